Context: an optimization exercise on an open-source flow, tuned for small area and a short achievable clock period. The choices shown serve that exercise and are no tape-out recipe.
Where RTL was checked, it was by simulation tests only, not by an equivalence proof against the original.
Order is by start time. A run may have started before the one above it ended, and the first run may already hold edits.
The series may have gaps, and a smaller design here may also do less where the tests do not look.
The RTL of runs 2 to 5, 7, 9 and 20 was laid out without a check of its function.
In runs 21 to 24 the design's own scripts or RTL, not TritonCTS, make the clock network.
The clock port is modelled as an ideal driver, which makes a skipped or thinned clock tree look cheaper than it is; a real chip needs a root buffer or a tree.

File: run.sh
#!/bin/bash
# synth_recipe.tcl (not shown) runs the flow's synth.tcl, then flattens the netlist and writes it again
# the make line also repeats each setting of config.mk as NAME=value (left out here)
make -C /OpenROAD-flow-scripts/flow DESIGN_CONFIG=/design/flow/config.mk WORK_HOME=/design/flow/orfs CLKGATE_MAP_FILE= SYNTH_SCRIPT=/design/flow/synth_recipe.tcl finish
File: constraint.sdc
create_clock -name core_clock -period 40.0 [get_ports {clk}]
set_input_delay 8.0000 -clock core_clock [delete_from_list [all_inputs] [get_ports {clk}]]
set_output_delay 8.0000 -clock core_clock [all_outputs]
set_load 0.01 [all_outputs]
File: config.mk
export PLATFORM = sky130hd
export DESIGN_NAME = conv2d_3x3
export DESIGN_NICKNAME = conv2d_3x3
export VERILOG_FILES = /design/flow/design.v
export SDC_FILE = /design/flow/constraint.sdc
export NUM_CORES = 8
export LEC_CHECK = 0
export CAP_MARGIN = 20
export CORE_MARGIN = 2
export CORE_UTILIZATION = 32
export PLACE_DENSITY = 0.42
export SLEW_MARGIN = 20
File: design.v
`timescale 1ns / 1ps
module   register 
#(
    parameter SIZE = 32
)
(
    input clk,
    input reset_n,
    input load,
    input [SIZE-1:0] in,
    output reg[SIZE-1:0] out
);
    always @(negedge reset_n, posedge clk) begin
        if(!reset_n) begin
            out <= {SIZE{1'b0}};
        end else if (load) begin
            out <= in;
        end
    end
endmodule
`timescale 1ns / 1ps
module shift_register 
#(
    parameter LENGHT = 32,
    localparam SIZE = 32 
)
(
    input clk,
    input reset_n,
    input load,
    input [SIZE -1 : 0 ] in,
    output[SIZE -1 : 0 ] out  
);
    wire [SIZE -1 : 0 ] flow[LENGHT - 1 : 0];
    genvar i;
    generate
        for(i = 0;i<LENGHT;i=i+1) begin : shift
            if( !i ) begin
                register regg_b
                (
                    .clk(clk),
                    .reset_n(reset_n),
                    .load(load),
                    .in(in),
                    .out(flow[i])
                );
            end
            else if (i  == LENGHT -1 ) begin
                register regg_l
                (
                    .clk(clk),
                    .reset_n(reset_n),
                    .load(load),
                    .in(flow[i-1]),
                    .out(out)
                );
            end else begin
                register regg
                (
                    .clk(clk),
                    .reset_n(reset_n),
                    .load(load),
                    .in(flow[i-1]),
                    .out(flow[i])
                );
            end
        end
    endgenerate
endmodule
`timescale 1ns / 1ps
module shift_left
#(parameter SIZE = 32)
(
    input[SIZE-1:0] In,
    input [$clog2(SIZE)-1:0]  Bit_shift,
    input Check,
    output [SIZE-1:0]Out
);
    assign Out[SIZE-2:0]=   Check ? (In[SIZE-2:0] << ( Bit_shift-(SIZE/2) ) ) : 0;
    assign Out[SIZE-1]  =   Check ? In[SIZE-1] : 0;
endmodule
`timescale 1ns / 1ps
module shift_right
#(parameter SIZE = 32)
(
    input[SIZE-1:0]             In,
    input [$clog2(SIZE/2)-1:0]  Bit_shift,
    input                       Check,
    output [SIZE-1:0]           Out
);
    assign Out[SIZE-2:0]=   Check ? (In[SIZE-2:0] >> (SIZE/2-Bit_shift)) : 0;
    assign Out[SIZE-1]  =   Check ? In[SIZE-1] : 0;
endmodule
`timescale 1ns / 1ps
module Adder 
#(
parameter SIZE = 32
)
(   input  [SIZE-1:0] A,
    input  [SIZE-1:0] B,
    output [SIZE-1:0] Out
);
    wire [SIZE-2 : 0 ] Sub_AB;
    wire [SIZE-2 : 0 ] Sub_BA;
    wire [SIZE-2 : 0 ] Sum;
    assign Sub_AB = A[SIZE-2:0] - B[SIZE-2:0];
    assign Sub_BA = B[SIZE-2:0] - A[SIZE-2:0];
    assign Sum = A[SIZE-2:0] + B[SIZE-2:0];
    assign Out[SIZE-2 : 0] =  (A[SIZE-1]== B[SIZE-1]) ? Sum : ( (A[SIZE-2:0] >= B[SIZE-2 : 0]) ? Sub_AB : Sub_BA ) ;
    assign Out[SIZE-1] =  (A[SIZE-1] == B[SIZE-1]) ? A[SIZE-1] : ( (A[SIZE-2:0] >= B[SIZE-2:0]) ? A[SIZE-1] : B[SIZE-1] );
endmodule
`timescale 1ns / 1ps
module Mul_int
#(parameter SIZE = 32)
(
    input [SIZE-1:0] A,  
    input [SIZE-1:0] B,  
    output [SIZE-1:0] Out  
);
    wire [SIZE-1:0] Mul_w  [SIZE/2-1:0];
    wire [SIZE-1:0] Mul_w2 [SIZE/4-1:0];
    wire [SIZE-1:0] Mul_w3 [SIZE/8-1:0];
    wire [SIZE-1:0] Mul_w4;
    genvar i;
    generate 
        for(i=0;i<8;i=i+1) begin
                shift_left sl(.In(A),.Bit_shift(i+16),.Check(B[i+16]),.Out(Mul_w[i]));
                if( (i+1)%2 == 0 ) 
                    Adder add1(.A(Mul_w[i-1]),.B(Mul_w[i]),.Out(Mul_w2[i/2]));
                if( (i+1)%4 == 0 )
                    Adder add2(.A(Mul_w2[(i+1)/2-2]),.B(Mul_w2[(i+1)/2-1]),.Out(Mul_w3[i/4]));
                if( (i+1)%8 == 0 )
                    Adder add3(.A(Mul_w3[(i+1)/4-2]),.B(Mul_w3[(i+1)/4-1]),.Out(Mul_w4));
        end
    endgenerate
    assign Out = Mul_w4;
endmodule
`timescale 1ns / 1ps
module Mul_frac
#(parameter SIZE = 32)
(
    input [SIZE-1:0] A,
    input [SIZE-1:0] B,
    output [SIZE-1:0] Out
);
    wire [SIZE-1:0] Mul_w  [SIZE/2-1:0];
    wire [SIZE-1:0] Mul_w2 [SIZE/4-1:0];
    wire [SIZE-1:0] Mul_w3 [SIZE/8-1:0];
    wire [SIZE-1:0] Mul_w4 [SIZE/16-1:0];
    wire [SIZE-1:0] Mul_w5; 
    genvar i;
    generate 
        for(i=0;i<(SIZE/2);i=i+1) begin
                shift_right sft(.In(A),.Bit_shift(i),.Check(B[i]),.Out(Mul_w[i]));
                if( (i+1)%2 == 0 ) 
                    Adder add1(.A(Mul_w[i-1]),.B(Mul_w[i]),.Out(Mul_w2[i/2]));
                if( (i+1)%4 == 0 )
                    Adder add2(.A(Mul_w2[(i+1)/2-2]),.B(Mul_w2[(i+1)/2-1]),.Out(Mul_w3[i/4]));
                if( (i+1)%8 == 0 )
                    Adder add3(.A(Mul_w3[(i+1)/4-2]),.B(Mul_w3[(i+1)/4-1]),.Out(Mul_w4[i/8]));
                if( (i+1)%16 == 0 )
                    Adder add4(.A(Mul_w4[(i+1)/8-2]),.B(Mul_w4[(i+1)/8-1]),.Out(Mul_w5));
        end
    endgenerate
    assign Out = Mul_w5;
endmodule
`timescale 1ns / 1ps
module Mul
#(parameter SIZE = 32)
(
    input [SIZE-1:0] A,
    input [SIZE-1:0] B,
    output[SIZE-1:0] Out
); 
    wire [SIZE-1:0] wire_frac;
    wire [SIZE-1:0] wire_int;
    wire [SIZE-1:0] wire_out;
    Mul_int ngn(.A(A),.B(B),.Out(wire_frac));
    Mul_frac tp(.A(A),.B(B),.Out(wire_int));
    Adder add(.A(wire_frac),.B(wire_int),.Out(wire_out));
    assign Out[SIZE-2:0] = wire_out[SIZE-2:0];
    assign Out[SIZE-1] = (A[31] && B[31]) ? 0 : ((~A[31] && ~B[31]) ? 0 : 1); 
endmodule
`timescale 1ns/1ps
module line_buffer_3x3 
#(
    parameter SIZE = 32,
    parameter WEIGHT = 10
)
(
    input clk,
    input reset_n,
    input en,
    input load,
    input [SIZE - 1: 0] in,
    output[SIZE -1 : 0] w1,
    output[SIZE -1 : 0] w2,
    output[SIZE -1 : 0] w3,
    output[SIZE -1 : 0] w4,
    output[SIZE -1 : 0] w5,
    output[SIZE -1 : 0] w6,
    output[SIZE -1 : 0] w7,
    output[SIZE -1 : 0] w8,
    output[SIZE -1 : 0] w9
);
    wire [SIZE -1 : 0 ] wire_w1;
    wire [SIZE -1 : 0 ] wire_w2;
    wire [SIZE -1 : 0 ] wire_w3;
    wire [SIZE -1 : 0 ] wire_w4;
    wire [SIZE -1 : 0 ] wire_w5;
    wire [SIZE -1 : 0 ] wire_w6;
    wire [SIZE -1 : 0 ] wire_w7;
    wire [SIZE -1 : 0 ] wire_w8;
    wire [SIZE -1 : 0 ] wire_w9;
    register ww9
    (
        .clk(clk),
        .reset_n(reset_n),
        .load(load),
        .in(in),
        .out(wire_w9)
    );
    register ww8
    (
        .clk(clk),
        .reset_n(reset_n),
        .load(load),
        .in(wire_w9),
        .out(wire_w8)
    );
    register ww7
    (
        .clk(clk),
        .reset_n(reset_n),
        .load(load),
        .in(wire_w8),
        .out(wire_w7)
    );
    shift_register #(.LENGHT(WEIGHT - 2)) ww6
    (
        .clk(clk),
        .reset_n(reset_n),
        .load(load),
        .in(wire_w7),
        .out(wire_w6)
    );
    register ww5
    (
        .clk(clk),
        .reset_n(reset_n),
        .load(load),
        .in(wire_w6),
        .out(wire_w5)
    );
    register ww4
    (
        .clk(clk),
        .reset_n(reset_n),
        .load(load),
        .in(wire_w5),
        .out(wire_w4)
    );
    shift_register #(.LENGHT(WEIGHT - 2)) ww3
    (
        .clk(clk),
        .reset_n(reset_n),
        .load(load),
        .in(wire_w4),
        .out(wire_w3)
    );
    register ww2
    (
        .clk(clk),
        .reset_n(reset_n),
        .load(load),
        .in(wire_w3),
        .out(wire_w2)
    );
    register ww1
    (
        .clk(clk),
        .reset_n(reset_n),
        .load(load),
        .in(wire_w2),
        .out(wire_w1)
    );
    assign w1 = en ? wire_w1 : 32'b0;
    assign w2 = en ? wire_w2 : 32'b0;
    assign w3 = en ? wire_w3 : 32'b0;
    assign w4 = en ? wire_w4 : 32'b0;
    assign w5 = en ? wire_w5 : 32'b0;
    assign w6 = en ? wire_w6 : 32'b0;
    assign w7 = en ? wire_w7 : 32'b0;
    assign w8 = en ? wire_w8 : 32'b0;
    assign w9 = en ? wire_w9 : 32'b0;
endmodule
`timescale 1ns / 1ps
module conv2d_calculator 
#(
    parameter SIZE = 32
) 
(   
    input clk,
    input reset_n,
    input load,
    input  en,
    input  [SIZE-1:0] w1,
    input  [SIZE-1:0] w2,
    input  [SIZE-1:0] w3,    
    input  [SIZE-1:0] w4,
    input  [SIZE-1:0] w5,
    input  [SIZE-1:0] w6,
    input  [SIZE-1:0] w7,
    input  [SIZE-1:0] w8,
    input  [SIZE-1:0] w9,
    input  [SIZE-1:0] k1,
    input  [SIZE-1:0] k2,
    input  [SIZE-1:0] k3,
    input  [SIZE-1:0] k4,
    input  [SIZE-1:0] k5,
    input  [SIZE-1:0] k6,
    input  [SIZE-1:0] k7,
    input  [SIZE-1:0] k8,
    input  [SIZE-1:0] k9,
    output            valid_out,
    output [SIZE-1:0] out
);
    wire [SIZE-1:0] w [8:0];
    wire [SIZE-1:0] k [8:0];
    assign w[0] = w1;
    assign w[1] = w2;
    assign w[2] = w3;
    assign w[3] = w4;
    assign w[4] = w5;
    assign w[5] = w6;
    assign w[6] = w7;
    assign w[7] = w8;
    assign w[8] = w9;
    assign k[0] = k1;
    assign k[1] = k2;
    assign k[2] = k3;
    assign k[3] = k4;
    assign k[4] = k5;
    assign k[5] = k6;
    assign k[6] = k7;
    assign k[7] = k8;
    assign k[8] = k9;
    wire [SIZE-1:0] Mul_w  [SIZE/2-1:0];
    wire [SIZE-1:0] add_w2 [SIZE/4-1:0];
    wire [SIZE-1:0] add_w3 [SIZE/8-1:0];
    wire [SIZE-1:0] add_w4;
    wire [SIZE-1:0] add_w5;
    wire [SIZE-1:0] Mul_ww  [SIZE/2-1:0];
    wire [SIZE-1:0] add_ww2 [SIZE/4-1:0];
    wire [SIZE-1:0] add_ww3 [SIZE/8-1:0];
    wire [SIZE-1:0] add_ww4;
    wire [SIZE-1:0] add_ww5;
    wire [SIZE-1:0] wire_mul_w9[4:0];
    genvar i;
    generate 
        for(i=0;i<8;i=i+1) begin
            Mul mul(.A(w[i]),.B(k[i]),.Out(Mul_ww[i]));
            register r(.clk(clk),.reset_n(reset_n),.load(load),.in(Mul_ww[i]),.out(Mul_w[i]));
            if( (i+1)%2 == 0 ) begin
                Adder add1(.A(Mul_w[i-1]),.B(Mul_w[i]),.Out(add_ww2[i/2]));
                register r1(.clk(clk),.reset_n(reset_n),.load(load),.in(add_ww2[i/2]),.out(add_w2[i/2]));
            end
            if( (i+1)%4 == 0 ) begin
                Adder add2(.A(add_w2[(i+1)/2-2]),.B(add_w2[(i+1)/2-1]),.Out(add_ww3[i/4]));
                register r2(.clk(clk),.reset_n(reset_n),.load(load),.in(add_ww3[i/4]),.out(add_w3[i/4]));
            end
            if( (i+1)%8 == 0 ) begin
                Adder add3(.A(add_w3[(i+1)/4-2]),.B(add_w3[(i+1)/4-1]),.Out(add_ww4));
                register r3(.clk(clk),.reset_n(reset_n),.load(load),.in(add_ww4),.out(add_w4));
            end
        end
    endgenerate 
    Mul mulw9(.A(w[8]),.B(k[8]),.Out(wire_mul_w9[0]));
    register r(.clk(clk),.reset_n(reset_n),.load(load),.in(wire_mul_w9[0]),.out(wire_mul_w9[1]));
    register r1(.clk(clk),.reset_n(reset_n),.load(load),.in(wire_mul_w9[1]),.out(wire_mul_w9[2]));
    register r2(.clk(clk),.reset_n(reset_n),.load(load),.in(wire_mul_w9[2]),.out(wire_mul_w9[3]));
    register r3(.clk(clk),.reset_n(reset_n),.load(load),.in(wire_mul_w9[3]),.out(wire_mul_w9[4]));
    wire  en1,en2,en3,en4,en5;
    register #(.SIZE(1)) r_en(.clk(clk),.reset_n(reset_n),.load(load),.in(en),.out(en1));
    register #(.SIZE(1)) r_en1(.clk(clk),.reset_n(reset_n),.load(load),.in(en1),.out(en2));
    register #(.SIZE(1)) r_en2(.clk(clk),.reset_n(reset_n),.load(load),.in(en2),.out(en3));
    register #(.SIZE(1)) r_en3(.clk(clk),.reset_n(reset_n),.load(load),.in(en3),.out(en4));
    register #(.SIZE(1)) r_en4(.clk(clk),.reset_n(reset_n),.load(load),.in(en4),.out(en5));
    Adder add4(.A(add_w4),.B(wire_mul_w9[4]),.Out(add_ww5));
    register r4(.clk(clk),.reset_n(reset_n),.load(load),.in(add_ww5),.out(add_w5));
    assign  out = en5 ? add_w5: 32'b0;
    assign  valid_out = en5 ? 1 : 0;
endmodule
`timescale 1ns / 1ps
module conv2d_3x3 #(
    parameter SIZE  = 32 ,
    WEIGHT = 34,
    LENGHT = 302   
) (
    input clk,
    input reset_n,
    input load,
    input en,
    input [SIZE-1:0] in,
    input [SIZE-1:0] k1,
    input [SIZE-1:0] k2,
    input [SIZE-1:0] k3,
    input [SIZE-1:0] k4,
    input [SIZE-1:0] k5,
    input [SIZE-1:0] k6,
    input [SIZE-1:0] k7,
    input [SIZE-1:0] k8,
    input [SIZE-1:0] k9,
    output valid_out,
    output[SIZE-1:0] out
);  
    wire [SIZE-1:0] w1;
    wire [SIZE-1:0] w2;
    wire [SIZE-1:0] w3;
    wire [SIZE-1:0] w4;
    wire [SIZE-1:0] w5;
    wire [SIZE-1:0] w6;
    wire [SIZE-1:0] w7;
    wire [SIZE-1:0] w8;
    wire [SIZE-1:0] w9;
    line_buffer_3x3 #(.WEIGHT(WEIGHT)) lb
    (
        .clk(clk),
        .reset_n(reset_n),
        .en(en),
        .load(load),
        .in(in),
        .w1(w1),
        .w2(w2),
        .w3(w3),
        .w4(w4),
        .w5(w5),
        .w6(w6),
        .w7(w7),
        .w8(w8),
        .w9(w9)
    );
    conv2d_calculator conv2dd
    (   .clk(clk),
        .reset_n(reset_n),
        .en(en),
        .load(load),
        .w1(w1),
        .w2(w2),
        .w3(w3),
        .w4(w4),
        .w5(w5),
        .w6(w6),
        .w7(w7),
        .w8(w8),
        .w9(w9),
        .k1(k1),
        .k2(k2),
        .k3(k3),
        .k4(k4),
        .k5(k5),
        .k6(k6),
        .k7(k7),
        .k8(k8),
        .k9(k9),
        .valid_out(valid_out),
        .out(out)
    );
endmodule
==> results of run 1 <==
[cell families (layout without fill, tap and decap cells)]
logic type                 count (synthesis)  after routing  synth area share (%)
buffers and inverters                  24200          19300                  9.41
xor gates and xnor gates                6880           6880                  6.22
and+or+nand+nor                        37700          37700                  18.0
AOI/OAI and AO/OA                      45100          45100                  29.3
adders and majority gates              17700          17700                  23.3
muxes                                   5569           5569                  6.14
DFF                                     2917           2917                  7.53
other                                      0            892                     0
[worst register-to-register path, delay by kind of cell (launching register included)]
family          cells  cell delay, ps
fa+ha+maj           5            2500
mux                 4             860
flops               1             430
simple gates       18            6370
xor+xnor            4            2420
compound gates     39           11020
buf+inv             9            3110
[synth_stat cells (1310+ instances only)]
| cell type | count |
|---|---|
| ha_1 | 17100 |
| a21oi_1 | 16600 |
| inv_1 | 16200 |
| nor2_1 | 12900 |
| nand2_1 | 9889 |
| o21ai_0 | 7912 |
| clkbuf_1 | 7035 |
| xnor2_1 | 5666 |
| o21bai_1 | 4503 |
| a21o_1 | 3487 |
| nor3_1 | 3060 |
| mux2_2 | 3018 |
| dfrtp_1 | 2917 |
| mux2i_1 | 2547 |
| and3_1 | 2431 |
| a211oi_1 | 1596 |
| nand3_1 | 1496 |
| a31oi_1 | 1416 |
| nor2b_1 | 1398 |
| nand2b_1 | 1310 |
[sequential cells by signal, indices dropped and copies added, names as in the netlist, 64 cells and up]
| register | flops |
|---|---|
| lb.ww3.shift.genblk1.genblk1.regg.out | 960 |
| conv2dd.genblk1.r.out | 256 |
| lb.ww6.shift.genblk1.genblk1.regg.out | 960 |
| conv2dd.genblk1.genblk2.r2.out | 64 |
| conv2dd.genblk1.genblk1.r1.out | 128 |
[worst paths after layout]
kind	from	to	slack, ps	cells past startpoint
setup reg to reg	lb.ww2.out[26]$_DFFE_PN0P_	conv2dd.genblk1[1].r.out[18]$_DFFE_PN0P_	13050	79
max in group asynchronous	reset_n	lb.ww7.out[18]$_DFFE_PN0P_	27560	8
hold reg to reg	lb.ww3.shift[23].genblk1.genblk1.regg.out[22]$_DFFE_PN0P_	lb.ww3.shift[24].genblk1.genblk1.regg.out[22]$_DFFE_PN0P_	400	1
hold / removal	lb.ww3.shift[23].genblk1.genblk1.regg.out[22]$_DFFE_PN0P_	lb.ww3.shift[24].genblk1.genblk1.regg.out[22]$_DFFE_PN0P_	400	1
min in group asynchronous	reset_n	lb.ww1.out[16]$_DFFE_PN0P_	6630	1
setup / recovery	en	conv2dd.r.out[30]$_DFFE_PN0P_	5350	81
[per-stage QoR]
| step | setup WS, ps | utilization [%] | hold WS (ps) | area (µm²) |
|---|---|---|---|---|
| after floorplan | 10280 | - | 442 | 969000 |
| after global placement | 4890 | 33.4 | 477 | 1010000 |
| after detailed placement | 5020 | 33.4 | 479 | 1010000 |
| after CTS | 6160 | 33.8 | 391 | 1020000 |
| after global routing | 4330 | 33.9 | 428 | 1020000 |
| final | 5350 | 33.9 | 395 | 1030000 |
[metal layers]
metal	share of wire, %	vias to the layer above	wire [µm]
met1	45	484000	2020000
met4	4.9	76	218000
met2	45	32600	2010000
li1	-	478000	-
met3	5.5	4998	248000
met5	0.016	-	740
[cell type report]
cell class / count / area (µm²) / area share, %
Clock buffer: 495 / 10200 / 0.999
Clock inverter: 138 / 1890 / 0.184
Multi-Input combinational cell: 113000 / 808000 / 78.8
Timing Repair Buffer: 2279 / 18200 / 1.77
Inverter: 16400 / 61500 / 5.99
Sequential cell: 2917 / 73100 / 7.13
Antenna cell: 892 / 2230 / 0.218
Tap cell: 40400 / 50500 / 4.93
==> impl_results.md, run 1 <==
- First-pass GRT wire length: ~6500000 µm
- Clock transition at the registers of the reported paths: around 60 ps
- Setup bufs post-CTS: 0
- Mapped Area: around 0.97 mm²
- Drt pass-1 iters: 7
- Starting density of the core: 32.1%
- Io pins: around 360
- Layout fillers: 331000
- Slowest stage delay, CP: just under 900 ps
- CP max stage cell: xnor2_1
- Initial antenna violation count: 566
- Post-CTS Resized: 0
- Max-Cap Viols: 0
- Via count: 999000
- Fmax: 28.9 MHz
- Vias in the first global route: 950000
- Post-synth EDFFs: 0
- Die W: 1740 µm
- Crit path buf inv count: 11
- Rel. slew slack: 7.46%
- Max Transition Viols Final: 0
- Hold Path Class: register to register
- CP Capture Type: register
- Cts bufs inserted: between 300 and 400
- Global placement routability congestion: approximately 0.95
- Cell variety after synth: ~130
- Layout area overhead: 5.82%
- CTS tree: built
- RSZ-0062 raised after global routing: false
- Post-detail-place hpwl: 3660000 µm
- Clock Path Buffers: 5
- CTS sink count: 2917
- # DRC: 0
- Setup TNS: 0 ps
- Nets: 153000
- Sequential area share after synthesis: 7.53%
- Yosys top cell area share: roughly 22%
- CORE AREA: around 3 mm²
- Tightest Pin Transition: about 1400 ps
- Most crowded layer after global routing: met2
- H-tree depth: 5
- Top cells by area, synth: ha_1, a21oi_1, dfrtp_1, inv_1, xnor2_1
- Ys flop type: dfrtp_1
- Chip height: roughly 1700 µm
- GRT Overall Usage: 27.8%
- Share of layout cells above drive strength 1: under 10%
- Wire per inst: 25.5 µm
- Antenna-violating nets left: 0
- Worst-Skew Late Latency: 1230 ps
- Commonest cells after routing, fill and taps aside: ha_1, a21oi_1, inv_1
- Most common cell after layout, fill and taps aside: ha_1
- Yosys reg bits: 2917
- WL final: around 4500000 µm
- Row cnt: ~640
- Setup Viol. Count Final: 0
- Period utilisation layout: 86.6%
- CP Max Fanout: 57
- Async set-reset flop share out of synthesis: 100%
- GR Layer Usage met1: 37.5%
- Syn_area_per_cell: 6.92 µm²
- Initial DRC Count: 92700
- Cell mode on critical path: a21oi_1
- Final min period: 34650 ps
- CP Data Required Time: 40970 ps
- Cell count after synthesis: 140000
- Worst path top cell family by delay: compound AO/OA/AOI/OAI gates
- Placed Cells incl. Taps: 175000
- GRT Residual Overflow: 0
- Root Buffer: clkbuf_16
- CP Data Arrival Time: ~36000 ps
- Grt met2 use: 44.9%
- Die footprint: 3.04 mm²
- Hold_buf cts: 0
- Port bufs: 293
- Worst setup path class: input pin to register
- Largest net degree at the start of global routing: 180
- Layout Cells excl Fill: 176000
- Vias/cell: 5.66
- Final Hold Fails: 0
- Clock Skews: 171 ps
- Area leader, netlist: ha_1
- M3 GR Usage: 2.83%
- Status: finished clean
- Synth Warn #: 22
- Crit start category: input pin
Power of run 1 is not shown: the default activity estimate is doubtful for this run.
==> inputs of run 2 (changes only) <==
==> design.v (replaced) <==
`timescale 1ns / 1ps
`timescale 1ns / 1ps
`timescale 1ns / 1ps
`timescale 1ns / 1ps
`timescale 1ns / 1ps
`timescale 1ns / 1ps
`timescale 1ns / 1ps
`timescale 1ns / 1ps
`timescale 1ns / 1ps
`timescale 1ns / 1ps
`timescale 1ns / 1ps
module mulmag (
    input  [30:0] a,
    input  [23:0] b,
    output [30:0] p
);
    wire [30:0] t [0:23];
    genvar i;
    generate
        for (i = 0; i < 16; i = i + 1) begin : fr
            assign t[i] = b[i] ? (a >> (16 - i)) : 31'd0;
        end
        for (i = 16; i < 24; i = i + 1) begin : it
            assign t[i] = b[i] ? (a << (i - 16)) : 31'd0;
        end
    endgenerate
    assign p = t[0] + t[1] + t[2] + t[3] + t[4] + t[5] + t[6] + t[7]
             + t[8] + t[9] + t[10] + t[11] + t[12] + t[13] + t[14] + t[15]
             + t[16] + t[17] + t[18] + t[19] + t[20] + t[21] + t[22] + t[23];
endmodule
module mulsm (
    input  [31:0] a,
    input  [24:0] b,       
    input         v,
    output [31:0] p
);
    wire [30:0] m;
    mulmag u (.a(a[30:0]), .b(b[23:0] & {24{v}}), .p(m));
    assign p = {(a[31] & v) ^ b[24], m};
endmodule
module smadd (
    input  [31:0] x,
    input  [31:0] y,
    output [31:0] z
);
    wire        same = x[31] == y[31];
    wire [31:0] d    = {1'b0, x[30:0]} - {1'b0, y[30:0]};
    wire        ge   = ~d[31];
    wire [30:0] s    = x[30:0] + y[30:0];
    wire [30:0] dn   = y[30:0] - x[30:0];
    assign z[30:0] = same ? s : (ge ? d[30:0] : dn);
    assign z[31]   = (same | ge) ? x[31] : y[31];
endmodule
module conv2d_3x3 #(
    parameter SIZE  = 32 ,
    WEIGHT = 34,
    LENGHT = 302
) (
    input clk,
    input reset_n,
    input load,
    input en,
    input [SIZE-1:0] in,
    input [SIZE-1:0] k1,
    input [SIZE-1:0] k2,
    input [SIZE-1:0] k3,
    input [SIZE-1:0] k4,
    input [SIZE-1:0] k5,
    input [SIZE-1:0] k6,
    input [SIZE-1:0] k7,
    input [SIZE-1:0] k8,
    input [SIZE-1:0] k9,
    output valid_out,
    output[SIZE-1:0] out
);
    localparam N = 2 * WEIGHT + 4;    
    reg  [32*N-1:0] chain;
    always @(posedge clk)
        if (load) chain <= {chain[32*(N-1)-1:0], in};
    wire [31:0] c [0:N-1];
    genvar g;
    generate
        for (g = 0; g < N; g = g + 1) begin : cw
            assign c[g] = chain[32*g +: 32];
        end
    endgenerate
    reg [6:0] cnt;
    always @(posedge clk or negedge reset_n)
        if (!reset_n)            cnt <= 7'd0;
        else if (load && cnt != N) cnt <= cnt + 7'd1;
    reg e1, e2, e3, e4, e5;
    always @(posedge clk or negedge reset_n)
        if (!reset_n) {e1, e2, e3, e4, e5} <= 5'b0;
        else if (load) {e1, e2, e3, e4, e5} <= {en, e1, e2, e3, e4};
    reg [24:0] kr1, kr2, kr3, kr4, kr5, kr6, kr7, kr8, kr9;
    always @(posedge clk)
        if (load) begin
            kr1 <= {k1[31], k1[23:0]}; kr2 <= {k2[31], k2[23:0]};
            kr3 <= {k3[31], k3[23:0]}; kr4 <= {k4[31], k4[23:0]};
            kr5 <= {k5[31], k5[23:0]}; kr6 <= {k6[31], k6[23:0]};
            kr7 <= {k7[31], k7[23:0]}; kr8 <= {k8[31], k8[23:0]};
            kr9 <= {k9[31], k9[23:0]};
        end
    localparam W = WEIGHT;
    wire [31:0] p1, p2, p3, p4, p5, p6, p7, p8, p9;
    mulsm m1 (.a(c[2*W+3]), .b(kr1), .v(cnt > 2*W+3), .p(p1));
    mulsm m2 (.a(c[2*W+2]), .b(kr2), .v(cnt > 2*W+2), .p(p2));
    mulsm m3 (.a(c[2*W+1]), .b(kr3), .v(cnt > 2*W+1), .p(p3));
    mulsm m4 (.a(c[W+3]),   .b(kr4), .v(cnt > W+3),   .p(p4));
    mulsm m5 (.a(c[W+2]),   .b(kr5), .v(cnt > W+2),   .p(p5));
    mulsm m6 (.a(c[W+1]),   .b(kr6), .v(cnt > W+1),   .p(p6));
    mulsm m7 (.a(c[3]),     .b(kr7), .v(cnt > 3),     .p(p7));
    mulsm m8 (.a(c[2]),     .b(kr8), .v(cnt > 2),     .p(p8));
    wire [31:0] s12, s34, s56, s78;
    smadd a12 (.x(p1), .y(p2), .z(s12));
    smadd a34 (.x(p3), .y(p4), .z(s34));
    smadd a56 (.x(p5), .y(p6), .z(s56));
    smadd a78 (.x(p7), .y(p8), .z(s78));
    reg [31:0] r12, r34, r56, r78;
    reg [24:0] kd9;
    always @(posedge clk)
        if (load) begin
            r12 <= s12; r34 <= s34; r56 <= s56; r78 <= s78; kd9 <= kr9;
        end
    wire [31:0] s1234, s5678, s18;
    smadd a1234 (.x(r12), .y(r34), .z(s1234));
    smadd a5678 (.x(r56), .y(r78), .z(s5678));
    smadd a18   (.x(s1234), .y(s5678), .z(s18));
    reg [31:0] r18;
    reg [24:0] kdd9;
    always @(posedge clk)
        if (load) begin
            r18 <= s18; kdd9 <= kd9;
        end
    wire [31:0] sall;
    mulsm m9 (.a(c[3]), .b(kdd9), .v(cnt > 3), .p(p9));
    smadd a19 (.x(r18), .y(p9), .z(sall));
    reg [31:0] r19;
    always @(posedge clk)
        if (load) r19 <= sall;
    reg [31:0] r_out;
    always @(posedge clk)
        if (load) r_out <= r19;
    assign out       = r_out;
    assign valid_out = e5;
endmodule
==> impl_results.md, run 2 <==
- Chip height: 939 µm
- Rel. slew slack: 20.3%
- Cell variety after synth: 92
- Starting density of the core: approximately a third
- Top cells by area, synth: fa_1, edfxtp_1, ha_1, inv_1, nand2_1
- Cell mode on critical path: fa_1
- Status: finished clean
- Share of layout cells above drive strength 1: roughly 4.3%
- Cell count after synthesis: 26700
- Final worst slack: 23880 ps
- Die footprint: about 0.88 mm²
- Mapped Area: 0.280 mm²
- Max Transition Viols Final: 0
- Clock Path Buffers: 4
- Via count: 185000
- CP Capture Type: register
- Worst-Skew Late Latency: 1040 ps
- Port bufs: around 290
- Post-synth EDFFs: 2803
- First-pass GRT wire length: 1260000 µm
- CTS sink count: between 2000 and 3000
- Largest net degree at the start of global routing: 179
- # DRC: 0
- Layout area overhead: 9.65%
- Setup TNS: 0 ps
- Post-detail-place hpwl: 649000 µm
- Ys flop type: edfxtp_1
- Vias/cell: between 4 and 5
- Crit path buf inv count: 6
- Initial antenna violation count: 47
- Vias in the first global route: a little under 200k
- Setup Viol. Count Final: 0
- Initial DRC Count: 12200
- CORE AREA: slightly below 0.9 mm²
- Area leader, netlist: fa_1
- Worst path top cell family by delay: adder cells
- Yosys reg bits: 2815
- Crit start category: register
- Commonest cells after routing, fill and taps aside: inv_1, fa_1, nand2_1
- Root Buffer: clkbuf_16
- CTS tree: built
- Post-CTS Resized: 0
- Max-Cap Viols: 0
- CP max stage cell: xnor2_1
- Hold Path Class: register to register
- Count leader, synth: inv_1
- H-tree depth: 5
- Tightest Pin Transition: between 1000 and 1500 ps
- Nets: 32700
- Number of flip-flops in the largest register: 2304
- Syn_area_per_cell: 10.5 µm²
- Hold_buf cts: 0
- Worst setup path class: register to register
- Slowest stage delay, CP: 910 ps
- Drt pass-1 iters: 6
- Fmax: 62.0 MHz
- GRT Residual Overflow: 0
- Layout fillers: between 80000 and 90000
- Synth top cells by count: inv_1, fa_1, nand2_1
- CP Max Fanout: 52
- Die W: 939 µm
- Period utilisation layout: 40.3%
- Most common cell after layout, fill and taps aside: inv_1
- WL final: approximately 800000 µm
- Row cnt: 343
- Final min period: 16120 ps
- GRT Overall Usage: between 10% and 20%
- Synth Warn #: 2
- Hold slack: 349 ps
- Setup bufs post-CTS: 0
- Largest Register: chain
- Yosys top cell area share: about a third
- Async set-reset flop share out of synthesis: less than 1%
- Sequential area share after synthesis: 30.2%
- Pre-CTS setup slack: 23300 ps
- Clock transition at the registers of the reported paths: around 60 ps
- Io pins: 357
- Antenna-violating nets left: 0
- Cts bufs inserted: 333
- Global placement routability congestion: ~0.88
- RSZ-0062 raised after global routing: false
- CP Data Arrival Time: around 17000 ps
- CP Data Required Time: between 40000 and 50000 ps
- Clock Skews: roughly 94 ps
- Final Hold Fails: 0
- Wire per inst: 21.5 µm
==> run 2: final timing paths <==
| check | start | cells after the start | slack, ps | endpoint |
|---|---|---|---|---|
| setup / recovery | cnt[5]$_DFFE_PN0P_ | 46 | 23880 | r19[23]$_DFFE_PP_ |
| hold / removal | chain[1627]$_DFFE_PP_ | 0 | 350 | chain[1659]$_DFFE_PP_ |
| setup reg to reg | cnt[5]$_DFFE_PN0P_ | 46 | 23880 | r19[23]$_DFFE_PP_ |
| hold reg to reg | chain[1627]$_DFFE_PP_ | 0 | 350 | chain[1659]$_DFFE_PP_ |
| max in group asynchronous | reset_n | 2 | 32320 | e3$_DFFE_PN0P_ |
| min in group asynchronous | reset_n | 2 | 7370 | cnt[1]$_DFFE_PN0P_ |
==> run 2: layout make-up <==
cell class,count,area (µm²),share of cell area (%)
flip-flops and latches,2815,84500,27.6
clock buffers,402,8650,2.82
clock inverters,194,2200,0.718
inverters,4925,18500,6.03
repair buffers,762,6620,2.16
well taps,11600,14500,4.72
multi-input cells,17500,172000,56.0
diodes,15,37.5,0.0122
==> run 2: cells by family after synthesis <==
kind of cell             count (synthesis)  share of synthesized area (%)
AO/OA/AOI/OAI                         2921                           6.70
XOR/XNOR                               783                           2.45
adder cells (fa/ha/maj)               6021                           38.9
buffers and inverters                 6349                           8.55
flip-flops                            2815                           30.2
multiplexers                           118                          0.435
AND/OR/NAND/NOR                       7683                           12.7
==> run 2: metrics by stage <==
| stage | utilization, % | instances | area [µm²] |
|---|---|---|---|
| after floorplan | - | 26700 | 280000 |
| after global placement | 33.9 | 37600 | 296000 |
| after detailed placement | 33.9 | 37600 | 296000 |
| after CTS | 35.2 | 38200 | 306000 |
| after global routing | 35.2 | 38200 | 307000 |
| final | 35.2 | 38200 | 307000 |
==> run 2: worst register-to-register path, delay by kind of cell, from the launching register on <==
family / cells / cell delay [ps]
AO/OA/AOI/OAI: 16 / 3850
XOR/XNOR: 2 / 1560
adder cells (fa/ha/maj): 11 / 4620
buffers and inverters: 6 / 1280
flip-flops: 1 / 490
multiplexers: 1 / 430
AND/OR/NAND/NOR: 10 / 3540
==> run 2: layer usage <==
metal | vias to the layer above | GRT usage [%] | wire, µm
li1 | 84100 | - | -
met3 | 783 | 1.63 | 30600
met1 | 96800 | 25.9 | 372000
met2 | 3488 | 31.7 | 400000
met5 | - | 0 | 7
met4 | 2 | 3.83 | 18900
Power of run 2 is left out: the tool's default activity adds up to more than one toggle a clock period on the data nets, which glitch-free logic cannot reach.
==> run 3: too many edits to list; what changed since run 2 <==
design.v: 146 -> 2915 lines; modules unchanged: 0
  smadd: edited, 13 -> 35 lines
  mulmag: edited, 19 -> 2755 lines, shown in part
  fa_cell: new, 4 lines
  ha_cell: new, 4 lines
  mulsm: edited, 10 -> 10 lines
  conv2d_3x3: edited, 93 -> 96 lines
==> module smadd as of run 3 <==
module smadd (input [31:0] x, input [31:0] y, output [31:0] z);
    wire        op = x[31] ^ y[31];
    wire [30:0] a = x[30:0];
    wire [30:0] b = y[30:0] ^ {31{op}};
    wire [30:0] g0 = a & b;
    wire [30:0] p0 = a ^ b;
    wire [30:0] G [0:5];
    wire [30:0] P [0:5];
    assign G[0] = g0;
    assign P[0] = p0;
    genvar l, i;
    generate
        for (l = 0; l < 5; l = l + 1) begin : lv
            for (i = 0; i < 31; i = i + 1) begin : bt
                if ((i >> l) & 1) begin : m
                    localparam integer j = ((i >> l) << l) - 1;
                    assign G[l+1][i] = G[l][i] | (P[l][i] & G[l][j]);
                    assign P[l+1][i] = P[l][i] & P[l][j];
                end else begin : k
                    assign G[l+1][i] = G[l][i];
                    assign P[l+1][i] = P[l][i];
                end
            end
        end
    endgenerate
    wire [30:0] gc = G[5];   
    wire [30:0] pc = P[5];   
    wire [30:0] c0 = {gc[29:0], 1'b0};
    wire [30:0] c1 = {gc[29:0] | pc[29:0], 1'b1};
    wire [30:0] u0 = p0 ^ c0;
    wire [30:0] u1 = p0 ^ c1;
    wire        co = gc[30];           
    assign z[30:0] = ~op ? u0 : (co ? u1 : ~u0);
    assign z[31]   = (op & ~co & ~(&pc)) ? y[31] : x[31];
endmodule
==> module mulmag, changes in run 3, first 88 of 2774 lines <==
@@ -1,19 +1,2755 @@
-module mulmag (
-    input  [30:0] a,
-    input  [23:0] b,
-    output [30:0] p
-);
-    wire [30:0] t [0:23];
-    genvar i;
-    generate
-        for (i = 0; i < 16; i = i + 1) begin : fr
-            assign t[i] = b[i] ? (a >> (16 - i)) : 31'd0;
-        end
-        for (i = 16; i < 24; i = i + 1) begin : it
-            assign t[i] = b[i] ? (a << (i - 16)) : 31'd0;
-        end
-    endgenerate
-    assign p = t[0] + t[1] + t[2] + t[3] + t[4] + t[5] + t[6] + t[7]
-             + t[8] + t[9] + t[10] + t[11] + t[12] + t[13] + t[14] + t[15]
-             + t[16] + t[17] + t[18] + t[19] + t[20] + t[21] + t[22] + t[23];
+module mulmag (input [30:0] a, input [23:0] b, output [30:0] p);
+    wire pp1;
+    wire pp2;
+    wire pp3;
+    wire pp4;
+    wire pp5;
+    wire pp6;
+    wire pp7;
+    wire pp8;
+    wire pp9;
+    wire pp10;
+    wire pp11;
+    wire pp12;
+    wire pp13;
+    wire pp14;
+    wire pp15;
+    wire pp16;
+    wire pp17;
+    wire pp18;
+    wire pp19;
+    wire pp20;
+    wire pp21;
+    wire pp22;
+    wire pp23;
+    wire pp24;
+    wire pp25;
+    wire pp26;
+    wire pp27;
+    wire pp28;
+    wire pp29;
+    wire pp30;
+    wire pp31;
+    wire pp32;
+    wire pp33;
+    wire pp34;
+    wire pp35;
+    wire pp36;
+    wire pp37;
+    wire pp38;
+    wire pp39;
+    wire pp40;
+    wire pp41;
+    wire pp42;
+    wire pp43;
+    wire pp44;
+    wire pp45;
+    wire pp46;
+    wire pp47;
+    wire pp48;
+    wire pp49;
+    wire pp50;
+    wire pp51;
+    wire pp52;
+    wire pp53;
+    wire pp54;
+    wire pp55;
+    wire pp56;
+    wire pp57;
+    wire pp58;
+    wire pp59;
+    wire pp60;
+    wire pp61;
+    wire pp62;
+    wire pp63;
+    wire pp64;
+    wire pp65;
+    wire pp66;
+    wire pp67;
+    wire pp68;
==> module fa_cell as of run 3 <==
module fa_cell (input a, input b, input c, output s, output co);
    assign s = a ^ b ^ c;
    assign co = (a & b) | (a & c) | (b & c);
endmodule
==> module ha_cell as of run 3 <==
module ha_cell (input a, input b, output s, output co);
    assign s = a ^ b;
    assign co = a & b;
endmodule
==> module mulsm as of run 3 <==
module mulsm (
    input  [31:0] a,
    input  [24:0] b,
    input         v,
    output [31:0] p
);
    wire [30:0] m;
    mulmag u (.a(a[30:0]), .b(b[23:0]), .p(m));
    assign p = {(a[31] & v) ^ b[24], m};
endmodule
==> module conv2d_3x3 as of run 3 <==
module conv2d_3x3 #(
    parameter SIZE  = 32 ,
    WEIGHT = 34,
    LENGHT = 302
) (
    input clk,
    input reset_n,
    input load,
    input en,
    input [SIZE-1:0] in,
    input [SIZE-1:0] k1,
    input [SIZE-1:0] k2,
    input [SIZE-1:0] k3,
    input [SIZE-1:0] k4,
    input [SIZE-1:0] k5,
    input [SIZE-1:0] k6,
    input [SIZE-1:0] k7,
    input [SIZE-1:0] k8,
    input [SIZE-1:0] k9,
    output valid_out,
    output[SIZE-1:0] out
);
    localparam W = WEIGHT;
    localparam N = 2 * W + 4;    
    reg  [32*N-1:0] chain;
    always @(posedge clk)
        if (load) chain <= {chain[32*(N-1)-1:0], in};
    wire [31:0] c [0:N-1];
    genvar g;
    generate
        for (g = 0; g < N; g = g + 1) begin : cw
            assign c[g] = chain[32*g +: 32];
        end
    endgenerate
    reg [6:0] cnt;
    always @(posedge clk or negedge reset_n)
        if (!reset_n)              cnt <= 7'd0;
        else if (load && cnt != N) cnt <= cnt + 7'd1;
    reg e1, e2, e3, e4, e5;
    always @(posedge clk or negedge reset_n)
        if (!reset_n) {e1, e2, e3, e4, e5} <= 5'b0;
        else if (load) {e1, e2, e3, e4, e5} <= {en, e1, e2, e3, e4};
    reg [24:0] kr1, kr2, kr3, kr4, kr5, kr6, kr7, kr8, kr9;
    always @(posedge clk)
        if (load) begin
            kr1 <= {k1[31], k1[23:0] & {24{cnt >= 2*W+3}}};
            kr2 <= {k2[31], k2[23:0] & {24{cnt >= 2*W+2}}};
            kr3 <= {k3[31], k3[23:0] & {24{cnt >= 2*W+1}}};
            kr4 <= {k4[31], k4[23:0] & {24{cnt >= W+3}}};
            kr5 <= {k5[31], k5[23:0] & {24{cnt >= W+2}}};
            kr6 <= {k6[31], k6[23:0] & {24{cnt >= W+1}}};
            kr7 <= {k7[31], k7[23:0] & {24{cnt >= 3}}};
            kr8 <= {k8[31], k8[23:0] & {24{cnt >= 2}}};
            kr9 <= {k9[31], k9[23:0] & {24{cnt >= 1}}};
        end
    wire [31:0] p1, p2, p3, p4, p5, p6, p7, p8, p9;
    mulsm m1 (.a(c[2*W+3]), .b(kr1), .v(cnt > 2*W+3), .p(p1));
    mulsm m2 (.a(c[2*W+2]), .b(kr2), .v(cnt > 2*W+2), .p(p2));
    mulsm m3 (.a(c[2*W+1]), .b(kr3), .v(cnt > 2*W+1), .p(p3));
    mulsm m4 (.a(c[W+3]),   .b(kr4), .v(cnt > W+3),   .p(p4));
    mulsm m5 (.a(c[W+2]),   .b(kr5), .v(cnt > W+2),   .p(p5));
    mulsm m6 (.a(c[W+1]),   .b(kr6), .v(cnt > W+1),   .p(p6));
    mulsm m7 (.a(c[3]),     .b(kr7), .v(cnt > 3),     .p(p7));
    mulsm m8 (.a(c[2]),     .b(kr8), .v(cnt > 2),     .p(p8));
    wire [31:0] s12, s34, s56, s78;
    smadd a12 (.x(p1), .y(p2), .z(s12));
    smadd a34 (.x(p3), .y(p4), .z(s34));
    smadd a56 (.x(p5), .y(p6), .z(s56));
    smadd a78 (.x(p7), .y(p8), .z(s78));
    reg [31:0] r12, r34, r56, r78;
    reg [24:0] kd9;
    always @(posedge clk)
        if (load) begin
            r12 <= s12; r34 <= s34; r56 <= s56; r78 <= s78; kd9 <= kr9;
        end
    wire [31:0] s1234, s5678, s18;
    smadd a1234 (.x(r12), .y(r34), .z(s1234));
    smadd a5678 (.x(r56), .y(r78), .z(s5678));
    smadd a18   (.x(s1234), .y(s5678), .z(s18));
    mulsm m9 (.a(c[2]), .b(kd9), .v(cnt > 2), .p(p9));
    reg [31:0] r18, rp9;
    always @(posedge clk)
        if (load) begin
            r18 <= s18; rp9 <= p9;
        end
    wire [31:0] sall;
    smadd a19 (.x(r18), .y(rp9), .z(sall));
    reg [31:0] r19;
    always @(posedge clk)
        if (load) r19 <= sall;
    reg [31:0] r_out;
    always @(posedge clk)
        if (load) r_out <= r19;
    assign out       = r_out;
    assign valid_out = e5;
endmodule
removed: run.sh
==> flow/run.sh (new file) <==
#!/bin/bash
set -euo pipefail
export SETUP_SLACK_MARGIN=${FLOW_SETUP_MARGIN:-30}
bash standard.sh > flow_make.log 2>&1
==> standard.sh (new file) <==
#!/bin/bash
# synth_recipe.tcl (not shown) runs the flow's synth.tcl, then flattens the netlist and writes it again
# the make line also repeats each setting of config.mk as NAME=value (left out here)
make -C /OpenROAD-flow-scripts/flow DESIGN_CONFIG=/design/flow/config.mk WORK_HOME=/design/flow/orfs CLKGATE_MAP_FILE= SYNTH_SCRIPT=/design/flow/synth_recipe.tcl "${@:-finish}"
--- a/config.mk
+++ b/config.mk
@@ -7,6 +7,7 @@
 export LEC_CHECK = 0
 export CAP_MARGIN = 20
 export CORE_MARGIN = 2
-export CORE_UTILIZATION = 32
-export PLACE_DENSITY = 0.42
+export CORE_UTILIZATION = 45
+export PLACE_DENSITY = 0.55
 export SLEW_MARGIN = 20
+export SYNTH_HIERARCHICAL = 1
==> impl_results.md, run 3 <==
- Status: finished clean
- Placed cell area: 0.252 mm²
- Via count: 152000
- First-pass GRT wire length: ~1100000 µm
- Worst-Skew Late Latency: roughly 1000 ps
- Reg-to-reg critical path endpoint: r12[6]$_DFFE_PP_
- Clock Skews: 80.2 ps
- Period utilisation layout: 24.7%
- # DRC: 0
- Hold Path Class: register to register
- Most common cell after layout, fill and taps aside: nand2_1
- Row cnt: 268
- Rel. slew slack: between 20% and 30%
- Final Hold Fails: 0
- Fmax: 101 MHz
- GRT Overall Usage: roughly 26%
- CP Max Fanout: 1
- Ys flop type: edfxtp_1
- WL final: 687000 µm
- RSZ-0062 raised after global routing: true
- Multi-input logic area: around 0.15 mm²
- GRT Residual Overflow: 0
- Setup Viol. Count Final: 0
- Crit start category: register
- Layout fillers: 46500
- FF-to-FF setup slack: 30280 ps
- Initial DRC Count: between 10000 and 15000
- Final Util: 49.6%
- Global placement routability congestion: around 0.9
- Reg-to-reg critical path startpoint: kr2[6]$_DFFE_PP_
- Async set-reset flop share out of synthesis: 0.425%
- CTS tree: built
- Finished Cell Area: around 0.26 mm²
- Drt pass-1 iters: 6
- Area leader, netlist: fa_1
- Setup TNS: 0 ps
- Cell variety after synth: 85
- Share of layout cells above drive strength 1: under 10%
- Vias in the first global route: 167000
- Top cells by area, synth: fa_1, edfxtp_1, nand2_1, ha_1, xnor2_1
- CP Depth: 1
- Io pins: 357
- Max Transition Viols Final: 0
- Sequential area share after synthesis: a little over a third
- H-tree depth: 5
- Setup crit end: out[18]
- Crit path buf inv count: 1
- Vias/cell: 5.72
- Root Buffer: clkbuf_16
- Yosys reg bits: 2822
- CP Launch Point: r_out[18]$_DFFE_PP_
- Worst path top cell family by delay: buffers and inverters
- CP Data Arrival Time: 1870 ps
- CP Data Required Time: between 30000 and 40000 ps
- Nets: 24900
- Cell count after synthesis: around 19000
- Antenna-violating nets left: 0
- CP Capture Type: output port
- Chip height: 736 µm
- Largest Register: chain
- Initial antenna violation count: 24
- Post-detail-place hpwl: 471000 µm
- Final min period: 9870 ps
- Starting density of the core: 45.2%
- Mapped Area: between 0.2 and 0.25 mm²
- Layout area overhead: 9.69%
- CTS sink count: approximately 2800
- Cts bufs inserted: 304
- Max-Cap Viols: 0
- Wire per inst: 25.8 µm
- Clock transition at the registers of the reported paths: 70 ps
- Syn_area_per_cell: 12.5 µm²
- Die footprint: 0.542 mm²
- Die W: 736 µm
- Synth Warn #: 8
- CP max stage cell: clkdlybuf4s50_1
- Worst setup path class: register to output port
- Commonest cells after routing, fill and taps aside: nand2_1, fa_1, edfxtp_1
- Yosys top cell area share: 38.6%
- CORE AREA: 0.533 mm²
- Largest net degree at the start of global routing: 161
- Clock Path Buffers: 4
- Worst Reg-to-Reg Cells: 29
- Count leader, synth: nand2_1
- Tightest Pin Transition: 1100 ps
- Synth top cells by count: nand2_1, fa_1, edfxtp_1
- Crit path cell chain: clkdlybuf4s50_1
- Post-synth EDFFs: 2810
- Number of flip-flops in the largest register: 2304
- Slowest stage delay, CP: 600 ps
- Reg area: 0.0847 mm²
- Port bufs: a little under 300
-- run 3: modules after synthesis, one instance, submodules excluded --
module / cell area [µm²] / times used / flops+latches / cells inside
conv2d_3x3: 86700 / 1 / 2822 / 3137
mulmag: 4630 / 9 / 0 / 973
smadd: 2600 / 8 / 0 / 343
fa_cell: 20.0 / 4599 / 0 / 1
mulsm: 12.5 / 9 / 0 / 2
-- run 3: layer usage --
layer | part of all wire, % | track usage (%) | up-vias
li1 | - | - | 63400
met1 | 39 | 33.7 | 80400
met2 | 48 | 42.4 | 7000
met3 | 8.0 | 4.59 | 1649
met4 | 5.2 | 11.3 | 12
met5 | 0.010 | 0 | -
-- run 3: layout make-up --
class / count / area share, %
multi-input combinational: 14800 / 56.9
sequential: 2822 / 32.0
tap: 7155 / 3.38
timing repair buffer: 888 / 3.34
clock buffer: 355 / 2.97
clock inverter: 188 / 0.842
inverter: 383 / 0.543
antenna: 27 / 0.0255
-- run 3: logic make-up (layout without fill, tap and decap cells) --
group / count (synthesis) / in the layout / share of synthesized area, %
and+or+nand+nor: 6905 / 6905 / 12.1
xor gates and xnor gates: 725 / 725 / 2.63
AOI/OAI and AO/OA: 1834 / 1834 / 5.30
DFF: 2822 / 2822 / 35.1
buffers and inverters: 1587 / 1814 / 2.60
other: 0 / 27 / 0
muxes: 70 / 70 / 0.331
adders and majority gates: 5312 / 5312 / 42.0
-- run 3: worst min-delay path by stage --
| stage | to | startpoint | cells past startpoint | slack [ps] |
|---|---|---|---|---|
| CTS | chain[1035]$_DFFE_PP_ | chain[1003]$_DFFE_PP_ | 0 | 380 |
| detailed placement | chain[1009]$_DFFE_PP_ | chain[977]$_DFFE_PP_ | 0 | 400 |
| global placement | chain[1127]$_DFFE_PP_ | chain[1095]$_DFFE_PP_ | 0 | 400 |
| finish | chain[2161]$_DFFE_PP_ | chain[2129]$_DFFE_PP_ | 0 | 370 |
| floorplan | chain[1000]$_DFFE_PP_ | chain[968]$_DFFE_PP_ | 0 | 400 |
| global route | chain[1035]$_DFFE_PP_ | chain[1003]$_DFFE_PP_ | 0 | 390 |
-- run 3: metrics by stage --
| step | instances | worst slack (ps) | hold WS, ps |
|---|---|---|---|
| 5_1_grt | 26700 | 29970 | 385 |
| 4_1_cts | 26600 | 30010 | 376 |
| 3_5_place_dp | 25900 | 26210 | 405 |
| 6_report | 26700 | 30130 | 374 |
| 3_3_place_gp | 25900 | 26290 | 400 |
| 2_1_floorplan | 19300 | 31240 | 400 |
-- run 3: timing repair --
action | in CTS | in global routing
endpoints found under the setup margin | 1532 | 619
hold buffers | 0 | 0
gates resized for setup | 69 | 75
hold endpoints to repair | 0 | 0
pin swaps | 0 | 7
cloned | 8 | 2
buffers inserted | 122 | 47
Power of run 3 is left out for the same reason.
==> inputs of run 4 (changes only) <==
==> flow/run.sh (replaced) <==
#!/bin/bash
# Standard ORFS layout with timing repair aimed below the design's period
# (repair_timing treats slack under SETUP_SLACK_MARGIN as a violation) and
# plain buffers on the ports.  The SDC is the standard flow's, unchanged.
set -euo pipefail
export SETUP_SLACK_MARGIN=30.6
export BUFFER_PORTS_ARGS="-buffer_cell sky130_fd_sc_hd__buf_4"
bash standard.sh > flow_make.log 2>&1
==> impl_results.md, run 4 <==
- Die W: 736 µm
- Initial antenna violation count: 31
- Io pins: 357
- Ys flop type: edfxtp_1
- Synth Warn #: 8
- Final min period: around 9700 ps
- CP Capture Type: output port
- CP Data Arrival Time: about 1700 ps
- Status: finished clean
- Final Hold Fails: 0
- Chip height: 736 µm
- Clock Path Buffers: 4
- Mapped Area: 0.241 mm²
- Antenna-violating nets left: 0
- Fmax: 103 MHz
- Synth top cells by count: nand2_1, fa_1, edfxtp_1
- CP Max Fanout: 1
- Largest net degree at the start of global routing: 193
- Max Transition Viols Final: 0
- Share of layout cells above drive strength 1: 10.0%
- First-pass GRT wire length: between 1000000 and 1500000 µm
- Max-Cap Viols: 0
- Yosys top cell area share: around two fifths
- CP max stage cell: edfxtp_1
- # DRC: 0
- Worst setup path class: register to output port
- Top cells by area, synth: fa_1, edfxtp_1, nand2_1, ha_1, xnor2_1
- Crit path cell chain: buf_6
- CORE AREA: roughly 0.53 mm²
- Slowest stage delay, CP: 540 ps
- Reg-to-reg critical path startpoint: chain[82]$_DFFE_PP_
- Setup TNS: 0 ps
- CP Data Required Time: 32000 ps
- Layout fillers: between 40000 and 50000
- Async set-reset flop share out of synthesis: 0.425%
- Syn_area_per_cell: around 13 µm²
- Count leader, synth: nand2_1
- Largest Register: chain
- CTS sink count: approximately 2800
- Reg area: 0.0847 mm²
- Initial DRC Count: 13000
- H-tree depth: 5
- Layout area overhead: 11.0%
- Starting density of the core: a little under half
- Cell count after synthesis: 19300
- Post-detail-place hpwl: 469000 µm
- Vias/cell: ~5.7
- Area leader, netlist: fa_1
- Wire per inst: around 26 µm
- Tightest Pin Transition: 1090 ps
- Period utilisation layout: 24.3%
- Commonest cells after routing, fill and taps aside: nand2_1, fa_1, edfxtp_1
- Most common cell after layout, fill and taps aside: nand2_1
- Via count: 153000
- GRT Overall Usage: 25.8%
- Row cnt: 268
- Clock transition at the registers of the reported paths: 60 ps
- Crit start category: register
- Hold Path Class: register to register
- Global placement routability congestion: 0.906
- Multi-input logic area: roughly 0.15 mm²
- Root Buffer: clkbuf_16
- CTS tree: built
- Drt pass-1 iters: 6
- Number of flip-flops in the largest register: roughly 2300
- Worst path top cell family by delay: flip-flops
- Die footprint: 0.542 mm²
- Nets: 25000
- GRT Residual Overflow: 0
- Yosys reg bits: between 2000 and 3000
- Hold Crit Start: chain[1329]$_DFFE_PP_
- Port bufs: 293
- Sequential area share after synthesis: around a third
- Setup Viol. Count Final: 0
- WL final: 692000 µm
- Worst-Skew Late Latency: 990 ps
- Post-synth EDFFs: 2810
- CP Launch Point: r_out[6]$_DFFE_PP_
- RSZ-0062 raised after global routing: true
- Vias in the first global route: 167000
- Cts bufs inserted: 309
- Crit path buf inv count: 1
- Cell variety after synth: 85
- Clock Skews: around 77 ps
- Rel. slew slack: 27.2%
[run 4: cell counts after synthesis]
No cell type changed its count.
[run 4: per-module statistics from Yosys, one instance, submodules excluded]
module      flops+latches  times used
mulsm                   0           9
conv2d_3x3           2822           1
smadd                   0           8
mulmag                  0           9
fa_cell                 0        4599
[run 4: metrics by stage]
stage | instance area [µm²] | worst slack (ps) | util (%) | hold WS (ps) | instances
3_3_place_gp | 251000 | 23480 | 47.0 | 400 | 25900
4_1_cts | 265000 | 30200 | 49.7 | 339 | 26700
5_1_grt | 268000 | 30250 | 50.2 | 369 | 26800
2_1_floorplan | 241000 | 31240 | - | 400 | 19300
3_5_place_dp | 251000 | 23360 | 47.1 | 405 | 25900
6_report | 268000 | 30280 | 50.2 | 347 | 26800
[run 4: layout make-up]
type                            instances  area share, %
Sequential cell                      2822           31.6
Antenna cell                           34         0.0317
Inverter                              383          0.536
Multi-Input combinational cell      14900           56.5
Clock inverter                        192          0.807
Tap cell                             7155           3.34
Timing Repair Buffer                 1035           4.22
Clock buffer                          366           2.99
[run 4: logic make-up after synthesis]
| kind of cell | Yosys count | synth area share (%) |
|---|---|---|
| AO/OA/AOI/OAI | 1834 | 5.30 |
| flip-flops | 2822 | 35.1 |
| multiplexers | 70 | 0.331 |
| AND/OR/NAND/NOR | 6905 | 12.1 |
| buffers and inverters | 1587 | 2.60 |
| adder cells (fa/ha/maj) | 5312 | 42.0 |
| XOR/XNOR | 725 | 2.63 |
[run 4: timing repair]
item / 4_1_cts / 5_1_grt
buffers inserted: 177 / 95
pin swaps: 9 / 47
hold buffers: 0 / 0
resized for setup: 247 / 345
gates cloned: 33 / 21
endpoints found under the setup margin: 2188 / 642
[run 4: path summary, 6_finish.rpt]
path / end / slack [ps] / cells past startpoint
hold reg to reg: chain[1361]$_DFFE_PP_ / 350 / 0
setup / recovery: out[6] / 30280 / 1
min in group asynchronous: cnt[5]$_DFFE_PN0P_ / 6930 / 1
max in group asynchronous: e3$_DFFE_PN0P_ / 32790 / 1
setup reg to reg: r78[22]$_DFFE_PP_ / 30760 / 29
hold / removal: chain[1361]$_DFFE_PP_ / 350 / 0
[run 4: per-layer routing]
layer | wire [µm] | global-route usage, % | vias to the layer above
met3 | 54700 | 4.53 | 1659
met1 | 269000 | 33.8 | 81000
li1 | - | - | 63800
met5 | 88 | 0 | -
met2 | 331000 | 42.2 | 6900
met4 | 37000 | 11.9 | 12
Power of run 4 is left out for the same reason.
==> inputs of run 5 (changes only) <==
--- a/design.v
+++ b/design.v
@@ -3,45 +3,832 @@
 `timescale 1ns / 1ps
 `timescale 1ns / 1ps
 `timescale 1ns / 1ps
-module smadd (input [31:0] x, input [31:0] y, output [31:0] z);
-    wire        op = x[31] ^ y[31];
-    wire [30:0] a = x[30:0];
-    wire [30:0] b = y[30:0] ^ {31{op}};
-    wire [30:0] g0 = a & b;
-    wire [30:0] p0 = a ^ b;
-    wire [30:0] G [0:5];
-    wire [30:0] P [0:5];
-    assign G[0] = g0;
-    assign P[0] = p0;
-    genvar l, i;
-    generate
-        for (l = 0; l < 5; l = l + 1) begin : lv
-            for (i = 0; i < 31; i = i + 1) begin : bt
-                if ((i >> l) & 1) begin : m
-                    localparam integer j = ((i >> l) << l) - 1;
-                    assign G[l+1][i] = G[l][i] | (P[l][i] & G[l][j]);
-                    assign P[l+1][i] = P[l][i] & P[l][j];
-                end else begin : k
-                    assign G[l+1][i] = G[l][i];
-                    assign P[l+1][i] = P[l][i];
-                end
-            end
-        end
-    endgenerate
-    wire [30:0] gc = G[5];   
-    wire [30:0] pc = P[5];   
-    wire [30:0] c0 = {gc[29:0], 1'b0};
-    wire [30:0] c1 = {gc[29:0] | pc[29:0], 1'b1};
-    wire [30:0] u0 = p0 ^ c0;
-    wire [30:0] u1 = p0 ^ c1;
-    wire        co = gc[30];           
-    assign z[30:0] = ~op ? u0 : (co ? u1 : ~u0);
-    assign z[31]   = (op & ~co & ~(&pc)) ? y[31] : x[31];
+module csa4 (input [30:0] r0, input [30:0] r1, input [30:0] r2, input [30:0] r3, input ci, output [31:0] sa, output [31:0] sb);
+    wire s1;
+    wire c2;
+    wire s3;
+    wire c4;
+    wire s5;
+    wire c6;
+    wire s7;
+    wire c8;
+    wire s9;
+    wire c10;
+    wire s11;
+    wire c12;
+    wire s13;
+    wire c14;
+    wire s15;
+    wire c16;
+    wire s17;
+    wire c18;
+    wire s19;
+    wire c20;
+    wire s21;
+    wire c22;
+    wire s23;
+    wire c24;
+    wire s25;
+    wire c26;
+    wire s27;
+    wire c28;
+    wire s29;
+    wire c30;
+    wire s31;
+    wire c32;
+    wire s33;
+    wire c34;
+    wire s35;
+    wire c36;
+    wire s37;
+    wire c38;
+    wire s39;
+    wire c40;
+    wire s41;
+    wire c42;
+    wire s43;
+    wire c44;
+    wire s45;
+    wire c46;
+    wire s47;
+    wire c48;
+    wire s49;
+    wire c50;
+    wire s51;
+    wire c52;
+    wire s53;
+    wire c54;
+    wire s55;
+    wire c56;
+    wire s57;
+    wire c58;
+    wire s59;
+    wire c60;
+    wire s61;
+    wire c62;
+    wire s63;
+    wire c64;
+    wire s65;
+    wire c66;
+    wire s67;
+    wire c68;
+    wire s69;
+    wire c70;
+    wire s71;
+    wire c72;
+    wire s73;
+    wire c74;
+    wire s75;
+    wire c76;
+    wire s77;
+    wire c78;
+    wire s79;
+    wire c80;
+    wire s81;
+    wire c82;
+    wire s83;
+    wire c84;
+    wire s85;
+    wire c86;
+    wire s87;
+    wire c88;
+    wire s89;
+    wire c90;
+    wire s91;
+    wire c92;
+    wire s93;
+    wire c94;
+    wire s95;
+    wire c96;
+    wire s97;
+    wire c98;
+    wire s99;
+    wire c100;
+    wire s101;
+    wire c102;
+    wire s103;
+    wire c104;
+    wire s105;
+    wire c106;
+    wire s107;
+    wire c108;
+    wire s109;
+    wire c110;
+    wire s111;
+    wire c112;
+    wire s113;
+    wire c114;
+    wire s115;
+    wire c116;
+    wire s117;
+    wire c118;
+    wire s119;
+    wire c120;
+    wire s121;
+    wire c122;
+    wire s123;
+    wire c124;
+    wire s125;
+    wire c126;
+    wire s127;
+    wire c128;
+    wire s129;
+    wire c130;
+    wire s131;
+    wire c132;
+    wire s133;
+    wire c134;
+    wire s135;
+    wire c136;
+    wire s137;
+    wire c138;
+    wire s139;
+    wire c140;
+    wire s141;
+    wire c142;
+    wire s143;
+    wire c144;
+    wire s145;
+    wire c146;
+    wire s147;
+    wire c148;
+    wire s149;
+    wire c150;
+    wire s151;
+    wire c152;
+    wire s153;
+    wire c154;
+    wire s155;
+    wire c156;
+    wire s157;
+    wire c158;
+    wire s159;
+    wire c160;
+    wire s161;
+    wire c162;
+    wire s163;
+    wire c164;
+    wire s165;
+    wire c166;
+    wire s167;
+    wire c168;
+    wire s169;
+    wire c170;
+    wire s171;
+    wire c172;
+    wire s173;
+    wire c174;
+    wire s175;
+    wire c176;
+    wire s177;
+    wire c178;
+    wire s179;
+    wire c180;
+    wire s181;
+    wire c182;
+    wire s183;
+    wire c184;
+    wire s185;
+    wire c186;
+    wire s187;
+    wire c188;
+    assign s1 = ~(r0[0] ^ r1[0]);
+    assign c2 = r0[0] | r1[0];
+    assign s3 = ~(r0[1] ^ r1[1]);
+    assign c4 = r0[1] | r1[1];
+    assign s5 = ~(r0[2] ^ r1[2]);
+    assign c6 = r0[2] | r1[2];
+    assign s7 = ~(r0[3] ^ r1[3]);
+    assign c8 = r0[3] | r1[3];
+    assign s9 = ~(r0[4] ^ r1[4]);
+    assign c10 = r0[4] | r1[4];
+    assign s11 = ~(r0[5] ^ r1[5]);
+    assign c12 = r0[5] | r1[5];
+    assign s13 = ~(r0[6] ^ r1[6]);
+    assign c14 = r0[6] | r1[6];
+    assign s15 = ~(r0[7] ^ r1[7]);
+    assign c16 = r0[7] | r1[7];
+    assign s17 = ~(r0[8] ^ r1[8]);
+    assign c18 = r0[8] | r1[8];
+    assign s19 = ~(r0[9] ^ r1[9]);
+    assign c20 = r0[9] | r1[9];
+    assign s21 = ~(r0[10] ^ r1[10]);
+    assign c22 = r0[10] | r1[10];
+    assign s23 = ~(r0[11] ^ r1[11]);
+    assign c24 = r0[11] | r1[11];
+    assign s25 = ~(r0[12] ^ r1[12]);
+    assign c26 = r0[12] | r1[12];
+    assign s27 = ~(r0[13] ^ r1[13]);
+    assign c28 = r0[13] | r1[13];
+    assign s29 = ~(r0[14] ^ r1[14]);
+    assign c30 = r0[14] | r1[14];
+    assign s31 = ~(r0[15] ^ r1[15]);
+    assign c32 = r0[15] | r1[15];
+    assign s33 = ~(r0[16] ^ r1[16]);
+    assign c34 = r0[16] | r1[16];
+    assign s35 = ~(r0[17] ^ r1[17]);
+    assign c36 = r0[17] | r1[17];
+    assign s37 = ~(r0[18] ^ r1[18]);
+    assign c38 = r0[18] | r1[18];
+    assign s39 = ~(r0[19] ^ r1[19]);
+    assign c40 = r0[19] | r1[19];
+    assign s41 = ~(r0[20] ^ r1[20]);
+    assign c42 = r0[20] | r1[20];
+    assign s43 = ~(r0[21] ^ r1[21]);
+    assign c44 = r0[21] | r1[21];
+    assign s45 = ~(r0[22] ^ r1[22]);
+    assign c46 = r0[22] | r1[22];
+    assign s47 = ~(r0[23] ^ r1[23]);
+    assign c48 = r0[23] | r1[23];
+    assign s49 = ~(r0[24] ^ r1[24]);
+    assign c50 = r0[24] | r1[24];
+    assign s51 = ~(r0[25] ^ r1[25]);
+    assign c52 = r0[25] | r1[25];
+    assign s53 = ~(r0[26] ^ r1[26]);
+    assign c54 = r0[26] | r1[26];
+    assign s55 = ~(r0[27] ^ r1[27]);
+    assign c56 = r0[27] | r1[27];
+    assign s57 = ~(r0[28] ^ r1[28]);
+    assign c58 = r0[28] | r1[28];
+    assign s59 = ~(r0[29] ^ r1[29]);
+    assign c60 = r0[29] | r1[29];
+    assign s61 = ~(r0[30] ^ r1[30]);
+    assign c62 = r0[30] | r1[30];
+    assign s63 = ~(s1 ^ r2[0]);
+    assign c64 = s1 | r2[0];
+    fa_cell us65 (.a(c2), .b(s3), .c(r2[1]), .s(s65), .co(c66));
+    fa_cell us67 (.a(c4), .b(s5), .c(r2[2]), .s(s67), .co(c68));
+    fa_cell us69 (.a(c6), .b(s7), .c(r2[3]), .s(s69), .co(c70));
+    fa_cell us71 (.a(c8), .b(s9), .c(r2[4]), .s(s71), .co(c72));
+    fa_cell us73 (.a(c10), .b(s11), .c(r2[5]), .s(s73), .co(c74));
+    fa_cell us75 (.a(c12), .b(s13), .c(r2[6]), .s(s75), .co(c76));
+    fa_cell us77 (.a(c14), .b(s15), .c(r2[7]), .s(s77), .co(c78));
+    fa_cell us79 (.a(c16), .b(s17), .c(r2[8]), .s(s79), .co(c80));
+    fa_cell us81 (.a(c18), .b(s19), .c(r2[9]), .s(s81), .co(c82));
+    fa_cell us83 (.a(c20), .b(s21), .c(r2[10]), .s(s83), .co(c84));
+    fa_cell us85 (.a(c22), .b(s23), .c(r2[11]), .s(s85), .co(c86));
+    fa_cell us87 (.a(c24), .b(s25), .c(r2[12]), .s(s87), .co(c88));
+    fa_cell us89 (.a(c26), .b(s27), .c(r2[13]), .s(s89), .co(c90));
+    fa_cell us91 (.a(c28), .b(s29), .c(r2[14]), .s(s91), .co(c92));
+    fa_cell us93 (.a(c30), .b(s31), .c(r2[15]), .s(s93), .co(c94));
+    fa_cell us95 (.a(c32), .b(s33), .c(r2[16]), .s(s95), .co(c96));
+    fa_cell us97 (.a(c34), .b(s35), .c(r2[17]), .s(s97), .co(c98));
+    fa_cell us99 (.a(c36), .b(s37), .c(r2[18]), .s(s99), .co(c100));
+    fa_cell us101 (.a(c38), .b(s39), .c(r2[19]), .s(s101), .co(c102));
+    fa_cell us103 (.a(c40), .b(s41), .c(r2[20]), .s(s103), .co(c104));
+    fa_cell us105 (.a(c42), .b(s43), .c(r2[21]), .s(s105), .co(c106));
+    fa_cell us107 (.a(c44), .b(s45), .c(r2[22]), .s(s107), .co(c108));
+    fa_cell us109 (.a(c46), .b(s47), .c(r2[23]), .s(s109), .co(c110));
+    fa_cell us111 (.a(c48), .b(s49), .c(r2[24]), .s(s111), .co(c112));
+    fa_cell us113 (.a(c50), .b(s51), .c(r2[25]), .s(s113), .co(c114));
+    fa_cell us115 (.a(c52), .b(s53), .c(r2[26]), .s(s115), .co(c116));
+    fa_cell us117 (.a(c54), .b(s55), .c(r2[27]), .s(s117), .co(c118));
+    fa_cell us119 (.a(c56), .b(s57), .c(r2[28]), .s(s119), .co(c120));
+    fa_cell us121 (.a(c58), .b(s59), .c(r2[29]), .s(s121), .co(c122));
+    fa_cell us123 (.a(c60), .b(s61), .c(r2[30]), .s(s123), .co(c124));
+    assign s125 = ~(s63 ^ r3[0]);
+    assign c126 = s63 | r3[0];
+    fa_cell us127 (.a(c64), .b(s65), .c(r3[1]), .s(s127), .co(c128));
+    fa_cell us129 (.a(c66), .b(s67), .c(r3[2]), .s(s129), .co(c130));
+    fa_cell us131 (.a(c68), .b(s69), .c(r3[3]), .s(s131), .co(c132));
+    fa_cell us133 (.a(c70), .b(s71), .c(r3[4]), .s(s133), .co(c134));
+    fa_cell us135 (.a(c72), .b(s73), .c(r3[5]), .s(s135), .co(c136));
+    fa_cell us137 (.a(c74), .b(s75), .c(r3[6]), .s(s137), .co(c138));
+    fa_cell us139 (.a(c76), .b(s77), .c(r3[7]), .s(s139), .co(c140));
+    fa_cell us141 (.a(c78), .b(s79), .c(r3[8]), .s(s141), .co(c142));
+    fa_cell us143 (.a(c80), .b(s81), .c(r3[9]), .s(s143), .co(c144));
+    fa_cell us145 (.a(c82), .b(s83), .c(r3[10]), .s(s145), .co(c146));
+    fa_cell us147 (.a(c84), .b(s85), .c(r3[11]), .s(s147), .co(c148));
+    fa_cell us149 (.a(c86), .b(s87), .c(r3[12]), .s(s149), .co(c150));
+    fa_cell us151 (.a(c88), .b(s89), .c(r3[13]), .s(s151), .co(c152));
+    fa_cell us153 (.a(c90), .b(s91), .c(r3[14]), .s(s153), .co(c154));
+    fa_cell us155 (.a(c92), .b(s93), .c(r3[15]), .s(s155), .co(c156));
+    fa_cell us157 (.a(c94), .b(s95), .c(r3[16]), .s(s157), .co(c158));
+    fa_cell us159 (.a(c96), .b(s97), .c(r3[17]), .s(s159), .co(c160));
+    fa_cell us161 (.a(c98), .b(s99), .c(r3[18]), .s(s161), .co(c162));
+    fa_cell us163 (.a(c100), .b(s101), .c(r3[19]), .s(s163), .co(c164));
+    fa_cell us165 (.a(c102), .b(s103), .c(r3[20]), .s(s165), .co(c166));
+    fa_cell us167 (.a(c104), .b(s105), .c(r3[21]), .s(s167), .co(c168));
+    fa_cell us169 (.a(c106), .b(s107), .c(r3[22]), .s(s169), .co(c170));
+    fa_cell us171 (.a(c108), .b(s109), .c(r3[23]), .s(s171), .co(c172));
+    fa_cell us173 (.a(c110), .b(s111), .c(r3[24]), .s(s173), .co(c174));
+    fa_cell us175 (.a(c112), .b(s113), .c(r3[25]), .s(s175), .co(c176));
+    fa_cell us177 (.a(c114), .b(s115), .c(r3[26]), .s(s177), .co(c178));
+    fa_cell us179 (.a(c116), .b(s117), .c(r3[27]), .s(s179), .co(c180));
+    fa_cell us181 (.a(c118), .b(s119), .c(r3[28]), .s(s181), .co(c182));
+    fa_cell us183 (.a(c120), .b(s121), .c(r3[29]), .s(s183), .co(c184));
+    fa_cell us185 (.a(c122), .b(s123), .c(r3[30]), .s(s185), .co(c186));
+    assign s187 = ~(c124 ^ c62);
+    assign c188 = c124 | c62;
+    assign sa = {c186, c184, c182, c180, c178, c176, c174, c172, c170, c168, c166, c164, c162, c160, c158, c156, c154, c152, c150, c148, c146, c144, c142, c140, c138, c136, c134, c132, c130, c128, c126, s125};
+    assign sb = {s187, s185, s183, s181, s179, s177, s175, s173, s171, s169, s167, s165, s163, s161, s159, s157, s155, s153, s151, s149, s147, s145, s143, s141, s139, s137, s135, s133, s131, s129, s127, ci};
+endmodule
+module csa3 (input [30:0] r0, input [30:0] r1, input [30:0] r2, input ci, output [31:0] sa, output [31:0] sb);
+    wire s1;
+    wire c2;
+    wire s3;
+    wire c4;
+    wire s5;
+    wire c6;
+    wire s7;
+    wire c8;
+    wire s9;
+    wire c10;
+    wire s11;
+    wire c12;
+    wire s13;
+    wire c14;
+    wire s15;
+    wire c16;
+    wire s17;
+    wire c18;
+    wire s19;
+    wire c20;
+    wire s21;
+    wire c22;
+    wire s23;
+    wire c24;
+    wire s25;
+    wire c26;
+    wire s27;
+    wire c28;
+    wire s29;
+    wire c30;
+    wire s31;
+    wire c32;
+    wire s33;
+    wire c34;
+    wire s35;
+    wire c36;
+    wire s37;
+    wire c38;
+    wire s39;
+    wire c40;
+    wire s41;
+    wire c42;
+    wire s43;
+    wire c44;
+    wire s45;
+    wire c46;
+    wire s47;
+    wire c48;
+    wire s49;
+    wire c50;
+    wire s51;
+    wire c52;
+    wire s53;
+    wire c54;
+    wire s55;
+    wire c56;
+    wire s57;
+    wire c58;
+    wire s59;
+    wire c60;
+    wire s61;
+    wire c62;
+    wire s63;
+    wire c64;
+    wire s65;
+    wire c66;
+    wire s67;
+    wire c68;
+    wire s69;
+    wire c70;
+    wire s71;
+    wire c72;
+    wire s73;
+    wire c74;
+    wire s75;
+    wire c76;
+    wire s77;
+    wire c78;
+    wire s79;
+    wire c80;
+    wire s81;
+    wire c82;
+    wire s83;
+    wire c84;
+    wire s85;
+    wire c86;
+    wire s87;
+    wire c88;
+    wire s89;
+    wire c90;
+    wire s91;
+    wire c92;
+    wire s93;
+    wire c94;
+    wire s95;
+    wire c96;
+    wire s97;
+    wire c98;
+    wire s99;
+    wire c100;
+    wire s101;
+    wire c102;
+    wire s103;
+    wire c104;
+    wire s105;
+    wire c106;
+    wire s107;
+    wire c108;
+    wire s109;
+    wire c110;
+    wire s111;
+    wire c112;
+    wire s113;
+    wire c114;
+    wire s115;
+    wire c116;
+    wire s117;
+    wire c118;
+    wire s119;
+    wire c120;
+    wire s121;
+    wire c122;
+    wire s123;
+    wire c124;
+    assign s1 = ~(r0[0] ^ r1[0]);
+    assign c2 = r0[0] | r1[0];
+    assign s3 = ~(r0[1] ^ r1[1]);
+    assign c4 = r0[1] | r1[1];
+    assign s5 = ~(r0[2] ^ r1[2]);
+    assign c6 = r0[2] | r1[2];
+    assign s7 = ~(r0[3] ^ r1[3]);
+    assign c8 = r0[3] | r1[3];
+    assign s9 = ~(r0[4] ^ r1[4]);
+    assign c10 = r0[4] | r1[4];
+    assign s11 = ~(r0[5] ^ r1[5]);
+    assign c12 = r0[5] | r1[5];
+    assign s13 = ~(r0[6] ^ r1[6]);
+    assign c14 = r0[6] | r1[6];
+    assign s15 = ~(r0[7] ^ r1[7]);
+    assign c16 = r0[7] | r1[7];
+    assign s17 = ~(r0[8] ^ r1[8]);
+    assign c18 = r0[8] | r1[8];
+    assign s19 = ~(r0[9] ^ r1[9]);
+    assign c20 = r0[9] | r1[9];
+    assign s21 = ~(r0[10] ^ r1[10]);
+    assign c22 = r0[10] | r1[10];
+    assign s23 = ~(r0[11] ^ r1[11]);
+    assign c24 = r0[11] | r1[11];
+    assign s25 = ~(r0[12] ^ r1[12]);
+    assign c26 = r0[12] | r1[12];
+    assign s27 = ~(r0[13] ^ r1[13]);
+    assign c28 = r0[13] | r1[13];
+    assign s29 = ~(r0[14] ^ r1[14]);
+    assign c30 = r0[14] | r1[14];
+    assign s31 = ~(r0[15] ^ r1[15]);
+    assign c32 = r0[15] | r1[15];
+    assign s33 = ~(r0[16] ^ r1[16]);
+    assign c34 = r0[16] | r1[16];
+    assign s35 = ~(r0[17] ^ r1[17]);
+    assign c36 = r0[17] | r1[17];
+    assign s37 = ~(r0[18] ^ r1[18]);
+    assign c38 = r0[18] | r1[18];
+    assign s39 = ~(r0[19] ^ r1[19]);
+    assign c40 = r0[19] | r1[19];
+    assign s41 = ~(r0[20] ^ r1[20]);
+    assign c42 = r0[20] | r1[20];
+    assign s43 = ~(r0[21] ^ r1[21]);
+    assign c44 = r0[21] | r1[21];
+    assign s45 = ~(r0[22] ^ r1[22]);
+    assign c46 = r0[22] | r1[22];
+    assign s47 = ~(r0[23] ^ r1[23]);
+    assign c48 = r0[23] | r1[23];
+    assign s49 = ~(r0[24] ^ r1[24]);
+    assign c50 = r0[24] | r1[24];
+    assign s51 = ~(r0[25] ^ r1[25]);
+    assign c52 = r0[25] | r1[25];
+    assign s53 = ~(r0[26] ^ r1[26]);
+    assign c54 = r0[26] | r1[26];
+    assign s55 = ~(r0[27] ^ r1[27]);
+    assign c56 = r0[27] | r1[27];
+    assign s57 = ~(r0[28] ^ r1[28]);
+    assign c58 = r0[28] | r1[28];
+    assign s59 = ~(r0[29] ^ r1[29]);
+    assign c60 = r0[29] | r1[29];
+    assign s61 = ~(r0[30] ^ r1[30]);
+    assign c62 = r0[30] | r1[30];
+    assign s63 = ~(s1 ^ r2[0]);
+    assign c64 = s1 | r2[0];
+    fa_cell us65 (.a(c2), .b(s3), .c(r2[1]), .s(s65), .co(c66));
+    fa_cell us67 (.a(c4), .b(s5), .c(r2[2]), .s(s67), .co(c68));
+    fa_cell us69 (.a(c6), .b(s7), .c(r2[3]), .s(s69), .co(c70));
+    fa_cell us71 (.a(c8), .b(s9), .c(r2[4]), .s(s71), .co(c72));
+    fa_cell us73 (.a(c10), .b(s11), .c(r2[5]), .s(s73), .co(c74));
+    fa_cell us75 (.a(c12), .b(s13), .c(r2[6]), .s(s75), .co(c76));
+    fa_cell us77 (.a(c14), .b(s15), .c(r2[7]), .s(s77), .co(c78));
+    fa_cell us79 (.a(c16), .b(s17), .c(r2[8]), .s(s79), .co(c80));
+    fa_cell us81 (.a(c18), .b(s19), .c(r2[9]), .s(s81), .co(c82));
+    fa_cell us83 (.a(c20), .b(s21), .c(r2[10]), .s(s83), .co(c84));
+    fa_cell us85 (.a(c22), .b(s23), .c(r2[11]), .s(s85), .co(c86));
+    fa_cell us87 (.a(c24), .b(s25), .c(r2[12]), .s(s87), .co(c88));
+    fa_cell us89 (.a(c26), .b(s27), .c(r2[13]), .s(s89), .co(c90));
+    fa_cell us91 (.a(c28), .b(s29), .c(r2[14]), .s(s91), .co(c92));
+    fa_cell us93 (.a(c30), .b(s31), .c(r2[15]), .s(s93), .co(c94));
+    fa_cell us95 (.a(c32), .b(s33), .c(r2[16]), .s(s95), .co(c96));
+    fa_cell us97 (.a(c34), .b(s35), .c(r2[17]), .s(s97), .co(c98));
+    fa_cell us99 (.a(c36), .b(s37), .c(r2[18]), .s(s99), .co(c100));
+    fa_cell us101 (.a(c38), .b(s39), .c(r2[19]), .s(s101), .co(c102));
+    fa_cell us103 (.a(c40), .b(s41), .c(r2[20]), .s(s103), .co(c104));
+    fa_cell us105 (.a(c42), .b(s43), .c(r2[21]), .s(s105), .co(c106));
+    fa_cell us107 (.a(c44), .b(s45), .c(r2[22]), .s(s107), .co(c108));
+    fa_cell us109 (.a(c46), .b(s47), .c(r2[23]), .s(s109), .co(c110));
+    fa_cell us111 (.a(c48), .b(s49), .c(r2[24]), .s(s111), .co(c112));
+    fa_cell us113 (.a(c50), .b(s51), .c(r2[25]), .s(s113), .co(c114));
+    fa_cell us115 (.a(c52), .b(s53), .c(r2[26]), .s(s115), .co(c116));
+    fa_cell us117 (.a(c54), .b(s55), .c(r2[27]), .s(s117), .co(c118));
+    fa_cell us119 (.a(c56), .b(s57), .c(r2[28]), .s(s119), .co(c120));
+    fa_cell us121 (.a(c58), .b(s59), .c(r2[29]), .s(s121), .co(c122));
+    fa_cell us123 (.a(c60), .b(s61), .c(r2[30]), .s(s123), .co(c124));
+    assign sa = {c124, c122, c120, c118, c116, c114, c112, c110, c108, c106, c104, c102, c100, c98, c96, c94, c92, c90, c88, c86, c84, c82, c80, c78, c76, c74, c72, c70, c68, c66, c64, s63};
+    assign sb = {c62, s123, s121, s119, s117, s115, s113, s111, s109, s107, s105, s103, s101, s99, s97, s95, s93, s91, s89, s87, s85, s83, s81, s79, s77, s75, s73, s71, s69, s67, s65, ci};
+endmodule
+module cadd32 (input [31:0] a, input [31:0] b, output [31:0] s0, output [31:0] s1, output co0, output co1);
+    wire [31:0] g = a & b;
+    wire [31:0] p = a ^ b;
+    wire G1_1 = g[1] | (p[1] & g[0]);
+    wire P1_1 = p[1] & p[0];
+    wire G3_2 = g[3] | (p[3] & g[2]);
+    wire P3_2 = p[3] & p[2];
+    wire G5_3 = g[5] | (p[5] & g[4]);
+    wire P5_3 = p[5] & p[4];
+    wire G7_4 = g[7] | (p[7] & g[6]);
+    wire P7_4 = p[7] & p[6];
+    wire G9_5 = g[9] | (p[9] & g[8]);
+    wire P9_5 = p[9] & p[8];
+    wire G11_6 = g[11] | (p[11] & g[10]);
+    wire P11_6 = p[11] & p[10];
+    wire G13_7 = g[13] | (p[13] & g[12]);
+    wire P13_7 = p[13] & p[12];
+    wire G15_8 = g[15] | (p[15] & g[14]);
+    wire P15_8 = p[15] & p[14];
+    wire G17_9 = g[17] | (p[17] & g[16]);
+    wire P17_9 = p[17] & p[16];
+    wire G19_10 = g[19] | (p[19] & g[18]);
+    wire P19_10 = p[19] & p[18];
+    wire G21_11 = g[21] | (p[21] & g[20]);
+    wire P21_11 = p[21] & p[20];
+    wire G23_12 = g[23] | (p[23] & g[22]);
+    wire P23_12 = p[23] & p[22];
+    wire G25_13 = g[25] | (p[25] & g[24]);
+    wire P25_13 = p[25] & p[24];
+    wire G27_14 = g[27] | (p[27] & g[26]);
+    wire P27_14 = p[27] & p[26];
+    wire G29_15 = g[29] | (p[29] & g[28]);
+    wire P29_15 = p[29] & p[28];
+    wire G31_16 = g[31] | (p[31] & g[30]);
+    wire P31_16 = p[31] & p[30];
+    wire G2_17 = g[2] | (p[2] & G1_1);
+    wire P2_17 = p[2] & P1_1;
+    wire G3_18 = G3_2 | (P3_2 & G1_1);
+    wire P3_18 = P3_2 & P1_1;
+    wire G6_19 = g[6] | (p[6] & G5_3);
+    wire P6_19 = p[6] & P5_3;
+    wire G7_20 = G7_4 | (P7_4 & G5_3);
+    wire P7_20 = P7_4 & P5_3;
+    wire G10_21 = g[10] | (p[10] & G9_5);
+    wire P10_21 = p[10] & P9_5;
+    wire G11_22 = G11_6 | (P11_6 & G9_5);
+    wire P11_22 = P11_6 & P9_5;
+    wire G14_23 = g[14] | (p[14] & G13_7);
+    wire P14_23 = p[14] & P13_7;
+    wire G15_24 = G15_8 | (P15_8 & G13_7);
+    wire P15_24 = P15_8 & P13_7;
+    wire G18_25 = g[18] | (p[18] & G17_9);
+    wire P18_25 = p[18] & P17_9;
+    wire G19_26 = G19_10 | (P19_10 & G17_9);
+    wire P19_26 = P19_10 & P17_9;
+    wire G22_27 = g[22] | (p[22] & G21_11);
+    wire P22_27 = p[22] & P21_11;
+    wire G23_28 = G23_12 | (P23_12 & G21_11);
+    wire P23_28 = P23_12 & P21_11;
+    wire G26_29 = g[26] | (p[26] & G25_13);
+    wire P26_29 = p[26] & P25_13;
+    wire G27_30 = G27_14 | (P27_14 & G25_13);
+    wire P27_30 = P27_14 & P25_13;
+    wire G30_31 = g[30] | (p[30] & G29_15);
+    wire P30_31 = p[30] & P29_15;
+    wire G31_32 = G31_16 | (P31_16 & G29_15);
+    wire P31_32 = P31_16 & P29_15;
+    wire G4_33 = g[4] | (p[4] & G3_18);
+    wire P4_33 = p[4] & P3_18;
+    wire G5_34 = G5_3 | (P5_3 & G3_18);
+    wire P5_34 = P5_3 & P3_18;
+    wire G6_35 = G6_19 | (P6_19 & G3_18);
+    wire P6_35 = P6_19 & P3_18;
+    wire G7_36 = G7_20 | (P7_20 & G3_18);
+    wire P7_36 = P7_20 & P3_18;
+    wire G12_37 = g[12] | (p[12] & G11_22);
+    wire P12_37 = p[12] & P11_22;
+    wire G13_38 = G13_7 | (P13_7 & G11_22);
+    wire P13_38 = P13_7 & P11_22;
+    wire G14_39 = G14_23 | (P14_23 & G11_22);
+    wire P14_39 = P14_23 & P11_22;
+    wire G15_40 = G15_24 | (P15_24 & G11_22);
+    wire P15_40 = P15_24 & P11_22;
+    wire G20_41 = g[20] | (p[20] & G19_26);
+    wire P20_41 = p[20] & P19_26;
+    wire G21_42 = G21_11 | (P21_11 & G19_26);
+    wire P21_42 = P21_11 & P19_26;
+    wire G22_43 = G22_27 | (P22_27 & G19_26);
+    wire P22_43 = P22_27 & P19_26;
+    wire G23_44 = G23_28 | (P23_28 & G19_26);
+    wire P23_44 = P23_28 & P19_26;
+    wire G28_45 = g[28] | (p[28] & G27_30);
+    wire P28_45 = p[28] & P27_30;
+    wire G29_46 = G29_15 | (P29_15 & G27_30);
+    wire P29_46 = P29_15 & P27_30;
+    wire G30_47 = G30_31 | (P30_31 & G27_30);
+    wire P30_47 = P30_31 & P27_30;
+    wire G31_48 = G31_32 | (P31_32 & G27_30);
+    wire P31_48 = P31_32 & P27_30;
+    wire G8_49 = g[8] | (p[8] & G7_36);
+    wire P8_49 = p[8] & P7_36;
+    wire G9_50 = G9_5 | (P9_5 & G7_36);
+    wire P9_50 = P9_5 & P7_36;
+    wire G10_51 = G10_21 | (P10_21 & G7_36);
+    wire P10_51 = P10_21 & P7_36;
+    wire G11_52 = G11_22 | (P11_22 & G7_36);
+    wire P11_52 = P11_22 & P7_36;
+    wire G12_53 = G12_37 | (P12_37 & G7_36);
+    wire P12_53 = P12_37 & P7_36;
+    wire G13_54 = G13_38 | (P13_38 & G7_36);
+    wire P13_54 = P13_38 & P7_36;
+    wire G14_55 = G14_39 | (P14_39 & G7_36);
+    wire P14_55 = P14_39 & P7_36;
+    wire G15_56 = G15_40 | (P15_40 & G7_36);
+    wire P15_56 = P15_40 & P7_36;
+    wire G24_57 = g[24] | (p[24] & G23_44);
+    wire P24_57 = p[24] & P23_44;
+    wire G25_58 = G25_13 | (P25_13 & G23_44);
+    wire P25_58 = P25_13 & P23_44;
+    wire G26_59 = G26_29 | (P26_29 & G23_44);
+    wire P26_59 = P26_29 & P23_44;
+    wire G27_60 = G27_30 | (P27_30 & G23_44);
+    wire P27_60 = P27_30 & P23_44;
+    wire G28_61 = G28_45 | (P28_45 & G23_44);
+    wire P28_61 = P28_45 & P23_44;
+    wire G29_62 = G29_46 | (P29_46 & G23_44);
+    wire P29_62 = P29_46 & P23_44;
+    wire G30_63 = G30_47 | (P30_47 & G23_44);
+    wire P30_63 = P30_47 & P23_44;
+    wire G31_64 = G31_48 | (P31_48 & G23_44);
+    wire P31_64 = P31_48 & P23_44;
+    wire G16_65 = g[16] | (p[16] & G15_56);
+    wire P16_65 = p[16] & P15_56;
+    wire G17_66 = G17_9 | (P17_9 & G15_56);
+    wire P17_66 = P17_9 & P15_56;
+    wire G18_67 = G18_25 | (P18_25 & G15_56);
+    wire P18_67 = P18_25 & P15_56;
+    wire G19_68 = G19_26 | (P19_26 & G15_56);
+    wire P19_68 = P19_26 & P15_56;
+    wire G20_69 = G20_41 | (P20_41 & G15_56);
+    wire P20_69 = P20_41 & P15_56;
+    wire G21_70 = G21_42 | (P21_42 & G15_56);
+    wire P21_70 = P21_42 & P15_56;
+    wire G22_71 = G22_43 | (P22_43 & G15_56);
+    wire P22_71 = P22_43 & P15_56;
+    wire G23_72 = G23_44 | (P23_44 & G15_56);
+    wire P23_72 = P23_44 & P15_56;
+    wire G24_73 = G24_57 | (P24_57 & G15_56);
+    wire P24_73 = P24_57 & P15_56;
+    wire G25_74 = G25_58 | (P25_58 & G15_56);
+    wire P25_74 = P25_58 & P15_56;
+    wire G26_75 = G26_59 | (P26_59 & G15_56);
+    wire P26_75 = P26_59 & P15_56;
+    wire G27_76 = G27_60 | (P27_60 & G15_56);
+    wire P27_76 = P27_60 & P15_56;
+    wire G28_77 = G28_61 | (P28_61 & G15_56);
+    wire P28_77 = P28_61 & P15_56;
+    wire G29_78 = G29_62 | (P29_62 & G15_56);
+    wire P29_78 = P29_62 & P15_56;
+    wire G30_79 = G30_63 | (P30_63 & G15_56);
+    wire P30_79 = P30_63 & P15_56;
+    wire G31_80 = G31_64 | (P31_64 & G15_56);
+    wire P31_80 = P31_64 & P15_56;
+    assign s0 = p ^ {G30_79, G29_78, G28_77, G27_76, G26_75, G25_74, G24_73, G23_72, G22_71, G21_70, G20_69, G19_68, G18_67, G17_66, G16_65, G15_56, G14_55, G13_54, G12_53, G11_52, G10_51, G9_50, G8_49, G7_36, G6_35, G5_34, G4_33, G3_18, G2_17, G1_1, g[0], 1'b0};
+    assign s1 = p ^ {(G30_79 | P30_79), (G29_78 | P29_78), (G28_77 | P28_77), (G27_76 | P27_76), (G26_75 | P26_75), (G25_74 | P25_74), (G24_73 | P24_73), (G23_72 | P23_72), (G22_71 | P22_71), (G21_70 | P21_70), (G20_69 | P20_69), (G19_68 | P19_68), (G18_67 | P18_67), (G17_66 | P17_66), (G16_65 | P16_65), (G15_56 | P15_56), (G14_55 | P14_55), (G13_54 | P13_54), (G12_53 | P12_53), (G11_52 | P11_52), (G10_51 | P10_51), (G9_50 | P9_50), (G8_49 | P8_49), (G7_36 | P7_36), (G6_35 | P6_35), (G5_34 | P5_34), (G4_33 | P4_33), (G3_18 | P3_18), (G2_17 | P2_17), (G1_1 | P1_1), (g[0] | p[0]), 1'b1};
+    assign co0 = G31_80;
+    assign co1 = G31_80 | P31_80;
+endmodule
+module cadd31 (input [30:0] a, input [30:0] b, output [30:0] s0, output [30:0] s1, output co0, output co1);
+    wire [30:0] g = a & b;
+    wire [30:0] p = a ^ b;
+    wire G1_1 = g[1] | (p[1] & g[0]);
+    wire P1_1 = p[1] & p[0];
+    wire G3_2 = g[3] | (p[3] & g[2]);
+    wire P3_2 = p[3] & p[2];
+    wire G5_3 = g[5] | (p[5] & g[4]);
+    wire P5_3 = p[5] & p[4];
+    wire G7_4 = g[7] | (p[7] & g[6]);
+    wire P7_4 = p[7] & p[6];
+    wire G9_5 = g[9] | (p[9] & g[8]);
+    wire P9_5 = p[9] & p[8];
+    wire G11_6 = g[11] | (p[11] & g[10]);
+    wire P11_6 = p[11] & p[10];
+    wire G13_7 = g[13] | (p[13] & g[12]);
+    wire P13_7 = p[13] & p[12];
+    wire G15_8 = g[15] | (p[15] & g[14]);
+    wire P15_8 = p[15] & p[14];
+    wire G17_9 = g[17] | (p[17] & g[16]);
+    wire P17_9 = p[17] & p[16];
+    wire G19_10 = g[19] | (p[19] & g[18]);
+    wire P19_10 = p[19] & p[18];
+    wire G21_11 = g[21] | (p[21] & g[20]);
+    wire P21_11 = p[21] & p[20];
+    wire G23_12 = g[23] | (p[23] & g[22]);
+    wire P23_12 = p[23] & p[22];
+    wire G25_13 = g[25] | (p[25] & g[24]);
+    wire P25_13 = p[25] & p[24];
+    wire G27_14 = g[27] | (p[27] & g[26]);
+    wire P27_14 = p[27] & p[26];
+    wire G29_15 = g[29] | (p[29] & g[28]);
+    wire P29_15 = p[29] & p[28];
+    wire G3_16 = G3_2 | (P3_2 & G1_1);
+    wire P3_16 = P3_2 & P1_1;
+    wire G7_17 = G7_4 | (P7_4 & G5_3);
+    wire P7_17 = P7_4 & P5_3;
+    wire G11_18 = G11_6 | (P11_6 & G9_5);
+    wire P11_18 = P11_6 & P9_5;
+    wire G15_19 = G15_8 | (P15_8 & G13_7);
+    wire P15_19 = P15_8 & P13_7;
+    wire G19_20 = G19_10 | (P19_10 & G17_9);
+    wire P19_20 = P19_10 & P17_9;
+    wire G23_21 = G23_12 | (P23_12 & G21_11);
+    wire P23_21 = P23_12 & P21_11;
+    wire G27_22 = G27_14 | (P27_14 & G25_13);
+    wire P27_22 = P27_14 & P25_13;
+    wire G7_23 = G7_17 | (P7_17 & G3_16);
+    wire P7_23 = P7_17 & P3_16;
+    wire G15_24 = G15_19 | (P15_19 & G11_18);
+    wire P15_24 = P15_19 & P11_18;
+    wire G23_25 = G23_21 | (P23_21 & G19_20);
+    wire P23_25 = P23_21 & P19_20;
+    wire G15_26 = G15_24 | (P15_24 & G7_23);
+    wire P15_26 = P15_24 & P7_23;
+    wire G2_27 = g[2] | (p[2] & G1_1);
+    wire P2_27 = p[2] & P1_1;
+    wire G4_28 = g[4] | (p[4] & G3_16);
+    wire P4_28 = p[4] & P3_16;
+    wire G5_29 = G5_3 | (P5_3 & G3_16);
+    wire P5_29 = P5_3 & P3_16;
+    wire G6_30 = g[6] | (p[6] & G5_29);
+    wire P6_30 = p[6] & P5_29;
+    wire G8_31 = g[8] | (p[8] & G7_23);
+    wire P8_31 = p[8] & P7_23;
+    wire G9_32 = G9_5 | (P9_5 & G7_23);
+    wire P9_32 = P9_5 & P7_23;
+    wire G10_33 = g[10] | (p[10] & G9_32);
+    wire P10_33 = p[10] & P9_32;
+    wire G11_34 = G11_18 | (P11_18 & G7_23);
+    wire P11_34 = P11_18 & P7_23;
+    wire G12_35 = g[12] | (p[12] & G11_34);
+    wire P12_35 = p[12] & P11_34;
+    wire G13_36 = G13_7 | (P13_7 & G11_34);
+    wire P13_36 = P13_7 & P11_34;
+    wire G14_37 = g[14] | (p[14] & G13_36);
+    wire P14_37 = p[14] & P13_36;
+    wire G16_38 = g[16] | (p[16] & G15_26);
+    wire P16_38 = p[16] & P15_26;
+    wire G17_39 = G17_9 | (P17_9 & G15_26);
+    wire P17_39 = P17_9 & P15_26;
+    wire G18_40 = g[18] | (p[18] & G17_39);
+    wire P18_40 = p[18] & P17_39;
+    wire G19_41 = G19_20 | (P19_20 & G15_26);
+    wire P19_41 = P19_20 & P15_26;
+    wire G20_42 = g[20] | (p[20] & G19_41);
+    wire P20_42 = p[20] & P19_41;
+    wire G21_43 = G21_11 | (P21_11 & G19_41);
+    wire P21_43 = P21_11 & P19_41;
+    wire G22_44 = g[22] | (p[22] & G21_43);
+    wire P22_44 = p[22] & P21_43;
+    wire G23_45 = G23_25 | (P23_25 & G15_26);
+    wire P23_45 = P23_25 & P15_26;
+    wire G24_46 = g[24] | (p[24] & G23_45);
+    wire P24_46 = p[24] & P23_45;
+    wire G25_47 = G25_13 | (P25_13 & G23_45);
+    wire P25_47 = P25_13 & P23_45;
+    wire G26_48 = g[26] | (p[26] & G25_47);
+    wire P26_48 = p[26] & P25_47;
+    wire G27_49 = G27_22 | (P27_22 & G23_45);
+    wire P27_49 = P27_22 & P23_45;
+    wire G28_50 = g[28] | (p[28] & G27_49);
+    wire P28_50 = p[28] & P27_49;
+    wire G29_51 = G29_15 | (P29_15 & G27_49);
+    wire P29_51 = P29_15 & P27_49;
+    wire G30_52 = g[30] | (p[30] & G29_51);
+    wire P30_52 = p[30] & P29_51;
+    assign s0 = p ^ {G29_51, G28_50, G27_49, G26_48, G25_47, G24_46, G23_45, G22_44, G21_43, G20_42, G19_41, G18_40, G17_39, G16_38, G15_26, G14_37, G13_36, G12_35, G11_34, G10_33, G9_32, G8_31, G7_23, G6_30, G5_29, G4_28, G3_16, G2_27, G1_1, g[0], 1'b0};
+    assign s1 = p ^ {(G29_51 | P29_51), (G28_50 | P28_50), (G27_49 | P27_49), (G26_48 | P26_48), (G25_47 | P25_47), (G24_46 | P24_46), (G23_45 | P23_45), (G22_44 | P22_44), (G21_43 | P21_43), (G20_42 | P20_42), (G19_41 | P19_41), (G18_40 | P18_40), (G17_39 | P17_39), (G16_38 | P16_38), (G15_26 | P15_26), (G14_37 | P14_37), (G13_36 | P13_36), (G12_35 | P12_35), (G11_34 | P11_34), (G10_33 | P10_33), (G9_32 | P9_32), (G8_31 | P8_31), (G7_23 | P7_23), (G6_30 | P6_30), (G5_29 | P5_29), (G4_28 | P4_28), (G3_16 | P3_16), (G2_27 | P2_27), (G1_1 | P1_1), (g[0] | p[0]), 1'b1};
+    assign co0 = G30_52;
+    assign co1 = G30_52 | P30_52;
 endmodule
 `timescale 1ns / 1ps
 `timescale 1ns / 1ps
 `timescale 1ns / 1ps
-module mulmag (input [30:0] a, input [23:0] b, output [30:0] p);
+module mul_rows (input [30:0] a, input [23:0] b, output [30:0] ra, output [30:0] rb);
     wire pp1;
     wire pp2;
     wire pp3;
@@ -2791,32 +3578,64 @@
     fa_cell us1625 (.a(c1562), .b(s1563), .c(s1497), .s(s1625), .co(c1626));
     fa_cell us1627 (.a(c1564), .b(s1565), .c(s1501), .s(s1627), .co(c1628));
     fa_cell us1629 (.a(c1566), .b(s1567), .c(s1505), .s(s1629), .co(c1630));
-    wire [30:0] ra = {c1628, c1626, c1624, c1622, c1620, c1618, c1616, c1614, c1612, c1610, c1608, c1606, c1604, c1602, c1600, c1598, c1596, c1594, c1592, c1590, c1588, c1586, c1584, c1582, c1580, c1578, c1576, c1574, c1572, c1570, s1569};
-    wire [30:0] rb = {s1629, s1627, s1625, s1623, s1621, s1619, s1617, s1615, s1613, s1611, s1609, s1607, s1605, s1603, s1601, s1599, s1597, s1595, s1593, s1591, s1589, s1587, s1585, s1583, s1581, s1579, s1577, s1575, s1573, s1571, pp361};
-    wire [30:0] sn = ra + rb + 31'd1;
-    assign p = ~sn;
+    assign ra = {c1628, c1626, c1624, c1622, c1620, c1618, c1616, c1614, c1612, c1610, c1608, c1606, c1604, c1602, c1600, c1598, c1596, c1594, c1592, c1590, c1588, c1586, c1584, c1582, c1580, c1578, c1576, c1574, c1572, c1570, s1569};
+    assign rb = {s1629, s1627, s1625, s1623, s1621, s1619, s1617, s1615, s1613, s1611, s1609, s1607, s1605, s1603, s1601, s1599, s1597, s1595, s1593, s1591, s1589, s1587, s1585, s1583, s1581, s1579, s1577, s1575, s1573, s1571, pp361};
 endmodule
 module fa_cell (input a, input b, input c, output s, output co);
-    assign s = a ^ b ^ c;
+    assign s  = a ^ b ^ c;
     assign co = (a & b) | (a & c) | (b & c);
 endmodule
-module ha_cell (input a, input b, output s, output co);
-    assign s = a ^ b;
-    assign co = a & b;
-endmodule
 `timescale 1ns / 1ps
 `timescale 1ns / 1ps
-`timescale 1ns / 1ps
-module mulsm (
-    input  [31:0] a,
-    input  [24:0] b,
-    input         v,
-    output [31:0] p
+module wrap31 (input [30:0] ra, input [30:0] rb, output c);
+    wire [31:0] t = {1'b0, ra} + {1'b0, rb} + 32'd1;
+    assign c = ~t[31];
+endmodule
+module pair_add (
+    input  [30:0] ra1, input [30:0] rb1, input s1,
+    input  [30:0] ra2, input [30:0] rb2, input s2,
+    output [31:0] z
+);
+    wire        op = s1 ^ s2;
+    wire [31:0] sa, sb, h0, h1;
+    wire        c1, c2, u0, u1;
+    csa4 cs (.r0(ra1), .r1(rb1), .r2(ra2 ^ {31{op}}), .r3(rb2 ^ {31{op}}), .ci(~op), .sa(sa), .sb(sb));
+    cadd32 ad (.a(sa), .b(sb), .s0(h0), .s1(h1), .co0(u0), .co1(u1));
+    wrap31 w1 (.ra(ra1), .rb(rb1), .c(c1));
+    wrap31 w2 (.ra(ra2), .rb(rb2), .c(c2));
+    wire        neg = op & (~h0[31] ^ c1 ^ c2);
+    assign z[30:0] = ~op ? ~h1[30:0] : (neg ? h1[30:0] : ~h0[30:0]);
+    assign z[31]   = neg ? s2 : s1;
+endmodule
+module p9_add (
+    input  [30:0] xi, input sx,
+    input  [30:0] ra, input [30:0] rb, input s9,
+    output [31:0] z
 );
-    wire [30:0] m;
-    mulmag u (.a(a[30:0]), .b(b[23:0]), .p(m));
-    assign p = {(a[31] & v) ^ b[24], m};
+    wire        op = sx ^ s9;
+    wire [31:0] sa, sb, h0, h1;
+    wire        c9, u0, u1;
+    csa3 cs (.r0(xi), .r1(ra ^ {31{op}}), .r2(rb ^ {31{op}}), .ci(~op), .sa(sa), .sb(sb));
+    cadd32 ad (.a(sa), .b(sb), .s0(h0), .s1(h1), .co0(u0), .co1(u1));
+    wrap31 w9 (.ra(ra), .rb(rb), .c(c9));
+    wire        neg = op & (~h0[31] ^ c9);
+    assign z[30:0] = ~op ? ~h1[30:0] : (neg ? h1[30:0] : ~h0[30:0]);
+    assign z[31]   = neg ? s9 : sx;
 endmodule
+module smadd #(parameter INV = 0) (
+    input  [31:0] x,
+    input  [31:0] y,
+    output [31:0] z
+);
+    wire        op = x[31] ^ y[31];
+    wire [30:0] u0, u1;
+    wire        c0, ge;
+    cadd31 ad (.a(x[30:0]), .b(y[30:0] ^ {31{op}}), .s0(u0), .s1(u1), .co0(c0), .co1(ge));
+    wire [30:0] m = ~op ? u0 : (ge ? u1 : ~u0);
+    assign z[30:0] = INV ? ~m : m;
+    assign z[31]   = (op & ~ge) ? y[31] : x[31];
+endmodule
+`timescale 1ns / 1ps
 module conv2d_3x3 #(
     parameter SIZE  = 32 ,
     WEIGHT = 34,
@@ -2872,20 +3691,29 @@
             kr8 <= {k8[31], k8[23:0] & {24{cnt >= 2}}};
             kr9 <= {k9[31], k9[23:0] & {24{cnt >= 1}}};
         end
-    wire [31:0] p1, p2, p3, p4, p5, p6, p7, p8, p9;
-    mulsm m1 (.a(c[2*W+3]), .b(kr1), .v(cnt > 2*W+3), .p(p1));
-    mulsm m2 (.a(c[2*W+2]), .b(kr2), .v(cnt > 2*W+2), .p(p2));
-    mulsm m3 (.a(c[2*W+1]), .b(kr3), .v(cnt > 2*W+1), .p(p3));
-    mulsm m4 (.a(c[W+3]),   .b(kr4), .v(cnt > W+3),   .p(p4));
-    mulsm m5 (.a(c[W+2]),   .b(kr5), .v(cnt > W+2),   .p(p5));
-    mulsm m6 (.a(c[W+1]),   .b(kr6), .v(cnt > W+1),   .p(p6));
-    mulsm m7 (.a(c[3]),     .b(kr7), .v(cnt > 3),     .p(p7));
-    mulsm m8 (.a(c[2]),     .b(kr8), .v(cnt > 2),     .p(p8));
+    wire [30:0] ra1, rb1, ra2, rb2, ra3, rb3, ra4, rb4;
+    wire [30:0] ra5, rb5, ra6, rb6, ra7, rb7, ra8, rb8, ra9, rb9;
+    mul_rows m1 (.a(c[2*W+3][30:0]), .b(kr1[23:0]), .ra(ra1), .rb(rb1));
+    mul_rows m2 (.a(c[2*W+2][30:0]), .b(kr2[23:0]), .ra(ra2), .rb(rb2));
+    mul_rows m3 (.a(c[2*W+1][30:0]), .b(kr3[23:0]), .ra(ra3), .rb(rb3));
+    mul_rows m4 (.a(c[W+3][30:0]),   .b(kr4[23:0]), .ra(ra4), .rb(rb4));
+    mul_rows m5 (.a(c[W+2][30:0]),   .b(kr5[23:0]), .ra(ra5), .rb(rb5));
+    mul_rows m6 (.a(c[W+1][30:0]),   .b(kr6[23:0]), .ra(ra6), .rb(rb6));
+    mul_rows m7 (.a(c[3][30:0]),     .b(kr7[23:0]), .ra(ra7), .rb(rb7));
+    mul_rows m8 (.a(c[2][30:0]),     .b(kr8[23:0]), .ra(ra8), .rb(rb8));
+    wire sg1 = kr1[24] ^ (c[2*W+3][31] & (cnt > 2*W+3));
+    wire sg2 = kr2[24] ^ (c[2*W+2][31] & (cnt > 2*W+2));
+    wire sg3 = kr3[24] ^ (c[2*W+1][31] & (cnt > 2*W+1));
+    wire sg4 = kr4[24] ^ (c[W+3][31]   & (cnt > W+3));
+    wire sg5 = kr5[24] ^ (c[W+2][31]   & (cnt > W+2));
+    wire sg6 = kr6[24] ^ (c[W+1][31]   & (cnt > W+1));
+    wire sg7 = kr7[24] ^ (c[3][31]     & (cnt > 3));
+    wire sg8 = kr8[24] ^ (c[2][31]     & (cnt > 2));
     wire [31:0] s12, s34, s56, s78;
-    smadd a12 (.x(p1), .y(p2), .z(s12));
-    smadd a34 (.x(p3), .y(p4), .z(s34));
-    smadd a56 (.x(p5), .y(p6), .z(s56));
-    smadd a78 (.x(p7), .y(p8), .z(s78));
+    pair_add a12 (.ra1(ra1), .rb1(rb1), .s1(sg1), .ra2(ra2), .rb2(rb2), .s2(sg2), .z(s12));
+    pair_add a34 (.ra1(ra3), .rb1(rb3), .s1(sg3), .ra2(ra4), .rb2(rb4), .s2(sg4), .z(s34));
+    pair_add a56 (.ra1(ra5), .rb1(rb5), .s1(sg5), .ra2(ra6), .rb2(rb6), .s2(sg6), .z(s56));
+    pair_add a78 (.ra1(ra7), .rb1(rb7), .s1(sg7), .ra2(ra8), .rb2(rb8), .s2(sg8), .z(s78));
     reg [31:0] r12, r34, r56, r78;
     reg [24:0] kd9;
     always @(posedge clk)
@@ -2893,17 +3721,19 @@
             r12 <= s12; r34 <= s34; r56 <= s56; r78 <= s78; kd9 <= kr9;
         end
     wire [31:0] s1234, s5678, s18;
-    smadd a1234 (.x(r12), .y(r34), .z(s1234));
-    smadd a5678 (.x(r56), .y(r78), .z(s5678));
-    smadd a18   (.x(s1234), .y(s5678), .z(s18));
-    mulsm m9 (.a(c[2]), .b(kd9), .v(cnt > 2), .p(p9));
-    reg [31:0] r18, rp9;
+    smadd           a1234 (.x(r12), .y(r34), .z(s1234));
+    smadd           a5678 (.x(r56), .y(r78), .z(s5678));
+    smadd #(.INV(1)) a18  (.x(s1234), .y(s5678), .z(s18));    
+    reg [31:0] r18;
+    reg [24:0] kdd9;
     always @(posedge clk)
         if (load) begin
-            r18 <= s18; rp9 <= p9;
+            r18 <= s18; kdd9 <= kd9;
         end
+    mul_rows m9 (.a(c[3][30:0]), .b(kdd9[23:0]), .ra(ra9), .rb(rb9));
+    wire sg9 = kdd9[24] ^ (c[3][31] & (cnt > 3));
     wire [31:0] sall;
-    smadd a19 (.x(r18), .y(rp9), .z(sall));
+    p9_add a19 (.xi(r18[30:0]), .sx(r18[31]), .ra(ra9), .rb(rb9), .s9(sg9), .z(sall));
     reg [31:0] r19;
     always @(posedge clk)
         if (load) r19 <= sall;
==> impl_results.md, run 5 <==
- Crit path buf inv count: 1
- Worst setup path class: register to output port
- CP Capture Type: output port
- Hold Path Class: register to register
- Die footprint: 0.581 mm²
- Layout Cells excl Fill: 27600
- WL final: 692000 µm
- Setup TNS: 0 ps
- Io pins: 357
- Placed Cells incl. Taps: ~27000
- CP Data Arrival Time: between 1500 and 2000 ps
- Mapped Area: roughly 0.26 mm²
- GRT Residual Overflow: 0
- GRT Overall Usage: 24.0%
- RSZ-0062 raised after global routing: true
- Initial antenna violation count: 16
- Worst-Skew Late Latency: 1000 ps
- Via count: 153000
- Die W: 762 µm
- Final min period: 9640 ps
- Syn_area_per_cell: roughly 13 µm²
- Largest Register: chain
- Tightest Pin Transition: 1220 ps
- CP max stage cell: edfxtp_1
- H-tree depth: 5
- Setup Viol. Count Final: 0
- Port bufs: approximately 290
- Root Buffer: clkbuf_16
- Vias/cell: around 5.6
- Global placement routability congestion: 0.890
- Most common cell after layout, fill and taps aside: nand2_1
- Layout area overhead: 5.47%
- Number of flip-flops in the largest register: 2304
- Antenna-violating nets left: 0
- Post-detail-place hpwl: about 470000 µm
- CTS sink count: 2815
- Initial DRC Count: 13100
- Rel. slew slack: a little under a fifth
- Chip height: 762 µm
- Drt pass-1 iters: 6
- Starting density of the core: 45.2%
- Status: finished clean
- Slowest stage delay, CP: 470 ps
- Vias in the first global route: between 150k and 200k
- # DRC: 0
- Clock transition at the registers of the reported paths: 60 ps
- Crit start category: register
- Final Util: between 40% and 50%
- CP Data Required Time: 32000 ps
- Cell count after synthesis: slightly above 20000
- Row cnt: 278
- CTS tree: built
- Fmax: 104 MHz
- Worst path top cell family by delay: flip-flops
- Synth Warn #: 7
- Nets: 25900
- Wire per inst: 25.1 µm
- Hold slack: around 360 ps
- Largest net degree at the start of global routing: 190
- First-pass GRT wire length: 1050000 µm
- Max Transition Viols Final: 0
- CORE AREA: 0.573 mm²
- Crit path cell chain: buf_6
- Clock Skews: 122 ps
- CP Max Fanout: 1
- Cts bufs inserted: slightly above 300
- Share of layout cells above drive strength 1: 8.66%
- Clock Path Buffers: 4
- Period utilisation layout: approximately 24%
- Final Hold Fails: 0
- Hold_buf cts: 0
- Commonest cells after routing, fill and taps aside: nand2_1, fa_1, edfxtp_1
- Max-Cap Viols: 0
run 5: repair_timing:
item | in CTS | in global routing
pin swaps | 5 | 13
gates resized for setup | 217 | 192
gates cloned | 31 | 17
buffers inserted | 126 | 85
endpoints found under the setup margin | 2314 | 846
run 5: path summary, 6_finish.rpt:
check / startpoint / end / slack (ps) / depth (start not counted)
setup / recovery: r_out[4]$_DFFE_PP_ / out[4] / 30360 / 1
hold / removal: chain[993]$_DFFE_PP_ / chain[1025]$_DFFE_PP_ / 360 / 0
setup reg to reg: chain[2227]$_DFFE_PP_ / r34[27]$_DFFE_PP_ / 30750 / 24
hold reg to reg: chain[993]$_DFFE_PP_ / chain[1025]$_DFFE_PP_ / 360 / 0
max in group asynchronous: reset_n / cnt[2]$_DFFE_PN0P_ / 32820 / 1
min in group asynchronous: reset_n / e1$_DFFE_PN0P_ / 6890 / 1
run 5: metrics by stage:
| stage | setup slack, ps | area (µm²) |
|---|---|---|
| after floorplan | 31170 | 259000 |
| after global placement | 24540 | 258000 |
| after detailed placement | 24430 | 258000 |
| after CTS | 30190 | 271000 |
| after global routing | 30250 | 273000 |
| final | 30360 | 273000 |
run 5: metal layers:
metal | track usage [%] | wire length (µm)
met4 | 9.29 | 30600
met5 | 0 | 32
met3 | 4.94 | 61300
met1 | 32.1 | 274000
met2 | 38.8 | 326000
run 5: area by class of cell:
class,count,area (µm²)
multi-input cells,14700,155000
clock inverters,184,1890
inverters,991,3730
repair buffers,964,10700
diodes,10,25.0
fillers,50500,300000
well taps,7560,9460
clock buffers,366,7950
flip-flops and latches,2815,84500
Power of run 5 is left out for the same reason.
==> inputs of run 6 (changes only) <==
--- a/design.v
+++ b/design.v
@@ -128,200 +128,70 @@
     wire c122;
     wire s123;
     wire c124;
-    wire s125;
-    wire c126;
-    wire s127;
-    wire c128;
-    wire s129;
-    wire c130;
-    wire s131;
-    wire c132;
-    wire s133;
-    wire c134;
-    wire s135;
-    wire c136;
-    wire s137;
-    wire c138;
-    wire s139;
-    wire c140;
-    wire s141;
-    wire c142;
-    wire s143;
-    wire c144;
-    wire s145;
-    wire c146;
-    wire s147;
-    wire c148;
-    wire s149;
-    wire c150;
-    wire s151;
-    wire c152;
-    wire s153;
-    wire c154;
-    wire s155;
-    wire c156;
-    wire s157;
-    wire c158;
-    wire s159;
-    wire c160;
-    wire s161;
-    wire c162;
-    wire s163;
-    wire c164;
-    wire s165;
-    wire c166;
-    wire s167;
-    wire c168;
-    wire s169;
-    wire c170;
-    wire s171;
-    wire c172;
-    wire s173;
-    wire c174;
-    wire s175;
-    wire c176;
-    wire s177;
-    wire c178;
-    wire s179;
-    wire c180;
-    wire s181;
-    wire c182;
-    wire s183;
-    wire c184;
-    wire s185;
-    wire c186;
-    wire s187;
-    wire c188;
-    assign s1 = ~(r0[0] ^ r1[0]);
-    assign c2 = r0[0] | r1[0];
-    assign s3 = ~(r0[1] ^ r1[1]);
-    assign c4 = r0[1] | r1[1];
-    assign s5 = ~(r0[2] ^ r1[2]);
-    assign c6 = r0[2] | r1[2];
-    assign s7 = ~(r0[3] ^ r1[3]);
-    assign c8 = r0[3] | r1[3];
-    assign s9 = ~(r0[4] ^ r1[4]);
-    assign c10 = r0[4] | r1[4];
-    assign s11 = ~(r0[5] ^ r1[5]);
-    assign c12 = r0[5] | r1[5];
-    assign s13 = ~(r0[6] ^ r1[6]);
-    assign c14 = r0[6] | r1[6];
-    assign s15 = ~(r0[7] ^ r1[7]);
-    assign c16 = r0[7] | r1[7];
-    assign s17 = ~(r0[8] ^ r1[8]);
-    assign c18 = r0[8] | r1[8];
-    assign s19 = ~(r0[9] ^ r1[9]);
-    assign c20 = r0[9] | r1[9];
-    assign s21 = ~(r0[10] ^ r1[10]);
-    assign c22 = r0[10] | r1[10];
-    assign s23 = ~(r0[11] ^ r1[11]);
-    assign c24 = r0[11] | r1[11];
-    assign s25 = ~(r0[12] ^ r1[12]);
-    assign c26 = r0[12] | r1[12];
-    assign s27 = ~(r0[13] ^ r1[13]);
-    assign c28 = r0[13] | r1[13];
-    assign s29 = ~(r0[14] ^ r1[14]);
-    assign c30 = r0[14] | r1[14];
-    assign s31 = ~(r0[15] ^ r1[15]);
-    assign c32 = r0[15] | r1[15];
-    assign s33 = ~(r0[16] ^ r1[16]);
-    assign c34 = r0[16] | r1[16];
-    assign s35 = ~(r0[17] ^ r1[17]);
-    assign c36 = r0[17] | r1[17];
-    assign s37 = ~(r0[18] ^ r1[18]);
-    assign c38 = r0[18] | r1[18];
-    assign s39 = ~(r0[19] ^ r1[19]);
-    assign c40 = r0[19] | r1[19];
-    assign s41 = ~(r0[20] ^ r1[20]);
-    assign c42 = r0[20] | r1[20];
-    assign s43 = ~(r0[21] ^ r1[21]);
-    assign c44 = r0[21] | r1[21];
-    assign s45 = ~(r0[22] ^ r1[22]);
-    assign c46 = r0[22] | r1[22];
-    assign s47 = ~(r0[23] ^ r1[23]);
-    assign c48 = r0[23] | r1[23];
-    assign s49 = ~(r0[24] ^ r1[24]);
-    assign c50 = r0[24] | r1[24];
-    assign s51 = ~(r0[25] ^ r1[25]);
-    assign c52 = r0[25] | r1[25];
-    assign s53 = ~(r0[26] ^ r1[26]);
-    assign c54 = r0[26] | r1[26];
-    assign s55 = ~(r0[27] ^ r1[27]);
-    assign c56 = r0[27] | r1[27];
-    assign s57 = ~(r0[28] ^ r1[28]);
-    assign c58 = r0[28] | r1[28];
-    assign s59 = ~(r0[29] ^ r1[29]);
-    assign c60 = r0[29] | r1[29];
-    assign s61 = ~(r0[30] ^ r1[30]);
-    assign c62 = r0[30] | r1[30];
-    assign s63 = ~(s1 ^ r2[0]);
-    assign c64 = s1 | r2[0];
-    fa_cell us65 (.a(c2), .b(s3), .c(r2[1]), .s(s65), .co(c66));
-    fa_cell us67 (.a(c4), .b(s5), .c(r2[2]), .s(s67), .co(c68));
-    fa_cell us69 (.a(c6), .b(s7), .c(r2[3]), .s(s69), .co(c70));
-    fa_cell us71 (.a(c8), .b(s9), .c(r2[4]), .s(s71), .co(c72));
-    fa_cell us73 (.a(c10), .b(s11), .c(r2[5]), .s(s73), .co(c74));
-    fa_cell us75 (.a(c12), .b(s13), .c(r2[6]), .s(s75), .co(c76));
-    fa_cell us77 (.a(c14), .b(s15), .c(r2[7]), .s(s77), .co(c78));
-    fa_cell us79 (.a(c16), .b(s17), .c(r2[8]), .s(s79), .co(c80));
-    fa_cell us81 (.a(c18), .b(s19), .c(r2[9]), .s(s81), .co(c82));
-    fa_cell us83 (.a(c20), .b(s21), .c(r2[10]), .s(s83), .co(c84));
-    fa_cell us85 (.a(c22), .b(s23), .c(r2[11]), .s(s85), .co(c86));
-    fa_cell us87 (.a(c24), .b(s25), .c(r2[12]), .s(s87), .co(c88));
-    fa_cell us89 (.a(c26), .b(s27), .c(r2[13]), .s(s89), .co(c90));
-    fa_cell us91 (.a(c28), .b(s29), .c(r2[14]), .s(s91), .co(c92));
-    fa_cell us93 (.a(c30), .b(s31), .c(r2[15]), .s(s93), .co(c94));
-    fa_cell us95 (.a(c32), .b(s33), .c(r2[16]), .s(s95), .co(c96));
-    fa_cell us97 (.a(c34), .b(s35), .c(r2[17]), .s(s97), .co(c98));
-    fa_cell us99 (.a(c36), .b(s37), .c(r2[18]), .s(s99), .co(c100));
-    fa_cell us101 (.a(c38), .b(s39), .c(r2[19]), .s(s101), .co(c102));
-    fa_cell us103 (.a(c40), .b(s41), .c(r2[20]), .s(s103), .co(c104));
-    fa_cell us105 (.a(c42), .b(s43), .c(r2[21]), .s(s105), .co(c106));
-    fa_cell us107 (.a(c44), .b(s45), .c(r2[22]), .s(s107), .co(c108));
-    fa_cell us109 (.a(c46), .b(s47), .c(r2[23]), .s(s109), .co(c110));
-    fa_cell us111 (.a(c48), .b(s49), .c(r2[24]), .s(s111), .co(c112));
-    fa_cell us113 (.a(c50), .b(s51), .c(r2[25]), .s(s113), .co(c114));
-    fa_cell us115 (.a(c52), .b(s53), .c(r2[26]), .s(s115), .co(c116));
-    fa_cell us117 (.a(c54), .b(s55), .c(r2[27]), .s(s117), .co(c118));
-    fa_cell us119 (.a(c56), .b(s57), .c(r2[28]), .s(s119), .co(c120));
-    fa_cell us121 (.a(c58), .b(s59), .c(r2[29]), .s(s121), .co(c122));
-    fa_cell us123 (.a(c60), .b(s61), .c(r2[30]), .s(s123), .co(c124));
-    assign s125 = ~(s63 ^ r3[0]);
-    assign c126 = s63 | r3[0];
-    fa_cell us127 (.a(c64), .b(s65), .c(r3[1]), .s(s127), .co(c128));
-    fa_cell us129 (.a(c66), .b(s67), .c(r3[2]), .s(s129), .co(c130));
-    fa_cell us131 (.a(c68), .b(s69), .c(r3[3]), .s(s131), .co(c132));
-    fa_cell us133 (.a(c70), .b(s71), .c(r3[4]), .s(s133), .co(c134));
-    fa_cell us135 (.a(c72), .b(s73), .c(r3[5]), .s(s135), .co(c136));
-    fa_cell us137 (.a(c74), .b(s75), .c(r3[6]), .s(s137), .co(c138));
-    fa_cell us139 (.a(c76), .b(s77), .c(r3[7]), .s(s139), .co(c140));
-    fa_cell us141 (.a(c78), .b(s79), .c(r3[8]), .s(s141), .co(c142));
-    fa_cell us143 (.a(c80), .b(s81), .c(r3[9]), .s(s143), .co(c144));
-    fa_cell us145 (.a(c82), .b(s83), .c(r3[10]), .s(s145), .co(c146));
-    fa_cell us147 (.a(c84), .b(s85), .c(r3[11]), .s(s147), .co(c148));
-    fa_cell us149 (.a(c86), .b(s87), .c(r3[12]), .s(s149), .co(c150));
-    fa_cell us151 (.a(c88), .b(s89), .c(r3[13]), .s(s151), .co(c152));
-    fa_cell us153 (.a(c90), .b(s91), .c(r3[14]), .s(s153), .co(c154));
-    fa_cell us155 (.a(c92), .b(s93), .c(r3[15]), .s(s155), .co(c156));
-    fa_cell us157 (.a(c94), .b(s95), .c(r3[16]), .s(s157), .co(c158));
-    fa_cell us159 (.a(c96), .b(s97), .c(r3[17]), .s(s159), .co(c160));
-    fa_cell us161 (.a(c98), .b(s99), .c(r3[18]), .s(s161), .co(c162));
-    fa_cell us163 (.a(c100), .b(s101), .c(r3[19]), .s(s163), .co(c164));
-    fa_cell us165 (.a(c102), .b(s103), .c(r3[20]), .s(s165), .co(c166));
-    fa_cell us167 (.a(c104), .b(s105), .c(r3[21]), .s(s167), .co(c168));
-    fa_cell us169 (.a(c106), .b(s107), .c(r3[22]), .s(s169), .co(c170));
-    fa_cell us171 (.a(c108), .b(s109), .c(r3[23]), .s(s171), .co(c172));
-    fa_cell us173 (.a(c110), .b(s111), .c(r3[24]), .s(s173), .co(c174));
-    fa_cell us175 (.a(c112), .b(s113), .c(r3[25]), .s(s175), .co(c176));
-    fa_cell us177 (.a(c114), .b(s115), .c(r3[26]), .s(s177), .co(c178));
-    fa_cell us179 (.a(c116), .b(s117), .c(r3[27]), .s(s179), .co(c180));
-    fa_cell us181 (.a(c118), .b(s119), .c(r3[28]), .s(s181), .co(c182));
-    fa_cell us183 (.a(c120), .b(s121), .c(r3[29]), .s(s183), .co(c184));
-    fa_cell us185 (.a(c122), .b(s123), .c(r3[30]), .s(s185), .co(c186));
-    assign s187 = ~(c124 ^ c62);
-    assign c188 = c124 | c62;
-    assign sa = {c186, c184, c182, c180, c178, c176, c174, c172, c170, c168, c166, c164, c162, c160, c158, c156, c154, c152, c150, c148, c146, c144, c142, c140, c138, c136, c134, c132, c130, c128, c126, s125};
-    assign sb = {s187, s185, s183, s181, s179, s177, s175, s173, s171, s169, s167, s165, s163, s161, s159, s157, s155, s153, s151, s149, s147, s145, s143, s141, s139, s137, s135, s133, s131, s129, s127, ci};
+    fa_cell us1 (.a(r0[0]), .b(r1[0]), .c(r2[0]), .s(s1), .co(c2));
+    fa_cell us3 (.a(r0[1]), .b(r1[1]), .c(r2[1]), .s(s3), .co(c4));
+    fa_cell us5 (.a(r0[2]), .b(r1[2]), .c(r2[2]), .s(s5), .co(c6));
+    fa_cell us7 (.a(r0[3]), .b(r1[3]), .c(r2[3]), .s(s7), .co(c8));
+    fa_cell us9 (.a(r0[4]), .b(r1[4]), .c(r2[4]), .s(s9), .co(c10));
+    fa_cell us11 (.a(r0[5]), .b(r1[5]), .c(r2[5]), .s(s11), .co(c12));
+    fa_cell us13 (.a(r0[6]), .b(r1[6]), .c(r2[6]), .s(s13), .co(c14));
+    fa_cell us15 (.a(r0[7]), .b(r1[7]), .c(r2[7]), .s(s15), .co(c16));
+    fa_cell us17 (.a(r0[8]), .b(r1[8]), .c(r2[8]), .s(s17), .co(c18));
+    fa_cell us19 (.a(r0[9]), .b(r1[9]), .c(r2[9]), .s(s19), .co(c20));
+    fa_cell us21 (.a(r0[10]), .b(r1[10]), .c(r2[10]), .s(s21), .co(c22));
+    fa_cell us23 (.a(r0[11]), .b(r1[11]), .c(r2[11]), .s(s23), .co(c24));
+    fa_cell us25 (.a(r0[12]), .b(r1[12]), .c(r2[12]), .s(s25), .co(c26));
+    fa_cell us27 (.a(r0[13]), .b(r1[13]), .c(r2[13]), .s(s27), .co(c28));
+    fa_cell us29 (.a(r0[14]), .b(r1[14]), .c(r2[14]), .s(s29), .co(c30));
+    fa_cell us31 (.a(r0[15]), .b(r1[15]), .c(r2[15]), .s(s31), .co(c32));
+    fa_cell us33 (.a(r0[16]), .b(r1[16]), .c(r2[16]), .s(s33), .co(c34));
+    fa_cell us35 (.a(r0[17]), .b(r1[17]), .c(r2[17]), .s(s35), .co(c36));
+    fa_cell us37 (.a(r0[18]), .b(r1[18]), .c(r2[18]), .s(s37), .co(c38));
+    fa_cell us39 (.a(r0[19]), .b(r1[19]), .c(r2[19]), .s(s39), .co(c40));
+    fa_cell us41 (.a(r0[20]), .b(r1[20]), .c(r2[20]), .s(s41), .co(c42));
+    fa_cell us43 (.a(r0[21]), .b(r1[21]), .c(r2[21]), .s(s43), .co(c44));
+    fa_cell us45 (.a(r0[22]), .b(r1[22]), .c(r2[22]), .s(s45), .co(c46));
+    fa_cell us47 (.a(r0[23]), .b(r1[23]), .c(r2[23]), .s(s47), .co(c48));
+    fa_cell us49 (.a(r0[24]), .b(r1[24]), .c(r2[24]), .s(s49), .co(c50));
+    fa_cell us51 (.a(r0[25]), .b(r1[25]), .c(r2[25]), .s(s51), .co(c52));
+    fa_cell us53 (.a(r0[26]), .b(r1[26]), .c(r2[26]), .s(s53), .co(c54));
+    fa_cell us55 (.a(r0[27]), .b(r1[27]), .c(r2[27]), .s(s55), .co(c56));
+    fa_cell us57 (.a(r0[28]), .b(r1[28]), .c(r2[28]), .s(s57), .co(c58));
+    fa_cell us59 (.a(r0[29]), .b(r1[29]), .c(r2[29]), .s(s59), .co(c60));
+    fa_cell us61 (.a(r0[30]), .b(r1[30]), .c(r2[30]), .s(s61), .co(c62));
+    fa_cell us63 (.a(s1), .b(r3[0]), .c(ci), .s(s63), .co(c64));
+    fa_cell us65 (.a(s3), .b(r3[1]), .c(c2), .s(s65), .co(c66));
+    fa_cell us67 (.a(s5), .b(r3[2]), .c(c4), .s(s67), .co(c68));
+    fa_cell us69 (.a(s7), .b(r3[3]), .c(c6), .s(s69), .co(c70));
+    fa_cell us71 (.a(s9), .b(r3[4]), .c(c8), .s(s71), .co(c72));
+    fa_cell us73 (.a(s11), .b(r3[5]), .c(c10), .s(s73), .co(c74));
+    fa_cell us75 (.a(s13), .b(r3[6]), .c(c12), .s(s75), .co(c76));
+    fa_cell us77 (.a(s15), .b(r3[7]), .c(c14), .s(s77), .co(c78));
+    fa_cell us79 (.a(s17), .b(r3[8]), .c(c16), .s(s79), .co(c80));
+    fa_cell us81 (.a(s19), .b(r3[9]), .c(c18), .s(s81), .co(c82));
+    fa_cell us83 (.a(s21), .b(r3[10]), .c(c20), .s(s83), .co(c84));
+    fa_cell us85 (.a(s23), .b(r3[11]), .c(c22), .s(s85), .co(c86));
+    fa_cell us87 (.a(s25), .b(r3[12]), .c(c24), .s(s87), .co(c88));
+    fa_cell us89 (.a(s27), .b(r3[13]), .c(c26), .s(s89), .co(c90));
+    fa_cell us91 (.a(s29), .b(r3[14]), .c(c28), .s(s91), .co(c92));
+    fa_cell us93 (.a(s31), .b(r3[15]), .c(c30), .s(s93), .co(c94));
+    fa_cell us95 (.a(s33), .b(r3[16]), .c(c32), .s(s95), .co(c96));
+    fa_cell us97 (.a(s35), .b(r3[17]), .c(c34), .s(s97), .co(c98));
+    fa_cell us99 (.a(s37), .b(r3[18]), .c(c36), .s(s99), .co(c100));
+    fa_cell us101 (.a(s39), .b(r3[19]), .c(c38), .s(s101), .co(c102));
+    fa_cell us103 (.a(s41), .b(r3[20]), .c(c40), .s(s103), .co(c104));
+    fa_cell us105 (.a(s43), .b(r3[21]), .c(c42), .s(s105), .co(c106));
+    fa_cell us107 (.a(s45), .b(r3[22]), .c(c44), .s(s107), .co(c108));
+    fa_cell us109 (.a(s47), .b(r3[23]), .c(c46), .s(s109), .co(c110));
+    fa_cell us111 (.a(s49), .b(r3[24]), .c(c48), .s(s111), .co(c112));
+    fa_cell us113 (.a(s51), .b(r3[25]), .c(c50), .s(s113), .co(c114));
+    fa_cell us115 (.a(s53), .b(r3[26]), .c(c52), .s(s115), .co(c116));
+    fa_cell us117 (.a(s55), .b(r3[27]), .c(c54), .s(s117), .co(c118));
+    fa_cell us119 (.a(s57), .b(r3[28]), .c(c56), .s(s119), .co(c120));
+    fa_cell us121 (.a(s59), .b(r3[29]), .c(c58), .s(s121), .co(c122));
+    fa_cell us123 (.a(s61), .b(r3[30]), .c(c60), .s(s123), .co(c124));
+    assign sa = {c62, s123, s121, s119, s117, s115, s113, s111, s109, s107, s105, s103, s101, s99, s97, s95, s93, s91, s89, s87, s85, s83, s81, s79, s77, s75, s73, s71, s69, s67, s65, s63};
+    assign sb = {c124, c122, c120, c118, c116, c114, c112, c110, c108, c106, c104, c102, c100, c98, c96, c94, c92, c90, c88, c86, c84, c82, c80, c78, c76, c74, c72, c70, c68, c66, c64, 1'b1};
 endmodule
 module csa3 (input [30:0] r0, input [30:0] r1, input [30:0] r2, input ci, output [31:0] sa, output [31:0] sb);
     wire s1;
@@ -386,164 +256,39 @@
     wire c60;
     wire s61;
     wire c62;
-    wire s63;
-    wire c64;
-    wire s65;
-    wire c66;
-    wire s67;
-    wire c68;
-    wire s69;
-    wire c70;
-    wire s71;
-    wire c72;
-    wire s73;
-    wire c74;
-    wire s75;
-    wire c76;
-    wire s77;
-    wire c78;
-    wire s79;
-    wire c80;
-    wire s81;
-    wire c82;
-    wire s83;
-    wire c84;
-    wire s85;
-    wire c86;
-    wire s87;
-    wire c88;
-    wire s89;
-    wire c90;
-    wire s91;
-    wire c92;
-    wire s93;
-    wire c94;
-    wire s95;
-    wire c96;
-    wire s97;
-    wire c98;
-    wire s99;
-    wire c100;
-    wire s101;
-    wire c102;
-    wire s103;
-    wire c104;
-    wire s105;
-    wire c106;
-    wire s107;
-    wire c108;
-    wire s109;
-    wire c110;
-    wire s111;
-    wire c112;
-    wire s113;
-    wire c114;
-    wire s115;
-    wire c116;
-    wire s117;
-    wire c118;
-    wire s119;
-    wire c120;
-    wire s121;
-    wire c122;
-    wire s123;
-    wire c124;
-    assign s1 = ~(r0[0] ^ r1[0]);
-    assign c2 = r0[0] | r1[0];
-    assign s3 = ~(r0[1] ^ r1[1]);
-    assign c4 = r0[1] | r1[1];
-    assign s5 = ~(r0[2] ^ r1[2]);
-    assign c6 = r0[2] | r1[2];
-    assign s7 = ~(r0[3] ^ r1[3]);
-    assign c8 = r0[3] | r1[3];
-    assign s9 = ~(r0[4] ^ r1[4]);
-    assign c10 = r0[4] | r1[4];
-    assign s11 = ~(r0[5] ^ r1[5]);
-    assign c12 = r0[5] | r1[5];
-    assign s13 = ~(r0[6] ^ r1[6]);
-    assign c14 = r0[6] | r1[6];
-    assign s15 = ~(r0[7] ^ r1[7]);
-    assign c16 = r0[7] | r1[7];
-    assign s17 = ~(r0[8] ^ r1[8]);
-    assign c18 = r0[8] | r1[8];
-    assign s19 = ~(r0[9] ^ r1[9]);
-    assign c20 = r0[9] | r1[9];
-    assign s21 = ~(r0[10] ^ r1[10]);
-    assign c22 = r0[10] | r1[10];
-    assign s23 = ~(r0[11] ^ r1[11]);
-    assign c24 = r0[11] | r1[11];
-    assign s25 = ~(r0[12] ^ r1[12]);
-    assign c26 = r0[12] | r1[12];
-    assign s27 = ~(r0[13] ^ r1[13]);
-    assign c28 = r0[13] | r1[13];
-    assign s29 = ~(r0[14] ^ r1[14]);
-    assign c30 = r0[14] | r1[14];
-    assign s31 = ~(r0[15] ^ r1[15]);
-    assign c32 = r0[15] | r1[15];
-    assign s33 = ~(r0[16] ^ r1[16]);
-    assign c34 = r0[16] | r1[16];
-    assign s35 = ~(r0[17] ^ r1[17]);
-    assign c36 = r0[17] | r1[17];
-    assign s37 = ~(r0[18] ^ r1[18]);
-    assign c38 = r0[18] | r1[18];
-    assign s39 = ~(r0[19] ^ r1[19]);
-    assign c40 = r0[19] | r1[19];
-    assign s41 = ~(r0[20] ^ r1[20]);
-    assign c42 = r0[20] | r1[20];
-    assign s43 = ~(r0[21] ^ r1[21]);
-    assign c44 = r0[21] | r1[21];
-    assign s45 = ~(r0[22] ^ r1[22]);
-    assign c46 = r0[22] | r1[22];
-    assign s47 = ~(r0[23] ^ r1[23]);
-    assign c48 = r0[23] | r1[23];
-    assign s49 = ~(r0[24] ^ r1[24]);
-    assign c50 = r0[24] | r1[24];
-    assign s51 = ~(r0[25] ^ r1[25]);
-    assign c52 = r0[25] | r1[25];
-    assign s53 = ~(r0[26] ^ r1[26]);
-    assign c54 = r0[26] | r1[26];
-    assign s55 = ~(r0[27] ^ r1[27]);
-    assign c56 = r0[27] | r1[27];
-    assign s57 = ~(r0[28] ^ r1[28]);
-    assign c58 = r0[28] | r1[28];
-    assign s59 = ~(r0[29] ^ r1[29]);
-    assign c60 = r0[29] | r1[29];
-    assign s61 = ~(r0[30] ^ r1[30]);
-    assign c62 = r0[30] | r1[30];
-    assign s63 = ~(s1 ^ r2[0]);
-    assign c64 = s1 | r2[0];
-    fa_cell us65 (.a(c2), .b(s3), .c(r2[1]), .s(s65), .co(c66));
-    fa_cell us67 (.a(c4), .b(s5), .c(r2[2]), .s(s67), .co(c68));
-    fa_cell us69 (.a(c6), .b(s7), .c(r2[3]), .s(s69), .co(c70));
-    fa_cell us71 (.a(c8), .b(s9), .c(r2[4]), .s(s71), .co(c72));
-    fa_cell us73 (.a(c10), .b(s11), .c(r2[5]), .s(s73), .co(c74));
-    fa_cell us75 (.a(c12), .b(s13), .c(r2[6]), .s(s75), .co(c76));
-    fa_cell us77 (.a(c14), .b(s15), .c(r2[7]), .s(s77), .co(c78));
-    fa_cell us79 (.a(c16), .b(s17), .c(r2[8]), .s(s79), .co(c80));
-    fa_cell us81 (.a(c18), .b(s19), .c(r2[9]), .s(s81), .co(c82));
-    fa_cell us83 (.a(c20), .b(s21), .c(r2[10]), .s(s83), .co(c84));
-    fa_cell us85 (.a(c22), .b(s23), .c(r2[11]), .s(s85), .co(c86));
-    fa_cell us87 (.a(c24), .b(s25), .c(r2[12]), .s(s87), .co(c88));
-    fa_cell us89 (.a(c26), .b(s27), .c(r2[13]), .s(s89), .co(c90));
-    fa_cell us91 (.a(c28), .b(s29), .c(r2[14]), .s(s91), .co(c92));
-    fa_cell us93 (.a(c30), .b(s31), .c(r2[15]), .s(s93), .co(c94));
-    fa_cell us95 (.a(c32), .b(s33), .c(r2[16]), .s(s95), .co(c96));
-    fa_cell us97 (.a(c34), .b(s35), .c(r2[17]), .s(s97), .co(c98));
-    fa_cell us99 (.a(c36), .b(s37), .c(r2[18]), .s(s99), .co(c100));
-    fa_cell us101 (.a(c38), .b(s39), .c(r2[19]), .s(s101), .co(c102));
-    fa_cell us103 (.a(c40), .b(s41), .c(r2[20]), .s(s103), .co(c104));
-    fa_cell us105 (.a(c42), .b(s43), .c(r2[21]), .s(s105), .co(c106));
-    fa_cell us107 (.a(c44), .b(s45), .c(r2[22]), .s(s107), .co(c108));
-    fa_cell us109 (.a(c46), .b(s47), .c(r2[23]), .s(s109), .co(c110));
-    fa_cell us111 (.a(c48), .b(s49), .c(r2[24]), .s(s111), .co(c112));
-    fa_cell us113 (.a(c50), .b(s51), .c(r2[25]), .s(s113), .co(c114));
-    fa_cell us115 (.a(c52), .b(s53), .c(r2[26]), .s(s115), .co(c116));
-    fa_cell us117 (.a(c54), .b(s55), .c(r2[27]), .s(s117), .co(c118));
-    fa_cell us119 (.a(c56), .b(s57), .c(r2[28]), .s(s119), .co(c120));
-    fa_cell us121 (.a(c58), .b(s59), .c(r2[29]), .s(s121), .co(c122));
-    fa_cell us123 (.a(c60), .b(s61), .c(r2[30]), .s(s123), .co(c124));
-    assign sa = {c124, c122, c120, c118, c116, c114, c112, c110, c108, c106, c104, c102, c100, c98, c96, c94, c92, c90, c88, c86, c84, c82, c80, c78, c76, c74, c72, c70, c68, c66, c64, s63};
-    assign sb = {c62, s123, s121, s119, s117, s115, s113, s111, s109, s107, s105, s103, s101, s99, s97, s95, s93, s91, s89, s87, s85, s83, s81, s79, s77, s75, s73, s71, s69, s67, s65, ci};
+    fa_cell us1 (.a(r0[0]), .b(r1[0]), .c(r2[0]), .s(s1), .co(c2));
+    fa_cell us3 (.a(r0[1]), .b(r1[1]), .c(r2[1]), .s(s3), .co(c4));
+    fa_cell us5 (.a(r0[2]), .b(r1[2]), .c(r2[2]), .s(s5), .co(c6));
+    fa_cell us7 (.a(r0[3]), .b(r1[3]), .c(r2[3]), .s(s7), .co(c8));
+    fa_cell us9 (.a(r0[4]), .b(r1[4]), .c(r2[4]), .s(s9), .co(c10));
+    fa_cell us11 (.a(r0[5]), .b(r1[5]), .c(r2[5]), .s(s11), .co(c12));
+    fa_cell us13 (.a(r0[6]), .b(r1[6]), .c(r2[6]), .s(s13), .co(c14));
+    fa_cell us15 (.a(r0[7]), .b(r1[7]), .c(r2[7]), .s(s15), .co(c16));
+    fa_cell us17 (.a(r0[8]), .b(r1[8]), .c(r2[8]), .s(s17), .co(c18));
+    fa_cell us19 (.a(r0[9]), .b(r1[9]), .c(r2[9]), .s(s19), .co(c20));
+    fa_cell us21 (.a(r0[10]), .b(r1[10]), .c(r2[10]), .s(s21), .co(c22));
+    fa_cell us23 (.a(r0[11]), .b(r1[11]), .c(r2[11]), .s(s23), .co(c24));
+    fa_cell us25 (.a(r0[12]), .b(r1[12]), .c(r2[12]), .s(s25), .co(c26));
+    fa_cell us27 (.a(r0[13]), .b(r1[13]), .c(r2[13]), .s(s27), .co(c28));
+    fa_cell us29 (.a(r0[14]), .b(r1[14]), .c(r2[14]), .s(s29), .co(c30));
+    fa_cell us31 (.a(r0[15]), .b(r1[15]), .c(r2[15]), .s(s31), .co(c32));
+    fa_cell us33 (.a(r0[16]), .b(r1[16]), .c(r2[16]), .s(s33), .co(c34));
+    fa_cell us35 (.a(r0[17]), .b(r1[17]), .c(r2[17]), .s(s35), .co(c36));
+    fa_cell us37 (.a(r0[18]), .b(r1[18]), .c(r2[18]), .s(s37), .co(c38));
+    fa_cell us39 (.a(r0[19]), .b(r1[19]), .c(r2[19]), .s(s39), .co(c40));
+    fa_cell us41 (.a(r0[20]), .b(r1[20]), .c(r2[20]), .s(s41), .co(c42));
+    fa_cell us43 (.a(r0[21]), .b(r1[21]), .c(r2[21]), .s(s43), .co(c44));
+    fa_cell us45 (.a(r0[22]), .b(r1[22]), .c(r2[22]), .s(s45), .co(c46));
+    fa_cell us47 (.a(r0[23]), .b(r1[23]), .c(r2[23]), .s(s47), .co(c48));
+    fa_cell us49 (.a(r0[24]), .b(r1[24]), .c(r2[24]), .s(s49), .co(c50));
+    fa_cell us51 (.a(r0[25]), .b(r1[25]), .c(r2[25]), .s(s51), .co(c52));
+    fa_cell us53 (.a(r0[26]), .b(r1[26]), .c(r2[26]), .s(s53), .co(c54));
+    fa_cell us55 (.a(r0[27]), .b(r1[27]), .c(r2[27]), .s(s55), .co(c56));
+    fa_cell us57 (.a(r0[28]), .b(r1[28]), .c(r2[28]), .s(s57), .co(c58));
+    fa_cell us59 (.a(r0[29]), .b(r1[29]), .c(r2[29]), .s(s59), .co(c60));
+    fa_cell us61 (.a(r0[30]), .b(r1[30]), .c(r2[30]), .s(s61), .co(c62));
+    assign sa = {1'b1, s61, s59, s57, s55, s53, s51, s49, s47, s45, s43, s41, s39, s37, s35, s33, s31, s29, s27, s25, s23, s21, s19, s17, s15, s13, s11, s9, s7, s5, s3, s1};
+    assign sb = {c62, c60, c58, c56, c54, c52, c50, c48, c46, c44, c42, c40, c38, c36, c34, c32, c30, c28, c26, c24, c22, c20, c18, c16, c14, c12, c10, c8, c6, c4, c2, ci};
 endmodule
 module cadd32 (input [31:0] a, input [31:0] b, output [31:0] s0, output [31:0] s1, output co0, output co1);
     wire [31:0] g = a & b;
@@ -3039,26 +2784,21 @@
     assign pp578 = ~(a[21] & b[23]);
     assign pp579 = ~(a[22] & b[23]);
     assign pp580 = ~(a[23] & b[23]);
-    assign s581 = ~(pp4 ^ pp19);
-    assign c582 = pp4 | pp19;
+    fa_cell us581 (.a(pp4), .b(pp19), .c(1'b1), .s(s581), .co(c582));
     fa_cell us583 (.a(pp5), .b(pp20), .c(pp36), .s(s583), .co(c584));
-    assign s585 = ~(pp53 ^ pp71);
-    assign c586 = pp53 | pp71;
+    fa_cell us585 (.a(pp53), .b(pp71), .c(1'b1), .s(s585), .co(c586));
     fa_cell us587 (.a(pp6), .b(pp21), .c(pp37), .s(s587), .co(c588));
     fa_cell us589 (.a(pp54), .b(pp72), .c(pp91), .s(s589), .co(c590));
-    assign s591 = ~(pp111 ^ pp132);
-    assign c592 = pp111 | pp132;
+    fa_cell us591 (.a(pp111), .b(pp132), .c(1'b1), .s(s591), .co(c592));
     fa_cell us593 (.a(pp7), .b(pp22), .c(pp38), .s(s593), .co(c594));
     fa_cell us595 (.a(pp55), .b(pp73), .c(pp92), .s(s595), .co(c596));
     fa_cell us597 (.a(pp112), .b(pp133), .c(pp155), .s(s597), .co(c598));
-    assign s599 = ~(pp178 ^ pp202);
-    assign c600 = pp178 | pp202;
+    fa_cell us599 (.a(pp178), .b(pp202), .c(1'b1), .s(s599), .co(c600));
     fa_cell us601 (.a(pp8), .b(pp23), .c(pp39), .s(s601), .co(c602));
     fa_cell us603 (.a(pp56), .b(pp74), .c(pp93), .s(s603), .co(c604));
     fa_cell us605 (.a(pp113), .b(pp134), .c(pp156), .s(s605), .co(c606));
     fa_cell us607 (.a(pp179), .b(pp203), .c(pp228), .s(s607), .co(c608));
-    assign s609 = ~(pp254 ^ pp281);
-    assign c610 = pp254 | pp281;
+    fa_cell us609 (.a(pp254), .b(pp281), .c(1'b1), .s(s609), .co(c610));
     fa_cell us611 (.a(pp9), .b(pp24), .c(pp40), .s(s611), .co(c612));
     fa_cell us613 (.a(pp57), .b(pp75), .c(pp94), .s(s613), .co(c614));
     fa_cell us615 (.a(pp114), .b(pp135), .c(pp157), .s(s615), .co(c616));
@@ -3098,8 +2838,7 @@
     fa_cell us683 (.a(pp82), .b(pp101), .c(pp121), .s(s683), .co(c684));
     fa_cell us685 (.a(pp142), .b(pp164), .c(pp187), .s(s685), .co(c686));
     fa_cell us687 (.a(pp211), .b(pp236), .c(pp262), .s(s687), .co(c688));
-    assign s689 = ~(pp289 ^ pp317);
-    assign c690 = pp289 | pp317;
+    fa_cell us689 (.a(pp289), .b(pp317), .c(1'b1), .s(s689), .co(c690));
     fa_cell us691 (.a(pp48), .b(pp65), .c(pp83), .s(s691), .co(c692));
     fa_cell us693 (.a(pp102), .b(pp122), .c(pp143), .s(s693), .co(c694));
     fa_cell us695 (.a(pp165), .b(pp188), .c(pp212), .s(s695), .co(c696));
@@ -3115,8 +2854,7 @@
     fa_cell us715 (.a(pp2), .b(pp17), .c(pp33), .s(s715), .co(c716));
     fa_cell us717 (.a(pp50), .b(pp68), .c(pp87), .s(s717), .co(c718));
     fa_cell us719 (.a(pp107), .b(pp128), .c(pp150), .s(s719), .co(c720));
-    assign s721 = ~(pp173 ^ pp197);
-    assign c722 = pp173 | pp197;
+    fa_cell us721 (.a(pp173), .b(pp197), .c(1'b1), .s(s721), .co(c722));
     fa_cell us723 (.a(pp3), .b(pp18), .c(pp34), .s(s723), .co(c724));
     fa_cell us725 (.a(pp51), .b(pp69), .c(pp88), .s(s725), .co(c726));
     fa_cell us727 (.a(pp108), .b(pp129), .c(pp151), .s(s727), .co(c728));
@@ -3127,8 +2865,7 @@
     fa_cell us737 (.a(pp130), .b(pp152), .c(pp175), .s(s737), .co(c738));
     fa_cell us739 (.a(pp199), .b(pp224), .c(pp250), .s(s739), .co(c740));
     fa_cell us741 (.a(pp277), .b(pp305), .c(pp334), .s(s741), .co(c742));
-    assign s743 = ~(pp364 ^ pp394);
-    assign c744 = pp364 | pp394;
+    fa_cell us743 (.a(pp364), .b(pp394), .c(1'b1), .s(s743), .co(c744));
     fa_cell us745 (.a(c582), .b(s583), .c(s585), .s(s745), .co(c746));
     fa_cell us747 (.a(pp90), .b(pp110), .c(pp131), .s(s747), .co(c748));
     fa_cell us749 (.a(pp153), .b(pp176), .c(pp200), .s(s749), .co(c750));
@@ -3254,8 +2991,7 @@
     fa_cell us989 (.a(c716), .b(c718), .c(c720), .s(s989), .co(c990));
     fa_cell us991 (.a(c722), .b(s723), .c(s725), .s(s991), .co(c992));
     fa_cell us993 (.a(s727), .b(s729), .c(s731), .s(s993), .co(c994));
-    assign s995 = ~(pp333 ^ pp363);
-    assign c996 = pp333 | pp363;
+    fa_cell us995 (.a(pp333), .b(pp363), .c(1'b1), .s(s995), .co(c996));
     fa_cell us997 (.a(c724), .b(c726), .c(c728), .s(s997), .co(c998));
     fa_cell us999 (.a(c730), .b(c732), .c(s733), .s(s999), .co(c1000));
     fa_cell us1001 (.a(s735), .b(s737), .c(s739), .s(s1001), .co(c1002));
@@ -3359,12 +3095,10 @@
     fa_cell us1197 (.a(pp419), .b(pp448), .c(pp476), .s(s1197), .co(c1198));
     fa_cell us1199 (.a(pp360), .b(pp390), .c(pp420), .s(s1199), .co(c1200));
     fa_cell us1201 (.a(s979), .b(s981), .c(pp196), .s(s1201), .co(c1202));
-    assign s1203 = ~(pp221 ^ pp247);
-    assign c1204 = pp221 | pp247;
+    fa_cell us1203 (.a(pp221), .b(pp247), .c(1'b1), .s(s1203), .co(c1204));
     fa_cell us1205 (.a(c980), .b(c982), .c(s983), .s(s1205), .co(c1206));
     fa_cell us1207 (.a(s985), .b(s987), .c(pp303), .s(s1207), .co(c1208));
-    assign s1209 = ~(pp332 ^ pp362);
-    assign c1210 = pp332 | pp362;
+    fa_cell us1209 (.a(pp332), .b(pp362), .c(1'b1), .s(s1209), .co(c1210));
     fa_cell us1211 (.a(c984), .b(c986), .c(c988), .s(s1211), .co(c1212));
     fa_cell us1213 (.a(s989), .b(s991), .c(s993), .s(s1213), .co(c1214));
     fa_cell us1215 (.a(s995), .b(pp393), .c(pp422), .s(s1215), .co(c1216));
@@ -3454,8 +3188,7 @@
     fa_cell us1383 (.a(pp531), .b(pp556), .c(pp580), .s(s1383), .co(c1384));
     fa_cell us1385 (.a(s1201), .b(s1203), .c(pp274), .s(s1385), .co(c1386));
     fa_cell us1387 (.a(c1202), .b(c1204), .c(s1205), .s(s1387), .co(c1388));
-    assign s1389 = ~(s1207 ^ s1209);
-    assign c1390 = s1207 | s1209;
+    fa_cell us1389 (.a(s1207), .b(s1209), .c(1'b1), .s(s1389), .co(c1390));
     fa_cell us1391 (.a(c1206), .b(c1208), .c(c1210), .s(s1391), .co(c1392));
     fa_cell us1393 (.a(s1211), .b(s1213), .c(s1215), .s(s1393), .co(c1394));
     fa_cell us1395 (.a(c1212), .b(c1214), .c(c1216), .s(s1395), .co(c1396));
@@ -3514,8 +3247,7 @@
     fa_cell us1501 (.a(s1373), .b(s1375), .c(s1377), .s(s1501), .co(c1502));
     fa_cell us1503 (.a(c1374), .b(c1376), .c(c1378), .s(s1503), .co(c1504));
     fa_cell us1505 (.a(s1379), .b(s1381), .c(s1383), .s(s1505), .co(c1506));
-    assign s1507 = ~(s1385 ^ pp302);
-    assign c1508 = s1385 | pp302;
+    fa_cell us1507 (.a(s1385), .b(pp302), .c(1'b1), .s(s1507), .co(c1508));
     fa_cell us1509 (.a(c1386), .b(s1387), .c(s1389), .s(s1509), .co(c1510));
     fa_cell us1511 (.a(c1388), .b(c1390), .c(s1391), .s(s1511), .co(c1512));
     fa_cell us1513 (.a(c1392), .b(c1394), .c(s1395), .s(s1513), .co(c1514));
@@ -3546,8 +3278,7 @@
     fa_cell us1563 (.a(c1492), .b(c1494), .c(s1495), .s(s1563), .co(c1564));
     fa_cell us1565 (.a(c1496), .b(c1498), .c(s1499), .s(s1565), .co(c1566));
     fa_cell us1567 (.a(c1500), .b(c1502), .c(s1503), .s(s1567), .co(c1568));
-    assign s1569 = ~(s1507 ^ pp331);
-    assign c1570 = s1507 | pp331;
+    fa_cell us1569 (.a(s1507), .b(pp331), .c(1'b1), .s(s1569), .co(c1570));
     fa_cell us1571 (.a(c1508), .b(s1509), .c(pp392), .s(s1571), .co(c1572));
     fa_cell us1573 (.a(c1510), .b(s1511), .c(s1393), .s(s1573), .co(c1574));
     fa_cell us1575 (.a(c1512), .b(s1513), .c(s1397), .s(s1575), .co(c1576));
==> flow/run.sh (replaced) <==
#!/bin/bash
# Standard ORFS layout (standard.sh) with:
#  - timing repair aimed below the design's period: repair_timing treats
#    slack under SETUP_SLACK_MARGIN as a violation (the SDC is the standard flow's);
#  - plain buffers on the ports;
#  - after repair_design, flow/load_tree.tcl rebuilds the buffer tree of the
#    load input as a clustered two-level tree, and puts each output's port
#    buffer and its flip-flop next to the pin;
#  - larger clock-tree sink clusters.
set -euo pipefail
export SETUP_SLACK_MARGIN=30.55
export BUFFER_PORTS_ARGS="-buffer_cell sky130_fd_sc_hd__buf_4"
export POST_RESIZE_TCL=$PWD/flow/load_tree.tcl
export CTS_ARGS="-sink_clustering_enable -repair_clock_nets -sink_clustering_size 25 -sink_clustering_max_diameter 80"
bash standard.sh > flow_make.log 2>&1
==> flow/load_tree.tcl (new file) <==
# Rebuild the buffer tree of the load input as a balanced, clustered tree.
# Sourced after repair_design (POST_RESIZE), before detailed placement.
namespace eval lt {
  variable block
  proc is_buf {inst} {
    return [regexp {__(buf|clkbuf|bufbuf)_[0-9]+$} [[$inst getMaster] getName]]
  }
  proc drv_iterm {net} {
    foreach it [$net getITerms] { if {[$it isOutputSignal]} { return $it } }
    return ""
  }
  # all non-buffer sinks below net, deleting the buffers in between
  proc collect {net sinksVar} {
    upvar $sinksVar sinks
    foreach it [$net getITerms] {
      if {[$it isOutputSignal]} continue
      set inst [$it getInst]
      if {[is_buf $inst]} {
        set onet ""
        foreach o [$inst getITerms] { if {[$o isOutputSignal]} { set onet [$o getNet] } }
        if {$onet ne "" && $onet ne "NULL"} { collect $onet sinks }
        odb::dbInst_destroy $inst
        if {$onet ne "" && $onet ne "NULL"} { odb::dbNet_destroy $onet }
      } else {
        lappend sinks $it
      }
    }
  }
  proc center {inst} {
    set b [$inst getBBox]
    return [list [expr {([$b xMin] + [$b xMax]) / 2}] [expr {([$b yMin] + [$b yMax]) / 2}]]
  }
  # k-means of points {x y}, returns list of cluster index per point
  proc kmeans {pts k} {
    set n [llength $pts]
    set cs {}
    for {set i 0} {$i < $k} {incr i} { lappend cs [lindex $pts [expr {($i * $n) / $k}]] }
    # seed by sorting along x then y bands for a spread start
    set asg [lrepeat $n 0]
    for {set it 0} {$it < 25} {incr it} {
      set asg {}
      foreach p $pts {
        set best 0; set bd 1e30; set j 0
        lassign $p px py
        foreach c $cs {
          lassign $c cx cy
          set d [expr {abs($px - $cx) + abs($py - $cy)}]
          if {$d < $bd} { set bd $d; set best $j }
          incr j
        }
        lappend asg $best
      }
      set sx [lrepeat $k 0.0]; set sy [lrepeat $k 0.0]; set sn [lrepeat $k 0]
      foreach p $pts a $asg {
        lset sx $a [expr {[lindex $sx $a] + [lindex $p 0]}]
        lset sy $a [expr {[lindex $sy $a] + [lindex $p 1]}]
        lset sn $a [expr {[lindex $sn $a] + 1}]
      }
      set ncs {}
      for {set j 0} {$j < $k} {incr j} {
        if {[lindex $sn $j] > 0} {
          lappend ncs [list [expr {int([lindex $sx $j] / [lindex $sn $j])}] [expr {int([lindex $sy $j] / [lindex $sn $j])}]]
        } else { lappend ncs [lindex $cs $j] }
      }
      set cs $ncs
    }
    return [list $asg $cs]
  }
  variable cnt 0
  proc mkbuf {master x y innet outnet} {
    variable block; variable cnt
    incr cnt
    set inst [odb::dbInst_create $block $master "ltbuf_$cnt"]
    $inst setLocation $x $y
    $inst setPlacementStatus PLACED
    [$inst findITerm A] connect $innet
    [$inst findITerm X] connect $outnet
    return $inst
  }
  proc mknet {} {
    variable block; variable cnt
    incr cnt
    set net [odb::dbNet_create $block "ltnet_$cnt"]
    $net setSigType SIGNAL
    return $net
  }
  proc build {port leaf_size fan2 leafcell midcell} {
    variable block
    set block [ord::get_db_block]
    set db [ord::get_db]
    set bt [$block findBTerm $port]
    set pnet [$bt getNet]
    # the input buffer on the port
    set ibuf ""
    foreach it [$pnet getITerms] { set ibuf [$it getInst] }
    set root ""
    foreach o [$ibuf getITerms] { if {[$o isOutputSignal]} { set root [$o getNet] } }
    set sinks {}
    collect $root sinks
    foreach it $sinks { $it disconnect }
    set n [llength $sinks]
    set pts {}
    foreach it $sinks { lappend pts [center [$it getInst]] }
    set k1 [expr {($n + $leaf_size - 1) / $leaf_size}]
    lassign [kmeans $pts $k1] asg cs
    set lm [$db findMaster $leafcell]
    set mm [$db findMaster $midcell]
    # level 2 clustering of leaf buffers
    set k2 [expr {($k1 + $fan2 - 1) / $fan2}]
    lassign [kmeans $cs $k2] asg2 cs2
    set midnets {}
    foreach c $cs2 {
      set net [mknet]
      lassign $c x y
      mkbuf $mm $x $y $root $net
      lappend midnets $net
    }
    set j 0
    foreach c $cs a2 $asg2 {
      set net [mknet]
      lassign $c x y
      mkbuf $lm $x $y [lindex $midnets $a2] $net
      set leafnets($j) $net
      incr j
    }
    foreach it $sinks a $asg { $it connect $leafnets($a) }
    puts "load tree: $n sinks, $k1 leaf buffers ($leafcell), $k2 mid buffers ($midcell)"
  }
}
lt::build load 40 8 sky130_fd_sc_hd__buf_8 sky130_fd_sc_hd__buf_16

# Put each output's port buffer and the flip-flop that drives it next to the
# port's pin, so that the register-to-output paths stay short.
namespace eval lt {
  proc out_regs {} {
    set block [ord::get_db_block]
    set core [$block getCoreArea]
    set cx0 [$core xMin]; set cy0 [$core yMin]; set cx1 [$core xMax]; set cy1 [$core yMax]
    set moved 0
    foreach bt [$block getBTerms] {
      if {[$bt getIoType] ne "OUTPUT"} continue
      set net [$bt getNet]
      set buf ""
      foreach it [$net getITerms] { if {[$it isOutputSignal]} { set buf [$it getInst] } }
      if {$buf eq ""} continue
      set bnet [[$buf findITerm A] getNet]
      set ff ""
      foreach it [$bnet getITerms] { if {[$it isOutputSignal]} { set ff [$it getInst] } }
      if {$ff eq ""} continue
      set bb [$bt getBBox]
      set px [expr {([$bb xMin] + [$bb xMax]) / 2}]
      set py [expr {([$bb yMin] + [$bb yMax]) / 2}]
      # inside the core, a little away from the edge
      set m 4000
      set x [expr {min(max($px, $cx0 + $m), $cx1 - $m - 20000)}]
      set y [expr {min(max($py, $cy0 + $m), $cy1 - $m - 3000)}]
      # direction towards the core: flop one cell further in
      set dx 0; set dy 0
      if {$px <= $cx0} { set dx 6000 } elseif {$px >= $cx1} { set dx -6000 } elseif {$py <= $cy0} { set dy 3000 } else { set dy -3000 }
      $buf setLocation $x $y
      $ff setLocation [expr {$x + $dx}] [expr {$y + $dy}]
      incr moved
    }
    puts "output registers moved next to their pins: $moved"
  }
}
lt::out_regs

# Inputs other than load have time to spare: their port buffers can be the
# smallest buffer (repair_timing sizes them up if a path needs it).
namespace eval lt {
  proc small_inbufs {keep cell} {
    set block [ord::get_db_block]
    set m [[ord::get_db] findMaster $cell]
    set n 0
    foreach bt [$block getBTerms] {
      if {[$bt getIoType] ne "INPUT" || [lsearch $keep [$bt getName]] >= 0} continue
      set net [$bt getNet]
      if {$net eq "NULL"} continue
      foreach it [$net getITerms] {
        set inst [$it getInst]
        if {[regexp {__buf_[0-9]+$} [[$inst getMaster] getName]]} { $inst swapMaster $m; incr n }
      }
    }
    puts "input port buffers set to $cell: $n"
  }
}
lt::small_inbufs {load clk reset_n} sky130_fd_sc_hd__buf_1
==> impl_results.md, run 6 <==
- Setup Viol. Count Final: 0
- Crit path cell chain: buf_6
- Largest net degree at the start of global routing: 94
- Wire per inst: 25.6 µm
- RSZ-0062 raised after global routing: true
- CP Data Required Time: 32000 ps
- Reg area: between 0.08 and 0.09 mm²
- CP Max Fanout: 1
- Mapped Area: about 0.25 mm²
- Post-detail-place hpwl: 469000 µm
- Routed length on met1: 261000 µm
- Share of layout cells above drive strength 1: 6.78%
- Initial DRC Count: 12600
- Tightest Pin Transition: 1120 ps
- Cell count after synthesis: 19700
- Fmax: 105 MHz
- Row cnt: 276
- WL met2: 315000 µm
- Clock Skews: 62.4 ps
- Starting density of the core: around 45%
- Crit path buf inv count: 1
- Layout Cells excl Fill: 26300
- Global placement routability congestion: 0.890
- Root Buffer: clkbuf_16
- Status: finished clean
- Layout fillers: 50300
- Most common cell after layout, fill and taps aside: nand2_1
- Final min period: between 9000 and 10000 ps
- Clock transition at the registers of the reported paths: ~100 ps
- Antenna-violating nets left: 0
- Placed Cells incl. Taps: approximately 26000
- Setup TNS: 0 ps
- Multi-input logic area: 0.154 mm²
- Worst path top cell family by delay: flip-flops
- Max Transition Viols Final: 0
- CTS tree: built
- Number of flip-flops in the largest register: approximately 2300
- Clock Path Buffers: 4
- Chip height: approximately 760 µm
- Worst-Skew Late Latency: 950 ps
- # DRC: 0
- GRT Overall Usage: 24.0%
- Die W: 756 µm
- Rel. slew slack: 25.0%
- Slowest stage delay, CP: 430 ps
- H-tree depth: 4
- Synth Warn #: 7
- Vias/cell: 5.63
- Layout area overhead: 3.02%
- Largest Register: chain
- DR top layer: met5
- Vias in the first global route: 163000
- Hold slack: 374 ps
- Hold Path Class: register to register
- First-pass GRT wire length: 1030000 µm
- Hold_buf cts: 0
- Die footprint: 0.572 mm²
- Io pins: around 360
- WL met3: a little under 60000 µm
- GRT Residual Overflow: 0
- Port bufs: 293
- Final Hold Fails: 0
- CP Capture Type: output port
- Nets: between 20000 and 25000
- Commonest cells after routing, fill and taps aside: nand2_1, fa_1, edfxtp_1
- Cts bufs inserted: 174
- Drt pass-1 iters: 8
- CP Data Arrival Time: around 1500 ps
- Initial antenna violation count: 11
- CP max stage cell: edfxtp_1
- Crit start category: register
- CORE AREA: approximately 0.56 mm²
- Period utilisation layout: about a quarter
- CTS sink count: 2815
- Max-Cap Viols: 0
- Via count: 148000
- WL final: 674000 µm
- Syn_area_per_cell: 12.9 µm²
- Worst setup path class: register to output port
## run 6: through the flow
| stage | worst slack, ps | instance area [µm²] | util (%) |
|---|---|---|---|
| CTS | 30400 | 261000 | 46.3 |
| global placement | 27250 | 253000 | 44.9 |
| floorplan | 31170 | 255000 | - |
| detailed placement | 29130 | 253000 | 44.9 |
| finish | 30490 | 262000 | 46.5 |
| global route | 30410 | 262000 | 46.5 |
## run 6: what timing repair did
action | CTS | global route
pin swaps | 1 | 3
cloned | 1 | 1
buffers inserted | 129 | 54
resized for setup | 72 | 114
endpoints found under the setup margin | 200 | 193
## run 6: final cells by class
cell class | instances | share of cell area [%]
buffer | 80 | 0.501
inverter | 120 | 0.175
sequential | 2815 | 32.2
clock inverter | 90 | 0.632
multi-input combinational | 14700 | 58.6
tap | 7506 | 3.58
clock buffer | 189 | 1.69
antenna | 5 | 0.00477
timing repair buffer | 855 | 2.61
## run 6: final timing paths
path,endpoint,cells after the start,from,slack [ps]
setup / recovery,out[29],1,r_out[29]$_DFFE_PP_,30490
hold / removal,chain[663]$_DFFE_PP_,0,chain[631]$_DFFE_PP_,370
setup reg to reg,r56[28]$_DFFE_PP_,21,kr5[14]$_DFFE_PP_,30800
hold reg to reg,chain[663]$_DFFE_PP_,0,chain[631]$_DFFE_PP_,370
max in group asynchronous,e5$_DFFE_PN0P_,1,reset_n,32780
min in group asynchronous,cnt[6]$_DFFE_PN0P_,1,reset_n,6970
## run 6: worst register-to-register path: stages (launching register included)
cell and delay [ps]:
edfxtp_1 330, buf_4 490, nand2_1 180, fa_1 520
fa_1 520, fa_1 580, fa_1 440, fa_1 400
fa_1 510, fa_1 610, fa_1 470, fa_1 620
ha_1 450, a211oi_2 300, o21ai_1 200, a41oi_4 370
nand2_4 230, o31ai_2 300, xnor2_1 220, xnor3_2 420
buf_12 210, a311o_1 500
## run 6: layer usage
| metal | vias up | track usage (%) |
|---|---|---|
| met5 | - | 0.0673 |
| met4 | 5 | 11.0 |
| met3 | 1751 | 5.00 |
| met2 | 6925 | 38.3 |
| met1 | 78600 | 31.7 |
| li1 | 61100 | - |
Power of run 6 is left out for the same reason.
==> inputs of run 7 (changes only) <==
--- a/design.v
+++ b/design.v
@@ -3469,8 +3469,9 @@
     always @(posedge clk)
         if (load) r19 <= sall;
     reg [31:0] r_out;
-    always @(posedge clk)
-        if (load) r_out <= r19;
+    always @(posedge clk or negedge reset_n)
+        if (!reset_n)  r_out <= 32'd0;
+        else if (load) r_out <= r19;
     assign out       = r_out;
     assign valid_out = e5;
 endmodule
--- a/flow/run.sh
+++ b/flow/run.sh
@@ -8,7 +8,7 @@
 #    buffer and its flip-flop next to the pin;
 #  - larger clock-tree sink clusters.
 set -euo pipefail
-export SETUP_SLACK_MARGIN=30.55
+export SETUP_SLACK_MARGIN=30.65
 export BUFFER_PORTS_ARGS="-buffer_cell sky130_fd_sc_hd__buf_4"
 export POST_RESIZE_TCL=$PWD/flow/load_tree.tcl
 export CTS_ARGS="-sink_clustering_enable -repair_clock_nets -sink_clustering_size 25 -sink_clustering_max_diameter 80"
--- a/config.mk
+++ b/config.mk
@@ -7,7 +7,7 @@
 export LEC_CHECK = 0
 export CAP_MARGIN = 20
 export CORE_MARGIN = 2
-export CORE_UTILIZATION = 45
-export PLACE_DENSITY = 0.55
+export CORE_UTILIZATION = 55
+export PLACE_DENSITY = 0.65
 export SLEW_MARGIN = 20
 export SYNTH_HIERARCHICAL = 1
==> impl_results.md, run 7 <==
- Status: finished clean
- WL final: 650000 µm
- Die footprint: 0.469 mm²
- Via count: between 150k and 200k
- Drt pass-1 iters: 7
- CP max stage cell: dfrtp_1
- Final min period: ~9500 ps
- CP Capture Type: output port
- CTS tree: built
- Number of flip-flops in the largest register: around 2300
- CTS sink count: 2815
- Mapped Area: 0.255 mm²
- RSZ-0062 raised after global routing: true
- Root Buffer: clkbuf_16
- Hold Path Class: register to register
- Max-Cap Viols: 0
- GRT Residual Overflow: 0
- Multi-input logic area: 0.154 mm²
- CORE AREA: 0.463 mm²
- Nets: 24800
- Antenna-violating nets left: 0
- Starting density of the core: a little under three fifths
- Row cnt: 250
- Initial DRC Count: 14200
- Reg area: 0.0843 mm²
- Worst setup path class: register to output port
- Cell count after synthesis: 19800
- Syn_area_per_cell: 12.9 µm²
- Setup TNS: 0 ps
- Vias/cell: 5.99
- Chip height: roughly 680 µm
- Clock transition at the registers of the reported paths: 100 ps
- Global placement routability congestion: 0.927
- Commonest cells after routing, fill and taps aside: nand2_1, fa_1, edfxtp_1
- CP Data Arrival Time: between 1500 and 2000 ps
- Synth Warn #: 7
- H-tree depth: 4
- Layout Cells excl Fill: around 25000
- Io pins: ~360
- Tightest Pin Transition: 1150 ps
- Setup Viol. Count Final: 0
- Fmax: 105 MHz
- Crit path cell chain: buf_6
- Layout area overhead: 2.65%
- Crit path buf inv count: 1
- Rel. slew slack: 23.4%
- Clock Skews: 113 ps
- Slowest stage delay, CP: 440 ps
- Worst-Skew Late Latency: 980 ps
- Initial antenna violation count: 15
- Share of layout cells above drive strength 1: roughly 7.4%
- Post-detail-place hpwl: 445000 µm
- Die W: 685 µm
- Layout fillers: 37000
- Most common cell after layout, fill and taps aside: nand2_1
- Port bufs: slightly below 300
- Vias in the first global route: 164000
- Crit start category: register
- Period utilisation layout: 23.8%
- CP Max Fanout: 2
- Largest net degree at the start of global routing: 74
- CP Data Required Time: 32000 ps
- Cts bufs inserted: 165
- Max Transition Viols Final: 0
- Largest Register: chain
- Final Hold Fails: 0
- First-pass GRT wire length: 998000 µm
- Placed Cells incl. Taps: 24500
- Worst path top cell family by delay: flip-flops
- GRT Overall Usage: 28.3%
- Wire per inst: 25.9 µm
- Hold slack: 375 ps
- Clock Path Buffers: 4
- # DRC: 0
-- run 7: final timing paths --
| kind | startpoint | endpoint | slack, ps | cells past startpoint |
|---|---|---|---|---|
| setup / recovery | r_out[14]$_DFFE_PN0P_ | out[14] | 30490 | 1 |
| hold / removal | chain[1029]$_DFFE_PP_ | chain[1061]$_DFFE_PP_ | 370 | 0 |
| setup reg to reg | chain[112]$_DFFE_PP_ | r78[23]$_DFFE_PP_ | 30810 | 21 |
| hold reg to reg | chain[1029]$_DFFE_PP_ | chain[1061]$_DFFE_PP_ | 370 | 0 |
| max in group asynchronous | reset_n | r_out[2]$_DFFE_PN0P_ | 32480 | 1 |
| min in group asynchronous | reset_n | r_out[25]$_DFFE_PN0P_ | 7060 | 1 |
-- run 7: cell type report --
class	count	area share (%)
Multi-Input combinational cell	14700	59.0
Sequential cell	2815	32.2
Timing Repair Buffer	962	3.10
Tap cell	6174	2.95
Clock buffer	176	1.60
Buffer	80	0.502
Clock inverter	64	0.435
Inverter	120	0.176
Antenna cell	8	0.00765
-- run 7: repair_timing --
| item | CTS | global route |
|---|---|---|
| resized for setup | 92 | 159 |
| hold buffers | 0 | 0 |
| setup endpoints to repair | 201 | 225 |
| buffers inserted | 182 | 144 |
| gates cloned | 5 | 2 |
| pin swaps | 3 | 4 |
-- run 7: per-layer routing --
metal / track usage (%) / vias to the layer above / routed length [µm]
li1: - / 61400 / -
met1: 36.5 / 78100 / 234000
met2: 44.7 / 8776 / 303000
met3: 6.96 / 2282 / 69700
met4: 15.1 / 12 / 43400
met5: 0.0714 / - / 69
-- run 7: stage by stage --
step / instance area (µm²) / worst slack, ps / utilization [%]
after global routing: 262000 / 30430 / 56.6
after detailed placement: 252000 / 28840 / 54.4
final: 262000 / 30490 / 56.6
after CTS: 259000 / 30410 / 56.1
after floorplan: 255000 / 31100 / -
after global placement: 252000 / 25030 / 54.4
Power of run 7 is left out for the same reason.
==> inputs of run 8 (changes only) <==
--- a/design.v
+++ b/design.v
@@ -3469,9 +3469,8 @@
     always @(posedge clk)
         if (load) r19 <= sall;
     reg [31:0] r_out;
-    always @(posedge clk or negedge reset_n)
-        if (!reset_n)  r_out <= 32'd0;
-        else if (load) r_out <= r19;
+    always @(posedge clk)
+        if (load) r_out <= r19;
     assign out       = r_out;
     assign valid_out = e5;
 endmodule
--- a/flow/run.sh
+++ b/flow/run.sh
@@ -8,8 +8,8 @@
 #    buffer and its flip-flop next to the pin;
 #  - larger clock-tree sink clusters.
 set -euo pipefail
-export SETUP_SLACK_MARGIN=30.65
+export SETUP_SLACK_MARGIN=30.55
 export BUFFER_PORTS_ARGS="-buffer_cell sky130_fd_sc_hd__buf_4"
 export POST_RESIZE_TCL=$PWD/flow/load_tree.tcl
-export CTS_ARGS="-sink_clustering_enable -repair_clock_nets -sink_clustering_size 25 -sink_clustering_max_diameter 80"
+export CTS_ARGS="-sink_clustering_enable -repair_clock_nets -sink_clustering_size 25 -sink_clustering_max_diameter 80 -dont_use_dummy_load"
 bash standard.sh > flow_make.log 2>&1
--- a/flow/load_tree.tcl
+++ b/flow/load_tree.tcl
@@ -127,7 +127,7 @@
     puts "load tree: $n sinks, $k1 leaf buffers ($leafcell), $k2 mid buffers ($midcell)"
   }
 }
-lt::build load 40 8 sky130_fd_sc_hd__buf_8 sky130_fd_sc_hd__buf_16
+lt::build load 50 8 sky130_fd_sc_hd__buf_6 sky130_fd_sc_hd__buf_16
 
 # Put each output's port buffer and the flip-flop that drives it next to the
 # port's pin, so that the register-to-output paths stay short.
--- a/config.mk
+++ b/config.mk
@@ -7,7 +7,7 @@
 export LEC_CHECK = 0
 export CAP_MARGIN = 20
 export CORE_MARGIN = 2
-export CORE_UTILIZATION = 55
-export PLACE_DENSITY = 0.65
+export CORE_UTILIZATION = 45
+export PLACE_DENSITY = 0.55
 export SLEW_MARGIN = 20
 export SYNTH_HIERARCHICAL = 1
==> impl_results.md, run 8 <==
- Clock Skews: 112 ps
- Drt pass-1 iters: 9
- Final min period: 9460 ps
- Cts bufs inserted: 169
- Crit start category: register
- Initial DRC Count: roughly 13000
- Setup TNS: 0 ps
- Worst Reg-to-Reg Cells: 21
- Clock transition at the registers of the reported paths: 90 ps
- Cell count after synthesis: slightly below 20000
- Vias/cell: 5.64
- Syn_area_per_cell: 12.9 µm²
- Synth Warn #: 7
- H-tree depth: 4
- Number of flip-flops in the largest register: 2304
- Clock Path Buffers: 4
- Tightest Pin Transition: 1150 ps
- Worst-Skew Late Latency: 920 ps
- Port bufs: 293
- Worst hold path depth: 0
- Largest Register: chain
- GRT Residual Overflow: 0
- Vias in the first global route: between 150k and 200k
- Global placement routability congestion: just under 0.9
- Crit path buf inv count: 1
- Io pins: roughly 360
- Hold Path Class: register to register
- Setup Viol. Count Final: 0
- CP Capture Type: output port
- RSZ-0062 raised after global routing: true
- Via count: between 100k and 150k
- Antenna-violating nets left: 0
- First-pass GRT wire length: 1030000 µm
- Worst path top cell family by delay: flip-flops
- Nets: 24700
- Root Buffer: clkbuf_16
- CP Data Arrival Time: around 1500 ps
- CTS tree: built
- Die W: 756 µm
- GRT Overall Usage: a little under a quarter
- Max Transition Viols Final: 0
- CP max stage cell: edfxtp_1
- Rel. slew slack: 23.6%
- Share of layout cells above drive strength 1: 6.23%
- Status: finished clean
- Starting density of the core: 45.1%
- Most common cell after layout, fill and taps aside: nand2_1
- Worst setup path class: register to output port
- Wire per inst: 25.7 µm
- Initial antenna violation count: 7
- Die footprint: 0.572 mm²
- WL final: between 600000 and 700000 µm
- Crit path cell chain: buf_6
- Mapped Area: 0.255 mm²
- CP Depth: 1
- CP Max Fanout: 1
- Period utilisation layout: 23.7%
- CORE AREA: 0.564 mm²
- CTS sink count: 2815
- Final Hold Fails: 0
- Chip height: 756 µm
- Largest net degree at the start of global routing: 94
- Slowest stage delay, CP: 420 ps
- Commonest cells after routing, fill and taps aside: nand2_1, fa_1, edfxtp_1
- CP Data Required Time: 32000 ps
- Fmax: 106 MHz
- Post-detail-place hpwl: between 400000 and 500000 µm
- Row cnt: 276
- Hold_buf cts: 0
- # DRC: 0
- Max-Cap Viols: 0
- Layout area overhead: 2.11%
==> run 8: worst paths after layout <==
path                                       from                    to  slack (ps)
setup / recovery            r_out[19]$_DFFE_PP_               out[19]       30540
hold / removal             chain[637]$_DFFE_PP_  chain[669]$_DFFE_PP_         360
setup reg to reg           chain[107]$_DFFE_PP_     r78[11]$_DFFE_PP_       30770
hold reg to reg            chain[637]$_DFFE_PP_  chain[669]$_DFFE_PP_         360
max in group asynchronous               reset_n    cnt[0]$_DFFE_PN0P_       32700
min in group asynchronous               reset_n        e4$_DFFE_PN0P_        6990
==> run 8: area by class of cell <==
type / instances / area, µm²
multi-input cells: 14700 / 154000
inverters: 120 / 460
fillers: 50400 / 304000
plain buffers: 65 / 862
diodes: 7 / 17.5
repair buffers: 857 / 6840
clock buffers: 169 / 4230
well taps: 7506 / 9390
flip-flops and latches: 2815 / 84500
==> run 8: metal layers <==
layer | global-route usage, % | vias to the layer above | wire (µm)
met4 | 10.8 | 2 | 38000
li1 | - | 60900 | -
met1 | 31.7 | 78300 | 262000
met5 | 0 | - | 13
met3 | 4.99 | 1741 | 58900
met2 | 38.4 | 6954 | 314000
==> run 8: stage by stage <==
stage / util, % / std cells / instance area [µm²] / hold slack (ps) / setup slack (ps)
floorplan: - / 19800 / 255000 / 400 / 31170
finish: 46.1 / 26200 / 260000 / 357 / 30540
global placement: 44.9 / 25800 / 253000 / 400 / 27250
detailed placement: 44.8 / 25900 / 253000 / 405 / 29160
global route: 46.1 / 26200 / 260000 / 350 / 30450
CTS: 45.9 / 26200 / 259000 / 344 / 30420
==> run 8: repair_timing <==
item,4_1_cts,5_1_grt
hold endpoints to repair,0,0
gates cloned,1,1
setup endpoints to repair,209,192
gates resized for setup,65,136
buffers inserted,135,49
pin swaps,1,3
Power of run 8 is left out for the same reason.
==> inputs of run 9 (changes only) <==
--- a/design.v
+++ b/design.v
@@ -3412,34 +3412,33 @@
     reg [24:0] kr1, kr2, kr3, kr4, kr5, kr6, kr7, kr8, kr9;
     always @(posedge clk)
         if (load) begin
-            kr1 <= {k1[31], k1[23:0] & {24{cnt >= 2*W+3}}};
-            kr2 <= {k2[31], k2[23:0] & {24{cnt >= 2*W+2}}};
-            kr3 <= {k3[31], k3[23:0] & {24{cnt >= 2*W+1}}};
-            kr4 <= {k4[31], k4[23:0] & {24{cnt >= W+3}}};
-            kr5 <= {k5[31], k5[23:0] & {24{cnt >= W+2}}};
-            kr6 <= {k6[31], k6[23:0] & {24{cnt >= W+1}}};
-            kr7 <= {k7[31], k7[23:0] & {24{cnt >= 3}}};
-            kr8 <= {k8[31], k8[23:0] & {24{cnt >= 2}}};
-            kr9 <= {k9[31], k9[23:0] & {24{cnt >= 1}}};
+            kr1 <= {k1[31], k1[23:0]}; kr2 <= {k2[31], k2[23:0]};
+            kr3 <= {k3[31], k3[23:0]}; kr4 <= {k4[31], k4[23:0]};
+            kr5 <= {k5[31], k5[23:0]}; kr6 <= {k6[31], k6[23:0]};
+            kr7 <= {k7[31], k7[23:0]}; kr8 <= {k8[31], k8[23:0]};
+            kr9 <= {k9[31], k9[23:0]};
         end
     wire [30:0] ra1, rb1, ra2, rb2, ra3, rb3, ra4, rb4;
     wire [30:0] ra5, rb5, ra6, rb6, ra7, rb7, ra8, rb8, ra9, rb9;
-    mul_rows m1 (.a(c[2*W+3][30:0]), .b(kr1[23:0]), .ra(ra1), .rb(rb1));
-    mul_rows m2 (.a(c[2*W+2][30:0]), .b(kr2[23:0]), .ra(ra2), .rb(rb2));
-    mul_rows m3 (.a(c[2*W+1][30:0]), .b(kr3[23:0]), .ra(ra3), .rb(rb3));
-    mul_rows m4 (.a(c[W+3][30:0]),   .b(kr4[23:0]), .ra(ra4), .rb(rb4));
-    mul_rows m5 (.a(c[W+2][30:0]),   .b(kr5[23:0]), .ra(ra5), .rb(rb5));
-    mul_rows m6 (.a(c[W+1][30:0]),   .b(kr6[23:0]), .ra(ra6), .rb(rb6));
-    mul_rows m7 (.a(c[3][30:0]),     .b(kr7[23:0]), .ra(ra7), .rb(rb7));
-    mul_rows m8 (.a(c[2][30:0]),     .b(kr8[23:0]), .ra(ra8), .rb(rb8));
-    wire sg1 = kr1[24] ^ (c[2*W+3][31] & (cnt > 2*W+3));
-    wire sg2 = kr2[24] ^ (c[2*W+2][31] & (cnt > 2*W+2));
-    wire sg3 = kr3[24] ^ (c[2*W+1][31] & (cnt > 2*W+1));
-    wire sg4 = kr4[24] ^ (c[W+3][31]   & (cnt > W+3));
-    wire sg5 = kr5[24] ^ (c[W+2][31]   & (cnt > W+2));
-    wire sg6 = kr6[24] ^ (c[W+1][31]   & (cnt > W+1));
-    wire sg7 = kr7[24] ^ (c[3][31]     & (cnt > 3));
-    wire sg8 = kr8[24] ^ (c[2][31]     & (cnt > 2));
+    wire v1 = cnt > 2*W+3, v2 = cnt > 2*W+2, v3 = cnt > 2*W+1;
+    wire v4 = cnt > W+3,   v5 = cnt > W+2,   v6 = cnt > W+1;
+    wire v7 = cnt > 3,     v8 = cnt > 2;
+    mul_rows m1 (.a(c[2*W+3][30:0]), .b(kr1[23:0] & {24{v1}}), .ra(ra1), .rb(rb1));
+    mul_rows m2 (.a(c[2*W+2][30:0]), .b(kr2[23:0] & {24{v2}}), .ra(ra2), .rb(rb2));
+    mul_rows m3 (.a(c[2*W+1][30:0]), .b(kr3[23:0] & {24{v3}}), .ra(ra3), .rb(rb3));
+    mul_rows m4 (.a(c[W+3][30:0]),   .b(kr4[23:0] & {24{v4}}), .ra(ra4), .rb(rb4));
+    mul_rows m5 (.a(c[W+2][30:0]),   .b(kr5[23:0] & {24{v5}}), .ra(ra5), .rb(rb5));
+    mul_rows m6 (.a(c[W+1][30:0]),   .b(kr6[23:0] & {24{v6}}), .ra(ra6), .rb(rb6));
+    mul_rows m7 (.a(c[3][30:0]),     .b(kr7[23:0] & {24{v7}}), .ra(ra7), .rb(rb7));
+    mul_rows m8 (.a(c[2][30:0]),     .b(kr8[23:0] & {24{v8}}), .ra(ra8), .rb(rb8));
+    wire sg1 = kr1[24] ^ (c[2*W+3][31] & v1);
+    wire sg2 = kr2[24] ^ (c[2*W+2][31] & v2);
+    wire sg3 = kr3[24] ^ (c[2*W+1][31] & v3);
+    wire sg4 = kr4[24] ^ (c[W+3][31]   & v4);
+    wire sg5 = kr5[24] ^ (c[W+2][31]   & v5);
+    wire sg6 = kr6[24] ^ (c[W+1][31]   & v6);
+    wire sg7 = kr7[24] ^ (c[3][31]     & v7);
+    wire sg8 = kr8[24] ^ (c[2][31]     & v8);
     wire [31:0] s12, s34, s56, s78;
     pair_add a12 (.ra1(ra1), .rb1(rb1), .s1(sg1), .ra2(ra2), .rb2(rb2), .s2(sg2), .z(s12));
     pair_add a34 (.ra1(ra3), .rb1(rb3), .s1(sg3), .ra2(ra4), .rb2(rb4), .s2(sg4), .z(s34));
@@ -3461,8 +3460,9 @@
         if (load) begin
             r18 <= s18; kdd9 <= kd9;
         end
-    mul_rows m9 (.a(c[3][30:0]), .b(kdd9[23:0]), .ra(ra9), .rb(rb9));
-    wire sg9 = kdd9[24] ^ (c[3][31] & (cnt > 3));
+    wire v9 = cnt > 3;
+    mul_rows m9 (.a(c[3][30:0]), .b(kdd9[23:0] & {24{v9}}), .ra(ra9), .rb(rb9));
+    wire sg9 = kdd9[24] ^ (c[3][31] & v9);
     wire [31:0] sall;
     p9_add a19 (.xi(r18[30:0]), .sx(r18[31]), .ra(ra9), .rb(rb9), .s9(sg9), .z(sall));
     reg [31:0] r19;
==> impl_results.md, run 9 <==
- Status: finished clean
- CP Max Fanout: 8
- Most common cell after layout, fill and taps aside: nand2_1
- Share of layout cells above drive strength 1: roughly 15%
- CORE AREA: between 0.5 and 0.6 mm²
- Hold_buf cts: 0
- Synth Warn #: 7
- Hold Crit Start: chain[166]$_DFFE_PP_
- CP Data Required Time: approximately 41000 ps
- Initial DRC Count: 14300
- Worst-Skew Late Latency: 930 ps
- Fmax: 102 MHz
- FF-to-FF setup slack: 30180 ps
- Rel. slew slack: a little over 20%
- Io pins: 357
- Hold Path Class: register to register
- Number of flip-flops in the largest register: 2304
- Tightest Pin Transition: 1190 ps
- Global placement routability congestion: just under 0.9
- Period utilisation layout: roughly a quarter
- Final Hold Fails: 0
- Via count: 154000
- Final min period: between 9000 and 10000 ps
- Max-Cap Viols: 0
- CTS sink count: ~2800
- Commonest cells after routing, fill and taps aside: nand2_1, fa_1, edfxtp_1
- CTS tree: built
- Clock transition at the registers of the reported paths: 90 ps
- Drt pass-1 iters: 8
- Worst Reg-to-Reg Cells: 33
- GRT Residual Overflow: 0
- # DRC: 0
- Largest net degree at the start of global routing: 78
- WL final: roughly 730000 µm
- Syn_area_per_cell: 12.9 µm²
- Chip height: 756 µm
- Mapped Area: 0.255 mm²
- Worst setup path class: register to register
- Starting density of the core: 45.1%
- Wire per inst: roughly 27 µm
- Crit start category: register
- CP Capture Type: register
- Die footprint: 0.572 mm²
- Cell mode on critical path: fa_2
- Max Transition Viols Final: 0
- Root Buffer: clkbuf_16
- Row cnt: 276
- Worst hold path depth: 0
- Largest Register: chain
- Port bufs: 293
- Reg-to-reg critical path endpoint: r56[30]$_DFFE_PP_
- GRT Overall Usage: 25.6%
- Cts bufs inserted: 176
- H-tree depth: 4
- Layout area overhead: 7.56%
- Reg-to-reg critical path startpoint: cnt[1]$_DFFE_PN0P_
- CP max stage cell: fa_2
- Setup TNS: 0 ps
- Nets: 25200
- Vias/cell: 5.74
- Vias in the first global route: 167000
- Die W: 756 µm
- RSZ-0062 raised after global routing: true
- Post-detail-place hpwl: 464000 µm
- First-pass GRT wire length: 1090000 µm
- Slowest stage delay, CP: 580 ps
- Cell count after synthesis: 19700
- Setup Viol. Count Final: 0
- Clock Skews: 108 ps
- CP Data Arrival Time: around 10000 ps
- Layout fillers: 49100
- Hold EP: chain[198]$_DFFE_PP_
- Clock Path Buffers: 4
- Antenna-violating nets left: 0
- Initial antenna violation count: 19
## run 9: cell count changes in the layout (fill, tap and decap cells not counted), sizes merged, moves of 5 or more
cell    before   now
buf        916  1362
bufbuf       0    34
and3        65    98
nor2b      119   141
clkbuf     175   195
and2b       10     0
diode        7    14
and2       168   174
o21ai      141   147
inv        120   115
## run 9: timing repair
action,in CTS,in global routing
gates cloned,142,21
gates resized for setup,1423,436
setup buffers,506,132
pin swaps,713,351
endpoints found under the setup margin,225,225
## run 9: how the worst max path moves through the flow
stage	cells after the start	start	endpoint	slack (ps)
4_1_cts	32	cnt[1]$_DFFE_PN0P_	r56[30]$_DFFE_PP_	30300
2_1_floorplan	30	cnt[0]$_DFFE_PN0P_	r56[10]$_DFFE_PP_	30570
6_report	33	cnt[1]$_DFFE_PN0P_	r56[30]$_DFFE_PP_	30180
5_1_grt	33	cnt[1]$_DFFE_PN0P_	r34[6]$_DFFE_PP_	30050
3_5_place_dp	28	r12[31]$_DFFE_PP_	r18[19]$_DFFE_PP_	28410
3_3_place_gp	7	load	e3$_DFFE_PN0P_	27310
## run 9: cell type report
class,instances,area [µm²],area share (%)
antenna,14,35.0,0.0128
buffer,65,862,0.315
clock buffer,176,4400,1.61
inverter,119,472,0.172
multi-input combinational,14700,160000,58.3
sequential,2815,84500,30.9
tap,7506,9390,3.43
timing repair buffer,1350,14500,5.28
## run 9: worst max-delay path, delay by kind of cell (launching register included)
family,cells,cell delay (ps)
xor gates and xnor gates,3,790
adders and majority gates,11,4810
and+or+nand+nor,5,670
DFF,1,440
AOI/OAI and AO/OA,6,1550
buffers and inverters,8,1190
## run 9: metrics by stage
stage	hold WS, ps	std cells	cell area [µm²]	worst slack (ps)	util [%]
finish	336	26800	274000	30180	48.5
floorplan	400	19800	255000	30570	-
CTS	329	26600	270000	30300	47.9
detailed placement	405	25800	253000	28410	44.8
global route	323	26800	274000	30050	48.5
global placement	400	25700	253000	27310	44.9
## run 9: per-layer routing
| layer | up-vias | share of wire, % | GRT usage, % |
|---|---|---|---|
| met5 | - | 0.011 | 0 |
| met4 | 14 | 5.9 | 11.6 |
| met3 | 2202 | 10 | 6.06 |
| met2 | 8170 | 47 | 41.0 |
| met1 | 81100 | 38 | 33.3 |
| li1 | 62200 | - | - |
Power of run 9 is left out for the same reason.
==> inputs of run 10 (changes only) <==
==> design.v: back to that of run 6 <==
--- a/flow/run.sh
+++ b/flow/run.sh
@@ -11,5 +11,5 @@
 export SETUP_SLACK_MARGIN=30.55
 export BUFFER_PORTS_ARGS="-buffer_cell sky130_fd_sc_hd__buf_4"
 export POST_RESIZE_TCL=$PWD/flow/load_tree.tcl
-export CTS_ARGS="-sink_clustering_enable -repair_clock_nets -sink_clustering_size 25 -sink_clustering_max_diameter 80 -dont_use_dummy_load"
+export CTS_ARGS="-sink_clustering_enable -repair_clock_nets -sink_clustering_size 25 -sink_clustering_max_diameter 120 -dont_use_dummy_load"
 bash standard.sh > flow_make.log 2>&1
--- a/config.mk
+++ b/config.mk
@@ -5,9 +5,9 @@
 export SDC_FILE = /design/flow/constraint.sdc
 export NUM_CORES = 8
 export LEC_CHECK = 0
-export CAP_MARGIN = 20
+export CAP_MARGIN = 5
 export CORE_MARGIN = 2
 export CORE_UTILIZATION = 45
 export PLACE_DENSITY = 0.55
-export SLEW_MARGIN = 20
+export SLEW_MARGIN = 5
 export SYNTH_HIERARCHICAL = 1
==> impl_results.md, run 10 <==
- Status: finished clean
- Root Buffer: clkbuf_16
- CP Capture Type: output port
- Hold_buf cts: 0
- Cts bufs inserted: ~150
- Cell count after synthesis: 19700
- Largest net degree at the start of global routing: 94
- Hold Path Class: register to register
- Final worst slack: 30530 ps
- Fmax: 106 MHz
- # DRC: 0
- Crit start category: register
- Placed cell area: between 0.2 and 0.3 mm²
- Finished Cell Area: about 0.26 mm²
- Vias/cell: 5.64
- Tightest Pin Transition: 1260 ps
- CTS tree: built
- CTS sink count: 2815
- Post-detail-place hpwl: 468000 µm
- Final min period: 9470 ps
- Number of flip-flops in the largest register: 2304
- GRT Overall Usage: a little under a quarter
- Wire per inst: 25.7 µm
- Mapped Area: 0.255 mm²
- Share of layout cells above drive strength 1: 6.13%
- Crit path cell chain: buf_6
- Setup Viol. Count Final: 0
- Antenna-violating nets left: 0
- Layout area overhead: 1.93%
- Reg-to-reg critical path endpoint: r78[30]$_DFFE_PP_
- RSZ-0062 raised after global routing: true
- GRT Residual Overflow: 0
- Port bufs: 293
- Period utilisation layout: a little under a quarter
- Chip height: 756 µm
- Hold EP: chain[1273]$_DFFE_PP_
- Nets: 24600
- CP max stage cell: edfxtp_1
- H-tree depth: 4
- CP Data Arrival Time: 1470 ps
- Max-Cap Viols: 0
- Final Hold Fails: 0
- Via count: 148000
- Row cnt: approximately 280
- Worst-Skew Late Latency: 920 ps
- Most common cell after layout, fill and taps aside: nand2_1
- Starting density of the core: a little under half
- Global placement routability congestion: 0.890
- Largest Register: chain
- First-pass GRT wire length: slightly above 1000000 µm
- Pre-CTS setup slack: 29100 ps
- Commonest cells after routing, fill and taps aside: nand2_1, fa_1, edfxtp_1
- Synth Warn #: 7
- FF-to-FF setup slack: 30720 ps
- Die W: 756 µm
- CP Data Required Time: 32000 ps
- CORE AREA: 0.564 mm²
- Rel. slew slack: 16.3%
- Die footprint: 0.572 mm²
- Max Transition Viols Final: 0
- Clock Skews: between 100 and 150 ps
- Slowest stage delay, CP: 430 ps
- Reg-to-reg critical path startpoint: chain[120]$_DFFE_PP_
- Worst path top cell family by delay: flip-flops
- Hold slack: 346 ps
- Crit path buf inv count: 1
- WL final: 673000 µm
- Syn_area_per_cell: around 13 µm²
- Hold Crit Start: chain[1241]$_DFFE_PP_
- Clock Path Buffers: 4
- Initial antenna violation count: 11
- Clock transition at the registers of the reported paths: 100 ps
- Vias in the first global route: 163000
- Worst Reg-to-Reg Cells: 21
- Setup TNS: 0 ps
- CP Max Fanout: 1
- Io pins: around 360
- Drt pass-1 iters: 8
- Initial DRC Count: roughly 13000
- Worst setup path class: register to output port
- Worst hold path depth: 0
==> run 10: cell type report <==
class	instances	area (µm²)
Timing Repair Buffer	853	6850
Inverter	120	460
Clock buffer	151	3780
Tap cell	7506	9390
Sequential cell	2815	84500
Antenna cell	6	15.0
Buffer	65	862
Multi-Input combinational cell	14700	154000
Fill cell	50300	305000
==> run 10: what timing repair did <==
item | 4_1_cts | 5_1_grt
setup buffers | 143 | 42
resized for setup | 67 | 134
pin swaps | 1 | 4
gates cloned | 1 | 1
endpoints found under the setup margin | 207 | 193
==> run 10: worst max path at each step <==
stage	start	endpoint	slack [ps]	cells after the start
floorplan	load	cnt[1]$_DFFE_PN0P_	31170	3
global placement	load	chain[1666]$_DFFE_PP_	27250	6
detailed placement	r34[31]$_DFFE_PP_	r18[10]$_DFFE_PP_	29100	28
CTS	r_out[9]$_DFFE_PP_	out[9]	30420	1
global route	r_out[9]$_DFFE_PP_	out[9]	30460	1
finish	r_out[9]$_DFFE_PP_	out[9]	30530	1
==> run 10: metal layers <==
metal  routed length [µm]  part of all wire [%]  global-route usage [%]
met1               263000                    39                    31.8
met2               316000                    47                    38.4
met3                57300                   8.5                    4.89
met4                36300                   5.4                    10.6
met5                   21                0.0031                       0
==> run 10: per-stage QoR <==
stage	std cells	util, %
detailed placement	25900	44.8
global placement	25800	44.9
global route	26200	46.0
floorplan	19800	-
CTS	26200	45.8
finish	26200	46.0
Power of run 10 is left out for the same reason.
==> inputs of run 11 (changes only) <==
--- a/design.v
+++ b/design.v
@@ -570,6 +570,69 @@
     assign co0 = G30_52;
     assign co1 = G30_52 | P30_52;
 endmodule
+module wrap31 (input [30:0] ra, input [30:0] rb, output c);
+    wire g1 = (ra[1] & rb[1]) | ((ra[1] | rb[1]) & (ra[0] & rb[0]));
+    wire t1 = (ra[1] | rb[1]) & (ra[0] | rb[0]);
+    wire g2 = (ra[3] & rb[3]) | ((ra[3] | rb[3]) & (ra[2] & rb[2]));
+    wire t2 = (ra[3] | rb[3]) & (ra[2] | rb[2]);
+    wire g3 = (ra[5] & rb[5]) | ((ra[5] | rb[5]) & (ra[4] & rb[4]));
+    wire t3 = (ra[5] | rb[5]) & (ra[4] | rb[4]);
+    wire g4 = (ra[7] & rb[7]) | ((ra[7] | rb[7]) & (ra[6] & rb[6]));
+    wire t4 = (ra[7] | rb[7]) & (ra[6] | rb[6]);
+    wire g5 = (ra[9] & rb[9]) | ((ra[9] | rb[9]) & (ra[8] & rb[8]));
+    wire t5 = (ra[9] | rb[9]) & (ra[8] | rb[8]);
+    wire g6 = (ra[11] & rb[11]) | ((ra[11] | rb[11]) & (ra[10] & rb[10]));
+    wire t6 = (ra[11] | rb[11]) & (ra[10] | rb[10]);
+    wire g7 = (ra[13] & rb[13]) | ((ra[13] | rb[13]) & (ra[12] & rb[12]));
+    wire t7 = (ra[13] | rb[13]) & (ra[12] | rb[12]);
+    wire g8 = (ra[15] & rb[15]) | ((ra[15] | rb[15]) & (ra[14] & rb[14]));
+    wire t8 = (ra[15] | rb[15]) & (ra[14] | rb[14]);
+    wire g9 = (ra[17] & rb[17]) | ((ra[17] | rb[17]) & (ra[16] & rb[16]));
+    wire t9 = (ra[17] | rb[17]) & (ra[16] | rb[16]);
+    wire g10 = (ra[19] & rb[19]) | ((ra[19] | rb[19]) & (ra[18] & rb[18]));
+    wire t10 = (ra[19] | rb[19]) & (ra[18] | rb[18]);
+    wire g11 = (ra[21] & rb[21]) | ((ra[21] | rb[21]) & (ra[20] & rb[20]));
+    wire t11 = (ra[21] | rb[21]) & (ra[20] | rb[20]);
+    wire g12 = (ra[23] & rb[23]) | ((ra[23] | rb[23]) & (ra[22] & rb[22]));
+    wire t12 = (ra[23] | rb[23]) & (ra[22] | rb[22]);
+    wire g13 = (ra[25] & rb[25]) | ((ra[25] | rb[25]) & (ra[24] & rb[24]));
+    wire t13 = (ra[25] | rb[25]) & (ra[24] | rb[24]);
+    wire g14 = (ra[27] & rb[27]) | ((ra[27] | rb[27]) & (ra[26] & rb[26]));
+    wire t14 = (ra[27] | rb[27]) & (ra[26] | rb[26]);
+    wire g15 = (ra[29] & rb[29]) | ((ra[29] | rb[29]) & (ra[28] & rb[28]));
+    wire t15 = (ra[29] | rb[29]) & (ra[28] | rb[28]);
+    wire g16 = g2 | (t2 & g1);
+    wire t16 = t2 & t1;
+    wire g17 = g4 | (t4 & g3);
+    wire t17 = t4 & t3;
+    wire g18 = g6 | (t6 & g5);
+    wire t18 = t6 & t5;
+    wire g19 = g8 | (t8 & g7);
+    wire t19 = t8 & t7;
+    wire g20 = g10 | (t10 & g9);
+    wire t20 = t10 & t9;
+    wire g21 = g12 | (t12 & g11);
+    wire t21 = t12 & t11;
+    wire g22 = g14 | (t14 & g13);
+    wire t22 = t14 & t13;
+    wire g23 = (ra[30] & rb[30]) | ((ra[30] | rb[30]) & g15);
+    wire t23 = (ra[30] | rb[30]) & t15;
+    wire g24 = g17 | (t17 & g16);
+    wire t24 = t17 & t16;
+    wire g25 = g19 | (t19 & g18);
+    wire t25 = t19 & t18;
+    wire g26 = g21 | (t21 & g20);
+    wire t26 = t21 & t20;
+    wire g27 = g23 | (t23 & g22);
+    wire t27 = t23 & t22;
+    wire g28 = g25 | (t25 & g24);
+    wire t28 = t25 & t24;
+    wire g29 = g27 | (t27 & g26);
+    wire t29 = t27 & t26;
+    wire g30 = g29 | (t29 & g28);
+    wire t30 = t29 & t28;
+    assign c = ~(g30 | t30);
+endmodule
 `timescale 1ns / 1ps
 `timescale 1ns / 1ps
 `timescale 1ns / 1ps
@@ -3318,10 +3381,6 @@
 endmodule
 `timescale 1ns / 1ps
 `timescale 1ns / 1ps
-module wrap31 (input [30:0] ra, input [30:0] rb, output c);
-    wire [31:0] t = {1'b0, ra} + {1'b0, rb} + 32'd1;
-    assign c = ~t[31];
-endmodule
 module pair_add (
     input  [30:0] ra1, input [30:0] rb1, input s1,
     input  [30:0] ra2, input [30:0] rb2, input s2,
--- a/flow/run.sh
+++ b/flow/run.sh
@@ -11,5 +11,5 @@
 export SETUP_SLACK_MARGIN=30.55
 export BUFFER_PORTS_ARGS="-buffer_cell sky130_fd_sc_hd__buf_4"
 export POST_RESIZE_TCL=$PWD/flow/load_tree.tcl
-export CTS_ARGS="-sink_clustering_enable -repair_clock_nets -sink_clustering_size 25 -sink_clustering_max_diameter 120 -dont_use_dummy_load"
+export CTS_ARGS="-sink_clustering_enable -repair_clock_nets -sink_clustering_size 25 -sink_clustering_max_diameter 80 -dont_use_dummy_load"
 bash standard.sh > flow_make.log 2>&1
--- a/config.mk
+++ b/config.mk
@@ -5,9 +5,9 @@
 export SDC_FILE = /design/flow/constraint.sdc
 export NUM_CORES = 8
 export LEC_CHECK = 0
-export CAP_MARGIN = 5
+export CAP_MARGIN = 20
 export CORE_MARGIN = 2
 export CORE_UTILIZATION = 45
 export PLACE_DENSITY = 0.55
-export SLEW_MARGIN = 5
+export SLEW_MARGIN = 20
 export SYNTH_HIERARCHICAL = 1
==> impl_results.md, run 11 <==
- Status: finished clean
- Reg area: 0.0845 mm²
- Layout area overhead: 2.25%
- Multi-input logic area: roughly 0.15 mm²
- Commonest cells after routing, fill and taps aside: nand2_1, fa_1, edfxtp_1
- Layout fillers: 50000
- Setup TNS: 0 ps
- Worst-Skew Late Latency: about 940 ps
- CP max stage cell: edfxtp_1
- Slowest stage delay, CP: 430 ps
- Syn_area_per_cell: 12.9 µm²
- Clock Skews: 99.5 ps
- Vias in the first global route: 162000
- Clock transition at the registers of the reported paths: 80 ps
- Initial DRC Count: approximately 13000
- Tightest Pin Transition: 1140 ps
- Final Hold Fails: 0
- Starting density of the core: 45.1%
- Via count: between 100k and 150k
- Final min period: 9470 ps
- Fmax: 106 MHz
- CORE AREA: 0.561 mm²
- Die W: approximately 750 µm
- Placed cell area: 0.251 mm²
- CTS tree: built
- Worst setup path class: register to output port
- Setup Viol. Count Final: 0
- First-pass GRT wire length: 1030000 µm
- Post-detail-place hpwl: ~460000 µm
- Rel. slew slack: 23.9%
- CP Data Required Time: 32000 ps
- CP Data Arrival Time: around 1500 ps
- Die footprint: ~0.57 mm²
- Period utilisation layout: a little under a quarter
- Wire per inst: around 26 µm
- Synth Warn #: 7
- Cts bufs inserted: 176
- Crit start category: register
- Chip height: 754 µm
- Hold slack: 327 ps
- CP Capture Type: output port
- # DRC: 0
- Nets: 24300
- WL final: 672000 µm
- Worst path top cell family by delay: flip-flops
- Most common cell after layout, fill and taps aside: nand2_1
- Crit path cell chain: buf_6
- Antenna-violating nets left: 0
- Share of layout cells above drive strength 1: under 10%
- RSZ-0062 raised after global routing: true
- Final Util: 46.2%
- FF-to-FF setup slack: 30730 ps
- Row cnt: 275
- Drt pass-1 iters: 9
- CTS sink count: 2815
- Port bufs: 293
- Io pins: 357
- CP Max Fanout: 1
- Crit path buf inv count: 1
- Cell count after synthesis: 19700
- Number of flip-flops in the largest register: 2304
- Clock Path Buffers: 4
- Vias/cell: about 5.7
- H-tree depth: 4
- Global placement routability congestion: a little over 0.9
- Finished Cell Area: 0.259 mm²
- Root Buffer: clkbuf_16
- Hold Path Class: register to register
- Initial antenna violation count: 20
- Largest net degree at the start of global routing: 84
- Max-Cap Viols: 0
- GRT Overall Usage: 24.0%
- GRT Residual Overflow: 0
- Largest Register: chain
- Mapped Area: 0.253 mm²
- Max Transition Viols Final: 0
## run 11: layer usage
layer	routed length [µm]	global-route usage, %	part of all wire (%)
met5	75	0	0.011
met4	32200	9.34	4.8
met3	57300	4.54	8.5
met2	319000	39.0	47
met1	264000	32.1	39
## run 11: cell type report
| class | instances | share of cell area, % |
|---|---|---|
| antenna | 12 | 0.0116 |
| buffer | 65 | 0.333 |
| clock buffer | 176 | 1.70 |
| inverter | 111 | 0.165 |
| multi-input combinational | 14600 | 58.8 |
| sequential | 2815 | 32.6 |
| tap | 7479 | 3.62 |
| timing repair buffer | 852 | 2.71 |
## run 11: timing repair
item / 4_1_cts / 5_1_grt
gates resized for setup: 66 / 154
cloned: 2 / 0
hold buffers: 0 / 0
setup buffers: 113 / 65
pin swaps: 2 / 2
endpoints found under the setup margin: 214 / 225
hold endpoints to repair: 0 / 0
## run 11: path summary, 6_finish.rpt
kind                                       startpoint               endpoint  cells past startpoint
worst min register to register   chain[983]$_DFFE_PP_  chain[1015]$_DFFE_PP_                      0
worst max register to register  chain[1136]$_DFFE_PP_      r56[30]$_DFFE_PP_                     22
max in group asynchronous                     reset_n         e3$_DFFE_PN0P_                      1
min in group asynchronous                     reset_n         e4$_DFFE_PN0P_                      1
worst min-delay path             chain[983]$_DFFE_PP_  chain[1015]$_DFFE_PP_                      0
worst max-delay path               r_out[1]$_DFFE_PP_                 out[1]                      1
## run 11: per-stage QoR
stage,std cells,setup WS [ps]
after floorplan,19800,31170
after global placement,25700,24880
after detailed placement,25800,29500
after CTS,26100,30450
after global routing,26100,30470
final,26100,30530
Power of run 11 is left out for the same reason.
==> inputs of run 12 (changes only) <==
--- a/flow/run.sh
+++ b/flow/run.sh
@@ -11,5 +11,5 @@
 export SETUP_SLACK_MARGIN=30.55
 export BUFFER_PORTS_ARGS="-buffer_cell sky130_fd_sc_hd__buf_4"
 export POST_RESIZE_TCL=$PWD/flow/load_tree.tcl
-export CTS_ARGS="-sink_clustering_enable -repair_clock_nets -sink_clustering_size 25 -sink_clustering_max_diameter 80 -dont_use_dummy_load"
+export CTS_ARGS="-sink_clustering_enable -repair_clock_nets -sink_clustering_size 25 -sink_clustering_max_diameter 120 -dont_use_dummy_load"
 bash standard.sh > flow_make.log 2>&1
--- a/config.mk
+++ b/config.mk
@@ -5,6 +5,7 @@
 export SDC_FILE = /design/flow/constraint.sdc
 export NUM_CORES = 8
 export LEC_CHECK = 0
+export ABC_CLOCK_PERIOD_IN_PS = 9500
 export CAP_MARGIN = 20
 export CORE_MARGIN = 2
 export CORE_UTILIZATION = 45
==> impl_results.md, run 12 <==
- WL final: 674000 µm
- Post-detail-place hpwl: roughly 460000 µm
- Commonest cells after routing, fill and taps aside: nand2_1, fa_1, edfxtp_1
- Reg area: 0.0845 mm²
- Clock transition at the registers of the reported paths: approximately 100 ps
- GRT Residual Overflow: 0
- Worst setup path class: register to output port
- Crit path buf inv count: 1
- Final Hold Fails: 0
- GRT Overall Usage: 24.0%
- CP Max Fanout: 1
- Status: finished clean
- RSZ-0062 raised after global routing: true
- CP Data Required Time: between 30000 and 40000 ps
- Multi-input logic area: approximately 0.15 mm²
- Max-Cap Viols: 0
- Chip height: roughly 750 µm
- CP Capture Type: output port
- Rel. slew slack: 23.2%
- Max Transition Viols Final: 0
- Setup TNS: 0 ps
- Vias in the first global route: 162000
- Clock Path Buffers: 4
- Starting density of the core: 45.1%
- Syn_area_per_cell: 12.9 µm²
- Fmax: between 100 and 150 MHz
- Slowest stage delay, CP: between 400 and 500 ps
- Share of layout cells above drive strength 1: 6.39%
- Most common cell after layout, fill and taps aside: nand2_1
- Die footprint: 0.568 mm²
- Root Buffer: clkbuf_16
- Number of flip-flops in the largest register: ~2300
- CTS sink count: about 2800
- Io pins: 357
- Crit start category: register
- CORE AREA: 0.561 mm²
- Nets: 24300
- CTS tree: built
- Largest Register: chain
- CP max stage cell: edfxtp_1
- Port bufs: ~300
- Setup Viol. Count Final: 0
- Initial antenna violation count: 19
- Hold_buf cts: 0
- First-pass GRT wire length: between 1000000 and 1500000 µm
- Drt pass-1 iters: 8
- Worst path top cell family by delay: flip-flops
- CP Data Arrival Time: 1460 ps
- Mapped Area: roughly 0.25 mm²
- Cell count after synthesis: roughly 20000
- Clock Skews: just under 90 ps
- Via count: 148000
- Hold Path Class: register to register
- Row cnt: 275
- Period utilisation layout: 23.6%
- Synth Warn #: 7
- # DRC: 0
- Final min period: between 9000 and 10000 ps
- H-tree depth: 4
- Crit path cell chain: buf_6
- Cts bufs inserted: 153
- Layout area overhead: 2.05%
- Antenna-violating nets left: 0
- Layout fillers: 50000
- Die W: 754 µm
- Initial DRC Count: between 10000 and 15000
- Global placement routability congestion: 0.915
- Wire per inst: 25.8 µm
- Vias/cell: roughly 5.7
- Largest net degree at the start of global routing: 84
- Worst-Skew Late Latency: 920 ps
- Tightest Pin Transition: 1150 ps
-- run 12: changes by cell type in the layout (fill, tap and decap cells not counted) --
cell / change
buf_6: -7
buf_4: +11
xor2_1: +1
clkbuf_16: -23
diode_2: -2
buf_12: +6
xor2_4: -1
buf_8: -2
-- run 12: path summary, 6_finish.rpt --
check	slack, ps	endpoint	depth (start not counted)	start
setup reg to reg	30730	r56[30]$_DFFE_PP_	22	kr6[6]$_DFFE_PP_
hold / removal	360	chain[2132]$_DFFE_PP_	0	chain[2100]$_DFFE_PP_
max in group asynchronous	32750	cnt[3]$_DFFE_PN0P_	1	reset_n
setup / recovery	30540	out[10]	1	r_out[10]$_DFFE_PP_
min in group asynchronous	6950	e4$_DFFE_PN0P_	1	reset_n
hold reg to reg	360	chain[2132]$_DFFE_PP_	0	chain[2100]$_DFFE_PP_
-- run 12: through the flow --
stage,utilization (%),setup slack (ps),instance area (µm²),hold slack [ps],cells
finish,46.1,30540,258000,363,26100
global route,46.1,30450,258000,356,26100
CTS,45.8,30410,257000,361,26000
detailed placement,44.8,29500,251000,405,25800
global placement,44.9,24880,252000,400,25700
floorplan,-,31170,253000,400,19800
-- run 12: worst reg2reg max path: stages, from the launching register on --
cell and delay (ps):
edfxtp_1 340, buf_4 370, nand2_1 160, fa_1 530, fa_1 560, fa_1 500
fa_1 500, fa_1 420, fa_1 460, fa_1 580, xnor2_1 280, fa_1 500
fa_1 620, ha_1 490, a21o_1 300, a31o_1 390, a22oi_4 230, nand3b_4 120
o31ai_4 280, xnor2_1 180, xnor3_2 390, buf_12 210, a311o_1 510
-- run 12: area by class of cell --
class	instances	share of cell area, %
clock buffers	153	1.48
multi-input cells	14600	58.9
diodes	10	0.00969
repair buffers	860	2.75
well taps	7479	3.62
flip-flops and latches	2815	32.7
plain buffers	65	0.334
inverters	111	0.165
-- run 12: timing repair --
action	4_1_cts	5_1_grt
buffers inserted	116	70
setup endpoints to repair	198	225
gates resized for setup	68	141
pin swaps	2	2
gates cloned	2	0
-- run 12: per-layer routing --
| metal | track usage, % | wire (µm) |
|---|---|---|
| met1 | 32.2 | 265000 |
| met2 | 39.3 | 321000 |
| met3 | 4.48 | 58200 |
| met4 | 8.83 | 29800 |
| met5 | 0 | 80 |
Power of run 12 is left out for the same reason.
==> inputs of run 13 (changes only) <==
--- a/config.mk
+++ b/config.mk
@@ -5,7 +5,6 @@
 export SDC_FILE = /design/flow/constraint.sdc
 export NUM_CORES = 8
 export LEC_CHECK = 0
-export ABC_CLOCK_PERIOD_IN_PS = 9500
 export CAP_MARGIN = 20
 export CORE_MARGIN = 2
 export CORE_UTILIZATION = 45
==> impl_results.md, run 13 <==
- Status: finished clean
- Drt pass-1 iters: 8
- Placed cell area: 0.251 mm²
- Reg-to-reg critical path endpoint: r56[30]$_DFFE_PP_
- Commonest cells after routing, fill and taps aside: nand2_1, fa_1, edfxtp_1
- GRT Overall Usage: 24.0%
- Vias in the first global route: 162000
- Synth Warn #: 7
- Hold Path Class: register to register
- Via count: 148000
- Hold EP: chain[2132]$_DFFE_PP_
- Crit path buf inv count: 1
- Largest Register: chain
- Fmax: 106 MHz
- FF-to-FF setup slack: 30730 ps
- Worst path top cell family by delay: flip-flops
- Clock transition at the registers of the reported paths: 100 ps
- Row cnt: 275
- Finished Cell Area: 0.258 mm²
- Nets: 24300
- Io pins: 357
- # DRC: 0
- Rel. slew slack: 23.2%
- CTS tree: built
- Largest net degree at the start of global routing: 84
- Slowest stage delay, CP: 430 ps
- Tightest Pin Transition: around 1200 ps
- Reg-to-reg critical path startpoint: kr6[6]$_DFFE_PP_
- Layout area overhead: 2.05%
- Worst setup path class: register to output port
- Worst Reg-to-Reg Cells: 22
- Setup Viol. Count Final: 0
- Cts bufs inserted: 153
- Post-detail-place hpwl: 465000 µm
- CTS sink count: approximately 2800
- Max Transition Viols Final: 0
- Wire per inst: approximately 26 µm
- Worst hold path depth: 0
- First-pass GRT wire length: 1030000 µm
- Syn_area_per_cell: 12.9 µm²
- CORE AREA: 0.561 mm²
- Initial antenna violation count: 19
- Number of flip-flops in the largest register: roughly 2300
- Vias/cell: 5.68
- Global placement routability congestion: between 0.9 and 1
- CP max stage cell: edfxtp_1
- Share of layout cells above drive strength 1: 6.39%
- RSZ-0062 raised after global routing: true
- Root Buffer: clkbuf_16
- CP Data Required Time: 32000 ps
- H-tree depth: 4
- Chip height: 754 µm
- Crit start category: register
- Final Hold Fails: 0
- Max-Cap Viols: 0
- Die W: 754 µm
- Clock Skews: 87.1 ps
- Antenna-violating nets left: 0
- Crit path cell chain: buf_6
- Die footprint: 0.568 mm²
- CP Data Arrival Time: ~1500 ps
- WL final: 674000 µm
- Final min period: 9460 ps
- Mapped Area: between 0.2 and 0.3 mm²
- Worst-Skew Late Latency: 920 ps
- Period utilisation layout: a little under a quarter
- Most common cell after layout, fill and taps aside: nand2_1
- Hold_buf cts: 0
- Cell count after synthesis: 19700
- Setup TNS: 0 ps
- CP Capture Type: output port
- Clock Path Buffers: 4
- Initial DRC Count: 13600
- Final Util: a little under half
- Port bufs: 293
- CP Max Fanout: 1
- GRT Residual Overflow: 0
- Hold Crit Start: chain[2100]$_DFFE_PP_
- Starting density of the core: 45.1%
-- run 13: timing repair --
| item | CTS | global route |
|---|---|---|
| cloned | 2 | 0 |
| pin swaps | 2 | 2 |
| endpoints found under the setup margin | 198 | 225 |
| buffers inserted | 116 | 70 |
| resized for setup | 68 | 141 |
-- run 13: layer usage --
metal  GRT usage (%)  wire (µm)  share of wire, %
met3            4.48      58200               8.6
met5               0         80             0.012
met2            39.3     321000                48
met1            32.2     265000                39
met4            8.83      29800               4.4
-- run 13: worst max-delay path by stage --
stage | startpoint | end | slack, ps | cells after the start
2_1_floorplan | load | cnt[1]$_DFFE_PN0P_ | 31170 | 3
3_3_place_gp | load | chain[2149]$_DFFE_PP_ | 24880 | 9
3_5_place_dp | r78[31]$_DFFE_PP_ | r18[9]$_DFFE_PP_ | 29500 | 29
4_1_cts | r_out[10]$_DFFE_PP_ | out[10] | 30410 | 1
5_1_grt | r_out[10]$_DFFE_PP_ | out[10] | 30450 | 1
6_report | r_out[10]$_DFFE_PP_ | out[10] | 30540 | 1
-- run 13: layout make-up --
| class | instances | area (µm²) |
|---|---|---|
| inverters | 111 | 427 |
| clock buffers | 153 | 3830 |
| diodes | 10 | 25.0 |
| repair buffers | 860 | 7110 |
| plain buffers | 65 | 862 |
| multi-input cells | 14600 | 152000 |
| flip-flops and latches | 2815 | 84500 |
| fillers | 50000 | 302000 |
| well taps | 7479 | 9360 |
-- run 13: per-stage QoR --
step                      instances  hold WS (ps)  setup WS, ps
after floorplan               19800           400         31170
after detailed placement      25800           405         29500
final                         26100           363         30540
after CTS                     26000           361         30410
after global routing          26100           356         30450
after global placement        25700           400         24880
Power of run 13 is left out for the same reason.
==> inputs of run 14 (changes only) <==
--- a/config.mk
+++ b/config.mk
@@ -7,7 +7,7 @@
 export LEC_CHECK = 0
 export CAP_MARGIN = 20
 export CORE_MARGIN = 2
-export CORE_UTILIZATION = 45
-export PLACE_DENSITY = 0.55
+export CORE_UTILIZATION = 50
+export PLACE_DENSITY = 0.6
 export SLEW_MARGIN = 20
 export SYNTH_HIERARCHICAL = 1
==> impl_results.md, run 14 <==
- Setup TNS: 0 ps
- Pre-CTS setup slack: 29390 ps
- Chip height: 715 µm
- Share of layout cells above drive strength 1: 6.30%
- Clock Skews: ~110 ps
- Cts bufs inserted: roughly 150
- Final worst slack: 30540 ps
- Worst setup path class: register to output port
- Number of flip-flops in the largest register: 2304
- Commonest cells after routing, fill and taps aside: nand2_1, fa_1, edfxtp_1
- CP Data Required Time: roughly 32000 ps
- Slowest stage delay, CP: 430 ps
- Wire per inst: 25.6 µm
- FF-to-FF setup slack: 30730 ps
- Worst Reg-to-Reg Cells: 22
- CP Data Arrival Time: 1460 ps
- Via count: 148000
- Die W: 715 µm
- Global placement routability congestion: 0.907
- Root Buffer: clkbuf_16
- CTS tree: built
- Syn_area_per_cell: 12.9 µm²
- Hold Path Class: register to register
- Cell count after synthesis: 19700
- Initial antenna violation count: 9
- Rel. slew slack: around 24%
- Layout Cells excl Fill: about 25000
- WL final: about 650000 µm
- Most common cell after layout, fill and taps aside: nand2_1
- Crit path buf inv count: 1
- Starting density of the core: between 50% and 60%
- Period utilisation layout: 23.6%
- Largest net degree at the start of global routing: 94
- Row cnt: 261
- Worst-Skew Late Latency: 920 ps
- GR Layer Usage met1: between 30% and 40%
- Mapped Area: around 0.25 mm²
- # DRC: 0
- Placed Cells incl. Taps: 25000
- Clock transition at the registers of the reported paths: 90 ps
- Final Hold Fails: 0
- RSZ-0062 raised after global routing: true
- H-tree depth: 4
- Nets: about 24000
- M3 GR Usage: 5.29%
- Fmax: about 110 MHz
- CP max stage cell: edfxtp_1
- GRT Overall Usage: 25.9%
- Initial DRC Count: 12900
- Status: finished clean
- Tightest Pin Transition: 1140 ps
- Reg-to-reg critical path startpoint: chain[120]$_DFFE_PP_
- Drt pass-1 iters: 6
- Port bufs: 293
- Hold Crit Start: chain[800]$_DFFE_PP_
- Grt met2 use: between 40% and 50%
- CP Capture Type: output port
- Die footprint: 0.512 mm²
- Hold EP: chain[832]$_DFFE_PP_
- Io pins: between 300 and 400
- Vias in the first global route: approximately 160k
- Setup Viol. Count Final: 0
- GRT Residual Overflow: 0
- CP Max Fanout: 1
- Synth Warn #: 7
- CORE AREA: 0.505 mm²
- Antenna-violating nets left: 0
- Max Transition Viols Final: 0
- Reg-to-reg critical path endpoint: r78[23]$_DFFE_PP_
- Post-detail-place hpwl: ~450000 µm
- CTS sink count: 2815
- Final min period: 9460 ps
- Hold slack: 357 ps
- Crit path cell chain: buf_6
- Clock Path Buffers: 4
- Vias/cell: 5.86
- Max-Cap Viols: 0
- Crit start category: register
- Largest Register: chain
- First-pass GRT wire length: 997000 µm
- Worst path top cell family by delay: flip-flops
- Layout area overhead: 1.58%
- Worst hold path depth: 0
- Most crowded layer after global routing: met2
run 14: per-layer routing:
metal | routed length (µm) | part of all wire [%] | vias to the layer above
met5 | 36 | 0.0056 | -
met4 | 38900 | 6.0 | 6
met3 | 60000 | 9.3 | 1820
met2 | 303000 | 47 | 7773
met1 | 245000 | 38 | 78100
li1 | - | - | 60800
run 14: worst max-delay path by stage:
stage | start | end | slack, ps | cells after the start
2_1_floorplan | load | cnt[1]$_DFFE_PN0P_ | 31170 | 3
3_3_place_gp | load | chain[2051]$_DFFE_PP_ | 26210 | 7
3_5_place_dp | r78[31]$_DFFE_PP_ | r18[10]$_DFFE_PP_ | 29390 | 30
4_1_cts | r_out[10]$_DFFE_PP_ | out[10] | 30470 | 1
5_1_grt | r_out[23]$_DFFE_PP_ | out[23] | 30490 | 1
6_report | r_out[6]$_DFFE_PP_ | out[6] | 30540 | 1
run 14: final cells by class:
cell class              instances  area (µm²)
diodes                          6        15.0
plain buffers                  65         862
clock buffers                 152        3800
fillers                     43000      248000
inverters                     111         427
multi-input cells           14600      152000
flip-flops and latches       2815       84500
well taps                    6706        8390
repair buffers                836        6870
run 14: metrics by stage:
stage | area [µm²] | util, %
final | 257000 | 50.9
after global routing | 257000 | 50.9
after CTS | 255000 | 50.6
after detailed placement | 250000 | 49.6
after global placement | 250000 | 49.6
after floorplan | 253000 | -
run 14: repair_timing:
item | CTS | global route
buffers inserted | 100 | 84
gates resized for setup | 61 | 132
endpoints found under the hold margin | 0 | 0
setup endpoints to repair | 193 | 192
hold buffers | 0 | 0
gates cloned | 0 | 2
pin swaps | 0 | 5
Power of run 14 is left out for the same reason.
==> inputs of run 15 (changes only) <==
--- a/config.mk
+++ b/config.mk
@@ -7,7 +7,7 @@
 export LEC_CHECK = 0
 export CAP_MARGIN = 20
 export CORE_MARGIN = 2
-export CORE_UTILIZATION = 50
-export PLACE_DENSITY = 0.6
+export CORE_UTILIZATION = 40
+export PLACE_DENSITY = 0.5
 export SLEW_MARGIN = 20
 export SYNTH_HIERARCHICAL = 1
==> impl_results.md, run 15 <==
- Status: finished clean
- Synth Warn #: 7
- Final Hold Fails: 0
- Period utilisation layout: 23.7%
- Reg-to-reg critical path startpoint: chain[1204]$_DFFE_PP_
- Setup TNS: 0 ps
- Vias/cell: 5.47
- Clock Skews: 105 ps
- Initial DRC Count: 12100
- Largest Register: chain
- Worst Reg-to-Reg Cells: 22
- RSZ-0062 raised after global routing: true
- Worst-Skew Late Latency: 940 ps
- Rel. slew slack: 18.0%
- Hold EP: chain[2230]$_DFFE_PP_
- Reg area: 0.0845 mm²
- Nets: approximately 24000
- Wire per inst: ~26 µm
- Port bufs: just under 300
- Worst path top cell family by delay: flip-flops
- Post-detail-place hpwl: ~480000 µm
- Layout fillers: 59000
- CTS sink count: 2815
- Row cnt: a little under 300
- Global placement routability congestion: 0.868
- Finished Cell Area: 0.259 mm²
- CTS tree: built
- Initial antenna violation count: 16
- GRT Overall Usage: 22.0%
- Crit start category: register
- Die footprint: 0.639 mm²
- Cts bufs inserted: 159
- Slowest stage delay, CP: roughly 420 ps
- Final worst slack: between 30000 and 40000 ps
- Via count: between 100k and 150k
- # DRC: 0
- CP Data Arrival Time: about 1500 ps
- CP Max Fanout: 1
- Number of flip-flops in the largest register: 2304
- Root Buffer: clkbuf_16
- CP max stage cell: edfxtp_1
- Die W: roughly 800 µm
- Worst setup path class: register to output port
- Hold Crit Start: chain[2198]$_DFFE_PP_
- Starting density of the core: 40.1%
- Tightest Pin Transition: about 1200 ps
- Share of layout cells above drive strength 1: between 6 and 7%
- Final min period: 9480 ps
- Layout area overhead: 2.32%
- Crit path buf inv count: 1
- Fmax: 106 MHz
- Cell count after synthesis: between 15000 and 20000
- Largest net degree at the start of global routing: 85
- Hold Path Class: register to register
- Reg-to-reg critical path endpoint: r34[6]$_DFFE_PP_
- Pre-CTS setup slack: 29150 ps
- Clock Path Buffers: 4
- Multi-input logic area: 0.152 mm²
- WL final: approximately 700000 µm
- Placed cell area: 0.252 mm²
- Final Util: between 40% and 50%
- Max Transition Viols Final: 0
- Vias in the first global route: about 160k
- Mapped Area: 0.253 mm²
- CP Data Required Time: 32000 ps
- CORE AREA: 0.631 mm²
- Crit path cell chain: buf_6
- Syn_area_per_cell: between 10 and 15 µm²
- GRT Residual Overflow: 0
- First-pass GRT wire length: 1050000 µm
- Commonest cells after routing, fill and taps aside: nand2_1, fa_1, edfxtp_1
- Io pins: about 360
- Hold_buf cts: 0
- Worst hold path depth: 0
- Setup Viol. Count Final: 0
- CP Capture Type: output port
- Clock transition at the registers of the reported paths: 100 ps
- FF-to-FF setup slack: roughly 30000 ps
- Antenna-violating nets left: 0
- Most common cell after layout, fill and taps aside: nand2_1
- H-tree depth: 4
- Drt pass-1 iters: 8
- Max-Cap Viols: 0
- Chip height: between 700 and 800 µm
run 15: cell types whose count changed in the layout (fill, tap and decap cells not counted), moves of 6 or more:
cell / delta
xnor2_1: +11
buf_4: -17
clkbuf_16: +6
buf_6: +18
xnor2_2: -11
buf_12: -15
run 15: stage by stage:
stage,cells,hold WS [ps]
detailed placement,26700,405
CTS,26900,372
global route,27000,368
floorplan,19800,400
finish,27000,370
global placement,26600,400
run 15: area by class of cell:
cell class / count / area share, %
Timing Repair Buffer: 813 / 2.51
Sequential cell: 2815 / 32.6
Antenna cell: 11 / 0.0106
Tap cell: 8379 / 4.05
Buffer: 65 / 0.333
Multi-Input combinational cell: 14600 / 58.8
Clock buffer: 159 / 1.54
Inverter: 111 / 0.165
run 15: layer usage:
layer,global-route usage [%],vias up,wire length (µm)
met2,36.4,5894,334000
met1,29.7,79500,284000
met3,3.70,1416,50400
li1,-,60800,-
met5,0,-,29
met4,7.51,6,28000
run 15: how the worst max path moves through the flow:
stage / from / cells after the start / end / slack, ps
floorplan: load / 3 / cnt[1]$_DFFE_PN0P_ / 31170
global placement: load / 6 / chain[2056]$_DFFE_PP_ / 27120
detailed placement: r78[31]$_DFFE_PP_ / 29 / r18[10]$_DFFE_PP_ / 29150
CTS: r_out[19]$_DFFE_PP_ / 1 / out[19] / 30390
global route: r_out[20]$_DFFE_PP_ / 1 / out[20] / 30410
finish: r_out[19]$_DFFE_PP_ / 1 / out[19] / 30520
run 15: repair_timing:
item	CTS	global route
setup buffers	102	43
cloned	1	2
pin swaps	1	3
endpoints found under the setup margin	193	194
resized for setup	65	123
Power of run 15 is left out for the same reason.
==> inputs of run 16 (changes only) <==
--- a/flow/run.sh
+++ b/flow/run.sh
@@ -11,5 +11,6 @@
 export SETUP_SLACK_MARGIN=30.55
 export BUFFER_PORTS_ARGS="-buffer_cell sky130_fd_sc_hd__buf_4"
 export POST_RESIZE_TCL=$PWD/flow/load_tree.tcl
+export PRE_GLOBAL_PLACE_TCL=$PWD/flow/pre_gp.tcl
 export CTS_ARGS="-sink_clustering_enable -repair_clock_nets -sink_clustering_size 25 -sink_clustering_max_diameter 120 -dont_use_dummy_load"
 bash standard.sh > flow_make.log 2>&1
==> flow/pre_gp.tcl (new file) <==
# Without timing-driven global placement ORFS keeps the buffers that
# synthesis (abc) inserted; remove them before placement as the
# timing-driven mode does.
remove_buffers
--- a/config.mk
+++ b/config.mk
@@ -7,7 +7,8 @@
 export LEC_CHECK = 0
 export CAP_MARGIN = 20
 export CORE_MARGIN = 2
-export CORE_UTILIZATION = 40
-export PLACE_DENSITY = 0.5
+export CORE_UTILIZATION = 45
+export GPL_TIMING_DRIVEN = 0
+export PLACE_DENSITY = 0.55
 export SLEW_MARGIN = 20
 export SYNTH_HIERARCHICAL = 1
==> impl_results.md, run 16 <==
- Final Hold Fails: 0
- Setup Viol. Count Final: 0
- Tightest Pin Transition: 1200 ps
- CORE AREA: 0.561 mm²
- Vias in the first global route: 163000
- Chip height: 754 µm
- Die W: 754 µm
- Via count: 151000
- Status: finished clean
- Reg-to-reg critical path startpoint: chain[2298]$_DFFE_PP_
- Max Transition Viols Final: 0
- Nets: 24900
- Port bufs: 293
- Layout fillers: 48800
- Worst hold path depth: 0
- H-tree depth: 4
- Hold Path Class: register to register
- CP Launch Point: r_out[15]$_DFFE_PP_
- Syn_area_per_cell: around 13 µm²
- CP Data Arrival Time: between 1000 and 1500 ps
- Worst path top cell family by delay: flip-flops
- First-pass GRT wire length: 1050000 µm
- Crit path cell chain: buf_6
- GRT Overall Usage: between 20% and 30%
- Clock Path Buffers: 4
- Hold_buf cts: 0
- Cell count after synthesis: 19700
- Largest net degree at the start of global routing: 79
- Largest Register: chain
- # DRC: 0
- Clock transition at the registers of the reported paths: 100 ps
- Rel. slew slack: 20.3%
- CP max stage cell: edfxtp_1
- Setup TNS: 0 ps
- Hold slack: between 300 and 400 ps
- Finished Cell Area: 0.269 mm²
- Cts bufs inserted: 155
- Io pins: 357
- Final min period: 9470 ps
- CTS tree: built
- Final Util: 48.0%
- Synth Warn #: 7
- Drt pass-1 iters: 6
- Initial antenna violation count: 23
- CP Depth: 1
- Multi-input logic area: 0.153 mm²
- Share of layout cells above drive strength 1: 9.13%
- Layout area overhead: 6.37%
- Max-Cap Viols: 0
- Vias/cell: between 5 and 6
- Wire per inst: ~26 µm
- CTS sink count: 2815
- Placed cell area: 0.258 mm²
- Crit start category: register
- FF-to-FF setup slack: 30730 ps
- CP Data Required Time: 32000 ps
- Row cnt: 275
- Fmax: 106 MHz
- WL final: 691000 µm
- Slowest stage delay, CP: around 430 ps
- Commonest cells after routing, fill and taps aside: nand2_1, fa_1, edfxtp_1
- Global placement routability congestion: 0.903
- Starting density of the core: 45.1%
- Number of flip-flops in the largest register: 2304
- Period utilisation layout: 23.7%
- Initial DRC Count: 13700
- Root Buffer: clkbuf_16
- Most common cell after layout, fill and taps aside: nand2_1
- Mapped Area: 0.253 mm²
- Worst-Skew Late Latency: 930 ps
- CP Capture Type: output port
- Post-detail-place hpwl: 518000 µm
- Worst Reg-to-Reg Cells: 21
- Worst setup path class: register to output port
- Hold Crit Start: chain[1053]$_DFFE_PP_
- Die footprint: ~0.57 mm²
- Clock Skews: 111 ps
- Crit path buf inv count: 1
- CP Max Fanout: 1
- RSZ-0062 raised after global routing: true
- Antenna-violating nets left: 0
- GRT Residual Overflow: 0
- Reg area: 0.0845 mm²
==> run 16: stage by stage <==
step | setup slack [ps] | std cells
floorplan | 31170 | 19800
global placement | 1500 | 25300
detailed placement | 30010 | 25900
CTS | 30410 | 26400
global route | 30430 | 26700
finish | 30530 | 26700
==> run 16: area by class of cell <==
type	count	area share, %
antenna	11	0.0102
buffer	65	0.320
clock buffer	155	1.44
inverter	111	0.163
multi-input combinational	14600	56.7
sequential	2815	31.4
tap	7479	3.48
timing repair buffer	1397	6.52
==> run 16: worst register-to-register path, delay by kind of cell, from the launching register on <==
family,cells,cell delay (ps)
AND/OR/NAND/NOR,3,600
XOR/XNOR,2,780
flip-flops,1,730
AO/OA/AOI/OAI,4,1300
buffers and inverters,2,480
adder cells (fa/ha/maj),10,5190
==> run 16: repair_timing <==
action                                  CTS  global route
resized for setup                        34            37
endpoints found under the setup margin  179           203
pin swaps                                 6             7
setup buffers                           351           223
cloned                                    7             6
==> run 16: final timing paths <==
check                                        endpoint
worst max-delay path                          out[15]
worst min-delay path            chain[1085]$_DFFE_PP_
min in group asynchronous              e1$_DFFE_PN0P_
max in group asynchronous          cnt[5]$_DFFE_PN0P_
worst min register to register  chain[1085]$_DFFE_PP_
worst max register to register       r12[6]$_DFFE_PP_
==> run 16: metal layers <==
metal,track usage [%],vias to the layer above,wire [µm]
met5,0,-,104
met1,32.6,80000,271000
met4,9.58,16,32300
met2,40.0,7110,329000
li1,-,62000,-
met3,4.99,1708,58600
Power of run 16 is left out for the same reason.
==> inputs of run 17 (changes only) <==
--- a/flow/run.sh
+++ b/flow/run.sh
@@ -11,6 +11,5 @@
 export SETUP_SLACK_MARGIN=30.55
 export BUFFER_PORTS_ARGS="-buffer_cell sky130_fd_sc_hd__buf_4"
 export POST_RESIZE_TCL=$PWD/flow/load_tree.tcl
-export PRE_GLOBAL_PLACE_TCL=$PWD/flow/pre_gp.tcl
 export CTS_ARGS="-sink_clustering_enable -repair_clock_nets -sink_clustering_size 25 -sink_clustering_max_diameter 120 -dont_use_dummy_load"
 bash standard.sh > flow_make.log 2>&1
--- a/config.mk
+++ b/config.mk
@@ -7,8 +7,7 @@
 export LEC_CHECK = 0
 export CAP_MARGIN = 20
 export CORE_MARGIN = 2
-export CORE_UTILIZATION = 45
-export GPL_TIMING_DRIVEN = 0
-export PLACE_DENSITY = 0.55
+export CORE_UTILIZATION = 60
+export PLACE_DENSITY = 0.7
 export SLEW_MARGIN = 20
 export SYNTH_HIERARCHICAL = 1
removed: flow/pre_gp.tcl
==> impl_results.md, run 17 <==
- First-pass GRT wire length: between 900000 and 1000000 µm
- Routed length on met1: 217000 µm
- Number of flip-flops in the largest register: 2304
- Global placement routability congestion: 0.937
- Finished Cell Area: 0.256 mm²
- CP Max Fanout: 1
- Slowest stage delay, CP: 440 ps
- RSZ-0062 raised after global routing: true
- Setup Viol. Count Final: 0
- Fmax: 106 MHz
- Root Buffer: clkbuf_16
- Wire per inst: 25.6 µm
- Die footprint: about 0.43 mm²
- Hold_buf cts: 0
- Starting density of the core: 60.2%
- Cts bufs inserted: 148
- Synth Warn #: 7
- Post-detail-place hpwl: 432000 µm
- Largest Register: chain
- Worst-Skew Late Latency: approximately 930 ps
- Final Util: 60.8%
- WL final: 620000 µm
- Clock Path Buffers: 4
- Placed cell area: 0.249 mm²
- Vias/cell: 6.19
- Worst path top cell family by delay: flip-flops
- GRT Residual Overflow: 0
- Multi-input logic area: between 0.15 and 0.2 mm²
- CP Data Arrival Time: between 1000 and 1500 ps
- Die W: between 600 and 700 µm
- Mapped Area: 0.253 mm²
- Crit path cell chain: buf_6
- Row cnt: about 240
- Most common cell after layout, fill and taps aside: nand2_1
- Placed Cells incl. Taps: 23900
- Vias in the first global route: 164000
- CP max stage cell: edfxtp_1
- Final min period: 9460 ps
- DR top layer: met5
- WL met3: 69500 µm
- Max-Cap Viols: 0
- Rel. slew slack: ~18%
- Antenna-violating nets left: 0
- Final Hold Fails: 0
- Largest net degree at the start of global routing: between 90 and 100
- Layout area overhead: 0.979%
- Initial antenna violation count: 13
- Nets: 24300
- GRT Overall Usage: just under 30%
- H-tree depth: 4
- Cell count after synthesis: 19700
- CP Data Required Time: ~32000 ps
- CTS sink count: around 2800
- Period utilisation layout: 23.6%
- CTS tree: built
- Status: finished clean
- Hold Path Class: register to register
- Clock Skews: 99.4 ps
- Reg area: between 0.08 and 0.09 mm²
- Via count: 150000
- CORE AREA: around 0.42 mm²
- Layout fillers: 31800
- Tightest Pin Transition: 1220 ps
- Worst setup path class: register to output port
- # DRC: 0
- Syn_area_per_cell: between 10 and 15 µm²
- Max Transition Viols Final: 0
- Clock transition at the registers of the reported paths: 90 ps
- Crit path buf inv count: 1
- Port bufs: 293
- Layout Cells excl Fill: roughly 24000
- Share of layout cells above drive strength 1: 6.25%
- Io pins: 357
- Initial DRC Count: roughly 14000
- Drt pass-1 iters: 9
- WL met2: 287000 µm
- CP Capture Type: output port
- Chip height: 653 µm
- Commonest cells after routing, fill and taps aside: nand2_1, fa_1, edfxtp_1
- Crit start category: register
- Setup TNS: 0 ps
-- run 17: final timing paths --
kind | depth (start not counted) | slack (ps) | startpoint | end
worst min-delay path | 0 | 320 | chain[2005]$_DFFE_PP_ | chain[2037]$_DFFE_PP_
worst min register to register | 0 | 320 | chain[2005]$_DFFE_PP_ | chain[2037]$_DFFE_PP_
min in group asynchronous | 1 | 6970 | reset_n | cnt[1]$_DFFE_PN0P_
max in group asynchronous | 1 | 32800 | reset_n | e1$_DFFE_PN0P_
worst max-delay path | 1 | 30540 | r_out[17]$_DFFE_PP_ | out[17]
worst max register to register | 22 | 30740 | chain[1200]$_DFFE_PP_ | r34[17]$_DFFE_PP_
-- run 17: layer usage --
layer	GRT usage [%]	vias up
li1	-	60800
met1	38.4	77500
met2	46.5	9419
met3	7.09	2421
met4	17.9	14
met5	0	-
-- run 17: layout make-up --
type | instances | area share, %
plain buffers | 65 | 0.337
multi-input cells | 14600 | 59.6
clock buffers | 148 | 1.45
well taps | 5640 | 2.76
flip-flops and latches | 2815 | 33.1
repair buffers | 835 | 2.65
diodes | 1 | 0.000979
inverters | 111 | 0.167
-- run 17: timing repair --
item,in CTS,in global routing
endpoints found under the setup margin,193,194
setup buffers,102,102
resized for setup,56,111
pin swaps,1,2
cloned,1,3
-- run 17: through the flow --
| stage | hold WS (ps) | setup WS, ps |
|---|---|---|
| after floorplan | 400 | 31170 |
| after global placement | 400 | 25320 |
| after detailed placement | 405 | 29170 |
| after CTS | 309 | 30450 |
| after global routing | 357 | 30480 |
| final | 323 | 30540 |
Power of run 17 is left out for the same reason.
==> inputs of run 18 (changes only) <==
--- a/config.mk
+++ b/config.mk
@@ -7,7 +7,7 @@
 export LEC_CHECK = 0
 export CAP_MARGIN = 20
 export CORE_MARGIN = 2
-export CORE_UTILIZATION = 60
-export PLACE_DENSITY = 0.7
+export CORE_UTILIZATION = 66
+export PLACE_DENSITY = 0.76
 export SLEW_MARGIN = 20
 export SYNTH_HIERARCHICAL = 1
==> impl_results.md, run 18 <==
- Status: finished clean
- Mapped Area: 0.253 mm²
- CTS tree: built
- Vias/cell: around 6.4
- CP Max Fanout: 1
- Worst Reg-to-Reg Cells: 21
- Setup Viol. Count Final: 0
- Max Transition Viols Final: 0
- Antenna-violating nets left: 0
- FF-to-FF setup slack: 30740 ps
- CORE AREA: 0.382 mm²
- Crit start category: register
- Rel. slew slack: about a fifth
- GRT Residual Overflow: 0
- Row cnt: 227
- CP max stage cell: edfxtp_1
- Crit path cell chain: buf_6
- Port bufs: 293
- Die W: 623 µm
- Number of flip-flops in the largest register: 2304
- Tightest Pin Transition: roughly 1200 ps
- Global placement routability congestion: 0.953
- Drt pass-1 iters: 10
- Io pins: 357
- Max-Cap Viols: 0
- Worst path top cell family by delay: flip-flops
- CP Data Required Time: 32000 ps
- CP Capture Type: output port
- Reg-to-reg critical path startpoint: chain[1144]$_DFFE_PP_
- Slowest stage delay, CP: ~440 ps
- Clock Skews: 103 ps
- Share of layout cells above drive strength 1: 6.50%
- RSZ-0062 raised after global routing: true
- Crit path buf inv count: 1
- Hold Crit Start: chain[447]$_DFFE_PP_
- Commonest cells after routing, fill and taps aside: nand2_1, fa_1, edfxtp_1
- Chip height: 623 µm
- # DRC: 0
- Final min period: 9470 ps
- Clock Path Buffers: 4
- Starting density of the core: 66.2%
- Worst-Skew Late Latency: 910 ps
- Synth Warn #: 7
- Cts bufs inserted: ~150
- Via count: 153000
- Worst setup path class: register to output port
- Initial DRC Count: 16500
- Cell count after synthesis: 19700
- Fmax: 106 MHz
- Period utilisation layout: between 20% and 30%
- Vias in the first global route: around 170k
- First-pass GRT wire length: 973000 µm
- Layout area overhead: 1.02%
- Final Hold Fails: 0
- Setup TNS: 0 ps
- Most common cell after layout, fill and taps aside: nand2_1
- WL final: between 600000 and 700000 µm
- Nets: 24300
- Die footprint: 0.388 mm²
- H-tree depth: 4
- CTS sink count: 2815
- Worst hold path depth: 0
- Layout fillers: between 20000 and 30000
- Hold EP: chain[479]$_DFFE_PP_
- Hold_buf cts: 0
- Clock transition at the registers of the reported paths: 100 ps
- Reg-to-reg critical path endpoint: r56[30]$_DFFE_PP_
- Post-detail-place hpwl: 433000 µm
- Hold Path Class: register to register
- Syn_area_per_cell: 12.9 µm²
- Largest net degree at the start of global routing: 94
- GRT Overall Usage: ~33%
- Initial antenna violation count: 6
- CP Data Arrival Time: 1470 ps
- Largest Register: chain
- Root Buffer: clkbuf_16
- Wire per inst: around 27 µm
-- run 18: how the worst max path moves through the flow --
stage | start | end | depth (start not counted)
2_1_floorplan | load | cnt[1]$_DFFE_PN0P_ | 3
3_3_place_gp | load | chain[1612]$_DFFE_PP_ | 8
3_5_place_dp | r56[31]$_DFFE_PP_ | r18[3]$_DFFE_PP_ | 30
4_1_cts | r_out[30]$_DFFE_PP_ | out[30] | 1
5_1_grt | r_out[11]$_DFFE_PP_ | out[11] | 1
6_report | r_out[30]$_DFFE_PP_ | out[30] | 1
-- run 18: area by class of cell --
class / instances / area (µm²) / area share, %
multi-input cells: 14600 / 152000 / 59.6
flip-flops and latches: 2815 / 84500 / 33.0
repair buffers: 876 / 7510 / 2.94
well taps: 5038 / 6300 / 2.47
clock buffers: 146 / 3650 / 1.43
plain buffers: 65 / 862 / 0.337
inverters: 111 / 427 / 0.167
diodes: 8 / 20.0 / 0.00783
-- run 18: timing repair --
| action | CTS | global route |
|---|---|---|
| gates resized for setup | 64 | 107 |
| buffers inserted | 130 | 129 |
| pin swaps | 2 | 5 |
| gates cloned | 3 | 9 |
| setup endpoints to repair | 192 | 192 |
| hold endpoints to repair | 0 | 0 |
-- run 18: metal layers --
metal  vias to the layer above  global-route usage [%]  wire length [µm]
met2                     11000                    51.5            291000
met4                         8                    20.3             47900
li1                      60900                       -                 -
met5                         -                       0                47
met1                     77700                    42.3            211000
met3                      2945                    9.44             80700
-- run 18: per-stage QoR --
stage,util [%],std cells,area (µm²),hold WS (ps),setup WS (ps)
after floorplan,-,19800,253000,400,31170
after global placement,64.9,23200,248000,400,25250
after detailed placement,64.9,23300,248000,405,29540
after CTS,66.3,23600,253000,343,30440
after global routing,66.9,23700,256000,361,30490
final,66.9,23700,256000,356,30530
Power of run 18 is left out for the same reason.
==> inputs of run 19 (changes only) <==
--- a/flow/run.sh
+++ b/flow/run.sh
@@ -6,10 +6,13 @@
 #  - after repair_design, flow/load_tree.tcl rebuilds the buffer tree of the
 #    load input as a clustered two-level tree, and puts each output's port
 #    buffer and its flip-flop next to the pin;
-#  - larger clock-tree sink clusters.
+#  - larger clock-tree sink clusters; after CTS, flow/clk_inv.tcl turns the
+#    tree's first two levels into inverters (two per path, so every
+#    register still sees the clock unchanged, with less insertion delay).
 set -euo pipefail
-export SETUP_SLACK_MARGIN=30.55
+export SETUP_SLACK_MARGIN=30.75
 export BUFFER_PORTS_ARGS="-buffer_cell sky130_fd_sc_hd__buf_4"
 export POST_RESIZE_TCL=$PWD/flow/load_tree.tcl
+export POST_CTS_TCL=$PWD/flow/clk_inv.tcl
 export CTS_ARGS="-sink_clustering_enable -repair_clock_nets -sink_clustering_size 25 -sink_clustering_max_diameter 120 -dont_use_dummy_load"
 bash standard.sh > flow_make.log 2>&1
==> flow/clk_inv.tcl (new file) <==
# The clock tree's first two levels (the root buffer and the buffers it
# drives) become inverters: every path from the clock port keeps an even
# number of inversions (two inverters, then buffers), and the inverters'
# single stage shortens the insertion delay of all registers alike.
namespace eval ci {
  proc is_clkbuf {inst} { return [regexp {__clkbuf_[0-9]+$} [[$inst getMaster] getName]] }
  proc outnet {inst} {
    foreach it [$inst getITerms] { if {[$it isOutputSignal]} { return [$it getNet] } }
    return "NULL"
  }
  proc swap {inst cell} {
    set block [ord::get_db_block]
    set db [ord::get_db]
    set inet [[$inst findITerm A] getNet]
    set onet [[$inst findITerm X] getNet]
    lassign [$inst getLocation] x y
    set name [$inst getName]
    odb::dbInst_destroy $inst
    set ni [odb::dbInst_create $block [$db findMaster $cell] "${name}_inv"]
    $ni setLocation $x $y
    $ni setPlacementStatus PLACED
    [$ni findITerm A] connect $inet
    [$ni findITerm Y] connect $onet
  }
  proc run {cell} {
    set block [ord::get_db_block]
    set cnet [[$block findBTerm clk] getNet]
    set roots {}
    foreach it [$cnet getITerms] { lappend roots [$it getInst] }
    if {[llength $roots] != 1 || ![is_clkbuf [lindex $roots 0]]} { puts "clk_inv: clock port does not drive one buffer, nothing done"; return }
    set root [lindex $roots 0]
    set kids {}
    foreach it [[outnet $root] getITerms] {
      if {[$it isOutputSignal]} continue
      set k [$it getInst]
      if {![is_clkbuf $k]} { puts "clk_inv: root drives a non-buffer ([$k getName]), nothing done"; return }
      lappend kids $k
    }
    foreach k $kids {
      foreach it [[outnet $k] getITerms] {
        if {[$it isOutputSignal]} continue
        if {![is_clkbuf [$it getInst]]} { puts "clk_inv: level-2 buffer drives a non-buffer, nothing done"; return }
      }
    }
    swap $root $cell
    foreach k $kids { swap $k $cell }
    puts "clk_inv: root and [llength $kids] level-2 clock buffers replaced by $cell"
  }
}
ci::run sky130_fd_sc_hd__clkinv_16
detailed_placement
check_placement -verbose
estimate_parasitics -placement
repair_timing_helper
detailed_placement
check_placement -verbose
--- a/config.mk
+++ b/config.mk
@@ -7,7 +7,7 @@
 export LEC_CHECK = 0
 export CAP_MARGIN = 20
 export CORE_MARGIN = 2
-export CORE_UTILIZATION = 66
-export PLACE_DENSITY = 0.76
+export CORE_UTILIZATION = 50
+export PLACE_DENSITY = 0.6
 export SLEW_MARGIN = 20
 export SYNTH_HIERARCHICAL = 1
==> impl_results.md, run 19 <==
- Vias in the first global route: 163000
- Final Hold Fails: 0
- Clock transition at the registers of the reported paths: 90 ps
- Initial antenna violation count: 7
- Global placement routability congestion: 0.907
- RSZ-0062 raised after global routing: true
- GRT Residual Overflow: 0
- First-pass GRT wire length: 999000 µm
- Via count: 149000
- Nets: 24300
- Worst path top cell family by delay: flip-flops
- Layout area overhead: 1.84%
- Initial DRC Count: approximately 13000
- Crit path cell chain: buf_6
- Mapped Area: approximately 0.25 mm²
- Status: finished clean
- CTS sink count: around 2800
- Tightest Pin Transition: 1150 ps
- Crit path buf inv count: 1
- Synth Warn #: 7
- Io pins: roughly 360
- Crit start category: register
- Fmax: around 110 MHz
- Share of layout cells above drive strength 1: 6.58%
- Slowest stage delay, CP: ~430 ps
- Multi-input logic area: 0.152 mm²
- Die W: 715 µm
- Largest Register: chain
- Syn_area_per_cell: 12.9 µm²
- Port bufs: 293
- Most common cell after layout, fill and taps aside: nand2_1
- FF-to-FF setup slack: roughly 30000 ps
- Cell count after synthesis: 19700
- CP Max Fanout: 1
- Chip height: 715 µm
- Drt pass-1 iters: 6
- Reg area: 0.0845 mm²
- Starting density of the core: 50.2%
- Number of flip-flops in the largest register: 2304
- Hold slack: 358 ps
- Setup TNS: 0 ps
- CORE AREA: 0.505 mm²
- GRT Overall Usage: 25.9%
- Final min period: 9300 ps
- Period utilisation layout: 23.2%
- CP Capture Type: output port
- WL final: 648000 µm
- Max Transition Viols Final: 0
- Layout fillers: 42900
- # DRC: 0
- Clock Skews: 112 ps
- Rel. slew slack: 23.2%
- Die footprint: 0.512 mm²
- CP max stage cell: edfxtp_1
- Commonest cells after routing, fill and taps aside: nand2_1, fa_1, edfxtp_1
- Wire per inst: 25.5 µm
- Post-detail-place hpwl: 451000 µm
- Setup Viol. Count Final: 0
- CP Data Arrival Time: 1300 ps
- Largest net degree at the start of global routing: 94
- Worst setup path class: register to output port
- Row cnt: 261
- Worst-Skew Late Latency: 760 ps
- Vias/cell: 5.87
- CP Data Required Time: 32000 ps
- Antenna-violating nets left: 0
- Hold Path Class: register to register
- Max-Cap Viols: 0
[run 19: metal layers]
metal	GRT usage (%)	share of wire [%]
met2	41.1	47
met5	0	0.0015
met3	5.32	9.1
met4	13.1	6.1
met1	34.1	38
[run 19: per-stage QoR]
stage	utilization (%)	worst slack, ps	cell area [µm²]	instances
finish	51.1	30700	258000	25400
global route	51.1	30650	258000	25400
detailed placement	49.6	29390	250000	25000
global placement	49.6	26210	250000	24900
floorplan	-	31170	253000	19800
[run 19: final timing paths]
check	cells after the start	from	end
min reg2reg	0	chain[800]$_DFFE_PP_	chain[832]$_DFFE_PP_
max in group asynchronous	1	reset_n	cnt[4]$_DFFE_PN0P_
max	1	r_out[6]$_DFFE_PP_	out[6]
min in group asynchronous	1	reset_n	cnt[0]$_DFFE_PN0P_
max reg2reg	22	chain[119]$_DFFE_PP_	r78[23]$_DFFE_PP_
min	0	chain[800]$_DFFE_PP_	chain[832]$_DFFE_PP_
[run 19: layout make-up, without the clock buffers]
class / count / share of cell area, %
Buffer: 65 / 0.335
Sequential cell: 2815 / 32.8
Tap cell: 6706 / 3.26
Multi-Input combinational cell: 14600 / 59.1
Antenna cell: 4 / 0.00388
Timing Repair Buffer: 870 / 2.87
Inverter: 116 / 0.224
[run 19: worst reg2reg max path: cells and delay by family, from the launching register on]
| family | cells | cell delay, ps |
|---|---|---|
| buf+inv | 3 | 720 |
| simple gates | 3 | 620 |
| flops | 1 | 450 |
| xor+xnor | 2 | 570 |
| fa+ha+maj | 10 | 5000 |
| compound gates | 4 | 1410 |
Power of run 19 is left out for the same reason.
==> inputs of run 20 (changes only) <==
--- a/design.v
+++ b/design.v
@@ -290,7 +290,7 @@
     assign sa = {1'b1, s61, s59, s57, s55, s53, s51, s49, s47, s45, s43, s41, s39, s37, s35, s33, s31, s29, s27, s25, s23, s21, s19, s17, s15, s13, s11, s9, s7, s5, s3, s1};
     assign sb = {c62, c60, c58, c56, c54, c52, c50, c48, c46, c44, c42, c40, c38, c36, c34, c32, c30, c28, c26, c24, c22, c20, c18, c16, c14, c12, c10, c8, c6, c4, c2, ci};
 endmodule
-module cadd32 (input [31:0] a, input [31:0] b, output [31:0] s0, output [31:0] s1, output co0, output co1);
+module cadd32 (input [31:0] a, input [31:0] b, output [31:0] s0, output [31:0] s1, output co0, output co1, output cm);
     wire [31:0] g = a & b;
     wire [31:0] p = a ^ b;
     wire G1_1 = g[1] | (p[1] & g[0]);
@@ -455,10 +455,11 @@
     wire P31_80 = P31_64 & P15_56;
     assign s0 = p ^ {G30_79, G29_78, G28_77, G27_76, G26_75, G25_74, G24_73, G23_72, G22_71, G21_70, G20_69, G19_68, G18_67, G17_66, G16_65, G15_56, G14_55, G13_54, G12_53, G11_52, G10_51, G9_50, G8_49, G7_36, G6_35, G5_34, G4_33, G3_18, G2_17, G1_1, g[0], 1'b0};
     assign s1 = p ^ {(G30_79 | P30_79), (G29_78 | P29_78), (G28_77 | P28_77), (G27_76 | P27_76), (G26_75 | P26_75), (G25_74 | P25_74), (G24_73 | P24_73), (G23_72 | P23_72), (G22_71 | P22_71), (G21_70 | P21_70), (G20_69 | P20_69), (G19_68 | P19_68), (G18_67 | P18_67), (G17_66 | P17_66), (G16_65 | P16_65), (G15_56 | P15_56), (G14_55 | P14_55), (G13_54 | P13_54), (G12_53 | P12_53), (G11_52 | P11_52), (G10_51 | P10_51), (G9_50 | P9_50), (G8_49 | P8_49), (G7_36 | P7_36), (G6_35 | P6_35), (G5_34 | P5_34), (G4_33 | P4_33), (G3_18 | P3_18), (G2_17 | P2_17), (G1_1 | P1_1), (g[0] | p[0]), 1'b1};
+    assign cm = G30_79;
     assign co0 = G31_80;
     assign co1 = G31_80 | P31_80;
 endmodule
-module cadd31 (input [30:0] a, input [30:0] b, output [30:0] s0, output [30:0] s1, output co0, output co1);
+module cadd31 (input [30:0] a, input [30:0] b, output [30:0] s0, output [30:0] s1, output co0, output co1, output cm);
     wire [30:0] g = a & b;
     wire [30:0] p = a ^ b;
     wire G1_1 = g[1] | (p[1] & g[0]);
@@ -567,6 +568,7 @@
     wire P30_52 = p[30] & P29_51;
     assign s0 = p ^ {G29_51, G28_50, G27_49, G26_48, G25_47, G24_46, G23_45, G22_44, G21_43, G20_42, G19_41, G18_40, G17_39, G16_38, G15_26, G14_37, G13_36, G12_35, G11_34, G10_33, G9_32, G8_31, G7_23, G6_30, G5_29, G4_28, G3_16, G2_27, G1_1, g[0], 1'b0};
     assign s1 = p ^ {(G29_51 | P29_51), (G28_50 | P28_50), (G27_49 | P27_49), (G26_48 | P26_48), (G25_47 | P25_47), (G24_46 | P24_46), (G23_45 | P23_45), (G22_44 | P22_44), (G21_43 | P21_43), (G20_42 | P20_42), (G19_41 | P19_41), (G18_40 | P18_40), (G17_39 | P17_39), (G16_38 | P16_38), (G15_26 | P15_26), (G14_37 | P14_37), (G13_36 | P13_36), (G12_35 | P12_35), (G11_34 | P11_34), (G10_33 | P10_33), (G9_32 | P9_32), (G8_31 | P8_31), (G7_23 | P7_23), (G6_30 | P6_30), (G5_29 | P5_29), (G4_28 | P4_28), (G3_16 | P3_16), (G2_27 | P2_27), (G1_1 | P1_1), (g[0] | p[0]), 1'b1};
+    assign cm = G29_51;
     assign co0 = G30_52;
     assign co1 = G30_52 | P30_52;
 endmodule
@@ -633,6 +635,9 @@
     wire t30 = t29 & t28;
     assign c = ~(g30 | t30);
 endmodule
+module pick31 (input [30:0] a, input [30:0] b, input s, output [30:0] z);
+    assign z = s ? a : b;
+endmodule
 `timescale 1ns / 1ps
 `timescale 1ns / 1ps
 `timescale 1ns / 1ps
@@ -3388,14 +3393,17 @@
 );
     wire        op = s1 ^ s2;
     wire [31:0] sa, sb, h0, h1;
-    wire        c1, c2, u0, u1;
+    wire        c1, c2, u0, u1, g30;
     csa4 cs (.r0(ra1), .r1(rb1), .r2(ra2 ^ {31{op}}), .r3(rb2 ^ {31{op}}), .ci(~op), .sa(sa), .sb(sb));
-    cadd32 ad (.a(sa), .b(sb), .s0(h0), .s1(h1), .co0(u0), .co1(u1));
+    cadd32 ad (.a(sa), .b(sb), .s0(h0), .s1(h1), .co0(u0), .co1(u1), .cm(g30));
     wrap31 w1 (.ra(ra1), .rb(rb1), .c(c1));
     wrap31 w2 (.ra(ra2), .rb(rb2), .c(c2));
-    wire        neg = op & (~h0[31] ^ c1 ^ c2);
-    assign z[30:0] = ~op ? ~h1[30:0] : (neg ? h1[30:0] : ~h0[30:0]);
-    assign z[31]   = neg ? s2 : s1;
+    wire        y   = ~(sa[31] ^ sb[31]) ^ c1 ^ c2;
+    wire        neg = op & (y ^ g30);
+    wire [30:0] za  = ~op ? ~h1[30:0] : (y ? ~h0[30:0] : h1[30:0]);    
+    wire [30:0] zb  = ~op ? ~h1[30:0] : (y ? h1[30:0] : ~h0[30:0]);    
+    pick31 pk (.a(za), .b(zb), .s(g30), .z(z[30:0]));
+    assign z[31] = neg ? s2 : s1;
 endmodule
 module p9_add (
     input  [30:0] xi, input sx,
@@ -3404,13 +3412,16 @@
 );
     wire        op = sx ^ s9;
     wire [31:0] sa, sb, h0, h1;
-    wire        c9, u0, u1;
+    wire        c9, u0, u1, g30;
     csa3 cs (.r0(xi), .r1(ra ^ {31{op}}), .r2(rb ^ {31{op}}), .ci(~op), .sa(sa), .sb(sb));
-    cadd32 ad (.a(sa), .b(sb), .s0(h0), .s1(h1), .co0(u0), .co1(u1));
+    cadd32 ad (.a(sa), .b(sb), .s0(h0), .s1(h1), .co0(u0), .co1(u1), .cm(g30));
     wrap31 w9 (.ra(ra), .rb(rb), .c(c9));
-    wire        neg = op & (~h0[31] ^ c9);
-    assign z[30:0] = ~op ? ~h1[30:0] : (neg ? h1[30:0] : ~h0[30:0]);
-    assign z[31]   = neg ? s9 : sx;
+    wire        y   = ~(sa[31] ^ sb[31]) ^ c9;
+    wire        neg = op & (y ^ g30);
+    wire [30:0] za  = ~op ? ~h1[30:0] : (y ? ~h0[30:0] : h1[30:0]);
+    wire [30:0] zb  = ~op ? ~h1[30:0] : (y ? h1[30:0] : ~h0[30:0]);
+    pick31 pk (.a(za), .b(zb), .s(g30), .z(z[30:0]));
+    assign z[31] = neg ? s9 : sx;
 endmodule
 module smadd #(parameter INV = 0) (
     input  [31:0] x,
@@ -3420,7 +3431,8 @@
     wire        op = x[31] ^ y[31];
     wire [30:0] u0, u1;
     wire        c0, ge;
-    cadd31 ad (.a(x[30:0]), .b(y[30:0] ^ {31{op}}), .s0(u0), .s1(u1), .co0(c0), .co1(ge));
+    wire        cm;
+    cadd31 ad (.a(x[30:0]), .b(y[30:0] ^ {31{op}}), .s0(u0), .s1(u1), .co0(c0), .co1(ge), .cm(cm));
     wire [30:0] m = ~op ? u0 : (ge ? u1 : ~u0);
     assign z[30:0] = INV ? ~m : m;
     assign z[31]   = (op & ~ge) ? y[31] : x[31];
==> impl_results.md, run 20 <==
- Worst setup path class: register to output port
- Synth Warn #: 7
- Die footprint: between 0.5 and 0.6 mm²
- CORE AREA: between 0.5 and 0.6 mm²
- Clock transition at the registers of the reported paths: ~90 ps
- GRT Overall Usage: 26.1%
- Share of layout cells above drive strength 1: 7.04%
- Worst path top cell family by delay: flip-flops
- Max Transition Viols Final: 0
- DR top layer: met5
- Routed length on met1: 252000 µm
- Crit path buf inv count: 1
- Largest Register: chain
- Wire per inst: 25.7 µm
- Clock Skews: 111 ps
- CTS sink count: 2815
- Initial antenna violation count: 8
- Status: finished clean
- FF-to-FF setup slack: ~31000 ps
- Global placement routability congestion: 0.915
- Hold Path Class: register to register
- Antenna-violating nets left: 0
- Post-detail-place hpwl: 458000 µm
- Fmax: approximately 110 MHz
- Worst hold path depth: 0
- WL met3: 64600 µm
- Reg-to-reg critical path endpoint: r34[17]$_DFFE_PP_
- Mapped Area: 0.256 mm²
- Setup Viol. Count Final: 0
- Hold EP: chain[1376]$_DFFE_PP_
- Io pins: 357
- Die W: 720 µm
- Starting density of the core: between 50% and 60%
- Number of flip-flops in the largest register: 2304
- WL met2: ~310000 µm
- CP Capture Type: output port
- Hold Crit Start: chain[1344]$_DFFE_PP_
- CP Max Fanout: 1
- Layout area overhead: 2.22%
- Rel. slew slack: 23.9%
- Setup TNS: 0 ps
- CP Data Arrival Time: 1290 ps
- Final min period: 9290 ps
- Slowest stage delay, CP: 430 ps
- Nets: 24900
- Period utilisation layout: 23.2%
- Largest net degree at the start of global routing: 126
- First-pass GRT wire length: between 1000000 and 1500000 µm
- GRT Residual Overflow: 0
- Vias in the first global route: 166000
- Row cnt: ~260
- Crit path cell chain: buf_6
- CP max stage cell: edfxtp_1
- Port bufs: 293
- Syn_area_per_cell: 12.7 µm²
- Tightest Pin Transition: 1140 ps
- Via count: 154000
- Final Hold Fails: 0
- Vias/cell: 5.92
- # DRC: 0
- Max-Cap Viols: 0
- RSZ-0062 raised after global routing: true
- Reg-to-reg critical path startpoint: chain[2226]$_DFFE_PP_
- Most common cell after layout, fill and taps aside: nand2_1
- Worst-Skew Late Latency: between 700 and 800 ps
- WL final: 666000 µm
- Crit start category: register
- Commonest cells after routing, fill and taps aside: nand2_1, fa_1, edfxtp_1
- Cell count after synthesis: just over 20000
- CP Data Required Time: around 32000 ps
- Drt pass-1 iters: 8
- Chip height: a little over 700 µm
- Initial DRC Count: 13900
- Worst Reg-to-Reg Cells: 23
## run 20: cell types whose count changed in the layout (fill, tap and decap cells not counted), sizes merged, moves of 22 or more
cell,delta
a311o,+22
a31o,-28
xnor2,+29
and3,-34
nor3,+54
o311a,+154
buf,+70
o21ai,+70
inv,+26
nand2,+108
nand3,+115
mux2,+155
a21o,-42
or2,-46
## run 20: layer usage
| layer | vias to the layer above | global-route usage (%) |
|---|---|---|
| met3 | 1861 | 5.60 |
| met2 | 7901 | 41.7 |
| met4 | 6 | 12.0 |
| li1 | 63000 | - |
| met5 | - | 0 |
| met1 | 80700 | 34.5 |
## run 20: worst max path at each step
stage                               from                    end  slack, ps  depth (start not counted)
floorplan                           load     cnt[1]$_DFFE_PN0P_      31170                          3
global placement                    load  chain[1216]$_DFFE_PP_      25760                          9
detailed placement  chain[118]$_DFFE_PP_      r78[17]$_DFFE_PP_      29610                         24
global route          r_out[8]$_DFFE_PP_                 out[8]      30640                          1
finish               r_out[10]$_DFFE_PP_                out[10]      30710                          1
## run 20: layout make-up, without the clock buffers
cell class              count  area [µm²]
repair buffers            943        8280
inverters                 144         701
plain buffers              65         862
flip-flops and latches   2815       84500
fillers                 43300      248000
diodes                      8        20.0
well taps                6732        8420
multi-input cells       15100      155000
## run 20: per-stage QoR
step	utilization [%]	cells	worst slack (ps)	hold slack, ps	cell area, µm²
floorplan	-	20300	31170	400	257000
global placement	49.8	25500	25760	400	254000
detailed placement	49.8	25500	29610	405	254000
global route	51.4	25900	30640	353	262000
finish	51.4	25900	30710	330	262000
Power of run 20 is left out for the same reason.
==> inputs of run 21 (changes only) <==
==> design.v: back to that of run 11 <==
--- a/flow/run.sh
+++ b/flow/run.sh
@@ -7,10 +7,10 @@
 #    load input as a clustered two-level tree, and puts each output's port
 #    buffer and its flip-flop next to the pin;
 #  - larger clock-tree sink clusters; after CTS, flow/clk_inv.tcl turns the
-#    tree's first two levels into inverters (two per path, so every
+#    tree's buffers into inverters (an even number per path, so every
 #    register still sees the clock unchanged, with less insertion delay).
 set -euo pipefail
-export SETUP_SLACK_MARGIN=30.75
+export SETUP_SLACK_MARGIN=30.85
 export BUFFER_PORTS_ARGS="-buffer_cell sky130_fd_sc_hd__buf_4"
 export POST_RESIZE_TCL=$PWD/flow/load_tree.tcl
 export POST_CTS_TCL=$PWD/flow/clk_inv.tcl
--- a/flow/clk_inv.tcl
+++ b/flow/clk_inv.tcl
@@ -42,9 +42,40 @@
         if {![is_clkbuf [$it getInst]]} { puts "clk_inv: level-2 buffer drives a non-buffer, nothing done"; return }
       }
     }
-    swap $root $cell
-    foreach k $kids { swap $k $cell }
-    puts "clk_inv: root and [llength $kids] level-2 clock buffers replaced by $cell"
+    # every root-to-register path must hold the same number of buffers
+    set level [list $root]
+    set depth 1
+    set all {}
+    set leaves {}
+    while {[llength $level]} {
+      set next {}
+      foreach b $level {
+        lappend all [list $b $depth]
+        set nb 0; set nr 0
+        foreach it [[outnet $b] getITerms] {
+          if {[$it isOutputSignal]} continue
+          if {[is_clkbuf [$it getInst]]} { lappend next [$it getInst]; incr nb } else { incr nr }
+        }
+        if {$nb && $nr} { puts "clk_inv: mixed buffer drives registers and buffers, nothing done"; return }
+        if {$nr} { lappend leaves [list $b $depth $nr] }
+      }
+      set level $next
+      incr depth
+    }
+    set depths [lsort -unique [lmap l $leaves {lindex $l 1}]]
+    if {[llength $depths] != 1 || [lindex $depths 0] % 2} { puts "clk_inv: leaf depths $depths, nothing done"; return }
+    set nl 0
+    foreach l $leaves {
+      lassign $l b d nr
+      if {$nr > 30} { set c sky130_fd_sc_hd__clkinv_16 } elseif {$nr > 12} { set c sky130_fd_sc_hd__clkinv_8 } else { set c sky130_fd_sc_hd__clkinv_4 }
+      set leafcell([$b getName]) $c
+    }
+    foreach a $all {
+      lassign $a b d
+      set nm [$b getName]
+      if {[info exists leafcell($nm)]} { swap $b $leafcell($nm); incr nl } else { swap $b $cell }
+    }
+    puts "clk_inv: [llength $all] clock buffers (depth [lindex $depths 0]) replaced by inverters, $nl leaves sized by fanout"
   }
 }
 ci::run sky130_fd_sc_hd__clkinv_16
==> impl_results.md, run 21 <==
- Vias/cell: approximately 5.9
- Initial DRC Count: 13200
- Crit path cell chain: buf_6
- Chip height: 715 µm
- CP Capture Type: output port
- Worst path top cell family by delay: flip-flops
- Max-Cap Viols: 0
- Wire per inst: 25.7 µm
- CP max stage cell: edfxtp_1
- Setup Viol. Count Final: 0
- CORE AREA: 0.505 mm²
- Via count: 149000
- Die footprint: 0.512 mm²
- Antenna-violating nets left: 0
- Layout area overhead: 1.72%
- Mapped Area: 0.253 mm²
- Die W: between 700 and 800 µm
- Global placement routability congestion: between 0.9 and 1
- Drt pass-1 iters: 6
- Setup TNS: 0 ps
- Io pins: 357
- Tightest Pin Transition: between 1000 and 1500 ps
- Period utilisation layout: 23.1%
- Most common cell after layout, fill and taps aside: nand2_1
- GRT Residual Overflow: 0
- RSZ-0062 raised after global routing: true
- Final min period: between 9000 and 10000 ps
- Largest net degree at the start of global routing: 84
- Row cnt: between 200 and 300
- Number of flip-flops in the largest register: 2304
- CTS sink count: 2815
- CP Data Arrival Time: 1220 ps
- Commonest cells after routing, fill and taps aside: nand2_1, fa_1, edfxtp_1
- CP Max Fanout: 1
- Nets: 24400
- Vias in the first global route: approximately 160k
- Multi-input logic area: 0.152 mm²
- Synth Warn #: 7
- Max Transition Viols Final: 0
- Cell count after synthesis: 19700
- WL final: about 650000 µm
- Fmax: 108 MHz
- Post-detail-place hpwl: 451000 µm
- Final Hold Fails: 0
- Status: finished clean
- Hold Path Class: register to register
- Worst-Skew Late Latency: 680 ps
- Syn_area_per_cell: 12.9 µm²
- Reg area: 0.0845 mm²
- Clock Skews: 125 ps
- Layout fillers: 43100
- Slowest stage delay, CP: approximately 430 ps
- Share of layout cells above drive strength 1: under 10%
- CP Data Required Time: about 32000 ps
- First-pass GRT wire length: 1000000 µm
- Port bufs: 293
- GRT Overall Usage: between 20% and 30%
- Initial antenna violation count: 12
- Crit path buf inv count: 1
- Rel. slew slack: ~23%
- Crit start category: register
- Starting density of the core: 50.2%
- Largest Register: chain
- Worst setup path class: register to output port
- Clock transition at the registers of the reported paths: 100 ps
- # DRC: 0
- FF-to-FF setup slack: 30980 ps
==> run 21: area by class of cell <==
cell class                      instances  area share, %
Antenna cell                            5        0.00486
Buffer                                 65          0.335
Inverter                              263           1.18
Multi-Input combinational cell      14600           59.2
Sequential cell                      2815           32.8
Tap cell                             6706           3.26
Timing Repair Buffer                  911           3.18
==> run 21: path summary, 6_finish.rpt <==
path,from,end,cells past startpoint
worst max-delay path,r_out[23]$_DFFE_PP_,out[23],1
worst min-delay path,chain[800]$_DFFE_PP_,chain[832]$_DFFE_PP_,0
worst max register to register,chain[115]$_DFFE_PP_,r78[30]$_DFFE_PP_,21
worst min register to register,chain[800]$_DFFE_PP_,chain[832]$_DFFE_PP_,0
max in group asynchronous,reset_n,e5$_DFFE_PN0P_,1
min in group asynchronous,reset_n,cnt[0]$_DFFE_PN0P_,1
==> run 21: layer usage <==
metal	GRT usage [%]	vias to the layer above	routed length, µm
met5	0	-	67
met4	12.9	10	39600
met3	5.33	1848	61500
met2	41.3	7874	305000
met1	34.2	78500	246000
li1	-	61000	-
==> run 21: stage by stage <==
stage | hold slack [ps] | std cells | utilization, % | cell area, µm² | setup WS (ps)
5_1_grt | 344 | 25400 | 51.0 | 257000 | 30710
2_1_floorplan | 400 | 19800 | - | 253000 | 31170
3_5_place_dp | 405 | 25000 | 49.6 | 250000 | 29390
3_3_place_gp | 400 | 24900 | 49.6 | 250000 | 26210
6_report | 334 | 25400 | 51.0 | 257000 | 30780
Power of run 21 is left out for the same reason.
==> inputs of run 22 (changes only) <==
--- a/config.mk
+++ b/config.mk
@@ -7,7 +7,7 @@
 export LEC_CHECK = 0
 export CAP_MARGIN = 20
 export CORE_MARGIN = 2
-export CORE_UTILIZATION = 50
-export PLACE_DENSITY = 0.6
+export CORE_UTILIZATION = 60
+export PLACE_DENSITY = 0.7
 export SLEW_MARGIN = 20
 export SYNTH_HIERARCHICAL = 1
==> impl_results.md, run 22 <==
- Worst-Skew Late Latency: about 700 ps
- FF-to-FF setup slack: 31000 ps
- Initial antenna violation count: 13
- Max-Cap Viols: 0
- First-pass GRT wire length: 966000 µm
- # DRC: 0
- Chip height: 653 µm
- Reg-to-reg critical path endpoint: r34[17]$_DFFE_PP_
- CP Max Fanout: 1
- Port bufs: between 200 and 300
- Setup Viol. Count Final: 0
- WL final: 625000 µm
- Commonest cells after routing, fill and taps aside: nand2_1, fa_1, edfxtp_1
- Final min period: 9230 ps
- Most common cell after layout, fill and taps aside: nand2_1
- Worst setup path class: register to output port
- CP max stage cell: edfxtp_1
- Layout area overhead: 1.22%
- Fmax: 108 MHz
- Die W: 653 µm
- CP Data Arrival Time: 1230 ps
- Antenna-violating nets left: 0
- Mapped Area: 0.253 mm²
- Starting density of the core: 60.2%
- Worst hold path depth: 0
- Pre-CTS setup slack: between 20000 and 30000 ps
- Hold slack: approximately 310 ps
- Rel. slew slack: between 10% and 20%
- Share of layout cells above drive strength 1: 6.89%
- Crit path buf inv count: 1
- RSZ-0062 raised after global routing: true
- Hold Path Class: register to register
- Crit path cell chain: buf_6
- CP Launch Point: r_out[17]$_DFFE_PP_
- Final worst slack: 30770 ps
- Wire per inst: 25.7 µm
- Reg-to-reg critical path startpoint: kr3[11]$_DFFE_PP_
- CORE AREA: ~0.42 mm²
- Drt pass-1 iters: 8
- Initial DRC Count: 14700
- GRT Residual Overflow: 0
- Largest Register: chain
- Period utilisation layout: between 20% and 30%
- Final Hold Fails: 0
- Io pins: 357
- GRT Overall Usage: between 30% and 40%
- Hold EP: chain[2037]$_DFFE_PP_
- Hold Crit Start: chain[2005]$_DFFE_PP_
- Status: finished clean
- Number of flip-flops in the largest register: between 2000 and 2500
- Vias in the first global route: 164000
- Max Transition Viols Final: 0
- Tightest Pin Transition: 1220 ps
- Worst path top cell family by delay: flip-flops
- CP Capture Type: output port
- Post-detail-place hpwl: 432000 µm
- Largest net degree at the start of global routing: 94
- Placed Cells incl. Taps: ~24000
- Layout Cells excl Fill: ~24000
- Nets: 24400
- Clock transition at the registers of the reported paths: 100 ps
- Setup TNS: 0 ps
- CTS sink count: 2815
- Cell count after synthesis: 19700
- Worst Reg-to-Reg Cells: 21
- Row cnt: 238
- Synth Warn #: 7
- Syn_area_per_cell: 12.9 µm²
- Crit start category: register
- CP Data Required Time: 32000 ps
- Die footprint: roughly 0.43 mm²
- Via count: 151000
- Clock Skews: 128 ps
- Vias/cell: 6.19
- Global placement routability congestion: 0.937
- Slowest stage delay, CP: 440 ps
[run 22: cell type report]
type	count	area, µm²
fillers	31900	164000
multi-input cells	14600	153000
flip-flops and latches	2815	84500
repair buffers	918	8200
well taps	5640	7060
inverters	259	3010
plain buffers	65	871
diodes	3	7.51
[run 22: how the worst max path moves through the flow]
| stage | endpoint | slack (ps) | cells after the start |
|---|---|---|---|
| floorplan | cnt[1]$_DFFE_PN0P_ | 31170 | 3 |
| global route | out[17] | 30700 | 1 |
| global placement | chain[1902]$_DFFE_PP_ | 25320 | 8 |
| detailed placement | r18[10]$_DFFE_PP_ | 29170 | 29 |
| finish | out[17] | 30770 | 1 |
[run 22: layer usage]
| layer | global-route usage [%] | routed length [µm] | up-vias |
|---|---|---|---|
| met3 | 7.19 | 69400 | 2447 |
| met1 | 38.6 | 220000 | 77900 |
| met2 | 46.8 | 289000 | 9371 |
| met5 | 0 | 103 | - |
| met4 | 17.9 | 46600 | 16 |
| li1 | - | - | 61000 |
[run 22: through the flow]
step	utilization, %	instance area, µm²
2_1_floorplan	-	253000
3_3_place_gp	59.3	249000
3_5_place_dp	59.2	249000
5_1_grt	61.0	256000
6_report	61.0	256000
Power of run 22 is left out for the same reason.
==> inputs of run 23 (changes only) <==
--- a/flow/clk_inv.tcl
+++ b/flow/clk_inv.tcl
@@ -1,7 +1,10 @@
-# The clock tree's first two levels (the root buffer and the buffers it
-# drives) become inverters: every path from the clock port keeps an even
-# number of inversions (two inverters, then buffers), and the inverters'
-# single stage shortens the insertion delay of all registers alike.
+# Sourced after CTS (POST_CTS).  Every buffer of the clock tree becomes an
+# inverter, provided that every path from the clock port to a register
+# passes the same, even number of buffers (it is 4 here): each register
+# still sees the clock unchanged, and the inverters' single stage shortens
+# the insertion delay of all registers alike.  Inner levels use clkinv_16,
+# the last level an inverter sized by the number of registers it drives.
+# The tree is then legalized and timing repaired again.
 namespace eval ci {
   proc is_clkbuf {inst} { return [regexp {__clkbuf_[0-9]+$} [[$inst getMaster] getName]] }
   proc outnet {inst} {
--- a/flow/load_tree.tcl
+++ b/flow/load_tree.tcl
@@ -35,7 +35,6 @@
     set n [llength $pts]
     set cs {}
     for {set i 0} {$i < $k} {incr i} { lappend cs [lindex $pts [expr {($i * $n) / $k}]] }
-    # seed by sorting along x then y bands for a spread start
     set asg [lrepeat $n 0]
     for {set it 0} {$it < 25} {incr it} {
       set asg {}
--- a/config.mk
+++ b/config.mk
@@ -7,7 +7,7 @@
 export LEC_CHECK = 0
 export CAP_MARGIN = 20
 export CORE_MARGIN = 2
-export CORE_UTILIZATION = 60
-export PLACE_DENSITY = 0.7
+export CORE_UTILIZATION = 50
+export PLACE_DENSITY = 0.6
 export SLEW_MARGIN = 20
 export SYNTH_HIERARCHICAL = 1
==> impl_results.md, run 23 <==
- CORE AREA: approximately 0.50 mm²
- GRT Residual Overflow: 0
- Initial antenna violation count: 12
- Setup Viol. Count Final: 0
- Row cnt: 261
- RSZ-0062 raised after global routing: true
- Clock transition at the registers of the reported paths: 100 ps
- Placed cell area: 0.250 mm²
- Largest Register: chain
- Share of layout cells above drive strength 1: about 7%
- Rel. slew slack: 23.0%
- Starting density of the core: between 50% and 60%
- Vias in the first global route: 163000
- Final Hold Fails: 0
- Slowest stage delay, CP: about 430 ps
- Commonest cells after routing, fill and taps aside: nand2_1, fa_1, edfxtp_1
- CP Data Arrival Time: 1220 ps
- Crit start category: register
- First-pass GRT wire length: 1000000 µm
- Max Transition Viols Final: 0
- GRT Overall Usage: 26.0%
- Max-Cap Viols: 0
- Period utilisation layout: between 20% and 30%
- Wire per inst: 25.7 µm
- Chip height: between 700 and 800 µm
- Die footprint: 0.512 mm²
- Port bufs: around 290
- CP Data Required Time: 32000 ps
- Status: finished clean
- Post-detail-place hpwl: between 400000 and 500000 µm
- Hold Path Class: register to register
- Final min period: slightly above 9000 ps
- Largest net degree at the start of global routing: 84
- Drt pass-1 iters: 6
- Layout area overhead: 1.72%
- Setup TNS: 0 ps
- Die W: about 720 µm
- Initial DRC Count: 13200
- Global placement routability congestion: 0.907
- CTS sink count: 2815
- Number of flip-flops in the largest register: 2304
- Io pins: ~360
- Clock Skews: 125 ps
- Nets: 24400
- Worst path top cell family by delay: flip-flops
- Worst-Skew Late Latency: 680 ps
- Crit path buf inv count: 1
- Via count: 149000
- Layout fillers: 43100
- Synth Warn #: 7
- Most common cell after layout, fill and taps aside: nand2_1
- WL final: 653000 µm
- Worst setup path class: register to output port
- Vias/cell: ~6
- Mapped Area: roughly 0.25 mm²
- Finished Cell Area: roughly 0.26 mm²
- Crit path cell chain: buf_6
- CP Max Fanout: 1
- Hold slack: roughly 330 ps
- Fmax: 108 MHz
- CP Capture Type: output port
- Syn_area_per_cell: ~13 µm²
- Tightest Pin Transition: 1150 ps
- CP max stage cell: edfxtp_1
- Antenna-violating nets left: 0
- Cell count after synthesis: 19700
- # DRC: 0
## run 23: final timing paths
kind | start | to | slack, ps | depth (start not counted)
min in group asynchronous | reset_n | cnt[0]$_DFFE_PN0P_ | 7200 | 1
hold reg to reg | chain[800]$_DFFE_PP_ | chain[832]$_DFFE_PP_ | 330 | 0
setup / recovery | r_out[23]$_DFFE_PP_ | out[23] | 30780 | 1
setup reg to reg | chain[115]$_DFFE_PP_ | r78[30]$_DFFE_PP_ | 30980 | 21
max in group asynchronous | reset_n | e5$_DFFE_PN0P_ | 32510 | 1
hold / removal | chain[800]$_DFFE_PP_ | chain[832]$_DFFE_PP_ | 330 | 0
## run 23: layer usage
metal / track usage [%] / up-vias / part of all wire, %
li1: - / 61000 / -
met4: 12.9 / 10 / 6.1
met1: 34.2 / 78500 / 38
met5: 0 / - / 0.010
met2: 41.3 / 7874 / 47
met3: 5.33 / 1848 / 9.4
## run 23: stage by stage
stage | util, % | worst slack (ps) | cells
floorplan | - | 31170 | 19800
global placement | 49.6 | 26210 | 24900
detailed placement | 49.6 | 29390 | 25000
global route | 51.0 | 30710 | 25400
finish | 51.0 | 30780 | 25400
## run 23: layout make-up
class	instances	area, µm²	area share (%)
inverter	263	3050	1.18
antenna	5	12.5	0.00486
tap	6706	8390	3.26
buffer	65	862	0.335
sequential	2815	84500	32.8
timing repair buffer	911	8180	3.18
multi-input combinational	14600	152000	59.2
## run 23: worst reg2reg max path: cells and delay by family (launching register included)
family | cells | cell delay (ps)
fa+ha+maj | 10 | 4990
compound gates | 5 | 1610
buf+inv | 2 | 680
xor+xnor | 2 | 570
simple gates | 2 | 550
flops | 1 | 350
Power of run 23 is left out for the same reason.
==> inputs of run 24 (changes only) <==
--- a/flow/run.sh
+++ b/flow/run.sh
@@ -10,7 +10,7 @@
 #    tree's buffers into inverters (an even number per path, so every
 #    register still sees the clock unchanged, with less insertion delay).
 set -euo pipefail
-export SETUP_SLACK_MARGIN=30.85
+export SETUP_SLACK_MARGIN=30.80
 export BUFFER_PORTS_ARGS="-buffer_cell sky130_fd_sc_hd__buf_4"
 export POST_RESIZE_TCL=$PWD/flow/load_tree.tcl
 export POST_CTS_TCL=$PWD/flow/clk_inv.tcl
==> impl_results.md, run 24 <==
- Status: finished clean
- Hold Crit Start: chain[800]$_DFFE_PP_
- Crit path cell chain: buf_6
- GRT Overall Usage: 25.9%
- Antenna-violating nets left: 0
- Vias in the first global route: 163000
- CP Data Required Time: 32000 ps
- Tightest Pin Transition: about 1100 ps
- CORE AREA: about 0.50 mm²
- Layout fillers: ~43000
- Wire per inst: 25.7 µm
- Placed Cells incl. Taps: 25000
- CP Max Fanout: 1
- FF-to-FF setup slack: 30960 ps
- Clock Skews: 124 ps
- Global placement routability congestion: 0.907
- Crit start category: register
- Largest net degree at the start of global routing: 84
- GRT Residual Overflow: 0
- Largest Register: chain
- Initial antenna violation count: 10
- Cell count after synthesis: approximately 20000
- Crit path buf inv count: 1
- Fmax: 108 MHz
- Worst path top cell family by delay: flip-flops
- Via count: 149000
- Drt pass-1 iters: 6
- Worst setup path class: register to output port
- Mapped Area: between 0.2 and 0.3 mm²
- Synth Warn #: 7
- Final worst slack: 30780 ps
- Layout Cells excl Fill: 25400
- Io pins: 357
- Number of flip-flops in the largest register: between 2000 and 2500
- CP Launch Point: r_out[6]$_DFFE_PP_
- Hold Path Class: register to register
- Layout area overhead: 1.60%
- Row cnt: roughly 260
- RSZ-0062 raised after global routing: true
- Max Transition Viols Final: 0
- Commonest cells after routing, fill and taps aside: nand2_1, fa_1, edfxtp_1
- Final min period: approximately 9200 ps
- Syn_area_per_cell: 12.9 µm²
- Initial DRC Count: 13200
- Final Hold Fails: 0
- Setup Viol. Count Final: 0
- Port bufs: slightly below 300
- Chip height: 715 µm
- Die footprint: 0.512 mm²
- Hold slack: 336 ps
- Nets: between 20000 and 25000
- # DRC: 0
- CP Capture Type: output port
- CP max stage cell: edfxtp_1
- Slowest stage delay, CP: about 430 ps
- Vias/cell: 5.88
- Setup TNS: 0 ps
- Clock transition at the registers of the reported paths: 100 ps
- Share of layout cells above drive strength 1: between 6 and 7%
- CP Data Arrival Time: about 1200 ps
- Rel. slew slack: roughly a quarter
- Reg-to-reg critical path startpoint: chain[115]$_DFFE_PP_
- Post-detail-place hpwl: 451000 µm
- Worst-Skew Late Latency: 680 ps
- Starting density of the core: 50.2%
- Pre-CTS setup slack: 29390 ps
- Max-Cap Viols: 0
- First-pass GRT wire length: 999000 µm
- CTS sink count: 2815
- Die W: 715 µm
- Most common cell after layout, fill and taps aside: nand2_1
- Period utilisation layout: 23.1%
- WL final: 653000 µm
==> run 24: path summary, 6_finish.rpt <==
path / to / cells after the start
worst max-delay path: out[6] / 1
worst min-delay path: chain[832]$_DFFE_PP_ / 0
worst max register to register: r78[30]$_DFFE_PP_ / 21
worst min register to register: chain[832]$_DFFE_PP_ / 0
max in group asynchronous: e5$_DFFE_PN0P_ / 1
min in group asynchronous: cnt[0]$_DFFE_PN0P_ / 1
==> run 24: cell type report <==
| class | instances | area [µm²] | share of cell area (%) |
|---|---|---|---|
| plain buffers | 65 | 862 | 0.335 |
| well taps | 6706 | 8390 | 3.26 |
| inverters | 263 | 3050 | 1.18 |
| repair buffers | 898 | 7920 | 3.08 |
| diodes | 5 | 12.5 | 0.00487 |
| multi-input cells | 14600 | 152000 | 59.3 |
| flip-flops and latches | 2815 | 84500 | 32.9 |
==> run 24: through the flow <==
step	util, %	cell area [µm²]
2_1_floorplan	-	253000
3_3_place_gp	49.6	250000
3_5_place_dp	49.6	250000
5_1_grt	51.0	257000
6_report	51.0	257000
==> run 24: layer usage <==
layer  part of all wire [%]  wire length (µm)  vias up  GRT usage [%]
li1                       -                 -    61000              -
met1                     38            248000    78700           34.2
met2                     47            305000     7684           41.2
met3                    9.1             59600     1879           5.29
met4                    6.2             40300        4           13.0
met5                 0.0037                24        -              0
Power of run 24 is left out for the same reason.

## what the ideal ports hide
How much do the figures lean on ideal ports? The routed layouts below were timed once more, with nothing changed but the port constraints. Step 1: set_driving_cell puts a clkbuf_16 on clk and a buf_2 on each other input, an assumption about the parent block. Step 2 adds t to the input delays and takes it off the output delays; t is the mean of the earliest and latest rising clock arrival at the registers after step 1. Input paths then give back, and output paths get back, about the clock's delay inside the block. Three values: no drivers, after step 1, after step 2; two values: the first two.
run | t (ns) | setup WS [ns] | hold slack, ns | pins driven straight from the clock port
run 1 | 1.389 | 5.345 / 5.492 / 4.103 | 0.395 / 0.395 / 0.395 | 1
run 2 | 1.153 | 23.880 / 23.880 / 23.722 | 0.349 / 0.349 / 0.349 | 1
run 3 | 1.067 | 30.126 / 29.944 / 28.876 | 0.374 / 0.374 / 0.374 | 1
run 4 | 1.083 | 30.282 / 30.161 / 29.325 | 0.347 / 0.347 / 0.347 | 1
run 5 | 1.068 | 30.363 / 30.232 / 29.216 | 0.360 / 0.360 / 0.360 | 1
run 6 | 1.051 | 30.491 / 30.363 / 30.250 | 0.374 / 0.374 / 0.374 | 1
run 7 | 1.044 | 30.485 / 30.361 / 30.303 | 0.375 / 0.375 / 0.375 | 1
run 8 | 0.994 | 30.539 / 30.415 / 30.123 | 0.357 / 0.357 / 0.357 | 1
run 9 | 1.000 | 30.175 / 30.175 / 30.032 | 0.336 / 0.336 / 0.336 | 1
run 10 | 0.993 | 30.531 / 30.402 / 30.112 | 0.346 / 0.346 / 0.346 | 1
run 11 | 1.010 | 30.532 / 30.409 / 30.207 | 0.327 / 0.327 / 0.327 | 1
run 12 | 0.998 | 30.540 / 30.412 / 30.186 | 0.363 / 0.363 / 0.363 | 1
run 13 | 0.998 | 30.540 / 30.412 / 30.186 | 0.363 / 0.363 / 0.363 | 1
run 14 | 0.980 | 30.542 / 30.426 / 30.207 | 0.357 / 0.357 / 0.357 | 1
run 15 | 1.008 | 30.523 / 30.399 / 30.062 | 0.370 / 0.370 / 0.370 | 1
run 16 | 0.999 | 30.528 / 30.405 / 30.092 | 0.360 / 0.360 / 0.360 | 1
run 17 | 0.990 | 30.544 / 30.427 / 29.860 | 0.323 / 0.323 / 0.323 | 1
run 18 | 0.983 | 30.530 / 30.406 / 30.267 | 0.356 / 0.356 / 0.356 | 1
run 19 | 0.859 | 30.705 / 30.546 / 30.207 | 0.358 / 0.358 / 0.358 | 1
run 20 | 0.846 | 30.711 / 30.553 / 30.223 | 0.330 / 0.330 / 0.330 | 1
run 21 | 0.792 | 30.779 / 30.620 / 30.228 | 0.334 / 0.334 / 0.334 | 1
run 22 | 0.803 | 30.766 / 30.609 / 30.139 | 0.313 / 0.314 / 0.314 | 1
run 23 | 0.792 | 30.779 / 30.620 / 30.228 | 0.334 / 0.334 / 0.334 | 1
run 24 | 0.792 | 30.778 / 30.617 / 30.223 | 0.336 / 0.336 / 0.336 | 1
After both steps every run listed still meets setup and hold. For run 3, which loses most, drivers alone change the setup slack by -0.182 ns; drivers and shift together by -1.250 ns.
